Background: an optimization exercise with open tools, aiming at small area and a short achievable clock period. Do not read the settings as production practice.
RTL that was checked went through simulation tests only; none was proved equivalent to the original.
The runs stand in the order in which they began. Some may have run side by side, so a run need not build on the results above it, and the first need not be the original design.
Some runs may be left out. An edit can pass the tests and still lose a function that they never use.
No functional check of the RTL was part of runs 2 to 4, 9 to 13, 22, 30 and 31.

==> flow/design.v <==
module stage1(x0,x4,x2,x6, y0r,y0i,y1r,y1i,y2r,y2i,y3r,y3i);
input [31:0] x0,x4,x2,x6;
output reg[31:0] y0r,y1r,y2r,y3r,y0i,y1i,y2i,y3i;
reg [31:0] A,B,C,D,x4bar,x6bar,Cbar,Dbar;
always@(x0 or x4 or x2 or x6) 
begin
x4bar=comp(x4);  
x6bar=comp(x6);
A=fpaddsub(x0,x4);  
B=fpaddsub(x0,x4bar); 
C=fpaddsub (x2,x6); 
D=fpaddsub (x2,x6bar); 
Cbar=comp (C);
Dbar=comp (D);
y0r=fpaddsub(A,C); 
y0i=0; 
y1r=B;  
y1i=Dbar; 
y2r=fpaddsub(A,Cbar); 
y2i=0; 
y3r=B; 
y3i=D;  
end
function [31:0]fmul;
input [31:0] num1;
reg [31:0] num2;
reg [47:0]temp;
reg sgn_out;
reg [7:0]exp_res;
reg [23:0]multiplier,multiplicand;
integer i,a;
reg[5:0]count;
begin:mul
count=0;
temp=48'b0;
num2=32'b0_01111110_01101001111110111110100; 
multiplier={1'b1,num1[22:0]};
multiplicand={1'b1,num2[22:0]};
for(i=0; i<24; i=i+1)
          if( multiplier[i] == 1'b1 ) temp = temp + ( multiplicand << i );
if(temp[22]==1) temp={temp[47:23],1'b1,22'b0};
else temp={temp[47:23],1'b0,22'b0};
a=temp[47];
for(i=0; i< 24; i=i+1)
begin
case(a)
0:begin
temp=temp<<1;
a=temp[47];
count=count+1;
end
1:begin
temp=temp<<1;
a=2;
if(count==0) count=2;
end
default:a=2;
endcase
end
 exp_res=num1[30:23]+num2[30:23]-127+count-1;
sgn_out=num1[31]^num2[31];
fmul={sgn_out,exp_res,temp[47:25]} ;   
end
endfunction
function [31:0]fpaddsub;
input[31:0] a,b; 
reg [31:0] c; 
reg [7:0] exp_a,exp_b; 
reg signed [7:0] exp_diff; 
reg [7:0] exp_c;
reg [23:0] mant_a,mant_b; 
reg [23:0] mant_c;  
reg sign_a,sign_b,sign_c,carry;  
integer i,count;
reg[1:0] z;
begin:add
carry=0;
count=0;
c=32'b0;
exp_a = a[30:23];
exp_b = b[30:23];
sign_a = a[31];
sign_b = b[31];
mant_a = {1'b1,a[22:0]};
mant_b = {1'b1,b[22:0]};
exp_diff =exp_a - exp_b;
	if(exp_diff <0) 
	begin
        mant_a = mant_a >>(-1*exp_diff);
	exp_c = exp_b;
        end
	else
	begin
	mant_b = mant_b >> exp_diff;  
	exp_c = exp_a;
        end
if(sign_a^sign_b)
begin
if(exp_diff>=0)
begin 
if(mant_a>mant_b)
begin mant_c=mant_a-mant_b;end 
else begin mant_c=mant_b-mant_a; end 
end
else 
begin
if(mant_a>mant_b)begin mant_c=mant_a-mant_b;end 
else begin mant_c=mant_b-mant_a; end 
end
if(exp_diff>0) sign_c=sign_a;
else if(exp_diff==0) begin sign_c=(mant_a>mant_b)?sign_a:sign_b; end
else sign_c=sign_b;
end
else
begin
{carry,mant_c} = mant_a + mant_b;
if(carry==1) begin exp_c=exp_c+1;mant_c={carry,mant_c[23:1]}; end
if(exp_diff>0) sign_c=sign_a;
else if(exp_diff==0) begin sign_c=(mant_a>mant_b)?sign_a:sign_b; end
else sign_c=sign_b;
end
z=mant_c[23];
for(i=0; i< 24; i=i+1)
begin
case(z)
2'b00:begin
mant_c=mant_c<<1;
z=mant_c[23];
count=count+1;
end
2'b01:begin
mant_c=mant_c<<1;
z=2'b10;
count=count+1;
end
default:z=2'b10;
endcase
end
count=count-1;
exp_c=exp_c-count;
fpaddsub={sign_c,exp_c,mant_c[23:1]};
end
endfunction
function [31:0]comp;
input [31:0]c;
begin comp={~c[31],c[30:0]}; end
endfunction
endmodule
module stage2(x0r,x0i,x1r,x1i,x2r,x2i,x3r,x3i,x4r,x4i,x5r,x5i,x6r,x6i,x7r,x7i,p,b,dbar,r,d,t,f,hbar,v,h);
input [31:0] p,b,dbar,r,d,t,f,hbar,v,h;
output reg[31:0] x0r,x0i,x1r,x1i,x2r,x2i,x3r,x3i,x4r,x4i,x5r,x5i,x6r,x6i,x7r,x7i;
reg [31:0] temp1,temp2,temp3,temp4,temp5;
always@(*)
begin
temp1=fmul(f);  
temp2=comp(temp1); 
temp3=fmul(h);  
temp4=fmul(hbar);  
x0r=fpaddsub(p,t);
x0i=0;
temp5=fpaddsub(b,temp1);  
x1r=fpaddsub(temp5,temp4); 
temp5=fpaddsub(dbar,temp2); 
x1i=fpaddsub(temp5,temp4); 
x2r=r;  
x2i=comp(v);  
temp5=fpaddsub(b,temp2); 
x3r=fpaddsub(temp5,temp3); 
temp5=fpaddsub(d,temp2); 
x3i=fpaddsub(temp5,temp3); 
temp5=comp(t);
x4r=fpaddsub(p,t);
x4i=0;
x5r=x3r;
x5i=comp(x3i);
x6r=x2r;
x6i=comp(x2i);
x7r=x1r;
x7i=comp(x1i);
end
function [31:0]fpaddsub;
input[31:0] a,b; 
reg [31:0] c; 
reg [7:0] exp_a,exp_b; 
reg signed [7:0] exp_diff; 
reg [7:0] exp_c;
reg [23:0] mant_a,mant_b; 
reg [23:0] mant_c;  
reg sign_a,sign_b,sign_c,carry;  
integer i,count;
reg[1:0] z;
begin:add
carry=0;
count=0;
c=32'b0;
exp_a = a[30:23];
exp_b = b[30:23];
sign_a = a[31];
sign_b = b[31];
mant_a = {1'b1,a[22:0]};
mant_b = {1'b1,b[22:0]};
exp_diff =exp_a - exp_b;
	if(exp_diff <0) 
	begin
        mant_a = mant_a >>(-1*exp_diff);
	exp_c = exp_b;
        end
	else
	begin
	mant_b = mant_b >> exp_diff;  
	exp_c = exp_a;
        end
if(sign_a^sign_b)
begin
if(exp_diff>=0)
begin 
if(mant_a>mant_b)
begin mant_c=mant_a-mant_b;end 
else begin mant_c=mant_b-mant_a; end 
end
else 
begin
if(mant_a>mant_b)begin mant_c=mant_a-mant_b;end 
else begin mant_c=mant_b-mant_a; end 
end
if(exp_diff>0) sign_c=sign_a;
else if(exp_diff==0) begin sign_c=(mant_a>mant_b)?sign_a:sign_b; end
else sign_c=sign_b;
end
else
begin
{carry,mant_c} = mant_a + mant_b;
if(carry==1) begin exp_c=exp_c+1;mant_c={carry,mant_c[23:1]}; end
if(exp_diff>0) sign_c=sign_a;
else if(exp_diff==0) begin sign_c=(mant_a>mant_b)?sign_a:sign_b; end
else sign_c=sign_b;
end
z=mant_c[23];
for(i=0; i< 24; i=i+1)
begin
case(z)
2'b00:begin
mant_c=mant_c<<1;
z=mant_c[23];
count=count+1;
end
2'b01:begin
mant_c=mant_c<<1;
z=2'b10;
count=count+1;
end
default:z=2'b10;
endcase
end
count=count-1;
exp_c=exp_c-count;
fpaddsub={sign_c,exp_c,mant_c[23:1]};
end
endfunction
function [31:0]comp;
input [31:0]c;
begin comp={~c[31],c[30:0]}; end
endfunction
function [31:0]fmul;
input [31:0] num1;
reg [31:0] num2;
reg [47:0]temp;
reg sgn_out;
reg [7:0]exp_res;
reg [23:0]multiplier,multiplicand;
integer i,a;
reg[5:0]count;
begin:mul
count=0;
temp=48'b0;
num2=32'b0_01111110_01101001111110111110100; 
multiplier={1'b1,num1[22:0]};
multiplicand={1'b1,num2[22:0]};
for(i=0; i<24; i=i+1)
          if( multiplier[i] == 1'b1 ) temp = temp + ( multiplicand << i );
if(temp[22]==1) temp={temp[47:23],1'b1,22'b0};
else temp={temp[47:23],1'b0,22'b0};
a=temp[47];
for(i=0; i< 24; i=i+1)
begin
case(a)
0:begin
temp=temp<<1;
a=temp[47];
count=count+1;
end
1:begin
temp=temp<<1;
a=2;
if(count==0) count=2;
end
default:a=2;
endcase
end
 exp_res=num1[30:23]+num2[30:23]-127+count-1;
sgn_out=num1[31]^num2[31];
fmul={sgn_out,exp_res,temp[47:25]} ;   
end
endfunction
endmodule
module mux8to1(X0r,X0i,X1r,X1i,X2r,X2i,X3r,X3i,X4r,X4i,X5r,X5i,X6r,X6i,X7r,X7i,real_out,img_out,s,clk);
input clk;
input[2:0]s;
input [31:0] X0r,X0i,X1r,X1i,X2r,X2i,X3r,X3i,X4r,X4i,X5r,X5i,X6r,X6i,X7r,X7i;
reg [63:0]out;
output [31:0]real_out,img_out;
always@(posedge clk)
begin
case(s)
3'b000:out={X0r,X0i};
3'b001:out={X1r,X1i};
3'b010:out={X2r,X2i};
3'b011:out={X3r,X3i};
3'b100:out={X4r,X4i};
3'b101:out={X5r,X5i};
3'b110:out={X6r,X6i};
3'b111:out={X7r,X7i};
endcase
end
assign real_out=out[63:32];
assign img_out=out[31:0];
endmodule
module fft(rst,s,x0,x1,x2,x3,x4,x5,x6,x7,real_out,img_out,clk);
input rst;
reg [31:0] q[7:0];
input [31:0] x0,x1,x2,x3,x4,x5,x6,x7;
input [2:0] s;
input clk;
output[31:0] real_out,img_out;
wire [31:0] ins[7:0];
wire [31:0] X0r,X0i,X1r,X1i,X2r,X2i,X3r,X3i,X4r,X4i,X5r,X5i,X6r,X6i,X7r,X7i;
wire [31:0] pr,pi,qr,qi,rr,ri,sr,si,tr,ti,ur,ui,vr,vi,wr,wi;
assign ins[0]=q[0],ins[1]=q[1],ins[2]=q[2],ins[3]=q[3],ins[4]=q[4],ins[5]=q[5],ins[6]=q[6],ins[7]=q[7];
stage1 s1(.x0(ins[0]),.x4(ins[4]),.x2(ins[2]),.x6(ins[6]),.y0r(pr),.y0i(pi),.y1r(qr),.y1i(qi),.y2r(rr),.y2i(ri),.y3r(sr),.y3i(si));
stage1 s2(.x0(ins[1]),.x4(ins[5]),.x2(ins[3]),.x6(ins[7]),.y0r(tr),.y0i(ti),.y1r(ur),.y1i(ui),.y2r(vr),.y2i(vi),.y3r(wr),.y3i(wi));
stage2 st2(X0r,X0i,X1r,X1i,X2r,X2i,X3r,X3i,X4r,X4i,X5r,X5i,X6r,X6i,X7r,X7i,pr,qr,qi,rr,si,tr,ur,ui,vr,wi);
mux8to1 m1(X0r,X0i,X1r,X1i,X2r,X2i,X3r,X3i,X4r,X4i,X5r,X5i,X6r,X6i,X7r,X7i,real_out,img_out,s,clk);
always @(posedge clk)
begin
if(rst) 
begin
q[0]<=32'b0;
q[1]<=32'b0;
q[2]<=32'b0;
q[3]<=32'b0;
q[4]<=32'b0;
q[5]<=32'b0;
q[6]<=32'b0;
q[7]<=32'b0;
end
else
begin
q[0]<=x0;
q[1]<=x1;
q[2]<=x2;
q[3]<=x3;
q[4]<=x4;
q[5]<=x5;
q[6]<=x6;
q[7]<=x7;
end
end
endmodule
==> flow/run.sh <==
#!/bin/bash
# synth_recipe.tcl (not shown) runs the flow's synth.tcl, then flattens the netlist and writes it again
# the make line also repeats each setting of config.mk as NAME=value (left out here)
make -C /OpenROAD-flow-scripts/flow DESIGN_CONFIG=/design/flow/config.mk WORK_HOME=/design/flow/orfs CLKGATE_MAP_FILE= SYNTH_SCRIPT=/design/flow/synth_recipe.tcl finish
==> flow/config.mk <==
export PLATFORM = sky130hd
export DESIGN_NAME = fft
export DESIGN_NICKNAME = fft
export VERILOG_FILES = /design/flow/design.v
export SDC_FILE = /design/flow/constraint.sdc
export NUM_CORES = 8
export LEC_CHECK = 0
export CAP_MARGIN = 20
export CORE_MARGIN = 2
export CORE_UTILIZATION = 40
export SLEW_MARGIN = 20
==> flow/constraint.sdc <==
create_clock -name core_clock -period 72.0 [get_ports {clk}]
set_input_delay 14.4000 -clock core_clock [delete_from_list [all_inputs] [get_ports {clk}]]
set_output_delay 14.4000 -clock core_clock [all_outputs]
set_load 0.01 [all_outputs]
==> impl_summary.txt, run 1 <==
----------------------------------------------------
[Final layout]
  Area of the multi-input gates ... 233,000 um2
  Area used by sequential logic in the layout ... 6410 um2
  Filler cell count ... 65,800
  Relative area change from synthesis to final layout ... 15.5%
  Layout cell share with drive strength beyond 1 ... 14.9%
  Number of nets at the end of the flow ... 42,700

[Clock tree]
  CTS Sinks ... 320
  Clock tree from TritonCTS ... built
  Number of buffers on the longest clock path ... 3
  Total clock buffers created by CTS ... 42
  Clock slew at the register clock pins of the worst setup and hold paths ... 0.08 ns
  # H-tree levels ... 2
  Buffer cell driving the clock tree root ... sky130_fd_sc_hd__clkbuf_16
  Clock Latency Late Sink ... 0.80 ns

[Synth]
  Most used flip-flop cell after synthesis ... sky130_fd_sc_hd__dfxtp_1
  Cell type with the highest aggregate area in the netlist ... sky130_fd_sc_hd__ha_1
  Sequential cell area fraction in the yosys report ... 2.56%
  Count of yosys warnings during synthesis ... 6
  Average cell area after synthesis ... 6.46 um2
  Gate Count Post-Synth ... 38,700
  Distinct cells, synth ... 175
  Ranking of synthesized cells by area ... sky130_fd_sc_hd__ha_1 (9.2%), sky130_fd_sc_hd__mux2i_1 (7.9%), sky130_fd_sc_hd__a21oi_1 (6.8%)
  Top post-synthesis cells by count ... sky130_fd_sc_hd__nor2_1 (4,479), sky130_fd_sc_hd__nand2_1 (4,441), sky130_fd_sc_hd__a21oi_1 (3,399)
  Most repeated cell in the gate-level netlist after synthesis ... sky130_fd_sc_hd__nor2_1
  Post-synthesis async set-or-reset flop share ... 0%
  Number of enable flip-flop cells after synthesis ... 0
  Register bit count reported by yosys ... 320
  Synthesized cell area ... 250,000 um2
  Share of the synthesized area in the top cell type ... 9.18%

[Global route]
  Via count of the first global-routing pass ... 279,000
  Antenna violations before repair ... 27
  Pin count of the biggest net entering global routing ... 99
  Global-route wire length before repair ... 1710 mm
  Total routing usage reported by global routing ... 33.7%
  Overflow left after global routing ... 0

[Timing]
  Final critical delay including setup and external delays ... 68.76 ns
  Max-slew headroom at the worst pin ... 8.23%
  Final worst clock skew ... 0.0425 ns
  Total count of max-transition violations in the final report ... 0
  Period utilisation layout ... 95.5%
  Final setup violation count ... 0
  Slew at the pin closest to its max-slew limit ... 1.34 ns
  Final Hold Vio Count ... 0
  Timing-limited maximum frequency ... 14.5 MHz
  Setup Total Neg Slack ... 0 ns
  Post-route worst setup slack ... 3.24 ns

[Floorplan]
  Die width ... 795 um
  Effective utilization at floorplan ... 40.1%
  Core footprint ... 623,000 um2
  Row Count ... 290
  Height of the die ... 795 um
  Total die area ... 632,000 um2
  # IOs ... 325

[Detailed routing]
  Detailed-route wire length ... 1140 mm
  Uppermost signal routing layer after detailed routing ... met5
  Average vias per placed instance ... 6.14
  Detailed-route wire length on metal 1 ... 501 mm
  Post-route DRC ... 0
  Detail Route met2 WL ... 508 mm
  Total via count in the routed design ... 300,000
  Antenna Nets Post-Route ... 0
  Number of DRC violations after detailed-routing iteration 0 ... 29,400
  Routed length on met3 ... 70.9 mm
  Average wire length per cell after detail routing ... 23.2 um
  Number of detailed-routing iterations run before antenna repair ... 7

[Hold path]
  Worst Hold Endpoint ... m1.out[31]$_DFF_P_
  Hold Path Class ... reg2reg
  Hold wc startpoint ... q[5][31]$_SDFF_PP0_
  Worst hold path depth ... 8

[Job]
  Total of max-cap violations ... 0

[Worst setup path]
  Highest fanout seen on the critical path ... 14
  Reg-to-Reg Start ... q[5][24]$_SDFF_PP0_
  Delay of the slowest cell on the worst path ... 0.72 ns
  Arr. time, crit path ... 69.42 ns
  Slowest CP cell ... sky130_fd_sc_hd__or4b_2
  R2r endpoint ... m1.out[30]$_DFF_P_
  Most numerous cell on the critical path ... sky130_fd_sc_hd__ha_1
  CP endpoint kind ... flop
  Crit path kind ... reg2reg
  Number of cells on the worst reg-to-reg path ... 340
  CP Data Required Time ... 72.66 ns
  Worst reg2reg setup slack ... 3.24 ns
  Startpoint class of the critical path ... flop

[Place]
  Placement Setup Slack ... -0.651 ns
  Number of input and output port buffers inserted ... 324
  Detailed placer's ending HPWL ... 946 mm
  Placer's final routability congestion estimate ... 1.05

[Run status]
  Result of the run ... complete, no violations

----------------------------------------------------
state kept, by name, indices dropped and copies added, names as in the netlist:
| signal | cells |
|---|---|
| m1.out | 64 |
| q | 256 |
worst max-delay path by stage:
stage	startpoint	end	slack, ns	cells after the start
after CTS	q[5][24]$_SDFF_PP0_	m1.out[30]$_DFF_P_	0.05	347
after global routing	q[5][24]$_SDFF_PP0_	m1.out[30]$_DFF_P_	-0.45	368
after global placement	q[5][24]$_SDFF_PP0_	m1.out[30]$_DFF_P_	-0.10	344
after detailed placement	q[5][24]$_SDFF_PP0_	m1.out[30]$_DFF_P_	-0.65	347
final	q[5][24]$_SDFF_PP0_	m1.out[30]$_DFF_P_	3.24	340
after floorplan	q[5][24]$_SDFF_PP0_	m1.out[62]$_DFF_P_	0.12	363
what timing repair did:
item / in CTS / in global routing
hold buffers: 0 / 0
gates cloned: 0 / 6
endpoints found under the setup margin: 2 / 14
resized for setup: 11 / 793
pin swaps: 2 / 208
setup buffers: 3 / 124
worst max-delay path, delay by kind of cell, from the launching register on:
family / cells / cell delay, ns
AO/OA/AOI/OAI: 105 / 19.08
adder cells (fa/ha/maj): 57 / 16.42
multiplexers: 28 / 7.02
AND/OR/NAND/NOR: 81 / 13.93
buffers and inverters: 41 / 5.21
flip-flops: 1 / 0.34
XOR/XNOR: 28 / 6.49
layout by cell type, fill, tap and decap left out, types with 191 or more instances in the layout:
cell and count:
sky130_fd_sc_hd__o211ai_1 515, sky130_fd_sc_hd__or2_2 301, sky130_fd_sc_hd__nand4_1 287, sky130_fd_sc_hd__nor2_1 4416, sky130_fd_sc_hd__and3_1 341, sky130_fd_sc_hd__mux2i_1 1923
sky130_fd_sc_hd__mux2_2 673, sky130_fd_sc_hd__a31oi_1 452, sky130_fd_sc_hd__inv_1 1682, sky130_fd_sc_hd__nand2_1 4432, sky130_fd_sc_hd__nor2b_1 518, sky130_fd_sc_hd__nand2b_1 382
sky130_fd_sc_hd__ha_1 1792, sky130_fd_sc_hd__buf_4 3608, sky130_fd_sc_hd__xor2_1 758, sky130_fd_sc_hd__o21ai_1 223, sky130_fd_sc_hd__a21o_1 488, sky130_fd_sc_hd__xnor2_1 1674
sky130_fd_sc_hd__nand3_1 1117, sky130_fd_sc_hd__dfxtp_1 319, sky130_fd_sc_hd__clkdlybuf4s50_1 323, sky130_fd_sc_hd__and2_1 478, sky130_fd_sc_hd__o31ai_1 283, sky130_fd_sc_hd__a22o_1 191
sky130_fd_sc_hd__o21a_1 296, sky130_fd_sc_hd__a211oi_1 517, sky130_fd_sc_hd__o22ai_1 332, sky130_fd_sc_hd__o21ai_0 2742, sky130_fd_sc_hd__nor3_1 898, sky130_fd_sc_hd__nor4_1 241
sky130_fd_sc_hd__or3_1 298, sky130_fd_sc_hd__a21oi_1 3268, sky130_fd_sc_hd__o21bai_1 446
cell families after synthesis:
group / synth area share [%]
xor+xnor: 10.0
mux: 11.8
fa+ha+maj: 10.1
simple gates: 27.2
compound gates: 32.1
other cells: 0.00300
buf+inv: 6.22
flops: 2.56
routing by layer:
layer  vias to the layer above  global-route usage, %
met5                         -                      0
met2                     10900                   55.3
li1                     145000                      -
met3                      1775                   3.58
met1                    143000                   44.9
met4                        12                   14.0
area by class of cell:
type                            count  share of cell area, %
Multi-Input combinational cell  34400                   80.6
Inverter                         1755                   2.29
Sequential cell                   320                   2.22
Tap cell                         8322                   3.60
Clock inverter                     18                 0.0922
Timing Repair inverter              1                0.00173
Clock buffer                       56                  0.410
Antenna cell                       15                 0.0130
Timing Repair Buffer             3987                   10.8
per-stage QoR:
step	cells	instance area (um2)	utilization, %	hold slack (ns)
after floorplan	38700	250000	-	0.837
after global placement	48700	283000	45.4	1.94
after detailed placement	48700	283000	45.4	1.98
after CTS	48800	285000	45.7	2.00
after global routing	48900	289000	46.4	2.03
final	48900	289000	46.4	1.96
Power of run 1 is not shown: default switching activity piles up to over one toggle a cycle in this logic, so the estimate is an artifact.
==> run 2: changes to the inputs <==
==> flow/design.v (replaced) <==
module fa_dual(input [31:0] a, input [31:0] b, output [31:0] y, output [31:0] z);
  wire sa = a[31], sb = b[31];
  wire [7:0] ea = a[30:23], eb = b[30:23];
  wire [22:0] fa = a[22:0], fb = b[22:0];
  wire [7:0] d = ea - eb;
  wire [7:0] dn = eb - ea;
  wire dz = (ea == eb);
  wire fgt = fa > fb;
  wire swap = d[7] | (dz & ~fgt);
  wire [7:0] sh = d[7] ? dn : d;
  wire [7:0] eg = swap ? eb : ea;
  wire [23:0] mg = {1'b1, swap ? fb : fa};
  wire [23:0] ml0 = {1'b1, swap ? fa : fb};
  wire [23:0] ml = (sh > 8'd23) ? 24'd0 : (ml0 >> sh[4:0]);
  wire [24:0] s = mg + ml;
  wire [22:0] fs = s[24] ? s[23:1] : s[22:0];
  wire [7:0] es = eg + {7'd0, s[24]};
  wire [23:0] df = mg - ml;
  reg [4:0] L;
  integer i;
  always @* begin
    L = 5'd23;
    for (i = 0; i < 24; i = i + 1)
      if (df[i]) L = 5'd23 - i[4:0];
  end
  wire [23:0] dn2 = df << L;
  wire [22:0] fd = dn2[22:0];
  wire [7:0] ed = eg - {3'd0, L};
  wire sy = swap ? sb : sa;
  wire sz = swap ? ~sb : sa;
  wire eff = sa ^ sb;
  assign y = eff ? {sy, ed, fd} : {sy, es, fs};
  assign z = eff ? {sz, es, fs} : {sz, ed, fd};
endmodule
module stage1(x0,x4,x2,x6,A,B,C,D);
  input [31:0] x0,x4,x2,x6;
  output [31:0] A,B,C,D;
  fa_dual u0(.a(x0), .b(x4), .y(A), .z(B));
  fa_dual u1(.a(x2), .b(x6), .y(C), .z(D));
endmodule
module fm707(input [31:0] a, output [31:0] y);
  wire [23:0] m = {1'b1, a[22:0]};
  wire [47:0] p = m * 24'hB4FDF4;
  assign y = p[47] ? {a[31], a[30:23], p[46:24]} : {a[31], a[30:23] - 8'd1, p[45:23]};
endmodule
module stage2(s,A1,B1,C1,D1,A2,B2,C2,D2,X,Y,M3);
  input [2:0] s;
  input [31:0] A1,B1,C1,D1,A2,B2,C2,D2;
  output [31:0] X,Y,M3;
  wire [31:0] M1;
  fm707 m1(.a(B2), .y(M1));
  fm707 m3(.a(D2), .y(M3));
  wire odd = s[0];
  wire rho = s[1] ^ s[2];
  wire sg = odd ? rho : s[1];
  wire [31:0] ra = odd ? B1 : A1;
  wire [31:0] rb = odd ? M1 : C1;
  wire [31:0] ia = odd ? D1 : A2;
  wire [31:0] ib = odd ? M1 : C2;
  wire [31:0] unused_x, unused_y;
  fa_dual ur(.a(ra), .b({rb[31] ^ sg, rb[30:0]}), .y(X), .z(unused_x));
  fa_dual ui(.a(ia), .b({ib[31] ^ sg, ib[30:0]}), .y(Y), .z(unused_y));
endmodule
module mux8to1(s,X,Y,M3,real_out,img_out);
  input [2:0] s;
  input [31:0] X,Y,M3;
  output [31:0] real_out,img_out;
  wire odd = s[0];
  wire rho = s[1] ^ s[2];
  wire [31:0] w = odd ? {M3[31] ^ ~rho, M3[30:0]} : Y;
  wire [31:0] rs, is, unused_r, unused_i;
  fa_dual ur(.a(X), .b(w), .y(rs), .z(unused_r));
  fa_dual ui(.a(Y), .b(M3), .y(is), .z(unused_i));
  assign real_out = (odd | ~s[1]) ? rs : X;
  assign img_out = odd ? {is[31] ^ ~s[1], is[30:0]} :
                   (~s[1] ? 32'd0 : {Y[31] ^ ~s[2], Y[30:0]});
endmodule
module fft(rst,s,x0,x1,x2,x3,x4,x5,x6,x7,real_out,img_out,clk);
input rst;
input [31:0] x0,x1,x2,x3,x4,x5,x6,x7;
input [2:0] s;
input clk;
output [31:0] real_out,img_out;
wire [31:0] A1,B1,C1,D1,A2,B2,C2,D2;
stage1 s1(.x0(x0),.x4(x4),.x2(x2),.x6(x6),.A(A1),.B(B1),.C(C1),.D(D1));
stage1 s2(.x0(x1),.x4(x5),.x2(x3),.x6(x7),.A(A2),.B(B2),.C(C2),.D(D2));
reg [31:0] qA1,qB1,qC1,qD1,qA2,qB2,qC2,qD2;
always @(posedge clk)
begin
if(rst)
begin
qA1<=32'h00800000; qB1<=32'hF4800000; qC1<=32'h00800000; qD1<=32'hF4800000;
qA2<=32'h00800000; qB2<=32'hF4800000; qC2<=32'h00800000; qD2<=32'hF4800000;
end
else
begin
qA1<=A1; qB1<=B1; qC1<=C1; qD1<=D1;
qA2<=A2; qB2<=B2; qC2<=C2; qD2<=D2;
end
end
wire [31:0] X,Y,M3;
stage2 st2(.s(s),.A1(qA1),.B1(qB1),.C1(qC1),.D1(qD1),.A2(qA2),.B2(qB2),.C2(qC2),.D2(qD2),.X(X),.Y(Y),.M3(M3));
reg [31:0] qX,qY,qM3;
reg [2:0] qs;
always @(posedge clk)
begin
qX<=X; qY<=Y; qM3<=M3; qs<=s;
end
mux8to1 m1(.s(qs),.X(qX),.Y(qY),.M3(qM3),.real_out(real_out),.img_out(img_out));
endmodule
==> run 2 against run 1 <==
Net effect: synthesized cell count fell by 69%; highest routed layer unchanged; largest cell class unchanged; critical endpoint is now real_out[30]; routed wire length is 71% lower; final cell count decreased by 69%; sequential share of layout area up 4.8 points; worst hold slack worse by 1.5 ns; sequential cell count up 35; via count decreased by 71%; register-to-register slack better by 48 ns; first-iteration DRC count is 75% lower; critical path depth decreased by 288; clock-buffer cell count down 6.
==> impl_summary.txt, run 2 <==
----------------------------------------------------
[Run status]
  Result of the run ... complete, no violations

[Worst setup path]
  Delay of the slowest cell on the worst path ... 0.73 ns
  CP endpoint kind ... output port
  Arr. time, crit path ... 13.44 ns
  Startpoint class of the critical path ... flop
  CP Data Required Time ... 57.60 ns
  Most numerous cell on the critical path ... sky130_fd_sc_hd__o21ai_0
  Crit path kind ... reg2out
  Highest fanout seen on the critical path ... 88
  Slowest CP cell ... sky130_fd_sc_hd__buf_4

[Synth]
  Most repeated cell in the gate-level netlist after synthesis ... sky130_fd_sc_hd__inv_1
  Most used flip-flop cell after synthesis ... sky130_fd_sc_hd__dfxtp_1
  Distinct cells, synth ... 119
  Sequential cell area fraction in the yosys report ... 7.58%
  Top post-synthesis cells by count ... sky130_fd_sc_hd__inv_1 (1,533), sky130_fd_sc_hd__ha_1 (1,146), sky130_fd_sc_hd__nand2_1 (910)
  Share of the synthesized area in the top cell type ... 15.3%
  Number of enable flip-flop cells after synthesis ... 0
  Post-synthesis async set-or-reset flop share ... 0%
  Cell type with the highest aggregate area in the netlist ... sky130_fd_sc_hd__ha_1
  Gate Count Post-Synth ... 12,000
  Count of yosys warnings during synthesis ... 2
  Synthesized cell area ... 93,800 um2
  Register bit count reported by yosys ... 355
  Ranking of synthesized cells by area ... sky130_fd_sc_hd__ha_1 (15%), sky130_fd_sc_hd__fa_1 (12%), sky130_fd_sc_hd__dfxtp_1 (7.6%)
  Average cell area after synthesis ... 7.83 um2

[Timing]
  Period utilisation layout ... 38.7%
  Final worst clock skew ... 0.0313 ns
  Timing-limited maximum frequency ... 35.9 MHz
  Slew at the pin closest to its max-slew limit ... 1.27 ns
  Setup repair after global routing missed its margin ... no
  Max-slew headroom at the worst pin ... 15.3%
  Total count of max-transition violations in the final report ... 0
  Final critical delay including setup and external delays ... 27.84 ns
  Final setup violation count ... 0
  Setup Total Neg Slack ... 0 ns
  Final Hold Vio Count ... 0

[Final layout]
  Most frequent standard cell in the layout excluding fill and tap cells ... sky130_fd_sc_hd__inv_1
  Utilization of the core after routing ... 43.5%
  Commonest non-fill, non-tap cells in the layout ... sky130_fd_sc_hd__inv_1 (1,532), sky130_fd_sc_hd__ha_1 (1,146), sky130_fd_sc_hd__nand2_1 (909)
  Layout cell share with drive strength beyond 1 ... 7.03%
  Filler cell count ... 23,500
  Number of nets at the end of the flow ... 13,900
  Relative area change from synthesis to final layout ... 8.06%

[Global route]
  Total routing usage reported by global routing ... 26.9%
  Global-route wire length before repair ... 511 mm
  Pin count of the biggest net entering global routing ... 89
  Via count of the first global-routing pass ... 86,200
  Antenna violations before repair ... 5
  Overflow left after global routing ... 0

[Clock tree]
  Clock slew at the register clock pins of the worst setup and hold paths ... 0.06 ns
  Number of buffers on the longest clock path ... 3
  Count of buffers added by post-CTS timing repair for setup ... 0
  Clock tree from TritonCTS ... built
  Buffer cell driving the clock tree root ... sky130_fd_sc_hd__clkbuf_16
  CTS Sinks ... 355
  Gates resized, CTS repair ... 0
  Number of buffers inserted for hold repair after clock tree synthesis ... 0
  Clock Latency Late Sink ... 0.63 ns
  # H-tree levels ... 2
  Total clock buffers created by CTS ... 40

[Detailed routing]
  Post-route DRC ... 0
  Number of detailed-routing iterations run before antenna repair ... 7
  Average vias per placed instance ... 5.84
  Detailed-route wire length ... 330 mm
  Average wire length per cell after detail routing ... 21.9 um
  Total via count in the routed design ... 88,100
  Antenna Nets Post-Route ... 0
  Number of DRC violations after detailed-routing iteration 0 ... 7,406

[Floorplan]
  Die width ... 488 um
  # IOs ... 325
  Core footprint ... 233,000 um2
  Total die area ... 238,000 um2
  Height of the die ... 488 um
  Row Count ... 177
  Effective utilization at floorplan ... 40.3%

[Place]
  Detailed placer's ending HPWL ... 281 mm
  Placer's final routability congestion estimate ... 1.00
  Number of input and output port buffers inserted ... 324

[Hold path]
  Hold Path Class ... reg2reg

[Job]
  Total of max-cap violations ... 0

----------------------------------------------------
==> run 2: changes by cell type after synthesis, sizes merged, moves of 1322 or more <==
cell    previous run  this run
nor2            4494       898
mux2i           1993       671
a21oi           3414       874
o21ai           3024       582
nand2           4450       911
clkbuf          1848       426
xnor2           1797       367
==> run 2: through the flow <==
stage               hold WS, ns  setup slack (ns)  instances  area (um2)
finish                    0.486             44.16      15100      101000
global route              0.505             43.10      15100      101000
detailed placement        0.471             44.79      15000       99900
floorplan                 0.310             45.54      12000       93800
CTS                       0.494             44.23      15100      101000
global placement          0.464             44.96      15000       99900
==> run 2: cell families (layout without fill, tap and decap cells) <==
logic type | count (synthesis) | after routing | synth area share, %
compound gates | 3051 | 3051 | 21.4
mux | 1107 | 1107 | 14.4
other cells | 0 | 1 | 0
xor+xnor | 509 | 509 | 4.81
flops | 355 | 355 | 7.58
fa+ha+maj | 1718 | 1718 | 27.5
simple gates | 3147 | 3147 | 15.8
buf+inv | 2100 | 2050 | 8.53
==> run 2: per-layer routing <==
layer	global-route usage, %	routed length [um]	up-vias
li1	-	-	42100
met1	37.4	151000	42500
met2	43.5	148000	3056
met3	2.67	19600	463
met4	9.02	12200	4
met5	0	30	-
==> run 2: worst max-delay path, delay by kind of cell, from the launching register on <==
| kind | cells | cell delay (ns) |
|---|---|---|
| AO/OA/AOI/OAI | 28 | 5.95 |
| XOR/XNOR | 2 | 0.36 |
| adder cells (fa/ha/maj) | 4 | 1.34 |
| buffers and inverters | 7 | 2.65 |
| flip-flops | 1 | 0.31 |
| multiplexers | 3 | 1.19 |
| AND/OR/NAND/NOR | 8 | 0.95 |
==> run 2: final cells by class <==
type	instances	area, um2	area share [%]
clock buffers	50	1120	1.10
inverters	1550	5820	5.74
clock inverters	21	305	0.301
flip-flops and latches	355	7110	7.01
multi-input cells	9532	79100	78.0
diodes	1	2.50	0.00247
well taps	3132	3920	3.87
repair buffers	429	4040	3.99
==> run 2: worst paths after layout <==
| check | start | to | slack, ns | cells after the start |
|---|---|---|---|---|
| worst max-delay path | qs[0]$_DFF_P_ | real_out[30] | 44.16 | 52 |
| worst min-delay path | qD2[31]$_SDFF_PP1_ | qM3[31]$_DFF_P_ | 0.49 | 0 |
| worst max register to register | qB2[11]$_SDFF_PP0_ | qX[30]$_DFF_P_ | 51.09 | 69 |
| worst min register to register | qD2[31]$_SDFF_PP1_ | qM3[31]$_DFF_P_ | 0.49 | 0 |
Power of run 2 is left out for the same reason.
==> run 3: too many edits to list; what changed since run 2 <==
flow/design.v: 110 -> 415 lines; modules unchanged: 3
  fa_one: new, 28 lines, not shown
  fm707: edited, 5 -> 283 lines, not shown
  stage2: edited, 18 -> 17 lines, not shown
  mux8to1: edited, 14 -> 14 lines
==> module mux8to1 as of run 3 <==
module mux8to1(s,X,Y,M3,real_out,img_out);
  input [2:0] s;
  input [31:0] X,Y,M3;
  output [31:0] real_out,img_out;
  wire odd = s[0];
  wire rho = s[1] ^ s[2];
  wire [31:0] w = odd ? {M3[31] ^ ~rho, M3[30:0]} : Y;
  wire [31:0] rs, is;
  fa_one ur(.a(X), .b(w), .y(rs));
  fa_one ui(.a(Y), .b(M3), .y(is));
  assign real_out = (odd | ~s[1]) ? rs : X;
  assign img_out = odd ? {is[31] ^ ~s[1], is[30:0]} :
                   (~s[1] ? 32'd0 : {Y[31] ^ ~s[2], Y[30:0]});
endmodule
==> run 3 against run 2 <==
Net effect: utilization is 0.55 points higher; sequential cell count stayed put; clock skew is 0.0027 ns higher.
==> impl_summary.txt, run 3 <==
----------------------------------------------------
[Synth]
  Register bit count reported by yosys ... 355
  Synthesized cell area ... 75,200 um2
  Share of the synthesized area in the top cell type ... 13.5%
  Post-synthesis async set-or-reset flop share ... 0%
  Cell type with the highest aggregate area in the netlist ... sky130_fd_sc_hd__ha_1
  Number of enable flip-flop cells after synthesis ... 0
  Gate Count Post-Synth ... 10,300
  Average cell area after synthesis ... 7.33 um2
  Most used flip-flop cell after synthesis ... sky130_fd_sc_hd__dfxtp_1
  Count of yosys warnings during synthesis ... 3
  Ranking of synthesized cells by area ... sky130_fd_sc_hd__ha_1 (14%), sky130_fd_sc_hd__mux2i_1 (12%), sky130_fd_sc_hd__dfxtp_1 (9.4%)
  Distinct cells, synth ... 116
  Most repeated cell in the gate-level netlist after synthesis ... sky130_fd_sc_hd__nand2_1
  Top post-synthesis cells by count ... sky130_fd_sc_hd__nand2_1 (1,057), sky130_fd_sc_hd__inv_1 (1,023), sky130_fd_sc_hd__mux2i_1 (867)
  Sequential cell area fraction in the yosys report ... 9.44%

[Worst setup path]
  Startpoint class of the critical path ... flop
  Highest fanout seen on the critical path ... 53
  Crit path kind ... reg2out
  Most numerous cell on the critical path ... sky130_fd_sc_hd__a21oi_1
  Slowest CP cell ... sky130_fd_sc_hd__clkdlybuf4s50_1
  Arr. time, crit path ... 14.65 ns
  CP Data Required Time ... 57.60 ns
  Delay of the slowest cell on the worst path ... 0.64 ns
  CP endpoint kind ... output port

[Clock tree]
  Clock slew at the register clock pins of the worst setup and hold paths ... 0.07 ns
  # H-tree levels ... 2
  Clock Latency Late Sink ... 0.62 ns
  Buffer cell driving the clock tree root ... sky130_fd_sc_hd__clkbuf_16
  Count of buffers added by post-CTS timing repair for setup ... 0
  Clock tree from TritonCTS ... built
  Total clock buffers created by CTS ... 41
  Number of buffers inserted for hold repair after clock tree synthesis ... 0
  Gates resized, CTS repair ... 0
  CTS Sinks ... 355
  Number of buffers on the longest clock path ... 3

[Final layout]
  Relative area change from synthesis to final layout ... 9.73%
  Filler cell count ... 19,400
  Commonest non-fill, non-tap cells in the layout ... sky130_fd_sc_hd__nand2_1 (1,057), sky130_fd_sc_hd__inv_1 (1,022), sky130_fd_sc_hd__mux2i_1 (862)
  Post-layout instance count excluding filler cells ... 12,800
  Most frequent standard cell in the layout excluding fill and tap cells ... sky130_fd_sc_hd__nand2_1
  Layout cell share with drive strength beyond 1 ... 5.88%
  Number of nets at the end of the flow ... 11,600

[Global route]
  Total routing usage reported by global routing ... 27.1%
  Global-route wire length before repair ... 415 mm
  Overflow left after global routing ... 0
  Pin count of the biggest net entering global routing ... 90
  Antenna violations before repair ... 13
  Via count of the first global-routing pass ... 70,500

[Place]
  Inst Count DP ... 12,700
  Detailed placer's ending HPWL ... 229 mm
  Placer's final routability congestion estimate ... 0.985
  Number of input and output port buffers inserted ... 324
  Placement Setup Slack ... 43.56 ns

[Floorplan]
  Effective utilization at floorplan ... 40.2%
  Height of the die ... 438 um
  Total die area ... 192,000 um2
  Core footprint ... 187,000 um2
  Die width ... 438 um
  Row Count ... 159
  # IOs ... 325

[Timing]
  Hold slack final ... 0.450 ns
  Timing-limited maximum frequency ... 34.4 MHz
  Period utilisation layout ... 40.3%
  Setup repair after global routing missed its margin ... no
  Final Hold Vio Count ... 0
  Setup Total Neg Slack ... 0 ns
  Total count of max-transition violations in the final report ... 0
  Max-slew headroom at the worst pin ... 19.8%
  Final worst clock skew ... 0.0341 ns
  Post-route worst setup slack ... 42.95 ns
  Slew at the pin closest to its max-slew limit ... 1.19 ns
  Final setup violation count ... 0
  Final critical delay including setup and external delays ... 29.05 ns

[Detailed routing]
  Total via count in the routed design ... 73,900
  Post-route DRC ... 0
  Average wire length per cell after detail routing ... 21.2 um
  Number of DRC violations after detailed-routing iteration 0 ... 6,053
  Number of detailed-routing iterations run before antenna repair ... 9
  Detailed-route wire length ... 272 mm
  Antenna Nets Post-Route ... 0
  Average vias per placed instance ... 5.77

[Job]
  Total of max-cap violations ... 0

[Hold path]
  Hold Path Class ... reg2reg

[Run status]
  Result of the run ... complete, no violations

----------------------------------------------------
## run 3: cell types whose count changed after synthesis, moves of 49 or more
cell,change
sky130_fd_sc_hd__inv_1,-510
sky130_fd_sc_hd__fa_1,-340
sky130_fd_sc_hd__ha_1,-333
sky130_fd_sc_hd__mux2i_1,+204
sky130_fd_sc_hd__o21ai_0,+150
sky130_fd_sc_hd__nand2_1,+147
sky130_fd_sc_hd__mux4_2,-113
sky130_fd_sc_hd__nand3_1,-107
sky130_fd_sc_hd__mux2_2,-88
sky130_fd_sc_hd__nor2_1,-67
sky130_fd_sc_hd__clkbuf_1,-58
sky130_fd_sc_hd__a31oi_1,-54
sky130_fd_sc_hd__o21a_1,-53
sky130_fd_sc_hd__nor3_1,-49
## run 3: layout make-up
type                       instances  area, um2  share of cell area, %
sequential                       355       7110                   8.61
clock buffer                      47       1080                   1.31
tap                             2495       3120                   3.78
antenna                            4       10.0                 0.0121
inverter                        1034       3880                   4.70
timing repair buffer             442       4140                   5.01
clock inverter                    29        458                  0.555
multi-input combinational       8400      62800                   76.0
## run 3: path summary, 6_finish.rpt
path                                         start  slack, ns               to  cells after the start
worst max register to register  qB2[20]$_SDFF_PP0_      52.91   qX[30]$_DFF_P_                     62
worst max-delay path                 qs[0]$_DFF_P_      42.95     real_out[30]                     49
worst min-delay path            qD2[30]$_SDFF_PP1_       0.45  qM3[30]$_DFF_P_                      1
worst min register to register  qD2[30]$_SDFF_PP1_       0.45  qM3[30]$_DFF_P_                      1
## run 3: stage by stage
step | instance area (um2) | utilization [%]
floorplan | 75200 | -
global placement | 81000 | 43.2
detailed placement | 81000 | 43.2
CTS | 82500 | 44.0
global route | 82600 | 44.1
finish | 82600 | 44.1
## run 3: routing by layer
layer | track usage, % | wire length, um | vias up
met2 | 45.1 | 123000 | 2280
met4 | 10.8 | 12200 | 4
met3 | 1.86 | 12600 | 435
li1 | - | - | 36300
met5 | 0 | 23 | -
met1 | 36.5 | 124000 | 34900
## run 3: cell families after synthesis
family | Yosys count | share of synthesized area (%)
adders and majority gates | 1045 | 19.7
AOI/OAI and AO/OA | 2825 | 23.8
buffers and inverters | 1508 | 7.71
DFF | 355 | 9.44
and+or+nand+nor | 2922 | 17.6
muxes | 1105 | 15.8
xor gates and xnor gates | 503 | 5.91
## run 3: critical path: cells and delay by family (launching register included)
kind	cells	cell delay [ns]
xor gates and xnor gates	1	0.11
and+or+nand+nor	8	2.49
muxes	3	0.70
DFF	1	0.31
AOI/OAI and AO/OA	29	6.79
adders and majority gates	4	1.59
buffers and inverters	4	1.98
Power of run 3 is left out for the same reason.
==> run 4: changes to the inputs <==
--- a/flow/config.mk
+++ b/flow/config.mk
@@ -5,6 +5,7 @@
 export SDC_FILE = /design/flow/constraint.sdc
 export NUM_CORES = 8
 export LEC_CHECK = 0
+export ABC_AREA = 1
 export CAP_MARGIN = 20
 export CORE_MARGIN = 2
 export CORE_UTILIZATION = 40
==> run 4 against run 3 <==
Net effect: synthesized area fell by 2.3%; die area fell by 2.2%; routed wire length fell by 0.35%; register-to-register slack improved by 1.4 ns; worst setup slack improved by 1.5 ns; sequential share of layout area rose by 0.31 points; global-route usage rose by 0.82 points; critical path type unchanged; highest routed layer unchanged.
==> impl_summary.txt, run 4 <==
----------------------------------------------------
[Synth]
  Post-synthesis async set-or-reset flop share ... 0%
  Gate Count Post-Synth ... 12,300
  Count of yosys warnings during synthesis ... 3
  Distinct cells, synth ... 78
  Synthesized cell area ... 73,500 um2
  Most used flip-flop cell after synthesis ... sky130_fd_sc_hd__dfxtp_1
  Average cell area after synthesis ... 5.96 um2
  Ranking of synthesized cells by area ... sky130_fd_sc_hd__nand2_1 (16%), sky130_fd_sc_hd__ha_1 (14%), sky130_fd_sc_hd__o21ai_0 (9.8%)
  Register bit count reported by yosys ... 355
  Most repeated cell in the gate-level netlist after synthesis ... sky130_fd_sc_hd__nand2_1
  Share of the synthesized area in the top cell type ... 15.9%
  Number of enable flip-flop cells after synthesis ... 0
  Cell type with the highest aggregate area in the netlist ... sky130_fd_sc_hd__nand2_1
  Sequential cell area fraction in the yosys report ... 9.66%
  Top post-synthesis cells by count ... sky130_fd_sc_hd__nand2_1 (3,124), sky130_fd_sc_hd__inv_1 (1,773), sky130_fd_sc_hd__o21ai_0 (1,445)

[Worst setup path]
  Highest fanout seen on the critical path ... 71
  Worst reg2reg setup slack ... 54.34 ns
  R2r endpoint ... qY[29]$_DFF_P_
  CP endpoint kind ... output port
  Arr. time, crit path ... 13.16 ns
  Capture point of the critical path ... real_out[30]
  Most numerous cell on the critical path ... sky130_fd_sc_hd__nand2_1
  CP Data Required Time ... 57.60 ns
  Critical path buffers and inverters ... 9
  Delay of the slowest cell on the worst path ... 0.65 ns
  Reg-to-Reg Start ... qB2[5]$_SDFF_PP0_
  Startpoint class of the critical path ... flop
  CP Depth ... 59
  Slowest CP cell ... sky130_fd_sc_hd__clkdlybuf4s50_1
  Crit path kind ... reg2out
  Critical path's top delay family ... compound AO/OA/AOI/OAI gates
  Number of cells on the worst reg-to-reg path ... 79
  CP startpoint ... qs[0]$_DFF_P_

[Floorplan]
  Die width ... 433 um
  Total die area ... 187,000 um2
  Height of the die ... 433 um
  Effective utilization at floorplan ... 40.2%
  Row Count ... 157
  Core footprint ... 183,000 um2
  # IOs ... 325

[Final layout]
  Utilization of the core after routing ... 43.6%
  Number of nets at the end of the flow ... 13,600
  Commonest non-fill, non-tap cells in the layout ... sky130_fd_sc_hd__nand2_1 (3,116), sky130_fd_sc_hd__inv_1 (1,772), sky130_fd_sc_hd__o21ai_0 (1,436)
  Total non-filler cell area in the finished layout ... 79,700 um2
  Post-layout instance count excluding filler cells ... 14,800
  Most frequent standard cell in the layout excluding fill and tap cells ... sky130_fd_sc_hd__nand2_1
  Relative area change from synthesis to final layout ... 8.33%
  Layout cell share with drive strength beyond 1 ... 3.04%

[Hold path]
  Hold wc startpoint ... qD2[30]$_SDFF_PP1_
  Hold Path Class ... reg2reg

[Clock tree]
  Clock Latency Late Sink ... 0.60 ns
  Clock tree from TritonCTS ... built
  Number of buffers on the longest clock path ... 3
  Count of buffers added by post-CTS timing repair for setup ... 0
  Buffer cell driving the clock tree root ... sky130_fd_sc_hd__clkbuf_16
  Clock slew at the register clock pins of the worst setup and hold paths ... 0.06 ns
  Gates resized, CTS repair ... 0
  Number of buffers inserted for hold repair after clock tree synthesis ... 0
  CTS Sinks ... 355
  # H-tree levels ... 2
  Total clock buffers created by CTS ... 41

[Detailed routing]
  Average wire length per cell after detail routing ... 18.3 um
  Antenna Nets Post-Route ... 0
  Number of detailed-routing iterations run before antenna repair ... 7
  Total via count in the routed design ... 79,300
  Detailed-route wire length ... 271 mm
  Average vias per placed instance ... 5.37
  Post-route DRC ... 0
  Number of DRC violations after detailed-routing iteration 0 ... 6,977

[Timing]
  Final Hold Vio Count ... 0
  Setup Total Neg Slack ... 0 ns
  Final worst clock skew ... 0.0324 ns
  Final critical delay including setup and external delays ... 27.56 ns
  Timing-limited maximum frequency ... 36.3 MHz
  Period utilisation layout ... 38.3%
  Final setup violation count ... 0
  Max-slew headroom at the worst pin ... 14.9%
  Setup repair after global routing missed its margin ... no
  Slew at the pin closest to its max-slew limit ... 1.27 ns
  Total count of max-transition violations in the final report ... 0

[Place]
  Number of input and output port buffers inserted ... 324
  Detailed placer's ending HPWL ... 232 mm
  Placed cell area ... 78,300 um2
  Inst Count DP ... 14,700
  Placer's final routability congestion estimate ... 0.982

[Job]
  Total of max-cap violations ... 0

[Run status]
  Result of the run ... complete, no violations

[Global route]
  Global-route wire length before repair ... 417 mm
  Pin count of the biggest net entering global routing ... 169
  Antenna violations before repair ... 10
  Total routing usage reported by global routing ... 28.0%
  Via count of the first global-routing pass ... 72,700
  Overflow left after global routing ... 0

----------------------------------------------------
==> run 4: cell count changes after synthesis, moves of 94 or more <==
cell,before,now
sky130_fd_sc_hd__mux2_2,185,3
sky130_fd_sc_hd__nand2_1,1057,3124
sky130_fd_sc_hd__mux2i_1,867,49
sky130_fd_sc_hd__o21ai_0,713,1445
sky130_fd_sc_hd__xor2_1,106,415
sky130_fd_sc_hd__xnor2_1,393,70
sky130_fd_sc_hd__nand2b_1,94,0
sky130_fd_sc_hd__nor2_1,830,692
sky130_fd_sc_hd__a211oi_1,170,40
sky130_fd_sc_hd__nand3_1,174,926
sky130_fd_sc_hd__nor2b_1,111,0
sky130_fd_sc_hd__inv_1,1023,1773
sky130_fd_sc_hd__a21o_1,205,18
==> run 4: layer usage <==
layer	vias up	track usage, %	share of wire (%)
met5	-	0	0.020
met4	6	9.68	3.9
met2	2496	43.4	42
li1	40200	-	-
met3	321	2.24	5.8
met1	36300	40.3	48
==> run 4: metrics by stage <==
| step | hold WS, ns | setup WS, ns |
|---|---|---|
| 2_1_floorplan | 0.310 | 47.60 |
| 3_3_place_gp | 0.415 | 45.19 |
| 3_5_place_dp | 0.440 | 45.13 |
| 4_1_cts | 0.434 | 44.45 |
| 5_1_grt | 0.435 | 43.02 |
| 6_report | 0.430 | 44.44 |
==> run 4: final cells by class <==
class / instances / area (um2)
Sequential cell: 355 / 7110
Clock buffer: 54 / 1180
Tap cell: 2464 / 3080
Fill cell: 19900 / 103000
Timing Repair Buffer: 395 / 3780
Antenna cell: 6 / 15.0
Clock inverter: 20 / 214
Inverter: 1839 / 6910
Multi-Input combinational cell: 9630 / 57400
==> run 4: worst min-delay path by stage <==
stage | slack (ns) | end | cells past startpoint
final | 0.43 | qM3[30]$_DFF_P_ | 1
after CTS | 0.43 | qM3[30]$_DFF_P_ | 1
after detailed placement | 0.44 | qM3[30]$_DFF_P_ | 1
after global placement | 0.42 | qM3[30]$_DFF_P_ | 1
after floorplan | 0.31 | qM3[31]$_DFF_P_ | 0
after global routing | 0.44 | qM3[30]$_DFF_P_ | 1
==> run 4: logic make-up (layout without fill, tap and decap cells) <==
family / after synthesis / count (layout) / share of synthesized area (%)
adders and majority gates: 1045 / 1045 / 20.1
DFF: 355 / 355 / 9.66
muxes: 52 / 52 / 0.713
xor gates and xnor gates: 495 / 495 / 6.00
other: 0 / 6 / 0
AOI/OAI and AO/OA: 2914 / 2914 / 22.0
and+or+nand+nor: 5124 / 5124 / 29.0
buffers and inverters: 2352 / 2308 / 12.4
Power of run 4 is left out for the same reason.
==> run 5: changes to the inputs <==
--- a/flow/design.v
+++ b/flow/design.v
@@ -1,4 +1,5 @@
-module fa_dual(input [31:0] a, input [31:0] b, output [31:0] y, output [31:0] z);
+module fa_pair(input [31:0] a, input [31:0] b, output [30:0] rs, output [30:0] rd,
+               output sy, output sz, output eff);
   wire sa = a[31], sb = b[31];
   wire [7:0] ea = a[30:23], eb = b[30:23];
   wire [22:0] fa = a[22:0], fb = b[22:0];
@@ -26,11 +27,18 @@
   wire [23:0] dn2 = df << L;
   wire [22:0] fd = dn2[22:0];
   wire [7:0] ed = eg - {3'd0, L};
-  wire sy = swap ? sb : sa;
-  wire sz = swap ? ~sb : sa;
-  wire eff = sa ^ sb;
-  assign y = eff ? {sy, ed, fd} : {sy, es, fs};
-  assign z = eff ? {sz, es, fs} : {sz, ed, fd};
+  assign sy = swap ? sb : sa;
+  assign sz = swap ? ~sb : sa;
+  assign eff = sa ^ sb;
+  assign rs = {es, fs};
+  assign rd = {ed, fd};
+endmodule
+module fa_dual(input [31:0] a, input [31:0] b, output [31:0] y, output [31:0] z);
+  wire [30:0] rs, rd;
+  wire sy, sz, eff;
+  fa_pair u(.a(a), .b(b), .rs(rs), .rd(rd), .sy(sy), .sz(sz), .eff(eff));
+  assign y = eff ? {sy, rd} : {sy, rs};
+  assign z = eff ? {sz, rs} : {sz, rd};
 endmodule
 module fa_one(input [31:0] a, input [31:0] b, output [31:0] y);
   wire sa = a[31], sb = b[31];
@@ -60,11 +68,11 @@
   wire [7:0] e = eg + 8'd1 - {3'd0, L};
   assign y = {swap ? sb : sa, e, nr[23:1]};
 endmodule
-module stage1(x0,x4,x2,x6,A,B,C,D);
+module stage1(x0,x4,x2,x6,P,Q);
   input [31:0] x0,x4,x2,x6;
-  output [31:0] A,B,C,D;
-  fa_dual u0(.a(x0), .b(x4), .y(A), .z(B));
-  fa_dual u1(.a(x2), .b(x6), .y(C), .z(D));
+  output [64:0] P,Q;
+  fa_pair u0(.a(x0), .b(x4), .rs(P[61:31]), .rd(P[30:0]), .sy(P[64]), .eff(P[63]), .sz(P[62]));
+  fa_pair u1(.a(x2), .b(x6), .rs(Q[61:31]), .rd(Q[30:0]), .sy(Q[64]), .eff(Q[63]), .sz(Q[62]));
 endmodule
 module fm707(input [31:0] a, output [31:0] y);
   wire [22:0] f = a[22:0];
@@ -349,10 +357,20 @@
   wire [47:0] p = {q, 2'b00};
   assign y = p[47] ? {a[31], a[30:23], p[46:24]} : {a[31], a[30:23] - 8'd1, p[45:23]};
 endmodule
-module stage2(s,A1,B1,C1,D1,A2,B2,C2,D2,X,Y,M3);
+module stage2(s,P1,Q1,P2,Q2,X,Y,M3);
   input [2:0] s;
-  input [31:0] A1,B1,C1,D1,A2,B2,C2,D2;
+  input [64:0] P1,Q1,P2,Q2;
   output [31:0] X,Y,M3;
+  function [31:0] sum_of;
+    input [64:0] p;
+    sum_of = p[63] ? {p[64], p[30:0]} : {p[64], p[61:31]};
+  endfunction
+  function [31:0] diff_of;
+    input [64:0] p;
+    diff_of = p[63] ? {p[62], p[61:31]} : {p[62], p[30:0]};
+  endfunction
+  wire [31:0] A1 = sum_of(P1), B1 = diff_of(P1), C1 = sum_of(Q1), D1 = diff_of(Q1);
+  wire [31:0] A2 = sum_of(P2), B2 = diff_of(P2), C2 = sum_of(Q2), D2 = diff_of(Q2);
   wire [31:0] M1;
   fm707 m1(.a(B2), .y(M1));
   fm707 m3(.a(D2), .y(M3));
@@ -386,25 +404,24 @@
 input [2:0] s;
 input clk;
 output [31:0] real_out,img_out;
-wire [31:0] A1,B1,C1,D1,A2,B2,C2,D2;
-stage1 s1(.x0(x0),.x4(x4),.x2(x2),.x6(x6),.A(A1),.B(B1),.C(C1),.D(D1));
-stage1 s2(.x0(x1),.x4(x5),.x2(x3),.x6(x7),.A(A2),.B(B2),.C(C2),.D(D2));
-reg [31:0] qA1,qB1,qC1,qD1,qA2,qB2,qC2,qD2;
+wire [64:0] P1,Q1,P2,Q2;
+stage1 s1(.x0(x0),.x4(x4),.x2(x2),.x6(x6),.P(P1),.Q(Q1));
+stage1 s2(.x0(x1),.x4(x5),.x2(x3),.x6(x7),.P(P2),.Q(Q2));
+localparam [64:0] ZP = {1'b0, 1'b0, 1'b1, 8'h01, 23'd0, 8'hE9, 23'd0};
+reg [64:0] qP1,qQ1,qP2,qQ2;
 always @(posedge clk)
 begin
 if(rst)
 begin
-qA1<=32'h00800000; qB1<=32'hF4800000; qC1<=32'h00800000; qD1<=32'hF4800000;
-qA2<=32'h00800000; qB2<=32'hF4800000; qC2<=32'h00800000; qD2<=32'hF4800000;
+qP1<=ZP; qQ1<=ZP; qP2<=ZP; qQ2<=ZP;
 end
 else
 begin
-qA1<=A1; qB1<=B1; qC1<=C1; qD1<=D1;
-qA2<=A2; qB2<=B2; qC2<=C2; qD2<=D2;
+qP1<=P1; qQ1<=Q1; qP2<=P2; qQ2<=Q2;
 end
 end
 wire [31:0] X,Y,M3;
-stage2 st2(.s(s),.A1(qA1),.B1(qB1),.C1(qC1),.D1(qD1),.A2(qA2),.B2(qB2),.C2(qC2),.D2(qD2),.X(X),.Y(Y),.M3(M3));
+stage2 st2(.s(s),.P1(qP1),.Q1(qQ1),.P2(qP2),.Q2(qQ2),.X(X),.Y(Y),.M3(M3));
 reg [31:0] qX,qY,qM3;
 reg [2:0] qs;
 always @(posedge clk)
--- a/flow/config.mk
+++ b/flow/config.mk
@@ -8,5 +8,6 @@
 export ABC_AREA = 1
 export CAP_MARGIN = 20
 export CORE_MARGIN = 2
-export CORE_UTILIZATION = 40
+export CORE_UTILIZATION = 65
+export PLACE_DENSITY = 0.75
 export SLEW_MARGIN = 20
==> run 5 against run 4 <==
Net effect: first-iteration DRC count increased by 46%; global-route usage up 16 points; clock-buffer cell count fell by 4; sequential share of layout area rose by 0.21 points; via count up 6.3%; fmax grew 1.9%; non-clock buffer count increased by 30; cell area fell by 1.1%.
==> impl_summary.txt, run 5 <==
----------------------------------------------------
[Worst setup path]
  Startpoint class of the critical path ... flop
  Slowest CP cell ... sky130_fd_sc_hd__o21ai_0
  Reg-to-Reg Start ... qP2[63]$_SDFF_PP0_
  Highest fanout seen on the critical path ... 92
  CP startpoint ... qs[0]$_DFF_P_
  CP Data Required Time ... 57.60 ns
  CP endpoint kind ... output port
  Most numerous cell on the critical path ... sky130_fd_sc_hd__nand2_1
  Delay of the slowest cell on the worst path ... 0.88 ns
  Crit path kind ... reg2out
  Arr. time, crit path ... 12.66 ns

[Clock tree]
  Number of buffers inserted for hold repair after clock tree synthesis ... 0
  Number of buffers on the longest clock path ... 3
  Gates resized, CTS repair ... 0
  Clock Latency Late Sink ... 0.64 ns
  Clock tree from TritonCTS ... built
  CTS Sinks ... 359
  Buffer cell driving the clock tree root ... sky130_fd_sc_hd__clkbuf_16
  # H-tree levels ... 2
  Total clock buffers created by CTS ... 40
  Clock slew at the register clock pins of the worst setup and hold paths ... 0.07 ns
  Count of buffers added by post-CTS timing repair for setup ... 0

[Global route]
  Via count of the first global-routing pass ... 77,100
  Global-route wire length before repair ... 412 mm
  Overflow left after global routing ... 0
  Total routing usage reported by global routing ... 44.1%
  Antenna violations before repair ... 10
  Pin count of the biggest net entering global routing ... 105

[Final layout]
  Relative area change from synthesis to final layout ... 7.49%
  Area used by sequential logic in the layout ... 7190 um2
  Filler cell count ... 9,659
  Number of nets at the end of the flow ... 13,600
  Commonest non-fill, non-tap cells in the layout ... sky130_fd_sc_hd__nand2_1 (2,976), sky130_fd_sc_hd__inv_1 (1,801), sky130_fd_sc_hd__o21ai_0 (1,361)
  Most frequent standard cell in the layout excluding fill and tap cells ... sky130_fd_sc_hd__nand2_1
  Area of the multi-input gates ... 57,100 um2
  Layout cell share with drive strength beyond 1 ... 3.44%

[Synth]
  Distinct cells, synth ... 84
  Post-synthesis async set-or-reset flop share ... 0%
  Count of yosys warnings during synthesis ... 4
  Top post-synthesis cells by count ... sky130_fd_sc_hd__nand2_1 (2,982), sky130_fd_sc_hd__inv_1 (1,803), sky130_fd_sc_hd__o21ai_0 (1,378)
  Cell type with the highest aggregate area in the netlist ... sky130_fd_sc_hd__nand2_1
  Most used flip-flop cell after synthesis ... sky130_fd_sc_hd__dfxtp_1
  Mux share of post-synthesis cell area ... 1.13%
  Register bit count reported by yosys ... 359
  Share of the synthesized area in the top cell type ... 15.3%
  Average cell area after synthesis ... 5.95 um2
  Basic-gate share of the synthesized area counting and, or, nand and nor cells ... 29.8%
  Most repeated cell in the gate-level netlist after synthesis ... sky130_fd_sc_hd__nand2_1
  Compound-Gate Fraction of Synth Area ... 21.1%
  Synthesized cell area ... 73,300 um2
  Ranking of synthesized cells by area ... sky130_fd_sc_hd__nand2_1 (15%), sky130_fd_sc_hd__ha_1 (14%), sky130_fd_sc_hd__dfxtp_1 (9.8%)
  Dominant combinational cell family by area after synthesis ... simple AND/OR/NAND/NOR gates
  Number of enable flip-flop cells after synthesis ... 0
  Sequential cell area fraction in the yosys report ... 9.81%
  Gate Count Post-Synth ... 12,300
  Adder and majority cell fraction of the synthesized area ... 20.3%
  XOR/XNOR share of the synthesized area ... 5.53%

[Floorplan]
  Core footprint ... 112,000 um2
  # IOs ... 325
  Height of the die ... 340 um
  Total die area ... 115,000 um2
  Die width ... 340 um
  Effective utilization at floorplan ... 65.3%
  Row Count ... 123

[Place]
  Detailed placer's ending HPWL ... 222 mm
  Number of input and output port buffers inserted ... 324
  Placer's final routability congestion estimate ... 1.12

[Timing]
  Final Hold Vio Count ... 0
  Setup repair after global routing missed its margin ... no
  Setup Total Neg Slack ... 0 ns
  Timing-limited maximum frequency ... 37.0 MHz
  Max-slew headroom at the worst pin ... 19.1%
  Slew at the pin closest to its max-slew limit ... 1.20 ns
  Final setup violation count ... 0
  Final worst clock skew ... 0.0580 ns
  Period utilisation layout ... 37.6%
  Total count of max-transition violations in the final report ... 0
  Final critical delay including setup and external delays ... 27.06 ns

[Detailed routing]
  Average vias per placed instance ... 6.08
  Number of detailed-routing iterations run before antenna repair ... 9
  Number of DRC violations after detailed-routing iteration 0 ... 10,200
  Detailed-route wire length ... 266 mm
  Total via count in the routed design ... 84,200
  Post-route DRC ... 0
  Average wire length per cell after detail routing ... 19.2 um
  Antenna Nets Post-Route ... 0

[Hold path]
  Hold Path Class ... reg2reg
  Hold wc startpoint ... qQ2[62]$_SDFF_PP1_

[Job]
  Total of max-cap violations ... 0

[Run status]
  Result of the run ... complete, no violations

----------------------------------------------------
-- run 5: area by class of cell --
type	count	share of cell area, %
repair buffers	425	5.12
diodes	6	0.0191
inverters	1881	8.98
clock inverters	22	0.443
well taps	1500	2.38
clock buffers	50	1.39
multi-input cells	9606	72.5
flip-flops and latches	359	9.13
-- run 5: per-stage QoR --
| step | setup WS (ns) | cells | cell area, um2 | hold slack [ns] | util, % |
|---|---|---|---|---|---|
| 5_1_grt | 43.58 | 13800 | 78800 | 0.594 | 70.2 |
| 4_1_cts | 45.18 | 13800 | 78700 | 0.545 | 70.1 |
| 3_3_place_gp | 46.03 | 13800 | 77200 | 0.534 | 68.8 |
| 2_1_floorplan | 48.23 | 12300 | 73300 | 0.310 | - |
| 3_5_place_dp | 45.83 | 13800 | 77200 | 0.527 | 68.8 |
| 6_report | 44.94 | 13800 | 78800 | 0.588 | 70.2 |
-- run 5: kinds of logic (layout without fill, tap and decap cells) --
family / Yosys count / in the layout
AND/OR/NAND/NOR: 5246 / 5246
AO/OA/AOI/OAI: 2781 / 2781
buffers and inverters: 2356 / 2378
adder cells (fa/ha/maj): 1051 / 1051
XOR/XNOR: 449 / 449
flip-flops: 359 / 359
multiplexers: 79 / 79
other: 0 / 6
-- run 5: final timing paths --
path | end | slack, ns | depth (start not counted)
min | qM3[31]$_DFF_P_ | 0.59 | 0
max | real_out[30] | 44.94 | 63
min reg2reg | qM3[31]$_DFF_P_ | 0.59 | 0
max reg2reg | qY[29]$_DFF_P_ | 54.74 | 75
-- run 5: per-layer routing --
metal | share of wire [%] | global-route usage [%] | wire length, um | up-vias
met5 | 0.013 | 0 | 35 | -
met4 | 7.6 | 28.1 | 20100 | 6
met3 | 10 | 7.91 | 27500 | 1014
met2 | 43 | 70.0 | 115000 | 5042
met1 | 39 | 55.3 | 103000 | 38000
li1 | - | - | - | 40200
-- run 5: worst max-delay path, delay by kind of cell (launching register included) --
family                     cells  cell delay [ns]
adders and majority gates      5             1.37
xor gates and xnor gates       2             0.42
and+or+nand+nor               22             2.62
AOI/OAI and AO/OA             26             4.85
DFF                            1             0.31
buffers and inverters          8             2.42
Power of run 5 is left out for the same reason.
==> run 6: changes to the inputs <==
--- a/flow/config.mk
+++ b/flow/config.mk
@@ -8,6 +8,5 @@
 export ABC_AREA = 1
 export CAP_MARGIN = 20
 export CORE_MARGIN = 2
-export CORE_UTILIZATION = 65
-export PLACE_DENSITY = 0.75
+export CORE_UTILIZATION = 40
 export SLEW_MARGIN = 20
==> run 6 against run 5 <==
Net effect: worst hold slack worse by 0.20 ns; synthesized area unchanged; sequential share of layout area down 0.12 points; sequential cell count unchanged; critical endpoint unchanged; non-clock buffer count up 3; synthesized cell count unchanged; final cell count up 6.4%; clock skew down 0.0083 ns; critical path type unchanged; highest routed layer unchanged; first-iteration DRC count down 34%; clock-buffer cell count unchanged.
==> impl_summary.txt, run 6 <==
----------------------------------------------------
[Worst setup path]
  CP endpoint kind ... output port
  Highest fanout seen on the critical path ... 72
  Crit path kind ... reg2out
  Startpoint class of the critical path ... flop
  Critical path's top delay family ... compound AO/OA/AOI/OAI gates
  CP startpoint ... qs[0]$_DFF_P_
  Arr. time, crit path ... 12.77 ns
  CP Data Required Time ... 57.60 ns
  Critical path buffers and inverters ... 8
  Delay of the slowest cell on the worst path ... 0.62 ns
  Reg-to-Reg Start ... qP2[63]$_SDFF_PP0_
  Most numerous cell on the critical path ... sky130_fd_sc_hd__nand2_1
  Slowest CP cell ... sky130_fd_sc_hd__nand2_1

[Timing]
  Setup repair after global routing missed its margin ... no
  Total count of max-transition violations in the final report ... 0
  Final Hold Vio Count ... 0
  Slew at the pin closest to its max-slew limit ... 1.28 ns
  Final worst clock skew ... 0.0498 ns
  Final setup violation count ... 0
  Period utilisation layout ... 37.7%
  Setup Total Neg Slack ... 0 ns
  Max-slew headroom at the worst pin ... 14.3%
  Final critical delay including setup and external delays ... 27.17 ns
  Timing-limited maximum frequency ... 36.8 MHz

[Clock tree]
  Gates resized, CTS repair ... 0
  Clock Latency Late Sink ... 0.63 ns
  Number of buffers inserted for hold repair after clock tree synthesis ... 0
  Buffer cell driving the clock tree root ... sky130_fd_sc_hd__clkbuf_16
  Number of buffers on the longest clock path ... 3
  # H-tree levels ... 2
  Clock tree from TritonCTS ... built
  Count of buffers added by post-CTS timing repair for setup ... 0
  Total clock buffers created by CTS ... 41
  CTS Sinks ... 359
  Clock slew at the register clock pins of the worst setup and hold paths ... 0.08 ns

[Synth]
  Number of enable flip-flop cells after synthesis ... 0
  Synthesized cell area ... 73,300 um2
  Post-synthesis async set-or-reset flop share ... 0%
  Ranking of synthesized cells by area ... sky130_fd_sc_hd__nand2_1 (15%), sky130_fd_sc_hd__ha_1 (14%), sky130_fd_sc_hd__dfxtp_1 (9.8%)
  Count of yosys warnings during synthesis ... 4
  Most used flip-flop cell after synthesis ... sky130_fd_sc_hd__dfxtp_1
  Cell type with the highest aggregate area in the netlist ... sky130_fd_sc_hd__nand2_1
  Sequential cell area fraction in the yosys report ... 9.81%
  Most repeated cell in the gate-level netlist after synthesis ... sky130_fd_sc_hd__nand2_1
  Register bit count reported by yosys ... 359
  Share of the synthesized area in the top cell type ... 15.3%
  Gate Count Post-Synth ... 12,300
  Distinct cells, synth ... 84
  Average cell area after synthesis ... 5.95 um2
  Top post-synthesis cells by count ... sky130_fd_sc_hd__nand2_1 (2,982), sky130_fd_sc_hd__inv_1 (1,803), sky130_fd_sc_hd__o21ai_0 (1,378)

[Global route]
  Overflow left after global routing ... 0
  Antenna violations before repair ... 4
  Pin count of the biggest net entering global routing ... 92
  Total routing usage reported by global routing ... 28.9%
  Via count of the first global-routing pass ... 74,700
  Global-route wire length before repair ... 428 mm

[Place]
  Placer's final routability congestion estimate ... 1.05
  Detailed placer's ending HPWL ... 238 mm
  Number of input and output port buffers inserted ... 324

[Detailed routing]
  Routed length on met3 ... 16.0 mm
  Uppermost signal routing layer after detailed routing ... met5
  Average vias per placed instance ... 5.41
  Detailed-route wire length on metal 1 ... 128 mm
  Detailed-route wire length ... 278 mm
  Number of detailed-routing iterations run before antenna repair ... 6
  Number of DRC violations after detailed-routing iteration 0 ... 6,727
  Average wire length per cell after detail routing ... 18.9 um
  Antenna Nets Post-Route ... 0
  Detail Route met2 WL ... 120 mm
  Total via count in the routed design ... 79,800
  Post-route DRC ... 0

[Floorplan]
  Height of the die ... 432 um
  Core footprint ... 182,000 um2
  Total die area ... 187,000 um2
  # IOs ... 325
  Row Count ... 157
  Die width ... 432 um
  Effective utilization at floorplan ... 40.2%

[Final layout]
  Layout cell share with drive strength beyond 1 ... 3.51%
  Relative area change from synthesis to final layout ... 8.92%
  Commonest non-fill, non-tap cells in the layout ... sky130_fd_sc_hd__nand2_1 (2,976), sky130_fd_sc_hd__inv_1 (1,799), sky130_fd_sc_hd__o21ai_0 (1,356)
  Most frequent standard cell in the layout excluding fill and tap cells ... sky130_fd_sc_hd__nand2_1
  Number of nets at the end of the flow ... 13,600

[Hold path]
  Hold wc startpoint ... qQ2[62]$_SDFF_PP1_
  Hold Path Class ... reg2reg

[Run status]
  Result of the run ... complete, no violations

[Job]
  Total of max-cap violations ... 0

----------------------------------------------------
==> run 6: cell types whose count changed in the layout (fill, tap and decap cells not counted), moves of 2 or more <==
cell | previous run | this run
sky130_fd_sc_hd__o21ai_1 | 94 | 97
sky130_fd_sc_hd__inv_16 | 2 | 0
sky130_fd_sc_hd__inv_6 | 3 | 7
sky130_fd_sc_hd__inv_1 | 1801 | 1799
sky130_fd_sc_hd__buf_4 | 99 | 104
sky130_fd_sc_hd__o21ai_2 | 14 | 16
sky130_fd_sc_hd__o21ai_0 | 1361 | 1356
sky130_fd_sc_hd__bufinv_16 | 6 | 4
sky130_fd_sc_hd__clkbuf_8 | 6 | 4
sky130_fd_sc_hd__a21oi_2 | 1 | 3
==> run 6: final cells by class <==
class,instances,area [um2]
inverters,1881,7080
multi-input cells,9606,57100
clock buffers,50,1100
flip-flops and latches,359,7190
fillers,19800,103000
clock inverters,23,267
well taps,2385,2980
repair buffers,428,4040
diodes,5,12.5
==> run 6: per-stage QoR <==
step | hold slack [ns] | setup WS [ns] | util (%) | instance area (um2) | instances
after floorplan | 0.310 | 48.23 | - | 73300 | 12300
after global placement | 0.406 | 45.60 | 43.0 | 78400 | 14700
after detailed placement | 0.404 | 45.57 | 43.0 | 78400 | 14700
after CTS | 0.371 | 44.90 | 43.7 | 79800 | 14700
after global routing | 0.379 | 43.75 | 43.7 | 79800 | 14700
final | 0.384 | 44.83 | 43.7 | 79800 | 14700
==> run 6: layer usage <==
layer	vias to the layer above	track usage, %
met4	2	12.6
met2	2585	46.0
met1	36600	39.7
met3	407	2.51
met5	-	0
li1	40200	-
==> run 6: logic make-up after synthesis <==
family / count (synthesis) / share of synthesized area, %
XOR/XNOR: 449 / 5.53
adder cells (fa/ha/maj): 1051 / 20.3
AND/OR/NAND/NOR: 5246 / 29.8
AO/OA/AOI/OAI: 2781 / 21.1
flip-flops: 359 / 9.81
buffers and inverters: 2356 / 12.3
multiplexers: 79 / 1.13
==> run 6: path summary, 6_finish.rpt <==
kind	end	slack, ns	cells past startpoint
worst max register to register	qY[29]$_DFF_P_	53.69	79
worst min register to register	qM3[31]$_DFF_P_	0.38	0
worst max-delay path	real_out[30]	44.83	60
worst min-delay path	qM3[31]$_DFF_P_	0.38	0
==> run 6: worst reg2reg max path: cells and delay by family (launching register included) <==
family | cells | cell delay, ns
AND/OR/NAND/NOR | 34 | 5.98
adder cells (fa/ha/maj) | 9 | 3.95
buffers and inverters | 14 | 3.90
AO/OA/AOI/OAI | 19 | 3.68
XOR/XNOR | 3 | 0.40
flip-flops | 1 | 0.31
Power of run 6 is left out for the same reason.
==> run 7: changes to the inputs <==
==> flow/flow/run.sh (new file) <==
#!/bin/bash
cp standard.sh standard_copy.log 2>/dev/null
export SETUP_SLACK_MARGIN=47
bash standard.sh > standard.log 2>&1
==> flow/standard.sh (new file) <==
#!/bin/bash
# synth_recipe.tcl (not shown) runs the flow's synth.tcl, then flattens the netlist and writes it again
# the make line also repeats each setting of config.mk as NAME=value (left out here)
make -C /OpenROAD-flow-scripts/flow DESIGN_CONFIG=/design/flow/config.mk WORK_HOME=/design/flow/orfs CLKGATE_MAP_FILE= SYNTH_SCRIPT=/design/flow/synth_recipe.tcl "${@:-finish}"
removed: flow/run.sh
==> run 7 against run 6 <==
Net effect: sequential cell count is the same; routed wire length rose by 2.1%; utilization up 0.96 points; clock skew decreased by 0.0039 ns; worst setup slack gained 2.7 ns; synthesized cell count unchanged; fmax increased by 11%; sequential share of layout area decreased by 0.18 points; critical endpoint is now real_out[29].
==> impl_summary.txt, run 7 <==
----------------------------------------------------
[Run status]
  Result of the run ... complete, no violations

[Global route]
  Total routing usage reported by global routing ... 29.1%
  Met1 capacity usage during global routing ... 39.9%
  Met3 global-route usage ... 2.46%
  Met2 routing resource usage after global routing ... 46.3%
  Via count of the first global-routing pass ... 75,100
  Global-route wire length before repair ... 430 mm
  Overflow left after global routing ... 0
  Antenna violations before repair ... 5
  Most used routing layer ... met2
  Pin count of the biggest net entering global routing ... 91

[Timing]
  Total count of max-transition violations in the final report ... 0
  Final worst clock skew ... 0.0459 ns
  Max-slew headroom at the worst pin ... 17.2%
  Slew at the pin closest to its max-slew limit ... 1.23 ns
  Final critical delay including setup and external delays ... 24.47 ns
  Period utilisation layout ... 34.0%
  Final Hold Vio Count ... 0
  Setup Total Neg Slack ... 0 ns
  Timing-limited maximum frequency ... 40.9 MHz
  Setup repair after global routing missed its margin ... no
  Final setup violation count ... 0

[Synth]
  Ranking of synthesized cells by area ... sky130_fd_sc_hd__nand2_1 (15%), sky130_fd_sc_hd__ha_1 (14%), sky130_fd_sc_hd__dfxtp_1 (9.8%)
  Distinct cells, synth ... 84
  Post-synthesis async set-or-reset flop share ... 0%
  Sequential cell area fraction in the yosys report ... 9.81%
  Synthesized cell area ... 73,300 um2
  Cell type with the highest aggregate area in the netlist ... sky130_fd_sc_hd__nand2_1
  Count of yosys warnings during synthesis ... 4
  Share of the synthesized area in the top cell type ... 15.3%
  Register bit count reported by yosys ... 359
  Most repeated cell in the gate-level netlist after synthesis ... sky130_fd_sc_hd__nand2_1
  Average cell area after synthesis ... 5.95 um2
  Most used flip-flop cell after synthesis ... sky130_fd_sc_hd__dfxtp_1
  Number of enable flip-flop cells after synthesis ... 0
  Top post-synthesis cells by count ... sky130_fd_sc_hd__nand2_1 (2,982), sky130_fd_sc_hd__inv_1 (1,803), sky130_fd_sc_hd__o21ai_0 (1,378)
  Gate Count Post-Synth ... 12,300

[Detailed routing]
  Detailed-route wire length ... 284 mm
  Antenna Nets Post-Route ... 0
  Post-route DRC ... 0
  Average wire length per cell after detail routing ... 19.2 um
  Total via count in the routed design ... 80,700
  Number of DRC violations after detailed-routing iteration 0 ... 6,913
  Number of detailed-routing iterations run before antenna repair ... 8
  Average vias per placed instance ... 5.45

[Worst setup path]
  CP startpoint ... qs[0]$_DFF_P_
  Highest fanout seen on the critical path ... 28
  CP Data Required Time ... 57.60 ns
  R2r endpoint ... qX[30]$_DFF_P_
  Critical path buffers and inverters ... 7
  Reg-to-Reg Start ... qP2[63]$_SDFF_PP0_
  Delay of the slowest cell on the worst path ... 0.52 ns
  Crit path kind ... reg2out
  CP endpoint kind ... output port
  Number of cells on the worst reg-to-reg path ... 79
  Worst reg2reg setup slack ... 54.74 ns
  Arr. time, crit path ... 10.07 ns
  Most numerous cell on the critical path ... sky130_fd_sc_hd__nand2_1
  Critical path's top delay family ... simple AND/OR/NAND/NOR gates
  Startpoint class of the critical path ... flop
  Slowest CP cell ... sky130_fd_sc_hd__dfxtp_4

[Hold path]
  Worst Hold Endpoint ... qM3[31]$_DFF_P_
  Worst hold path depth ... 0
  Hold wc startpoint ... qQ2[62]$_SDFF_PP1_
  Hold Path Class ... reg2reg

[Floorplan]
  Core footprint ... 182,000 um2
  Height of the die ... 432 um
  Effective utilization at floorplan ... 40.2%
  Total die area ... 187,000 um2
  # IOs ... 325
  Row Count ... 157
  Die width ... 432 um

[Final layout]
  Layout cell share with drive strength beyond 1 ... 5.13%
  Relative area change from synthesis to final layout ... 11.3%
  Commonest non-fill, non-tap cells in the layout ... sky130_fd_sc_hd__nand2_1 (2,959), sky130_fd_sc_hd__inv_1 (1,788), sky130_fd_sc_hd__o21ai_0 (1,306)
  Number of nets at the end of the flow ... 13,700
  Most frequent standard cell in the layout excluding fill and tap cells ... sky130_fd_sc_hd__nand2_1

[Clock tree]
  Clock tree from TritonCTS ... built
  Buffer cell driving the clock tree root ... sky130_fd_sc_hd__clkbuf_16
  Total clock buffers created by CTS ... 41
  # H-tree levels ... 2
  Clock Latency Late Sink ... 0.63 ns
  Clock slew at the register clock pins of the worst setup and hold paths ... 0.08 ns
  Number of buffers on the longest clock path ... 3
  CTS Sinks ... 359

[Job]
  Total of max-cap violations ... 0

[Place]
  Number of input and output port buffers inserted ... 324
  Detailed placer's ending HPWL ... 238 mm
  Placer's final routability congestion estimate ... 1.05

----------------------------------------------------
-- run 7: cell counts after synthesis --
Identical to the previous run, type by type.
-- run 7: layer usage --
metal	wire length [um]	part of all wire, %
met5	34	0.012
met3	16000	5.6
met4	14000	4.9
met1	130000	46
met2	123000	43
-- run 7: worst max path at each step --
stage / endpoint / slack, ns / depth (start not counted)
floorplan: qX[29]$_DFF_P_ / 48.23 / 61
global placement: real_out[30] / 45.60 / 60
detailed placement: qX[29]$_DFF_P_ / 45.57 / 59
CTS: real_out[30] / 46.89 / 63
global route: img_out[29] / 46.93 / 62
finish: real_out[29] / 47.53 / 57
-- run 7: cell type report --
cell class / instances / area, um2
Clock inverter: 23 / 267
Multi-Input combinational cell: 9618 / 58100
Fill cell: 19700 / 101000
Timing Repair inverter: 5 / 27.5
Clock buffer: 50 / 1100
Antenna cell: 2 / 5.00
Tap cell: 2385 / 2980
Sequential cell: 359 / 7200
Timing Repair Buffer: 475 / 4710
Inverter: 1881 / 7160
-- run 7: per-stage QoR --
step | cell area, um2 | instances | util [%] | hold slack, ns | setup WS, ns
2_1_floorplan | 73300 | 12300 | - | 0.310 | 48.23
3_5_place_dp | 78400 | 14700 | 43.0 | 0.404 | 45.57
6_report | 81600 | 14800 | 44.7 | 0.381 | 47.53
3_3_place_gp | 78400 | 14700 | 43.0 | 0.406 | 45.60
5_1_grt | 81600 | 14800 | 44.7 | 0.379 | 46.93
4_1_cts | 80300 | 14700 | 44.0 | 0.371 | 46.89
-- run 7: cell families (layout without fill, tap and decap cells) --
group / Yosys count / count (layout) / synth area share [%]
and+or+nand+nor: 5246 / 5253 / 29.8
DFF: 359 / 359 / 9.81
other: 0 / 2 / 0
AOI/OAI and AO/OA: 2781 / 2782 / 21.1
xor gates and xnor gates: 449 / 453 / 5.53
buffers and inverters: 2356 / 2434 / 12.3
adders and majority gates: 1051 / 1051 / 20.3
muxes: 79 / 79 / 1.13
-- run 7: repair_timing --
action | CTS | global route
resized for setup | 112 | 202
buffers inserted | 11 | 24
gates cloned | 7 | 23
pin swaps | 6 | 22
endpoints found under the hold margin | 0 | 0
hold buffers | 0 | 0
setup endpoints to repair | 108 | 260
Power of run 7 is left out for the same reason.
==> run 8: changes to the inputs <==
==> flow/flow/run.sh (replaced) <==
#!/bin/bash
export SETUP_SLACK_MARGIN=47
bash standard.sh > standard.log 2>&1
==> run 8 against run 7 <==
Net effect: synthesized cell count stayed put; sequential cell count stayed put; non-clock buffer count stayed put; sequential share of layout area stayed put; critical path type unchanged.
==> impl_summary.txt, run 8 <==
----------------------------------------------------
[Run status]
  Result of the run ... complete, no violations

[Timing]
  Period utilisation layout ... 34.0%
  Setup repair after global routing missed its margin ... no
  Final Hold Vio Count ... 0
  Final critical delay including setup and external delays ... 24.47 ns
  Final setup violation count ... 0
  Final worst clock skew ... 0.0459 ns
  Setup Total Neg Slack ... 0 ns
  Timing-limited maximum frequency ... 40.9 MHz
  Total count of max-transition violations in the final report ... 0
  Max-slew headroom at the worst pin ... 17.2%
  Slew at the pin closest to its max-slew limit ... 1.23 ns

[Worst setup path]
  Most numerous cell on the critical path ... sky130_fd_sc_hd__nand2_1
  Delay of the slowest cell on the worst path ... 0.52 ns
  Arr. time, crit path ... 10.07 ns
  CP Data Required Time ... 57.60 ns
  Crit path kind ... reg2out
  Highest fanout seen on the critical path ... 28
  Startpoint class of the critical path ... flop
  CP endpoint kind ... output port
  Slowest CP cell ... sky130_fd_sc_hd__dfxtp_4

[Synth]
  Count of yosys warnings during synthesis ... 4
  Sequential cell area fraction in the yosys report ... 9.81%
  Number of enable flip-flop cells after synthesis ... 0
  Most repeated cell in the gate-level netlist after synthesis ... sky130_fd_sc_hd__nand2_1
  Mux share of post-synthesis cell area ... 1.13%
  Share of the synthesized area in the top cell type ... 15.3%
  Top post-synthesis cells by count ... sky130_fd_sc_hd__nand2_1 (2,982), sky130_fd_sc_hd__inv_1 (1,803), sky130_fd_sc_hd__o21ai_0 (1,378)
  Distinct cells, synth ... 84
  Adder and majority cell fraction of the synthesized area ... 20.3%
  Basic-gate share of the synthesized area counting and, or, nand and nor cells ... 29.8%
  Post-synthesis async set-or-reset flop share ... 0%
  Dominant combinational cell family by area after synthesis ... simple AND/OR/NAND/NOR gates
  Average cell area after synthesis ... 5.95 um2
  Compound-Gate Fraction of Synth Area ... 21.1%
  XOR/XNOR share of the synthesized area ... 5.53%
  Most used flip-flop cell after synthesis ... sky130_fd_sc_hd__dfxtp_1
  Gate Count Post-Synth ... 12,300
  Cell type with the highest aggregate area in the netlist ... sky130_fd_sc_hd__nand2_1
  Ranking of synthesized cells by area ... sky130_fd_sc_hd__nand2_1 (15%), sky130_fd_sc_hd__ha_1 (14%), sky130_fd_sc_hd__dfxtp_1 (9.8%)
  Register bit count reported by yosys ... 359
  Synthesized cell area ... 73,300 um2

[Floorplan]
  Die width ... 432 um
  Row Count ... 157
  Effective utilization at floorplan ... 40.2%
  Core footprint ... 182,000 um2
  Height of the die ... 432 um
  Total die area ... 187,000 um2
  # IOs ... 325

[Place]
  Placer's final routability congestion estimate ... 1.05
  Detailed placer's ending HPWL ... 238 mm
  Number of input and output port buffers inserted ... 324

[Clock tree]
  Clock slew at the register clock pins of the worst setup and hold paths ... 0.08 ns
  CTS Sinks ... 359
  Clock Latency Late Sink ... 0.63 ns
  Number of buffers on the longest clock path ... 3
  Buffer cell driving the clock tree root ... sky130_fd_sc_hd__clkbuf_16
  Clock tree from TritonCTS ... built
  # H-tree levels ... 2
  Total clock buffers created by CTS ... 41

[Global route]
  Overflow left after global routing ... 0
  Via count of the first global-routing pass ... 75,100
  Total routing usage reported by global routing ... 29.1%
  Global-route wire length before repair ... 430 mm
  Antenna violations before repair ... 5
  Pin count of the biggest net entering global routing ... 91

[Hold path]
  Hold Path Class ... reg2reg

[Final layout]
  Filler cell count ... 19,700
  Number of nets at the end of the flow ... 13,700
  Commonest non-fill, non-tap cells in the layout ... sky130_fd_sc_hd__nand2_1 (2,959), sky130_fd_sc_hd__inv_1 (1,788), sky130_fd_sc_hd__o21ai_0 (1,306)
  Relative area change from synthesis to final layout ... 11.3%
  Layout cell share with drive strength beyond 1 ... 5.13%
  Most frequent standard cell in the layout excluding fill and tap cells ... sky130_fd_sc_hd__nand2_1

[Detailed routing]
  Antenna Nets Post-Route ... 0
  Average vias per placed instance ... 5.45
  Number of DRC violations after detailed-routing iteration 0 ... 6,913
  Number of detailed-routing iterations run before antenna repair ... 8
  Detailed-route wire length ... 284 mm
  Post-route DRC ... 0
  Total via count in the routed design ... 80,700
  Average wire length per cell after detail routing ... 19.2 um

[Job]
  Total of max-cap violations ... 0

----------------------------------------------------
run 8: cell counts in the layout (fill, tap and decap cells not counted):
Identical to the previous run, type by type.
run 8: through the flow:
step	std cells	util, %	setup WS (ns)	hold WS (ns)	area (um2)
floorplan	12300	-	48.23	0.310	73300
global placement	14700	43.0	45.60	0.406	78400
detailed placement	14700	43.0	45.57	0.404	78400
CTS	14700	44.0	46.89	0.371	80300
global route	14800	44.7	46.93	0.379	81600
finish	14800	44.7	47.53	0.381	81600
run 8: worst paths after layout:
kind | from | end | slack (ns) | cells after the start
max | qs[0]$_DFF_P_ | real_out[29] | 47.53 | 57
min | qQ2[62]$_SDFF_PP1_ | qM3[31]$_DFF_P_ | 0.38 | 0
max reg2reg | qP2[63]$_SDFF_PP0_ | qX[30]$_DFF_P_ | 54.74 | 79
min reg2reg | qQ2[62]$_SDFF_PP1_ | qM3[31]$_DFF_P_ | 0.38 | 0
run 8: final cells by class:
class / instances / area (um2) / area share (%)
multi-input combinational: 9618 / 58100 / 71.2
sequential: 359 / 7200 / 8.83
inverter: 1881 / 7160 / 8.78
timing repair buffer: 475 / 4710 / 5.77
tap: 2385 / 2980 / 3.66
clock buffer: 50 / 1100 / 1.35
clock inverter: 23 / 267 / 0.327
timing repair inverter: 5 / 27.5 / 0.0337
antenna: 2 / 5.00 / 0.00614
run 8: worst max-delay path: cells and delay by family (launching register included):
kind	cells	cell delay, ns
AOI/OAI and AO/OA	18	2.76
xor gates and xnor gates	3	0.47
adders and majority gates	4	1.30
buffers and inverters	7	1.57
DFF	1	0.52
and+or+nand+nor	25	2.78
run 8: cells by family (layout without fill, tap and decap cells):
group,Yosys count,in the layout
buffers and inverters,2356,2434
muxes,79,79
and+or+nand+nor,5246,5253
other,0,2
xor gates and xnor gates,449,453
AOI/OAI and AO/OA,2781,2782
DFF,359,359
adders and majority gates,1051,1051
run 8: layer usage:
layer | routed length [um] | vias to the layer above | GRT usage, %
met2 | 123000 | 2813 | 46.3
met1 | 130000 | 37100 | 39.9
met4 | 14000 | 4 | 12.7
met5 | 34 | - | 0
met3 | 16000 | 457 | 2.46
li1 | - | 40300 | -
run 8: repair_timing:
action / in CTS / in global routing
hold buffers: 0 / 0
endpoints found under the setup margin: 108 / 260
buffers inserted: 11 / 24
pin swaps: 6 / 22
cloned: 7 / 23
gates resized for setup: 112 / 202
Power of run 8 is left out for the same reason.
==> run 9: too many edits to list; what changed since run 8 <==
flow/design.v: 432 -> 1273 lines; modules unchanged: 3
  fa_pair: edited, 35 -> 38 lines, not shown
  fa_one: edited, 28 -> 30 lines, not shown
  pa_a8: new, 28 lines, not shown
  pa_a23: new, 86 lines, not shown
  pa_a24: new, 88 lines, not shown
  pa_a25: new, 92 lines, not shown
  fm707: edited, 283 -> 283 lines, not shown
  fm707_add: new, 170 lines, not shown
  fm707s: new, 283 lines, not shown
  fm707s_add: new, 96 lines, not shown
  stage2: edited, 27 -> 27 lines
  removed: fa_dual
==> module stage2, changes in run 9 <==
@@ -14,7 +14,7 @@
   wire [31:0] A2 = sum_of(P2), B2 = diff_of(P2), C2 = sum_of(Q2), D2 = diff_of(Q2);
   wire [31:0] M1;
   fm707 m1(.a(B2), .y(M1));
-  fm707 m3(.a(D2), .y(M3));
+  fm707s m3(.a(D2), .y(M3));
   wire odd = s[0];
   wire rho = s[1] ^ s[2];
   wire sg = odd ? rho : s[1];
==> run 9 against run 8 <==
Net effect: final cell count down 8.4%; non-clock buffer count shrank 2; highest routed layer is now met4; sequential cell count unchanged; critical path type unchanged.
==> impl_summary.txt, run 9 <==
----------------------------------------------------
[Floorplan]
  Total die area ... 180,000 um2
  Height of the die ... 424 um
  Core footprint ... 176,000 um2
  Row Count ... 154
  Effective utilization at floorplan ... 40.2%
  # IOs ... 325
  Die width ... 424 um

[Clock tree]
  Buffer cell driving the clock tree root ... sky130_fd_sc_hd__clkbuf_16
  CTS Sinks ... 359
  # H-tree levels ... 2
  Total clock buffers created by CTS ... 39
  Clock tree from TritonCTS ... built
  Number of buffers inserted for hold repair after clock tree synthesis ... 0
  Clock slew at the register clock pins of the worst setup and hold paths ... 0.06 ns
  Number of buffers on the longest clock path ... 3
  Clock Latency Late Sink ... 0.60 ns

[Synth]
  Distinct cells, synth ... 83
  Top post-synthesis cells by count ... sky130_fd_sc_hd__nand2_1 (2,423), sky130_fd_sc_hd__inv_1 (1,931), sky130_fd_sc_hd__o21ai_0 (1,489)
  Gate Count Post-Synth ... 11,100
  Average cell area after synthesis ... 6.33 um2
  Synthesized cell area ... 70,500 um2
  Cell type with the highest aggregate area in the netlist ... sky130_fd_sc_hd__ha_1
  Number of enable flip-flop cells after synthesis ... 0
  Ranking of synthesized cells by area ... sky130_fd_sc_hd__ha_1 (14%), sky130_fd_sc_hd__nand2_1 (13%), sky130_fd_sc_hd__fa_1 (11%)
  Post-synthesis async set-or-reset flop share ... 0%
  Count of yosys warnings during synthesis ... 4
  Sequential cell area fraction in the yosys report ... 10.2%
  Register bit count reported by yosys ... 359
  Share of the synthesized area in the top cell type ... 14.0%
  Most used flip-flop cell after synthesis ... sky130_fd_sc_hd__dfxtp_1
  Most repeated cell in the gate-level netlist after synthesis ... sky130_fd_sc_hd__nand2_1

[Timing]
  Final setup violation count ... 0
  Timing-limited maximum frequency ... 40.9 MHz
  Period utilisation layout ... 34.0%
  Hold slack final ... 0.327 ns
  Total count of max-transition violations in the final report ... 0
  Slew at the pin closest to its max-slew limit ... 1.01 ns
  Setup Total Neg Slack ... 0 ns
  Final Hold Vio Count ... 0
  Final critical delay including setup and external delays ... 24.46 ns
  Max-slew headroom at the worst pin ... 31.7%
  Final worst clock skew ... 0.0451 ns
  Setup repair after global routing missed its margin ... yes

[Global route]
  Pin count of the biggest net entering global routing ... 109
  Global-route wire length before repair ... 383 mm
  Total routing usage reported by global routing ... 26.7%
  Via count of the first global-routing pass ... 67,600
  Antenna violations before repair ... 1
  Overflow left after global routing ... 0

[Place]
  Placer's final routability congestion estimate ... 1.01
  Inst Count DP ... 13,400
  Number of input and output port buffers inserted ... 324
  Detailed placer's ending HPWL ... 211 mm

[Final layout]
  Filler cell count ... 18,500
  Number of nets at the end of the flow ... 12,600
  Post-layout instance count excluding filler cells ... 13,600
  Layout cell share with drive strength beyond 1 ... 5.73%
  Utilization of the core after routing ... 44.5%
  Relative area change from synthesis to final layout ... 10.8%
  Commonest non-fill, non-tap cells in the layout ... sky130_fd_sc_hd__nand2_1 (2,414), sky130_fd_sc_hd__inv_1 (1,913), sky130_fd_sc_hd__o21ai_0 (1,449)
  Most frequent standard cell in the layout excluding fill and tap cells ... sky130_fd_sc_hd__nand2_1

[Worst setup path]
  Startpoint class of the critical path ... flop
  Number of cells on the worst reg-to-reg path ... 72
  Critical path's top delay family ... compound AO/OA/AOI/OAI gates
  Reg-to-Reg Start ... qP2[63]$_SDFF_PP0_
  Critical path buffers and inverters ... 9
  Delay of the slowest cell on the worst path ... 0.65 ns
  R2r endpoint ... qX[30]$_DFF_P_
  Crit path kind ... reg2out
  Arr. time, crit path ... 10.06 ns
  Highest fanout seen on the critical path ... 45
  Slowest CP cell ... sky130_fd_sc_hd__clkdlybuf4s50_1
  Most numerous cell on the critical path ... sky130_fd_sc_hd__o21ai_0
  Worst reg2reg setup slack ... 56.37 ns
  CP endpoint kind ... output port
  CP Data Required Time ... 57.60 ns

[Hold path]
  Worst hold path depth ... 0
  Hold Path Class ... reg2reg
  Worst Hold Endpoint ... qM3[31]$_DFF_P_
  Hold wc startpoint ... qQ2[62]$_SDFF_PP1_

[Run status]
  Result of the run ... complete, no violations

[Detailed routing]
  Total via count in the routed design ... 72,500
  Post-route DRC ... 0
  Detailed-route wire length ... 250 mm
  Antenna Nets Post-Route ... 0
  Average vias per placed instance ... 5.35
  Average wire length per cell after detail routing ... 18.4 um
  Number of detailed-routing iterations run before antenna repair ... 7
  Number of DRC violations after detailed-routing iteration 0 ... 6,472

[Job]
  Total of max-cap violations ... 0

----------------------------------------------------
run 9: per-layer routing:
layer | vias to the layer above | wire, um | global-route usage [%]
li1 | 36100 | - | -
met1 | 33700 | 116000 | 37.5
met2 | 2411 | 109000 | 42.5
met3 | 382 | 13300 | 1.85
met4 | 0 | 11400 | 10.2
met5 | - | 0 | 0
run 9: cell type report:
class | count | area, um2 | area share, %
Sequential cell | 359 | 7200 | 9.21
Timing Repair Buffer | 473 | 4510 | 5.78
Timing Repair inverter | 13 | 71.3 | 0.0913
Tap cell | 2340 | 2930 | 3.75
Clock buffer | 48 | 1070 | 1.37
Antenna cell | 1 | 2.50 | 0.00320
Clock inverter | 23 | 295 | 0.378
Multi-Input combinational cell | 8302 | 54400 | 69.7
Inverter | 1996 | 7590 | 9.72
run 9: worst max-delay path by stage:
stage	cells past startpoint	startpoint	slack, ns	end
after detailed placement	47	s[0]	45.53	qX[30]$_DFF_P_
after global placement	46	qs[0]$_DFF_P_	45.54	real_out[30]
after CTS	55	qs[0]$_DFF_P_	46.89	real_out[30]
final	48	qM3[2]$_DFF_P_	47.54	img_out[25]
after floorplan	52	qs[0]$_DFF_P_	48.74	real_out[30]
after global routing	59	qs[0]$_DFF_P_	46.85	real_out[30]
run 9: per-stage QoR:
step                worst slack (ns)  cell area [um2]
global route                   46.85            78100
global placement               45.54            75400
finish                         47.54            78100
detailed placement             45.53            75400
CTS                            46.89            77000
floorplan                      48.74            70500
run 9: logic make-up after synthesis:
kind of cell             synth area share, %
AO/OA/AOI/OAI                           21.9
adder cells (fa/ha/maj)                 25.5
multiplexers                            1.53
flip-flops                              10.2
XOR/XNOR                                4.24
buffers and inverters                   13.6
AND/OR/NAND/NOR                         23.0
run 9: what timing repair did:
action,in CTS,in global routing
cloned,3,19
pin swaps,4,16
resized for setup,35,172
setup buffers,10,38
endpoints found under the setup margin,64,226
Power of run 9 is left out for the same reason.
==> run 10: changes to the inputs <==
--- a/flow/config.mk
+++ b/flow/config.mk
@@ -8,5 +8,6 @@
 export ABC_AREA = 1
 export CAP_MARGIN = 20
 export CORE_MARGIN = 2
-export CORE_UTILIZATION = 40
+export CORE_UTILIZATION = 65
+export PLACE_DENSITY = 0.75
 export SLEW_MARGIN = 20
==> run 10 against run 9 <==
Net effect: synthesized area unchanged; still clean on timing, DRC and antenna; clock skew up 0.020 ns; sequential cell count did not move; utilization increased by 27 points; worst hold slack improved by 0.020 ns; worst setup slack got worse by 0.077 ns; clock-buffer cell count decreased by 1.
==> impl_summary.txt, run 10 <==
----------------------------------------------------
[Run status]
  Result of the run ... complete, no violations

[Global route]
  Total routing usage reported by global routing ... 42.8%
  Pin count of the biggest net entering global routing ... 109
  Via count of the first global-routing pass ... 70,400
  Global-route wire length before repair ... 381 mm
  Antenna violations before repair ... 10
  Overflow left after global routing ... 0

[Worst setup path]
  Crit path kind ... reg2out
  Arr. time, crit path ... 10.13 ns
  Startpoint class of the critical path ... flop
  CP endpoint kind ... output port
  Highest fanout seen on the critical path ... 33
  Most numerous cell on the critical path ... sky130_fd_sc_hd__o21ai_0
  Slowest CP cell ... sky130_fd_sc_hd__o21ai_0
  Delay of the slowest cell on the worst path ... 0.80 ns
  Critical path buffers and inverters ... 4
  Critical path's top delay family ... compound AO/OA/AOI/OAI gates
  CP Data Required Time ... 57.60 ns

[Clock tree]
  Clock Latency Late Sink ... 0.62 ns
  CTS Sinks ... 359
  Buffer cell driving the clock tree root ... sky130_fd_sc_hd__clkbuf_16
  Clock slew at the register clock pins of the worst setup and hold paths ... 0.07 ns
  # H-tree levels ... 2
  Number of buffers on the longest clock path ... 3
  Clock tree from TritonCTS ... built
  Total clock buffers created by CTS ... 40

[Final layout]
  Relative area change from synthesis to final layout ... 8.86%
  Utilization of the core after routing ... 71.5%
  Number of nets at the end of the flow ... 12,600
  Layout cell share with drive strength beyond 1 ... 5.47%
  Post-layout instance count excluding filler cells ... 12,600
  Commonest non-fill, non-tap cells in the layout ... sky130_fd_sc_hd__nand2_1 (2,411), sky130_fd_sc_hd__inv_1 (1,913), sky130_fd_sc_hd__o21ai_0 (1,439)
  Most frequent standard cell in the layout excluding fill and tap cells ... sky130_fd_sc_hd__nand2_1

[Detailed routing]
  Average vias per placed instance ... 6.08
  Total via count in the routed design ... 76,700
  Number of DRC violations after detailed-routing iteration 0 ... 9,549
  Antenna Nets Post-Route ... 0
  Detailed-route wire length ... 250 mm
  Average wire length per cell after detail routing ... 19.8 um
  Number of detailed-routing iterations run before antenna repair ... 8
  Post-route DRC ... 0

[Floorplan]
  Effective utilization at floorplan ... 65.7%
  # IOs ... 325
  Die width ... 333 um
  Height of the die ... 333 um
  Row Count ... 120
  Total die area ... 111,000 um2
  Core footprint ... 107,000 um2

[Synth]
  Gate Count Post-Synth ... 11,100
  Register bit count reported by yosys ... 359
  Sequential cell area fraction in the yosys report ... 10.2%
  Top post-synthesis cells by count ... sky130_fd_sc_hd__nand2_1 (2,423), sky130_fd_sc_hd__inv_1 (1,931), sky130_fd_sc_hd__o21ai_0 (1,489)
  Distinct cells, synth ... 83
  Number of enable flip-flop cells after synthesis ... 0
  Cell type with the highest aggregate area in the netlist ... sky130_fd_sc_hd__ha_1
  Ranking of synthesized cells by area ... sky130_fd_sc_hd__ha_1 (14%), sky130_fd_sc_hd__nand2_1 (13%), sky130_fd_sc_hd__fa_1 (11%)
  Count of yosys warnings during synthesis ... 4
  Post-synthesis async set-or-reset flop share ... 0%
  Share of the synthesized area in the top cell type ... 14.0%
  Synthesized cell area ... 70,500 um2
  Most used flip-flop cell after synthesis ... sky130_fd_sc_hd__dfxtp_1
  Most repeated cell in the gate-level netlist after synthesis ... sky130_fd_sc_hd__nand2_1
  Average cell area after synthesis ... 6.33 um2

[Timing]
  Final critical delay including setup and external delays ... 24.53 ns
  Total count of max-transition violations in the final report ... 0
  Max-slew headroom at the worst pin ... 24.5%
  Period utilisation layout ... 34.1%
  Timing-limited maximum frequency ... 40.8 MHz
  Final setup violation count ... 0
  Final Hold Vio Count ... 0
  Setup Total Neg Slack ... 0 ns
  Slew at the pin closest to its max-slew limit ... 1.12 ns
  Setup repair after global routing missed its margin ... no
  Final worst clock skew ... 0.0646 ns

[Hold path]
  Hold Path Class ... reg2reg

[Place]
  Detailed placer's ending HPWL ... 205 mm
  Inst Count DP ... 12,500
  Number of input and output port buffers inserted ... 324
  Placer's final routability congestion estimate ... 1.07

[Job]
  Total of max-cap violations ... 0

----------------------------------------------------
==> run 10: cell counts after synthesis <==
Identical to the previous run, type by type.
==> run 10: path summary, 6_finish.rpt <==
| kind | startpoint | endpoint | slack (ns) | cells past startpoint |
|---|---|---|---|---|
| setup reg to reg | qP2[63]$_SDFF_PP0_ | qX[30]$_DFF_P_ | 55.55 | 70 |
| setup / recovery | qs[0]$_DFF_P_ | real_out[29] | 47.47 | 49 |
| hold reg to reg | qQ2[62]$_SDFF_PP1_ | qM3[31]$_DFF_P_ | 0.35 | 0 |
| hold / removal | qQ2[62]$_SDFF_PP1_ | qM3[31]$_DFF_P_ | 0.35 | 0 |
==> run 10: routing by layer <==
metal / GRT usage (%) / routed length [um] / vias up
li1: - / - / 36100
met1: 55.3 / 97800 / 35000
met2: 66.9 / 107000 / 4651
met3: 7.87 / 27400 / 913
met4: 25.2 / 17800 / 4
met5: 0 / 32 / -
==> run 10: kinds of logic (layout without fill, tap and decap cells) <==
group / Yosys count / count (layout) / synth area share (%)
fa+ha+maj: 1193 / 1193 / 25.5
xor+xnor: 332 / 332 / 4.24
mux: 104 / 104 / 1.53
other cells: 0 / 6 / 0
compound gates: 2752 / 2753 / 21.9
buf+inv: 2488 / 2538 / 13.6
simple gates: 3915 / 3916 / 23.0
flops: 359 / 359 / 10.2
==> run 10: through the flow <==
step / setup slack (ns) / cell area [um2] / hold WS, ns
5_1_grt: 46.92 / 76700 / 0.365
4_1_cts: 46.84 / 75700 / 0.346
6_report: 47.47 / 76700 / 0.347
3_3_place_gp: 46.06 / 74100 / 0.318
3_5_place_dp: 45.74 / 74100 / 0.333
2_1_floorplan: 48.74 / 70500 / 0.310
==> run 10: final cells by class <==
class	instances	area (um2)
Tap cell	1403	1760
Clock buffer	47	1080
Timing Repair Buffer	455	4450
Antenna cell	6	15.0
Multi-Input combinational cell	8298	54300
Fill cell	8912	30600
Sequential cell	359	7200
Inverter	1996	7600
Clock inverter	27	285
Timing Repair inverter	13	70.1
==> run 10: what timing repair did <==
action,4_1_cts,5_1_grt
hold buffers,0,0
resized for setup,43,165
gates cloned,5,16
buffers inserted,9,28
pin swaps,2,9
endpoints found under the setup margin,68,205
==> run 10: worst reg2reg max path: cells and delay by family (launching register included) <==
family / cells / cell delay [ns]
adders and majority gates: 11 / 4.05
buffers and inverters: 12 / 2.73
and+or+nand+nor: 20 / 2.75
xor gates and xnor gates: 4 / 0.94
DFF: 1 / 0.31
AOI/OAI and AO/OA: 22 / 5.33
muxes: 1 / 0.19
Power of run 10 is left out for the same reason.
==> run 11: changes to the inputs <==
==> flow/flow/run.sh (replaced) <==
#!/bin/bash
export SETUP_SLACK_MARGIN=47
export BUFFER_PORTS_ARGS="-buffer_cell sky130_fd_sc_hd__buf_2"
bash standard.sh > standard.log 2>&1
--- a/flow/config.mk
+++ b/flow/config.mk
@@ -8,6 +8,5 @@
 export ABC_AREA = 1
 export CAP_MARGIN = 20
 export CORE_MARGIN = 2
-export CORE_UTILIZATION = 65
-export PLACE_DENSITY = 0.75
+export CORE_UTILIZATION = 40
 export SLEW_MARGIN = 20
==> run 11 against run 10 <==
Net effect: critical path depth is 7 higher; clock-buffer cell count is 2 higher; first-iteration DRC count is 33% lower; synthesized area stayed put; fmax is 1.1% higher; sequential cell count stayed put; utilization is 28 points lower; critical endpoint is now real_out[30]; synthesized cell count stayed put.
==> impl_summary.txt, run 11 <==
----------------------------------------------------
[Timing]
  Final Hold Vio Count ... 0
  Slew at the pin closest to its max-slew limit ... 1.22 ns
  Timing-limited maximum frequency ... 41.2 MHz
  Setup Total Neg Slack ... 0 ns
  Final worst clock skew ... 0.0198 ns
  Total count of max-transition violations in the final report ... 0
  Max-slew headroom at the worst pin ... 18.3%
  Setup repair after global routing missed its margin ... yes
  Period utilisation layout ... 33.7%
  Final setup violation count ... 0
  Final critical delay including setup and external delays ... 24.28 ns

[Detailed routing]
  Average vias per placed instance ... 5.33
  Post-route DRC ... 0
  Detailed-route wire length ... 248 mm
  Antenna Nets Post-Route ... 0
  Number of detailed-routing iterations run before antenna repair ... 8
  Total via count in the routed design ... 72,100
  Average wire length per cell after detail routing ... 18.4 um
  Number of DRC violations after detailed-routing iteration 0 ... 6,373

[Final layout]
  Filler cell count ... 18,700
  Layout cell share with drive strength beyond 1 ... 8.03%
  Most frequent standard cell in the layout excluding fill and tap cells ... sky130_fd_sc_hd__nand2_1
  Area used by sequential logic in the layout ... 7190 um2
  Number of nets at the end of the flow ... 12,600
  Area of the multi-input gates ... 54,200 um2
  Number of antenna cells inserted ... 0
  Commonest non-fill, non-tap cells in the layout ... sky130_fd_sc_hd__nand2_1 (2,416), sky130_fd_sc_hd__inv_1 (1,917), sky130_fd_sc_hd__o21ai_0 (1,454)
  Total non-filler cell area in the finished layout ... 76,000 um2
  Relative area change from synthesis to final layout ... 7.83%

[Global route]
  Pin count of the biggest net entering global routing ... 109
  Total routing usage reported by global routing ... 26.6%
  Overflow left after global routing ... 0
  Via count of the first global-routing pass ... 66,700
  Global-route wire length before repair ... 381 mm
  Antenna violations before repair ... 0

[Worst setup path]
  Highest fanout seen on the critical path ... 73
  Slowest CP cell ... sky130_fd_sc_hd__fa_1
  Startpoint class of the critical path ... flop
  CP Data Required Time ... 57.60 ns
  CP endpoint kind ... output port
  Crit path kind ... reg2out
  Arr. time, crit path ... 9.88 ns
  Delay of the slowest cell on the worst path ... 0.41 ns
  Most numerous cell on the critical path ... sky130_fd_sc_hd__nand2_1

[Synth]
  Average cell area after synthesis ... 6.33 um2
  Cell type with the highest aggregate area in the netlist ... sky130_fd_sc_hd__ha_1
  Sequential cell area fraction in the yosys report ... 10.2%
  Ranking of synthesized cells by area ... sky130_fd_sc_hd__ha_1 (14%), sky130_fd_sc_hd__nand2_1 (13%), sky130_fd_sc_hd__fa_1 (11%)
  Most repeated cell in the gate-level netlist after synthesis ... sky130_fd_sc_hd__nand2_1
  Distinct cells, synth ... 83
  Count of yosys warnings during synthesis ... 4
  Most used flip-flop cell after synthesis ... sky130_fd_sc_hd__dfxtp_1
  Gate Count Post-Synth ... 11,100
  Register bit count reported by yosys ... 359
  Post-synthesis async set-or-reset flop share ... 0%
  Top post-synthesis cells by count ... sky130_fd_sc_hd__nand2_1 (2,423), sky130_fd_sc_hd__inv_1 (1,931), sky130_fd_sc_hd__o21ai_0 (1,489)
  Synthesized cell area ... 70,500 um2
  Number of enable flip-flop cells after synthesis ... 0
  Share of the synthesized area in the top cell type ... 14.0%

[Clock tree]
  Number of buffers inserted for hold repair after clock tree synthesis ... 0
  Number of buffers on the longest clock path ... 3
  Buffer cell driving the clock tree root ... sky130_fd_sc_hd__clkbuf_16
  Total clock buffers created by CTS ... 38
  Clock slew at the register clock pins of the worst setup and hold paths ... 0.07 ns
  CTS Sinks ... 359
  Clock Latency Late Sink ... 0.59 ns
  Clock tree from TritonCTS ... built
  # H-tree levels ... 2

[Floorplan]
  Total die area ... 180,000 um2
  Core footprint ... 176,000 um2
  Row Count ... 154
  # IOs ... 325
  Die width ... 424 um
  Height of the die ... 424 um
  Effective utilization at floorplan ... 40.2%

[Job]
  Total of max-cap violations ... 0

[Run status]
  Result of the run ... complete, no violations

[Place]
  Detailed placer's ending HPWL ... 211 mm
  Number of input and output port buffers inserted ... 324
  Placer's final routability congestion estimate ... 1.00
  Placed cell area ... 73,800 um2

[Hold path]
  Hold Path Class ... reg2reg

----------------------------------------------------
run 11: routing by layer:
layer	routed length [um]	global-route usage [%]	vias to the layer above	part of all wire [%]
met2	109000	42.3	2270	44
met1	116000	37.3	33500	47
li1	-	-	36100	-
met4	10700	10.0	0	4.3
met3	13300	2.15	327	5.4
met5	0	0	-	0
run 11: final cells by class:
cell class	instances	share of cell area (%)
Inverter	1996	9.97
Clock buffer	49	1.36
Clock inverter	19	0.305
Timing Repair Buffer	457	3.63
Sequential cell	359	9.47
Timing Repair inverter	12	0.0856
Tap cell	2340	3.85
Multi-Input combinational cell	8301	71.3
run 11: critical path, delay by kind of cell, from the launching register on:
family / cells / cell delay (ns)
buffers and inverters: 9 / 1.24
and+or+nand+nor: 27 / 2.92
muxes: 1 / 0.29
xor gates and xnor gates: 4 / 0.72
adders and majority gates: 6 / 1.95
DFF: 1 / 0.34
AOI/OAI and AO/OA: 9 / 1.82
run 11: final timing paths:
check	startpoint	endpoint	slack, ns	cells after the start
min reg2reg	qQ2[62]$_SDFF_PP1_	qM3[31]$_DFF_P_	0.33	0
max	qs[0]$_DFF_P_	real_out[30]	47.72	56
max reg2reg	qP2[63]$_SDFF_PP0_	qX[30]$_DFF_P_	56.09	78
min	qQ2[62]$_SDFF_PP1_	qM3[31]$_DFF_P_	0.33	0
run 11: per-stage QoR:
step / hold WS [ns] / worst slack [ns] / instances / utilization, %
2_1_floorplan: 0.310 / 48.74 / 11100 / -
3_3_place_gp: 0.316 / 45.80 / 13400 / 42.0
3_5_place_dp: 0.333 / 45.83 / 13400 / 42.0
4_1_cts: 0.334 / 46.85 / 13500 / 42.8
5_1_grt: 0.337 / 46.94 / 13500 / 43.3
6_report: 0.334 / 47.72 / 13500 / 43.3
run 11: cells by family (layout without fill, tap and decap cells):
| logic type | count (synthesis) | in the layout | synth area share, % |
|---|---|---|---|
| flops | 359 | 359 | 10.2 |
| mux | 104 | 104 | 1.53 |
| xor+xnor | 332 | 332 | 4.24 |
| compound gates | 2752 | 2753 | 21.9 |
| simple gates | 3915 | 3919 | 23.0 |
| fa+ha+maj | 1193 | 1193 | 25.5 |
| buf+inv | 2488 | 2533 | 13.6 |
run 11: timing repair:
action,CTS,global route
setup endpoints to repair,39,193
hold endpoints to repair,0,0
gates resized for setup,20,126
pin swaps,2,9
cloned,4,16
buffers inserted,6,26
Power of run 11 is left out for the same reason.
==> run 12: changes to the inputs <==
--- a/flow/design.v
+++ b/flow/design.v
@@ -1210,31 +1210,34 @@
     input [64:0] p;
     diff_of = p[63] ? {p[62], p[61:31]} : {p[62], p[30:0]};
   endfunction
-  wire [31:0] A1 = sum_of(P1), B1 = diff_of(P1), C1 = sum_of(Q1), D1 = diff_of(Q1);
-  wire [31:0] A2 = sum_of(P2), B2 = diff_of(P2), C2 = sum_of(Q2), D2 = diff_of(Q2);
+  wire [30:0] mA1 = P1[63] ? P1[30:0] : P1[61:31];
+  wire [30:0] mC1 = Q1[63] ? Q1[30:0] : Q1[61:31];
+  wire [30:0] mD1 = Q1[63] ? Q1[61:31] : Q1[30:0];
+  wire [30:0] mA2 = P2[63] ? P2[30:0] : P2[61:31];
+  wire [30:0] mC2 = Q2[63] ? Q2[30:0] : Q2[61:31];
+  wire [31:0] B2 = diff_of(P2), D2 = diff_of(Q2);
   wire [31:0] M1;
   fm707 m1(.a(B2), .y(M1));
   fm707s m3(.a(D2), .y(M3));
   wire odd = s[0];
   wire rho = s[1] ^ s[2];
   wire sg = odd ? rho : s[1];
-  wire [31:0] ra = odd ? B1 : A1;
-  wire [31:0] rb = odd ? M1 : C1;
-  wire [31:0] ia = odd ? D1 : A2;
-  wire [31:0] ib = odd ? M1 : C2;
+  wire [31:0] ra = {odd ? P1[62] : P1[64], (odd == P1[63]) ? P1[61:31] : P1[30:0]};
+  wire [31:0] rb = odd ? M1 : {Q1[64], mC1};
+  wire [31:0] ia = odd ? {Q1[62], mD1} : {P2[64], mA2};
+  wire [31:0] ib = odd ? M1 : {Q2[64], mC2};
   fa_one ur(.a(ra), .b({rb[31] ^ sg, rb[30:0]}), .y(X));
   fa_one ui(.a(ia), .b({ib[31] ^ sg, ib[30:0]}), .y(Y));
 endmodule
-module mux8to1(s,X,Y,M3,real_out,img_out);
+module mux8to1(s,X,Y,W,M3s,real_out,img_out);
   input [2:0] s;
-  input [31:0] X,Y,M3;
+  input [31:0] X,Y,W;
+  input M3s;
   output [31:0] real_out,img_out;
   wire odd = s[0];
-  wire rho = s[1] ^ s[2];
-  wire [31:0] w = odd ? {M3[31] ^ ~rho, M3[30:0]} : Y;
   wire [31:0] rs, is;
-  fa_one ur(.a(X), .b(w), .y(rs));
-  fa_one ui(.a(Y), .b(M3), .y(is));
+  fa_one ur(.a(X), .b(W), .y(rs));
+  fa_one ui(.a(Y), .b({M3s, W[30:0]}), .y(is));
   assign real_out = (odd | ~s[1]) ? rs : X;
   assign img_out = odd ? {is[31] ^ ~s[1], is[30:0]} :
                    (~s[1] ? 32'd0 : {Y[31] ^ ~s[2], Y[30:0]});
@@ -1263,11 +1266,13 @@
 end
 wire [31:0] X,Y,M3;
 stage2 st2(.s(s),.P1(qP1),.Q1(qQ1),.P2(qP2),.Q2(qQ2),.X(X),.Y(Y),.M3(M3));
-reg [31:0] qX,qY,qM3;
+wire [31:0] W = s[0] ? {M3[31] ^ ~(s[1] ^ s[2]), M3[30:0]} : Y;
+reg [31:0] qX,qY,qW;
+reg qM3s;
 reg [2:0] qs;
 always @(posedge clk)
 begin
-qX<=X; qY<=Y; qM3<=M3; qs<=s;
+qX<=X; qY<=Y; qW<=W; qM3s<=M3[31]; qs<=s;
 end
-mux8to1 m1(.s(qs),.X(qX),.Y(qY),.M3(qM3),.real_out(real_out),.img_out(img_out));
+mux8to1 m1(.s(qs),.X(qX),.Y(qY),.W(qW),.M3s(qM3s),.real_out(real_out),.img_out(img_out));
 endmodule
==> run 12 against run 11 <==
Net effect: still clean on timing, DRC and antenna; die area up 0.36%; synthesized area is 0.36% higher; worst hold slack better by 0.14 ns.
==> impl_summary.txt, run 12 <==
----------------------------------------------------
[Run status]
  Result of the run ... complete, no violations

[Synth]
  Sequential cell area fraction in the yosys report ... 10.2%
  Gate Count Post-Synth ... 11,200
  Synthesized cell area ... 70,700 um2
  Most used flip-flop cell after synthesis ... sky130_fd_sc_hd__dfxtp_1
  Most repeated cell in the gate-level netlist after synthesis ... sky130_fd_sc_hd__nand2_1
  Cell type with the highest aggregate area in the netlist ... sky130_fd_sc_hd__ha_1
  Number of enable flip-flop cells after synthesis ... 0
  Share of the synthesized area in the top cell type ... 13.9%
  Distinct cells, synth ... 90
  Ranking of synthesized cells by area ... sky130_fd_sc_hd__ha_1 (14%), sky130_fd_sc_hd__nand2_1 (13%), sky130_fd_sc_hd__fa_1 (11%)
  Top post-synthesis cells by count ... sky130_fd_sc_hd__nand2_1 (2,499), sky130_fd_sc_hd__inv_1 (1,955), sky130_fd_sc_hd__o21ai_0 (1,431)
  Average cell area after synthesis ... 6.30 um2
  Count of yosys warnings during synthesis ... 4
  Post-synthesis async set-or-reset flop share ... 0%
  Register bit count reported by yosys ... 360

[Worst setup path]
  CP endpoint kind ... output port
  CP Data Required Time ... 57.60 ns
  Capture point of the critical path ... img_out[30]
  R2r endpoint ... qX[30]$_DFF_P_
  Arr. time, crit path ... 9.99 ns
  Crit path kind ... reg2out
  Worst reg2reg setup slack ... 55.83 ns
  Reg-to-Reg Start ... qP2[63]$_SDFF_PP0_
  Slowest CP cell ... sky130_fd_sc_hd__fa_1
  CP startpoint ... qW[28]$_DFF_P_
  Startpoint class of the critical path ... flop
  Highest fanout seen on the critical path ... 47
  Number of cells on the worst reg-to-reg path ... 76
  Most numerous cell on the critical path ... sky130_fd_sc_hd__nand2_1
  Delay of the slowest cell on the worst path ... 0.52 ns

[Floorplan]
  Total die area ... 180,000 um2
  # IOs ... 325
  Core footprint ... 176,000 um2
  Effective utilization at floorplan ... 40.2%
  Row Count ... 154
  Die width ... 425 um
  Height of the die ... 425 um

[Timing]
  Final Hold Vio Count ... 0
  Total count of max-transition violations in the final report ... 0
  Slew at the pin closest to its max-slew limit ... 1.13 ns
  Final setup violation count ... 0
  Setup repair after global routing missed its margin ... yes
  Period utilisation layout ... 33.9%
  Timing-limited maximum frequency ... 41.0 MHz
  Setup Total Neg Slack ... 0 ns
  Max-slew headroom at the worst pin ... 24.0%
  Final critical delay including setup and external delays ... 24.39 ns
  Final worst clock skew ... 0.0340 ns

[Final layout]
  Number of nets at the end of the flow ... 12,700
  Commonest non-fill, non-tap cells in the layout ... sky130_fd_sc_hd__nand2_1 (2,490), sky130_fd_sc_hd__inv_1 (1,939), sky130_fd_sc_hd__o21ai_0 (1,412)
  Layout cell share with drive strength beyond 1 ... 8.17%
  Most frequent standard cell in the layout excluding fill and tap cells ... sky130_fd_sc_hd__nand2_1
  Relative area change from synthesis to final layout ... 8.35%

[Detailed routing]
  Average wire length per cell after detail routing ... 18.4 um
  Antenna Nets Post-Route ... 0
  Number of DRC violations after detailed-routing iteration 0 ... 5,693
  Number of detailed-routing iterations run before antenna repair ... 9
  Post-route DRC ... 0
  Total via count in the routed design ... 72,600
  Detailed-route wire length ... 252 mm
  Average vias per placed instance ... 5.32

[Clock tree]
  Buffer cell driving the clock tree root ... sky130_fd_sc_hd__clkbuf_16
  Clock tree from TritonCTS ... built
  Clock slew at the register clock pins of the worst setup and hold paths ... 0.07 ns
  Clock Latency Late Sink ... 0.59 ns
  CTS Sinks ... 360
  Number of buffers inserted for hold repair after clock tree synthesis ... 0
  Total clock buffers created by CTS ... 40
  # H-tree levels ... 2
  Number of buffers on the longest clock path ... 3

[Global route]
  Pin count of the biggest net entering global routing ... 99
  Via count of the first global-routing pass ... 67,600
  Antenna violations before repair ... 10
  Total routing usage reported by global routing ... 26.8%
  Global-route wire length before repair ... 384 mm
  Overflow left after global routing ... 0

[Place]
  Number of input and output port buffers inserted ... 324
  Detailed placer's ending HPWL ... 213 mm
  Placer's final routability congestion estimate ... 0.987

[Job]
  Total of max-cap violations ... 0

[Hold path]
  Hold Path Class ... reg2reg

----------------------------------------------------
==> run 12: logic make-up after synthesis <==
logic type / count (synthesis) / share of synthesized area [%]
adders and majority gates: 1192 / 25.4
xor gates and xnor gates: 323 / 4.06
and+or+nand+nor: 4029 / 23.8
buffers and inverters: 2510 / 13.7
DFF: 360 / 10.2
AOI/OAI and AO/OA: 2759 / 22.1
muxes: 59 / 0.844
==> run 12: timing repair <==
item / in CTS / in global routing
cloned: 5 / 17
resized for setup: 39 / 122
endpoints found under the setup margin: 121 / 220
pin swaps: 3 / 7
buffers inserted: 5 / 35
==> run 12: worst max-delay path, delay by kind of cell (launching register included) <==
kind / cells / cell delay [ns]
simple gates: 23 / 2.80
compound gates: 12 / 2.24
fa+ha+maj: 6 / 1.91
buf+inv: 11 / 1.57
flops: 1 / 0.48
xor+xnor: 2 / 0.42
==> run 12: cell type report <==
class / count / area (um2)
timing repair inverter: 13 / 70.1
fill: 18700 / 99300
timing repair buffer: 466 / 2800
inverter: 2021 / 7680
tap: 2340 / 2930
multi-input combinational: 8371 / 54500
clock buffer: 49 / 1090
clock inverter: 24 / 374
sequential: 360 / 7220
antenna: 4 / 10.0
==> run 12: worst min-delay path by stage <==
stage,startpoint,end,slack (ns),cells past startpoint
final,qQ2[62]$_SDFF_PP1_,qM3s$_DFF_P_,0.48,0
after global routing,qQ2[62]$_SDFF_PP1_,qM3s$_DFF_P_,0.49,0
after CTS,qQ2[62]$_SDFF_PP1_,qM3s$_DFF_P_,0.50,0
after detailed placement,qQ2[62]$_SDFF_PP1_,qM3s$_DFF_P_,0.49,0
after global placement,qQ2[62]$_SDFF_PP1_,qM3s$_DFF_P_,0.48,0
after floorplan,qQ2[62]$_SDFF_PP1_,qM3s$_DFF_P_,0.35,0
==> run 12: per-stage QoR <==
stage	hold WS (ns)	setup WS [ns]	area, um2	utilization [%]	std cells
after global routing	0.490	46.78	76600	43.6	13600
final	0.476	47.61	76600	43.6	13600
after global placement	0.481	43.99	74100	42.1	13500
after CTS	0.501	46.87	75800	43.1	13600
after detailed placement	0.490	43.97	74100	42.1	13500
after floorplan	0.350	48.43	70700	-	11200
==> run 12: per-layer routing <==
layer / wire, um / GRT usage, % / up-vias
li1: - / - / 36400
met1: 117000 / 37.4 / 33600
met2: 111000 / 43.1 / 2251
met3: 12300 / 1.64 / 365
met4: 10700 / 10.1 / 8
met5: 51 / 0 / -
Power of run 12 is left out for the same reason.
==> run 13: changes to the inputs <==
--- a/flow/design.v
+++ b/flow/design.v
@@ -1229,15 +1229,16 @@
   fa_one ur(.a(ra), .b({rb[31] ^ sg, rb[30:0]}), .y(X));
   fa_one ui(.a(ia), .b({ib[31] ^ sg, ib[30:0]}), .y(Y));
 endmodule
-module mux8to1(s,X,Y,W,M3s,real_out,img_out);
+module mux8to1(s,X,Y,M3,real_out,img_out);
   input [2:0] s;
-  input [31:0] X,Y,W;
-  input M3s;
+  input [31:0] X,Y,M3;
   output [31:0] real_out,img_out;
   wire odd = s[0];
+  wire rho = s[1] ^ s[2];
+  wire [31:0] w = odd ? {M3[31] ^ ~rho, M3[30:0]} : Y;
   wire [31:0] rs, is;
-  fa_one ur(.a(X), .b(W), .y(rs));
-  fa_one ui(.a(Y), .b({M3s, W[30:0]}), .y(is));
+  fa_one ur(.a(X), .b(w), .y(rs));
+  fa_one ui(.a(Y), .b(M3), .y(is));
   assign real_out = (odd | ~s[1]) ? rs : X;
   assign img_out = odd ? {is[31] ^ ~s[1], is[30:0]} :
                    (~s[1] ? 32'd0 : {Y[31] ^ ~s[2], Y[30:0]});
@@ -1266,13 +1267,11 @@
 end
 wire [31:0] X,Y,M3;
 stage2 st2(.s(s),.P1(qP1),.Q1(qQ1),.P2(qP2),.Q2(qQ2),.X(X),.Y(Y),.M3(M3));
-wire [31:0] W = s[0] ? {M3[31] ^ ~(s[1] ^ s[2]), M3[30:0]} : Y;
-reg [31:0] qX,qY,qW;
-reg qM3s;
+reg [31:0] qX,qY,qM3;
 reg [2:0] qs;
 always @(posedge clk)
 begin
-qX<=X; qY<=Y; qW<=W; qM3s<=M3[31]; qs<=s;
+qX<=X; qY<=Y; qM3<=M3; qs<=s;
 end
-mux8to1 m1(.s(qs),.X(qX),.Y(qY),.W(qW),.M3s(qM3s),.real_out(real_out),.img_out(img_out));
+mux8to1 m1(.s(qs),.X(qX),.Y(qY),.M3(qM3),.real_out(real_out),.img_out(img_out));
 endmodule
==> run 13 against run 12 <==
Net effect: die area is 0.47% lower; register-to-register slack better by 0.32 ns; worst setup slack better by 0.048 ns; sequential cell count shrank 1; worst hold slack worse by 0.15 ns; critical endpoint is now qY[30]$_DFF_P_; sequential share of layout area about the same; critical path depth decreased by 4; clock skew up 0.024 ns; routed wire length down 1.2%; non-clock buffer count down 18.
==> impl_summary.txt, run 13 <==
----------------------------------------------------
[Timing]
  Final setup violation count ... 0
  Max-slew headroom at the worst pin ... 22.4%
  Timing-limited maximum frequency ... 41.1 MHz
  Period utilisation layout ... 33.8%
  Final critical delay including setup and external delays ... 24.34 ns
  Setup Total Neg Slack ... 0 ns
  Final Hold Vio Count ... 0
  Slew at the pin closest to its max-slew limit ... 1.15 ns
  Setup repair after global routing missed its margin ... yes
  Final worst clock skew ... 0.0578 ns
  Total count of max-transition violations in the final report ... 0

[Floorplan]
  Height of the die ... 424 um
  Effective utilization at floorplan ... 40.4%
  Core footprint ... 174,000 um2
  # IOs ... 325
  Die width ... 424 um
  Row Count ... 153
  Total die area ... 179,000 um2

[Worst setup path]
  Arr. time, crit path ... 24.79 ns
  Slowest CP cell ... sky130_fd_sc_hd__a31oi_1
  Crit path kind ... in2reg
  Delay of the slowest cell on the worst path ... 0.50 ns
  Most numerous cell on the critical path ... sky130_fd_sc_hd__nand2_1
  Number of cells on the worst reg-to-reg path ... 82
  Highest fanout seen on the critical path ... 52
  Critical path's top delay family ... simple AND/OR/NAND/NOR gates
  CP Data Required Time ... 72.45 ns
  CP Depth ... 50
  Startpoint class of the critical path ... input pin
  CP endpoint kind ... flop
  Critical path buffers and inverters ... 9

[Global route]
  Total routing usage reported by global routing ... 26.7%
  Pin count of the biggest net entering global routing ... 110
  Global-route wire length before repair ... 383 mm
  Antenna violations before repair ... 10
  Overflow left after global routing ... 0
  Via count of the first global-routing pass ... 67,300

[Detailed routing]
  Number of detailed-routing iterations run before antenna repair ... 10
  Detail Route met2 WL ... 110 mm
  Uppermost signal routing layer after detailed routing ... met5
  Post-route DRC ... 0
  Routed length on met3 ... 12.7 mm
  Average vias per placed instance ... 5.32
  Detailed-route wire length on metal 1 ... 116 mm
  Antenna Nets Post-Route ... 0
  Detailed-route wire length ... 249 mm
  Number of DRC violations after detailed-routing iteration 0 ... 6,053
  Average wire length per cell after detail routing ... 18.3 um
  Total via count in the routed design ... 72,100

[Final layout]
  Total non-filler cell area in the finished layout ... 76,100 um2
  Layout cell share with drive strength beyond 1 ... 7.85%
  Area used by sequential logic in the layout ... 7190 um2
  Most frequent standard cell in the layout excluding fill and tap cells ... sky130_fd_sc_hd__nand2_1
  Filler cell count ... 18,700
  Area of the multi-input gates ... 54,300 um2
  Relative area change from synthesis to final layout ... 8.07%
  Commonest non-fill, non-tap cells in the layout ... sky130_fd_sc_hd__nand2_1 (2,486), sky130_fd_sc_hd__inv_1 (1,920), sky130_fd_sc_hd__o21ai_0 (1,401)
  Number of nets at the end of the flow ... 12,700

[Place]
  Placed cell area ... 73,700 um2
  Number of input and output port buffers inserted ... 324
  Placer's final routability congestion estimate ... 0.986
  Detailed placer's ending HPWL ... 212 mm

[Synth]
  Count of yosys warnings during synthesis ... 4
  Distinct cells, synth ... 82
  Sequential cell area fraction in the yosys report ... 10.2%
  Post-synthesis async set-or-reset flop share ... 0%
  Ranking of synthesized cells by area ... sky130_fd_sc_hd__ha_1 (14%), sky130_fd_sc_hd__nand2_1 (13%), sky130_fd_sc_hd__fa_1 (11%)
  Register bit count reported by yosys ... 359
  Top post-synthesis cells by count ... sky130_fd_sc_hd__nand2_1 (2,498), sky130_fd_sc_hd__inv_1 (1,931), sky130_fd_sc_hd__o21ai_0 (1,431)
  Most used flip-flop cell after synthesis ... sky130_fd_sc_hd__dfxtp_1
  Average cell area after synthesis ... 6.29 um2
  Synthesized cell area ... 70,400 um2
  Most repeated cell in the gate-level netlist after synthesis ... sky130_fd_sc_hd__nand2_1
  Cell type with the highest aggregate area in the netlist ... sky130_fd_sc_hd__ha_1
  Share of the synthesized area in the top cell type ... 14.0%
  Gate Count Post-Synth ... 11,200
  Number of enable flip-flop cells after synthesis ... 0

[Clock tree]
  # H-tree levels ... 2
  Clock tree from TritonCTS ... built
  Buffer cell driving the clock tree root ... sky130_fd_sc_hd__clkbuf_16
  Number of buffers on the longest clock path ... 3
  Clock slew at the register clock pins of the worst setup and hold paths ... 0.07 ns
  Total clock buffers created by CTS ... 39
  Number of buffers inserted for hold repair after clock tree synthesis ... 0
  CTS Sinks ... 359
  Clock Latency Late Sink ... 0.62 ns

[Run status]
  Result of the run ... complete, no violations

[Hold path]
  Hold Path Class ... reg2reg
  Worst hold path depth ... 0

[Job]
  Total of max-cap violations ... 0

----------------------------------------------------
## run 13: cell count changes after synthesis, sizes merged, moves of 13 or more
| cell | before | now |
|---|---|---|
| a21oi | 568 | 511 |
| a32oi | 23 | 10 |
| inv | 2004 | 1987 |
| mux2i | 57 | 77 |
| nand2 | 2562 | 2537 |
| nand3 | 439 | 398 |
| nor2 | 720 | 741 |
| o211ai | 121 | 137 |
| o21ai | 1536 | 1590 |
| o22ai | 54 | 69 |
| xnor2 | 48 | 67 |
| xor2 | 275 | 259 |
## run 13: metrics by stage
stage / setup slack [ns] / utilization (%) / cells / hold WS (ns)
after floorplan: 48.26 / - / 11200 / 0.310
after global placement: 44.64 / 42.2 / 13400 / 0.317
after detailed placement: 44.64 / 42.2 / 13400 / 0.312
after CTS: 46.82 / 43.1 / 13500 / 0.325
after global routing: 46.81 / 43.6 / 13600 / 0.328
final: 47.66 / 43.6 / 13600 / 0.326
## run 13: area by class of cell
class                   count  area share, %
multi-input cells        8341           71.3
inverters                2002           10.0
flip-flops and latches    359           9.46
well taps                2325           3.82
repair buffers            448           3.53
clock buffers              48           1.45
clock inverters            22          0.342
repair inverters            7         0.0493
diodes                      3        0.00987
## run 13: routing by layer
metal | up-vias | GRT usage, %
met5 | - | 0
li1 | 36100 | -
met1 | 33300 | 37.5
met4 | 6 | 9.20
met2 | 2299 | 43.2
met3 | 353 | 1.52
## run 13: worst paths after layout
kind	start	to	slack, ns
setup / recovery	s[0]	qY[30]$_DFF_P_	47.66
hold reg to reg	qQ2[62]$_SDFF_PP1_	qM3[31]$_DFF_P_	0.33
hold / removal	qQ2[62]$_SDFF_PP1_	qM3[31]$_DFF_P_	0.33
setup reg to reg	qP2[63]$_SDFF_PP0_	qX[30]$_DFF_P_	56.15
## run 13: repair_timing
action                                  CTS  global route
buffers inserted                          0            24
gates resized for setup                  44           128
pin swaps                                 1            11
gates cloned                              0            15
endpoints found under the setup margin   77           187
endpoints found under the hold margin     0             0
## run 13: cells by family (layout without fill, tap and decap cells)
family / after synthesis / count (layout) / synth area share [%]
buffers and inverters: 2493 / 2527 / 13.6
adders and majority gates: 1193 / 1193 / 25.5
xor gates and xnor gates: 326 / 326 / 4.16
other: 0 / 3 / 0
muxes: 82 / 82 / 1.20
AOI/OAI and AO/OA: 2767 / 2768 / 22.2
and+or+nand+nor: 3967 / 3972 / 23.1
DFF: 359 / 359 / 10.2
Power of run 13 is left out for the same reason.
==> run 14: too many edits to list; what changed since run 13 <==
flow/design.v: 1277 -> 1179 lines; modules unchanged: 9
  fm707: edited, 283 -> 156 lines, not shown
  fm707_x3: new, 92 lines, not shown
  fm707s: edited, 283 -> 156 lines, not shown
  fm707s_x3: new, 54 lines, not shown
  stage2: edited, 31 -> 32 lines
  mux8to1: edited, 14 -> 27 lines, not shown
  fft: edited, 32 -> 28 lines, not shown
==> module stage2, changes in run 14 <==
@@ -1,7 +1,8 @@
 module stage2(s,P1,Q1,P2,Q2,X,Y,M3);
   input [2:0] s;
   input [64:0] P1,Q1,P2,Q2;
-  output [31:0] X,Y,M3;
+  output [31:0] X,Y;
+  output [31:0] M3;
   function [31:0] sum_of;
     input [64:0] p;
     sum_of = p[63] ? {p[64], p[30:0]} : {p[64], p[61:31]};
==> flow/flow/run.sh (replaced) <==
#!/bin/bash
export SETUP_SLACK_MARGIN=48
export BUFFER_PORTS_ARGS="-buffer_cell sky130_fd_sc_hd__buf_2"
bash standard.sh > standard.log 2>&1
==> run 14 against run 13 <==
Net effect: still clean; clock skew down 0.011 ns; final cell count is 1.0% lower; register-to-register slack got worse by 5.4 ns; synthesized cell count decreased by 0.71%; worst hold slack gained 0.0025 ns; cell area fell by 0.93%; global-route usage up 1.6 points; sequential share of layout area increased by 0.23 points; fmax is 3.2% higher; critical endpoint is now real_out[30].
==> impl_summary.txt, run 14 <==
----------------------------------------------------
[Hold path]
  Hold Path Class ... reg2reg
  Worst hold path depth ... 0
  Hold wc startpoint ... rst1$_DFF_P_

[Clock tree]
  Clock slew at the register clock pins of the worst setup and hold paths ... 0.07 ns
  Number of buffers on the longest clock path ... 3
  Clock Latency Late Sink ... 0.62 ns
  Total clock buffers created by CTS ... 41
  Buffer cell driving the clock tree root ... sky130_fd_sc_hd__clkbuf_16
  # H-tree levels ... 2
  Clock tree from TritonCTS ... built
  CTS Sinks ... 362

[Global route]
  Pin count of the biggest net entering global routing ... 86
  Overflow left after global routing ... 0
  Total routing usage reported by global routing ... 28.3%
  Antenna violations before repair ... 3
  Global-route wire length before repair ... 391 mm
  Via count of the first global-routing pass ... 67,500

[Worst setup path]
  Highest fanout seen on the critical path ... 28
  Number of cells on the worst reg-to-reg path ... 65
  Reg-to-Reg Start ... qQ2[63]$_DFF_P_
  Arr. time, crit path ... 9.19 ns
  CP Data Required Time ... 57.60 ns
  Startpoint class of the critical path ... flop
  Slowest CP cell ... sky130_fd_sc_hd__dfxtp_4
  Delay of the slowest cell on the worst path ... 0.40 ns
  CP endpoint kind ... output port
  CP startpoint ... qW[24]$_DFF_P_
  Crit path kind ... reg2out

[Synth]
  Most used flip-flop cell after synthesis ... sky130_fd_sc_hd__dfxtp_1
  Synthesized cell area ... 68,700 um2
  Cell type with the highest aggregate area in the netlist ... sky130_fd_sc_hd__nand2_1
  Gate Count Post-Synth ... 11,100
  Number of enable flip-flop cells after synthesis ... 0
  Share of the synthesized area in the top cell type ... 15.0%
  Sequential cell area fraction in the yosys report ... 10.5%
  Count of yosys warnings during synthesis ... 5
  Top post-synthesis cells by count ... sky130_fd_sc_hd__nand2_1 (2,754), sky130_fd_sc_hd__inv_1 (1,659), sky130_fd_sc_hd__o21ai_0 (1,149)
  Register bit count reported by yosys ... 362
  Most repeated cell in the gate-level netlist after synthesis ... sky130_fd_sc_hd__nand2_1
  Average cell area after synthesis ... 6.19 um2
  Distinct cells, synth ... 78
  Post-synthesis async set-or-reset flop share ... 0%
  Ranking of synthesized cells by area ... sky130_fd_sc_hd__nand2_1 (15%), sky130_fd_sc_hd__ha_1 (14%), sky130_fd_sc_hd__dfxtp_1 (11%)

[Timing]
  Final worst clock skew ... 0.0466 ns
  Slew at the pin closest to its max-slew limit ... 1.15 ns
  Period utilisation layout ... 32.8%
  Total count of max-transition violations in the final report ... 0
  Setup Total Neg Slack ... 0 ns
  Setup repair after global routing missed its margin ... yes
  Final critical delay including setup and external delays ... 23.59 ns
  Final setup violation count ... 0
  Hold slack final ... 0.328 ns
  Timing-limited maximum frequency ... 42.4 MHz
  Final Hold Vio Count ... 0
  Post-route worst setup slack ... 48.41 ns
  Max-slew headroom at the worst pin ... 22.2%

[Place]
  Number of input and output port buffers inserted ... 324
  Detailed placer's ending HPWL ... 218 mm
  Placement Setup Slack ... 45.03 ns
  Placer's final routability congestion estimate ... 1.05

[Detailed routing]
  Average wire length per cell after detail routing ... 19.3 um
  Antenna Nets Post-Route ... 0
  Number of DRC violations after detailed-routing iteration 0 ... 6,085
  Average vias per placed instance ... 5.44
  Detailed-route wire length ... 259 mm
  Post-route DRC ... 0
  Total via count in the routed design ... 72,900
  Number of detailed-routing iterations run before antenna repair ... 7

[Floorplan]
  Core footprint ... 171,000 um2
  Die width ... 419 um
  Row Count ... 152
  # IOs ... 325
  Effective utilization at floorplan ... 40.2%
  Height of the die ... 419 um
  Total die area ... 175,000 um2

[Final layout]
  Utilization of the core after routing ... 44.0%
  Relative area change from synthesis to final layout ... 9.66%
  Commonest non-fill, non-tap cells in the layout ... sky130_fd_sc_hd__nand2_1 (2,736), sky130_fd_sc_hd__inv_1 (1,633), sky130_fd_sc_hd__o21ai_0 (1,100)
  Number of nets at the end of the flow ... 12,500
  Layout cell share with drive strength beyond 1 ... 8.77%
  Most frequent standard cell in the layout excluding fill and tap cells ... sky130_fd_sc_hd__nand2_1
  Number of antenna cells inserted ... 0
  Filler cell count ... 18,400

[Job]
  Total of max-cap violations ... 0

[Run status]
  Result of the run ... complete, no violations

----------------------------------------------------
## run 14: cell count changes in the layout (fill, tap and decap cells not counted), sizes merged, moves of 27 or more
cell / delta
nand4: +32
nand3: +563
a211oi: -27
inv: -305
nor2: -114
nand2: +238
o221ai: -27
o21ai: -350
o22ai: -41
fa: -84
xnor2: +47
a21oi: -72
## run 14: kinds of logic after synthesis
| kind of cell | count (synthesis) | synth area share [%] |
|---|---|---|
| muxes | 59 | 0.870 |
| xor gates and xnor gates | 380 | 4.95 |
| and+or+nand+nor | 4725 | 29.1 |
| DFF | 362 | 10.5 |
| AOI/OAI and AO/OA | 2268 | 18.7 |
| adders and majority gates | 1096 | 23.4 |
| buffers and inverters | 2218 | 12.4 |
## run 14: worst max-delay path, delay by kind of cell, from the launching register on
kind	cells	cell delay, ns
buffers and inverters	12	1.75
adder cells (fa/ha/maj)	5	1.57
AO/OA/AOI/OAI	13	2.40
flip-flops	1	0.40
XOR/XNOR	4	0.82
AND/OR/NAND/NOR	14	1.67
## run 14: cell type report
type                    count  area (um2)  area share (%)
flip-flops and latches    362        7300            9.68
repair inverters           13        72.6          0.0963
clock inverters            23         269           0.357
well taps                2233        2790            3.71
repair buffers            479        3150            4.17
clock buffers              51        1130            1.51
multi-input cells        8537       54000            71.7
inverters                1718        6630            8.80
## run 14: layer usage
metal,GRT usage (%),wire length (um),vias to the layer above
met1,38.0,117000,34000
met3,2.36,13700,377
met4,10.9,11100,2
li1,-,-,36300
met5,0,7,-
met2,46.9,118000,2270
## run 14: repair_timing
item                                    4_1_cts  5_1_grt
cloned                                       16       14
pin swaps                                     8       21
endpoints found under the hold margin         0        0
buffers inserted                             24       38
endpoints found under the setup margin      158      268
gates resized for setup                     120      247
hold buffers                                  0        0
## run 14: final timing paths
kind	to	slack [ns]
setup / recovery	real_out[30]	48.41
hold / removal	rst2$_DFF_P_	0.33
setup reg to reg	qW[30]$_DFF_P_	50.76
hold reg to reg	rst2$_DFF_P_	0.33
## run 14: metrics by stage
| stage | cells | area (um2) |
|---|---|---|
| after global routing | 13400 | 75400 |
| final | 13400 | 75400 |
| after global placement | 13300 | 71700 |
| after floorplan | 11100 | 68700 |
| after detailed placement | 13300 | 71700 |
| after CTS | 13400 | 73900 |
Power of run 14 is left out for the same reason.
==> run 15: changes to the inputs <==
==> flow/flow/run.sh (replaced) <==
#!/bin/bash
export SETUP_SLACK_MARGIN=47
export BUFFER_PORTS_ARGS="-buffer_cell sky130_fd_sc_hd__buf_2"
bash standard.sh > standard.log 2>&1
==> run 15 against run 14 <==
Net effect: largest cell class unchanged; sequential cell count is the same; final cell count shrank 0.42%; via count shrank 0.82%; fmax shrank 2.9%; still clean; global-route usage shrank 0.23 points; utilization shrank 0.86 points.
==> impl_summary.txt, run 15 <==
----------------------------------------------------
[Run status]
  Result of the run ... complete, no violations

[Worst setup path]
  Slowest CP cell ... sky130_fd_sc_hd__dfxtp_1
  Crit path kind ... reg2out
  Startpoint class of the critical path ... flop
  Critical path buffers and inverters ... 7
  Most numerous cell on the critical path ... sky130_fd_sc_hd__nand2_1
  CP Data Required Time ... 57.60 ns
  CP endpoint kind ... output port
  Critical path's top delay family ... compound AO/OA/AOI/OAI gates
  Highest fanout seen on the critical path ... 62
  Delay of the slowest cell on the worst path ... 0.60 ns
  Arr. time, crit path ... 9.90 ns

[Synth]
  Register bit count reported by yosys ... 362
  Cell type with the highest aggregate area in the netlist ... sky130_fd_sc_hd__nand2_1
  Post-synthesis async set-or-reset flop share ... 0%
  Number of enable flip-flop cells after synthesis ... 0
  Count of yosys warnings during synthesis ... 5
  Gate Count Post-Synth ... 11,100
  Distinct cells, synth ... 78
  Synthesized cell area ... 68,700 um2
  Share of the synthesized area in the top cell type ... 15.0%
  Average cell area after synthesis ... 6.19 um2
  Sequential cell area fraction in the yosys report ... 10.5%
  Most used flip-flop cell after synthesis ... sky130_fd_sc_hd__dfxtp_1
  Top post-synthesis cells by count ... sky130_fd_sc_hd__nand2_1 (2,754), sky130_fd_sc_hd__inv_1 (1,659), sky130_fd_sc_hd__o21ai_0 (1,149)
  Ranking of synthesized cells by area ... sky130_fd_sc_hd__nand2_1 (15%), sky130_fd_sc_hd__ha_1 (14%), sky130_fd_sc_hd__dfxtp_1 (11%)
  Most repeated cell in the gate-level netlist after synthesis ... sky130_fd_sc_hd__nand2_1

[Place]
  Placer's final routability congestion estimate ... 1.05
  Number of input and output port buffers inserted ... 324
  Detailed placer's ending HPWL ... 218 mm

[Clock tree]
  Buffer cell driving the clock tree root ... sky130_fd_sc_hd__clkbuf_16
  Clock tree from TritonCTS ... built
  Total clock buffers created by CTS ... 41
  # H-tree levels ... 2
  CTS Sinks ... 362
  Number of buffers on the longest clock path ... 3
  Clock Latency Late Sink ... 0.62 ns
  Clock slew at the register clock pins of the worst setup and hold paths ... 0.07 ns

[Floorplan]
  Height of the die ... 419 um
  Row Count ... 152
  Total die area ... 175,000 um2
  # IOs ... 325
  Core footprint ... 171,000 um2
  Die width ... 419 um
  Effective utilization at floorplan ... 40.2%

[Final layout]
  Relative area change from synthesis to final layout ... 7.52%
  Filler cell count ... 18,600
  Commonest non-fill, non-tap cells in the layout ... sky130_fd_sc_hd__nand2_1 (2,742), sky130_fd_sc_hd__inv_1 (1,645), sky130_fd_sc_hd__o21ai_0 (1,131)
  Number of nets at the end of the flow ... 12,500
  Most frequent standard cell in the layout excluding fill and tap cells ... sky130_fd_sc_hd__nand2_1
  Layout cell share with drive strength beyond 1 ... 7.24%

[Detailed routing]
  Post-route DRC ... 0
  Total via count in the routed design ... 72,300
  Antenna Nets Post-Route ... 0
  Average wire length per cell after detail routing ... 19.2 um
  Average vias per placed instance ... 5.41
  Number of detailed-routing iterations run before antenna repair ... 6
  Detailed-route wire length ... 256 mm
  Number of DRC violations after detailed-routing iteration 0 ... 5,870

[Global route]
  Overflow left after global routing ... 0
  Pin count of the biggest net entering global routing ... 93
  Global-route wire length before repair ... 388 mm
  Antenna violations before repair ... 3
  Total routing usage reported by global routing ... 28.1%
  Via count of the first global-routing pass ... 67,100

[Timing]
  Timing-limited maximum frequency ... 41.1 MHz
  Slew at the pin closest to its max-slew limit ... 1.14 ns
  Setup repair after global routing missed its margin ... yes
  Final setup violation count ... 0
  Setup Total Neg Slack ... 0 ns
  Final Hold Vio Count ... 0
  Final critical delay including setup and external delays ... 24.30 ns
  Max-slew headroom at the worst pin ... 23.4%
  Period utilisation layout ... 33.8%
  Total count of max-transition violations in the final report ... 0
  Final worst clock skew ... 0.0491 ns

[Hold path]
  Hold Path Class ... reg2reg

[Job]
  Total of max-cap violations ... 0

----------------------------------------------------
[run 15: area by class of cell]
type / instances / area (um2) / share of cell area, %
Multi-Input combinational cell: 8533 / 53400 / 72.2
Sequential cell: 362 / 7260 / 9.82
Inverter: 1718 / 6530 / 8.84
Tap cell: 2233 / 2790 / 3.78
Timing Repair Buffer: 428 / 2500 / 3.39
Clock buffer: 51 / 1130 / 1.54
Clock inverter: 23 / 269 / 0.364
Timing Repair inverter: 10 / 52.6 / 0.0711
Antenna cell: 1 / 2.50 / 0.00339
[run 15: timing repair]
action	in CTS	in global routing
endpoints found under the hold margin	0	0
gates resized for setup	38	88
endpoints found under the setup margin	105	75
pin swaps	1	6
setup buffers	1	17
hold buffers	0	0
gates cloned	3	13
[run 15: metrics by stage]
| step | hold WS, ns | std cells | setup WS [ns] | area, um2 | utilization, % |
|---|---|---|---|---|---|
| 5_1_grt | 0.330 | 13400 | 46.84 | 73900 | 43.2 |
| 6_report | 0.328 | 13400 | 47.70 | 73900 | 43.2 |
| 2_1_floorplan | 0.310 | 11100 | 48.71 | 68700 | - |
| 4_1_cts | 0.329 | 13300 | 46.96 | 73300 | 42.8 |
| 3_5_place_dp | 0.312 | 13300 | 45.03 | 71700 | 41.9 |
| 3_3_place_gp | 0.319 | 13300 | 45.04 | 71700 | 41.9 |
[run 15: cells by family (layout without fill, tap and decap cells)]
| family | after synthesis | after routing | share of synthesized area (%) |
|---|---|---|---|
| other | 0 | 1 | 0 |
| muxes | 59 | 59 | 0.870 |
| DFF | 362 | 362 | 10.5 |
| buffers and inverters | 2218 | 2230 | 12.4 |
| adders and majority gates | 1096 | 1096 | 23.4 |
| AOI/OAI and AO/OA | 2268 | 2270 | 18.7 |
| xor gates and xnor gates | 380 | 380 | 4.95 |
| and+or+nand+nor | 4725 | 4728 | 29.1 |
[run 15: layer usage]
| metal | vias up | GRT usage (%) | part of all wire (%) |
|---|---|---|---|
| met3 | 380 | 2.26 | 5.3 |
| met5 | - | 0 | 0.0027 |
| li1 | 36200 | - | - |
| met1 | 33500 | 37.8 | 45 |
| met2 | 2250 | 46.5 | 45 |
| met4 | 2 | 10.7 | 4.4 |
[run 15: path summary, 6_finish.rpt]
path	startpoint	to	slack, ns	depth (start not counted)
hold / removal	rst1$_DFF_P_	rst2$_DFF_P_	0.33	0
setup reg to reg	qQ2[63]$_DFF_P_	qW[30]$_DFF_P_	50.77	65
setup / recovery	qW[4]$_DFF_P_	real_out[30]	47.70	53
hold reg to reg	rst1$_DFF_P_	rst2$_DFF_P_	0.33	0
Power of run 15 is left out for the same reason.
==> run 16: changes to the inputs <==
==> flow/flow/run.sh (replaced) <==
#!/bin/bash
export SETUP_SLACK_MARGIN=50
export BUFFER_PORTS_ARGS="-buffer_cell sky130_fd_sc_hd__buf_2"
bash standard.sh > standard.log 2>&1
==> run 16 against run 15 <==
Net effect: clock skew fell by 0.0024 ns; critical path depth grew 9; synthesized cell count did not move; via count grew 7.8%; utilization grew 8.7 points; sequential share of layout area shrank 1.6 points; die area unchanged; sequential cell count stayed put; clock-buffer cell count is 1 higher; global-route usage up 1.8 points; routed wire length rose by 10%.
==> impl_summary.txt, run 16 <==
----------------------------------------------------
[Run status]
  Result of the run ... complete, no violations

[Final layout]
  Area used by sequential logic in the layout ... 7340 um2
  Layout cell share with drive strength beyond 1 ... 22.8%
  Relative area change from synthesis to final layout ... 29.1%
  Commonest non-fill, non-tap cells in the layout ... sky130_fd_sc_hd__nand2_1 (2,570), sky130_fd_sc_hd__inv_1 (1,546), sky130_fd_sc_hd__o21ai_0 (855)
  Number of nets at the end of the flow ... 13,200
  Area of the multi-input gates ... 60,800 um2
  Filler cell count ... 17,000
  Most frequent standard cell in the layout excluding fill and tap cells ... sky130_fd_sc_hd__nand2_1

[Clock tree]
  Buffer cell driving the clock tree root ... sky130_fd_sc_hd__clkbuf_16
  CTS Sinks ... 362
  Clock slew at the register clock pins of the worst setup and hold paths ... 0.08 ns
  Total clock buffers created by CTS ... 41
  Clock tree from TritonCTS ... built
  Clock Latency Late Sink ... 0.62 ns
  Number of buffers inserted for hold repair after clock tree synthesis ... 0
  Number of buffers on the longest clock path ... 3
  # H-tree levels ... 2

[Job]
  Total of max-cap violations ... 0

[Worst setup path]
  Crit path kind ... reg2out
  Arr. time, crit path ... 8.76 ns
  Delay of the slowest cell on the worst path ... 0.61 ns
  Startpoint class of the critical path ... flop
  Critical path buffers and inverters ... 22
  CP endpoint kind ... output port
  Most numerous cell on the critical path ... sky130_fd_sc_hd__buf_6
  CP Data Required Time ... 57.60 ns
  Highest fanout seen on the critical path ... 7
  Critical path's top delay family ... buffers and inverters
  Slowest CP cell ... sky130_fd_sc_hd__fa_2

[Global route]
  Via count of the first global-routing pass ... 72,100
  Total routing usage reported by global routing ... 29.8%
  Global-route wire length before repair ... 413 mm
  Pin count of the biggest net entering global routing ... 97
  Antenna violations before repair ... 15
  Overflow left after global routing ... 0

[Synth]
  Synthesized cell area ... 68,700 um2
  Post-synthesis async set-or-reset flop share ... 0%
  Most used flip-flop cell after synthesis ... sky130_fd_sc_hd__dfxtp_1
  Count of yosys warnings during synthesis ... 5
  Top post-synthesis cells by count ... sky130_fd_sc_hd__nand2_1 (2,754), sky130_fd_sc_hd__inv_1 (1,659), sky130_fd_sc_hd__o21ai_0 (1,149)
  Ranking of synthesized cells by area ... sky130_fd_sc_hd__nand2_1 (15%), sky130_fd_sc_hd__ha_1 (14%), sky130_fd_sc_hd__dfxtp_1 (11%)
  Average cell area after synthesis ... 6.19 um2
  Gate Count Post-Synth ... 11,100
  Most repeated cell in the gate-level netlist after synthesis ... sky130_fd_sc_hd__nand2_1
  Distinct cells, synth ... 78
  Number of enable flip-flop cells after synthesis ... 0
  Share of the synthesized area in the top cell type ... 15.0%
  Sequential cell area fraction in the yosys report ... 10.5%
  Register bit count reported by yosys ... 362
  Cell type with the highest aggregate area in the netlist ... sky130_fd_sc_hd__nand2_1

[Floorplan]
  Total die area ... 175,000 um2
  Effective utilization at floorplan ... 40.2%
  Height of the die ... 419 um
  Die width ... 419 um
  Core footprint ... 171,000 um2
  Row Count ... 152
  # IOs ... 325

[Timing]
  Max-slew headroom at the worst pin ... 18.8%
  Setup repair after global routing missed its margin ... yes
  Final worst clock skew ... 0.0467 ns
  Final setup violation count ... 0
  Final critical delay including setup and external delays ... 23.16 ns
  Total count of max-transition violations in the final report ... 0
  Timing-limited maximum frequency ... 43.2 MHz
  Slew at the pin closest to its max-slew limit ... 1.20 ns
  Setup Total Neg Slack ... 0 ns
  Period utilisation layout ... 32.2%
  Final Hold Vio Count ... 0

[Detailed routing]
  Detailed-route wire length ... 282 mm
  Average wire length per cell after detail routing ... 20.0 um
  Antenna Nets Post-Route ... 0
  Post-route DRC ... 0
  Average vias per placed instance ... 5.54
  Number of DRC violations after detailed-routing iteration 0 ... 6,880
  Total via count in the routed design ... 77,900
  Number of detailed-routing iterations run before antenna repair ... 8

[Place]
  Detailed placer's ending HPWL ... 212 mm
  Number of input and output port buffers inserted ... 324
  Placer's final routability congestion estimate ... 1.00

[Hold path]
  Hold Path Class ... reg2reg

----------------------------------------------------
[run 16: metal layers]
layer / vias to the layer above / track usage, % / part of all wire (%)
li1: 37700 / - / -
met1: 36500 / 39.8 / 43
met2: 3105 / 48.6 / 45
met3: 688 / 2.69 / 6.4
met4: 8 / 13.5 / 5.7
met5: - / 0 / 0.016
[run 16: metrics by stage]
stage	cells	util, %	worst slack, ns	hold WS (ns)	cell area (um2)
floorplan	11100	-	49.99	0.310	69200
global placement	13200	42.0	46.55	0.315	71900
detailed placement	13200	42.0	46.32	0.317	71900
CTS	13800	47.9	49.16	0.335	82000
global route	14100	51.8	48.51	0.339	88700
finish	14100	51.8	48.84	0.334	88700
[run 16: kinds of logic (layout without fill, tap and decap cells)]
logic type	Yosys count	after routing	synth area share (%)
multiplexers	59	59	0.870
flip-flops	362	362	10.5
buffers and inverters	2218	2915	12.4
AO/OA/AOI/OAI	2268	2272	18.7
adder cells (fa/ha/maj)	1096	1096	23.4
other	0	6	0
XOR/XNOR	380	380	4.95
AND/OR/NAND/NOR	4725	4751	29.1
[run 16: path summary, 6_finish.rpt]
kind                    from              to  slack (ns)  depth (start not counted)
max           qW[14]$_DFF_P_     img_out[14]       48.84                         62
min             rst1$_DFF_P_    rst2$_DFF_P_        0.33                          0
max reg2reg  qQ2[63]$_DFF_P_  qW[30]$_DFF_P_       50.74                         68
min reg2reg     rst1$_DFF_P_    rst2$_DFF_P_        0.33                          0
[run 16: cell type report]
type	instances	area share, %
sequential	362	8.27
tap	2233	3.15
clock buffer	52	1.25
antenna	6	0.0169
inverter	1718	7.68
timing repair inverter	27	0.230
timing repair buffer	1094	10.5
clock inverter	24	0.386
multi-input combinational	8558	68.5
[run 16: worst reg2reg max path, delay by kind of cell (launching register included)]
family / cells / cell delay (ns)
AO/OA/AOI/OAI: 3 / 0.71
XOR/XNOR: 1 / 0.18
adder cells (fa/ha/maj): 46 / 17.11
buffers and inverters: 13 / 1.67
flip-flops: 1 / 0.47
AND/OR/NAND/NOR: 5 / 1.05
[run 16: timing repair]
action / 4_1_cts / 5_1_grt
gates resized for setup: 1152 / 996
pin swaps: 260 / 401
buffers inserted: 359 / 283
gates cloned: 73 / 33
setup endpoints to repair: 403 / 346
Power of run 16 is left out for the same reason.
==> run 17: changes to the inputs <==
==> flow/flow/run.sh (replaced) <==
#!/bin/bash
export SETUP_SLACK_MARGIN=49
export BUFFER_PORTS_ARGS="-buffer_cell sky130_fd_sc_hd__buf_2"
bash standard.sh > standard.log 2>&1
==> run 17 against run 16 <==
Net effect: non-clock buffer count is 374 lower; routed wire length decreased by 4.5%; synthesized area stayed put; worst hold slack got worse by 0.00061 ns; via count shrank 3.6%; synthesized cell count unchanged.
==> impl_summary.txt, run 17 <==
----------------------------------------------------
[Clock tree]
  Clock tree from TritonCTS ... built
  Clock Latency Late Sink ... 0.64 ns
  Number of buffers on the longest clock path ... 3
  Clock slew at the register clock pins of the worst setup and hold paths ... 0.06 ns
  CTS Sinks ... 362
  Total clock buffers created by CTS ... 42
  # H-tree levels ... 2
  Buffer cell driving the clock tree root ... sky130_fd_sc_hd__clkbuf_16

[Timing]
  Final worst clock skew ... 0.0342 ns
  Max-slew headroom at the worst pin ... 24.1%
  Final setup violation count ... 0
  Final critical delay including setup and external delays ... 23.10 ns
  Setup Total Neg Slack ... 0 ns
  Slew at the pin closest to its max-slew limit ... 1.13 ns
  Setup repair after global routing missed its margin ... yes
  Period utilisation layout ... 32.1%
  Total count of max-transition violations in the final report ... 0
  Timing-limited maximum frequency ... 43.3 MHz
  Final Hold Vio Count ... 0
  Hold slack final ... 0.333 ns

[Worst setup path]
  Capture point of the critical path ... img_out[30]
  Worst reg2reg setup slack ... 50.78 ns
  CP Data Required Time ... 57.60 ns
  Highest fanout seen on the critical path ... 15
  Startpoint class of the critical path ... flop
  CP startpoint ... qW[15]$_DFF_P_
  R2r endpoint ... qW[30]$_DFF_P_
  Reg-to-Reg Start ... qQ2[63]$_DFF_P_
  Crit path kind ... reg2out
  Slowest CP cell ... sky130_fd_sc_hd__dfxtp_2
  CP endpoint kind ... output port
  Arr. time, crit path ... 8.70 ns
  Delay of the slowest cell on the worst path ... 0.44 ns
  Number of cells on the worst reg-to-reg path ... 68

[Detailed routing]
  Average vias per placed instance ... 5.49
  Number of detailed-routing iterations run before antenna repair ... 8
  Post-route DRC ... 0
  Average wire length per cell after detail routing ... 19.7 um
  Number of DRC violations after detailed-routing iteration 0 ... 6,439
  Detailed-route wire length ... 269 mm
  Total via count in the routed design ... 75,100
  Antenna Nets Post-Route ... 0

[Synth]
  Cell type with the highest aggregate area in the netlist ... sky130_fd_sc_hd__nand2_1
  Top post-synthesis cells by count ... sky130_fd_sc_hd__nand2_1 (2,754), sky130_fd_sc_hd__inv_1 (1,659), sky130_fd_sc_hd__o21ai_0 (1,149)
  Count of yosys warnings during synthesis ... 5
  Number of enable flip-flop cells after synthesis ... 0
  Register bit count reported by yosys ... 362
  Most repeated cell in the gate-level netlist after synthesis ... sky130_fd_sc_hd__nand2_1
  Sequential cell area fraction in the yosys report ... 10.5%
  Average cell area after synthesis ... 6.19 um2
  Share of the synthesized area in the top cell type ... 15.0%
  Ranking of synthesized cells by area ... sky130_fd_sc_hd__nand2_1 (15%), sky130_fd_sc_hd__ha_1 (14%), sky130_fd_sc_hd__dfxtp_1 (11%)
  Most used flip-flop cell after synthesis ... sky130_fd_sc_hd__dfxtp_1
  Distinct cells, synth ... 78
  Synthesized cell area ... 68,700 um2
  Gate Count Post-Synth ... 11,100
  Post-synthesis async set-or-reset flop share ... 0%

[Place]
  Detailed placer's ending HPWL ... 216 mm
  Placer's final routability congestion estimate ... 1.03
  Number of input and output port buffers inserted ... 324

[Run status]
  Result of the run ... complete, no violations

[Hold path]
  Hold Path Class ... reg2reg

[Final layout]
  Relative area change from synthesis to final layout ... 17.1%
  Most frequent standard cell in the layout excluding fill and tap cells ... sky130_fd_sc_hd__nand2_1
  Layout cell share with drive strength beyond 1 ... 14.1%
  Number of nets at the end of the flow ... 12,800
  Commonest non-fill, non-tap cells in the layout ... sky130_fd_sc_hd__nand2_1 (2,680), sky130_fd_sc_hd__inv_1 (1,600), sky130_fd_sc_hd__o21ai_0 (1,018)
  Filler cell count ... 17,900

[Floorplan]
  Core footprint ... 171,000 um2
  Die width ... 419 um
  Row Count ... 152
  Effective utilization at floorplan ... 40.2%
  Height of the die ... 419 um
  Total die area ... 175,000 um2
  # IOs ... 325

[Global route]
  Pin count of the biggest net entering global routing ... 97
  Via count of the first global-routing pass ... 69,400
  Global-route wire length before repair ... 400 mm
  Antenna violations before repair ... 4
  Overflow left after global routing ... 0
  Total routing usage reported by global routing ... 29.0%

[Job]
  Total of max-cap violations ... 0

----------------------------------------------------
run 17: cell counts after synthesis:
Identical to the previous run, type by type.
run 17: layout make-up:
class	instances	area, um2	area share, %
sequential	362	7320	9.09
clock buffer	51	1130	1.41
timing repair buffer	720	5680	7.06
multi-input combinational	8537	56400	70.0
timing repair inverter	26	161	0.201
inverter	1718	6720	8.34
clock inverter	24	327	0.406
tap	2233	2790	3.47
antenna	2	5.00	0.00622
run 17: worst min path at each step:
stage          slack (ns)    startpoint           end  cells after the start
6_report             0.33  rst1$_DFF_P_  rst2$_DFF_P_                      0
5_1_grt              0.35  rst1$_DFF_P_  rst2$_DFF_P_                      0
4_1_cts              0.34  rst1$_DFF_P_  rst2$_DFF_P_                      0
3_5_place_dp         0.32  rst1$_DFF_P_  rst2$_DFF_P_                      0
3_3_place_gp         0.32  rst1$_DFF_P_  rst2$_DFF_P_                      0
2_1_floorplan        0.31  rst1$_DFF_P_  rst2$_DFF_P_                      0
run 17: timing repair:
item                                    4_1_cts  5_1_grt
gates cloned                                 35       33
hold buffers                                  0        0
pin swaps                                    63      177
setup buffers                               115      162
endpoints found under the hold margin         0        0
resized for setup                           433      558
endpoints found under the setup margin      283      316
run 17: kinds of logic after synthesis:
kind of cell	Yosys count	synth area share, %
flip-flops	362	10.5
AND/OR/NAND/NOR	4725	29.1
multiplexers	59	0.870
AO/OA/AOI/OAI	2268	18.7
adder cells (fa/ha/maj)	1096	23.4
buffers and inverters	2218	12.4
XOR/XNOR	380	4.95
run 17: metrics by stage:
stage	std cells	utilization, %	cell area, um2	worst slack, ns
after floorplan	11100	-	68700	49.07
after global placement	13300	41.9	71800	45.54
after detailed placement	13300	41.9	71800	45.34
after CTS	13500	44.6	76300	48.95
after global routing	13700	47.0	80500	48.46
final	13700	47.0	80500	48.90
run 17: critical path, delay by kind of cell (launching register included):
kind	cells	cell delay (ns)
simple gates	25	2.67
compound gates	12	1.81
fa+ha+maj	5	1.63
buf+inv	8	1.07
flops	1	0.44
xor+xnor	3	0.41
run 17: per-layer routing:
layer / vias to the layer above / GRT usage, % / share of wire, % / wire length, um
li1: 36800 / - / - / -
met2: 2742 / 47.0 / 45 / 121000
met1: 35000 / 38.9 / 44 / 118000
met4: 2 / 13.4 / 5.4 / 14700
met3: 527 / 2.30 / 5.9 / 15800
met5: - / 0 / 0.0048 / 13
Power of run 17 is left out for the same reason.
==> run 18: changes to the inputs <==
==> flow/flow/run.sh (replaced) <==
#!/bin/bash
# The standard layout (standard.sh) with three changes:
#  - synthesis maps the logic with ABC's area mapper: the standard flow's synthesis script
#    (synth_recipe.tcl, unchanged) runs with the ABC script flow/abc_amap.script
#    in place of ORFS's abc_area.script. Registers are mapped before ABC runs,
#    so they are the standard synthesis's;
#  - the timing repair steps (floorplan, CTS, global route) aim for a setup
#    slack of SETUP_SLACK_MARGIN ns; the SDC and clock period are unchanged;
#  - every input and output port gets a buf_2 as its buffer.
# Tool output: standard.log here, and ORFS's logs under orfs/logs.
set -e
W=$PWD
cat > $W/synth_abc.tcl <<EOT
proc abc {args} {
  set i [lsearch -exact \$args -script]
  if {\$i >= 0} { lset args [expr {\$i + 1}] $W/flow/abc_amap.script }
  yosys abc {*}\$args
}
source $W/synth_recipe.tcl
EOT
sed -e "s|SYNTH_SCRIPT=[^ ]*|SYNTH_SCRIPT=$W/synth_abc.tcl|" standard.sh > standard_abc.sh
export SETUP_SLACK_MARGIN=48
export BUFFER_PORTS_ARGS="-buffer_cell sky130_fd_sc_hd__buf_2"
bash standard_abc.sh > standard.log 2>&1
==> flow/flow/abc_amap.script (new file) <==
strash
dch
amap
topo
stime -c
buffer -c
upsize -c
dnsize -c
==> run 18 against run 17 <==
Net effect: first-iteration DRC count up 13%; synthesized area down 11%; non-clock buffer count up 269; critical path depth down 2; sequential share of layout area up 0.17 points; clock skew up 0.0054 ns; cell area down 2.4%; still clean on timing, DRC and antenna; highest routed layer unchanged; critical path type unchanged; final cell count down 16%; routed wire length down 5.1%; synthesized cell count down 21%; global-route usage up 0.78 points.
==> impl_summary.txt, run 18 <==
----------------------------------------------------
[Timing]
  Max-slew headroom at the worst pin ... 19.3%
  Timing-limited maximum frequency ... 40.0 MHz
  Slew at the pin closest to its max-slew limit ... 1.20 ns
  Setup Total Neg Slack ... 0 ns
  Final setup violation count ... 0
  Total count of max-transition violations in the final report ... 0
  Hold slack final ... 0.339 ns
  Period utilisation layout ... 34.7%
  Final Hold Vio Count ... 0
  Setup repair after global routing missed its margin ... yes
  Final critical delay including setup and external delays ... 24.97 ns
  Final worst clock skew ... 0.0396 ns

[Synth]
  Average cell area after synthesis ... 6.97 um2
  Ranking of synthesized cells by area ... sky130_fd_sc_hd__ha_1 (16%), sky130_fd_sc_hd__dfxtp_1 (12%), sky130_fd_sc_hd__fa_1 (10%)
  Number of enable flip-flop cells after synthesis ... 0
  Synthesized cell area ... 61,200 um2
  Cell type with the highest aggregate area in the netlist ... sky130_fd_sc_hd__ha_1
  Share of the synthesized area in the top cell type ... 15.9%
  Distinct cells, synth ... 85
  Most repeated cell in the gate-level netlist after synthesis ... sky130_fd_sc_hd__nor2_1
  Top post-synthesis cells by count ... sky130_fd_sc_hd__nor2_1 (1,252), sky130_fd_sc_hd__inv_1 (1,097), sky130_fd_sc_hd__a21oi_1 (883)
  Gate Count Post-Synth ... 8,788
  Most used flip-flop cell after synthesis ... sky130_fd_sc_hd__dfxtp_1
  Sequential cell area fraction in the yosys report ... 11.8%
  Count of yosys warnings during synthesis ... 5
  Post-synthesis async set-or-reset flop share ... 0%
  Register bit count reported by yosys ... 362

[Clock tree]
  # H-tree levels ... 2
  Number of buffers inserted for hold repair after clock tree synthesis ... 0
  CTS Sinks ... 362
  Total clock buffers created by CTS ... 40
  Clock Latency Late Sink ... 0.61 ns
  Clock tree from TritonCTS ... built
  Number of buffers on the longest clock path ... 3
  Buffer cell driving the clock tree root ... sky130_fd_sc_hd__clkbuf_16
  Clock slew at the register clock pins of the worst setup and hold paths ... 0.06 ns

[Final layout]
  Most frequent standard cell in the layout excluding fill and tap cells ... sky130_fd_sc_hd__nor2_1
  Layout cell share with drive strength beyond 1 ... 26.2%
  Relative area change from synthesis to final layout ... 28.3%
  Number of nets at the end of the flow ... 10,700
  Commonest non-fill, non-tap cells in the layout ... sky130_fd_sc_hd__nor2_1 (1,123), sky130_fd_sc_hd__inv_1 (1,006), sky130_fd_sc_hd__o22ai_1 (740)
  Total non-filler cell area in the finished layout ... 78,600 um2
  Post-layout instance count excluding filler cells ... 11,400

[Floorplan]
  Effective utilization at floorplan ... 40.3%
  Core footprint ... 152,000 um2
  Height of the die ... 395 um
  Die width ... 395 um
  Row Count ... 143
  # IOs ... 325
  Total die area ... 156,000 um2

[Worst setup path]
  Reg-to-Reg Start ... qP2[63]$_DFF_P_
  CP endpoint kind ... output port
  Arr. time, crit path ... 10.57 ns
  Worst reg2reg setup slack ... 49.28 ns
  Startpoint class of the critical path ... flop
  Delay of the slowest cell on the worst path ... 0.59 ns
  Critical path's top delay family ... compound AO/OA/AOI/OAI gates
  Most numerous cell on the critical path ... sky130_fd_sc_hd__a21oi_2
  CP Data Required Time ... 57.60 ns
  Number of cells on the worst reg-to-reg path ... 110
  Crit path kind ... reg2out
  R2r endpoint ... qW[30]$_DFF_P_
  Highest fanout seen on the critical path ... 13
  Critical path buffers and inverters ... 9
  Slowest CP cell ... sky130_fd_sc_hd__or4_4

[Hold path]
  Worst Hold Endpoint ... rst2$_DFF_P_
  Hold wc startpoint ... rst1$_DFF_P_
  Hold Path Class ... reg2reg
  Worst hold path depth ... 0

[Detailed routing]
  Number of DRC violations after detailed-routing iteration 0 ... 7,253
  Total via count in the routed design ... 69,400
  Number of detailed-routing iterations run before antenna repair ... 8
  Average vias per placed instance ... 6.06
  Antenna Nets Post-Route ... 0
  Average wire length per cell after detail routing ... 22.3 um
  Post-route DRC ... 0
  Detailed-route wire length ... 255 mm

[Place]
  Number of input and output port buffers inserted ... 324
  Inst Count DP ... 10,700
  Placer's final routability congestion estimate ... 1.03
  Detailed placer's ending HPWL ... 190 mm
  Placed cell area ... 64,600 um2

[Global route]
  Met1 capacity usage during global routing ... 41.3%
  Global-route wire length before repair ... 369 mm
  Via count of the first global-routing pass ... 62,500
  Overflow left after global routing ... 0
  Met2 routing resource usage after global routing ... 47.0%
  Pin count of the biggest net entering global routing ... 79
  Antenna violations before repair ... 15
  Total routing usage reported by global routing ... 29.7%
  Most used routing layer ... met2
  Met3 global-route usage ... 2.54%

[Job]
  Total of max-cap violations ... 0

[Run status]
  Result of the run ... complete, no violations

----------------------------------------------------
## run 18: cell types whose count changed after synthesis, moves of 111 or more
cell                       before   now
sky130_fd_sc_hd__xor2_1       261     1
sky130_fd_sc_hd__o22a_1         0   414
sky130_fd_sc_hd__o22ai_1       28   858
sky130_fd_sc_hd__o211ai_1     145     2
sky130_fd_sc_hd__o21ai_0     1149   361
sky130_fd_sc_hd__a21oi_1      433   883
sky130_fd_sc_hd__xnor2_1      111     0
sky130_fd_sc_hd__inv_1       1659  1097
sky130_fd_sc_hd__nand2_1     2754   631
sky130_fd_sc_hd__nand3_1      945    44
sky130_fd_sc_hd__nor2_1       622  1252
## run 18: area by class of cell
type / instances / area [um2]
Fill cell: 14600 / 73400
Multi-Input combinational cell: 6783 / 54200
Timing Repair Buffer: 989 / 7880
Sequential cell: 362 / 7280
Inverter: 1148 / 4720
Tap cell: 2030 / 2540
Clock buffer: 49 / 1090
Clock inverter: 25 / 405
Timing Repair inverter: 47 / 398
Antenna cell: 10 / 25.0
## run 18: through the flow
step                      setup slack [ns]  util [%]
final                                47.03      51.7
after global routing                 46.52      51.7
after CTS                            46.92      47.3
after detailed placement             44.47      42.6
after global placement               44.60      42.6
after floorplan                      47.79         -
## run 18: worst reg2reg max path: cells and delay by family (launching register included)
family / cells / cell delay (ns)
AO/OA/AOI/OAI: 46 / 10.63
adder cells (fa/ha/maj): 13 / 5.01
AND/OR/NAND/NOR: 35 / 4.21
buffers and inverters: 16 / 2.50
flip-flops: 1 / 0.33
## run 18: worst max path at each step
stage          cells after the start            from  slack [ns]             end
2_1_floorplan                     59            s[0]       47.79  qX[30]$_DFF_P_
3_3_place_gp                      57            s[0]       44.60  qX[30]$_DFF_P_
3_5_place_dp                      57            s[0]       44.47  qX[30]$_DFF_P_
4_1_cts                           59   qW[2]$_DFF_P_       46.92     img_out[30]
5_1_grt                           60  qW[24]$_DFF_P_       46.52     img_out[30]
6_report                          51  qW[24]$_DFF_P_       47.03     img_out[30]
## run 18: kinds of logic (layout without fill, tap and decap cells)
kind of cell | Yosys count | in the layout | share of synthesized area, %
flops | 362 | 362 | 11.8
xor+xnor | 1 | 1 | 0.0143
other cells | 0 | 10 | 0
fa+ha+maj | 1096 | 1096 | 26.3
buf+inv | 1663 | 2258 | 10.4
simple gates | 2371 | 2382 | 16.2
compound gates | 3295 | 3304 | 35.3
## run 18: routing by layer
layer / vias up / part of all wire [%]
li1: 32900 / -
met4: 8 / 5.1
met3: 555 / 6.8
met2: 3093 / 45
met1: 32900 / 43
met5: - / 0.021
## run 18: timing repair
item	4_1_cts	5_1_grt
buffers inserted	237	317
gates cloned	68	42
pin swaps	245	504
setup endpoints to repair	403	391
endpoints found under the hold margin	0	0
gates resized for setup	719	811
Power of run 18 is left out for the same reason.
==> run 19: changes to the inputs <==
==> flow/flow/run.sh (replaced) <==
#!/bin/bash
# The standard layout (standard.sh) with these changes:
#  - synthesis: the standard flow's synthesis script (synth_recipe.tcl, unchanged) runs
#    with ABC's area mapper (flow/abc_amap.script) in place of ORFS's abc_area.script, and without Yosys's extract_fa, so ABC maps the adders too. Registers are mapped before either step, so they
#    are the standard synthesis's;
#  - the timing repair steps (floorplan, CTS, global route) aim for a setup
#    slack of SETUP_SLACK_MARGIN ns; the SDC and clock period are unchanged;
#  - every input and output port gets a buf_2 as its buffer.
# Tool output: standard.log here, and ORFS's logs under orfs/logs.
set -e
W=$PWD
cat > $W/synth_own.tcl <<EOT
proc extract_fa {args} { puts "extract_fa skipped" }
proc abc {args} {
  set i [lsearch -exact \$args -script]
  if {\$i >= 0 && "abc_amap.script" ne ""} { lset args [expr {\$i + 1}] $W/flow/abc_amap.script }
  yosys abc {*}\$args
}
source $W/synth_recipe.tcl
EOT
sed -e "s|SYNTH_SCRIPT=[^ ]*|SYNTH_SCRIPT=$W/synth_own.tcl|" standard.sh > standard_own.sh
export SETUP_SLACK_MARGIN=48
export BUFFER_PORTS_ARGS="-buffer_cell sky130_fd_sc_hd__buf_2"
bash standard_own.sh > standard.log 2>&1
==> run 19 against run 18 <==
Net effect: the layout now fails its checks (max-capacitance violations, max-slew violations); via count up 25%; non-clock buffer count up 1237; cell area up 14%; critical endpoint is now real_out[30]; sequential share of layout area down 1.1 points.
==> impl_summary.txt, run 19 <==
----------------------------------------------------
[Synth]
  Distinct cells, synth ... 120
  Synthesized cell area ... 54,900 um2
  Post-synthesis async set-or-reset flop share ... 0%
  Most used flip-flop cell after synthesis ... sky130_fd_sc_hd__dfxtp_1
  Sequential cell area fraction in the yosys report ... 13.2%
  Ranking of synthesized cells by area ... sky130_fd_sc_hd__dfxtp_1 (13%), sky130_fd_sc_hd__nor2_1 (13%), sky130_fd_sc_hd__o22ai_1 (12%)
  Number of enable flip-flop cells after synthesis ... 0
  Cell type with the highest aggregate area in the netlist ... sky130_fd_sc_hd__dfxtp_1
  Count of yosys warnings during synthesis ... 5
  Register bit count reported by yosys ... 362
  Average cell area after synthesis ... 5.84 um2
  Share of the synthesized area in the top cell type ... 13.2%
  Top post-synthesis cells by count ... sky130_fd_sc_hd__nor2_1 (1,836), sky130_fd_sc_hd__o22ai_1 (1,021), sky130_fd_sc_hd__a21oi_1 (1,014)
  Most repeated cell in the gate-level netlist after synthesis ... sky130_fd_sc_hd__nor2_1
  Gate Count Post-Synth ... 9,395

[Place]
  Placer's final routability congestion estimate ... 1.05
  Number of input and output port buffers inserted ... 324
  Placement Setup Slack ... 42.14 ns
  Inst Count DP ... 11,100
  Detailed placer's ending HPWL ... 186 mm

[Worst setup path]
  Most numerous cell on the critical path ... sky130_fd_sc_hd__nand2_2
  CP endpoint kind ... output port
  Critical path buffers and inverters ... 13
  Startpoint class of the critical path ... flop
  Crit path kind ... reg2out
  R2r endpoint ... qW[30]$_DFF_P_
  Delay of the slowest cell on the worst path ... 0.47 ns
  CP Depth ... 93
  Slowest CP cell ... sky130_fd_sc_hd__a222oi_1
  Highest fanout seen on the critical path ... 16
  CP startpoint ... qW[24]$_DFF_P_
  Capture point of the critical path ... real_out[30]
  Critical path's top delay family ... compound AO/OA/AOI/OAI gates
  Reg-to-Reg Start ... qP2[63]$_DFF_P_
  Arr. time, crit path ... 13.17 ns
  CP Data Required Time ... 57.60 ns
  Worst reg2reg setup slack ... 51.76 ns
  Number of cells on the worst reg-to-reg path ... 109

[Global route]
  Pin count of the biggest net entering global routing ... 66
  Overflow left after global routing ... 0
  Global-route wire length before repair ... 418 mm
  Total routing usage reported by global routing ... 37.1%
  Via count of the first global-routing pass ... 73,800
  Antenna violations before repair ... 10

[Clock tree]
  # H-tree levels ... 2
  Clock slew at the register clock pins of the worst setup and hold paths ... 0.07 ns
  Buffer cell driving the clock tree root ... sky130_fd_sc_hd__clkbuf_16
  CTS Sinks ... 362
  Clock Latency Late Sink ... 0.59 ns
  Number of buffers inserted for hold repair after clock tree synthesis ... 0
  Clock tree from TritonCTS ... built
  Total clock buffers created by CTS ... 39
  Number of buffers on the longest clock path ... 3

[Timing]
  Final critical delay including setup and external delays ... 27.57 ns
  Hold slack final ... 0.328 ns
  Total count of max-transition violations in the final report ... 4
  Final Hold Vio Count ... 0
  Timing-limited maximum frequency ... 36.3 MHz
  Setup Total Neg Slack ... 0 ns
  Slew at the pin closest to its max-slew limit ... 1.68 ns
  Final setup violation count ... 0
  Setup repair after global routing missed its margin ... yes
  Final worst clock skew ... 0.0216 ns
  Post-route worst setup slack ... 44.43 ns
  Period utilisation layout ... 38.3%
  Max-slew headroom at the worst pin ... -13.2%

[Final layout]
  Area used by sequential logic in the layout ... 7280 um2
  Post-layout instance count excluding filler cells ... 13,100
  Number of nets at the end of the flow ... 11,500
  Most frequent standard cell in the layout excluding fill and tap cells ... sky130_fd_sc_hd__nor2_1
  Commonest non-fill, non-tap cells in the layout ... sky130_fd_sc_hd__nor2_1 (1,468), sky130_fd_sc_hd__buf_4 (1,229), sky130_fd_sc_hd__nand2_1 (868)
  Area of the multi-input gates ... 54,500 um2
  Filler cell count ... 10,700
  Relative area change from synthesis to final layout ... 63.3%
  Layout cell share with drive strength beyond 1 ... 41.3%

[Floorplan]
  Die width ... 374 um
  Core footprint ... 136,000 um2
  # IOs ... 325
  Row Count ... 135
  Total die area ... 140,000 um2
  Effective utilization at floorplan ... 40.4%
  Height of the die ... 374 um

[Detailed routing]
  Number of detailed-routing iterations run before antenna repair ... 35
  Average wire length per cell after detail routing ... 24.8 um
  Total via count in the routed design ... 87,100
  Antenna Nets Post-Route ... 0
  Number of DRC violations after detailed-routing iteration 0 ... 13,500
  Average vias per placed instance ... 6.66
  Detailed-route wire length ... 324 mm
  Post-route DRC ... 0

[Job]
  Total of max-cap violations ... 1

[Run status]
  Result of the run ... failed layout checks
  Checks that blocked a clean result ... max-capacitance violations, max-slew violations

[Hold path]
  Hold Path Class ... reg2reg

----------------------------------------------------
==> run 19: changes by cell type after synthesis, sizes merged, moves of 100 or more <==
cell and change:
ha -776, o22ai +180, nand2 +383, nor2 +607, inv -336, o21ai +507
o21a +100, a21oi +148, fa -320
==> run 19: worst min-delay path by stage <==
stage	startpoint	to	cells past startpoint
2_1_floorplan	rst1$_DFF_P_	rst2$_DFF_P_	0
3_3_place_gp	rst1$_DFF_P_	rst2$_DFF_P_	0
5_1_grt	rst1$_DFF_P_	rst2$_DFF_P_	0
6_report	rst1$_DFF_P_	rst2$_DFF_P_	0
3_5_place_dp	rst1$_DFF_P_	rst2$_DFF_P_	0
4_1_cts	rst1$_DFF_P_	rst2$_DFF_P_	0
==> run 19: stage by stage <==
step                      utilization (%)  instance area [um2]
final                                66.0                89600
after CTS                            57.7                78400
after global routing                 66.0                89600
after floorplan                         -                57000
after global placement               43.5                59000
after detailed placement             43.5                59000
==> run 19: logic make-up (layout without fill, tap and decap cells) <==
group | after synthesis | in the layout | synth area share, %
compound gates | 4252 | 4256 | 50.1
xor+xnor | 10 | 10 | 0.160
buf+inv | 1292 | 3175 | 9.65
flops | 362 | 362 | 13.2
other cells | 0 | 2 | 0
simple gates | 3479 | 3491 | 26.8
==> run 19: per-layer routing <==
metal  global-route usage (%)  share of wire, %  up-vias
li1                         -                 -    38400
met1                     45.3                36    39800
met2                     60.3                43     6544
met3                     5.93                12     2281
met4                     23.8               9.7       22
met5                        0             0.089        -
==> run 19: repair_timing <==
action	4_1_cts	5_1_grt
setup buffers	1199	551
endpoints found under the setup margin	403	403
pin swaps	599	743
gates cloned	114	32
resized for setup	1662	1564
==> run 19: cell type report <==
| type | instances | share of cell area [%] |
|---|---|---|
| inverter | 813 | 4.03 |
| sequential | 362 | 8.12 |
| clock buffer | 49 | 1.19 |
| clock inverter | 21 | 0.218 |
| multi-input combinational | 7757 | 60.9 |
| antenna | 2 | 0.00559 |
| tap | 1781 | 2.49 |
| timing repair buffer | 2226 | 22.5 |
| timing repair inverter | 66 | 0.621 |
Power of run 19 is left out for the same reason.
==> run 20: changes to the inputs <==
--- a/flow/flow/run.sh
+++ b/flow/flow/run.sh
@@ -19,6 +19,6 @@
 source $W/synth_recipe.tcl
 EOT
 sed -e "s|SYNTH_SCRIPT=[^ ]*|SYNTH_SCRIPT=$W/synth_own.tcl|" standard.sh > standard_own.sh
-export SETUP_SLACK_MARGIN=48
+export SETUP_SLACK_MARGIN=46
 export BUFFER_PORTS_ARGS="-buffer_cell sky130_fd_sc_hd__buf_2"
 bash standard_own.sh > standard.log 2>&1
==> flow/flow/abc_amap.script (replaced) <==
strash
balance
rewrite
refactor
balance
rewrite
rewrite -z
balance
refactor -z
rewrite -z
balance
dch
amap
topo
stime -c
buffer -c
upsize -c
dnsize -c
==> run 20 against run 19 <==
Net effect: the run now finishes clean; clock skew rose by 0.021 ns; fmax rose by 6.3%; global-route usage fell by 6.1 points; non-clock buffer count fell by 1526; sequential cell count did not move; worst hold slack got worse by 0.021 ns; clock-buffer cell count rose by 2; final cell count fell by 14%.
==> impl_summary.txt, run 20 <==
----------------------------------------------------
[Clock tree]
  Number of buffers on the longest clock path ... 3
  Buffer cell driving the clock tree root ... sky130_fd_sc_hd__clkbuf_16
  CTS Sinks ... 362
  Clock Latency Late Sink ... 0.61 ns
  Clock tree from TritonCTS ... built
  Total clock buffers created by CTS ... 40
  # H-tree levels ... 2
  Clock slew at the register clock pins of the worst setup and hold paths ... 0.08 ns
  Number of buffers inserted for hold repair after clock tree synthesis ... 0

[Synth]
  Synthesized cell area ... 53,200 um2
  Post-synthesis async set-or-reset flop share ... 0%
  Average cell area after synthesis ... 5.76 um2
  Top post-synthesis cells by count ... sky130_fd_sc_hd__nor2_1 (1,713), sky130_fd_sc_hd__o22ai_1 (1,286), sky130_fd_sc_hd__nand2_1 (922)
  Most repeated cell in the gate-level netlist after synthesis ... sky130_fd_sc_hd__nor2_1
  Most used flip-flop cell after synthesis ... sky130_fd_sc_hd__dfxtp_1
  Cell type with the highest aggregate area in the netlist ... sky130_fd_sc_hd__o22ai_1
  Register bit count reported by yosys ... 362
  Distinct cells, synth ... 93
  Sequential cell area fraction in the yosys report ... 13.6%
  Number of enable flip-flop cells after synthesis ... 0
  Ranking of synthesized cells by area ... sky130_fd_sc_hd__o22ai_1 (15%), sky130_fd_sc_hd__dfxtp_1 (14%), sky130_fd_sc_hd__nor2_1 (12%)
  Share of the synthesized area in the top cell type ... 15.1%
  Gate Count Post-Synth ... 9,227
  Count of yosys warnings during synthesis ... 5

[Final layout]
  Most frequent standard cell in the layout excluding fill and tap cells ... sky130_fd_sc_hd__nor2_1
  Number of nets at the end of the flow ... 9,780
  Utilization of the core after routing ... 47.8%
  Relative area change from synthesis to final layout ... 18.6%
  Layout cell share with drive strength beyond 1 ... 17.4%
  Filler cell count ... 13,900
  Commonest non-fill, non-tap cells in the layout ... sky130_fd_sc_hd__nor2_1 (1,638), sky130_fd_sc_hd__o22ai_1 (1,140), sky130_fd_sc_hd__nand2_1 (856)

[Worst setup path]
  Crit path kind ... reg2out
  Delay of the slowest cell on the worst path ... 0.43 ns
  Startpoint class of the critical path ... flop
  Most numerous cell on the critical path ... sky130_fd_sc_hd__nand2_2
  CP Data Required Time ... 57.60 ns
  Reg-to-Reg Start ... qP2[63]$_DFF_P_
  CP startpoint ... qY[1]$_DFF_P_
  Highest fanout seen on the critical path ... 11
  Slowest CP cell ... sky130_fd_sc_hd__or4_4
  Arr. time, crit path ... 11.54 ns
  CP endpoint kind ... output port

[Floorplan]
  Height of the die ... 369 um
  Die width ... 369 um
  Row Count ... 133
  Core footprint ... 132,000 um2
  Effective utilization at floorplan ... 40.4%
  Total die area ... 136,000 um2
  # IOs ... 325

[Timing]
  Period utilisation layout ... 36.0%
  Final critical delay including setup and external delays ... 25.94 ns
  Total count of max-transition violations in the final report ... 0
  Max-slew headroom at the worst pin ... 20.0%
  Final setup violation count ... 0
  Final worst clock skew ... 0.0423 ns
  Final Hold Vio Count ... 0
  Setup Total Neg Slack ... 0 ns
  Slew at the pin closest to its max-slew limit ... 1.19 ns
  Setup repair after global routing missed its margin ... yes
  Timing-limited maximum frequency ... 38.6 MHz

[Detailed routing]
  Detailed-route wire length ... 233 mm
  Total via count in the routed design ... 71,900
  Post-route DRC ... 0
  Number of detailed-routing iterations run before antenna repair ... 7
  Number of DRC violations after detailed-routing iteration 0 ... 8,257
  Average wire length per cell after detail routing ... 20.6 um
  Average vias per placed instance ... 6.36
  Antenna Nets Post-Route ... 0

[Global route]
  Overflow left after global routing ... 0
  Total routing usage reported by global routing ... 30.9%
  Global-route wire length before repair ... 340 mm
  Antenna violations before repair ... 13
  Pin count of the biggest net entering global routing ... 68
  Via count of the first global-routing pass ... 59,800

[Run status]
  Result of the run ... complete, no violations

[Job]
  Total of max-cap violations ... 0

[Hold path]
  Hold wc startpoint ... rst1$_DFF_P_
  Hold Path Class ... reg2reg

[Place]
  Placer's final routability congestion estimate ... 1.06
  Number of input and output port buffers inserted ... 324
  Detailed placer's ending HPWL ... 180 mm

----------------------------------------------------
## run 20: cell types whose count changed after synthesis, moves of 58 or more
cell                       change
sky130_fd_sc_hd__nor2_1      -123
sky130_fd_sc_hd__o22a_1      -137
sky130_fd_sc_hd__nand2_1      -86
sky130_fd_sc_hd__o221a_2      +58
sky130_fd_sc_hd__inv_1       +120
sky130_fd_sc_hd__o221ai_1     +67
sky130_fd_sc_hd__o22ai_1     +265
sky130_fd_sc_hd__a21oi_1     -103
## run 20: layout make-up
| class | instances | area (um2) | area share [%] |
|---|---|---|---|
| Clock buffer | 51 | 1060 | 1.68 |
| Antenna cell | 2 | 5.00 | 0.00794 |
| Inverter | 927 | 3650 | 5.79 |
| Timing Repair Buffer | 700 | 5070 | 8.05 |
| Multi-Input combinational cell | 7463 | 43300 | 68.7 |
| Sequential cell | 362 | 7280 | 11.5 |
| Tap cell | 1755 | 2200 | 3.48 |
| Timing Repair inverter | 25 | 153 | 0.242 |
| Clock inverter | 23 | 293 | 0.464 |
## run 20: through the flow
| step | hold slack [ns] | std cells | worst slack [ns] | cell area, um2 |
|---|---|---|---|---|
| global placement | 0.315 | 10900 | 44.22 | 56000 |
| global route | 0.315 | 11300 | 45.33 | 63100 |
| CTS | 0.310 | 11100 | 45.79 | 59000 |
| floorplan | 0.310 | 9227 | 46.80 | 53200 |
| finish | 0.307 | 11300 | 46.06 | 63100 |
| detailed placement | 0.314 | 10900 | 44.01 | 56000 |
## run 20: layer usage
layer,global-route usage (%),wire [um],up-vias,share of wire [%]
met3,3.42,20300,626,8.7
met4,13.5,12500,14,5.3
met1,42.5,100000,33000,43
met5,0,83,-,0.036
li1,-,-,34700,-
met2,48.6,99900,3546,43
## run 20: worst paths after layout
check	endpoint	slack, ns	cells after the start
max	img_out[30]	46.06	88
min	rst2$_DFF_P_	0.31	0
max reg2reg	qW[30]$_DFF_P_	52.29	90
min reg2reg	rst2$_DFF_P_	0.31	0
## run 20: cells by family after synthesis
kind of cell | count (synthesis) | synth area share, %
compound gates | 4280 | 51.4
buf+inv | 1413 | 10.1
flops | 362 | 13.6
simple gates | 3172 | 24.9
## run 20: timing repair
item | CTS | global route
cloned | 19 | 44
resized for setup | 206 | 618
buffers inserted | 86 | 159
pin swaps | 77 | 230
endpoints found under the setup margin | 176 | 364
## run 20: critical path, delay by kind of cell, from the launching register on
family                 cells  cell delay (ns)
and+or+nand+nor           48             5.14
AOI/OAI and AO/OA         34             4.59
buffers and inverters      6             0.77
DFF                        1             0.38
Power of run 20 is left out for the same reason.
==> run 21: changes to the inputs <==
==> flow/flow/run.sh (replaced) <==
#!/bin/bash
# The standard layout (standard.sh) with these changes:
#  - synthesis: the standard flow's synthesis script (synth_recipe.tcl, unchanged) runs
#    with ORFS's own ABC script, and without Yosys's extract_fa, so ABC maps the adders too. Registers are mapped before either step, so they
#    are the standard synthesis's;
#  - the timing repair steps (floorplan, CTS, global route) aim for a setup
#    slack of SETUP_SLACK_MARGIN ns; the SDC and clock period are unchanged;
#  - every input and output port gets a buf_2 as its buffer.
# Tool output: standard.log here, and ORFS's logs under orfs/logs.
set -e
W=$PWD
cat > $W/synth_own.tcl <<EOT
proc extract_fa {args} { puts "extract_fa skipped" }
proc abc {args} {
  set i [lsearch -exact \$args -script]
  if {\$i >= 0 && "" ne ""} { lset args [expr {\$i + 1}] $W/flow/ }
  yosys abc {*}\$args
}
source $W/synth_recipe.tcl
EOT
sed -e "s|SYNTH_SCRIPT=[^ ]*|SYNTH_SCRIPT=$W/synth_own.tcl|" standard.sh > standard_own.sh
export SETUP_SLACK_MARGIN=48
export BUFFER_PORTS_ARGS="-buffer_cell sky130_fd_sc_hd__buf_2"
bash standard_own.sh > standard.log 2>&1
removed: flow/flow/abc_amap.script
==> run 21 against run 20 <==
Net effect: still clean; first-iteration DRC count rose by 7.2%; cell area increased by 18%; die area rose by 25%; clock skew rose by 0.013 ns; largest cell class unchanged.
==> impl_summary.txt, run 21 <==
----------------------------------------------------
[Detailed routing]
  Post-route DRC ... 0
  Number of DRC violations after detailed-routing iteration 0 ... 8,853
  Average wire length per cell after detail routing ... 15.8 um
  Antenna Nets Post-Route ... 0
  Total via count in the routed design ... 83,100
  Average vias per placed instance ... 5.25
  Detailed-route wire length ... 249 mm
  Number of detailed-routing iterations run before antenna repair ... 8

[Synth]
  Gate Count Post-Synth ... 13,400
  Count of yosys warnings during synthesis ... 5
  Most used flip-flop cell after synthesis ... sky130_fd_sc_hd__dfxtp_1
  Register bit count reported by yosys ... 362
  Average cell area after synthesis ... 4.97 um2
  Cell type with the highest aggregate area in the netlist ... sky130_fd_sc_hd__nand2_1
  Number of enable flip-flop cells after synthesis ... 0
  Share of the synthesized area in the top cell type ... 28.3%
  Post-synthesis async set-or-reset flop share ... 0%
  Ranking of synthesized cells by area ... sky130_fd_sc_hd__nand2_1 (28%), sky130_fd_sc_hd__dfxtp_1 (11%), sky130_fd_sc_hd__nand3_1 (10%)
  Distinct cells, synth ... 83
  Most repeated cell in the gate-level netlist after synthesis ... sky130_fd_sc_hd__nand2_1
  Top post-synthesis cells by count ... sky130_fd_sc_hd__nand2_1 (5,037), sky130_fd_sc_hd__inv_1 (1,765), sky130_fd_sc_hd__nand3_1 (1,396)
  Sequential cell area fraction in the yosys report ... 10.9%
  Synthesized cell area ... 66,700 um2

[Clock tree]
  Number of buffers on the longest clock path ... 3
  # H-tree levels ... 2
  Buffer cell driving the clock tree root ... sky130_fd_sc_hd__clkbuf_16
  Number of buffers inserted for hold repair after clock tree synthesis ... 0
  Clock tree from TritonCTS ... built
  Total clock buffers created by CTS ... 41
  CTS Sinks ... 362
  Clock Latency Late Sink ... 0.64 ns
  Clock slew at the register clock pins of the worst setup and hold paths ... 0.07 ns

[Worst setup path]
  CP Data Required Time ... 57.60 ns
  Slowest CP cell ... sky130_fd_sc_hd__dfxtp_1
  Crit path kind ... reg2out
  Startpoint class of the critical path ... flop
  CP endpoint kind ... output port
  Highest fanout seen on the critical path ... 32
  Most numerous cell on the critical path ... sky130_fd_sc_hd__nand2_1
  Reg-to-Reg Start ... qP2[63]$_DFF_P_
  CP startpoint ... qX[25]$_DFF_P_
  Arr. time, crit path ... 8.87 ns
  Delay of the slowest cell on the worst path ... 0.39 ns

[Floorplan]
  Row Count ... 149
  Effective utilization at floorplan ... 40.4%
  Core footprint ... 165,000 um2
  # IOs ... 325
  Die width ... 412 um
  Total die area ... 170,000 um2
  Height of the die ... 412 um

[Timing]
  Final Hold Vio Count ... 0
  Final critical delay including setup and external delays ... 23.27 ns
  Final worst clock skew ... 0.0557 ns
  Period utilisation layout ... 32.3%
  Setup Total Neg Slack ... 0 ns
  Slew at the pin closest to its max-slew limit ... 1.26 ns
  Final setup violation count ... 0
  Setup repair after global routing missed its margin ... yes
  Max-slew headroom at the worst pin ... 15.5%
  Total count of max-transition violations in the final report ... 0
  Hold slack final ... 0.334 ns
  Timing-limited maximum frequency ... 43.0 MHz

[Run status]
  Result of the run ... complete, no violations

[Global route]
  Overflow left after global routing ... 0
  Via count of the first global-routing pass ... 69,800
  Global-route wire length before repair ... 379 mm
  Antenna violations before repair ... 11
  Pin count of the biggest net entering global routing ... 105
  Total routing usage reported by global routing ... 27.3%

[Final layout]
  Filler cell count ... 18,700
  Commonest non-fill, non-tap cells in the layout ... sky130_fd_sc_hd__nand2_1 (4,973), sky130_fd_sc_hd__inv_1 (1,723), sky130_fd_sc_hd__nand3_1 (1,381)
  Relative area change from synthesis to final layout ... 11.2%
  Number of nets at the end of the flow ... 13,900
  Layout cell share with drive strength beyond 1 ... 9.47%
  Most frequent standard cell in the layout excluding fill and tap cells ... sky130_fd_sc_hd__nand2_1

[Hold path]
  Hold wc startpoint ... rst1$_DFF_P_
  Hold Path Class ... reg2reg

[Job]
  Total of max-cap violations ... 0

[Place]
  Detailed placer's ending HPWL ... 203 mm
  Number of input and output port buffers inserted ... 324
  Placer's final routability congestion estimate ... 1.05

----------------------------------------------------
[run 21: cell count changes after synthesis, sizes merged, moves of 161 or more]
cell and delta:
nand2 +4186, nand3 +1384, o22ai -1245, inv +903
nor2 -689, a21oi -558, o21ai +549, xor2 +375
o22a -236, o211ai +161
[run 21: area by class of cell]
type                            count  area (um2)  share of cell area [%]
Multi-Input combinational cell  10800       51900                    69.9
Clock buffer                       51        1100                    1.49
Tap cell                         2189        2740                    3.69
Timing Repair inverter             17        95.1                   0.128
Antenna cell                        5        12.5                  0.0169
Timing Repair Buffer              560        3820                    5.14
Clock inverter                     20         264                   0.356
Inverter                         1837        7040                    9.49
Sequential cell                   362        7290                    9.83
[run 21: kinds of logic after synthesis]
family	synth area share [%]
and+or+nand+nor	49.7
buffers and inverters	13.3
adders and majority gates	0.0300
DFF	10.9
xor gates and xnor gates	6.11
muxes	0.600
AOI/OAI and AO/OA	19.4
[run 21: metal layers]
metal,GRT usage [%],up-vias,wire (um)
met5,0,-,49
met4,11.8,8,12600
met3,2.81,479,18800
met2,41.4,3138,102000
met1,39.0,36200,116000
li1,-,43300,-
[run 21: final timing paths]
| path | endpoint | slack, ns | cells past startpoint |
|---|---|---|---|
| max | real_out[30] | 48.73 | 62 |
| min | rst2$_DFF_P_ | 0.33 | 0 |
| max reg2reg | qX[30]$_DFF_P_ | 58.68 | 88 |
| min reg2reg | rst2$_DFF_P_ | 0.33 | 0 |
[run 21: what timing repair did]
action / 4_1_cts / 5_1_grt
endpoints found under the setup margin: 219 / 391
resized for setup: 85 / 411
pin swaps: 5 / 72
cloned: 7 / 38
buffers inserted: 17 / 132
[run 21: worst max-delay path: cells and delay by family (launching register included)]
kind | cells | cell delay (ns)
AND/OR/NAND/NOR | 44 | 4.83
XOR/XNOR | 1 | 0.20
flip-flops | 1 | 0.39
AO/OA/AOI/OAI | 11 | 1.89
buffers and inverters | 6 | 0.92
[run 21: stage by stage]
step | worst slack [ns] | utilization (%) | instance area, um2 | cells
finish | 48.73 | 44.9 | 74200 | 15800
global route | 47.83 | 44.9 | 74200 | 15800
CTS | 47.99 | 43.3 | 71600 | 15700
detailed placement | 46.06 | 42.2 | 69700 | 15600
global placement | 46.28 | 42.2 | 69700 | 15600
floorplan | 49.78 | - | 66700 | 13400
Power of run 21 is left out for the same reason.
==> run 22: changes to the inputs <==
--- a/flow/design.v
+++ b/flow/design.v
@@ -1,5 +1,5 @@
-module fa_pair(input [31:0] a, input [31:0] b, output [30:0] rs, output [30:0] rd,
-               output sy, output sz, output eff);
+module fa_pair_raw(input [31:0] a, input [31:0] b, output [24:0] s, output [23:0] df,
+               output [7:0] eg, output sy, output sz, output eff);
   wire sa = a[31], sb = b[31];
   wire [7:0] ea = a[30:23], eb = b[30:23];
   wire [22:0] fa = a[22:0], fb = b[22:0];
@@ -9,17 +9,22 @@
   wire dz = (ea == eb);
   wire [22:0] cmps; wire fgt; pa_a23 uc(.a(fa), .b(~fb), .cin(1'b0), .s(cmps), .cout(fgt));
   wire swap = d[7] | (dz & ~fgt);
-  wire [7:0] eg = swap ? eb : ea;
+  assign eg = swap ? eb : ea;
   wire [23:0] mg = {1'b1, swap ? fb : fa};
   wire [23:0] ml0 = {1'b1, swap ? fa : fb};
   wire big = (sh[7:5] != 3'd0) | (sh[4] & sh[3]);
   wire [23:0] ml = big ? 24'd0 : (ml0 >> sh[4:0]);
-  wire [24:0] s; wire sco;
+  wire sco;
   pa_a25 as(.a({1'b0, mg}), .b({1'b0, ml}), .cin(1'b0), .s(s), .cout(sco));
+  wire dfco;
+  pa_a24 adf(.a(mg), .b(~ml), .cin(1'b1), .s(df), .cout(dfco));
+  assign sy = swap ? sb : sa;
+  assign sz = swap ? ~sb : sa;
+  assign eff = sa ^ sb;
+endmodule
+module fa_pair_norm(input [24:0] s, input [23:0] df, input [7:0] eg, output [30:0] rs, output [30:0] rd);
   wire [22:0] fs = s[24] ? s[23:1] : s[22:0];
   wire [7:0] es = eg + {7'd0, s[24]};
-  wire [23:0] df; wire dfco;
-  pa_a24 adf(.a(mg), .b(~ml), .cin(1'b1), .s(df), .cout(dfco));
   reg [4:0] L;
   integer i_L;
   always @* begin
@@ -30,9 +35,6 @@
   wire [23:0] dn2 = df << L;
   wire [22:0] fd = dn2[22:0];
   wire [7:0] ed = eg - {3'd0, L};
-  assign sy = swap ? sb : sa;
-  assign sz = swap ? ~sb : sa;
-  assign eff = sa ^ sb;
   assign rs = {es, fs};
   assign rd = {ed, fd};
 endmodule
@@ -66,6 +68,44 @@
   wire [7:0] e = eg + 8'd1 - {3'd0, L};
   assign y = {swap ? sb : sa, e, nr[23:1]};
 endmodule
+module fa_one_ctl(input [31:0] a, input [31:0] b, output [6:0] c);
+  wire sa = a[31], sb = b[31];
+  wire [7:0] ea = a[30:23], eb = b[30:23];
+  wire [22:0] fa = a[22:0], fb = b[22:0];
+  wire [7:0] d; wire dco; pa_a8 ud(.a(ea), .b(~eb), .cin(1'b1), .s(d), .cout(dco));
+  wire [7:0] dn = eb - ea;
+  wire [7:0] sh = d[7] ? dn : d;
+  wire dz = (ea == eb);
+  wire [22:0] cmps; wire fgt; pa_a23 uc(.a(fa), .b(~fb), .cin(1'b0), .s(cmps), .cout(fgt));
+  wire swap = d[7] | (dz & ~fgt);
+  wire big = (sh[7:5] != 3'd0) | (sh[4] & sh[3]);
+  assign c = {swap, big, sh[4:0]};
+endmodule
+module fa_one_dp(input [31:0] a, input [31:0] b, input [6:0] c, output [31:0] y);
+  wire sa = a[31], sb = b[31];
+  wire [7:0] ea = a[30:23], eb = b[30:23];
+  wire [22:0] fa = a[22:0], fb = b[22:0];
+  wire swap = c[6], big = c[5];
+  wire [7:0] sh = {3'd0, c[4:0]};
+  wire [7:0] eg = swap ? eb : ea;
+  wire [23:0] mg = {1'b1, swap ? fb : fa};
+  wire [23:0] ml0 = {1'b1, swap ? fa : fb};
+  wire [23:0] ml = big ? 24'd0 : (ml0 >> sh[4:0]);
+  wire eff = sa ^ sb;
+  wire [24:0] r; wire rco;
+  pa_a25 ad(.a({1'b0, mg}), .b({1'b0, ml} ^ {25{eff}}), .cin(eff), .s(r), .cout(rco));
+  wire [24:0] rm = {r[24] & ~eff, r[23:0]};
+  reg [4:0] L;
+  integer i_L;
+  always @* begin
+    L = 5'd24;
+    for (i_L = 0; i_L < 25; i_L = i_L + 1)
+      if (rm[i_L]) L = 5'd24 - i_L[4:0];
+  end
+  wire [24:0] nr = rm << L;
+  wire [7:0] e = eg + 8'd1 - {3'd0, L};
+  assign y = {swap ? sb : sa, e, nr[23:1]};
+endmodule
 module pa_a8(input [7:0] a, input [7:0] b, input cin, output [7:0] s, output cout);
   wire [7:0] g0 = a & b; wire [7:0] p0 = a ^ b;
   wire G1 = g0[0] | (p0[0] & cin);
@@ -362,9 +402,9 @@
 endmodule
 module stage1(x0,x4,x2,x6,P,Q);
   input [31:0] x0,x4,x2,x6;
-  output [64:0] P,Q;
-  fa_pair u0(.a(x0), .b(x4), .rs(P[61:31]), .rd(P[30:0]), .sy(P[64]), .eff(P[63]), .sz(P[62]));
-  fa_pair u1(.a(x2), .b(x6), .rs(Q[61:31]), .rd(Q[30:0]), .sy(Q[64]), .eff(Q[63]), .sz(Q[62]));
+  output [59:0] P,Q;
+  fa_pair_raw u0(.a(x0), .b(x4), .s(P[24:0]), .df(P[48:25]), .eg(P[56:49]), .sz(P[57]), .eff(P[58]), .sy(P[59]));
+  fa_pair_raw u1(.a(x2), .b(x6), .s(Q[24:0]), .df(Q[48:25]), .eg(Q[56:49]), .sz(Q[57]), .eff(Q[58]), .sy(Q[59]));
 endmodule
 module fm707(input [31:0] a, output [31:0] y);
   wire [22:0] f = a[22:0];
@@ -1090,11 +1130,20 @@
   assign s[24] = p0[24] ^ G24;
   assign cout = G25;
 endmodule
-module stage2(s,P1,Q1,P2,Q2,X,Y,M3);
+module stage2(s,R1,S1,R2,S2,X,Y,M3);
   input [2:0] s;
-  input [64:0] P1,Q1,P2,Q2;
+  input [59:0] R1,S1,R2,S2;
   output [31:0] X,Y;
   output [31:0] M3;
+  wire [64:0] P1,Q1,P2,Q2;
+  fa_pair_norm n1(.s(R1[24:0]), .df(R1[48:25]), .eg(R1[56:49]), .rs(P1[61:31]), .rd(P1[30:0]));
+  fa_pair_norm n2(.s(S1[24:0]), .df(S1[48:25]), .eg(S1[56:49]), .rs(Q1[61:31]), .rd(Q1[30:0]));
+  fa_pair_norm n3(.s(R2[24:0]), .df(R2[48:25]), .eg(R2[56:49]), .rs(P2[61:31]), .rd(P2[30:0]));
+  fa_pair_norm n4(.s(S2[24:0]), .df(S2[48:25]), .eg(S2[56:49]), .rs(Q2[61:31]), .rd(Q2[30:0]));
+  assign P1[64:62] = R1[59:57];
+  assign Q1[64:62] = S1[59:57];
+  assign P2[64:62] = R2[59:57];
+  assign Q2[64:62] = S2[59:57];
   function [31:0] sum_of;
     input [64:0] p;
     sum_of = p[63] ? {p[64], p[30:0]} : {p[64], p[61:31]};
@@ -1122,16 +1171,17 @@
   fa_one ur(.a(ra), .b({rb[31] ^ sg, rb[30:0]}), .y(X));
   fa_one ui(.a(ia), .b({ib[31] ^ sg, ib[30:0]}), .y(Y));
 endmodule
-module mux8to1(s,z,X,Y,W,M3s,real_out,img_out);
+module mux8to1(s,z,X,Y,W,M3s,cR,cI,real_out,img_out);
   input [2:0] s;
   input z;
   input [31:0] X,Y,W;
   input M3s;
+  input [6:0] cR,cI;
   output [31:0] real_out,img_out;
   wire odd = s[0];
   wire [31:0] rs, is;
-  fa_one ur(.a(X), .b(W), .y(rs));
-  fa_one ui(.a(Y), .b({M3s, W[30:0]}), .y(is));
+  fa_one_dp ur(.a(X), .b(W), .c(cR), .y(rs));
+  fa_one_dp ui(.a(Y), .b({M3s, W[30:0]}), .c(cI), .y(is));
   reg [31:0] zr, zi;
   always @* begin
     case (s)
@@ -1155,25 +1205,29 @@
 input [2:0] s;
 input clk;
 output [31:0] real_out,img_out;
-wire [64:0] P1,Q1,P2,Q2;
-stage1 s1(.x0(x0),.x4(x4),.x2(x2),.x6(x6),.P(P1),.Q(Q1));
-stage1 s2(.x0(x1),.x4(x5),.x2(x3),.x6(x7),.P(P2),.Q(Q2));
-reg [64:0] qP1,qQ1,qP2,qQ2;
+wire [59:0] R1,S1,R2,S2;
+stage1 s1(.x0(x0),.x4(x4),.x2(x2),.x6(x6),.P(R1),.Q(S1));
+stage1 s2(.x0(x1),.x4(x5),.x2(x3),.x6(x7),.P(R2),.Q(S2));
+reg [59:0] qR1,qS1,qR2,qS2;
 reg rst1, rst2;
 always @(posedge clk)
 begin
-qP1<=P1; qQ1<=Q1; qP2<=P2; qQ2<=Q2;
+qR1<=R1; qS1<=S1; qR2<=R2; qS2<=S2;
 rst1<=rst; rst2<=rst1;
 end
 wire [31:0] X,Y,M3;
-stage2 st2(.s(s),.P1(qP1),.Q1(qQ1),.P2(qP2),.Q2(qQ2),.X(X),.Y(Y),.M3(M3));
+stage2 st2(.s(s),.R1(qR1),.S1(qS1),.R2(qR2),.S2(qS2),.X(X),.Y(Y),.M3(M3));
 wire [31:0] W = s[0] ? {M3[31] ^ ~(s[1] ^ s[2]), M3[30:0]} : Y;
+wire [6:0] cR, cI;
+fa_one_ctl kr(.a(X), .b(W), .c(cR));
+fa_one_ctl ki(.a(Y), .b(W), .c(cI));
 reg [31:0] qX,qY,qW;
+reg [6:0] qcR,qcI;
 reg qM3s;
 reg [2:0] qs;
 always @(posedge clk)
 begin
-qX<=X; qY<=Y; qW<=W; qM3s<=M3[31]; qs<=s;
+qX<=X; qY<=Y; qW<=W; qM3s<=M3[31]; qs<=s; qcR<=cR; qcI<=cI;
 end
-mux8to1 m1(.s(qs),.z(rst2),.X(qX),.Y(qY),.W(qW),.M3s(qM3s),.real_out(real_out),.img_out(img_out));
+mux8to1 m1(.s(qs),.z(rst2),.X(qX),.Y(qY),.W(qW),.M3s(qM3s),.cR(qcR),.cI(qcI),.real_out(real_out),.img_out(img_out));
 endmodule
==> run 22 against run 21 <==
Net effect: global-route usage is 0.49 points higher; critical path type unchanged; utilization rose by 0.18 points; still clean; synthesized cell count decreased by 2.2%; clock-buffer cell count shrank 1; final cell count fell by 2.0%.
==> impl_summary.txt, run 22 <==
----------------------------------------------------
[Clock tree]
  # H-tree levels ... 2
  Number of buffers inserted for hold repair after clock tree synthesis ... 0
  CTS Sinks ... 352
  Total clock buffers created by CTS ... 41
  Number of buffers on the longest clock path ... 3
  Clock tree from TritonCTS ... built
  Clock slew at the register clock pins of the worst setup and hold paths ... 0.09 ns
  Clock Latency Late Sink ... 0.63 ns
  Buffer cell driving the clock tree root ... sky130_fd_sc_hd__clkbuf_16

[Timing]
  Timing-limited maximum frequency ... 42.6 MHz
  Final critical delay including setup and external delays ... 23.47 ns
  Period utilisation layout ... 32.6%
  Setup Total Neg Slack ... 0 ns
  Total count of max-transition violations in the final report ... 0
  Final Hold Vio Count ... 0
  Max-slew headroom at the worst pin ... 21.8%
  Final worst clock skew ... 0.0559 ns
  Final setup violation count ... 0
  Slew at the pin closest to its max-slew limit ... 1.16 ns
  Setup repair after global routing missed its margin ... yes

[Worst setup path]
  Crit path kind ... reg2out
  Most numerous cell on the critical path ... sky130_fd_sc_hd__nand2_1
  Highest fanout seen on the critical path ... 16
  CP endpoint kind ... output port
  Startpoint class of the critical path ... flop
  Slowest CP cell ... sky130_fd_sc_hd__dfxtp_4
  Delay of the slowest cell on the worst path ... 0.48 ns
  Arr. time, crit path ... 9.07 ns
  CP Data Required Time ... 57.60 ns

[Run status]
  Result of the run ... complete, no violations

[Place]
  Inst Count DP ... 15,300
  Placer's final routability congestion estimate ... 1.05
  Detailed placer's ending HPWL ... 204 mm
  Number of input and output port buffers inserted ... 324

[Synth]
  Count of yosys warnings during synthesis ... 6
  Most used flip-flop cell after synthesis ... sky130_fd_sc_hd__dfxtp_1
  Cell type with the highest aggregate area in the netlist ... sky130_fd_sc_hd__nand2_1
  Average cell area after synthesis ... 5.04 um2
  Distinct cells, synth ... 84
  Synthesized cell area ... 66,200 um2
  Share of the synthesized area in the top cell type ... 26.9%
  Register bit count reported by yosys ... 352
  Post-synthesis async set-or-reset flop share ... 0%
  Number of enable flip-flop cells after synthesis ... 0
  Sequential cell area fraction in the yosys report ... 10.6%
  Gate Count Post-Synth ... 13,100
  Most repeated cell in the gate-level netlist after synthesis ... sky130_fd_sc_hd__nand2_1
  Top post-synthesis cells by count ... sky130_fd_sc_hd__nand2_1 (4,743), sky130_fd_sc_hd__inv_1 (1,705), sky130_fd_sc_hd__o21ai_0 (1,335)
  Ranking of synthesized cells by area ... sky130_fd_sc_hd__nand2_1 (27%), sky130_fd_sc_hd__dfxtp_1 (11%), sky130_fd_sc_hd__o21ai_0 (10%)

[Detailed routing]
  Post-route DRC ... 0
  Number of detailed-routing iterations run before antenna repair ... 8
  Average wire length per cell after detail routing ... 16.2 um
  Average vias per placed instance ... 5.22
  Detailed-route wire length ... 251 mm
  Antenna Nets Post-Route ... 0
  Number of DRC violations after detailed-routing iteration 0 ... 8,217
  Total via count in the routed design ... 81,000

[Floorplan]
  Core footprint ... 165,000 um2
  Total die area ... 169,000 um2
  Die width ... 411 um
  Row Count ... 149
  Effective utilization at floorplan ... 40.2%
  # IOs ... 325
  Height of the die ... 411 um

[Final layout]
  Commonest non-fill, non-tap cells in the layout ... sky130_fd_sc_hd__nand2_1 (4,692), sky130_fd_sc_hd__inv_1 (1,679), sky130_fd_sc_hd__nand3_1 (1,200)
  Relative area change from synthesis to final layout ... 12.1%
  Most frequent standard cell in the layout excluding fill and tap cells ... sky130_fd_sc_hd__nand2_1
  Number of nets at the end of the flow ... 13,600
  Post-layout instance count excluding filler cells ... 15,500
  Layout cell share with drive strength beyond 1 ... 10.7%

[Global route]
  Via count of the first global-routing pass ... 69,000
  Total routing usage reported by global routing ... 27.8%
  Antenna violations before repair ... 7
  Global-route wire length before repair ... 381 mm
  Pin count of the biggest net entering global routing ... 104
  Overflow left after global routing ... 0

[Job]
  Total of max-cap violations ... 0

[Hold path]
  Hold Path Class ... reg2reg

----------------------------------------------------
run 22: final timing paths:
| path | from | to | slack (ns) | depth (start not counted) |
|---|---|---|---|---|
| setup / recovery | qcR[6]$_DFF_P_ | real_out[30] | 48.53 | 71 |
| hold / removal | rst1$_DFF_P_ | rst2$_DFF_P_ | 0.33 | 0 |
| setup reg to reg | qR2[27]$_DFF_P_ | qcR[6]$_DFF_P_ | 56.25 | 111 |
| hold reg to reg | rst1$_DFF_P_ | rst2$_DFF_P_ | 0.33 | 0 |
run 22: metal layers:
metal  vias up  track usage, %  wire length (um)
li1      42400               -                 -
met1     35400            39.4            117000
met2      2814            42.3            105000
met3       454            2.27             16100
met4         2            13.3             13500
met5         -               0                11
run 22: worst max-delay path, delay by kind of cell (launching register included):
kind                     cells  cell delay, ns
multiplexers                 1            0.16
AO/OA/AOI/OAI               12            1.90
XOR/XNOR                     1            0.28
AND/OR/NAND/NOR             48            4.27
flip-flops                   1            0.48
adder cells (fa/ha/maj)      2            0.55
buffers and inverters        7            0.78
run 22: layout make-up:
class | count | area (um2)
fill | 18500 | 90400
multi-input combinational | 10500 | 51800
sequential | 352 | 7070
inverter | 1803 | 6910
timing repair buffer | 573 | 4270
tap | 2189 | 2740
clock buffer | 50 | 1110
clock inverter | 25 | 303
timing repair inverter | 3 | 15.0
antenna | 1 | 2.50
run 22: cells by family after synthesis:
family | after synthesis | synth area share (%)
adder cells (fa/ha/maj) | 58 | 0.877
multiplexers | 88 | 1.33
flip-flops | 352 | 10.6
XOR/XNOR | 483 | 6.47
buffers and inverters | 2261 | 13.2
AO/OA/AOI/OAI | 2291 | 19.3
AND/OR/NAND/NOR | 7594 | 48.2
run 22: what timing repair did:
item                                    CTS  global route
pin swaps                                17           105
endpoints found under the setup margin  157           171
cloned                                   13            26
gates resized for setup                 129           484
setup buffers                            27           110
run 22: stage by stage:
stage | utilization (%) | cell area, um2 | hold WS, ns | setup slack [ns]
floorplan | - | 66200 | 0.310 | 47.99
global placement | 42.1 | 69300 | 0.319 | 45.03
detailed placement | 42.1 | 69300 | 0.314 | 44.84
CTS | 43.5 | 71600 | 0.337 | 48.00
global route | 45.1 | 74200 | 0.343 | 47.75
finish | 45.1 | 74200 | 0.334 | 48.53
Power of run 22 is left out for the same reason.
==> run 23: changes to the inputs <==
==> flow/design.v: back to that of run 14 <==
==> flow/flow/run.sh (replaced) <==
#!/bin/bash
# The standard layout (standard.sh) with these changes:
#  - synthesis: the standard flow's synthesis script (synth_recipe.tcl, unchanged) runs
#    with ABC's area mapper (flow/abc_amap.script) in place of ORFS's abc_area.script, and without Yosys's extract_fa, so ABC maps the adders too. Registers are mapped before either step, so they
#    are the standard synthesis's;
#  - the timing repair steps (floorplan, CTS, global route) aim for a setup
#    slack of SETUP_SLACK_MARGIN ns; the SDC and clock period are unchanged;
#  - every input and output port gets a buf_2 as its buffer.
# Tool output: standard.log here, and ORFS's logs under orfs/logs.
set -e
W=$PWD
cat > $W/synth_own.tcl <<EOT
proc extract_fa {args} { puts "extract_fa skipped" }
proc abc {args} {
  set i [lsearch -exact \$args -script]
  if {\$i >= 0 && "abc_amap.script" ne ""} { lset args [expr {\$i + 1}] $W/flow/abc_amap.script }
  yosys abc {*}\$args
}
source $W/synth_recipe.tcl
EOT
sed -e "s|SYNTH_SCRIPT=[^ ]*|SYNTH_SCRIPT=$W/synth_own.tcl|" standard.sh > standard_own.sh
export SETUP_SLACK_MARGIN=42
export BUFFER_PORTS_ARGS="-buffer_cell sky130_fd_sc_hd__buf_2"
bash standard_own.sh > standard.log 2>&1
==> flow/flow/abc_amap.script (new file) <==
strash
balance
rewrite
refactor
balance
rewrite
rewrite -z
balance
refactor -z
rewrite -z
balance
dch
amap
topo
stime -c
buffer -c
upsize -c
dnsize -c
==> run 23 against run 22 <==
Net effect: die area fell by 19%; sequential share of layout area rose by 3.1 points; clock-buffer cell count rose by 1; via count fell by 15%; critical endpoint is now real_out[29]; synthesized cell count fell by 30%; critical path type unchanged; worst hold slack got worse by 0.026 ns; non-clock buffer count fell by 144; routed wire length fell by 12%; register-to-register slack got worse by 5.0 ns; sequential cell count rose by 10.
==> impl_summary.txt, run 23 <==
----------------------------------------------------
[Run status]
  Result of the run ... complete, no violations

[Final layout]
  Layout cell share with drive strength beyond 1 ... 9.00%
  Utilization of the core after routing ... 43.6%
  Most frequent standard cell in the layout excluding fill and tap cells ... sky130_fd_sc_hd__nor2_1
  Filler cell count ... 14,400
  Commonest non-fill, non-tap cells in the layout ... sky130_fd_sc_hd__nor2_1 (1,708), sky130_fd_sc_hd__o22ai_1 (1,285), sky130_fd_sc_hd__nand2_1 (919)
  Relative area change from synthesis to final layout ... 7.96%
  Number of nets at the end of the flow ... 9,473

[Detailed routing]
  Antenna Nets Post-Route ... 0
  Detailed-route wire length ... 220 mm
  Average vias per placed instance ... 6.25
  Number of detailed-routing iterations run before antenna repair ... 8
  Post-route DRC ... 0
  Average wire length per cell after detail routing ... 20.0 um
  Total via count in the routed design ... 68,700
  Number of DRC violations after detailed-routing iteration 0 ... 7,408

[Worst setup path]
  Highest fanout seen on the critical path ... 38
  Number of cells on the worst reg-to-reg path ... 89
  Arr. time, crit path ... 13.91 ns
  Startpoint class of the critical path ... flop
  CP endpoint kind ... output port
  CP Data Required Time ... 57.60 ns
  Delay of the slowest cell on the worst path ... 0.61 ns
  Slowest CP cell ... sky130_fd_sc_hd__or4_1
  Most numerous cell on the critical path ... sky130_fd_sc_hd__nand2_1
  Crit path kind ... reg2out

[Global route]
  Pin count of the biggest net entering global routing ... 68
  Total routing usage reported by global routing ... 30.4%
  Global-route wire length before repair ... 333 mm
  Overflow left after global routing ... 0
  Via count of the first global-routing pass ... 58,600
  Antenna violations before repair ... 13

[Clock tree]
  Count of buffers added by post-CTS timing repair for setup ... 0
  Total clock buffers created by CTS ... 40
  # H-tree levels ... 2
  Buffer cell driving the clock tree root ... sky130_fd_sc_hd__clkbuf_16
  Clock Latency Late Sink ... 0.60 ns
  Number of buffers on the longest clock path ... 3
  CTS Sinks ... 362
  Clock slew at the register clock pins of the worst setup and hold paths ... 0.08 ns
  Gates resized, CTS repair ... 0
  Clock tree from TritonCTS ... built
  Number of buffers inserted for hold repair after clock tree synthesis ... 0

[Synth]
  Synthesized cell area ... 53,200 um2
  Top post-synthesis cells by count ... sky130_fd_sc_hd__nor2_1 (1,713), sky130_fd_sc_hd__o22ai_1 (1,286), sky130_fd_sc_hd__nand2_1 (922)
  Register bit count reported by yosys ... 362
  Average cell area after synthesis ... 5.76 um2
  Post-synthesis async set-or-reset flop share ... 0%
  Gate Count Post-Synth ... 9,227
  Sequential cell area fraction in the yosys report ... 13.6%
  Share of the synthesized area in the top cell type ... 15.1%
  Ranking of synthesized cells by area ... sky130_fd_sc_hd__o22ai_1 (15%), sky130_fd_sc_hd__dfxtp_1 (14%), sky130_fd_sc_hd__nor2_1 (12%)
  Distinct cells, synth ... 93
  Most used flip-flop cell after synthesis ... sky130_fd_sc_hd__dfxtp_1
  Count of yosys warnings during synthesis ... 5
  Most repeated cell in the gate-level netlist after synthesis ... sky130_fd_sc_hd__nor2_1
  Cell type with the highest aggregate area in the netlist ... sky130_fd_sc_hd__o22ai_1
  Number of enable flip-flop cells after synthesis ... 0

[Timing]
  Hold slack final ... 0.308 ns
  Final setup violation count ... 0
  Setup repair after global routing missed its margin ... no
  Final Hold Vio Count ... 0
  Setup Total Neg Slack ... 0 ns
  Final critical delay including setup and external delays ... 28.31 ns
  Period utilisation layout ... 39.3%
  Total count of max-transition violations in the final report ... 0
  Slew at the pin closest to its max-slew limit ... 1.17 ns
  Post-route worst setup slack ... 43.69 ns
  Max-slew headroom at the worst pin ... 21.6%
  Timing-limited maximum frequency ... 35.3 MHz
  Final worst clock skew ... 0.0359 ns

[Floorplan]
  Height of the die ... 369 um
  # IOs ... 325
  Die width ... 369 um
  Row Count ... 133
  Effective utilization at floorplan ... 40.4%
  Total die area ... 136,000 um2
  Core footprint ... 132,000 um2

[Hold path]
  Hold Path Class ... reg2reg
  Worst hold path depth ... 0

[Place]
  Number of input and output port buffers inserted ... 324
  Detailed placer's ending HPWL ... 180 mm
  Placement Setup Slack ... 44.01 ns
  Placer's final routability congestion estimate ... 1.06

[Job]
  Total of max-cap violations ... 0

----------------------------------------------------
-- run 23: cell count changes after synthesis, sizes merged, moves of 399 or more --
cell,previous run,this run
nor2,1028,1722
xor2,399,0
nand3,1264,31
nand2,4909,923
a21oi,406,922
o21ai,1414,886
o22ai,45,1303
inv,1777,912
-- run 23: path summary, 6_finish.rpt --
path | slack (ns) | endpoint | start
worst max-delay path | 43.69 | real_out[29] | qX[1]$_SDFF_PP0_
worst min-delay path | 0.31 | rst2$_DFF_P_ | rst1$_DFF_P_
worst max register to register | 51.22 | qW[30]$_DFF_P_ | qP2[63]$_DFF_P_
worst min register to register | 0.31 | rst2$_DFF_P_ | rst1$_DFF_P_
-- run 23: logic make-up after synthesis --
group                  after synthesis  share of synthesized area [%]
AOI/OAI and AO/OA                 4280                           51.4
buffers and inverters             1413                           10.1
DFF                                362                           13.6
and+or+nand+nor                   3172                           24.9
-- run 23: through the flow --
step,instance area [um2],instances
2_1_floorplan,53200,9227
5_1_grt,57400,11000
3_5_place_dp,56000,10900
6_report,57400,11000
4_1_cts,57300,11000
3_3_place_gp,56000,10900
-- run 23: area by class of cell --
class,instances,area (um2),share of cell area (%)
Multi-Input combinational cell,7452,40700,70.9
Sequential cell,362,7250,12.6
Inverter,927,3480,6.07
Timing Repair Buffer,429,2430,4.24
Tap cell,1755,2200,3.82
Clock buffer,51,1060,1.85
Clock inverter,23,293,0.510
Antenna cell,3,7.51,0.0131
-- run 23: per-layer routing --
| layer | track usage [%] | share of wire [%] |
|---|---|---|
| met2 | 47.8 | 43 |
| met4 | 12.2 | 4.5 |
| met1 | 42.0 | 45 |
| met5 | 0 | 0.037 |
| met3 | 3.27 | 7.9 |
-- run 23: worst max-delay path, delay by kind of cell, from the launching register on --
family          cells  cell delay, ns
compound gates     31            5.60
flops               1            0.52
buf+inv             7            1.89
simple gates       52            5.27
Power of run 23 is left out for the same reason.
==> run 24: changes to the inputs <==
--- a/flow/flow/run.sh
+++ b/flow/flow/run.sh
@@ -19,6 +19,6 @@
 source $W/synth_recipe.tcl
 EOT
 sed -e "s|SYNTH_SCRIPT=[^ ]*|SYNTH_SCRIPT=$W/synth_own.tcl|" standard.sh > standard_own.sh
-export SETUP_SLACK_MARGIN=42
+export SETUP_SLACK_MARGIN=40
 export BUFFER_PORTS_ARGS="-buffer_cell sky130_fd_sc_hd__buf_2"
 bash standard_own.sh > standard.log 2>&1
==> run 24 against run 23 <==
Net effect: final cell count stayed put; non-clock buffer count did not move; sequential share of layout area unchanged; critical path type unchanged; critical endpoint unchanged.
==> impl_summary.txt, run 24 <==
----------------------------------------------------
[Global route]
  Global-route wire length before repair ... 333 mm
  Via count of the first global-routing pass ... 58,600
  Pin count of the biggest net entering global routing ... 68
  Antenna violations before repair ... 13
  Total routing usage reported by global routing ... 30.4%
  Overflow left after global routing ... 0

[Timing]
  Max-slew headroom at the worst pin ... 21.6%
  Final worst clock skew ... 0.0359 ns
  Final critical delay including setup and external delays ... 28.31 ns
  Final Hold Vio Count ... 0
  Period utilisation layout ... 39.3%
  Timing-limited maximum frequency ... 35.3 MHz
  Setup repair after global routing missed its margin ... no
  Final setup violation count ... 0
  Setup Total Neg Slack ... 0 ns
  Total count of max-transition violations in the final report ... 0
  Slew at the pin closest to its max-slew limit ... 1.17 ns

[Synth]
  Mux share of post-synthesis cell area ... 0%
  Ranking of synthesized cells by area ... sky130_fd_sc_hd__o22ai_1 (15%), sky130_fd_sc_hd__dfxtp_1 (14%), sky130_fd_sc_hd__nor2_1 (12%)
  Synthesized cell area ... 53,200 um2
  Top post-synthesis cells by count ... sky130_fd_sc_hd__nor2_1 (1,713), sky130_fd_sc_hd__o22ai_1 (1,286), sky130_fd_sc_hd__nand2_1 (922)
  Distinct cells, synth ... 93
  XOR/XNOR share of the synthesized area ... 0%
  Average cell area after synthesis ... 5.76 um2
  Dominant combinational cell family by area after synthesis ... compound AO/OA/AOI/OAI gates
  Most used flip-flop cell after synthesis ... sky130_fd_sc_hd__dfxtp_1
  Basic-gate share of the synthesized area counting and, or, nand and nor cells ... 24.9%
  Post-synthesis async set-or-reset flop share ... 0%
  Count of yosys warnings during synthesis ... 5
  Sequential cell area fraction in the yosys report ... 13.6%
  Adder and majority cell fraction of the synthesized area ... 0%
  Cell type with the highest aggregate area in the netlist ... sky130_fd_sc_hd__o22ai_1
  Compound-Gate Fraction of Synth Area ... 51.4%
  Register bit count reported by yosys ... 362
  Gate Count Post-Synth ... 9,227
  Most repeated cell in the gate-level netlist after synthesis ... sky130_fd_sc_hd__nor2_1
  Share of the synthesized area in the top cell type ... 15.1%
  Number of enable flip-flop cells after synthesis ... 0

[Detailed routing]
  Antenna Nets Post-Route ... 0
  Total via count in the routed design ... 68,700
  Post-route DRC ... 0
  Number of detailed-routing iterations run before antenna repair ... 8
  Detailed-route wire length ... 220 mm
  Average wire length per cell after detail routing ... 20.0 um
  Number of DRC violations after detailed-routing iteration 0 ... 7,408
  Average vias per placed instance ... 6.25

[Clock tree]
  Count of buffers added by post-CTS timing repair for setup ... 0
  Total clock buffers created by CTS ... 40
  Clock tree from TritonCTS ... built
  Clock Latency Late Sink ... 0.60 ns
  CTS Sinks ... 362
  Number of buffers inserted for hold repair after clock tree synthesis ... 0
  Clock slew at the register clock pins of the worst setup and hold paths ... 0.08 ns
  # H-tree levels ... 2
  Buffer cell driving the clock tree root ... sky130_fd_sc_hd__clkbuf_16
  Number of buffers on the longest clock path ... 3
  Gates resized, CTS repair ... 0

[Worst setup path]
  CP startpoint ... qX[1]$_SDFF_PP0_
  Slowest CP cell ... sky130_fd_sc_hd__or4_1
  Capture point of the critical path ... real_out[29]
  Reg-to-Reg Start ... qP2[63]$_DFF_P_
  CP endpoint kind ... output port
  CP Data Required Time ... 57.60 ns
  Most numerous cell on the critical path ... sky130_fd_sc_hd__nand2_1
  Worst reg2reg setup slack ... 51.22 ns
  Arr. time, crit path ... 13.91 ns
  Crit path kind ... reg2out
  Startpoint class of the critical path ... flop
  Delay of the slowest cell on the worst path ... 0.61 ns
  Highest fanout seen on the critical path ... 38
  Number of cells on the worst reg-to-reg path ... 89
  R2r endpoint ... qW[30]$_DFF_P_

[Floorplan]
  # IOs ... 325
  Effective utilization at floorplan ... 40.4%
  Die width ... 369 um
  Total die area ... 136,000 um2
  Core footprint ... 132,000 um2
  Height of the die ... 369 um
  Row Count ... 133

[Hold path]
  Hold wc startpoint ... rst1$_DFF_P_
  Hold Path Class ... reg2reg

[Final layout]
  Layout cell share with drive strength beyond 1 ... 9.00%
  Number of nets at the end of the flow ... 9,473
  Most frequent standard cell in the layout excluding fill and tap cells ... sky130_fd_sc_hd__nor2_1
  Relative area change from synthesis to final layout ... 7.96%
  Commonest non-fill, non-tap cells in the layout ... sky130_fd_sc_hd__nor2_1 (1,708), sky130_fd_sc_hd__o22ai_1 (1,285), sky130_fd_sc_hd__nand2_1 (919)
  Utilization of the core after routing ... 43.6%

[Run status]
  Result of the run ... complete, no violations

[Job]
  Total of max-cap violations ... 0

[Place]
  Placer's final routability congestion estimate ... 1.06
  Number of input and output port buffers inserted ... 324
  Detailed placer's ending HPWL ... 180 mm

----------------------------------------------------
[run 24: cell counts after synthesis]
No cell type changed its count.
[run 24: worst min-delay path by stage]
stage               depth (start not counted)           end  slack (ns)
finish                                      0  rst2$_DFF_P_        0.31
global placement                            0  rst2$_DFF_P_        0.31
global route                                0  rst2$_DFF_P_        0.31
CTS                                         0  rst2$_DFF_P_        0.31
detailed placement                          0  rst2$_DFF_P_        0.31
floorplan                                   0  rst2$_DFF_P_        0.31
[run 24: per-layer routing]
layer	up-vias	GRT usage, %	routed length, um
met5	-	0	82
met4	14	12.2	9840
met3	423	3.27	17400
met2	2890	47.8	94500
met1	31300	42.0	98500
li1	34100	-	-
[run 24: final cells by class]
cell class                      instances  area [um2]
Antenna cell                            3        7.51
Clock buffer                           51        1060
Clock inverter                         23         293
Fill cell                           14400       74400
Inverter                              927        3480
Multi-Input combinational cell       7452       40700
Sequential cell                       362        7250
Tap cell                             1755        2200
Timing Repair Buffer                  429        2430
[run 24: per-stage QoR]
step                      hold WS (ns)  setup WS, ns  area, um2  std cells
final                            0.308         43.69      57400      11000
after CTS                        0.310         43.94      57300      11000
after detailed placement         0.314         44.01      56000      10900
after floorplan                  0.310         46.80      53200       9227
after global routing             0.312         42.15      57400      11000
after global placement           0.315         44.22      56000      10900
[run 24: critical path, delay by kind of cell, from the launching register on]
family / cells / cell delay [ns]
AO/OA/AOI/OAI: 31 / 5.60
AND/OR/NAND/NOR: 52 / 5.27
buffers and inverters: 7 / 1.89
flip-flops: 1 / 0.52
[run 24: logic make-up (layout without fill, tap and decap cells)]
family,Yosys count,in the layout
AOI/OAI and AO/OA,4280,4280
buffers and inverters,1413,1430
DFF,362,362
other,0,3
and+or+nand+nor,3172,3172
Power of run 24 is left out for the same reason.
==> run 25: changes to the inputs <==
--- a/flow/flow/run.sh
+++ b/flow/flow/run.sh
@@ -19,6 +19,6 @@
 source $W/synth_recipe.tcl
 EOT
 sed -e "s|SYNTH_SCRIPT=[^ ]*|SYNTH_SCRIPT=$W/synth_own.tcl|" standard.sh > standard_own.sh
-export SETUP_SLACK_MARGIN=40
+export SETUP_SLACK_MARGIN=44
 export BUFFER_PORTS_ARGS="-buffer_cell sky130_fd_sc_hd__buf_2"
 bash standard_own.sh > standard.log 2>&1
--- a/flow/flow/abc_amap.script
+++ b/flow/flow/abc_amap.script
@@ -10,7 +10,7 @@
 rewrite -z
 balance
 dch
-amap
+amap -m -F 2 -A 8
 topo
 stime -c
 buffer -c
==> run 25 against run 24 <==
Net effect: still clean; worst setup slack improved by 1.2 ns; first-iteration DRC count rose by 3.6%; utilization rose by 0.72 points; worst hold slack improved by 0.031 ns; critical path depth fell by 9; synthesized cell count fell by 1.2%; critical path type unchanged; largest cell class unchanged.
==> impl_summary.txt, run 25 <==
----------------------------------------------------
[Synth]
  Most used flip-flop cell after synthesis ... sky130_fd_sc_hd__dfxtp_1
  Distinct cells, synth ... 100
  Adder and majority cell fraction of the synthesized area ... 0%
  Basic-gate share of the synthesized area counting and, or, nand and nor cells ... 23.0%
  Ranking of synthesized cells by area ... sky130_fd_sc_hd__o22ai_1 (16%), sky130_fd_sc_hd__dfxtp_1 (14%), sky130_fd_sc_hd__nor2_1 (12%)
  Dominant combinational cell family by area after synthesis ... compound AO/OA/AOI/OAI gates
  Average cell area after synthesis ... 5.81 um2
  Count of yosys warnings during synthesis ... 5
  Most repeated cell in the gate-level netlist after synthesis ... sky130_fd_sc_hd__nor2_1
  Mux share of post-synthesis cell area ... 0%
  Top post-synthesis cells by count ... sky130_fd_sc_hd__nor2_1 (1,730), sky130_fd_sc_hd__o22ai_1 (1,324), sky130_fd_sc_hd__o21ai_0 (910)
  Sequential cell area fraction in the yosys report ... 13.7%
  Compound-Gate Fraction of Synth Area ... 53.3%
  Cell type with the highest aggregate area in the netlist ... sky130_fd_sc_hd__o22ai_1
  XOR/XNOR share of the synthesized area ... 0.0331%
  Gate Count Post-Synth ... 9,118
  Register bit count reported by yosys ... 362
  Number of enable flip-flop cells after synthesis ... 0
  Share of the synthesized area in the top cell type ... 15.6%
  Synthesized cell area ... 53,000 um2
  Post-synthesis async set-or-reset flop share ... 0%

[Floorplan]
  Effective utilization at floorplan ... 40.3%
  Total die area ... 135,000 um2
  Die width ... 368 um
  # IOs ... 325
  Core footprint ... 131,000 um2
  Row Count ... 133
  Height of the die ... 368 um

[Final layout]
  Area used by sequential logic in the layout ... 7260 um2
  Commonest non-fill, non-tap cells in the layout ... sky130_fd_sc_hd__nor2_1 (1,706), sky130_fd_sc_hd__o22ai_1 (1,297), sky130_fd_sc_hd__o21ai_0 (890)
  Number of nets at the end of the flow ... 9,413
  Most frequent standard cell in the layout excluding fill and tap cells ... sky130_fd_sc_hd__nor2_1
  Area of the multi-input gates ... 41,000 um2
  Filler cell count ... 14,200
  Relative area change from synthesis to final layout ... 9.90%
  Layout cell share with drive strength beyond 1 ... 9.74%

[Detailed routing]
  Routed length on met3 ... 15.4 mm
  Post-route DRC ... 0
  Detailed-route wire length ... 225 mm
  Detailed-route wire length on metal 1 ... 99.4 mm
  Number of detailed-routing iterations run before antenna repair ... 9
  Average wire length per cell after detail routing ... 20.5 um
  Number of DRC violations after detailed-routing iteration 0 ... 7,673
  Antenna Nets Post-Route ... 0
  Total via count in the routed design ... 68,800
  Uppermost signal routing layer after detailed routing ... met5
  Detail Route met2 WL ... 100 mm
  Average vias per placed instance ... 6.28

[Global route]
  Pin count of the biggest net entering global routing ... 102
  Overflow left after global routing ... 0
  Via count of the first global-routing pass ... 59,500
  Antenna violations before repair ... 2
  Global-route wire length before repair ... 339 mm
  Total routing usage reported by global routing ... 30.9%

[Worst setup path]
  CP endpoint kind ... output port
  Arr. time, crit path ... 12.74 ns
  Worst reg2reg setup slack ... 52.33 ns
  Reg-to-Reg Start ... qP2[63]$_DFF_P_
  Highest fanout seen on the critical path ... 26
  CP Depth ... 81
  CP startpoint ... qW[24]$_DFF_P_
  Startpoint class of the critical path ... flop
  Most numerous cell on the critical path ... sky130_fd_sc_hd__nor2_1
  Critical path's top delay family ... compound AO/OA/AOI/OAI gates
  Number of cells on the worst reg-to-reg path ... 89
  Delay of the slowest cell on the worst path ... 0.78 ns
  CP Data Required Time ... 57.60 ns
  Slowest CP cell ... sky130_fd_sc_hd__a2111oi_0
  Crit path kind ... reg2out
  R2r endpoint ... qX[29]$_DFF_P_
  Critical path buffers and inverters ... 11
  Capture point of the critical path ... img_out[16]

[Clock tree]
  Number of buffers inserted for hold repair after clock tree synthesis ... 0
  Clock tree from TritonCTS ... built
  Clock Latency Late Sink ... 0.59 ns
  Buffer cell driving the clock tree root ... sky130_fd_sc_hd__clkbuf_16
  Total clock buffers created by CTS ... 42
  # H-tree levels ... 2
  Clock slew at the register clock pins of the worst setup and hold paths ... 0.07 ns
  Number of buffers on the longest clock path ... 3
  CTS Sinks ... 362

[Timing]
  Total count of max-transition violations in the final report ... 0
  Final critical delay including setup and external delays ... 27.14 ns
  Slew at the pin closest to its max-slew limit ... 1.19 ns
  Final worst clock skew ... 0.0261 ns
  Timing-limited maximum frequency ... 36.8 MHz
  Max-slew headroom at the worst pin ... 19.7%
  Final setup violation count ... 0
  Setup repair after global routing missed its margin ... yes
  Setup Total Neg Slack ... 0 ns
  Period utilisation layout ... 37.7%
  Final Hold Vio Count ... 0

[Job]
  Total of max-cap violations ... 0

[Place]
  Number of input and output port buffers inserted ... 324
  Placer's final routability congestion estimate ... 0.982
  Detailed placer's ending HPWL ... 181 mm

[Run status]
  Result of the run ... complete, no violations

[Hold path]
  Hold Path Class ... reg2reg

----------------------------------------------------
run 25: changes by cell type after synthesis, sizes merged, moves of 28 or more:
cell / delta
o22ai: +31
inv: -34
o21ai: +144
nand2: -184
o22a: +52
o221ai: +28
o21a: -48
or2: -59
a22o: +54
a21oi: -45
o211ai: +38
a31oi: -69
run 25: worst min-delay path by stage:
stage,start,to,slack [ns],depth (start not counted)
6_report,rst1$_DFF_P_,rst2$_DFF_P_,0.34,0
5_1_grt,rst1$_DFF_P_,rst2$_DFF_P_,0.35,0
4_1_cts,rst1$_DFF_P_,rst2$_DFF_P_,0.34,0
3_5_place_dp,rst1$_DFF_P_,rst2$_DFF_P_,0.32,0
3_3_place_gp,rst1$_DFF_P_,rst2$_DFF_P_,0.31,0
2_1_floorplan,rst1$_DFF_P_,rst2$_DFF_P_,0.31,0
run 25: logic make-up after synthesis:
logic type,after synthesis
simple gates,2945
buf+inv,1381
compound gates,4428
flops,362
xor+xnor,2
run 25: metrics by stage:
step	worst slack (ns)	hold slack, ns	cell area [um2]	std cells	util [%]
after floorplan	45.89	0.310	53000	9118	-
after global placement	42.50	0.311	55900	10800	42.5
after detailed placement	42.49	0.317	55900	10800	42.5
after CTS	44.00	0.341	57500	10900	43.7
after global routing	43.86	0.345	58200	10900	44.3
final	44.86	0.339	58200	10900	44.3
run 25: layout make-up:
class	count	area share (%)
Antenna cell	4	0.0172
Clock buffer	51	2.02
Clock inverter	27	0.453
Inverter	897	5.90
Multi-Input combinational cell	7375	70.4
Sequential cell	362	12.5
Tap cell	1755	3.77
Timing Repair Buffer	471	4.96
Timing Repair inverter	3	0.0344
run 25: routing by layer:
layer / global-route usage (%) / vias up
met5: 0 / -
met4: 12.3 / 2
met3: 3.11 / 409
met2: 50.4 / 2617
met1: 41.6 / 31600
li1: - / 34100
run 25: timing repair:
| action | in CTS | in global routing |
|---|---|---|
| resized for setup | 26 | 131 |
| pin swaps | 2 | 27 |
| setup buffers | 4 | 18 |
| endpoints found under the setup margin | 35 | 67 |
| cloned | 2 | 8 |
Power of run 25 is left out for the same reason.
==> run 26: changes to the inputs <==
==> flow/flow/abc_amap.script (replaced) <==
strash
balance
rewrite
refactor
balance
rewrite
rewrite -z
balance
refactor -z
rewrite -z
balance
dch
amap
==> run 26 against run 25 <==
Net effect: fmax increased by 0.25%; clock-buffer cell count down 1; register-to-register slack lost 3.7 ns; worst hold slack lost 0.012 ns; final cell count about the same.
==> impl_summary.txt, run 26 <==
----------------------------------------------------
[Run status]
  Result of the run ... complete, no violations

[Worst setup path]
  Arr. time, crit path ... 27.54 ns
  Startpoint class of the critical path ... input pin
  CP Data Required Time ... 72.46 ns
  Critical path's top delay family ... compound AO/OA/AOI/OAI gates
  Critical path buffers and inverters ... 7
  Highest fanout seen on the critical path ... 59
  Most numerous cell on the critical path ... sky130_fd_sc_hd__nor2_1
  Crit path kind ... in2reg
  Slowest CP cell ... sky130_fd_sc_hd__a211oi_1
  Delay of the slowest cell on the worst path ... 0.84 ns
  CP endpoint kind ... flop

[Synth]
  Most repeated cell in the gate-level netlist after synthesis ... sky130_fd_sc_hd__nor2_1
  Post-synthesis async set-or-reset flop share ... 0%
  Share of the synthesized area in the top cell type ... 16.1%
  Top post-synthesis cells by count ... sky130_fd_sc_hd__nor2_1 (1,722), sky130_fd_sc_hd__o22ai_1 (1,303), sky130_fd_sc_hd__clkinv_1 (927)
  Gate Count Post-Synth ... 8,741
  Sequential cell area fraction in the yosys report ... 14.3%
  Most used flip-flop cell after synthesis ... sky130_fd_sc_hd__dfxtp_1
  Average cell area after synthesis ... 5.81 um2
  Number of enable flip-flop cells after synthesis ... 0
  Distinct cells, synth ... 57
  Ranking of synthesized cells by area ... sky130_fd_sc_hd__o22ai_1 (16%), sky130_fd_sc_hd__dfxtp_1 (14%), sky130_fd_sc_hd__nor2_1 (13%)
  Synthesized cell area ... 50,800 um2
  Cell type with the highest aggregate area in the netlist ... sky130_fd_sc_hd__o22ai_1
  Register bit count reported by yosys ... 362
  Count of yosys warnings during synthesis ... 5

[Floorplan]
  Die width ... 360 um
  Effective utilization at floorplan ... 40.4%
  Total die area ... 130,000 um2
  Row Count ... 130
  Core footprint ... 126,000 um2
  Height of the die ... 360 um
  # IOs ... 325

[Clock tree]
  Buffer cell driving the clock tree root ... sky130_fd_sc_hd__clkbuf_16
  CTS Sinks ... 362
  Number of buffers on the longest clock path ... 3
  # H-tree levels ... 2
  Clock Latency Late Sink ... 0.62 ns
  Number of buffers inserted for hold repair after clock tree synthesis ... 0
  Clock slew at the register clock pins of the worst setup and hold paths ... 0.06 ns
  Clock tree from TritonCTS ... built
  Total clock buffers created by CTS ... 41

[Detailed routing]
  Number of DRC violations after detailed-routing iteration 0 ... 8,377
  Average wire length per cell after detail routing ... 20.7 um
  Total via count in the routed design ... 69,500
  Antenna Nets Post-Route ... 0
  Detailed-route wire length ... 227 mm
  Post-route DRC ... 0
  Average vias per placed instance ... 6.35
  Number of detailed-routing iterations run before antenna repair ... 10

[Timing]
  Setup repair after global routing missed its margin ... yes
  Timing-limited maximum frequency ... 36.9 MHz
  Slew at the pin closest to its max-slew limit ... 1.22 ns
  Total count of max-transition violations in the final report ... 0
  Final setup violation count ... 0
  Period utilisation layout ... 37.6%
  Final Hold Vio Count ... 0
  Final worst clock skew ... 0.0399 ns
  Setup Total Neg Slack ... 0 ns
  Max-slew headroom at the worst pin ... 18.0%
  Final critical delay including setup and external delays ... 27.08 ns

[Global route]
  Total routing usage reported by global routing ... 32.5%
  Overflow left after global routing ... 0
  Pin count of the biggest net entering global routing ... 68
  Antenna violations before repair ... 4
  Global-route wire length before repair ... 340 mm
  Via count of the first global-routing pass ... 58,900

[Final layout]
  Relative area change from synthesis to final layout ... 13.7%
  Commonest non-fill, non-tap cells in the layout ... sky130_fd_sc_hd__nor2_1 (1,711), sky130_fd_sc_hd__o22ai_1 (1,289), sky130_fd_sc_hd__nand2_1 (912)
  Number of nets at the end of the flow ... 9,529
  Most frequent standard cell in the layout excluding fill and tap cells ... sky130_fd_sc_hd__nor2_1
  Layout cell share with drive strength beyond 1 ... 7.33%
  Number of antenna cells inserted ... 0

[Place]
  Placer's final routability congestion estimate ... 1.05
  Detailed placer's ending HPWL ... 183 mm
  Number of input and output port buffers inserted ... 324

[Job]
  Total of max-cap violations ... 0

[Hold path]
  Hold Path Class ... reg2reg

----------------------------------------------------
==> run 26: cell types whose count changed in the layout (fill, tap and decap cells not counted), sizes merged, moves of 52 or more <==
cell,change
a31oi,+69
o21ai,-144
clkinv,+885
or2,+59
a22o,-54
o22a,-52
inv,-872
nand2,+184
==> run 26: layout make-up <==
cell class              count  area (um2)
fillers                 13600       68000
multi-input cells        7454       40600
flip-flops and latches    362        7250
inverters                 927        3580
repair buffers            473        2830
well taps                1650        2060
clock buffers              50        1120
clock inverters            25         240
repair inverters            9        45.0
==> run 26: cells by family after synthesis <==
| logic type | after synthesis | synth area share (%) |
|---|---|---|
| buffers and inverters | 927 | 6.86 |
| AND/OR/NAND/NOR | 3172 | 25.7 |
| AO/OA/AOI/OAI | 4280 | 53.2 |
| flip-flops | 362 | 14.3 |
==> run 26: stage by stage <==
step                instance area (um2)  setup slack, ns  hold slack, ns  std cells  util [%]
floorplan                         50800            44.08           0.310       8741         -
global placement                  55500            44.11           0.312      10800      44.2
detailed placement                55500            43.71           0.315      10800      44.2
CTS                               56900            44.05           0.329      10900      45.2
global route                      57700            43.93           0.342      11000      45.9
finish                            57700            44.92           0.327      11000      45.9
==> run 26: routing by layer <==
| layer | vias up | global-route usage, % | part of all wire [%] |
|---|---|---|---|
| li1 | 34400 | - | - |
| met1 | 31500 | 45.8 | 44 |
| met2 | 3173 | 49.8 | 42 |
| met3 | 460 | 3.75 | 8.4 |
| met4 | 6 | 13.8 | 4.9 |
| met5 | - | 0 | 0.019 |
==> run 26: final timing paths <==
path,from,end,slack [ns],cells past startpoint
worst min-delay path,rst1$_DFF_P_,rst2$_DFF_P_,0.33,0
worst max-delay path,s[0],qX[30]$_DFF_P_,44.92,52
worst max register to register,qP2[63]$_DFF_P_,qX[30]$_DFF_P_,48.63,93
worst min register to register,rst1$_DFF_P_,rst2$_DFF_P_,0.33,0
==> run 26: repair_timing <==
action | in CTS | in global routing
resized for setup | 6 | 148
hold endpoints to repair | 0 | 0
setup endpoints to repair | 5 | 237
setup buffers | 0 | 23
cloned | 1 | 12
pin swaps | 1 | 8
Power of run 26 is left out for the same reason.
==> run 27: changes to the inputs <==
==> flow/flow/abc_amap.script (replaced) <==
strash
balance
rewrite
refactor
balance
rewrite
rewrite -z
balance
refactor -z
rewrite -z
balance
dch
amap
topo
stime -c
buffer -c
upsize -c
dnsize -c
==> run 27 against run 26 <==
Net effect: first-iteration DRC count shrank 7.9%; clock-buffer cell count increased by 1; worst hold slack worse by 0.020 ns; highest routed layer unchanged; sequential cell count did not move; via count shrank 0.50%; worst setup slack improved by 0.22 ns.
==> impl_summary.txt, run 27 <==
----------------------------------------------------
[Run status]
  Result of the run ... complete, no violations

[Synth]
  Most used flip-flop cell after synthesis ... sky130_fd_sc_hd__dfxtp_1
  Gate Count Post-Synth ... 9,227
  Register bit count reported by yosys ... 362
  Most repeated cell in the gate-level netlist after synthesis ... sky130_fd_sc_hd__nor2_1
  Distinct cells, synth ... 93
  Top post-synthesis cells by count ... sky130_fd_sc_hd__nor2_1 (1,713), sky130_fd_sc_hd__o22ai_1 (1,286), sky130_fd_sc_hd__nand2_1 (922)
  Synthesized cell area ... 53,200 um2
  Post-synthesis async set-or-reset flop share ... 0%
  Average cell area after synthesis ... 5.76 um2
  Number of enable flip-flop cells after synthesis ... 0
  Count of yosys warnings during synthesis ... 5
  Sequential cell area fraction in the yosys report ... 13.6%
  Share of the synthesized area in the top cell type ... 15.1%
  Cell type with the highest aggregate area in the netlist ... sky130_fd_sc_hd__o22ai_1
  Ranking of synthesized cells by area ... sky130_fd_sc_hd__o22ai_1 (15%), sky130_fd_sc_hd__dfxtp_1 (14%), sky130_fd_sc_hd__nor2_1 (12%)

[Worst setup path]
  CP endpoint kind ... output port
  Most numerous cell on the critical path ... sky130_fd_sc_hd__nand2_1
  Reg-to-Reg Start ... qP2[63]$_DFF_P_
  Delay of the slowest cell on the worst path ... 0.42 ns
  Highest fanout seen on the critical path ... 53
  CP startpoint ... qY[2]$_DFF_P_
  Slowest CP cell ... sky130_fd_sc_hd__or4_1
  Startpoint class of the critical path ... flop
  CP Data Required Time ... 57.60 ns
  Arr. time, crit path ... 12.46 ns
  Crit path kind ... reg2out

[Global route]
  Overflow left after global routing ... 0
  Antenna violations before repair ... 13
  Pin count of the biggest net entering global routing ... 68
  Total routing usage reported by global routing ... 30.4%
  Via count of the first global-routing pass ... 58,600
  Global-route wire length before repair ... 333 mm

[Timing]
  Setup Total Neg Slack ... 0 ns
  Timing-limited maximum frequency ... 37.2 MHz
  Setup repair after global routing missed its margin ... no
  Final critical delay including setup and external delays ... 26.86 ns
  Final worst clock skew ... 0.0408 ns
  Max-slew headroom at the worst pin ... 15.4%
  Final Hold Vio Count ... 0
  Final setup violation count ... 0
  Slew at the pin closest to its max-slew limit ... 1.26 ns
  Total count of max-transition violations in the final report ... 0
  Period utilisation layout ... 37.3%

[Detailed routing]
  Total via count in the routed design ... 69,200
  Detailed-route wire length ... 222 mm
  Detailed-route wire length on metal 1 ... 98.6 mm
  Detail Route met2 WL ... 94.9 mm
  Number of detailed-routing iterations run before antenna repair ... 6
  Routed length on met3 ... 18.1 mm
  Post-route DRC ... 0
  Average vias per placed instance ... 6.27
  Number of DRC violations after detailed-routing iteration 0 ... 7,717
  Antenna Nets Post-Route ... 0
  Uppermost signal routing layer after detailed routing ... met5
  Average wire length per cell after detail routing ... 20.1 um

[Clock tree]
  Number of buffers on the longest clock path ... 3
  Number of buffers inserted for hold repair after clock tree synthesis ... 0
  Clock tree from TritonCTS ... built
  Buffer cell driving the clock tree root ... sky130_fd_sc_hd__clkbuf_16
  Clock Latency Late Sink ... 0.61 ns
  CTS Sinks ... 362
  # H-tree levels ... 2
  Clock slew at the register clock pins of the worst setup and hold paths ... 0.08 ns
  Total clock buffers created by CTS ... 40

[Job]
  Total of max-cap violations ... 0

[Place]
  Detailed placer's ending HPWL ... 180 mm
  Placer's final routability congestion estimate ... 1.06
  Number of input and output port buffers inserted ... 324

[Final layout]
  Relative area change from synthesis to final layout ... 9.13%
  Layout cell share with drive strength beyond 1 ... 10.0%
  Most frequent standard cell in the layout excluding fill and tap cells ... sky130_fd_sc_hd__nor2_1
  Number of nets at the end of the flow ... 9,505
  Filler cell count ... 14,300
  Commonest non-fill, non-tap cells in the layout ... sky130_fd_sc_hd__nor2_1 (1,702), sky130_fd_sc_hd__o22ai_1 (1,275), sky130_fd_sc_hd__nand2_1 (914)

[Floorplan]
  Effective utilization at floorplan ... 40.4%
  Core footprint ... 132,000 um2
  Total die area ... 136,000 um2
  Die width ... 369 um
  Height of the die ... 369 um
  # IOs ... 325
  Row Count ... 133

[Hold path]
  Hold wc startpoint ... rst1$_DFF_P_
  Hold Path Class ... reg2reg

----------------------------------------------------
[run 27: changes by cell type after synthesis, moves of 77 or more]
cell,change
sky130_fd_sc_hd__clkbuf_1,+413
sky130_fd_sc_hd__or2_0,-117
sky130_fd_sc_hd__inv_1,+873
sky130_fd_sc_hd__or2_2,+110
sky130_fd_sc_hd__o221a_2,+77
sky130_fd_sc_hd__clkinv_1,-912
sky130_fd_sc_hd__o221a_1,-77
[run 27: critical path: cells and delay by family, from the launching register on]
kind                   cells  cell delay [ns]
and+or+nand+nor           41             4.63
AOI/OAI and AO/OA         29             5.42
buffers and inverters      6             1.36
DFF                        1             0.40
[run 27: cells by family after synthesis]
kind of cell           after synthesis  synth area share, %
AOI/OAI and AO/OA                 4280                 51.4
buffers and inverters             1413                 10.1
DFF                                362                 13.6
and+or+nand+nor                   3172                 24.9
[run 27: final cells by class]
type,count,area (um2),share of cell area [%]
antenna,4,10.0,0.0172
clock buffer,51,1060,1.83
clock inverter,23,293,0.504
inverter,927,3520,6.07
multi-input combinational,7453,41000,70.6
sequential,362,7260,12.5
tap,1755,2200,3.78
timing repair buffer,453,2700,4.66
timing repair inverter,7,37.5,0.0647
[run 27: through the flow]
| stage | std cells | util, % | cell area, um2 | setup slack [ns] | hold WS, ns |
|---|---|---|---|---|---|
| detailed placement | 10900 | 42.5 | 56000 | 44.01 | 0.314 |
| floorplan | 9227 | - | 53200 | 46.80 | 0.310 |
| global route | 11000 | 44.0 | 58000 | 43.87 | 0.312 |
| global placement | 10900 | 42.5 | 56000 | 44.22 | 0.315 |
| finish | 11000 | 44.0 | 58000 | 45.14 | 0.307 |
| CTS | 11000 | 43.5 | 57400 | 44.07 | 0.310 |
[run 27: path summary, 6_finish.rpt]
check / endpoint / slack, ns / depth (start not counted)
max reg2reg: qX[30]$_DFF_P_ / 51.24 / 84
min: rst2$_DFF_P_ / 0.31 / 0
min reg2reg: rst2$_DFF_P_ / 0.31 / 0
max: img_out[22] / 45.14 / 76
[run 27: metal layers]
metal / vias up / track usage, %
li1: 34100 / -
met1: 31600 / 42.1
met2: 3005 / 47.8
met3: 475 / 3.28
met4: 14 / 12.3
met5: - / 0
[run 27: repair_timing]
item / CTS / global route
pin swaps: 0 / 12
gates resized for setup: 1 / 121
buffers inserted: 0 / 22
cloned: 1 / 9
endpoints found under the setup margin: 2 / 95
Power of run 27 is left out for the same reason.
==> run 28: changes to the inputs <==
--- a/flow/flow/run.sh
+++ b/flow/flow/run.sh
@@ -19,6 +19,6 @@
 source $W/synth_recipe.tcl
 EOT
 sed -e "s|SYNTH_SCRIPT=[^ ]*|SYNTH_SCRIPT=$W/synth_own.tcl|" standard.sh > standard_own.sh
-export SETUP_SLACK_MARGIN=44
+export SETUP_SLACK_MARGIN=45
 export BUFFER_PORTS_ARGS="-buffer_cell sky130_fd_sc_hd__buf_2"
 bash standard_own.sh > standard.log 2>&1
==> run 28 against run 27 <==
Net effect: still clean; worst setup slack better by 0.59 ns; first-iteration DRC count is 0.98% higher; worst hold slack worse by 0.0026 ns; die area stayed put; fmax is 2.2% higher; sequential share of layout area is 0.33 points lower; synthesized cell count stayed put; non-clock buffer count is 87 higher; clock skew is 0.00059 ns higher; critical path type unchanged.
==> impl_summary.txt, run 28 <==
----------------------------------------------------
[Final layout]
  Layout cell share with drive strength beyond 1 ... 12.4%
  Total non-filler cell area in the finished layout ... 59,700 um2
  Utilization of the core after routing ... 45.3%
  Most frequent standard cell in the layout excluding fill and tap cells ... sky130_fd_sc_hd__nor2_1
  Commonest non-fill, non-tap cells in the layout ... sky130_fd_sc_hd__nor2_1 (1,687), sky130_fd_sc_hd__o22ai_1 (1,238), sky130_fd_sc_hd__nand2_1 (896)
  Post-layout instance count excluding filler cells ... 11,100
  Number of nets at the end of the flow ... 9,604
  Relative area change from synthesis to final layout ... 12.2%

[Global route]
  Pin count of the biggest net entering global routing ... 68
  Total routing usage reported by global routing ... 30.4%
  Overflow left after global routing ... 0
  Global-route wire length before repair ... 334 mm
  Antenna violations before repair ... 13
  Via count of the first global-routing pass ... 58,800

[Synth]
  Top post-synthesis cells by count ... sky130_fd_sc_hd__nor2_1 (1,713), sky130_fd_sc_hd__o22ai_1 (1,286), sky130_fd_sc_hd__nand2_1 (922)
  Distinct cells, synth ... 93
  Gate Count Post-Synth ... 9,227
  Synthesized cell area ... 53,200 um2
  Count of yosys warnings during synthesis ... 5
  Average cell area after synthesis ... 5.76 um2
  Sequential cell area fraction in the yosys report ... 13.6%
  Post-synthesis async set-or-reset flop share ... 0%
  Cell type with the highest aggregate area in the netlist ... sky130_fd_sc_hd__o22ai_1
  Most repeated cell in the gate-level netlist after synthesis ... sky130_fd_sc_hd__nor2_1
  Most used flip-flop cell after synthesis ... sky130_fd_sc_hd__dfxtp_1
  Ranking of synthesized cells by area ... sky130_fd_sc_hd__o22ai_1 (15%), sky130_fd_sc_hd__dfxtp_1 (14%), sky130_fd_sc_hd__nor2_1 (12%)
  Register bit count reported by yosys ... 362
  Share of the synthesized area in the top cell type ... 15.1%
  Number of enable flip-flop cells after synthesis ... 0

[Detailed routing]
  Average wire length per cell after detail routing ... 20.2 um
  Number of detailed-routing iterations run before antenna repair ... 8
  Total via count in the routed design ... 70,000
  Average vias per placed instance ... 6.29
  Detailed-route wire length ... 225 mm
  Antenna Nets Post-Route ... 0
  Number of DRC violations after detailed-routing iteration 0 ... 7,793
  Post-route DRC ... 0

[Timing]
  Final worst clock skew ... 0.0414 ns
  Final critical delay including setup and external delays ... 26.27 ns
  Final setup violation count ... 0
  Setup repair after global routing missed its margin ... yes
  Period utilisation layout ... 36.5%
  Timing-limited maximum frequency ... 38.1 MHz
  Slew at the pin closest to its max-slew limit ... 1.23 ns
  Setup Total Neg Slack ... 0 ns
  Max-slew headroom at the worst pin ... 17.7%
  Final Hold Vio Count ... 0
  Total count of max-transition violations in the final report ... 0

[Floorplan]
  # IOs ... 325
  Core footprint ... 132,000 um2
  Total die area ... 136,000 um2
  Row Count ... 133
  Effective utilization at floorplan ... 40.4%
  Die width ... 369 um
  Height of the die ... 369 um

[Worst setup path]
  Delay of the slowest cell on the worst path ... 0.86 ns
  Arr. time, crit path ... 11.87 ns
  R2r endpoint ... qX[30]$_DFF_P_
  CP Data Required Time ... 57.60 ns
  Number of cells on the worst reg-to-reg path ... 86
  Crit path kind ... reg2out
  Startpoint class of the critical path ... flop
  Highest fanout seen on the critical path ... 27
  CP endpoint kind ... output port
  Reg-to-Reg Start ... qP2[63]$_DFF_P_
  CP startpoint ... qY[1]$_DFF_P_
  Most numerous cell on the critical path ... sky130_fd_sc_hd__nand2_1
  Slowest CP cell ... sky130_fd_sc_hd__a2111oi_0
  Worst reg2reg setup slack ... 51.73 ns

[Place]
  Placer's final routability congestion estimate ... 1.06
  Number of input and output port buffers inserted ... 324
  Inst Count DP ... 10,900
  Placed cell area ... 56,000 um2
  Detailed placer's ending HPWL ... 180 mm

[Hold path]
  Hold wc startpoint ... rst1$_DFF_P_
  Worst Hold Endpoint ... rst2$_DFF_P_
  Hold Path Class ... reg2reg
  Worst hold path depth ... 0

[Job]
  Total of max-cap violations ... 0

[Clock tree]
  # H-tree levels ... 2
  CTS Sinks ... 362
  Number of buffers on the longest clock path ... 3
  Clock slew at the register clock pins of the worst setup and hold paths ... 0.08 ns
  Total clock buffers created by CTS ... 40
  Clock tree from TritonCTS ... built
  Clock Latency Late Sink ... 0.61 ns
  Buffer cell driving the clock tree root ... sky130_fd_sc_hd__clkbuf_16

[Run status]
  Result of the run ... complete, no violations

----------------------------------------------------
## run 28: routing by layer
layer  GRT usage, %  wire, um
met5              0        82
met4           12.4     10600
met3           3.28     19000
met2           47.8     96300
met1           42.1     99100
## run 28: cells by family after synthesis
| logic type | count (synthesis) | synth area share, % |
|---|---|---|
| flops | 362 | 13.6 |
| compound gates | 4280 | 51.4 |
| simple gates | 3172 | 24.9 |
| buf+inv | 1413 | 10.1 |
## run 28: cell type report
class	count	area [um2]
clock inverters	23	293
repair buffers	540	3540
fillers	14200	72100
multi-input cells	7458	41700
well taps	1755	2200
inverters	927	3570
repair inverters	14	72.6
flip-flops and latches	362	7260
diodes	3	7.51
clock buffers	51	1060
## run 28: what timing repair did
item	4_1_cts	5_1_grt
setup buffers	3	95
gates cloned	4	29
resized for setup	41	282
pin swaps	2	88
setup endpoints to repair	18	277
hold buffers	0	0
## run 28: how the worst max path moves through the flow
| stage | end | slack [ns] | cells after the start |
|---|---|---|---|
| after floorplan | img_out[30] | 46.80 | 82 |
| after global placement | qQ2[30]$_DFF_P_ | 44.22 | 80 |
| after detailed placement | qQ2[30]$_DFF_P_ | 44.01 | 80 |
| after CTS | real_out[30] | 44.99 | 85 |
| after global routing | real_out[29] | 44.84 | 94 |
| final | img_out[16] | 45.73 | 79 |
## run 28: metrics by stage
step                      hold slack (ns)  setup slack [ns]
final                               0.305             45.73
after global routing                0.313             44.84
after CTS                           0.310             44.99
after detailed placement            0.314             44.01
after global placement              0.315             44.22
after floorplan                     0.310             46.80
## run 28: critical path: cells and delay by family, from the launching register on
family,cells,cell delay [ns]
compound gates,27,5.18
simple gates,46,4.54
buf+inv,6,1.12
flops,1,0.38
Power of run 28 is left out for the same reason.
==> run 29: changes to the inputs <==
--- a/flow/flow/run.sh
+++ b/flow/flow/run.sh
@@ -19,6 +19,6 @@
 source $W/synth_recipe.tcl
 EOT
 sed -e "s|SYNTH_SCRIPT=[^ ]*|SYNTH_SCRIPT=$W/synth_own.tcl|" standard.sh > standard_own.sh
-export SETUP_SLACK_MARGIN=45
+export SETUP_SLACK_MARGIN=43
 export BUFFER_PORTS_ARGS="-buffer_cell sky130_fd_sc_hd__buf_2"
 bash standard_own.sh > standard.log 2>&1
==> run 29 against run 28 <==
Net effect: via count fell by 1.7%; utilization fell by 1.6 points; synthesized area did not move; sequential share of layout area rose by 0.42 points; highest routed layer unchanged.
==> impl_summary.txt, run 29 <==
----------------------------------------------------
[Job]
  Total of max-cap violations ... 0

[Detailed routing]
  Antenna Nets Post-Route ... 0
  Post-route DRC ... 0
  Number of detailed-routing iterations run before antenna repair ... 8
  Number of DRC violations after detailed-routing iteration 0 ... 7,674
  Total via count in the routed design ... 68,800
  Average vias per placed instance ... 6.25
  Detailed-route wire length ... 221 mm
  Average wire length per cell after detail routing ... 20.0 um

[Worst setup path]
  Critical path buffers and inverters ... 6
  Critical path's top delay family ... compound AO/OA/AOI/OAI gates
  Delay of the slowest cell on the worst path ... 0.61 ns
  Highest fanout seen on the critical path ... 56
  Slowest CP cell ... sky130_fd_sc_hd__or4_1
  CP Data Required Time ... 57.60 ns
  CP Depth ... 83
  Number of cells on the worst reg-to-reg path ... 89
  Arr. time, crit path ... 13.31 ns
  Crit path kind ... reg2out
  Startpoint class of the critical path ... flop
  CP endpoint kind ... output port
  Most numerous cell on the critical path ... sky130_fd_sc_hd__nand2_1

[Clock tree]
  Number of buffers on the longest clock path ... 3
  Total clock buffers created by CTS ... 40
  Clock slew at the register clock pins of the worst setup and hold paths ... 0.08 ns
  Clock Latency Late Sink ... 0.61 ns
  # H-tree levels ... 2
  Clock tree from TritonCTS ... built
  Buffer cell driving the clock tree root ... sky130_fd_sc_hd__clkbuf_16
  Number of buffers inserted for hold repair after clock tree synthesis ... 0
  CTS Sinks ... 362

[Timing]
  Max-slew headroom at the worst pin ... 16.7%
  Period utilisation layout ... 38.5%
  Total count of max-transition violations in the final report ... 0
  Final worst clock skew ... 0.0382 ns
  Setup Total Neg Slack ... 0 ns
  Final Hold Vio Count ... 0
  Slew at the pin closest to its max-slew limit ... 1.24 ns
  Final critical delay including setup and external delays ... 27.71 ns
  Setup repair after global routing missed its margin ... no
  Final setup violation count ... 0
  Timing-limited maximum frequency ... 36.1 MHz

[Synth]
  Most repeated cell in the gate-level netlist after synthesis ... sky130_fd_sc_hd__nor2_1
  Mux share of post-synthesis cell area ... 0%
  Average cell area after synthesis ... 5.76 um2
  Top post-synthesis cells by count ... sky130_fd_sc_hd__nor2_1 (1,713), sky130_fd_sc_hd__o22ai_1 (1,286), sky130_fd_sc_hd__nand2_1 (922)
  Post-synthesis async set-or-reset flop share ... 0%
  Register bit count reported by yosys ... 362
  Sequential cell area fraction in the yosys report ... 13.6%
  Cell type with the highest aggregate area in the netlist ... sky130_fd_sc_hd__o22ai_1
  Number of enable flip-flop cells after synthesis ... 0
  Share of the synthesized area in the top cell type ... 15.1%
  Synthesized cell area ... 53,200 um2
  Adder and majority cell fraction of the synthesized area ... 0%
  Dominant combinational cell family by area after synthesis ... compound AO/OA/AOI/OAI gates
  Compound-Gate Fraction of Synth Area ... 51.4%
  Count of yosys warnings during synthesis ... 5
  Ranking of synthesized cells by area ... sky130_fd_sc_hd__o22ai_1 (15%), sky130_fd_sc_hd__dfxtp_1 (14%), sky130_fd_sc_hd__nor2_1 (12%)
  Distinct cells, synth ... 93
  Most used flip-flop cell after synthesis ... sky130_fd_sc_hd__dfxtp_1
  XOR/XNOR share of the synthesized area ... 0%
  Basic-gate share of the synthesized area counting and, or, nand and nor cells ... 24.9%
  Gate Count Post-Synth ... 9,227

[Global route]
  Antenna violations before repair ... 13
  Pin count of the biggest net entering global routing ... 68
  Global-route wire length before repair ... 333 mm
  Total routing usage reported by global routing ... 30.4%
  Overflow left after global routing ... 0
  Via count of the first global-routing pass ... 58,600

[Hold path]
  Hold Path Class ... reg2reg
  Worst hold path depth ... 0

[Final layout]
  Filler cell count ... 14,400
  Most frequent standard cell in the layout excluding fill and tap cells ... sky130_fd_sc_hd__nor2_1
  Commonest non-fill, non-tap cells in the layout ... sky130_fd_sc_hd__nor2_1 (1,708), sky130_fd_sc_hd__o22ai_1 (1,283), sky130_fd_sc_hd__nand2_1 (916)
  Relative area change from synthesis to final layout ... 8.27%
  Number of nets at the end of the flow ... 9,483
  Utilization of the core after routing ... 43.7%
  Layout cell share with drive strength beyond 1 ... 9.26%

[Floorplan]
  # IOs ... 325
  Effective utilization at floorplan ... 40.4%
  Die width ... 369 um
  Core footprint ... 132,000 um2
  Height of the die ... 369 um
  Total die area ... 136,000 um2
  Row Count ... 133

[Place]
  Detailed placer's ending HPWL ... 180 mm
  Number of input and output port buffers inserted ... 324
  Placer's final routability congestion estimate ... 1.06

[Run status]
  Result of the run ... complete, no violations

----------------------------------------------------
==> run 29: cell count changes in the layout (fill, tap and decap cells not counted), moves of 22 or more <==
cell                      change
sky130_fd_sc_hd__o22ai_1     +45
sky130_fd_sc_hd__buf_4       -78
sky130_fd_sc_hd__a21oi_1     +23
sky130_fd_sc_hd__o21ai_0     +36
sky130_fd_sc_hd__a21oi_2     -22
sky130_fd_sc_hd__o22ai_2     -43
sky130_fd_sc_hd__inv_1       +23
==> run 29: timing repair <==
| action | 4_1_cts | 5_1_grt |
|---|---|---|
| setup endpoints to repair | 0 | 12 |
| gates resized for setup | 0 | 29 |
| buffers inserted | 0 | 8 |
==> run 29: path summary, 6_finish.rpt <==
| check | startpoint | end | slack [ns] |
|---|---|---|---|
| worst min-delay path | rst1$_DFF_P_ | rst2$_DFF_P_ | 0.31 |
| worst max register to register | qP2[63]$_DFF_P_ | qW[30]$_DFF_P_ | 51.10 |
| worst max-delay path | qX[2]$_SDFF_PP0_ | real_out[30] | 44.29 |
| worst min register to register | rst1$_DFF_P_ | rst2$_DFF_P_ | 0.31 |
==> run 29: worst reg2reg max path: cells and delay by family (launching register included) <==
kind | cells | cell delay (ns)
compound gates | 45 | 10.33
flops | 1 | 0.31
simple gates | 32 | 6.60
buf+inv | 12 | 3.49
==> run 29: layer usage <==
| metal | share of wire (%) | GRT usage [%] | wire length [um] |
|---|---|---|---|
| met1 | 45 | 42.0 | 98300 |
| met2 | 43 | 47.8 | 94900 |
| met3 | 8.1 | 3.27 | 17900 |
| met4 | 4.3 | 12.2 | 9570 |
| met5 | 0.038 | 0 | 83 |
==> run 29: layout make-up <==
class	instances	area, um2	area share [%]
multi-input combinational	7452	40700	70.8
clock buffer	51	1060	1.84
timing repair buffer	437	2520	4.37
tap	1755	2200	3.81
timing repair inverter	2	10.0	0.0174
inverter	927	3500	6.08
clock inverter	23	293	0.508
antenna	3	7.51	0.0130
sequential	362	7250	12.6
==> run 29: through the flow <==
step	cell area, um2	hold WS, ns	setup WS (ns)	instances
2_1_floorplan	53200	0.310	46.80	9227
3_3_place_gp	56000	0.315	44.22	10900
3_5_place_dp	56000	0.314	44.01	10900
4_1_cts	57300	0.310	43.94	11000
5_1_grt	57600	0.312	42.97	11000
6_report	57600	0.308	44.29	11000
==> run 29: cell families (layout without fill, tap and decap cells) <==
kind of cell           count (synthesis)  after routing
DFF                                  362            362
other                                  0              3
buffers and inverters               1413           1440
and+or+nand+nor                     3172           3172
AOI/OAI and AO/OA                   4280           4280
Power of run 29 is left out for the same reason.
==> run 30: changes to the inputs <==
--- a/flow/design.v
+++ b/flow/design.v
@@ -20,13 +20,70 @@
   wire [7:0] es = eg + {7'd0, s[24]};
   wire [23:0] df; wire dfco;
   pa_a24 adf(.a(mg), .b(~ml), .cin(1'b1), .s(df), .cout(dfco));
-  reg [4:0] L;
-  integer i_L;
-  always @* begin
-    L = 5'd23;
-    for (i_L = 0; i_L < 24; i_L = i_L + 1)
-      if (df[i_L]) L = 5'd23 - i_L[4:0];
-  end
+  wire [31:0] dn2_x = {df[23:1], 1'b1, {8{1'b1}}};
+  wire dn2_v5 = dn2_x[31] | dn2_x[30];
+  wire [0:0] dn2_c5 = ~dn2_x[31];
+  wire dn2_v6 = dn2_x[29] | dn2_x[28];
+  wire [0:0] dn2_c6 = ~dn2_x[29];
+  wire dn2_v4 = dn2_v5 | dn2_v6;
+  wire [1:0] dn2_c4 = dn2_v5 ? {1'b0, dn2_c5} : {1'b1, dn2_c6};
+  wire dn2_v8 = dn2_x[27] | dn2_x[26];
+  wire [0:0] dn2_c8 = ~dn2_x[27];
+  wire dn2_v9 = dn2_x[25] | dn2_x[24];
+  wire [0:0] dn2_c9 = ~dn2_x[25];
+  wire dn2_v7 = dn2_v8 | dn2_v9;
+  wire [1:0] dn2_c7 = dn2_v8 ? {1'b0, dn2_c8} : {1'b1, dn2_c9};
+  wire dn2_v3 = dn2_v4 | dn2_v7;
+  wire [2:0] dn2_c3 = dn2_v4 ? {1'b0, dn2_c4} : {1'b1, dn2_c7};
+  wire dn2_v12 = dn2_x[23] | dn2_x[22];
+  wire [0:0] dn2_c12 = ~dn2_x[23];
+  wire dn2_v13 = dn2_x[21] | dn2_x[20];
+  wire [0:0] dn2_c13 = ~dn2_x[21];
+  wire dn2_v11 = dn2_v12 | dn2_v13;
+  wire [1:0] dn2_c11 = dn2_v12 ? {1'b0, dn2_c12} : {1'b1, dn2_c13};
+  wire dn2_v15 = dn2_x[19] | dn2_x[18];
+  wire [0:0] dn2_c15 = ~dn2_x[19];
+  wire dn2_v16 = dn2_x[17] | dn2_x[16];
+  wire [0:0] dn2_c16 = ~dn2_x[17];
+  wire dn2_v14 = dn2_v15 | dn2_v16;
+  wire [1:0] dn2_c14 = dn2_v15 ? {1'b0, dn2_c15} : {1'b1, dn2_c16};
+  wire dn2_v10 = dn2_v11 | dn2_v14;
+  wire [2:0] dn2_c10 = dn2_v11 ? {1'b0, dn2_c11} : {1'b1, dn2_c14};
+  wire dn2_v2 = dn2_v3 | dn2_v10;
+  wire [3:0] dn2_c2 = dn2_v3 ? {1'b0, dn2_c3} : {1'b1, dn2_c10};
+  wire dn2_v20 = dn2_x[15] | dn2_x[14];
+  wire [0:0] dn2_c20 = ~dn2_x[15];
+  wire dn2_v21 = dn2_x[13] | dn2_x[12];
+  wire [0:0] dn2_c21 = ~dn2_x[13];
+  wire dn2_v19 = dn2_v20 | dn2_v21;
+  wire [1:0] dn2_c19 = dn2_v20 ? {1'b0, dn2_c20} : {1'b1, dn2_c21};
+  wire dn2_v23 = dn2_x[11] | dn2_x[10];
+  wire [0:0] dn2_c23 = ~dn2_x[11];
+  wire dn2_v24 = dn2_x[9] | dn2_x[8];
+  wire [0:0] dn2_c24 = ~dn2_x[9];
+  wire dn2_v22 = dn2_v23 | dn2_v24;
+  wire [1:0] dn2_c22 = dn2_v23 ? {1'b0, dn2_c23} : {1'b1, dn2_c24};
+  wire dn2_v18 = dn2_v19 | dn2_v22;
+  wire [2:0] dn2_c18 = dn2_v19 ? {1'b0, dn2_c19} : {1'b1, dn2_c22};
+  wire dn2_v27 = dn2_x[7] | dn2_x[6];
+  wire [0:0] dn2_c27 = ~dn2_x[7];
+  wire dn2_v28 = dn2_x[5] | dn2_x[4];
+  wire [0:0] dn2_c28 = ~dn2_x[5];
+  wire dn2_v26 = dn2_v27 | dn2_v28;
+  wire [1:0] dn2_c26 = dn2_v27 ? {1'b0, dn2_c27} : {1'b1, dn2_c28};
+  wire dn2_v30 = dn2_x[3] | dn2_x[2];
+  wire [0:0] dn2_c30 = ~dn2_x[3];
+  wire dn2_v31 = dn2_x[1] | dn2_x[0];
+  wire [0:0] dn2_c31 = ~dn2_x[1];
+  wire dn2_v29 = dn2_v30 | dn2_v31;
+  wire [1:0] dn2_c29 = dn2_v30 ? {1'b0, dn2_c30} : {1'b1, dn2_c31};
+  wire dn2_v25 = dn2_v26 | dn2_v29;
+  wire [2:0] dn2_c25 = dn2_v26 ? {1'b0, dn2_c26} : {1'b1, dn2_c29};
+  wire dn2_v17 = dn2_v18 | dn2_v25;
+  wire [3:0] dn2_c17 = dn2_v18 ? {1'b0, dn2_c18} : {1'b1, dn2_c25};
+  wire dn2_v1 = dn2_v2 | dn2_v17;
+  wire [4:0] dn2_c1 = dn2_v2 ? {1'b0, dn2_c2} : {1'b1, dn2_c17};
+  wire [4:0] L = dn2_c1;
   wire [23:0] dn2 = df << L;
   wire [22:0] fd = dn2[22:0];
   wire [7:0] ed = eg - {3'd0, L};
@@ -55,13 +112,70 @@
   wire [24:0] r; wire rco;
   pa_a25 ad(.a({1'b0, mg}), .b({1'b0, ml} ^ {25{eff}}), .cin(eff), .s(r), .cout(rco));
   wire [24:0] rm = {r[24] & ~eff, r[23:0]};
-  reg [4:0] L;
-  integer i_L;
-  always @* begin
-    L = 5'd24;
-    for (i_L = 0; i_L < 25; i_L = i_L + 1)
-      if (rm[i_L]) L = 5'd24 - i_L[4:0];
-  end
+  wire [31:0] nr_x = {rm[24:1], 1'b1, {7{1'b1}}};
+  wire nr_v5 = nr_x[31] | nr_x[30];
+  wire [0:0] nr_c5 = ~nr_x[31];
+  wire nr_v6 = nr_x[29] | nr_x[28];
+  wire [0:0] nr_c6 = ~nr_x[29];
+  wire nr_v4 = nr_v5 | nr_v6;
+  wire [1:0] nr_c4 = nr_v5 ? {1'b0, nr_c5} : {1'b1, nr_c6};
+  wire nr_v8 = nr_x[27] | nr_x[26];
+  wire [0:0] nr_c8 = ~nr_x[27];
+  wire nr_v9 = nr_x[25] | nr_x[24];
+  wire [0:0] nr_c9 = ~nr_x[25];
+  wire nr_v7 = nr_v8 | nr_v9;
+  wire [1:0] nr_c7 = nr_v8 ? {1'b0, nr_c8} : {1'b1, nr_c9};
+  wire nr_v3 = nr_v4 | nr_v7;
+  wire [2:0] nr_c3 = nr_v4 ? {1'b0, nr_c4} : {1'b1, nr_c7};
+  wire nr_v12 = nr_x[23] | nr_x[22];
+  wire [0:0] nr_c12 = ~nr_x[23];
+  wire nr_v13 = nr_x[21] | nr_x[20];
+  wire [0:0] nr_c13 = ~nr_x[21];
+  wire nr_v11 = nr_v12 | nr_v13;
+  wire [1:0] nr_c11 = nr_v12 ? {1'b0, nr_c12} : {1'b1, nr_c13};
+  wire nr_v15 = nr_x[19] | nr_x[18];
+  wire [0:0] nr_c15 = ~nr_x[19];
+  wire nr_v16 = nr_x[17] | nr_x[16];
+  wire [0:0] nr_c16 = ~nr_x[17];
+  wire nr_v14 = nr_v15 | nr_v16;
+  wire [1:0] nr_c14 = nr_v15 ? {1'b0, nr_c15} : {1'b1, nr_c16};
+  wire nr_v10 = nr_v11 | nr_v14;
+  wire [2:0] nr_c10 = nr_v11 ? {1'b0, nr_c11} : {1'b1, nr_c14};
+  wire nr_v2 = nr_v3 | nr_v10;
+  wire [3:0] nr_c2 = nr_v3 ? {1'b0, nr_c3} : {1'b1, nr_c10};
+  wire nr_v20 = nr_x[15] | nr_x[14];
+  wire [0:0] nr_c20 = ~nr_x[15];
+  wire nr_v21 = nr_x[13] | nr_x[12];
+  wire [0:0] nr_c21 = ~nr_x[13];
+  wire nr_v19 = nr_v20 | nr_v21;
+  wire [1:0] nr_c19 = nr_v20 ? {1'b0, nr_c20} : {1'b1, nr_c21};
+  wire nr_v23 = nr_x[11] | nr_x[10];
+  wire [0:0] nr_c23 = ~nr_x[11];
+  wire nr_v24 = nr_x[9] | nr_x[8];
+  wire [0:0] nr_c24 = ~nr_x[9];
+  wire nr_v22 = nr_v23 | nr_v24;
+  wire [1:0] nr_c22 = nr_v23 ? {1'b0, nr_c23} : {1'b1, nr_c24};
+  wire nr_v18 = nr_v19 | nr_v22;
+  wire [2:0] nr_c18 = nr_v19 ? {1'b0, nr_c19} : {1'b1, nr_c22};
+  wire nr_v27 = nr_x[7] | nr_x[6];
+  wire [0:0] nr_c27 = ~nr_x[7];
+  wire nr_v28 = nr_x[5] | nr_x[4];
+  wire [0:0] nr_c28 = ~nr_x[5];
+  wire nr_v26 = nr_v27 | nr_v28;
+  wire [1:0] nr_c26 = nr_v27 ? {1'b0, nr_c27} : {1'b1, nr_c28};
+  wire nr_v30 = nr_x[3] | nr_x[2];
+  wire [0:0] nr_c30 = ~nr_x[3];
+  wire nr_v31 = nr_x[1] | nr_x[0];
+  wire [0:0] nr_c31 = ~nr_x[1];
+  wire nr_v29 = nr_v30 | nr_v31;
+  wire [1:0] nr_c29 = nr_v30 ? {1'b0, nr_c30} : {1'b1, nr_c31};
+  wire nr_v25 = nr_v26 | nr_v29;
+  wire [2:0] nr_c25 = nr_v26 ? {1'b0, nr_c26} : {1'b1, nr_c29};
+  wire nr_v17 = nr_v18 | nr_v25;
+  wire [3:0] nr_c17 = nr_v18 ? {1'b0, nr_c18} : {1'b1, nr_c25};
+  wire nr_v1 = nr_v2 | nr_v17;
+  wire [4:0] nr_c1 = nr_v2 ? {1'b0, nr_c2} : {1'b1, nr_c17};
+  wire [4:0] L = nr_c1;
   wire [24:0] nr = rm << L;
   wire [7:0] e = eg + 8'd1 - {3'd0, L};
   assign y = {swap ? sb : sa, e, nr[23:1]};
--- a/flow/flow/run.sh
+++ b/flow/flow/run.sh
@@ -19,6 +19,6 @@
 source $W/synth_recipe.tcl
 EOT
 sed -e "s|SYNTH_SCRIPT=[^ ]*|SYNTH_SCRIPT=$W/synth_own.tcl|" standard.sh > standard_own.sh
-export SETUP_SLACK_MARGIN=43
+export SETUP_SLACK_MARGIN=44
 export BUFFER_PORTS_ARGS="-buffer_cell sky130_fd_sc_hd__buf_2"
 bash standard_own.sh > standard.log 2>&1
==> run 30 against run 29 <==
Net effect: still clean; die area fell by 0.36%; register-to-register slack improved by 1.7 ns; sequential cell count did not move; global-route usage rose by 1.2 points; clock-buffer cell count rose by 6; worst hold slack improved by 0.021 ns; largest cell class unchanged.
==> impl_summary.txt, run 30 <==
----------------------------------------------------
[Run status]
  Result of the run ... complete, no violations

[Timing]
  Period utilisation layout ... 37.6%
  Final Hold Vio Count ... 0
  Total count of max-transition violations in the final report ... 0
  Final critical delay including setup and external delays ... 27.07 ns
  Setup Total Neg Slack ... 0 ns
  Final setup violation count ... 0
  Slew at the pin closest to its max-slew limit ... 1.14 ns
  Setup repair after global routing missed its margin ... yes
  Max-slew headroom at the worst pin ... 23.5%
  Final worst clock skew ... 0.0381 ns
  Post-route worst setup slack ... 44.93 ns
  Timing-limited maximum frequency ... 36.9 MHz

[Worst setup path]
  Slowest CP cell ... sky130_fd_sc_hd__or4b_2
  Critical path's top delay family ... compound AO/OA/AOI/OAI gates
  Highest fanout seen on the critical path ... 13
  Number of cells on the worst reg-to-reg path ... 91
  R2r endpoint ... qW[19]$_DFF_P_
  CP endpoint kind ... output port
  Critical path buffers and inverters ... 9
  Reg-to-Reg Start ... qP2[63]$_DFF_P_
  Delay of the slowest cell on the worst path ... 0.62 ns
  Startpoint class of the critical path ... flop
  Most numerous cell on the critical path ... sky130_fd_sc_hd__nand2_1
  Arr. time, crit path ... 12.67 ns
  Worst reg2reg setup slack ... 52.80 ns
  Crit path kind ... reg2out
  CP Data Required Time ... 57.60 ns

[Clock tree]
  # H-tree levels ... 2
  Total clock buffers created by CTS ... 42
  Clock Latency Late Sink ... 0.64 ns
  Number of buffers on the longest clock path ... 3
  Clock tree from TritonCTS ... built
  Buffer cell driving the clock tree root ... sky130_fd_sc_hd__clkbuf_16
  Number of buffers inserted for hold repair after clock tree synthesis ... 0
  CTS Sinks ... 362
  Clock slew at the register clock pins of the worst setup and hold paths ... 0.06 ns

[Floorplan]
  Total die area ... 135,000 um2
  Row Count ... 133
  Effective utilization at floorplan ... 40.3%
  Die width ... 368 um
  Height of the die ... 368 um
  # IOs ... 325
  Core footprint ... 131,000 um2

[Hold path]
  Worst hold path depth ... 0
  Worst Hold Endpoint ... rst2$_DFF_P_
  Hold Path Class ... reg2reg
  Hold wc startpoint ... rst1$_DFF_P_

[Synth]
  Synthesized cell area ... 53,000 um2
  Distinct cells, synth ... 107
  Number of enable flip-flop cells after synthesis ... 0
  Post-synthesis async set-or-reset flop share ... 0%
  Cell type with the highest aggregate area in the netlist ... sky130_fd_sc_hd__o22ai_1
  Ranking of synthesized cells by area ... sky130_fd_sc_hd__o22ai_1 (16%), sky130_fd_sc_hd__dfxtp_1 (14%), sky130_fd_sc_hd__nor2_1 (12%)
  Sequential cell area fraction in the yosys report ... 13.7%
  Share of the synthesized area in the top cell type ... 15.6%
  Average cell area after synthesis ... 5.77 um2
  Top post-synthesis cells by count ... sky130_fd_sc_hd__nor2_1 (1,651), sky130_fd_sc_hd__o22ai_1 (1,323), sky130_fd_sc_hd__nand2_1 (944)
  Register bit count reported by yosys ... 362
  Most used flip-flop cell after synthesis ... sky130_fd_sc_hd__dfxtp_1
  Gate Count Post-Synth ... 9,184
  Count of yosys warnings during synthesis ... 3
  Most repeated cell in the gate-level netlist after synthesis ... sky130_fd_sc_hd__nor2_1

[Final layout]
  Filler cell count ... 14,300
  Relative area change from synthesis to final layout ... 10.9%
  Commonest non-fill, non-tap cells in the layout ... sky130_fd_sc_hd__nor2_1 (1,630), sky130_fd_sc_hd__o22ai_1 (1,298), sky130_fd_sc_hd__nand2_1 (940)
  Number of nets at the end of the flow ... 9,532
  Most frequent standard cell in the layout excluding fill and tap cells ... sky130_fd_sc_hd__nor2_1
  Layout cell share with drive strength beyond 1 ... 10.7%

[Detailed routing]
  Average vias per placed instance ... 6.28
  Antenna Nets Post-Route ... 0
  Average wire length per cell after detail routing ... 21.0 um
  Number of detailed-routing iterations run before antenna repair ... 9
  Post-route DRC ... 0
  Detailed-route wire length ... 232 mm
  Total via count in the routed design ... 69,400
  Number of DRC violations after detailed-routing iteration 0 ... 8,019

[Global route]
  Pin count of the biggest net entering global routing ... 64
  Most used routing layer ... met2
  Met1 capacity usage during global routing ... 43.8%
  Total routing usage reported by global routing ... 31.6%
  Via count of the first global-routing pass ... 59,000
  Met2 routing resource usage after global routing ... 49.5%
  Global-route wire length before repair ... 342 mm
  Antenna violations before repair ... 8
  Met3 global-route usage ... 3.00%
  Overflow left after global routing ... 0

[Place]
  Detailed placer's ending HPWL ... 187 mm
  Number of input and output port buffers inserted ... 324
  Placement Setup Slack ... 43.00 ns
  Placer's final routability congestion estimate ... 1.08

[Job]
  Total of max-cap violations ... 0

----------------------------------------------------
## run 30: metrics by stage
stage          hold WS (ns)  util, %  instance area (um2)  cells
2_1_floorplan         0.310        -                53000   9184
3_3_place_gp          0.317     42.5                55800  10900
3_5_place_dp          0.314     42.5                55900  10900
4_1_cts               0.329     43.7                57400  11000
5_1_grt               0.349     44.7                58800  11100
6_report              0.329     44.7                58800  11100
## run 30: area by class of cell
cell class / instances / area, um2 / area share, %
inverter: 953 / 3660 / 6.23
timing repair buffer: 509 / 3300 / 5.61
timing repair inverter: 8 / 42.5 / 0.0724
clock buffer: 57 / 1200 / 2.04
multi-input combinational: 7395 / 40900 / 69.5
antenna: 1 / 2.50 / 0.00426
clock inverter: 20 / 250 / 0.426
tap: 1755 / 2200 / 3.74
sequential: 362 / 7260 / 12.4
## run 30: cell families after synthesis
family | Yosys count | synth area share [%]
compound gates | 4345 | 52.2
simple gates | 3045 | 23.7
buf+inv | 1431 | 10.4
flops | 362 | 13.7
xor+xnor | 1 | 0.0165
## run 30: worst max path at each step
stage / startpoint / endpoint / slack [ns] / cells past startpoint
after floorplan: qY[2]$_DFF_P_ / img_out[30] / 45.94 / 92
after global placement: x5[0] / qP2[30]$_DFF_P_ / 43.12 / 92
after detailed placement: x5[0] / qP2[30]$_DFF_P_ / 43.00 / 92
after CTS: qW[0]$_DFF_P_ / img_out[30] / 43.93 / 95
after global routing: x7[0] / qQ2[30]$_DFF_P_ / 43.87 / 95
final: qY[2]$_DFF_P_ / img_out[30] / 44.93 / 94
## run 30: timing repair
item                                    in CTS  in global routing
endpoints found under the hold margin        0                  0
endpoints found under the setup margin      61                182
resized for setup                           37                168
gates cloned                                 2                 22
pin swaps                                    1                 41
buffers inserted                             2                 58
## run 30: per-layer routing
layer	up-vias	part of all wire, %
li1	34200	-
met1	31600	44
met2	3119	43
met3	457	7.8
met4	2	4.9
met5	-	0.0060
Power of run 30 is left out for the same reason.
==> run 31: changes to the inputs <==
--- a/flow/design.v
+++ b/flow/design.v
@@ -1,5 +1,5 @@
-module fa_pair(input [31:0] a, input [31:0] b, output [30:0] rs, output [30:0] rd,
-               output sy, output sz, output eff);
+module fa_pair_front(input [31:0] a, input [31:0] b, output [22:0] mgf, output [23:0] mla,
+               output [7:0] eg, output sy, output sz, output eff);
   wire sa = a[31], sb = b[31];
   wire [7:0] ea = a[30:23], eb = b[30:23];
   wire [22:0] fa = a[22:0], fb = b[22:0];
@@ -9,87 +9,36 @@
   wire dz = (ea == eb);
   wire [22:0] cmps; wire fgt; pa_a23 uc(.a(fa), .b(~fb), .cin(1'b0), .s(cmps), .cout(fgt));
   wire swap = d[7] | (dz & ~fgt);
-  wire [7:0] eg = swap ? eb : ea;
+  assign eg = swap ? eb : ea;
   wire [23:0] mg = {1'b1, swap ? fb : fa};
   wire [23:0] ml0 = {1'b1, swap ? fa : fb};
   wire big = (sh[7:5] != 3'd0) | (sh[4] & sh[3]);
   wire [23:0] ml = big ? 24'd0 : (ml0 >> sh[4:0]);
+  assign mgf = mg[22:0];
+  assign mla = ml;
+  assign sy = swap ? sb : sa;
+  assign sz = swap ? ~sb : sa;
+  assign eff = sa ^ sb;
+endmodule
+module fa_pair_back(input [22:0] mgf, input [23:0] mla, input [7:0] eg, output [30:0] rs, output [30:0] rd);
+  wire [23:0] mg = {1'b1, mgf};
+  wire [23:0] ml = mla;
   wire [24:0] s; wire sco;
   pa_a25 as(.a({1'b0, mg}), .b({1'b0, ml}), .cin(1'b0), .s(s), .cout(sco));
   wire [22:0] fs = s[24] ? s[23:1] : s[22:0];
   wire [7:0] es = eg + {7'd0, s[24]};
   wire [23:0] df; wire dfco;
   pa_a24 adf(.a(mg), .b(~ml), .cin(1'b1), .s(df), .cout(dfco));
-  wire [31:0] dn2_x = {df[23:1], 1'b1, {8{1'b1}}};
-  wire dn2_v5 = dn2_x[31] | dn2_x[30];
-  wire [0:0] dn2_c5 = ~dn2_x[31];
-  wire dn2_v6 = dn2_x[29] | dn2_x[28];
-  wire [0:0] dn2_c6 = ~dn2_x[29];
-  wire dn2_v4 = dn2_v5 | dn2_v6;
-  wire [1:0] dn2_c4 = dn2_v5 ? {1'b0, dn2_c5} : {1'b1, dn2_c6};
-  wire dn2_v8 = dn2_x[27] | dn2_x[26];
-  wire [0:0] dn2_c8 = ~dn2_x[27];
-  wire dn2_v9 = dn2_x[25] | dn2_x[24];
-  wire [0:0] dn2_c9 = ~dn2_x[25];
-  wire dn2_v7 = dn2_v8 | dn2_v9;
-  wire [1:0] dn2_c7 = dn2_v8 ? {1'b0, dn2_c8} : {1'b1, dn2_c9};
-  wire dn2_v3 = dn2_v4 | dn2_v7;
-  wire [2:0] dn2_c3 = dn2_v4 ? {1'b0, dn2_c4} : {1'b1, dn2_c7};
-  wire dn2_v12 = dn2_x[23] | dn2_x[22];
-  wire [0:0] dn2_c12 = ~dn2_x[23];
-  wire dn2_v13 = dn2_x[21] | dn2_x[20];
-  wire [0:0] dn2_c13 = ~dn2_x[21];
-  wire dn2_v11 = dn2_v12 | dn2_v13;
-  wire [1:0] dn2_c11 = dn2_v12 ? {1'b0, dn2_c12} : {1'b1, dn2_c13};
-  wire dn2_v15 = dn2_x[19] | dn2_x[18];
-  wire [0:0] dn2_c15 = ~dn2_x[19];
-  wire dn2_v16 = dn2_x[17] | dn2_x[16];
-  wire [0:0] dn2_c16 = ~dn2_x[17];
-  wire dn2_v14 = dn2_v15 | dn2_v16;
-  wire [1:0] dn2_c14 = dn2_v15 ? {1'b0, dn2_c15} : {1'b1, dn2_c16};
-  wire dn2_v10 = dn2_v11 | dn2_v14;
-  wire [2:0] dn2_c10 = dn2_v11 ? {1'b0, dn2_c11} : {1'b1, dn2_c14};
-  wire dn2_v2 = dn2_v3 | dn2_v10;
-  wire [3:0] dn2_c2 = dn2_v3 ? {1'b0, dn2_c3} : {1'b1, dn2_c10};
-  wire dn2_v20 = dn2_x[15] | dn2_x[14];
-  wire [0:0] dn2_c20 = ~dn2_x[15];
-  wire dn2_v21 = dn2_x[13] | dn2_x[12];
-  wire [0:0] dn2_c21 = ~dn2_x[13];
-  wire dn2_v19 = dn2_v20 | dn2_v21;
-  wire [1:0] dn2_c19 = dn2_v20 ? {1'b0, dn2_c20} : {1'b1, dn2_c21};
-  wire dn2_v23 = dn2_x[11] | dn2_x[10];
-  wire [0:0] dn2_c23 = ~dn2_x[11];
-  wire dn2_v24 = dn2_x[9] | dn2_x[8];
-  wire [0:0] dn2_c24 = ~dn2_x[9];
-  wire dn2_v22 = dn2_v23 | dn2_v24;
-  wire [1:0] dn2_c22 = dn2_v23 ? {1'b0, dn2_c23} : {1'b1, dn2_c24};
-  wire dn2_v18 = dn2_v19 | dn2_v22;
-  wire [2:0] dn2_c18 = dn2_v19 ? {1'b0, dn2_c19} : {1'b1, dn2_c22};
-  wire dn2_v27 = dn2_x[7] | dn2_x[6];
-  wire [0:0] dn2_c27 = ~dn2_x[7];
-  wire dn2_v28 = dn2_x[5] | dn2_x[4];
-  wire [0:0] dn2_c28 = ~dn2_x[5];
-  wire dn2_v26 = dn2_v27 | dn2_v28;
-  wire [1:0] dn2_c26 = dn2_v27 ? {1'b0, dn2_c27} : {1'b1, dn2_c28};
-  wire dn2_v30 = dn2_x[3] | dn2_x[2];
-  wire [0:0] dn2_c30 = ~dn2_x[3];
-  wire dn2_v31 = dn2_x[1] | dn2_x[0];
-  wire [0:0] dn2_c31 = ~dn2_x[1];
-  wire dn2_v29 = dn2_v30 | dn2_v31;
-  wire [1:0] dn2_c29 = dn2_v30 ? {1'b0, dn2_c30} : {1'b1, dn2_c31};
-  wire dn2_v25 = dn2_v26 | dn2_v29;
-  wire [2:0] dn2_c25 = dn2_v26 ? {1'b0, dn2_c26} : {1'b1, dn2_c29};
-  wire dn2_v17 = dn2_v18 | dn2_v25;
-  wire [3:0] dn2_c17 = dn2_v18 ? {1'b0, dn2_c18} : {1'b1, dn2_c25};
-  wire dn2_v1 = dn2_v2 | dn2_v17;
-  wire [4:0] dn2_c1 = dn2_v2 ? {1'b0, dn2_c2} : {1'b1, dn2_c17};
-  wire [4:0] L = dn2_c1;
+  reg [4:0] L;
+  integer i_L;
+  always @* begin
+    L = 5'd23;
+    for (i_L = 0; i_L < 24; i_L = i_L + 1)
+      if (df[i_L]) L = 5'd23 - i_L[4:0];
+  end
   wire [23:0] dn2 = df << L;
   wire [22:0] fd = dn2[22:0];
   wire [7:0] ed = eg - {3'd0, L};
-  assign sy = swap ? sb : sa;
-  assign sz = swap ? ~sb : sa;
-  assign eff = sa ^ sb;
   assign rs = {es, fs};
   assign rd = {ed, fd};
 endmodule
@@ -112,70 +61,13 @@
   wire [24:0] r; wire rco;
   pa_a25 ad(.a({1'b0, mg}), .b({1'b0, ml} ^ {25{eff}}), .cin(eff), .s(r), .cout(rco));
   wire [24:0] rm = {r[24] & ~eff, r[23:0]};
-  wire [31:0] nr_x = {rm[24:1], 1'b1, {7{1'b1}}};
-  wire nr_v5 = nr_x[31] | nr_x[30];
-  wire [0:0] nr_c5 = ~nr_x[31];
-  wire nr_v6 = nr_x[29] | nr_x[28];
-  wire [0:0] nr_c6 = ~nr_x[29];
-  wire nr_v4 = nr_v5 | nr_v6;
-  wire [1:0] nr_c4 = nr_v5 ? {1'b0, nr_c5} : {1'b1, nr_c6};
-  wire nr_v8 = nr_x[27] | nr_x[26];
-  wire [0:0] nr_c8 = ~nr_x[27];
-  wire nr_v9 = nr_x[25] | nr_x[24];
-  wire [0:0] nr_c9 = ~nr_x[25];
-  wire nr_v7 = nr_v8 | nr_v9;
-  wire [1:0] nr_c7 = nr_v8 ? {1'b0, nr_c8} : {1'b1, nr_c9};
-  wire nr_v3 = nr_v4 | nr_v7;
-  wire [2:0] nr_c3 = nr_v4 ? {1'b0, nr_c4} : {1'b1, nr_c7};
-  wire nr_v12 = nr_x[23] | nr_x[22];
-  wire [0:0] nr_c12 = ~nr_x[23];
-  wire nr_v13 = nr_x[21] | nr_x[20];
-  wire [0:0] nr_c13 = ~nr_x[21];
-  wire nr_v11 = nr_v12 | nr_v13;
-  wire [1:0] nr_c11 = nr_v12 ? {1'b0, nr_c12} : {1'b1, nr_c13};
-  wire nr_v15 = nr_x[19] | nr_x[18];
-  wire [0:0] nr_c15 = ~nr_x[19];
-  wire nr_v16 = nr_x[17] | nr_x[16];
-  wire [0:0] nr_c16 = ~nr_x[17];
-  wire nr_v14 = nr_v15 | nr_v16;
-  wire [1:0] nr_c14 = nr_v15 ? {1'b0, nr_c15} : {1'b1, nr_c16};
-  wire nr_v10 = nr_v11 | nr_v14;
-  wire [2:0] nr_c10 = nr_v11 ? {1'b0, nr_c11} : {1'b1, nr_c14};
-  wire nr_v2 = nr_v3 | nr_v10;
-  wire [3:0] nr_c2 = nr_v3 ? {1'b0, nr_c3} : {1'b1, nr_c10};
-  wire nr_v20 = nr_x[15] | nr_x[14];
-  wire [0:0] nr_c20 = ~nr_x[15];
-  wire nr_v21 = nr_x[13] | nr_x[12];
-  wire [0:0] nr_c21 = ~nr_x[13];
-  wire nr_v19 = nr_v20 | nr_v21;
-  wire [1:0] nr_c19 = nr_v20 ? {1'b0, nr_c20} : {1'b1, nr_c21};
-  wire nr_v23 = nr_x[11] | nr_x[10];
-  wire [0:0] nr_c23 = ~nr_x[11];
-  wire nr_v24 = nr_x[9] | nr_x[8];
-  wire [0:0] nr_c24 = ~nr_x[9];
-  wire nr_v22 = nr_v23 | nr_v24;
-  wire [1:0] nr_c22 = nr_v23 ? {1'b0, nr_c23} : {1'b1, nr_c24};
-  wire nr_v18 = nr_v19 | nr_v22;
-  wire [2:0] nr_c18 = nr_v19 ? {1'b0, nr_c19} : {1'b1, nr_c22};
-  wire nr_v27 = nr_x[7] | nr_x[6];
-  wire [0:0] nr_c27 = ~nr_x[7];
-  wire nr_v28 = nr_x[5] | nr_x[4];
-  wire [0:0] nr_c28 = ~nr_x[5];
-  wire nr_v26 = nr_v27 | nr_v28;
-  wire [1:0] nr_c26 = nr_v27 ? {1'b0, nr_c27} : {1'b1, nr_c28};
-  wire nr_v30 = nr_x[3] | nr_x[2];
-  wire [0:0] nr_c30 = ~nr_x[3];
-  wire nr_v31 = nr_x[1] | nr_x[0];
-  wire [0:0] nr_c31 = ~nr_x[1];
-  wire nr_v29 = nr_v30 | nr_v31;
-  wire [1:0] nr_c29 = nr_v30 ? {1'b0, nr_c30} : {1'b1, nr_c31};
-  wire nr_v25 = nr_v26 | nr_v29;
-  wire [2:0] nr_c25 = nr_v26 ? {1'b0, nr_c26} : {1'b1, nr_c29};
-  wire nr_v17 = nr_v18 | nr_v25;
-  wire [3:0] nr_c17 = nr_v18 ? {1'b0, nr_c18} : {1'b1, nr_c25};
-  wire nr_v1 = nr_v2 | nr_v17;
-  wire [4:0] nr_c1 = nr_v2 ? {1'b0, nr_c2} : {1'b1, nr_c17};
-  wire [4:0] L = nr_c1;
+  reg [4:0] L;
+  integer i_L;
+  always @* begin
+    L = 5'd24;
+    for (i_L = 0; i_L < 25; i_L = i_L + 1)
+      if (rm[i_L]) L = 5'd24 - i_L[4:0];
+  end
   wire [24:0] nr = rm << L;
   wire [7:0] e = eg + 8'd1 - {3'd0, L};
   assign y = {swap ? sb : sa, e, nr[23:1]};
@@ -476,9 +368,9 @@
 endmodule
 module stage1(x0,x4,x2,x6,P,Q);
   input [31:0] x0,x4,x2,x6;
-  output [64:0] P,Q;
-  fa_pair u0(.a(x0), .b(x4), .rs(P[61:31]), .rd(P[30:0]), .sy(P[64]), .eff(P[63]), .sz(P[62]));
-  fa_pair u1(.a(x2), .b(x6), .rs(Q[61:31]), .rd(Q[30:0]), .sy(Q[64]), .eff(Q[63]), .sz(Q[62]));
+  output [57:0] P,Q;
+  fa_pair_front u0(.a(x0), .b(x4), .mgf(P[22:0]), .mla(P[46:23]), .eg(P[54:47]), .sz(P[55]), .eff(P[56]), .sy(P[57]));
+  fa_pair_front u1(.a(x2), .b(x6), .mgf(Q[22:0]), .mla(Q[46:23]), .eg(Q[54:47]), .sz(Q[55]), .eff(Q[56]), .sy(Q[57]));
 endmodule
 module fm707(input [31:0] a, output [31:0] y);
   wire [22:0] f = a[22:0];
@@ -1204,11 +1096,20 @@
   assign s[24] = p0[24] ^ G24;
   assign cout = G25;
 endmodule
-module stage2(s,P1,Q1,P2,Q2,X,Y,M3);
+module stage2(s,R1,S1,R2,S2,X,Y,M3);
   input [2:0] s;
-  input [64:0] P1,Q1,P2,Q2;
+  input [57:0] R1,S1,R2,S2;
   output [31:0] X,Y;
   output [31:0] M3;
+  wire [64:0] P1,Q1,P2,Q2;
+  fa_pair_back n1(.mgf(R1[22:0]), .mla(R1[46:23]), .eg(R1[54:47]), .rs(P1[61:31]), .rd(P1[30:0]));
+  fa_pair_back n2(.mgf(S1[22:0]), .mla(S1[46:23]), .eg(S1[54:47]), .rs(Q1[61:31]), .rd(Q1[30:0]));
+  fa_pair_back n3(.mgf(R2[22:0]), .mla(R2[46:23]), .eg(R2[54:47]), .rs(P2[61:31]), .rd(P2[30:0]));
+  fa_pair_back n4(.mgf(S2[22:0]), .mla(S2[46:23]), .eg(S2[54:47]), .rs(Q2[61:31]), .rd(Q2[30:0]));
+  assign P1[64:62] = R1[57:55];
+  assign Q1[64:62] = S1[57:55];
+  assign P2[64:62] = R2[57:55];
+  assign Q2[64:62] = S2[57:55];
   function [31:0] sum_of;
     input [64:0] p;
     sum_of = p[63] ? {p[64], p[30:0]} : {p[64], p[61:31]};
@@ -1269,18 +1170,18 @@
 input [2:0] s;
 input clk;
 output [31:0] real_out,img_out;
-wire [64:0] P1,Q1,P2,Q2;
-stage1 s1(.x0(x0),.x4(x4),.x2(x2),.x6(x6),.P(P1),.Q(Q1));
-stage1 s2(.x0(x1),.x4(x5),.x2(x3),.x6(x7),.P(P2),.Q(Q2));
-reg [64:0] qP1,qQ1,qP2,qQ2;
+wire [57:0] R1,S1,R2,S2;
+stage1 s1(.x0(x0),.x4(x4),.x2(x2),.x6(x6),.P(R1),.Q(S1));
+stage1 s2(.x0(x1),.x4(x5),.x2(x3),.x6(x7),.P(R2),.Q(S2));
+reg [57:0] qR1,qS1,qR2,qS2;
 reg rst1, rst2;
 always @(posedge clk)
 begin
-qP1<=P1; qQ1<=Q1; qP2<=P2; qQ2<=Q2;
+qR1<=R1; qS1<=S1; qR2<=R2; qS2<=S2;
 rst1<=rst; rst2<=rst1;
 end
 wire [31:0] X,Y,M3;
-stage2 st2(.s(s),.P1(qP1),.Q1(qQ1),.P2(qP2),.Q2(qQ2),.X(X),.Y(Y),.M3(M3));
+stage2 st2(.s(s),.R1(qR1),.S1(qS1),.R2(qR2),.S2(qS2),.X(X),.Y(Y),.M3(M3));
 wire [31:0] W = s[0] ? {M3[31] ^ ~(s[1] ^ s[2]), M3[30:0]} : Y;
 reg [31:0] qX,qY,qW;
 reg qM3s;
==> run 31 against run 30 <==
Net effect: clock skew rose by 0.022 ns; first-iteration DRC count rose by 8.8%; worst hold slack improved by 0.0063 ns; non-clock buffer count fell by 63; global-route usage rose by 0.076 points; register-to-register slack got worse by 5.3 ns; largest cell class unchanged; utilization fell by 0.87 points; sequential cell count fell by 28; cell area fell by 0.21%; fmax rose by 0.50%.
==> impl_summary.txt, run 31 <==
----------------------------------------------------
[Timing]
  Slew at the pin closest to its max-slew limit ... 1.32 ns
  Final Hold Vio Count ... 0
  Final setup violation count ... 0
  Final critical delay including setup and external delays ... 26.94 ns
  Max-slew headroom at the worst pin ... 11.4%
  Setup Total Neg Slack ... 0 ns
  Timing-limited maximum frequency ... 37.1 MHz
  Final worst clock skew ... 0.0601 ns
  Total count of max-transition violations in the final report ... 0
  Setup repair after global routing missed its margin ... yes
  Period utilisation layout ... 37.4%

[Synth]
  Gate Count Post-Synth ... 9,430
  Number of enable flip-flop cells after synthesis ... 0
  Most used flip-flop cell after synthesis ... sky130_fd_sc_hd__dfxtp_1
  Cell type with the highest aggregate area in the netlist ... sky130_fd_sc_hd__o22ai_1
  Count of yosys warnings during synthesis ... 5
  Synthesized cell area ... 54,100 um2
  Most repeated cell in the gate-level netlist after synthesis ... sky130_fd_sc_hd__nor2_1
  Top post-synthesis cells by count ... sky130_fd_sc_hd__nor2_1 (1,650), sky130_fd_sc_hd__o22ai_1 (1,231), sky130_fd_sc_hd__nand2_1 (1,059)
  Average cell area after synthesis ... 5.74 um2
  Ranking of synthesized cells by area ... sky130_fd_sc_hd__o22ai_1 (14%), sky130_fd_sc_hd__dfxtp_1 (12%), sky130_fd_sc_hd__nor2_1 (11%)
  Distinct cells, synth ... 107
  Post-synthesis async set-or-reset flop share ... 0%
  Share of the synthesized area in the top cell type ... 14.2%
  Register bit count reported by yosys ... 334
  Sequential cell area fraction in the yosys report ... 12.4%

[Clock tree]
  Clock slew at the register clock pins of the worst setup and hold paths ... 0.06 ns
  Total clock buffers created by CTS ... 42
  Clock tree from TritonCTS ... built
  # H-tree levels ... 2
  Clock Latency Late Sink ... 0.66 ns
  Number of buffers on the longest clock path ... 3
  CTS Sinks ... 334
  Buffer cell driving the clock tree root ... sky130_fd_sc_hd__clkbuf_16

[Global route]
  Antenna violations before repair ... 5
  Total routing usage reported by global routing ... 31.7%
  Pin count of the biggest net entering global routing ... 100
  Overflow left after global routing ... 0
  Global-route wire length before repair ... 347 mm
  Via count of the first global-routing pass ... 60,000

[Final layout]
  Relative area change from synthesis to final layout ... 8.36%
  Filler cell count ... 14,700
  Layout cell share with drive strength beyond 1 ... 11.1%
  Utilization of the core after routing ... 43.8%
  Number of antenna cells inserted ... 0
  Most frequent standard cell in the layout excluding fill and tap cells ... sky130_fd_sc_hd__nor2_1
  Number of nets at the end of the flow ... 9,708
  Commonest non-fill, non-tap cells in the layout ... sky130_fd_sc_hd__nor2_1 (1,645), sky130_fd_sc_hd__o22ai_1 (1,214), sky130_fd_sc_hd__nand2_1 (1,052)

[Floorplan]
  Row Count ... 134
  # IOs ... 325
  Core footprint ... 134,000 um2
  Effective utilization at floorplan ... 40.4%
  Height of the die ... 372 um
  Total die area ... 138,000 um2
  Die width ... 372 um

[Detailed routing]
  Average vias per placed instance ... 6.23
  Detailed-route wire length on metal 1 ... 104 mm
  Uppermost signal routing layer after detailed routing ... met5
  Routed length on met3 ... 19.6 mm
  Antenna Nets Post-Route ... 0
  Detailed-route wire length ... 233 mm
  Total via count in the routed design ... 70,100
  Number of detailed-routing iterations run before antenna repair ... 14
  Post-route DRC ... 0
  Average wire length per cell after detail routing ... 20.7 um
  Detail Route met2 WL ... 97.1 mm
  Number of DRC violations after detailed-routing iteration 0 ... 8,722

[Place]
  Placer's final routability congestion estimate ... 1.06
  Detailed placer's ending HPWL ... 189 mm
  Number of input and output port buffers inserted ... 324

[Worst setup path]
  Startpoint class of the critical path ... flop
  Delay of the slowest cell on the worst path ... 0.33 ns
  Most numerous cell on the critical path ... sky130_fd_sc_hd__nand2_1
  Slowest CP cell ... sky130_fd_sc_hd__dfxtp_1
  Highest fanout seen on the critical path ... 49
  CP endpoint kind ... output port
  Arr. time, crit path ... 12.54 ns
  CP Data Required Time ... 57.60 ns
  Crit path kind ... reg2out

[Run status]
  Result of the run ... complete, no violations

[Hold path]
  Hold Path Class ... reg2reg

[Job]
  Total of max-cap violations ... 0

----------------------------------------------------
[run 31: cell count changes in the layout (fill, tap and decap cells not counted), moves of 35 or more]
cell                       before   now
sky130_fd_sc_hd__o22ai_1     1298  1214
sky130_fd_sc_hd__or2_2         55   135
sky130_fd_sc_hd__nand2_1      940  1052
sky130_fd_sc_hd__buf_4        156   113
sky130_fd_sc_hd__inv_1        864   986
sky130_fd_sc_hd__o221a_2       59   113
sky130_fd_sc_hd__a21oi_1      870   798
sky130_fd_sc_hd__o221ai_1     156   120
sky130_fd_sc_hd__a31oi_1      109   163
sky130_fd_sc_hd__o21a_1       115   150
[run 31: final timing paths]
path	end	cells past startpoint	slack, ns	startpoint
worst min register to register	rst2$_DFF_P_	0	0.34	rst1$_DFF_P_
worst max-delay path	img_out[30]	91	45.06	qW[1]$_DFF_P_
worst min-delay path	rst2$_DFF_P_	0	0.34	rst1$_DFF_P_
worst max register to register	qX[29]$_DFF_P_	120	47.54	qR2[24]$_SDFF_PP0_
[run 31: cell type report]
cell class	instances	area [um2]	share of cell area, %
multi-input combinational	7538	41600	70.9
sequential	334	6690	11.4
inverter	1082	4090	6.98
timing repair buffer	446	2610	4.45
tap	1768	2210	3.77
clock buffer	51	1130	1.92
clock inverter	23	314	0.536
timing repair inverter	3	17.5	0.0299
[run 31: critical path: cells and delay by family, from the launching register on]
kind	cells	cell delay, ns
buffers and inverters	6	1.21
flip-flops	1	0.33
AND/OR/NAND/NOR	49	4.86
AO/OA/AOI/OAI	36	5.46
[run 31: through the flow]
step                      hold WS, ns  worst slack [ns]  cell area [um2]  cells
after floorplan                 0.310             46.83            54100   9430
after global placement          0.312             44.78            56700  11100
after detailed placement        0.317             44.78            56700  11100
after CTS                       0.337             44.05            58100  11200
after global routing            0.341             43.89            58600  11200
final                           0.336             45.06            58600  11200
[run 31: timing repair]
action,CTS,global route
buffers inserted,0,20
endpoints found under the setup margin,0,46
hold buffers,0,0
resized for setup,0,81
[run 31: logic make-up (layout without fill, tap and decap cells)]
group           after synthesis  after routing  synth area share [%]
buf+inv                    1558           1605                  11.4
simple gates               3280           3280                  25.4
compound gates             4257           4257                  50.9
xor+xnor                      1              1                0.0162
flops                       334            334                  12.4
[run 31: per-layer routing]
metal	vias up	GRT usage (%)
met4	2	14.1
met1	31600	44.4
li1	34600	-
met3	498	3.86
met5	-	0
met2	3336	48.3
Power of run 31 is left out for the same reason.
==> run 32: changes to the inputs <==
==> flow/design.v: back to that of run 14 <==
--- a/flow/config.mk
+++ b/flow/config.mk
@@ -8,5 +8,6 @@
 export ABC_AREA = 1
 export CAP_MARGIN = 20
 export CORE_MARGIN = 2
-export CORE_UTILIZATION = 40
+export CORE_UTILIZATION = 65
+export PLACE_DENSITY = 0.8
 export SLEW_MARGIN = 20
==> run 32 against run 31 <==
Net effect: cell area is 2.2% lower; critical endpoint is now real_out[28]; critical path type unchanged; final cell count down 8.0%; sequential share of layout area up 1.2 points; clock-buffer cell count up 2.
==> impl_summary.txt, run 32 <==
----------------------------------------------------
[Worst setup path]
  Slowest CP cell ... sky130_fd_sc_hd__o31ai_1
  Crit path kind ... reg2out
  Startpoint class of the critical path ... flop
  Arr. time, crit path ... 12.82 ns
  Critical path's top delay family ... simple AND/OR/NAND/NOR gates
  CP endpoint kind ... output port
  Delay of the slowest cell on the worst path ... 0.56 ns
  Critical path buffers and inverters ... 8
  CP Data Required Time ... 57.60 ns
  Highest fanout seen on the critical path ... 26
  Most numerous cell on the critical path ... sky130_fd_sc_hd__nand2_1

[Final layout]
  Relative area change from synthesis to final layout ... 7.88%
  Number of nets at the end of the flow ... 9,511
  Layout cell share with drive strength beyond 1 ... 10.2%
  Most frequent standard cell in the layout excluding fill and tap cells ... sky130_fd_sc_hd__nor2_1
  Area used by sequential logic in the layout ... 7250 um2
  Area of the multi-input gates ... 41,100 um2
  Filler cell count ... 7,169
  Commonest non-fill, non-tap cells in the layout ... sky130_fd_sc_hd__nor2_1 (1,703), sky130_fd_sc_hd__o22ai_1 (1,266), sky130_fd_sc_hd__nand2_1 (912)

[Hold path]
  Hold Path Class ... reg2reg

[Synth]
  Gate Count Post-Synth ... 9,227
  Number of enable flip-flop cells after synthesis ... 0
  Most used flip-flop cell after synthesis ... sky130_fd_sc_hd__dfxtp_1
  Cell type with the highest aggregate area in the netlist ... sky130_fd_sc_hd__o22ai_1
  Ranking of synthesized cells by area ... sky130_fd_sc_hd__o22ai_1 (15%), sky130_fd_sc_hd__dfxtp_1 (14%), sky130_fd_sc_hd__nor2_1 (12%)
  Count of yosys warnings during synthesis ... 5
  Sequential cell area fraction in the yosys report ... 13.6%
  Share of the synthesized area in the top cell type ... 15.1%
  Most repeated cell in the gate-level netlist after synthesis ... sky130_fd_sc_hd__nor2_1
  Distinct cells, synth ... 93
  Top post-synthesis cells by count ... sky130_fd_sc_hd__nor2_1 (1,713), sky130_fd_sc_hd__o22ai_1 (1,286), sky130_fd_sc_hd__nand2_1 (922)
  Register bit count reported by yosys ... 362
  Synthesized cell area ... 53,200 um2
  Post-synthesis async set-or-reset flop share ... 0%
  Average cell area after synthesis ... 5.76 um2

[Floorplan]
  # IOs ... 325
  Effective utilization at floorplan ... 65.8%
  Die width ... 290 um
  Total die area ... 84,100 um2
  Row Count ... 104
  Height of the die ... 290 um
  Core footprint ... 80,800 um2

[Timing]
  Slew at the pin closest to its max-slew limit ... 1.20 ns
  Setup repair after global routing missed its margin ... no
  Final setup violation count ... 0
  Period utilisation layout ... 37.8%
  Post-route worst setup slack ... 44.78 ns
  Timing-limited maximum frequency ... 36.7 MHz
  Setup Total Neg Slack ... 0 ns
  Total count of max-transition violations in the final report ... 0
  Final worst clock skew ... 0.0335 ns
  Max-slew headroom at the worst pin ... 19.0%
  Final critical delay including setup and external delays ... 27.22 ns
  Final Hold Vio Count ... 0

[Clock tree]
  CTS Sinks ... 362
  Number of buffers on the longest clock path ... 3
  Clock slew at the register clock pins of the worst setup and hold paths ... 0.07 ns
  # H-tree levels ... 2
  Clock Latency Late Sink ... 0.61 ns
  Total clock buffers created by CTS ... 41
  Clock tree from TritonCTS ... built
  Buffer cell driving the clock tree root ... sky130_fd_sc_hd__clkbuf_16

[Detailed routing]
  Number of detailed-routing iterations run before antenna repair ... 10
  Post-route DRC ... 0
  Antenna Nets Post-Route ... 0
  Total via count in the routed design ... 72,700
  Average vias per placed instance ... 7.03
  Detailed-route wire length ... 214 mm
  Number of DRC violations after detailed-routing iteration 0 ... 11,800
  Average wire length per cell after detail routing ... 20.7 um

[Run status]
  Result of the run ... complete, no violations

[Global route]
  Overflow left after global routing ... 0
  Pin count of the biggest net entering global routing ... 83
  Total routing usage reported by global routing ... 46.6%
  Via count of the first global-routing pass ... 60,900
  Global-route wire length before repair ... 322 mm
  Antenna violations before repair ... 8

[Place]
  Number of input and output port buffers inserted ... 324
  Placement Setup Slack ... 43.37 ns
  Detailed placer's ending HPWL ... 167 mm
  Placer's final routability congestion estimate ... 1.12

[Job]
  Total of max-cap violations ... 0

----------------------------------------------------
run 32: repair_timing:
action | CTS | global route
cloned | 1 | 13
setup endpoints to repair | 9 | 98
buffers inserted | 1 | 27
hold buffers | 0 | 0
pin swaps | 0 | 22
resized for setup | 12 | 119
run 32: worst register-to-register path: cells and delay by family, from the launching register on:
family / cells / cell delay [ns]
buffers and inverters: 13 / 3.16
AOI/OAI and AO/OA: 46 / 12.44
and+or+nand+nor: 27 / 5.24
DFF: 1 / 0.31
run 32: routing by layer:
layer / GRT usage [%] / wire length [um] / up-vias
li1: - / - / 34200
met1: 61.1 / 81700 / 32300
met2: 69.0 / 86600 / 5349
met3: 12.7 / 31600 / 953
met4: 25.9 / 14100 / 10
met5: 0.964 / 142 / -
run 32: stage by stage:
stage | utilization (%) | instances | area, um2 | hold WS [ns]
3_3_place_gp | 68.2 | 10200 | 55100 | 0.311
5_1_grt | 71.0 | 10300 | 57400 | 0.326
6_report | 71.0 | 10300 | 57400 | 0.317
3_5_place_dp | 68.2 | 10200 | 55100 | 0.313
4_1_cts | 69.9 | 10300 | 56500 | 0.319
2_1_floorplan | - | 9227 | 53200 | 0.310
run 32: area by class of cell:
cell class	instances	area share (%)
multi-input combinational	7453	71.6
sequential	362	12.6
inverter	927	6.14
timing repair buffer	457	4.86
tap	1060	2.31
clock buffer	53	1.97
clock inverter	21	0.406
timing repair inverter	8	0.0785
antenna	5	0.0218
run 32: worst paths after layout:
check                  start              to  slack (ns)  depth (start not counted)
max           qW[24]$_DFF_P_    real_out[28]       44.78                         84
min             rst1$_DFF_P_    rst2$_DFF_P_        0.32                          0
max reg2reg  qP2[63]$_DFF_P_  qX[30]$_DFF_P_       50.72                         86
min reg2reg     rst1$_DFF_P_    rst2$_DFF_P_        0.32                          0
run 32: kinds of logic (layout without fill, tap and decap cells):
| family | count (synthesis) | count (layout) | share of synthesized area, % |
|---|---|---|---|
| AOI/OAI and AO/OA | 4280 | 4280 | 51.4 |
| buffers and inverters | 1413 | 1466 | 10.1 |
| DFF | 362 | 362 | 13.6 |
| other | 0 | 5 | 0 |
| and+or+nand+nor | 3172 | 3173 | 24.9 |
Power of run 32 is left out for the same reason.
==> run 33: changes to the inputs <==
--- a/flow/flow/run.sh
+++ b/flow/flow/run.sh
@@ -19,6 +19,6 @@
 source $W/synth_recipe.tcl
 EOT
 sed -e "s|SYNTH_SCRIPT=[^ ]*|SYNTH_SCRIPT=$W/synth_own.tcl|" standard.sh > standard_own.sh
-export SETUP_SLACK_MARGIN=44
+export SETUP_SLACK_MARGIN=45
 export BUFFER_PORTS_ARGS="-buffer_cell sky130_fd_sc_hd__buf_2"
 bash standard_own.sh > standard.log 2>&1
==> run 33 against run 32 <==
Net effect: still clean on timing, DRC and antenna; via count up 2.0%; synthesized cell count unchanged; fmax up 1.1%; sequential cell count unchanged; worst setup slack better by 0.30 ns; utilization up 2.1 points; cell area up 3.0%; synthesized area unchanged; routed wire length up 3.0%; die area unchanged.
==> impl_summary.txt, run 33 <==
----------------------------------------------------
[Timing]
  Final worst clock skew ... 0.0338 ns
  Setup Total Neg Slack ... 0 ns
  Final critical delay including setup and external delays ... 26.92 ns
  Max-slew headroom at the worst pin ... 16.3%
  Period utilisation layout ... 37.4%
  Slew at the pin closest to its max-slew limit ... 1.25 ns
  Setup repair after global routing missed its margin ... no
  Post-route worst setup slack ... 45.08 ns
  Timing-limited maximum frequency ... 37.1 MHz
  Final setup violation count ... 0
  Final Hold Vio Count ... 0
  Total count of max-transition violations in the final report ... 0

[Synth]
  Cell type with the highest aggregate area in the netlist ... sky130_fd_sc_hd__o22ai_1
  Compound-Gate Fraction of Synth Area ... 51.4%
  Basic-gate share of the synthesized area counting and, or, nand and nor cells ... 24.9%
  Gate Count Post-Synth ... 9,227
  XOR/XNOR share of the synthesized area ... 0%
  Number of enable flip-flop cells after synthesis ... 0
  Average cell area after synthesis ... 5.76 um2
  Register bit count reported by yosys ... 362
  Distinct cells, synth ... 93
  Sequential cell area fraction in the yosys report ... 13.6%
  Share of the synthesized area in the top cell type ... 15.1%
  Adder and majority cell fraction of the synthesized area ... 0%
  Count of yosys warnings during synthesis ... 5
  Post-synthesis async set-or-reset flop share ... 0%
  Dominant combinational cell family by area after synthesis ... compound AO/OA/AOI/OAI gates
  Synthesized cell area ... 53,200 um2
  Mux share of post-synthesis cell area ... 0%
  Most used flip-flop cell after synthesis ... sky130_fd_sc_hd__dfxtp_1
  Ranking of synthesized cells by area ... sky130_fd_sc_hd__o22ai_1 (15%), sky130_fd_sc_hd__dfxtp_1 (14%), sky130_fd_sc_hd__nor2_1 (12%)
  Most repeated cell in the gate-level netlist after synthesis ... sky130_fd_sc_hd__nor2_1
  Top post-synthesis cells by count ... sky130_fd_sc_hd__nor2_1 (1,713), sky130_fd_sc_hd__o22ai_1 (1,286), sky130_fd_sc_hd__nand2_1 (922)

[Detailed routing]
  Number of DRC violations after detailed-routing iteration 0 ... 12,500
  Detailed-route wire length ... 221 mm
  Average wire length per cell after detail routing ... 21.1 um
  Number of detailed-routing iterations run before antenna repair ... 12
  Post-route DRC ... 0
  Total via count in the routed design ... 74,200
  Antenna Nets Post-Route ... 0
  Average vias per placed instance ... 7.11

[Worst setup path]
  CP Data Required Time ... 57.60 ns
  Highest fanout seen on the critical path ... 11
  CP endpoint kind ... output port
  Critical path buffers and inverters ... 6
  Delay of the slowest cell on the worst path ... 0.55 ns
  Most numerous cell on the critical path ... sky130_fd_sc_hd__nand2_2
  Slowest CP cell ... sky130_fd_sc_hd__or4_4
  Crit path kind ... reg2out
  Startpoint class of the critical path ... flop
  Arr. time, crit path ... 12.52 ns
  Critical path's top delay family ... compound AO/OA/AOI/OAI gates

[Clock tree]
  # H-tree levels ... 2
  Clock tree from TritonCTS ... built
  Number of buffers on the longest clock path ... 3
  Buffer cell driving the clock tree root ... sky130_fd_sc_hd__clkbuf_16
  Number of buffers inserted for hold repair after clock tree synthesis ... 0
  Clock slew at the register clock pins of the worst setup and hold paths ... 0.07 ns
  Total clock buffers created by CTS ... 41
  Clock Latency Late Sink ... 0.61 ns
  CTS Sinks ... 362

[Floorplan]
  Die width ... 290 um
  Total die area ... 84,100 um2
  # IOs ... 325
  Core footprint ... 80,800 um2
  Row Count ... 104
  Effective utilization at floorplan ... 65.8%
  Height of the die ... 290 um

[Hold path]
  Hold Path Class ... reg2reg

[Place]
  Placement Setup Slack ... 43.37 ns
  Placer's final routability congestion estimate ... 1.12
  Number of input and output port buffers inserted ... 324
  Detailed placer's ending HPWL ... 167 mm

[Final layout]
  Commonest non-fill, non-tap cells in the layout ... sky130_fd_sc_hd__nor2_1 (1,684), sky130_fd_sc_hd__o22ai_1 (1,232), sky130_fd_sc_hd__nand2_1 (880)
  Most frequent standard cell in the layout excluding fill and tap cells ... sky130_fd_sc_hd__nor2_1
  Number of nets at the end of the flow ... 9,596
  Filler cell count ... 6,919
  Relative area change from synthesis to final layout ... 11.1%
  Area of the multi-input gates ... 41,900 um2
  Layout cell share with drive strength beyond 1 ... 12.8%
  Area used by sequential logic in the layout ... 7260 um2

[Global route]
  Global-route wire length before repair ... 324 mm
  Overflow left after global routing ... 0
  Via count of the first global-routing pass ... 61,100
  Total routing usage reported by global routing ... 46.8%
  Pin count of the biggest net entering global routing ... 83
  Antenna violations before repair ... 11

[Job]
  Total of max-cap violations ... 0

[Run status]
  Result of the run ... complete, no violations

----------------------------------------------------
[run 33: layout make-up]
class	count	share of cell area [%]
repair inverters	18	0.165
diodes	5	0.0212
well taps	1060	2.24
repair buffers	528	6.00
flip-flops and latches	362	12.3
inverters	927	6.05
clock inverters	21	0.394
multi-input cells	7457	70.9
clock buffers	53	1.91
[run 33: through the flow]
step | utilization [%] | std cells | hold slack [ns] | instance area, um2
3_5_place_dp | 68.2 | 10200 | 0.313 | 55100
4_1_cts | 70.3 | 10300 | 0.319 | 56800
5_1_grt | 73.1 | 10400 | 0.325 | 59100
3_3_place_gp | 68.2 | 10200 | 0.311 | 55100
2_1_floorplan | - | 9227 | 0.310 | 53200
6_report | 73.1 | 10400 | 0.314 | 59100
[run 33: routing by layer]
layer / part of all wire, % / track usage [%]
met1: 37 / 61.4
met2: 41 / 69.7
met3: 15 / 12.1
met4: 6.8 / 25.4
met5: 0.083 / 1.64
[run 33: repair_timing]
item | CTS | global route
endpoints found under the setup margin | 63 | 235
cloned | 4 | 33
buffers inserted | 7 | 84
gates resized for setup | 69 | 328
pin swaps | 7 | 117
[run 33: kinds of logic after synthesis]
family,count (synthesis)
compound gates,4280
buf+inv,1413
flops,362
simple gates,3172
[run 33: final timing paths]
path,start,end,slack [ns],cells after the start
worst max-delay path,qW[1]$_DFF_P_,img_out[29],45.08,87
worst min-delay path,rst1$_DFF_P_,rst2$_DFF_P_,0.31,0
worst max register to register,qP2[63]$_DFF_P_,qX[30]$_DFF_P_,51.08,90
worst min register to register,rst1$_DFF_P_,rst2$_DFF_P_,0.31,0
Power of run 33 is left out for the same reason.
==> run 34: changes to the inputs <==
--- a/flow/flow/run.sh
+++ b/flow/flow/run.sh
@@ -5,7 +5,7 @@
 #    are the standard synthesis's;
 #  - the timing repair steps (floorplan, CTS, global route) aim for a setup
 #    slack of SETUP_SLACK_MARGIN ns; the SDC and clock period are unchanged;
-#  - every input and output port gets a buf_2 as its buffer.
+#  - every input and output port gets a buf_1 as its buffer.
 # Tool output: standard.log here, and ORFS's logs under orfs/logs.
 set -e
 W=$PWD
@@ -19,6 +19,6 @@
 source $W/synth_recipe.tcl
 EOT
 sed -e "s|SYNTH_SCRIPT=[^ ]*|SYNTH_SCRIPT=$W/synth_own.tcl|" standard.sh > standard_own.sh
-export SETUP_SLACK_MARGIN=45
-export BUFFER_PORTS_ARGS="-buffer_cell sky130_fd_sc_hd__buf_2"
+export SETUP_SLACK_MARGIN=44
+export BUFFER_PORTS_ARGS="-buffer_cell sky130_fd_sc_hd__buf_1"
 bash standard_own.sh > standard.log 2>&1
--- a/flow/config.mk
+++ b/flow/config.mk
@@ -8,6 +8,5 @@
 export ABC_AREA = 1
 export CAP_MARGIN = 20
 export CORE_MARGIN = 2
-export CORE_UTILIZATION = 65
-export PLACE_DENSITY = 0.8
+export CORE_UTILIZATION = 40
 export SLEW_MARGIN = 20
==> run 34 against run 33 <==
Net effect: final cell count is 5.7% higher; sequential cell count stayed put; largest cell class unchanged; non-clock buffer count is 82 lower; routed wire length hardly changed; fmax is 0.23% lower; critical path type unchanged; still clean on timing, DRC and antenna; sequential share of layout area is 0.33 points higher; worst hold slack better by 0.018 ns; worst setup slack worse by 0.061 ns.
==> impl_summary.txt, run 34 <==
----------------------------------------------------
[Run status]
  Result of the run ... complete, no violations

[Place]
  Detailed placer's ending HPWL ... 179 mm
  Number of input and output port buffers inserted ... 324
  Placer's final routability congestion estimate ... 1.03

[Floorplan]
  Total die area ... 136,000 um2
  Effective utilization at floorplan ... 40.4%
  # IOs ... 325
  Die width ... 369 um
  Core footprint ... 132,000 um2
  Height of the die ... 369 um
  Row Count ... 133

[Synth]
  Share of the synthesized area in the top cell type ... 15.1%
  Most repeated cell in the gate-level netlist after synthesis ... sky130_fd_sc_hd__nor2_1
  Post-synthesis async set-or-reset flop share ... 0%
  Cell type with the highest aggregate area in the netlist ... sky130_fd_sc_hd__o22ai_1
  Count of yosys warnings during synthesis ... 5
  Number of enable flip-flop cells after synthesis ... 0
  Ranking of synthesized cells by area ... sky130_fd_sc_hd__o22ai_1 (15%), sky130_fd_sc_hd__dfxtp_1 (14%), sky130_fd_sc_hd__nor2_1 (12%)
  Gate Count Post-Synth ... 9,227
  Distinct cells, synth ... 93
  Register bit count reported by yosys ... 362
  Synthesized cell area ... 53,200 um2
  Average cell area after synthesis ... 5.76 um2
  Most used flip-flop cell after synthesis ... sky130_fd_sc_hd__dfxtp_1
  Top post-synthesis cells by count ... sky130_fd_sc_hd__nor2_1 (1,713), sky130_fd_sc_hd__o22ai_1 (1,286), sky130_fd_sc_hd__nand2_1 (922)
  Sequential cell area fraction in the yosys report ... 13.6%

[Detailed routing]
  Detailed-route wire length ... 220 mm
  Post-route DRC ... 0
  Total via count in the routed design ... 69,100
  Average wire length per cell after detail routing ... 20.0 um
  Average vias per placed instance ... 6.27
  Number of detailed-routing iterations run before antenna repair ... 9
  Antenna Nets Post-Route ... 0
  Number of DRC violations after detailed-routing iteration 0 ... 8,483

[Timing]
  Period utilisation layout ... 37.5%
  Final worst clock skew ... 0.0348 ns
  Timing-limited maximum frequency ... 37.1 MHz
  Setup repair after global routing missed its margin ... yes
  Slew at the pin closest to its max-slew limit ... 1.24 ns
  Final Hold Vio Count ... 0
  Final critical delay including setup and external delays ... 26.98 ns
  Total count of max-transition violations in the final report ... 0
  Final setup violation count ... 0
  Max-slew headroom at the worst pin ... 16.5%
  Setup Total Neg Slack ... 0 ns

[Job]
  Total of max-cap violations ... 0

[Global route]
  Pin count of the biggest net entering global routing ... 73
  Via count of the first global-routing pass ... 58,500
  Antenna violations before repair ... 8
  Global-route wire length before repair ... 332 mm
  Overflow left after global routing ... 0
  Total routing usage reported by global routing ... 30.2%

[Worst setup path]
  CP endpoint kind ... output port
  Highest fanout seen on the critical path ... 28
  CP Data Required Time ... 57.60 ns
  Delay of the slowest cell on the worst path ... 0.41 ns
  Number of cells on the worst reg-to-reg path ... 88
  Crit path kind ... reg2out
  Most numerous cell on the critical path ... sky130_fd_sc_hd__nand2_1
  Arr. time, crit path ... 12.58 ns
  Slowest CP cell ... sky130_fd_sc_hd__or4_1
  Startpoint class of the critical path ... flop

[Clock tree]
  Number of buffers inserted for hold repair after clock tree synthesis ... 0
  CTS Sinks ... 362
  # H-tree levels ... 2
  Clock Latency Late Sink ... 0.61 ns
  Total clock buffers created by CTS ... 39
  Clock slew at the register clock pins of the worst setup and hold paths ... 0.06 ns
  Buffer cell driving the clock tree root ... sky130_fd_sc_hd__clkbuf_16
  Clock tree from TritonCTS ... built
  Number of buffers on the longest clock path ... 3

[Hold path]
  Worst hold path depth ... 0
  Hold Path Class ... reg2reg

[Final layout]
  Relative area change from synthesis to final layout ... 8.09%
  Filler cell count ... 14,300
  Layout cell share with drive strength beyond 1 ... 6.37%
  Most frequent standard cell in the layout excluding fill and tap cells ... sky130_fd_sc_hd__nor2_1
  Number of nets at the end of the flow ... 9,500
  Commonest non-fill, non-tap cells in the layout ... sky130_fd_sc_hd__nor2_1 (1,705), sky130_fd_sc_hd__o22ai_1 (1,273), sky130_fd_sc_hd__nand2_1 (914)

----------------------------------------------------
-- run 34: cell counts after synthesis --
No cell type changed its count.
-- run 34: layout make-up --
cell class              instances  area [um2]  area share, %
repair buffers                446        2200           3.84
clock inverters                18         206          0.359
clock buffers                  51        1120           1.95
inverters                     927        3520           6.12
flip-flops and latches        362        7260           12.6
multi-input cells            7452       40900           71.2
diodes                          4        10.0         0.0174
repair inverters               11        60.1          0.104
well taps                    1755        2200           3.82
-- run 34: routing by layer --
| metal | global-route usage [%] | vias to the layer above | wire [um] |
|---|---|---|---|
| met3 | 3.12 | 453 | 18300 |
| met2 | 47.0 | 3188 | 93200 |
| met5 | 0 | - | 13 |
| met1 | 42.1 | 31400 | 97900 |
| li1 | - | 34100 | - |
| met4 | 12.4 | 2 | 11000 |
-- run 34: path summary, 6_finish.rpt --
kind                                 startpoint              to  slack, ns
worst min-delay path               rst1$_DFF_P_    rst2$_DFF_P_       0.33
worst min register to register     rst1$_DFF_P_    rst2$_DFF_P_       0.33
worst max register to register  qP2[63]$_DFF_P_  qX[30]$_DFF_P_      51.76
worst max-delay path              qY[1]$_DFF_P_     img_out[22]      45.02
-- run 34: repair_timing --
item | in CTS | in global routing
buffers inserted | 0 | 17
gates resized for setup | 0 | 96
setup endpoints to repair | 0 | 83
-- run 34: cell families (layout without fill, tap and decap cells) --
group | count (synthesis) | in the layout | synth area share [%]
buffers and inverters | 1413 | 1453 | 10.1
other | 0 | 4 | 0
AOI/OAI and AO/OA | 4280 | 4280 | 51.4
and+or+nand+nor | 3172 | 3172 | 24.9
DFF | 362 | 362 | 13.6
-- run 34: worst max-delay path: cells and delay by family, from the launching register on --
kind            cells  cell delay, ns
compound gates     28            5.11
buf+inv             7            1.48
simple gates       43            5.01
flops               1            0.39
-- run 34: stage by stage --
step                util (%)  setup WS [ns]  cell area [um2]  hold WS [ns]  std cells
floorplan                  -          46.80            53200         0.310       9227
global placement        42.2          44.50            55600         0.313      10900
detailed placement      42.2          44.22            55600         0.318      10900
CTS                     43.2          44.00            56900         0.334      11000
global route            43.6          43.77            57500         0.348      11000
finish                  43.6          45.02            57500         0.333      11000
Power of run 34 is left out for the same reason.
==> run 35: changes to the inputs <==
--- a/flow/design.v
+++ b/flow/design.v
@@ -1,5 +1,5 @@
-module fa_pair(input [31:0] a, input [31:0] b, output [30:0] rs, output [30:0] rd,
-               output sy, output sz, output eff);
+module fa_pair_front(input [31:0] a, input [31:0] b, output [22:0] mgf, output [23:0] mla,
+               output [7:0] eg, output sy, output sz, output eff);
   wire sa = a[31], sb = b[31];
   wire [7:0] ea = a[30:23], eb = b[30:23];
   wire [22:0] fa = a[22:0], fb = b[22:0];
@@ -9,11 +9,20 @@
   wire dz = (ea == eb);
   wire [22:0] cmps; wire fgt; pa_a23 uc(.a(fa), .b(~fb), .cin(1'b0), .s(cmps), .cout(fgt));
   wire swap = d[7] | (dz & ~fgt);
-  wire [7:0] eg = swap ? eb : ea;
+  assign eg = swap ? eb : ea;
   wire [23:0] mg = {1'b1, swap ? fb : fa};
   wire [23:0] ml0 = {1'b1, swap ? fa : fb};
   wire big = (sh[7:5] != 3'd0) | (sh[4] & sh[3]);
   wire [23:0] ml = big ? 24'd0 : (ml0 >> sh[4:0]);
+  assign mgf = mg[22:0];
+  assign mla = ml;
+  assign sy = swap ? sb : sa;
+  assign sz = swap ? ~sb : sa;
+  assign eff = sa ^ sb;
+endmodule
+module fa_pair_back(input [22:0] mgf, input [23:0] mla, input [7:0] eg, output [30:0] rs, output [30:0] rd);
+  wire [23:0] mg = {1'b1, mgf};
+  wire [23:0] ml = mla;
   wire [24:0] s; wire sco;
   pa_a25 as(.a({1'b0, mg}), .b({1'b0, ml}), .cin(1'b0), .s(s), .cout(sco));
   wire [22:0] fs = s[24] ? s[23:1] : s[22:0];
@@ -30,13 +39,10 @@
   wire [23:0] dn2 = df << L;
   wire [22:0] fd = dn2[22:0];
   wire [7:0] ed = eg - {3'd0, L};
-  assign sy = swap ? sb : sa;
-  assign sz = swap ? ~sb : sa;
-  assign eff = sa ^ sb;
   assign rs = {es, fs};
   assign rd = {ed, fd};
 endmodule
-module fa_one(input [31:0] a, input [31:0] b, output [31:0] y);
+module fa_one_ctl(input [31:0] a, input [31:0] b, output [6:0] c);
   wire sa = a[31], sb = b[31];
   wire [7:0] ea = a[30:23], eb = b[30:23];
   wire [22:0] fa = a[22:0], fb = b[22:0];
@@ -46,10 +52,18 @@
   wire dz = (ea == eb);
   wire [22:0] cmps; wire fgt; pa_a23 uc(.a(fa), .b(~fb), .cin(1'b0), .s(cmps), .cout(fgt));
   wire swap = d[7] | (dz & ~fgt);
+  wire big = (sh[7:5] != 3'd0) | (sh[4] & sh[3]);
+  assign c = {swap, big, sh[4:0]};
+endmodule
+module fa_one_dp(input [31:0] a, input [31:0] b, input [6:0] c, output [31:0] y);
+  wire sa = a[31], sb = b[31];
+  wire [7:0] ea = a[30:23], eb = b[30:23];
+  wire [22:0] fa = a[22:0], fb = b[22:0];
+  wire swap = c[6], big = c[5];
+  wire [7:0] sh = {3'd0, c[4:0]};
   wire [7:0] eg = swap ? eb : ea;
   wire [23:0] mg = {1'b1, swap ? fb : fa};
   wire [23:0] ml0 = {1'b1, swap ? fa : fb};
-  wire big = (sh[7:5] != 3'd0) | (sh[4] & sh[3]);
   wire [23:0] ml = big ? 24'd0 : (ml0 >> sh[4:0]);
   wire eff = sa ^ sb;
   wire [24:0] r; wire rco;
@@ -362,9 +376,9 @@
 endmodule
 module stage1(x0,x4,x2,x6,P,Q);
   input [31:0] x0,x4,x2,x6;
-  output [64:0] P,Q;
-  fa_pair u0(.a(x0), .b(x4), .rs(P[61:31]), .rd(P[30:0]), .sy(P[64]), .eff(P[63]), .sz(P[62]));
-  fa_pair u1(.a(x2), .b(x6), .rs(Q[61:31]), .rd(Q[30:0]), .sy(Q[64]), .eff(Q[63]), .sz(Q[62]));
+  output [57:0] P,Q;
+  fa_pair_front u0(.a(x0), .b(x4), .mgf(P[22:0]), .mla(P[46:23]), .eg(P[54:47]), .sz(P[55]), .eff(P[56]), .sy(P[57]));
+  fa_pair_front u1(.a(x2), .b(x6), .mgf(Q[22:0]), .mla(Q[46:23]), .eg(Q[54:47]), .sz(Q[55]), .eff(Q[56]), .sy(Q[57]));
 endmodule
 module fm707(input [31:0] a, output [31:0] y);
   wire [22:0] f = a[22:0];
@@ -1090,11 +1104,20 @@
   assign s[24] = p0[24] ^ G24;
   assign cout = G25;
 endmodule
-module stage2(s,P1,Q1,P2,Q2,X,Y,M3);
+module stage2(s,R1,S1,R2,S2,X,Y,M3);
   input [2:0] s;
-  input [64:0] P1,Q1,P2,Q2;
+  input [57:0] R1,S1,R2,S2;
   output [31:0] X,Y;
   output [31:0] M3;
+  wire [64:0] P1,Q1,P2,Q2;
+  fa_pair_back n1(.mgf(R1[22:0]), .mla(R1[46:23]), .eg(R1[54:47]), .rs(P1[61:31]), .rd(P1[30:0]));
+  fa_pair_back n2(.mgf(S1[22:0]), .mla(S1[46:23]), .eg(S1[54:47]), .rs(Q1[61:31]), .rd(Q1[30:0]));
+  fa_pair_back n3(.mgf(R2[22:0]), .mla(R2[46:23]), .eg(R2[54:47]), .rs(P2[61:31]), .rd(P2[30:0]));
+  fa_pair_back n4(.mgf(S2[22:0]), .mla(S2[46:23]), .eg(S2[54:47]), .rs(Q2[61:31]), .rd(Q2[30:0]));
+  assign P1[64:62] = R1[57:55];
+  assign Q1[64:62] = S1[57:55];
+  assign P2[64:62] = R2[57:55];
+  assign Q2[64:62] = S2[57:55];
   function [31:0] sum_of;
     input [64:0] p;
     sum_of = p[63] ? {p[64], p[30:0]} : {p[64], p[61:31]};
@@ -1103,35 +1126,38 @@
     input [64:0] p;
     diff_of = p[63] ? {p[62], p[61:31]} : {p[62], p[30:0]};
   endfunction
-  wire [30:0] mA1 = P1[63] ? P1[30:0] : P1[61:31];
-  wire [30:0] mC1 = Q1[63] ? Q1[30:0] : Q1[61:31];
-  wire [30:0] mD1 = Q1[63] ? Q1[61:31] : Q1[30:0];
-  wire [30:0] mA2 = P2[63] ? P2[30:0] : P2[61:31];
-  wire [30:0] mC2 = Q2[63] ? Q2[30:0] : Q2[61:31];
-  wire [31:0] B2 = diff_of(P2), D2 = diff_of(Q2);
+  wire [31:0] A1 = sum_of(P1), B1 = diff_of(P1), C1 = sum_of(Q1), D1 = diff_of(Q1);
+  wire [31:0] A2 = sum_of(P2), B2 = diff_of(P2), C2 = sum_of(Q2);
+  wire [31:0] D2 = diff_of(Q2);
   wire [31:0] M1;
   fm707 m1(.a(B2), .y(M1));
   fm707s m3(.a(D2), .y(M3));
+  wire [6:0] c_re, c_ro, c_ie, c_io;
+  fa_one_ctl fre(.a(A1), .b(C1), .c(c_re));
+  fa_one_ctl fro(.a(B1), .b(M1), .c(c_ro));
+  fa_one_ctl fie(.a(A2), .b(C2), .c(c_ie));
+  fa_one_ctl fio(.a(D1), .b(M1), .c(c_io));
   wire odd = s[0];
   wire rho = s[1] ^ s[2];
   wire sg = odd ? rho : s[1];
-  wire [31:0] ra = {odd ? P1[62] : P1[64], (odd == P1[63]) ? P1[61:31] : P1[30:0]};
-  wire [31:0] rb = odd ? M1 : {Q1[64], mC1};
-  wire [31:0] ia = odd ? {Q1[62], mD1} : {P2[64], mA2};
-  wire [31:0] ib = odd ? M1 : {Q2[64], mC2};
-  fa_one ur(.a(ra), .b({rb[31] ^ sg, rb[30:0]}), .y(X));
-  fa_one ui(.a(ia), .b({ib[31] ^ sg, ib[30:0]}), .y(Y));
+  wire [31:0] ra = odd ? B1 : A1;
+  wire [31:0] rb = odd ? M1 : C1;
+  wire [31:0] ia = odd ? D1 : A2;
+  wire [31:0] ib = odd ? M1 : C2;
+  fa_one_dp ur(.a(ra), .b({rb[31] ^ sg, rb[30:0]}), .c(odd ? c_ro : c_re), .y(X));
+  fa_one_dp ui(.a(ia), .b({ib[31] ^ sg, ib[30:0]}), .c(odd ? c_io : c_ie), .y(Y));
 endmodule
-module mux8to1(s,z,X,Y,W,M3s,real_out,img_out);
+module mux8to1(s,z,X,Y,W,M3s,cR,cI,real_out,img_out);
   input [2:0] s;
   input z;
   input [31:0] X,Y,W;
   input M3s;
+  input [6:0] cR,cI;
   output [31:0] real_out,img_out;
   wire odd = s[0];
   wire [31:0] rs, is;
-  fa_one ur(.a(X), .b(W), .y(rs));
-  fa_one ui(.a(Y), .b({M3s, W[30:0]}), .y(is));
+  fa_one_dp ur(.a(X), .b(W), .c(cR), .y(rs));
+  fa_one_dp ui(.a(Y), .b({M3s, W[30:0]}), .c(cI), .y(is));
   reg [31:0] zr, zi;
   always @* begin
     case (s)
@@ -1155,25 +1181,29 @@
 input [2:0] s;
 input clk;
 output [31:0] real_out,img_out;
-wire [64:0] P1,Q1,P2,Q2;
-stage1 s1(.x0(x0),.x4(x4),.x2(x2),.x6(x6),.P(P1),.Q(Q1));
-stage1 s2(.x0(x1),.x4(x5),.x2(x3),.x6(x7),.P(P2),.Q(Q2));
-reg [64:0] qP1,qQ1,qP2,qQ2;
+wire [57:0] R1,S1,R2,S2;
+stage1 s1(.x0(x0),.x4(x4),.x2(x2),.x6(x6),.P(R1),.Q(S1));
+stage1 s2(.x0(x1),.x4(x5),.x2(x3),.x6(x7),.P(R2),.Q(S2));
+reg [57:0] qR1,qS1,qR2,qS2;
 reg rst1, rst2;
 always @(posedge clk)
 begin
-qP1<=P1; qQ1<=Q1; qP2<=P2; qQ2<=Q2;
+qR1<=R1; qS1<=S1; qR2<=R2; qS2<=S2;
 rst1<=rst; rst2<=rst1;
 end
 wire [31:0] X,Y,M3;
-stage2 st2(.s(s),.P1(qP1),.Q1(qQ1),.P2(qP2),.Q2(qQ2),.X(X),.Y(Y),.M3(M3));
+stage2 st2(.s(s),.R1(qR1),.S1(qS1),.R2(qR2),.S2(qS2),.X(X),.Y(Y),.M3(M3));
 wire [31:0] W = s[0] ? {M3[31] ^ ~(s[1] ^ s[2]), M3[30:0]} : Y;
+wire [6:0] cR, cI;
+fa_one_ctl kr(.a(X), .b(W), .c(cR));
+fa_one_ctl ki(.a(Y), .b(W), .c(cI));
 reg [31:0] qX,qY,qW;
+reg [6:0] qcR,qcI;
 reg qM3s;
 reg [2:0] qs;
 always @(posedge clk)
 begin
-qX<=X; qY<=Y; qW<=W; qM3s<=M3[31]; qs<=s;
+qX<=X; qY<=Y; qW<=W; qM3s<=M3[31]; qs<=s; qcR<=cR; qcI<=cI;
 end
-mux8to1 m1(.s(qs),.z(rst2),.X(qX),.Y(qY),.W(qW),.M3s(qM3s),.real_out(real_out),.img_out(img_out));
+mux8to1 m1(.s(qs),.z(rst2),.X(qX),.Y(qY),.W(qW),.M3s(qM3s),.cR(qcR),.cI(qcI),.real_out(real_out),.img_out(img_out));
 endmodule
--- a/flow/flow/run.sh
+++ b/flow/flow/run.sh
@@ -5,7 +5,7 @@
 #    are the standard synthesis's;
 #  - the timing repair steps (floorplan, CTS, global route) aim for a setup
 #    slack of SETUP_SLACK_MARGIN ns; the SDC and clock period are unchanged;
-#  - every input and output port gets a buf_1 as its buffer.
+#  - every input and output port gets a buf_2 as its buffer.
 # Tool output: standard.log here, and ORFS's logs under orfs/logs.
 set -e
 W=$PWD
@@ -19,6 +19,6 @@
 source $W/synth_recipe.tcl
 EOT
 sed -e "s|SYNTH_SCRIPT=[^ ]*|SYNTH_SCRIPT=$W/synth_own.tcl|" standard.sh > standard_own.sh
-export SETUP_SLACK_MARGIN=44
-export BUFFER_PORTS_ARGS="-buffer_cell sky130_fd_sc_hd__buf_1"
+export SETUP_SLACK_MARGIN=46
+export BUFFER_PORTS_ARGS="-buffer_cell sky130_fd_sc_hd__buf_2"
 bash standard_own.sh > standard.log 2>&1
==> run 35 against run 34 <==
Net effect: final cell count is 6.2% higher; critical endpoint is now real_out[30]; largest cell class unchanged; critical path depth is 6 lower; synthesized cell count is 6.0% higher; sequential cell count is 14 lower; worst hold slack hardly changed; register-to-register slack worse by 3.8 ns; routed wire length is 11% higher; synthesized area is 5.3% higher; fmax is 8.0% higher; critical path type unchanged.
==> impl_summary.txt, run 35 <==
----------------------------------------------------
[Place]
  Placed cell area ... 58,800 um2
  Placer's final routability congestion estimate ... 1.06
  Detailed placer's ending HPWL ... 200 mm
  Number of input and output port buffers inserted ... 324
  Placement Setup Slack ... 45.62 ns

[Final layout]
  Most frequent standard cell in the layout excluding fill and tap cells ... sky130_fd_sc_hd__nor2_1
  Filler cell count ... 15,200
  Total non-filler cell area in the finished layout ... 61,100 um2
  Layout cell share with drive strength beyond 1 ... 9.08%
  Commonest non-fill, non-tap cells in the layout ... sky130_fd_sc_hd__nor2_1 (1,749), sky130_fd_sc_hd__o22ai_1 (1,412), sky130_fd_sc_hd__inv_1 (1,038)
  Relative area change from synthesis to final layout ... 9.08%
  Number of nets at the end of the flow ... 10,100

[Worst setup path]
  Delay of the slowest cell on the worst path ... 0.57 ns
  Startpoint class of the critical path ... flop
  Arr. time, crit path ... 10.58 ns
  Crit path kind ... reg2out
  Reg-to-Reg Start ... qR2[1]$_DFF_P_
  Most numerous cell on the critical path ... sky130_fd_sc_hd__nand2_1
  CP Data Required Time ... 57.60 ns
  Highest fanout seen on the critical path ... 26
  CP endpoint kind ... output port
  Slowest CP cell ... sky130_fd_sc_hd__or4_1
  CP startpoint ... qcR[6]$_DFF_P_

[Detailed routing]
  Post-route DRC ... 0
  Antenna Nets Post-Route ... 0
  Average wire length per cell after detail routing ... 20.9 um
  Average vias per placed instance ... 6.26
  Detailed-route wire length ... 245 mm
  Number of DRC violations after detailed-routing iteration 0 ... 7,889
  Number of detailed-routing iterations run before antenna repair ... 8
  Total via count in the routed design ... 73,300

[Timing]
  Total count of max-transition violations in the final report ... 0
  Period utilisation layout ... 34.7%
  Final critical delay including setup and external delays ... 24.98 ns
  Final worst clock skew ... 0.0359 ns
  Timing-limited maximum frequency ... 40.0 MHz
  Slew at the pin closest to its max-slew limit ... 1.25 ns
  Setup repair after global routing missed its margin ... yes
  Max-slew headroom at the worst pin ... 15.5%
  Post-route worst setup slack ... 47.02 ns
  Final Hold Vio Count ... 0
  Setup Total Neg Slack ... 0 ns
  Final setup violation count ... 0

[Clock tree]
  Total clock buffers created by CTS ... 43
  Clock tree from TritonCTS ... built
  CTS Sinks ... 348
  Number of buffers on the longest clock path ... 3
  Buffer cell driving the clock tree root ... sky130_fd_sc_hd__clkbuf_16
  # H-tree levels ... 2
  Clock slew at the register clock pins of the worst setup and hold paths ... 0.07 ns
  Clock Latency Late Sink ... 0.63 ns
  Number of buffers inserted for hold repair after clock tree synthesis ... 0

[Synth]
  Sequential cell area fraction in the yosys report ... 12.4%
  Register bit count reported by yosys ... 348
  Average cell area after synthesis ... 5.72 um2
  Count of yosys warnings during synthesis ... 5
  Distinct cells, synth ... 105
  Top post-synthesis cells by count ... sky130_fd_sc_hd__nor2_1 (1,757), sky130_fd_sc_hd__o22ai_1 (1,425), sky130_fd_sc_hd__inv_1 (1,047)
  Number of enable flip-flop cells after synthesis ... 0
  Synthesized cell area ... 56,000 um2
  Most used flip-flop cell after synthesis ... sky130_fd_sc_hd__dfxtp_1
  Share of the synthesized area in the top cell type ... 15.9%
  Cell type with the highest aggregate area in the netlist ... sky130_fd_sc_hd__o22ai_1
  Most repeated cell in the gate-level netlist after synthesis ... sky130_fd_sc_hd__nor2_1
  Ranking of synthesized cells by area ... sky130_fd_sc_hd__o22ai_1 (16%), sky130_fd_sc_hd__dfxtp_1 (12%), sky130_fd_sc_hd__nor2_1 (12%)
  Gate Count Post-Synth ... 9,780
  Post-synthesis async set-or-reset flop share ... 0%

[Floorplan]
  Core footprint ... 139,000 um2
  # IOs ... 325
  Height of the die ... 378 um
  Total die area ... 143,000 um2
  Effective utilization at floorplan ... 40.2%
  Row Count ... 137
  Die width ... 378 um

[Global route]
  Total routing usage reported by global routing ... 32.1%
  Antenna violations before repair ... 12
  Via count of the first global-routing pass ... 63,600
  Global-route wire length before repair ... 363 mm
  Overflow left after global routing ... 0
  Pin count of the biggest net entering global routing ... 87

[Job]
  Total of max-cap violations ... 0

[Hold path]
  Hold wc startpoint ... rst1$_DFF_P_
  Hold Path Class ... reg2reg

[Run status]
  Result of the run ... complete, no violations

----------------------------------------------------
## run 35: cell count changes after synthesis, sizes merged, moves of 53 or more
cell	before	now
nor2	1722	1775
o21ai	886	989
a21oi	922	859
o22ai	1303	1443
or2	117	49
o22a	236	322
nand2	923	1007
inv	912	1098
## run 35: area by class of cell
cell class	count	area, um2	share of cell area, %
Clock buffer	47	1110	1.82
Sequential cell	348	6980	11.4
Tap cell	1876	2350	3.84
Inverter	1132	4310	7.05
Clock inverter	30	380	0.623
Antenna cell	9	22.5	0.0369
Timing Repair Buffer	448	2670	4.37
Multi-Input combinational cell	7812	43200	70.8
Timing Repair inverter	5	25.0	0.0410
## run 35: timing repair
action                                  CTS  global route
resized for setup                         2           117
pin swaps                                 0            10
setup buffers                             0            25
endpoints found under the setup margin    1            69
cloned                                    0            13
## run 35: cells by family (layout without fill, tap and decap cells)
logic type,count (synthesis),after routing,synth area share [%]
xor gates and xnor gates,7,7,0.110
and+or+nand+nor,3260,3262,24.1
other,0,9,0
AOI/OAI and AO/OA,4540,4543,52.2
buffers and inverters,1625,1662,11.1
DFF,348,348,12.4
## run 35: layer usage
layer	track usage (%)	routed length (um)	up-vias	part of all wire (%)
met5	0	35	-	0.014
met4	14.1	12400	6	5.1
met3	4.38	19600	606	8.0
met2	52.5	109000	3360	44
met1	41.8	104000	33200	42
li1	-	-	36100	-
## run 35: final timing paths
kind	to	cells past startpoint	slack (ns)
worst min-delay path	rst2$_DFF_P_	0	0.33
worst max-delay path	real_out[30]	72	47.02
worst min register to register	rst2$_DFF_P_	0	0.33
worst max register to register	qcR[6]$_DFF_P_	123	47.93
## run 35: worst max-delay path, delay by kind of cell, from the launching register on
family | cells | cell delay (ns)
AOI/OAI and AO/OA | 26 | 4.40
buffers and inverters | 6 | 1.03
DFF | 1 | 0.45
and+or+nand+nor | 40 | 4.03
## run 35: per-stage QoR
step / utilization, % / hold slack (ns) / instances
3_3_place_gp: 42.3 / 0.311 / 11600
5_1_grt: 43.9 / 0.341 / 11700
3_5_place_dp: 42.3 / 0.319 / 11600
6_report: 43.9 / 0.333 / 11700
4_1_cts: 43.3 / 0.335 / 11700
2_1_floorplan: - / 0.310 / 9780
Power of run 35 is left out for the same reason.
==> run 36: changes to the inputs <==
--- a/flow/flow/run.sh
+++ b/flow/flow/run.sh
@@ -19,6 +19,6 @@
 source $W/synth_recipe.tcl
 EOT
 sed -e "s|SYNTH_SCRIPT=[^ ]*|SYNTH_SCRIPT=$W/synth_own.tcl|" standard.sh > standard_own.sh
-export SETUP_SLACK_MARGIN=46
+export SETUP_SLACK_MARGIN=45
 export BUFFER_PORTS_ARGS="-buffer_cell sky130_fd_sc_hd__buf_2"
 bash standard_own.sh > standard.log 2>&1
==> run 36 against run 35 <==
Net effect: clock skew is 0.0018 ns higher; fmax shrank 3.3%; cell area fell by 0.94%; clock-buffer cell count did not move; final cell count shrank 0.25%; sequential share of layout area is 0.094 points higher; global-route usage unchanged; via count is 0.21% lower; first-iteration DRC count decreased by 1.4%; critical path depth down 19; register-to-register slack lost 0.80 ns.
==> impl_summary.txt, run 36 <==
----------------------------------------------------
[Worst setup path]
  Delay of the slowest cell on the worst path ... 0.75 ns
  Arr. time, crit path ... 26.32 ns
  Most numerous cell on the critical path ... sky130_fd_sc_hd__nand2_1
  Startpoint class of the critical path ... input pin
  Crit path kind ... in2reg
  Highest fanout seen on the critical path ... 86
  Slowest CP cell ... sky130_fd_sc_hd__clkinv_2
  CP Data Required Time ... 72.49 ns
  CP endpoint kind ... flop

[Global route]
  Total routing usage reported by global routing ... 32.1%
  Via count of the first global-routing pass ... 63,600
  Pin count of the biggest net entering global routing ... 87
  Global-route wire length before repair ... 363 mm
  Antenna violations before repair ... 12
  Overflow left after global routing ... 0

[Detailed routing]
  Detail Route met2 WL ... 108 mm
  Number of DRC violations after detailed-routing iteration 0 ... 7,775
  Post-route DRC ... 0
  Routed length on met3 ... 19.4 mm
  Antenna Nets Post-Route ... 0
  Detailed-route wire length ... 243 mm
  Total via count in the routed design ... 73,200
  Average wire length per cell after detail routing ... 20.8 um
  Uppermost signal routing layer after detailed routing ... met5
  Average vias per placed instance ... 6.26
  Number of detailed-routing iterations run before antenna repair ... 19
  Detailed-route wire length on metal 1 ... 103 mm

[Clock tree]
  Clock slew at the register clock pins of the worst setup and hold paths ... 0.07 ns
  CTS Sinks ... 348
  Number of buffers on the longest clock path ... 3
  Buffer cell driving the clock tree root ... sky130_fd_sc_hd__clkbuf_16
  # H-tree levels ... 2
  Total clock buffers created by CTS ... 43
  Clock tree from TritonCTS ... built
  Clock Latency Late Sink ... 0.63 ns

[Synth]
  Average cell area after synthesis ... 5.72 um2
  Ranking of synthesized cells by area ... sky130_fd_sc_hd__o22ai_1 (16%), sky130_fd_sc_hd__dfxtp_1 (12%), sky130_fd_sc_hd__nor2_1 (12%)
  Most repeated cell in the gate-level netlist after synthesis ... sky130_fd_sc_hd__nor2_1
  Gate Count Post-Synth ... 9,780
  Top post-synthesis cells by count ... sky130_fd_sc_hd__nor2_1 (1,757), sky130_fd_sc_hd__o22ai_1 (1,425), sky130_fd_sc_hd__inv_1 (1,047)
  Count of yosys warnings during synthesis ... 5
  Register bit count reported by yosys ... 348
  Synthesized cell area ... 56,000 um2
  Distinct cells, synth ... 105
  Post-synthesis async set-or-reset flop share ... 0%
  Sequential cell area fraction in the yosys report ... 12.4%
  Number of enable flip-flop cells after synthesis ... 0
  Share of the synthesized area in the top cell type ... 15.9%
  Most used flip-flop cell after synthesis ... sky130_fd_sc_hd__dfxtp_1
  Cell type with the highest aggregate area in the netlist ... sky130_fd_sc_hd__o22ai_1

[Timing]
  Period utilisation layout ... 35.9%
  Timing-limited maximum frequency ... 38.7 MHz
  Slew at the pin closest to its max-slew limit ... 1.24 ns
  Max-slew headroom at the worst pin ... 16.1%
  Setup repair after global routing missed its margin ... yes
  Setup Total Neg Slack ... 0 ns
  Final Hold Vio Count ... 0
  Final critical delay including setup and external delays ... 25.82 ns
  Final setup violation count ... 0
  Total count of max-transition violations in the final report ... 0
  Final worst clock skew ... 0.0377 ns

[Place]
  Number of input and output port buffers inserted ... 324
  Detailed placer's ending HPWL ... 200 mm
  Placer's final routability congestion estimate ... 1.06

[Floorplan]
  Total die area ... 143,000 um2
  Die width ... 378 um
  Row Count ... 137
  Effective utilization at floorplan ... 40.2%
  Core footprint ... 139,000 um2
  Height of the die ... 378 um
  # IOs ... 325

[Hold path]
  Hold Path Class ... reg2reg

[Final layout]
  Number of nets at the end of the flow ... 10,000
  Area used by sequential logic in the layout ... 6970 um2
  Layout cell share with drive strength beyond 1 ... 8.34%
  Commonest non-fill, non-tap cells in the layout ... sky130_fd_sc_hd__nor2_1 (1,751), sky130_fd_sc_hd__o22ai_1 (1,424), sky130_fd_sc_hd__inv_1 (1,045)
  Area of the multi-input gates ... 43,000 um2
  Most frequent standard cell in the layout excluding fill and tap cells ... sky130_fd_sc_hd__nor2_1
  Relative area change from synthesis to final layout ... 8.06%
  Filler cell count ... 15,200

[Run status]
  Result of the run ... complete, no violations

[Job]
  Total of max-cap violations ... 0

----------------------------------------------------
-- run 36: cells by family after synthesis --
logic type	after synthesis	share of synthesized area, %
flip-flops	348	12.4
buffers and inverters	1625	11.1
AO/OA/AOI/OAI	4540	52.2
AND/OR/NAND/NOR	3260	24.1
XOR/XNOR	7	0.110
-- run 36: worst max-delay path: cells and delay by family --
family                 cells  cell delay, ns
buffers and inverters      9            2.99
and+or+nand+nor           17            2.87
AOI/OAI and AO/OA         27            5.94
-- run 36: layer usage --
| layer | GRT usage, % | up-vias |
|---|---|---|
| li1 | - | 36100 |
| met1 | 41.8 | 33200 |
| met2 | 52.5 | 3278 |
| met3 | 4.38 | 571 |
| met4 | 14.1 | 6 |
| met5 | 0 | - |
-- run 36: through the flow --
| step | std cells | setup slack, ns | area [um2] | hold WS (ns) | util [%] |
|---|---|---|---|---|---|
| finish | 11700 | 46.18 | 60500 | 0.332 | 43.5 |
| global route | 11700 | 44.86 | 60500 | 0.341 | 43.5 |
| CTS | 11700 | 45.98 | 60300 | 0.335 | 43.3 |
| detailed placement | 11600 | 45.62 | 58800 | 0.319 | 42.3 |
| global placement | 11600 | 45.72 | 58800 | 0.311 | 42.3 |
| floorplan | 9780 | 48.64 | 56000 | 0.310 | - |
-- run 36: worst paths after layout --
kind / startpoint / endpoint / slack, ns / depth (start not counted)
worst max register to register: qR2[1]$_DFF_P_ / qcR[5]$_DFF_P_ / 47.13 / 126
worst max-delay path: s[0] / qcR[5]$_DFF_P_ / 46.18 / 53
worst min-delay path: rst1$_DFF_P_ / rst2$_DFF_P_ / 0.33 / 0
worst min register to register: rst1$_DFF_P_ / rst2$_DFF_P_ / 0.33 / 0
-- run 36: area by class of cell --
cell class | instances | area share, %
inverters | 1132 | 7.05
flip-flops and latches | 348 | 11.5
repair inverters | 1 | 0.00827
multi-input cells | 7811 | 71.0
clock inverters | 30 | 0.629
diodes | 10 | 0.0414
well taps | 1876 | 3.88
clock buffers | 47 | 1.84
repair buffers | 423 | 3.98
-- run 36: what timing repair did --
item,4_1_cts,5_1_grt
setup buffers,0,3
setup endpoints to repair,0,19
hold buffers,0,0
resized for setup,0,24
Power of run 36 is left out for the same reason.
==> run 37: changes to the inputs <==
--- a/flow/flow/run.sh
+++ b/flow/flow/run.sh
@@ -5,7 +5,7 @@
 #    are the standard synthesis's;
 #  - the timing repair steps (floorplan, CTS, global route) aim for a setup
 #    slack of SETUP_SLACK_MARGIN ns; the SDC and clock period are unchanged;
-#  - every input and output port gets a buf_2 as its buffer.
+#  - every input and output port gets a buf_1 as its buffer.
 # Tool output: standard.log here, and ORFS's logs under orfs/logs.
 set -e
 W=$PWD
@@ -19,6 +19,6 @@
 source $W/synth_recipe.tcl
 EOT
 sed -e "s|SYNTH_SCRIPT=[^ ]*|SYNTH_SCRIPT=$W/synth_own.tcl|" standard.sh > standard_own.sh
-export SETUP_SLACK_MARGIN=45
-export BUFFER_PORTS_ARGS="-buffer_cell sky130_fd_sc_hd__buf_2"
+export SETUP_SLACK_MARGIN=48
+export BUFFER_PORTS_ARGS="-buffer_cell sky130_fd_sc_hd__buf_1"
 bash standard_own.sh > standard.log 2>&1
==> run 37 against run 36 <==
Net effect: sequential cell count unchanged; critical endpoint is now real_out[29]; first-iteration DRC count rose by 12%; via count up 3.2%; synthesized area unchanged; clock-buffer cell count is 4 higher; sequential share of layout area down 0.60 points.
==> impl_summary.txt, run 37 <==
----------------------------------------------------
[Synth]
  Top post-synthesis cells by count ... sky130_fd_sc_hd__nor2_1 (1,757), sky130_fd_sc_hd__o22ai_1 (1,425), sky130_fd_sc_hd__inv_1 (1,047)
  Synthesized cell area ... 56,000 um2
  Post-synthesis async set-or-reset flop share ... 0%
  Register bit count reported by yosys ... 348
  Number of enable flip-flop cells after synthesis ... 0
  Share of the synthesized area in the top cell type ... 15.9%
  Count of yosys warnings during synthesis ... 5
  Gate Count Post-Synth ... 9,780
  Most repeated cell in the gate-level netlist after synthesis ... sky130_fd_sc_hd__nor2_1
  Distinct cells, synth ... 105
  Cell type with the highest aggregate area in the netlist ... sky130_fd_sc_hd__o22ai_1
  Ranking of synthesized cells by area ... sky130_fd_sc_hd__o22ai_1 (16%), sky130_fd_sc_hd__dfxtp_1 (12%), sky130_fd_sc_hd__nor2_1 (12%)
  Most used flip-flop cell after synthesis ... sky130_fd_sc_hd__dfxtp_1
  Average cell area after synthesis ... 5.72 um2
  Sequential cell area fraction in the yosys report ... 12.4%

[Job]
  Total of max-cap violations ... 0

[Worst setup path]
  Critical path's top delay family ... simple AND/OR/NAND/NOR gates
  R2r endpoint ... qcR[5]$_DFF_P_
  Highest fanout seen on the critical path ... 7
  Crit path kind ... reg2out
  CP Data Required Time ... 57.60 ns
  Reg-to-Reg Start ... qR2[1]$_DFF_P_
  Worst reg2reg setup slack ... 49.15 ns
  Arr. time, crit path ... 9.66 ns
  Critical path buffers and inverters ... 6
  Number of cells on the worst reg-to-reg path ... 125
  Delay of the slowest cell on the worst path ... 0.57 ns
  Slowest CP cell ... sky130_fd_sc_hd__or4_4
  Startpoint class of the critical path ... flop
  CP endpoint kind ... output port

[Detailed routing]
  Number of detailed-routing iterations run before antenna repair ... 9
  Antenna Nets Post-Route ... 0
  Average vias per placed instance ... 6.34
  Average wire length per cell after detail routing ... 21.4 um
  Detailed-route wire length ... 255 mm
  Total via count in the routed design ... 75,500
  Post-route DRC ... 0
  Number of DRC violations after detailed-routing iteration 0 ... 8,689

[Floorplan]
  Total die area ... 143,000 um2
  Row Count ... 137
  Height of the die ... 378 um
  Core footprint ... 139,000 um2
  Effective utilization at floorplan ... 40.2%
  Die width ... 378 um
  # IOs ... 325

[Place]
  Detailed placer's ending HPWL ... 201 mm
  Placer's final routability congestion estimate ... 1.04
  Inst Count DP ... 11,600
  Number of input and output port buffers inserted ... 324

[Final layout]
  Number of nets at the end of the flow ... 10,300
  Most frequent standard cell in the layout excluding fill and tap cells ... sky130_fd_sc_hd__nor2_1
  Layout cell share with drive strength beyond 1 ... 10.2%
  Relative area change from synthesis to final layout ... 14.3%
  Commonest non-fill, non-tap cells in the layout ... sky130_fd_sc_hd__nor2_1 (1,707), sky130_fd_sc_hd__o22ai_1 (1,373), sky130_fd_sc_hd__inv_1 (1,012)
  Post-layout instance count excluding filler cells ... 11,900

[Global route]
  Total routing usage reported by global routing ... 32.7%
  Antenna violations before repair ... 4
  Pin count of the biggest net entering global routing ... 95
  Global-route wire length before repair ... 371 mm
  Overflow left after global routing ... 0
  Via count of the first global-routing pass ... 64,800

[Clock tree]
  Number of buffers inserted for hold repair after clock tree synthesis ... 0
  Clock slew at the register clock pins of the worst setup and hold paths ... 0.07 ns
  Total clock buffers created by CTS ... 43
  # H-tree levels ... 2
  Clock Latency Late Sink ... 0.65 ns
  Number of buffers on the longest clock path ... 3
  CTS Sinks ... 348
  Buffer cell driving the clock tree root ... sky130_fd_sc_hd__clkbuf_16
  Clock tree from TritonCTS ... built

[Timing]
  Hold slack final ... 0.327 ns
  Timing-limited maximum frequency ... 41.6 MHz
  Total count of max-transition violations in the final report ... 0
  Final worst clock skew ... 0.0344 ns
  Final Hold Vio Count ... 0
  Final critical delay including setup and external delays ... 24.06 ns
  Setup repair after global routing missed its margin ... yes
  Setup Total Neg Slack ... 0 ns
  Slew at the pin closest to its max-slew limit ... 1.12 ns
  Final setup violation count ... 0
  Period utilisation layout ... 33.4%
  Max-slew headroom at the worst pin ... 25.5%

[Hold path]
  Worst hold path depth ... 0
  Worst Hold Endpoint ... rst2$_DFF_P_
  Hold wc startpoint ... rst1$_DFF_P_
  Hold Path Class ... reg2reg

[Run status]
  Result of the run ... complete, no violations

----------------------------------------------------
run 37: cell counts after synthesis:
No cell type changed its count.
run 37: area by class of cell:
cell class	instances	area (um2)
Antenna cell	2	5.00
Inverter	1132	4440
Tap cell	1876	2350
Sequential cell	348	6990
Multi-Input combinational cell	7813	44600
Timing Repair Buffer	631	4080
Fill cell	14900	75200
Timing Repair inverter	23	128
Clock buffer	51	1130
Clock inverter	26	312
run 37: how the worst max path moves through the flow:
stage | endpoint | slack [ns] | start | depth (start not counted)
after global routing | real_out[29] | 47.41 | qcR[6]$_DFF_P_ | 74
after detailed placement | qcR[5]$_DFF_P_ | 45.95 | s[0] | 53
after floorplan | img_out[29] | 48.64 | qcI[6]$_DFF_P_ | 68
after CTS | qcR[5]$_DFF_P_ | 48.00 | qR2[1]$_DFF_P_ | 129
after global placement | qcR[5]$_DFF_P_ | 46.13 | s[0] | 52
final | real_out[29] | 47.94 | qcR[6]$_DFF_P_ | 74
run 37: layer usage:
| metal | share of wire, % | up-vias | global-route usage [%] |
|---|---|---|---|
| met5 | 0.011 | - | 0 |
| met4 | 4.9 | 4 | 13.8 |
| met3 | 8.9 | 673 | 4.67 |
| met2 | 45 | 3886 | 53.7 |
| met1 | 42 | 34300 | 42.7 |
| li1 | - | 36600 | - |
run 37: stage by stage:
step	util, %	area [um2]	setup slack (ns)
2_1_floorplan	-	56000	48.64
3_3_place_gp	42.0	58400	46.13
3_5_place_dp	42.0	58400	45.95
4_1_cts	43.9	61100	48.00
5_1_grt	46.0	64000	47.41
6_report	46.0	64000	47.94
run 37: kinds of logic (layout without fill, tap and decap cells):
| group | after synthesis | after routing | share of synthesized area, % |
|---|---|---|---|
| compound gates | 4540 | 4543 | 52.2 |
| xor+xnor | 7 | 7 | 0.110 |
| buf+inv | 1625 | 1863 | 11.1 |
| flops | 348 | 348 | 12.4 |
| other cells | 0 | 2 | 0 |
| simple gates | 3260 | 3263 | 24.1 |
run 37: repair_timing:
item,CTS,global route
pin swaps,30,129
setup endpoints to repair,78,157
gates cloned,17,31
setup buffers,52,137
gates resized for setup,135,413
Power of run 37 is left out for the same reason.
==> run 38: changes to the inputs <==
--- a/flow/design.v
+++ b/flow/design.v
@@ -1,4 +1,4 @@
-module fa_pair_front(input [31:0] a, input [31:0] b, output [22:0] mgf, output [23:0] mla,
+module fa_pair_raw(input [31:0] a, input [31:0] b, output [24:0] s, output [23:0] df,
                output [7:0] eg, output sy, output sz, output eff);
   wire sa = a[31], sb = b[31];
   wire [7:0] ea = a[30:23], eb = b[30:23];
@@ -14,21 +14,17 @@
   wire [23:0] ml0 = {1'b1, swap ? fa : fb};
   wire big = (sh[7:5] != 3'd0) | (sh[4] & sh[3]);
   wire [23:0] ml = big ? 24'd0 : (ml0 >> sh[4:0]);
-  assign mgf = mg[22:0];
-  assign mla = ml;
+  wire sco;
+  pa_a25 as(.a({1'b0, mg}), .b({1'b0, ml}), .cin(1'b0), .s(s), .cout(sco));
+  wire dfco;
+  pa_a24 adf(.a(mg), .b(~ml), .cin(1'b1), .s(df), .cout(dfco));
   assign sy = swap ? sb : sa;
   assign sz = swap ? ~sb : sa;
   assign eff = sa ^ sb;
 endmodule
-module fa_pair_back(input [22:0] mgf, input [23:0] mla, input [7:0] eg, output [30:0] rs, output [30:0] rd);
-  wire [23:0] mg = {1'b1, mgf};
-  wire [23:0] ml = mla;
-  wire [24:0] s; wire sco;
-  pa_a25 as(.a({1'b0, mg}), .b({1'b0, ml}), .cin(1'b0), .s(s), .cout(sco));
+module fa_pair_norm(input [24:0] s, input [23:0] df, input [7:0] eg, output [30:0] rs, output [30:0] rd);
   wire [22:0] fs = s[24] ? s[23:1] : s[22:0];
   wire [7:0] es = eg + {7'd0, s[24]};
-  wire [23:0] df; wire dfco;
-  pa_a24 adf(.a(mg), .b(~ml), .cin(1'b1), .s(df), .cout(dfco));
   reg [4:0] L;
   integer i_L;
   always @* begin
@@ -376,9 +372,9 @@
 endmodule
 module stage1(x0,x4,x2,x6,P,Q);
   input [31:0] x0,x4,x2,x6;
-  output [57:0] P,Q;
-  fa_pair_front u0(.a(x0), .b(x4), .mgf(P[22:0]), .mla(P[46:23]), .eg(P[54:47]), .sz(P[55]), .eff(P[56]), .sy(P[57]));
-  fa_pair_front u1(.a(x2), .b(x6), .mgf(Q[22:0]), .mla(Q[46:23]), .eg(Q[54:47]), .sz(Q[55]), .eff(Q[56]), .sy(Q[57]));
+  output [59:0] P,Q;
+  fa_pair_raw u0(.a(x0), .b(x4), .s(P[24:0]), .df(P[48:25]), .eg(P[56:49]), .sz(P[57]), .eff(P[58]), .sy(P[59]));
+  fa_pair_raw u1(.a(x2), .b(x6), .s(Q[24:0]), .df(Q[48:25]), .eg(Q[56:49]), .sz(Q[57]), .eff(Q[58]), .sy(Q[59]));
 endmodule
 module fm707(input [31:0] a, output [31:0] y);
   wire [22:0] f = a[22:0];
@@ -1106,18 +1102,18 @@
 endmodule
 module stage2(s,R1,S1,R2,S2,X,Y,M3);
   input [2:0] s;
-  input [57:0] R1,S1,R2,S2;
+  input [59:0] R1,S1,R2,S2;
   output [31:0] X,Y;
   output [31:0] M3;
   wire [64:0] P1,Q1,P2,Q2;
-  fa_pair_back n1(.mgf(R1[22:0]), .mla(R1[46:23]), .eg(R1[54:47]), .rs(P1[61:31]), .rd(P1[30:0]));
-  fa_pair_back n2(.mgf(S1[22:0]), .mla(S1[46:23]), .eg(S1[54:47]), .rs(Q1[61:31]), .rd(Q1[30:0]));
-  fa_pair_back n3(.mgf(R2[22:0]), .mla(R2[46:23]), .eg(R2[54:47]), .rs(P2[61:31]), .rd(P2[30:0]));
-  fa_pair_back n4(.mgf(S2[22:0]), .mla(S2[46:23]), .eg(S2[54:47]), .rs(Q2[61:31]), .rd(Q2[30:0]));
-  assign P1[64:62] = R1[57:55];
-  assign Q1[64:62] = S1[57:55];
-  assign P2[64:62] = R2[57:55];
-  assign Q2[64:62] = S2[57:55];
+  fa_pair_norm n1(.s(R1[24:0]), .df(R1[48:25]), .eg(R1[56:49]), .rs(P1[61:31]), .rd(P1[30:0]));
+  fa_pair_norm n2(.s(S1[24:0]), .df(S1[48:25]), .eg(S1[56:49]), .rs(Q1[61:31]), .rd(Q1[30:0]));
+  fa_pair_norm n3(.s(R2[24:0]), .df(R2[48:25]), .eg(R2[56:49]), .rs(P2[61:31]), .rd(P2[30:0]));
+  fa_pair_norm n4(.s(S2[24:0]), .df(S2[48:25]), .eg(S2[56:49]), .rs(Q2[61:31]), .rd(Q2[30:0]));
+  assign P1[64:62] = R1[59:57];
+  assign Q1[64:62] = S1[59:57];
+  assign P2[64:62] = R2[59:57];
+  assign Q2[64:62] = S2[59:57];
   function [31:0] sum_of;
     input [64:0] p;
     sum_of = p[63] ? {p[64], p[30:0]} : {p[64], p[61:31]};
@@ -1181,10 +1177,10 @@
 input [2:0] s;
 input clk;
 output [31:0] real_out,img_out;
-wire [57:0] R1,S1,R2,S2;
+wire [59:0] R1,S1,R2,S2;
 stage1 s1(.x0(x0),.x4(x4),.x2(x2),.x6(x6),.P(R1),.Q(S1));
 stage1 s2(.x0(x1),.x4(x5),.x2(x3),.x6(x7),.P(R2),.Q(S2));
-reg [57:0] qR1,qS1,qR2,qS2;
+reg [59:0] qR1,qS1,qR2,qS2;
 reg rst1, rst2;
 always @(posedge clk)
 begin
--- a/flow/flow/run.sh
+++ b/flow/flow/run.sh
@@ -19,6 +19,6 @@
 source $W/synth_recipe.tcl
 EOT
 sed -e "s|SYNTH_SCRIPT=[^ ]*|SYNTH_SCRIPT=$W/synth_own.tcl|" standard.sh > standard_own.sh
-export SETUP_SLACK_MARGIN=48
+export SETUP_SLACK_MARGIN=46
 export BUFFER_PORTS_ARGS="-buffer_cell sky130_fd_sc_hd__buf_1"
 bash standard_own.sh > standard.log 2>&1
==> run 38 against run 37 <==
Net effect: critical endpoint is now qcI[5]$_DFF_P_; global-route usage up 0.72 points; die area down 0.45%; utilization down 2.5 points; first-iteration DRC count down 7.9%; routed wire length down 0.17%.
==> impl_summary.txt, run 38 <==
----------------------------------------------------
[Run status]
  Result of the run ... complete, no violations

[Floorplan]
  Row Count ... 136
  Effective utilization at floorplan ... 40.4%
  Core footprint ... 138,000 um2
  # IOs ... 325
  Height of the die ... 377 um
  Die width ... 377 um
  Total die area ... 142,000 um2

[Global route]
  Antenna violations before repair ... 3
  Most used routing layer ... met2
  Met2 routing resource usage after global routing ... 53.2%
  Met3 global-route usage ... 3.85%
  Met1 capacity usage during global routing ... 45.9%
  Global-route wire length before repair ... 374 mm
  Total routing usage reported by global routing ... 33.5%
  Pin count of the biggest net entering global routing ... 67
  Via count of the first global-routing pass ... 62,700
  Overflow left after global routing ... 0

[Synth]
  Share of the synthesized area in the top cell type ... 16.8%
  Most used flip-flop cell after synthesis ... sky130_fd_sc_hd__dfxtp_1
  Post-synthesis async set-or-reset flop share ... 0%
  Top post-synthesis cells by count ... sky130_fd_sc_hd__nor2_1 (1,767), sky130_fd_sc_hd__o22ai_1 (1,501), sky130_fd_sc_hd__inv_1 (956)
  Cell type with the highest aggregate area in the netlist ... sky130_fd_sc_hd__o22ai_1
  Gate Count Post-Synth ... 9,592
  Sequential cell area fraction in the yosys report ... 12.6%
  Most repeated cell in the gate-level netlist after synthesis ... sky130_fd_sc_hd__nor2_1
  Count of yosys warnings during synthesis ... 5
  Distinct cells, synth ... 116
  Register bit count reported by yosys ... 352
  Synthesized cell area ... 55,700 um2
  Number of enable flip-flop cells after synthesis ... 0
  Ranking of synthesized cells by area ... sky130_fd_sc_hd__o22ai_1 (17%), sky130_fd_sc_hd__dfxtp_1 (13%), sky130_fd_sc_hd__nor2_1 (12%)
  Average cell area after synthesis ... 5.81 um2

[Final layout]
  Most frequent standard cell in the layout excluding fill and tap cells ... sky130_fd_sc_hd__nor2_1
  Layout cell share with drive strength beyond 1 ... 6.07%
  Relative area change from synthesis to final layout ... 7.50%
  Number of nets at the end of the flow ... 9,883
  Commonest non-fill, non-tap cells in the layout ... sky130_fd_sc_hd__nor2_1 (1,765), sky130_fd_sc_hd__o22ai_1 (1,484), sky130_fd_sc_hd__inv_1 (947)
  Number of antenna cells inserted ... 0

[Timing]
  Final Hold Vio Count ... 0
  Final setup violation count ... 0
  Final worst clock skew ... 0.0466 ns
  Period utilisation layout ... 34.9%
  Setup repair after global routing missed its margin ... yes
  Max-slew headroom at the worst pin ... 12.7%
  Setup Total Neg Slack ... 0 ns
  Timing-limited maximum frequency ... 39.8 MHz
  Slew at the pin closest to its max-slew limit ... 1.31 ns
  Total count of max-transition violations in the final report ... 0
  Final critical delay including setup and external delays ... 25.11 ns

[Job]
  Total of max-cap violations ... 0

[Worst setup path]
  Startpoint class of the critical path ... input pin
  Delay of the slowest cell on the worst path ... 0.62 ns
  Crit path kind ... in2reg
  Arr. time, crit path ... 25.58 ns
  Number of cells on the worst reg-to-reg path ... 124
  CP Data Required Time ... 72.47 ns
  Highest fanout seen on the critical path ... 62
  Slowest CP cell ... sky130_fd_sc_hd__buf_4
  Most numerous cell on the critical path ... sky130_fd_sc_hd__nor2_1
  CP endpoint kind ... flop

[Clock tree]
  Buffer cell driving the clock tree root ... sky130_fd_sc_hd__clkbuf_16
  Number of buffers inserted for hold repair after clock tree synthesis ... 0
  Number of buffers on the longest clock path ... 3
  # H-tree levels ... 2
  Clock slew at the register clock pins of the worst setup and hold paths ... 0.06 ns
  CTS Sinks ... 352
  Clock Latency Late Sink ... 0.61 ns
  Clock tree from TritonCTS ... built
  Total clock buffers created by CTS ... 40

[Detailed routing]
  Total via count in the routed design ... 72,400
  Average wire length per cell after detail routing ... 22.2 um
  Detailed-route wire length ... 254 mm
  Number of detailed-routing iterations run before antenna repair ... 7
  Post-route DRC ... 0
  Antenna Nets Post-Route ... 0
  Number of DRC violations after detailed-routing iteration 0 ... 8,001
  Average vias per placed instance ... 6.32

[Place]
  Number of input and output port buffers inserted ... 324
  Detailed placer's ending HPWL ... 210 mm
  Placer's final routability congestion estimate ... 1.05

[Hold path]
  Hold Path Class ... reg2reg
  Worst hold path depth ... 0

----------------------------------------------------
-- run 38: cell count changes after synthesis, moves of 44 or more --
cell,change
sky130_fd_sc_hd__clkbuf_1,-45
sky130_fd_sc_hd__o22ai_1,+76
sky130_fd_sc_hd__inv_1,-91
sky130_fd_sc_hd__buf_6,+44
sky130_fd_sc_hd__o21ai_0,-53
sky130_fd_sc_hd__nand2_1,-135
-- run 38: critical path: cells and delay by family --
family,cells,cell delay (ns)
AOI/OAI and AO/OA,25,5.64
buffers and inverters,9,2.48
and+or+nand+nor,22,2.89
-- run 38: cells by family (layout without fill, tap and decap cells) --
logic type             Yosys count  in the layout  share of synthesized area (%)
flip-flops                     352            352                           12.6
buffers and inverters         1532           1588                           11.4
XOR/XNOR                         7              7                          0.110
AO/OA/AOI/OAI                 4527           4527                           52.2
AND/OR/NAND/NOR               3174           3178                           23.6
-- run 38: timing repair --
action | 4_1_cts | 5_1_grt
endpoints found under the setup margin | 6 | 83
pin swaps | 0 | 3
setup buffers | 0 | 13
gates resized for setup | 2 | 98
cloned | 0 | 12
-- run 38: stage by stage --
stage | util, % | hold WS (ns) | worst slack [ns] | instance area (um2) | instances
4_1_cts | 43.0 | 0.329 | 46.08 | 59300 | 11400
5_1_grt | 43.5 | 0.336 | 45.74 | 59900 | 11400
3_3_place_gp | 42.0 | 0.312 | 45.26 | 57900 | 11300
3_5_place_dp | 42.0 | 0.314 | 45.06 | 57900 | 11300
6_report | 43.5 | 0.326 | 46.89 | 59900 | 11400
2_1_floorplan | - | 0.310 | 48.70 | 55700 | 9592
-- run 38: final timing paths --
kind	from	to	slack [ns]
worst max-delay path	s[0]	qcI[5]$_DFF_P_	46.89
worst min-delay path	rst1$_DFF_P_	rst2$_DFF_P_	0.33
worst max register to register	qR2[27]$_DFF_P_	qcI[5]$_DFF_P_	48.19
worst min register to register	rst1$_DFF_P_	rst2$_DFF_P_	0.33
-- run 38: final cells by class --
| type | instances | area, um2 |
|---|---|---|
| Clock buffer | 43 | 1030 |
| Clock inverter | 29 | 409 |
| Fill cell | 15000 | 77900 |
| Inverter | 1026 | 3880 |
| Multi-Input combinational cell | 7712 | 42700 |
| Sequential cell | 352 | 7060 |
| Tap cell | 1794 | 2240 |
| Timing Repair Buffer | 486 | 2600 |
| Timing Repair inverter | 4 | 22.5 |
-- run 38: metal layers --
metal,wire (um),part of all wire (%)
met1,112000,44
met2,110000,43
met3,19600,7.7
met4,11500,4.5
met5,28,0.011
Power of run 38 is left out for the same reason.
==> run 39: changes to the inputs <==
--- a/flow/flow/run.sh
+++ b/flow/flow/run.sh
@@ -19,6 +19,6 @@
 source $W/synth_recipe.tcl
 EOT
 sed -e "s|SYNTH_SCRIPT=[^ ]*|SYNTH_SCRIPT=$W/synth_own.tcl|" standard.sh > standard_own.sh
-export SETUP_SLACK_MARGIN=46
+export SETUP_SLACK_MARGIN=48
 export BUFFER_PORTS_ARGS="-buffer_cell sky130_fd_sc_hd__buf_1"
 bash standard_own.sh > standard.log 2>&1
==> run 39 against run 38 <==
Net effect: worst hold slack about the same; first-iteration DRC count fell by 0.34%; still clean; fmax increased by 5.3%; register-to-register slack better by 1.6 ns; worst setup slack improved by 1.3 ns.
==> impl_summary.txt, run 39 <==
----------------------------------------------------
[Place]
  Placer's final routability congestion estimate ... 1.05
  Detailed placer's ending HPWL ... 210 mm
  Placement Setup Slack ... 45.06 ns
  Placed cell area ... 57,900 um2
  Number of input and output port buffers inserted ... 324

[Worst setup path]
  Slowest CP cell ... sky130_fd_sc_hd__a221oi_1
  Crit path kind ... reg2out
  CP endpoint kind ... output port
  Most numerous cell on the critical path ... sky130_fd_sc_hd__nand2_2
  Arr. time, crit path ... 9.44 ns
  Highest fanout seen on the critical path ... 14
  Delay of the slowest cell on the worst path ... 0.76 ns
  Number of cells on the worst reg-to-reg path ... 116
  CP Data Required Time ... 57.60 ns
  Startpoint class of the critical path ... flop

[Floorplan]
  Core footprint ... 138,000 um2
  Die width ... 377 um
  Total die area ... 142,000 um2
  Height of the die ... 377 um
  Effective utilization at floorplan ... 40.4%
  Row Count ... 136
  # IOs ... 325

[Synth]
  Gate Count Post-Synth ... 9,592
  Average cell area after synthesis ... 5.81 um2
  Cell type with the highest aggregate area in the netlist ... sky130_fd_sc_hd__o22ai_1
  Synthesized cell area ... 55,700 um2
  Count of yosys warnings during synthesis ... 5
  Ranking of synthesized cells by area ... sky130_fd_sc_hd__o22ai_1 (17%), sky130_fd_sc_hd__dfxtp_1 (13%), sky130_fd_sc_hd__nor2_1 (12%)
  Top post-synthesis cells by count ... sky130_fd_sc_hd__nor2_1 (1,767), sky130_fd_sc_hd__o22ai_1 (1,501), sky130_fd_sc_hd__inv_1 (956)
  Number of enable flip-flop cells after synthesis ... 0
  Sequential cell area fraction in the yosys report ... 12.6%
  Share of the synthesized area in the top cell type ... 16.8%
  Distinct cells, synth ... 116
  Most repeated cell in the gate-level netlist after synthesis ... sky130_fd_sc_hd__nor2_1
  Register bit count reported by yosys ... 352
  Post-synthesis async set-or-reset flop share ... 0%
  Most used flip-flop cell after synthesis ... sky130_fd_sc_hd__dfxtp_1

[Global route]
  Overflow left after global routing ... 0
  Total routing usage reported by global routing ... 34.1%
  Via count of the first global-routing pass ... 63,700
  Global-route wire length before repair ... 381 mm
  Pin count of the biggest net entering global routing ... 64
  Antenna violations before repair ... 6

[Timing]
  Post-route worst setup slack ... 48.16 ns
  Final worst clock skew ... 0.0506 ns
  Setup Total Neg Slack ... 0 ns
  Setup repair after global routing missed its margin ... yes
  Period utilisation layout ... 33.1%
  Hold slack final ... 0.326 ns
  Max-slew headroom at the worst pin ... 11.2%
  Slew at the pin closest to its max-slew limit ... 1.33 ns
  Final setup violation count ... 0
  Total count of max-transition violations in the final report ... 0
  Timing-limited maximum frequency ... 42.0 MHz
  Final Hold Vio Count ... 0
  Final critical delay including setup and external delays ... 23.84 ns

[Clock tree]
  Number of buffers inserted for hold repair after clock tree synthesis ... 0
  Clock slew at the register clock pins of the worst setup and hold paths ... 0.06 ns
  Buffer cell driving the clock tree root ... sky130_fd_sc_hd__clkbuf_16
  Clock Latency Late Sink ... 0.61 ns
  CTS Sinks ... 352
  # H-tree levels ... 2
  Number of buffers on the longest clock path ... 3
  Total clock buffers created by CTS ... 40
  Clock tree from TritonCTS ... built

[Hold path]
  Worst hold path depth ... 0
  Hold Path Class ... reg2reg

[Final layout]
  Number of antenna cells inserted ... 0
  Layout cell share with drive strength beyond 1 ... 12.8%
  Number of nets at the end of the flow ... 10,100
  Total non-filler cell area in the finished layout ... 64,600 um2
  Commonest non-fill, non-tap cells in the layout ... sky130_fd_sc_hd__nor2_1 (1,691), sky130_fd_sc_hd__o22ai_1 (1,389), sky130_fd_sc_hd__inv_1 (920)
  Most frequent standard cell in the layout excluding fill and tap cells ... sky130_fd_sc_hd__nor2_1
  Relative area change from synthesis to final layout ... 16.0%

[Job]
  Total of max-cap violations ... 0

[Detailed routing]
  Antenna Nets Post-Route ... 0
  Average vias per placed instance ... 6.39
  Average wire length per cell after detail routing ... 22.8 um
  Detailed-route wire length ... 266 mm
  Post-route DRC ... 0
  Number of DRC violations after detailed-routing iteration 0 ... 7,974
  Number of detailed-routing iterations run before antenna repair ... 10
  Total via count in the routed design ... 74,600

[Run status]
  Result of the run ... complete, no violations

----------------------------------------------------
run 39: final timing paths:
kind,from,to,slack [ns]
min reg2reg,rst1$_DFF_P_,rst2$_DFF_P_,0.33
max reg2reg,qR2[26]$_DFF_P_,qcI[5]$_DFF_P_,49.82
max,qcR[6]$_DFF_P_,real_out[13],48.16
min,rst1$_DFF_P_,rst2$_DFF_P_,0.33
run 39: kinds of logic (layout without fill, tap and decap cells):
kind of cell	Yosys count	after routing	synth area share (%)
xor+xnor	7	7	0.110
flops	352	352	12.6
simple gates	3174	3179	23.6
compound gates	4527	4530	52.2
buf+inv	1532	1810	11.4
run 39: final cells by class:
class	count	area, um2
Fill cell	14600	73200
Multi-Input combinational cell	7716	44900
Sequential cell	352	7070
Timing Repair Buffer	693	4850
Inverter	1026	3990
Tap cell	1794	2240
Clock buffer	43	1030
Clock inverter	29	409
Timing Repair inverter	19	118
run 39: layer usage:
| metal | track usage, % | part of all wire (%) | wire length, um | up-vias |
|---|---|---|---|---|
| met5 | 0 | 0.012 | 33 | - |
| met4 | 14.3 | 5.0 | 13400 | 4 |
| met3 | 4.32 | 8.8 | 23400 | 570 |
| met2 | 54.0 | 43 | 116000 | 3588 |
| met1 | 46.5 | 43 | 114000 | 34300 |
| li1 | - | - | - | 36100 |
run 39: repair_timing:
item / CTS / global route
setup buffers: 27 / 156
gates resized for setup: 189 / 634
endpoints found under the setup margin: 119 / 132
pin swaps: 31 / 210
cloned: 22 / 46
hold endpoints to repair: 0 / 0
run 39: metrics by stage:
step	util [%]	instances
floorplan	-	9592
global placement	42.0	11300
detailed placement	42.0	11300
CTS	43.9	11500
global route	46.9	11700
finish	46.9	11700
run 39: critical path, delay by kind of cell, from the launching register on:
family / cells / cell delay, ns
flip-flops: 1 / 0.35
AND/OR/NAND/NOR: 37 / 3.73
buffers and inverters: 9 / 1.59
AO/OA/AOI/OAI: 20 / 3.15
Power of run 39 is left out for the same reason.
==> run 40: changes to the inputs <==
==> flow/design.v: back to that of run 35 <==
--- a/flow/flow/run.sh
+++ b/flow/flow/run.sh
@@ -19,6 +19,6 @@
 source $W/synth_recipe.tcl
 EOT
 sed -e "s|SYNTH_SCRIPT=[^ ]*|SYNTH_SCRIPT=$W/synth_own.tcl|" standard.sh > standard_own.sh
-export SETUP_SLACK_MARGIN=48
+export SETUP_SLACK_MARGIN=47
 export BUFFER_PORTS_ARGS="-buffer_cell sky130_fd_sc_hd__buf_1"
 bash standard_own.sh > standard.log 2>&1
==> run 40 against run 39 <==
Net effect: first-iteration DRC count up 7.9%; clock-buffer cell count up 8; routed wire length down 6.6%; synthesized area up 0.46%; worst hold slack better by 0.0013 ns; die area up 0.45%; sequential cell count down 4; utilization down 2.5 points; still clean; critical endpoint is now real_out[28]; critical path depth up 9; global-route usage down 1.9 points; fmax down 2.0%; worst setup slack worse by 0.50 ns.
==> impl_summary.txt, run 40 <==
----------------------------------------------------
[Synth]
  Basic-gate share of the synthesized area counting and, or, nand and nor cells ... 24.1%
  Mux share of post-synthesis cell area ... 0%
  Top post-synthesis cells by count ... sky130_fd_sc_hd__nor2_1 (1,757), sky130_fd_sc_hd__o22ai_1 (1,425), sky130_fd_sc_hd__inv_1 (1,047)
  Average cell area after synthesis ... 5.72 um2
  Ranking of synthesized cells by area ... sky130_fd_sc_hd__o22ai_1 (16%), sky130_fd_sc_hd__dfxtp_1 (12%), sky130_fd_sc_hd__nor2_1 (12%)
  XOR/XNOR share of the synthesized area ... 0.110%
  Post-synthesis async set-or-reset flop share ... 0%
  Distinct cells, synth ... 105
  Count of yosys warnings during synthesis ... 5
  Most used flip-flop cell after synthesis ... sky130_fd_sc_hd__dfxtp_1
  Gate Count Post-Synth ... 9,780
  Share of the synthesized area in the top cell type ... 15.9%
  Dominant combinational cell family by area after synthesis ... compound AO/OA/AOI/OAI gates
  Adder and majority cell fraction of the synthesized area ... 0%
  Number of enable flip-flop cells after synthesis ... 0
  Register bit count reported by yosys ... 348
  Cell type with the highest aggregate area in the netlist ... sky130_fd_sc_hd__o22ai_1
  Synthesized cell area ... 56,000 um2
  Most repeated cell in the gate-level netlist after synthesis ... sky130_fd_sc_hd__nor2_1
  Compound-Gate Fraction of Synth Area ... 52.2%
  Sequential cell area fraction in the yosys report ... 12.4%

[Final layout]
  Post-layout instance count excluding filler cells ... 11,800
  Filler cell count ... 15,100
  Utilization of the core after routing ... 44.4%
  Number of nets at the end of the flow ... 10,100
  Most frequent standard cell in the layout excluding fill and tap cells ... sky130_fd_sc_hd__nor2_1
  Commonest non-fill, non-tap cells in the layout ... sky130_fd_sc_hd__nor2_1 (1,736), sky130_fd_sc_hd__o22ai_1 (1,382), sky130_fd_sc_hd__inv_1 (1,027)
  Layout cell share with drive strength beyond 1 ... 7.39%
  Relative area change from synthesis to final layout ... 10.4%

[Timing]
  Total count of max-transition violations in the final report ... 0
  Final worst clock skew ... 0.0350 ns
  Final Hold Vio Count ... 0
  Max-slew headroom at the worst pin ... 28.1%
  Timing-limited maximum frequency ... 41.1 MHz
  Setup repair after global routing missed its margin ... yes
  Final setup violation count ... 0
  Period utilisation layout ... 33.8%
  Slew at the pin closest to its max-slew limit ... 1.07 ns
  Setup Total Neg Slack ... 0 ns
  Final critical delay including setup and external delays ... 24.34 ns

[Place]
  Detailed placer's ending HPWL ... 201 mm
  Number of input and output port buffers inserted ... 324
  Placer's final routability congestion estimate ... 1.04
  Inst Count DP ... 11,600

[Worst setup path]
  Worst reg2reg setup slack ... 48.68 ns
  Highest fanout seen on the critical path ... 27
  Startpoint class of the critical path ... flop
  Capture point of the critical path ... real_out[28]
  CP Data Required Time ... 57.60 ns
  Arr. time, crit path ... 9.94 ns
  Slowest CP cell ... sky130_fd_sc_hd__dfxtp_4
  CP startpoint ... qcR[6]$_DFF_P_
  CP endpoint kind ... output port
  Most numerous cell on the critical path ... sky130_fd_sc_hd__nand2_1
  Reg-to-Reg Start ... qR2[2]$_DFF_P_
  Number of cells on the worst reg-to-reg path ... 117
  Delay of the slowest cell on the worst path ... 0.39 ns
  Crit path kind ... reg2out
  R2r endpoint ... qcI[6]$_DFF_P_

[Floorplan]
  Height of the die ... 378 um
  Core footprint ... 139,000 um2
  Total die area ... 143,000 um2
  Effective utilization at floorplan ... 40.2%
  Die width ... 378 um
  Row Count ... 137
  # IOs ... 325

[Detailed routing]
  Average vias per placed instance ... 6.30
  Post-route DRC ... 0
  Average wire length per cell after detail routing ... 21.1 um
  Antenna Nets Post-Route ... 0
  Number of detailed-routing iterations run before antenna repair ... 9
  Total via count in the routed design ... 74,100
  Number of DRC violations after detailed-routing iteration 0 ... 8,600
  Detailed-route wire length ... 249 mm

[Run status]
  Result of the run ... complete, no violations

[Global route]
  Overflow left after global routing ... 0
  Total routing usage reported by global routing ... 32.3%
  Global-route wire length before repair ... 366 mm
  Antenna violations before repair ... 3
  Pin count of the biggest net entering global routing ... 95
  Via count of the first global-routing pass ... 63,900

[Clock tree]
  Clock Latency Late Sink ... 0.65 ns
  Number of buffers on the longest clock path ... 3
  CTS Sinks ... 348
  Total clock buffers created by CTS ... 43
  Clock slew at the register clock pins of the worst setup and hold paths ... 0.07 ns
  # H-tree levels ... 2
  Clock tree from TritonCTS ... built
  Buffer cell driving the clock tree root ... sky130_fd_sc_hd__clkbuf_16

[Hold path]
  Hold Path Class ... reg2reg

[Job]
  Total of max-cap violations ... 0

----------------------------------------------------
## run 40: what timing repair did
| action | in CTS | in global routing |
|---|---|---|
| hold buffers | 0 | 0 |
| gates cloned | 1 | 21 |
| gates resized for setup | 32 | 250 |
| setup buffers | 3 | 75 |
| setup endpoints to repair | 44 | 160 |
| pin swaps | 2 | 51 |
## run 40: per-layer routing
| metal | vias up | GRT usage [%] | share of wire, % |
|---|---|---|---|
| met5 | - | 0 | 0.0044 |
| met4 | 2 | 12.8 | 4.5 |
| met3 | 585 | 4.36 | 8.8 |
| met2 | 3547 | 53.3 | 45 |
| met1 | 33800 | 42.2 | 42 |
| li1 | 36300 | - | - |
## run 40: final cells by class
type | instances | area, um2 | area share [%]
antenna | 3 | 7.51 | 0.0122
clock buffer | 51 | 1130 | 1.82
clock inverter | 26 | 312 | 0.504
inverter | 1132 | 4360 | 7.06
multi-input combinational | 7813 | 43700 | 70.7
sequential | 348 | 6990 | 11.3
tap | 1876 | 2350 | 3.80
timing repair buffer | 511 | 2930 | 4.74
timing repair inverter | 6 | 35.0 | 0.0567
## run 40: stage by stage
stage	hold WS, ns	area [um2]	setup WS (ns)
4_1_cts	0.328	60000	46.99
3_3_place_gp	0.309	58400	46.13
5_1_grt	0.344	61800	46.87
2_1_floorplan	0.310	56000	48.64
3_5_place_dp	0.313	58400	45.95
6_report	0.327	61800	47.66
## run 40: worst min path at each step
stage / start / endpoint / cells after the start
floorplan: rst1$_DFF_P_ / rst2$_DFF_P_ / 0
global placement: rst1$_DFF_P_ / rst2$_DFF_P_ / 0
detailed placement: rst1$_DFF_P_ / rst2$_DFF_P_ / 0
CTS: rst1$_DFF_P_ / rst2$_DFF_P_ / 0
global route: rst1$_DFF_P_ / rst2$_DFF_P_ / 0
finish: rst1$_DFF_P_ / rst2$_DFF_P_ / 0
## run 40: kinds of logic after synthesis
group	count (synthesis)
simple gates	3260
xor+xnor	7
buf+inv	1625
flops	348
compound gates	4540
## run 40: worst max-delay path: cells and delay by family (launching register included)
kind | cells | cell delay [ns]
AO/OA/AOI/OAI | 21 | 3.66
AND/OR/NAND/NOR | 45 | 3.93
buffers and inverters | 9 | 1.28
flip-flops | 1 | 0.39
Power of run 40 is left out for the same reason.
==> run 41: changes to the inputs <==
==> flow/design.v: back to that of run 38 <==
==> flow/flow/abc_amap.script (replaced) <==
strash
balance
rewrite
refactor
balance
rewrite
rewrite -z
balance
refactor -z
rewrite -z
balance
dch
amap
==> run 41 against run 40 <==
Net effect: synthesized area fell by 6.2%; critical path depth rose by 2; die area fell by 6.1%; utilization rose by 2.5 points; critical endpoint is now qR2[48]$_DFF_P_.
==> impl_summary.txt, run 41 <==
----------------------------------------------------
[Worst setup path]
  CP endpoint kind ... flop
  Slowest CP cell ... sky130_fd_sc_hd__o21ai_4
  Startpoint class of the critical path ... input pin
  Delay of the slowest cell on the worst path ... 0.45 ns
  Highest fanout seen on the critical path ... 11
  Most numerous cell on the critical path ... sky130_fd_sc_hd__nor2_1
  Arr. time, crit path ... 24.84 ns
  Number of cells on the worst reg-to-reg path ... 121
  CP Data Required Time ... 72.51 ns
  Crit path kind ... in2reg

[Detailed routing]
  Total via count in the routed design ... 73,200
  Detailed-route wire length ... 252 mm
  Average wire length per cell after detail routing ... 22.0 um
  Post-route DRC ... 0
  Number of DRC violations after detailed-routing iteration 0 ... 8,184
  Antenna Nets Post-Route ... 0
  Number of detailed-routing iterations run before antenna repair ... 9
  Average vias per placed instance ... 6.39

[Timing]
  Total count of max-transition violations in the final report ... 0
  Slew at the pin closest to its max-slew limit ... 1.25 ns
  Final critical delay including setup and external delays ... 24.33 ns
  Setup Total Neg Slack ... 0 ns
  Final setup violation count ... 0
  Final Hold Vio Count ... 0
  Hold slack final ... 0.337 ns
  Final worst clock skew ... 0.0461 ns
  Setup repair after global routing missed its margin ... yes
  Timing-limited maximum frequency ... 41.1 MHz
  Period utilisation layout ... 33.8%
  Max-slew headroom at the worst pin ... 15.6%

[Final layout]
  Commonest non-fill, non-tap cells in the layout ... sky130_fd_sc_hd__nor2_1 (1,754), sky130_fd_sc_hd__o22ai_1 (1,470), sky130_fd_sc_hd__clkinv_1 (969)
  Total non-filler cell area in the finished layout ... 60,900 um2
  Post-layout instance count excluding filler cells ... 11,500
  Layout cell share with drive strength beyond 1 ... 6.01%
  Most frequent standard cell in the layout excluding fill and tap cells ... sky130_fd_sc_hd__nor2_1
  Number of nets at the end of the flow ... 9,948
  Relative area change from synthesis to final layout ... 16.0%

[Synth]
  Most repeated cell in the gate-level netlist after synthesis ... sky130_fd_sc_hd__nor2_1
  Ranking of synthesized cells by area ... sky130_fd_sc_hd__o22ai_1 (18%), sky130_fd_sc_hd__dfxtp_1 (13%), sky130_fd_sc_hd__nor2_1 (13%)
  Post-synthesis async set-or-reset flop share ... 0%
  Cell type with the highest aggregate area in the netlist ... sky130_fd_sc_hd__o22ai_1
  Register bit count reported by yosys ... 352
  Distinct cells, synth ... 59
  Synthesized cell area ... 52,500 um2
  Count of yosys warnings during synthesis ... 5
  Most used flip-flop cell after synthesis ... sky130_fd_sc_hd__dfxtp_1
  Number of enable flip-flop cells after synthesis ... 0
  Top post-synthesis cells by count ... sky130_fd_sc_hd__nor2_1 (1,792), sky130_fd_sc_hd__o22ai_1 (1,514), sky130_fd_sc_hd__clkinv_1 (1,026)
  Gate Count Post-Synth ... 9,086
  Share of the synthesized area in the top cell type ... 18.0%
  Sequential cell area fraction in the yosys report ... 13.4%
  Average cell area after synthesis ... 5.78 um2

[Floorplan]
  Effective utilization at floorplan ... 40.4%
  Die width ... 366 um
  Height of the die ... 366 um
  Total die area ... 134,000 um2
  Row Count ... 132
  # IOs ... 325
  Core footprint ... 130,000 um2

[Place]
  Detailed placer's ending HPWL ... 205 mm
  Placed cell area ... 57,200 um2
  Inst Count DP ... 11,300
  Number of input and output port buffers inserted ... 324
  Placer's final routability congestion estimate ... 1.13

[Global route]
  Pin count of the biggest net entering global routing ... 78
  Total routing usage reported by global routing ... 34.6%
  Antenna violations before repair ... 5
  Overflow left after global routing ... 0
  Global-route wire length before repair ... 368 mm
  Via count of the first global-routing pass ... 62,000

[Hold path]
  Worst hold path depth ... 0
  Hold Path Class ... reg2reg

[Job]
  Total of max-cap violations ... 0

[Clock tree]
  Number of buffers inserted for hold repair after clock tree synthesis ... 0
  Total clock buffers created by CTS ... 42
  Clock Latency Late Sink ... 0.63 ns
  # H-tree levels ... 2
  Buffer cell driving the clock tree root ... sky130_fd_sc_hd__clkbuf_16
  Clock slew at the register clock pins of the worst setup and hold paths ... 0.07 ns
  Clock tree from TritonCTS ... built
  Number of buffers on the longest clock path ... 3
  CTS Sinks ... 352

[Run status]
  Result of the run ... complete, no violations

----------------------------------------------------
[run 41: worst max-delay path: cells and delay by family]
kind	cells	cell delay [ns]
AND/OR/NAND/NOR	34	4.02
AO/OA/AOI/OAI	29	4.68
buffers and inverters	14	1.72
[run 41: area by class of cell]
cell class / count / area [um2]
Fill cell: 13900 / 69000
Multi-Input combinational cell: 7715 / 42900
Sequential cell: 352 / 7070
Inverter: 1026 / 4060
Timing Repair Buffer: 542 / 3160
Tap cell: 1742 / 2180
Clock buffer: 52 / 1130
Clock inverter: 24 / 364
Timing Repair inverter: 8 / 51.3
Antenna cell: 1 / 2.50
[run 41: worst paths after layout]
check                                     start              end  slack (ns)
worst max-delay path                     x5[24]  qR2[48]$_DFF_P_       47.67
worst min-delay path               rst1$_DFF_P_     rst2$_DFF_P_        0.34
worst max register to register  qR2[27]$_DFF_P_   qcR[6]$_DFF_P_       48.96
worst min register to register     rst1$_DFF_P_     rst2$_DFF_P_        0.34
[run 41: cell families (layout without fill, tap and decap cells)]
logic type / after synthesis / in the layout / share of synthesized area [%]
simple gates: 3174 / 3178 / 24.6
flops: 352 / 352 / 13.4
xor+xnor: 7 / 7 / 0.117
other cells: 0 / 1 / 0
compound gates: 4527 / 4530 / 54.5
buf+inv: 1026 / 1652 / 7.33
[run 41: per-layer routing]
layer  global-route usage (%)  up-vias  wire (um)
li1                         -    36000          -
met2                     53.9     3348     108000
met4                     14.5        6      12900
met5                        0        -         43
met3                     5.66      529      22400
met1                     47.0    33400     109000
[run 41: repair_timing]
| item | CTS | global route |
|---|---|---|
| gates resized for setup | 100 | 314 |
| setup buffers | 9 | 66 |
| setup endpoints to repair | 98 | 207 |
| pin swaps | 6 | 30 |
| gates cloned | 4 | 17 |
[run 41: metrics by stage]
step	util, %	setup WS [ns]
2_1_floorplan	-	46.99
3_3_place_gp	44.0	44.29
4_1_cts	45.5	46.95
6_report	46.9	47.67
3_5_place_dp	44.0	44.13
5_1_grt	46.9	46.79
Power of run 41 is left out for the same reason.
==> run 42: changes to the inputs <==
==> flow/flow/abc_amap.script (replaced) <==
strash
balance
rewrite
refactor
balance
rewrite
rewrite -z
balance
refactor -z
rewrite -z
balance
dch
amap
topo
stime -c
buffer -c
upsize -c
dnsize -c
==> run 42 against run 41 <==
Net effect: routed wire length rose by 2.6%; clock skew rose by 0.0015 ns; worst hold slack got worse by 0.012 ns; fmax rose by 0.25%; non-clock buffer count fell by 2; cell area rose by 0.68%; critical path depth fell by 28; still clean on timing, DRC and antenna; synthesized cell count rose by 5.6%; worst setup slack improved by 0.061 ns; utilization fell by 2.4 points; final cell count rose by 0.41%; die area rose by 6.0%.
==> impl_summary.txt, run 42 <==
----------------------------------------------------
[Run status]
  Result of the run ... complete, no violations

[Final layout]
  Number of antenna cells inserted ... 0
  Relative area change from synthesis to final layout ... 10.1%
  Commonest non-fill, non-tap cells in the layout ... sky130_fd_sc_hd__nor2_1 (1,747), sky130_fd_sc_hd__o22ai_1 (1,458), sky130_fd_sc_hd__inv_1 (940)
  Most frequent standard cell in the layout excluding fill and tap cells ... sky130_fd_sc_hd__nor2_1
  Number of nets at the end of the flow ... 9,946
  Layout cell share with drive strength beyond 1 ... 7.92%
  Filler cell count ... 14,800

[Timing]
  Timing-limited maximum frequency ... 41.2 MHz
  Setup Total Neg Slack ... 0 ns
  Slew at the pin closest to its max-slew limit ... 1.31 ns
  Max-slew headroom at the worst pin ... 12.5%
  Period utilisation layout ... 33.7%
  Final Hold Vio Count ... 0
  Final critical delay including setup and external delays ... 24.26 ns
  Setup repair after global routing missed its margin ... yes
  Total count of max-transition violations in the final report ... 0
  Final setup violation count ... 0
  Final worst clock skew ... 0.0476 ns

[Detailed routing]
  Average vias per placed instance ... 6.35
  Number of DRC violations after detailed-routing iteration 0 ... 8,119
  Antenna Nets Post-Route ... 0
  Average wire length per cell after detail routing ... 22.5 um
  Total via count in the routed design ... 73,100
  Post-route DRC ... 0
  Detailed-route wire length ... 259 mm
  Number of detailed-routing iterations run before antenna repair ... 9

[Clock tree]
  # H-tree levels ... 2
  Total clock buffers created by CTS ... 40
  Clock slew at the register clock pins of the worst setup and hold paths ... 0.06 ns
  Number of buffers inserted for hold repair after clock tree synthesis ... 0
  Clock Latency Late Sink ... 0.61 ns
  CTS Sinks ... 352
  Number of buffers on the longest clock path ... 3
  Buffer cell driving the clock tree root ... sky130_fd_sc_hd__clkbuf_16
  Clock tree from TritonCTS ... built

[Worst setup path]
  Crit path kind ... in2reg
  CP endpoint kind ... flop
  CP Data Required Time ... 72.49 ns
  Slowest CP cell ... sky130_fd_sc_hd__buf_4
  Highest fanout seen on the critical path ... 58
  Startpoint class of the critical path ... input pin
  Delay of the slowest cell on the worst path ... 0.59 ns
  Worst reg2reg setup slack ... 48.96 ns
  Arr. time, crit path ... 24.75 ns
  Critical path's top delay family ... compound AO/OA/AOI/OAI gates
  Most numerous cell on the critical path ... sky130_fd_sc_hd__nor2_1
  Critical path buffers and inverters ... 7

[Synth]
  Distinct cells, synth ... 116
  Sequential cell area fraction in the yosys report ... 12.6%
  Register bit count reported by yosys ... 352
  Share of the synthesized area in the top cell type ... 16.8%
  Ranking of synthesized cells by area ... sky130_fd_sc_hd__o22ai_1 (17%), sky130_fd_sc_hd__dfxtp_1 (13%), sky130_fd_sc_hd__nor2_1 (12%)
  Synthesized cell area ... 55,700 um2
  Average cell area after synthesis ... 5.81 um2
  Most repeated cell in the gate-level netlist after synthesis ... sky130_fd_sc_hd__nor2_1
  Compound-Gate Fraction of Synth Area ... 52.2%
  Cell type with the highest aggregate area in the netlist ... sky130_fd_sc_hd__o22ai_1
  Adder and majority cell fraction of the synthesized area ... 0%
  Gate Count Post-Synth ... 9,592
  Dominant combinational cell family by area after synthesis ... compound AO/OA/AOI/OAI gates
  XOR/XNOR share of the synthesized area ... 0.110%
  Number of enable flip-flop cells after synthesis ... 0
  Top post-synthesis cells by count ... sky130_fd_sc_hd__nor2_1 (1,767), sky130_fd_sc_hd__o22ai_1 (1,501), sky130_fd_sc_hd__inv_1 (956)
  Post-synthesis async set-or-reset flop share ... 0%
  Count of yosys warnings during synthesis ... 5
  Mux share of post-synthesis cell area ... 0%
  Basic-gate share of the synthesized area counting and, or, nand and nor cells ... 23.6%
  Most used flip-flop cell after synthesis ... sky130_fd_sc_hd__dfxtp_1

[Place]
  Number of input and output port buffers inserted ... 324
  Detailed placer's ending HPWL ... 210 mm
  Placer's final routability congestion estimate ... 1.05

[Floorplan]
  Die width ... 377 um
  Core footprint ... 138,000 um2
  # IOs ... 325
  Height of the die ... 377 um
  Row Count ... 136
  Total die area ... 142,000 um2
  Effective utilization at floorplan ... 40.4%

[Global route]
  Pin count of the biggest net entering global routing ... 67
  Overflow left after global routing ... 0
  Via count of the first global-routing pass ... 62,900
  Global-route wire length before repair ... 375 mm
  Antenna violations before repair ... 3
  Total routing usage reported by global routing ... 33.6%

[Hold path]
  Hold Path Class ... reg2reg

[Job]
  Total of max-cap violations ... 0

----------------------------------------------------
-- run 42: cell type report --
class,instances,area (um2),area share (%)
repair buffers,540,3330,5.43
repair inverters,10,60.1,0.0979
flip-flops and latches,352,7070,11.5
clock inverters,29,409,0.667
multi-input cells,7715,43300,70.5
clock buffers,43,1030,1.68
inverters,1026,3930,6.40
well taps,1794,2240,3.66
-- run 42: timing repair --
item,4_1_cts,5_1_grt
buffers inserted,2,51
gates resized for setup,44,272
setup endpoints to repair,41,113
cloned,6,29
pin swaps,3,38
-- run 42: logic make-up after synthesis --
family,after synthesis
AO/OA/AOI/OAI,4527
AND/OR/NAND/NOR,3174
buffers and inverters,1532
flip-flops,352
XOR/XNOR,7
-- run 42: stage by stage --
stage	std cells	worst slack (ns)	hold slack [ns]	utilization, %	cell area (um2)
floorplan	9592	48.70	0.310	-	55700
global placement	11300	45.26	0.312	42.0	57900
detailed placement	11300	45.06	0.314	42.0	57900
CTS	11400	46.99	0.329	43.2	59600
global route	11500	46.88	0.336	44.5	61300
finish	11500	47.74	0.325	44.5	61300
-- run 42: per-layer routing --
| metal | vias to the layer above | wire (um) | global-route usage, % |
|---|---|---|---|
| li1 | 35800 | - | - |
| met1 | 33500 | 113000 | 46.0 |
| met2 | 3326 | 112000 | 53.4 |
| met3 | 513 | 21700 | 4.08 |
| met4 | 4 | 12200 | 13.4 |
| met5 | - | 28 | 0 |
-- run 42: final timing paths --
check | from | to | cells past startpoint
worst max-delay path | s[0] | qcI[6]$_DFF_P_ | 49
worst min register to register | rst1$_DFF_P_ | rst2$_DFF_P_ | 0
worst min-delay path | rst1$_DFF_P_ | rst2$_DFF_P_ | 0
worst max register to register | qR2[26]$_DFF_P_ | qcI[6]$_DFF_P_ | 117
Power of run 42 is left out for the same reason.
==> run 43: changes to the inputs <==
--- a/flow/flow/run.sh
+++ b/flow/flow/run.sh
@@ -3,8 +3,9 @@
 #  - synthesis: the standard flow's synthesis script (synth_recipe.tcl, unchanged) runs
 #    with ABC's area mapper (flow/abc_amap.script) in place of ORFS's abc_area.script, and without Yosys's extract_fa, so ABC maps the adders too. Registers are mapped before either step, so they
 #    are the standard synthesis's;
-#  - the timing repair steps (floorplan, CTS, global route) aim for a setup
-#    slack of SETUP_SLACK_MARGIN ns; the SDC and clock period are unchanged;
+#  - the timing repair steps aim for a setup slack of SETUP_SLACK_MARGIN ns
+#    (0 up to CTS, 47 after global routing); the SDC and clock period
+#    are unchanged;
 #  - every input and output port gets a buf_1 as its buffer.
 # Tool output: standard.log here, and ORFS's logs under orfs/logs.
 set -e
@@ -19,6 +20,8 @@
 source $W/synth_recipe.tcl
 EOT
 sed -e "s|SYNTH_SCRIPT=[^ ]*|SYNTH_SCRIPT=$W/synth_own.tcl|" standard.sh > standard_own.sh
-export SETUP_SLACK_MARGIN=47
 export BUFFER_PORTS_ARGS="-buffer_cell sky130_fd_sc_hd__buf_1"
-bash standard_own.sh > standard.log 2>&1
+# repair up to CTS aims for SETUP_SLACK_MARGIN=0, the one after global
+# routing (with its better parasitics) for 47
+SETUP_SLACK_MARGIN=0 bash standard_own.sh cts > standard.log 2>&1
+SETUP_SLACK_MARGIN=47 bash standard_own.sh > standard_finish.log 2>&1
==> run 43 against run 42 <==
Net effect: die area is the same; worst hold slack hardly changed; utilization grew 0.077 points; clock skew shrank 0.0012 ns; critical path type unchanged; critical endpoint unchanged; highest routed layer unchanged.
==> impl_summary.txt, run 43 <==
----------------------------------------------------
[Synth]
  Cell type with the highest aggregate area in the netlist ... sky130_fd_sc_hd__o22ai_1
  Most repeated cell in the gate-level netlist after synthesis ... sky130_fd_sc_hd__nor2_1
  Post-synthesis async set-or-reset flop share ... 0%
  Sequential cell area fraction in the yosys report ... 12.6%
  Gate Count Post-Synth ... 9,592
  Most used flip-flop cell after synthesis ... sky130_fd_sc_hd__dfxtp_1
  Top post-synthesis cells by count ... sky130_fd_sc_hd__nor2_1 (1,767), sky130_fd_sc_hd__o22ai_1 (1,501), sky130_fd_sc_hd__inv_1 (956)
  Share of the synthesized area in the top cell type ... 16.8%
  Ranking of synthesized cells by area ... sky130_fd_sc_hd__o22ai_1 (17%), sky130_fd_sc_hd__dfxtp_1 (13%), sky130_fd_sc_hd__nor2_1 (12%)
  Average cell area after synthesis ... 5.81 um2
  Count of yosys warnings during synthesis ... 5
  Distinct cells, synth ... 116
  Number of enable flip-flop cells after synthesis ... 0
  Synthesized cell area ... 55,700 um2
  Register bit count reported by yosys ... 352

[Floorplan]
  Core footprint ... 138,000 um2
  Height of the die ... 377 um
  # IOs ... 325
  Effective utilization at floorplan ... 40.4%
  Row Count ... 136
  Total die area ... 142,000 um2
  Die width ... 377 um

[Global route]
  Global-route wire length before repair ... 373 mm
  Antenna violations before repair ... 3
  Total routing usage reported by global routing ... 33.5%
  Overflow left after global routing ... 0
  Via count of the first global-routing pass ... 62,700
  Pin count of the biggest net entering global routing ... 67

[Clock tree]
  Total clock buffers created by CTS ... 40
  Clock Latency Late Sink ... 0.61 ns
  Buffer cell driving the clock tree root ... sky130_fd_sc_hd__clkbuf_16
  Number of buffers inserted for hold repair after clock tree synthesis ... 0
  Clock tree from TritonCTS ... built
  # H-tree levels ... 2
  Number of buffers on the longest clock path ... 3
  CTS Sinks ... 352
  Clock slew at the register clock pins of the worst setup and hold paths ... 0.06 ns

[Timing]
  Setup repair after global routing missed its margin ... yes
  Slew at the pin closest to its max-slew limit ... 1.31 ns
  Max-slew headroom at the worst pin ... 12.4%
  Final worst clock skew ... 0.0465 ns
  Final Hold Vio Count ... 0
  Final setup violation count ... 0
  Period utilisation layout ... 33.8%
  Setup Total Neg Slack ... 0 ns
  Timing-limited maximum frequency ... 41.1 MHz
  Total count of max-transition violations in the final report ... 0
  Final critical delay including setup and external delays ... 24.33 ns

[Final layout]
  Number of antenna cells inserted ... 0
  Layout cell share with drive strength beyond 1 ... 8.08%
  Relative area change from synthesis to final layout ... 10.3%
  Number of nets at the end of the flow ... 9,966
  Most frequent standard cell in the layout excluding fill and tap cells ... sky130_fd_sc_hd__nor2_1
  Commonest non-fill, non-tap cells in the layout ... sky130_fd_sc_hd__nor2_1 (1,747), sky130_fd_sc_hd__o22ai_1 (1,458), sky130_fd_sc_hd__inv_1 (939)

[Worst setup path]
  Worst reg2reg setup slack ... 48.85 ns
  Startpoint class of the critical path ... input pin
  R2r endpoint ... qcI[6]$_DFF_P_
  Highest fanout seen on the critical path ... 62
  Delay of the slowest cell on the worst path ... 0.48 ns
  Most numerous cell on the critical path ... sky130_fd_sc_hd__nor2_1
  Crit path kind ... in2reg
  Arr. time, crit path ... 24.82 ns
  CP Data Required Time ... 72.49 ns
  Reg-to-Reg Start ... qR2[26]$_DFF_P_
  Number of cells on the worst reg-to-reg path ... 119
  Slowest CP cell ... sky130_fd_sc_hd__inv_1
  CP endpoint kind ... flop

[Detailed routing]
  Post-route DRC ... 0
  Antenna Nets Post-Route ... 0
  Total via count in the routed design ... 73,300
  Detailed-route wire length ... 259 mm
  Average wire length per cell after detail routing ... 22.4 um
  Number of detailed-routing iterations run before antenna repair ... 8
  Average vias per placed instance ... 6.36
  Number of DRC violations after detailed-routing iteration 0 ... 8,268

[Hold path]
  Hold wc startpoint ... rst1$_DFF_P_
  Worst Hold Endpoint ... rst2$_DFF_P_
  Worst hold path depth ... 0
  Hold Path Class ... reg2reg

[Place]
  Detailed placer's ending HPWL ... 210 mm
  Placer's final routability congestion estimate ... 1.05
  Number of input and output port buffers inserted ... 324

[Run status]
  Result of the run ... complete, no violations

[Job]
  Total of max-cap violations ... 0

----------------------------------------------------
[run 43: cell counts after synthesis]
No cell type changed its count.
[run 43: area by class of cell]
| cell class | instances | area [um2] |
|---|---|---|
| Timing Repair Buffer | 556 | 3390 |
| Tap cell | 1794 | 2240 |
| Fill cell | 14800 | 76400 |
| Timing Repair inverter | 13 | 77.6 |
| Clock buffer | 43 | 1030 |
| Sequential cell | 352 | 7070 |
| Inverter | 1026 | 3930 |
| Multi-Input combinational cell | 7716 | 43300 |
| Clock inverter | 29 | 409 |
[run 43: through the flow]
step	std cells	area (um2)	setup slack (ns)	utilization, %	hold WS (ns)
after floorplan	9592	55700	48.70	-	0.310
after global placement	11300	57900	45.26	42.0	0.312
after detailed placement	11300	57900	45.06	42.0	0.314
after CTS	11400	59300	45.59	43.0	0.329
after global routing	11500	61500	46.80	44.6	0.336
final	11500	61500	47.67	44.6	0.326
[run 43: metal layers]
metal | vias to the layer above | routed length (um) | global-route usage, %
li1 | 35800 | - | -
met1 | 33600 | 113000 | 45.9
met2 | 3287 | 112000 | 53.2
met3 | 518 | 20800 | 3.85
met4 | 4 | 12300 | 13.2
met5 | - | 24 | 0
[run 43: critical path, delay by kind of cell]
family	cells	cell delay, ns
buf+inv	9	2.43
compound gates	26	6.02
simple gates	15	1.78
[run 43: worst max path at each step]
stage | end | depth (start not counted) | slack, ns | start
final | qcI[6]$_DFF_P_ | 50 | 47.67 | s[0]
after global routing | qR2[23]$_DFF_P_ | 78 | 46.80 | x5[24]
after CTS | qR2[48]$_DFF_P_ | 80 | 45.59 | x5[24]
after detailed placement | qR2[48]$_DFF_P_ | 80 | 45.06 | x5[24]
after global placement | qR2[48]$_DFF_P_ | 80 | 45.26 | x5[24]
after floorplan | img_out[30] | 65 | 48.70 | qcI[6]$_DFF_P_
[run 43: kinds of logic (layout without fill, tap and decap cells)]
logic type,Yosys count,in the layout,synth area share [%]
xor+xnor,7,7,0.110
simple gates,3174,3180,23.6
flops,352,352,12.6
buf+inv,1532,1667,11.4
compound gates,4527,4529,52.2
[run 43: what timing repair did]
item,4_1_cts,5_1_grt
setup endpoints to repair,0,140
setup buffers,0,71
gates resized for setup,0,326
Power of run 43 is left out for the same reason.
==> run 44: changes to the inputs <==
--- a/flow/flow/run.sh
+++ b/flow/flow/run.sh
@@ -4,7 +4,7 @@
 #    with ABC's area mapper (flow/abc_amap.script) in place of ORFS's abc_area.script, and without Yosys's extract_fa, so ABC maps the adders too. Registers are mapped before either step, so they
 #    are the standard synthesis's;
 #  - the timing repair steps aim for a setup slack of SETUP_SLACK_MARGIN ns
-#    (0 up to CTS, 47 after global routing); the SDC and clock period
+#    (45 up to CTS, 47 after global routing); the SDC and clock period
 #    are unchanged;
 #  - every input and output port gets a buf_1 as its buffer.
 # Tool output: standard.log here, and ORFS's logs under orfs/logs.
@@ -21,7 +21,7 @@
 EOT
 sed -e "s|SYNTH_SCRIPT=[^ ]*|SYNTH_SCRIPT=$W/synth_own.tcl|" standard.sh > standard_own.sh
 export BUFFER_PORTS_ARGS="-buffer_cell sky130_fd_sc_hd__buf_1"
-# repair up to CTS aims for SETUP_SLACK_MARGIN=0, the one after global
+# repair up to CTS aims for SETUP_SLACK_MARGIN=45, the one after global
 # routing (with its better parasitics) for 47
-SETUP_SLACK_MARGIN=0 bash standard_own.sh cts > standard.log 2>&1
+SETUP_SLACK_MARGIN=45 bash standard_own.sh cts > standard.log 2>&1
 SETUP_SLACK_MARGIN=47 bash standard_own.sh > standard_finish.log 2>&1
==> run 44 against run 43 <==
Net effect: first-iteration DRC count did not move; largest cell class unchanged; final cell count did not move; critical endpoint unchanged; worst hold slack did not move; still clean on timing, DRC and antenna; global-route usage did not move; highest routed layer unchanged; routed wire length did not move; sequential cell count did not move; register-to-register slack barely moved; synthesized area did not move; critical path depth did not move.
==> impl_summary.txt, run 44 <==
----------------------------------------------------
[Worst setup path]
  Delay of the slowest cell on the worst path ... 0.48 ns
  Slowest CP cell ... sky130_fd_sc_hd__inv_1
  Arr. time, crit path ... 24.82 ns
  Critical path buffers and inverters ... 9
  Highest fanout seen on the critical path ... 62
  Startpoint class of the critical path ... input pin
  Crit path kind ... in2reg
  CP Depth ... 50
  Most numerous cell on the critical path ... sky130_fd_sc_hd__nor2_1
  CP endpoint kind ... flop
  Critical path's top delay family ... compound AO/OA/AOI/OAI gates
  CP Data Required Time ... 72.49 ns
  Number of cells on the worst reg-to-reg path ... 119

[Synth]
  Register bit count reported by yosys ... 352
  XOR/XNOR share of the synthesized area ... 0.110%
  Top post-synthesis cells by count ... sky130_fd_sc_hd__nor2_1 (1,767), sky130_fd_sc_hd__o22ai_1 (1,501), sky130_fd_sc_hd__inv_1 (956)
  Synthesized cell area ... 55,700 um2
  Distinct cells, synth ... 116
  Dominant combinational cell family by area after synthesis ... compound AO/OA/AOI/OAI gates
  Most used flip-flop cell after synthesis ... sky130_fd_sc_hd__dfxtp_1
  Gate Count Post-Synth ... 9,592
  Adder and majority cell fraction of the synthesized area ... 0%
  Number of enable flip-flop cells after synthesis ... 0
  Share of the synthesized area in the top cell type ... 16.8%
  Compound-Gate Fraction of Synth Area ... 52.2%
  Average cell area after synthesis ... 5.81 um2
  Mux share of post-synthesis cell area ... 0%
  Ranking of synthesized cells by area ... sky130_fd_sc_hd__o22ai_1 (17%), sky130_fd_sc_hd__dfxtp_1 (13%), sky130_fd_sc_hd__nor2_1 (12%)
  Most repeated cell in the gate-level netlist after synthesis ... sky130_fd_sc_hd__nor2_1
  Sequential cell area fraction in the yosys report ... 12.6%
  Count of yosys warnings during synthesis ... 5
  Basic-gate share of the synthesized area counting and, or, nand and nor cells ... 23.6%
  Cell type with the highest aggregate area in the netlist ... sky130_fd_sc_hd__o22ai_1
  Post-synthesis async set-or-reset flop share ... 0%

[Global route]
  Met1 capacity usage during global routing ... 45.9%
  Most used routing layer ... met2
  Met3 global-route usage ... 3.85%
  Pin count of the biggest net entering global routing ... 67
  Met2 routing resource usage after global routing ... 53.2%
  Via count of the first global-routing pass ... 62,700
  Antenna violations before repair ... 3
  Overflow left after global routing ... 0
  Global-route wire length before repair ... 373 mm
  Total routing usage reported by global routing ... 33.5%

[Clock tree]
  Clock tree from TritonCTS ... built
  Clock Latency Late Sink ... 0.61 ns
  Number of buffers inserted for hold repair after clock tree synthesis ... 0
  Clock slew at the register clock pins of the worst setup and hold paths ... 0.06 ns
  Total clock buffers created by CTS ... 40
  Number of buffers on the longest clock path ... 3
  Buffer cell driving the clock tree root ... sky130_fd_sc_hd__clkbuf_16
  # H-tree levels ... 2
  CTS Sinks ... 352

[Floorplan]
  Row Count ... 136
  Core footprint ... 138,000 um2
  # IOs ... 325
  Die width ... 377 um
  Effective utilization at floorplan ... 40.4%
  Total die area ... 142,000 um2
  Height of the die ... 377 um

[Detailed routing]
  Antenna Nets Post-Route ... 0
  Detailed-route wire length ... 259 mm
  Average vias per placed instance ... 6.36
  Average wire length per cell after detail routing ... 22.4 um
  Number of DRC violations after detailed-routing iteration 0 ... 8,268
  Total via count in the routed design ... 73,300
  Number of detailed-routing iterations run before antenna repair ... 8
  Post-route DRC ... 0

[Place]
  Detailed placer's ending HPWL ... 210 mm
  Placer's final routability congestion estimate ... 1.05
  Number of input and output port buffers inserted ... 324
  Inst Count DP ... 11,300

[Job]
  Total of max-cap violations ... 0

[Timing]
  Setup Total Neg Slack ... 0 ns
  Setup repair after global routing missed its margin ... yes
  Final worst clock skew ... 0.0465 ns
  Total count of max-transition violations in the final report ... 0
  Slew at the pin closest to its max-slew limit ... 1.31 ns
  Period utilisation layout ... 33.8%
  Max-slew headroom at the worst pin ... 12.4%
  Final critical delay including setup and external delays ... 24.33 ns
  Timing-limited maximum frequency ... 41.1 MHz
  Final setup violation count ... 0
  Final Hold Vio Count ... 0

[Hold path]
  Worst hold path depth ... 0
  Hold Path Class ... reg2reg

[Run status]
  Result of the run ... complete, no violations

[Final layout]
  Commonest non-fill, non-tap cells in the layout ... sky130_fd_sc_hd__nor2_1 (1,747), sky130_fd_sc_hd__o22ai_1 (1,458), sky130_fd_sc_hd__inv_1 (939)
  Area used by sequential logic in the layout ... 7070 um2
  Post-layout instance count excluding filler cells ... 11,500
  Most frequent standard cell in the layout excluding fill and tap cells ... sky130_fd_sc_hd__nor2_1
  Filler cell count ... 14,800
  Relative area change from synthesis to final layout ... 10.3%
  Number of antenna cells inserted ... 0
  Layout cell share with drive strength beyond 1 ... 8.08%
  Area of the multi-input gates ... 43,300 um2
  Number of nets at the end of the flow ... 9,966

----------------------------------------------------
-- run 44: cell counts after synthesis --
Identical to the previous run, type by type.
-- run 44: what timing repair did --
| item | 4_1_cts | 5_1_grt |
|---|---|---|
| setup endpoints to repair | 0 | 140 |
| gates resized for setup | 0 | 326 |
| setup buffers | 0 | 71 |
-- run 44: worst paths after layout --
path | start | slack [ns] | endpoint
max | s[0] | 47.67 | qcI[6]$_DFF_P_
min | rst1$_DFF_P_ | 0.33 | rst2$_DFF_P_
max reg2reg | qR2[26]$_DFF_P_ | 48.85 | qcI[6]$_DFF_P_
min reg2reg | rst1$_DFF_P_ | 0.33 | rst2$_DFF_P_
-- run 44: layout make-up --
cell class | instances | area share, %
Inverter | 1026 | 6.40
Sequential cell | 352 | 11.5
Timing Repair Buffer | 556 | 5.52
Clock inverter | 29 | 0.666
Clock buffer | 43 | 1.68
Timing Repair inverter | 13 | 0.126
Tap cell | 1794 | 3.65
Multi-Input combinational cell | 7716 | 70.5
-- run 44: cell families after synthesis --
family | count (synthesis)
simple gates | 3174
buf+inv | 1532
flops | 352
compound gates | 4527
xor+xnor | 7
-- run 44: per-stage QoR --
step	area, um2	utilization [%]	setup slack [ns]	hold slack (ns)
floorplan	55700	-	48.70	0.310
global placement	57900	42.0	45.26	0.312
detailed placement	57900	42.0	45.06	0.314
CTS	59300	43.0	45.59	0.329
global route	61500	44.6	46.80	0.336
finish	61500	44.6	47.67	0.326
-- run 44: routing by layer --
metal	share of wire [%]	wire length (um)
met5	0.0093	24
met4	4.8	12300
met3	8.0	20800
met2	43	112000
met1	44	113000
Power of run 44 is left out for the same reason.
==> run 45: changes to the inputs <==
==> flow/flow/run.sh (replaced) <==
#!/bin/bash
# The standard layout (standard.sh) with these changes:
#  - synthesis: the standard flow's synthesis script (synth_recipe.tcl, unchanged) runs
#    with ABC's area mapper (flow/abc_amap.script) in place of ORFS's abc_area.script, and without Yosys's extract_fa, so ABC maps the adders too. Registers are mapped before either step, so they
#    are the standard synthesis's;
#  - the timing repair steps (floorplan, CTS, global route) aim for a setup
#    slack of SETUP_SLACK_MARGIN ns; the SDC and clock period are unchanged;
#  - every input and output port gets a buf_1 as its buffer.
# Tool output: standard.log here, and ORFS's logs under orfs/logs.
set -e
W=$PWD
cat > $W/synth_own.tcl <<EOT
proc extract_fa {args} { puts "extract_fa skipped" }
proc abc {args} {
  set i [lsearch -exact \$args -script]
  if {\$i >= 0 && "abc_amap.script" ne ""} { lset args [expr {\$i + 1}] $W/flow/abc_amap.script }
  yosys abc {*}\$args
}
source $W/synth_recipe.tcl
EOT
sed -e "s|SYNTH_SCRIPT=[^ ]*|SYNTH_SCRIPT=$W/synth_own.tcl|" standard.sh > standard_own.sh
export SETUP_SLACK_MARGIN=47
export BUFFER_PORTS_ARGS="-buffer_cell sky130_fd_sc_hd__buf_1"
bash standard_own.sh > standard.log 2>&1
--- a/flow/config.mk
+++ b/flow/config.mk
@@ -9,4 +9,5 @@
 export CAP_MARGIN = 20
 export CORE_MARGIN = 2
 export CORE_UTILIZATION = 40
+export PLACE_DENSITY = 0.45
 export SLEW_MARGIN = 20
==> run 45 against run 44 <==
Net effect: die area stayed put; via count is 0.75% lower; sequential cell count stayed put; worst hold slack better by 0.00052 ns.
==> impl_summary.txt, run 45 <==
----------------------------------------------------
[Clock tree]
  Clock Latency Late Sink ... 0.64 ns
  Number of buffers on the longest clock path ... 3
  # H-tree levels ... 2
  CTS Sinks ... 352
  Clock slew at the register clock pins of the worst setup and hold paths ... 0.06 ns
  Total clock buffers created by CTS ... 43
  Number of buffers inserted for hold repair after clock tree synthesis ... 0
  Clock tree from TritonCTS ... built
  Buffer cell driving the clock tree root ... sky130_fd_sc_hd__clkbuf_16

[Synth]
  Most repeated cell in the gate-level netlist after synthesis ... sky130_fd_sc_hd__nor2_1
  Sequential cell area fraction in the yosys report ... 12.6%
  Average cell area after synthesis ... 5.81 um2
  Post-synthesis async set-or-reset flop share ... 0%
  Top post-synthesis cells by count ... sky130_fd_sc_hd__nor2_1 (1,767), sky130_fd_sc_hd__o22ai_1 (1,501), sky130_fd_sc_hd__inv_1 (956)
  Number of enable flip-flop cells after synthesis ... 0
  Gate Count Post-Synth ... 9,592
  Most used flip-flop cell after synthesis ... sky130_fd_sc_hd__dfxtp_1
  Ranking of synthesized cells by area ... sky130_fd_sc_hd__o22ai_1 (17%), sky130_fd_sc_hd__dfxtp_1 (13%), sky130_fd_sc_hd__nor2_1 (12%)
  Cell type with the highest aggregate area in the netlist ... sky130_fd_sc_hd__o22ai_1
  Register bit count reported by yosys ... 352
  Share of the synthesized area in the top cell type ... 16.8%
  Count of yosys warnings during synthesis ... 5
  Synthesized cell area ... 55,700 um2
  Distinct cells, synth ... 116

[Detailed routing]
  Number of DRC violations after detailed-routing iteration 0 ... 8,109
  Average vias per placed instance ... 6.33
  Uppermost signal routing layer after detailed routing ... met5
  Antenna Nets Post-Route ... 0
  Number of detailed-routing iterations run before antenna repair ... 6
  Detailed-route wire length on metal 1 ... 113 mm
  Detailed-route wire length ... 258 mm
  Total via count in the routed design ... 72,700
  Detail Route met2 WL ... 112 mm
  Routed length on met3 ... 19.1 mm
  Post-route DRC ... 0
  Average wire length per cell after detail routing ... 22.5 um

[Place]
  Placer's final routability congestion estimate ... 1.03
  Inst Count DP ... 11,300
  Number of input and output port buffers inserted ... 324
  Placed cell area ... 57,700 um2
  Detailed placer's ending HPWL ... 210 mm

[Timing]
  Final setup violation count ... 0
  Setup repair after global routing missed its margin ... yes
  Timing-limited maximum frequency ... 41.2 MHz
  Slew at the pin closest to its max-slew limit ... 1.29 ns
  Final critical delay including setup and external delays ... 24.28 ns
  Final worst clock skew ... 0.0469 ns
  Setup Total Neg Slack ... 0 ns
  Max-slew headroom at the worst pin ... 14.2%
  Total count of max-transition violations in the final report ... 0
  Final Hold Vio Count ... 0
  Period utilisation layout ... 33.7%

[Run status]
  Result of the run ... complete, no violations

[Final layout]
  Post-layout instance count excluding filler cells ... 11,500
  Commonest non-fill, non-tap cells in the layout ... sky130_fd_sc_hd__nor2_1 (1,755), sky130_fd_sc_hd__o22ai_1 (1,453), sky130_fd_sc_hd__inv_1 (940)
  Number of nets at the end of the flow ... 9,914
  Total non-filler cell area in the finished layout ... 61,000 um2
  Most frequent standard cell in the layout excluding fill and tap cells ... sky130_fd_sc_hd__nor2_1
  Utilization of the core after routing ... 44.3%
  Relative area change from synthesis to final layout ... 9.48%
  Layout cell share with drive strength beyond 1 ... 7.59%

[Worst setup path]
  Crit path kind ... reg2out
  Startpoint class of the critical path ... flop
  CP endpoint kind ... output port
  Worst reg2reg setup slack ... 49.03 ns
  Critical path's top delay family ... compound AO/OA/AOI/OAI gates
  Arr. time, crit path ... 9.88 ns
  Critical path buffers and inverters ... 7
  Highest fanout seen on the critical path ... 25
  CP Data Required Time ... 57.60 ns
  Most numerous cell on the critical path ... sky130_fd_sc_hd__nand2_1
  Delay of the slowest cell on the worst path ... 0.39 ns
  Slowest CP cell ... sky130_fd_sc_hd__or3_4

[Hold path]
  Hold Path Class ... reg2reg

[Global route]
  Via count of the first global-routing pass ... 62,200
  Overflow left after global routing ... 0
  Antenna violations before repair ... 4
  Pin count of the biggest net entering global routing ... 77
  Global-route wire length before repair ... 374 mm
  Total routing usage reported by global routing ... 33.7%

[Floorplan]
  # IOs ... 325
  Total die area ... 142,000 um2
  Core footprint ... 138,000 um2
  Row Count ... 136
  Die width ... 377 um
  Effective utilization at floorplan ... 40.4%
  Height of the die ... 377 um

[Job]
  Total of max-cap violations ... 0

----------------------------------------------------
[run 45: cell counts after synthesis]
No cell type changed its count.
[run 45: logic make-up after synthesis]
logic type / Yosys count / share of synthesized area (%)
flip-flops: 352 / 12.6
AO/OA/AOI/OAI: 4527 / 52.2
buffers and inverters: 1532 / 11.4
AND/OR/NAND/NOR: 3174 / 23.6
XOR/XNOR: 7 / 0.110
[run 45: layer usage]
metal	global-route usage [%]	vias up
met5	0	-
met4	14.7	4
met2	53.7	3058
li1	-	35700
met1	45.7	33400
met3	3.91	543
[run 45: layout make-up]
type	instances	area [um2]
Tap cell	1794	2240
Inverter	1026	3950
Timing Repair inverter	10	58.8
Multi-Input combinational cell	7709	43100
Clock buffer	53	1170
Fill cell	15100	76800
Clock inverter	25	339
Timing Repair Buffer	511	3030
Antenna cell	2	5.00
Sequential cell	352	7070
[run 45: timing repair]
| action | 4_1_cts | 5_1_grt |
|---|---|---|
| gates cloned | 3 | 23 |
| buffers inserted | 4 | 45 |
| pin swaps | 0 | 48 |
| gates resized for setup | 38 | 253 |
| setup endpoints to repair | 47 | 118 |
[run 45: worst register-to-register path, delay by kind of cell (launching register included)]
kind            cells  cell delay, ns
simple gates       45            6.42
compound gates     51           13.00
buf+inv            11            3.03
flops               1            0.39
[run 45: final timing paths]
kind | endpoint | cells after the start | from
worst max-delay path | img_out[30] | 69 | qcI[6]$_DFF_P_
worst min-delay path | rst2$_DFF_P_ | 0 | rst1$_DFF_P_
worst max register to register | qcI[6]$_DFF_P_ | 107 | qR2[28]$_DFF_P_
worst min register to register | rst2$_DFF_P_ | 0 | rst1$_DFF_P_
[run 45: metrics by stage]
| step | setup slack [ns] | hold WS, ns |
|---|---|---|
| floorplan | 48.70 | 0.310 |
| global placement | 46.15 | 0.310 |
| detailed placement | 45.94 | 0.315 |
| CTS | 47.01 | 0.328 |
| global route | 46.86 | 0.339 |
| finish | 47.72 | 0.326 |
Power of run 45 is left out for the same reason.
==> run 46: changes to the inputs <==
--- a/flow/config.mk
+++ b/flow/config.mk
@@ -9,5 +9,5 @@
 export CAP_MARGIN = 20
 export CORE_MARGIN = 2
 export CORE_UTILIZATION = 40
-export PLACE_DENSITY = 0.45
+export PLACE_DENSITY = 0.75
 export SLEW_MARGIN = 20
==> run 46 against run 45 <==
Net effect: fmax fell by 1.3%; cell area fell by 0.39%; still clean; synthesized area did not move; worst setup slack got worse by 0.31 ns; global-route usage fell by 3.2 points; die area did not move; register-to-register slack improved by 0.17 ns; utilization fell by 0.17 points; non-clock buffer count rose by 3; worst hold slack got worse by 0.0013 ns; critical path depth rose by 6; first-iteration DRC count rose by 21%.
==> impl_summary.txt, run 46 <==
----------------------------------------------------
[Worst setup path]
  Worst reg2reg setup slack ... 49.20 ns
  CP Data Required Time ... 57.60 ns
  CP endpoint kind ... output port
  CP startpoint ... qcR[6]$_DFF_P_
  Crit path kind ... reg2out
  Arr. time, crit path ... 10.19 ns
  Most numerous cell on the critical path ... sky130_fd_sc_hd__nand2_1
  Highest fanout seen on the critical path ... 8
  Reg-to-Reg Start ... qR2[28]$_DFF_P_
  Delay of the slowest cell on the worst path ... 0.59 ns
  Startpoint class of the critical path ... flop
  Slowest CP cell ... sky130_fd_sc_hd__or4_4

[Floorplan]
  Core footprint ... 138,000 um2
  Total die area ... 142,000 um2
  # IOs ... 325
  Row Count ... 136
  Height of the die ... 377 um
  Die width ... 377 um
  Effective utilization at floorplan ... 40.4%

[Detailed routing]
  Detailed-route wire length ... 237 mm
  Number of DRC violations after detailed-routing iteration 0 ... 9,823
  Total via count in the routed design ... 74,000
  Average vias per placed instance ... 6.45
  Post-route DRC ... 0
  Average wire length per cell after detail routing ... 20.6 um
  Number of detailed-routing iterations run before antenna repair ... 18
  Antenna Nets Post-Route ... 0

[Final layout]
  Area of the multi-input gates ... 43,100 um2
  Area used by sequential logic in the layout ... 7070 um2
  Number of nets at the end of the flow ... 9,914
  Layout cell share with drive strength beyond 1 ... 7.35%
  Relative area change from synthesis to final layout ... 9.06%
  Filler cell count ... 14,500
  Most frequent standard cell in the layout excluding fill and tap cells ... sky130_fd_sc_hd__nor2_1
  Commonest non-fill, non-tap cells in the layout ... sky130_fd_sc_hd__nor2_1 (1,749), sky130_fd_sc_hd__o22ai_1 (1,464), sky130_fd_sc_hd__inv_1 (941)

[Global route]
  Total routing usage reported by global routing ... 30.6%
  Antenna violations before repair ... 4
  Met3 global-route usage ... 4.58%
  Met2 routing resource usage after global routing ... 48.8%
  Overflow left after global routing ... 0
  Global-route wire length before repair ... 351 mm
  Met1 capacity usage during global routing ... 39.8%
  Most used routing layer ... met2
  Pin count of the biggest net entering global routing ... 129
  Via count of the first global-routing pass ... 63,600

[Run status]
  Result of the run ... complete, no violations

[Timing]
  Final setup violation count ... 0
  Max-slew headroom at the worst pin ... 13.1%
  Final Hold Vio Count ... 0
  Final worst clock skew ... 0.0435 ns
  Final critical delay including setup and external delays ... 24.59 ns
  Period utilisation layout ... 34.1%
  Setup repair after global routing missed its margin ... yes
  Total count of max-transition violations in the final report ... 0
  Slew at the pin closest to its max-slew limit ... 1.30 ns
  Setup Total Neg Slack ... 0 ns
  Timing-limited maximum frequency ... 40.7 MHz

[Synth]
  Count of yosys warnings during synthesis ... 5
  Most used flip-flop cell after synthesis ... sky130_fd_sc_hd__dfxtp_1
  Post-synthesis async set-or-reset flop share ... 0%
  Cell type with the highest aggregate area in the netlist ... sky130_fd_sc_hd__o22ai_1
  Dominant combinational cell family by area after synthesis ... compound AO/OA/AOI/OAI gates
  Mux share of post-synthesis cell area ... 0%
  Sequential cell area fraction in the yosys report ... 12.6%
  Compound-Gate Fraction of Synth Area ... 52.2%
  Register bit count reported by yosys ... 352
  Share of the synthesized area in the top cell type ... 16.8%
  Top post-synthesis cells by count ... sky130_fd_sc_hd__nor2_1 (1,767), sky130_fd_sc_hd__o22ai_1 (1,501), sky130_fd_sc_hd__inv_1 (956)
  Number of enable flip-flop cells after synthesis ... 0
  Average cell area after synthesis ... 5.81 um2
  Ranking of synthesized cells by area ... sky130_fd_sc_hd__o22ai_1 (17%), sky130_fd_sc_hd__dfxtp_1 (13%), sky130_fd_sc_hd__nor2_1 (12%)
  Basic-gate share of the synthesized area counting and, or, nand and nor cells ... 23.6%
  Gate Count Post-Synth ... 9,592
  XOR/XNOR share of the synthesized area ... 0.110%
  Adder and majority cell fraction of the synthesized area ... 0%
  Most repeated cell in the gate-level netlist after synthesis ... sky130_fd_sc_hd__nor2_1
  Synthesized cell area ... 55,700 um2
  Distinct cells, synth ... 116

[Clock tree]
  Number of buffers on the longest clock path ... 3
  Number of buffers inserted for hold repair after clock tree synthesis ... 0
  Buffer cell driving the clock tree root ... sky130_fd_sc_hd__clkbuf_16
  Clock tree from TritonCTS ... built
  CTS Sinks ... 352
  Total clock buffers created by CTS ... 39
  # H-tree levels ... 2
  Clock Latency Late Sink ... 0.61 ns
  Clock slew at the register clock pins of the worst setup and hold paths ... 0.07 ns

[Hold path]
  Hold wc startpoint ... rst1$_DFF_P_
  Hold Path Class ... reg2reg

[Place]
  Detailed placer's ending HPWL ... 190 mm
  Placer's final routability congestion estimate ... 1.12
  Number of input and output port buffers inserted ... 324

[Job]
  Total of max-cap violations ... 0

----------------------------------------------------
run 46: cell count changes in the layout (fill, tap and decap cells not counted), moves of 7 or more:
cell / delta
sky130_fd_sc_hd__nand2_1: +7
sky130_fd_sc_hd__nand2_2: -9
sky130_fd_sc_hd__o22ai_1: +11
sky130_fd_sc_hd__o22ai_2: -12
sky130_fd_sc_hd__buf_4: +11
run 46: metal layers:
layer | wire [um] | part of all wire [%]
met3 | 23200 | 9.8
met1 | 96700 | 41
met5 | 23 | 0.0097
met2 | 103000 | 43
met4 | 13800 | 5.9
run 46: through the flow:
step / cell area, um2 / utilization (%) / hold WS, ns / setup WS, ns / instances
after global placement: 57700 / 41.9 / 0.311 / 46.58 / 11300
after CTS: 59200 / 43.0 / 0.324 / 46.99 / 11400
after detailed placement: 57700 / 41.9 / 0.313 / 46.12 / 11300
final: 60800 / 44.1 / 0.325 / 47.41 / 11500
after global routing: 60800 / 44.1 / 0.329 / 46.80 / 11500
after floorplan: 55700 / - / 0.310 / 48.70 / 9592
run 46: layout make-up:
type / instances / area share, %
Timing Repair Buffer: 514 / 4.90
Timing Repair inverter: 7 / 0.0618
Sequential cell: 352 / 11.6
Antenna cell: 4 / 0.0165
Clock buffer: 48 / 1.78
Multi-Input combinational cell: 7713 / 71.0
Tap cell: 1794 / 3.69
Clock inverter: 24 / 0.492
Inverter: 1026 / 6.46
run 46: repair_timing:
item,4_1_cts,5_1_grt
cloned,1,23
buffers inserted,4,52
resized for setup,38,223
setup endpoints to repair,19,110
pin swaps,1,43
run 46: cells by family (layout without fill, tap and decap cells):
kind of cell / count (synthesis) / after routing
AOI/OAI and AO/OA: 4527 / 4528
and+or+nand+nor: 3174 / 3178
buffers and inverters: 1532 / 1619
DFF: 352 / 352
xor gates and xnor gates: 7 / 7
other: 0 / 4
run 46: final timing paths:
path,endpoint,cells after the start
max,real_out[30],75
min,rst2$_DFF_P_,0
max reg2reg,qcR[2]$_DFF_P_,116
min reg2reg,rst2$_DFF_P_,0
run 46: worst max-delay path, delay by kind of cell (launching register included):
family / cells / cell delay (ns)
AND/OR/NAND/NOR: 42 / 4.77
flip-flops: 1 / 0.39
buffers and inverters: 7 / 1.04
AO/OA/AOI/OAI: 26 / 3.37
Power of run 46 is left out for the same reason.

==> static timing again, ports no longer ideal <==
In the flow no input, the clock included, has a driving cell. The finished layouts below were timed again as built, in two steps.
Step 1: set_driving_cell puts a clkbuf_16 on clk and a buf_2 on each other input, an assumption about the parent block.
Step 2 moves the port delays by t, midway between the first and last clock arrival at a register: inputs arrive t later, outputs are due t later. That takes back most of the time a late clock gives input paths.
Three values: ideal, step 1, step 2; two values: the first two.
run	shift t [ns]	setup WS [ns]	worst setup path at the end
run 1	0.898	3.239 / 3.239 / 3.239	register to register
run 2	0.692	44.163 / 44.087 / 44.524	input to register
run 3	0.666	42.951 / 42.889 / 43.117	input to register
run 4	0.659	44.438 / 44.363 / 44.911	input to register
run 5	0.669	44.943 / 44.881 / 45.433	input to register
run 6	0.675	44.828 / 44.761 / 45.436	register to output
run 7	0.676	47.532 / 47.466 / 47.208	input to register
run 8	0.676	47.532 / 47.466 / 47.208	input to register
run 9	0.647	47.543 / 47.473 / 47.166	input to register
run 10	0.650	47.466 / 47.407 / 47.060	input to register
run 11	0.649	47.725 / 47.655 / 47.217	input to register
run 12	0.643	47.608 / 47.542 / 47.147	input to register
run 13	0.660	47.656 / 47.585 / 47.051	input to register
run 14	0.665	48.406 / 48.341 / 47.981	input to register
run 15	0.667	47.696 / 47.631 / 47.209	input to register
run 16	0.669	48.842 / 48.773 / 49.144	input to register
run 17	0.685	48.901 / 48.832 / 48.894	input to register
run 18	0.657	47.026 / 46.963 / 47.350	input to register
run 19	0.655	44.429 / 44.360 / 44.469	input to register
run 20	0.661	46.064 / 45.990 / 46.088	input to register
run 21	0.674	48.726 / 48.664 / 48.306	input to register
run 22	0.667	48.525 / 48.464 / 48.129	input to register
run 23	0.657	43.686 / 43.613 / 43.593	input to register
run 24	0.657	43.686 / 43.613 / 43.593	input to register
run 25	0.652	44.855 / 44.787 / 44.998	input to register
run 26	0.674	44.923 / 44.828 / 44.153	input to register
run 27	0.661	45.142 / 45.068 / 44.575	input to register
run 28	0.664	45.732 / 45.658 / 45.378	input to register
run 29	0.661	44.289 / 44.215 / 44.414	input to register
run 30	0.695	44.928 / 44.857 / 44.598	input to register
run 31	0.707	45.062 / 44.986 / 44.729	input to register
run 32	0.663	44.781 / 44.708 / 44.505	input to register
run 33	0.664	45.080 / 45.006 / 45.035	input to register
run 34	0.663	45.019 / 44.947 / 44.622	input to register
run 35	0.700	47.018 / 46.932 / 46.450	input to register
run 36	0.697	46.175 / 46.153 / 45.456	input to register
run 37	0.712	47.944 / 47.864 / 47.790	input to register
run 38	0.659	46.891 / 46.938 / 46.279	input to register
run 39	0.669	48.163 / 48.081 / 47.845	input to register
run 40	0.713	47.664 / 47.583 / 47.228	input to register
run 41	0.682	47.674 / 47.607 / 47.044	input to register
run 42	0.660	47.736 / 47.730 / 47.123	input to register
run 43	0.661	47.669 / 47.689 / 47.056	input to register
run 44	0.661	47.669 / 47.689 / 47.056	input to register
run 45	0.708	47.725 / 47.637 / 47.122	input to register
run 46	0.676	47.413 / 47.329 / 47.136	input to register
For run 26, which loses most, drivers alone change the setup slack by -0.095 ns; drivers and shift together by -0.770 ns.
